From an optimization exercise on the open Yosys and OpenROAD flow, aimed at small area and a short achievable clock period; shortcuts taken in it are not production practice. Where RTL was checked, it was by simulation tests only, not by an equivalence proof against the original. Runs are listed by start time; runs that overlapped did not see each other's results, and the first one shown may already differ from the original design. Not every run is shown, and edits may drop behaviour that the tests do not exercise. For runs 4 and 10, only the layout was checked, not whether the RTL still works. No activity file was given, so power comes from the tool's default toggle rates.

==> design.v <==
module ALU#(parameter BITS = 32,
            parameter opcode_size = 4)
        (clk, in_a, in_b, sum, carry_in, carry_out, opcode);
    input wire clk, carry_in;
    input wire [BITS-1:0] in_a;
    input wire [BITS-1:0] in_b;
    input wire [opcode_size-1:0] opcode;
    output reg [BITS-1:0] sum;
    output reg carry_out;
    always @(posedge clk) begin
        case (opcode)
            1: {carry_out, sum} <= in_a + in_b + carry_in;
            2: {carry_out, sum} <= in_a - in_b;
            3: {carry_out, sum} <= in_a * in_b;
            4: {carry_out, sum} <= (in_b == 0) ? {(BITS+1){1'b1}} : in_a / in_b;
            5: {carry_out, sum} <= in_a >> in_b;
            6: {carry_out, sum} <= in_a << in_b;
            7: {carry_out, sum} <= in_a | in_b;
            8: {carry_out, sum} <= in_a & in_b;
            9: {carry_out, sum} <= ~(in_a & in_b);
            10: {carry_out, sum} <= in_a ^ in_b;
            11: {carry_out, sum} <= in_a ^~ in_b;
            12: {carry_out, sum} <= ~(in_a | in_b);
            default:  {carry_out, sum} <= 0;
        endcase
    end
endmodule
==> run.sh <==
#!/bin/bash
# synth_recipe.tcl (not shown) runs the flow's synth.tcl, then flattens the netlist and writes it again
# the make line also repeats each setting of config.mk as NAME=value (left out here)
make -C /OpenROAD-flow-scripts/flow DESIGN_CONFIG=/design/flow/config.mk WORK_HOME=/design/flow/orfs CLKGATE_MAP_FILE= SYNTH_SCRIPT=/design/flow/synth_recipe.tcl finish
==> config.mk <==
export PLATFORM = sky130hd
export DESIGN_NAME = ALU
export DESIGN_NICKNAME = ALU
export VERILOG_FILES = /design/flow/design.v
export SDC_FILE = /design/flow/constraint.sdc
export NUM_CORES = 4
export LEC_CHECK = 0
export CAP_MARGIN = 20
export CORE_MARGIN = 2
export CORE_UTILIZATION = 40
export SLEW_MARGIN = 20
==> constraint.sdc <==
create_clock -name core_clock -period 85.0 [get_ports {clk}]
set_input_delay 17.0000 -clock core_clock [delete_from_list [all_inputs] [get_ports {clk}]]
set_output_delay 17.0000 -clock core_clock [all_outputs]
set_load 0.01 [all_outputs]
==> notes.md, run 1 <==
* Primary FF master, synth: dfxtp_1
* Peak supply drop at between 0.09 and 0.1 mV
* Initial antenna violation count at 26
* Ys Warns at 1
* Minimum clock period at 82.63 ns
* Most common cell after layout, fill and taps aside: buf_4
* CTS tree: done
* Hold slack at between 15 and 20 ns
* Grt ovf at 0
* HPWL Detailed at 238.7 mm
* Worst path required time at 85.24 ns
* Die area at 0.1451 mm²
* CTS Root Cell: clkbuf_16
* Vias in the first global route at 65440
* Post-CTS Hold Fix Bufs at 0
* Mapped cell area at ~0.057 mm²
* First-pass GRT wire length at ~440 mm
* Synth Area per Inst at 7.107 µm²
* # fillers at around 14000
* Largest cells by area after synthesis: ha_1 (17%), fa_1 (16%), nand2_1 (6.6%)
* Leak pwr at between 30 and 40 nW
* Register share of total power at 1.3%
* Port-buffer cells at 102
* Worst Path Buf+Inv at 36
* Dpl ws at -4.405 ns
* CP max-delay cell: or4_1
* Die W at 380.9 µm
* Seq cells post-synth at 33
* Synth Net Count at 9285
* Max stage delay on crit path at 0.60 ns
* Fin crit share at 97.21%
* Fmax at 12.10 MHz
* Worst Setup SP: in_b[24]
* Hold Fails Final Rpt at 0
* Initial DRC Count at 7767
* Core ar. at 0.1412 mm²
* Row count at 138
* DRT antenna net count at 0
* Final WL at between 300 and 400 mm
* Die height at 380.9 µm
* Largest net degree at the start of global routing at 89
* CTS sink cnt at 33
* Final total power at between 2 and 2.5 mW
* Hold Path Sink: sum[12]
* Initial Util at approximately two fifths
* Share of cells above drive strength 1 at between 10% and 20%
* Commonest cells after routing, fill and taps aside: buf_4 (1178), nand2_1 (999), nor2_1 (771)
* Number of remaining DRC errors at 0
* Crit path launch type: primary input
* Arr. time, crit path at 82.87 ns
* Synth Instances at 7993
* Worst-Margin Slew at 1.204 ns
* Async S/R FF share, synth at 0%
* Slew Limit Fails at 0
* Comb power frac at 97.4%
* Int Pwr at just over 900 µW
* Longest Clk Path Bufs at 2
* TNS Setup at 0 ns
* CTS buffer count at 5
* Outcome: complete, no violations
* Normalized max-slew margin at 19.72%
* Pre-Repair DR Iteration Count at 10
* Synth-to-Final Area Change at 23.02%
* Cell area after layout at 0.06989 mm²
* Top Ports at 103
* Dpl cell area at 0.06741 mm²
* CP endpoint kind: flop
* Worst-path fanout max at 16
* Synth cell types at 120
* NetSw at 1.436 mW
* Final #Nets at between 10000 and 15000
* Post-synth top area share at 17.20%
* Clk slew on worst S/H paths at around 0.09 ns
* Pwr Density at 33.56 mW/mm²
* Worst path depth at 308
* Via Count at 67570
* Sequential cell area fraction in the yosys report at 1.163%
* Via density at ~6.2
* Worst hold start: in_b[4]
* MaxCap Viol Count at 0
* Synth area leader: ha_1
* Clock network fraction of total power at under 10%
* Setup violations, final at 0
* DR WL/cell at approximately 28 µm
* Hold Path Depth at 6
* Sw frac at 61.22%
* Final worst setup slack at 2.371 ns
* GRT Total Usage at 40.09%
* CP Class: primary input to flop
* Worst path top cell family by delay: compound AO/OA/AOI/OAI gates
* Htree depth at 2
* Worst hold path type: primary input to flop
* Routability cong. at 1.104
* EDFF count, synth at 0
==> worst min-delay path: cells and delay by family <==
family,cells,cell delay [ns]
buffers and inverters,2,0.28
AOI/OAI and AO/OA,2,0.23
and+or+nand+nor,2,0.12
==> final cells by class <==
| class | instances | area [µm²] | share of cell area, % |
|---|---|---|---|
| clock buffers | 5 | 125.1 | 0.1790 |
| repair buffers | 1301 | 10140 | 14.51 |
| well taps | 1890 | 2365 | 3.384 |
| flip-flops and latches | 33 | 660.6 | 0.9453 |
| inverters | 756 | 2844 | 4.069 |
| diodes | 5 | 12.51 | 0.01790 |
| clock inverters | 3 | 65.06 | 0.09310 |
| multi-input cells | 6827 | 53680 | 76.80 |
==> synth_stat cells (all sizes together) (29+ instances only) <==
master / n
a21boi: 30
nand2: 1006
o21a: 145
xor2: 160
o221ai: 29
nor4: 44
a221oi: 39
and2: 53
a21oi: 525
o31a: 30
o31ai: 47
a2111oi: 32
mux2i: 96
or3: 78
xnor2: 292
a211oi: 96
o211ai: 92
a211o: 32
inv: 741
a21o: 203
or2: 38
o21bai: 52
o22ai: 52
nand4: 52
mux2: 74
nor2b: 78
buf: 95
ha: 781
nand2b: 63
and3: 66
nor2: 790
fa: 441
a31oi: 103
nand3: 152
nor3: 188
clkbuf: 283
a22oi: 38
o21ai: 486
dfxtp: 33
==> sequential cells by signal, summed over array words and instances, names as in the netlist <==
signal and flops:
sum 32, carry_out 1
==> per-layer routing <==
metal	wire, µm	track usage [%]	vias to the layer above
met1	120700	51.83	32720
li1	-	-	30130
met3	31690	8.392	961
met4	21400	23.29	26
met2	128600	61.53	3737
met5	209	0	-
==> cell families after synthesis <==
group                    Yosys count  share of synthesized area (%)
flip-flops                        33                          1.163
multiplexers                     173                          3.277
AND/OR/NAND/NOR                 2699                          21.55
XOR/XNOR                         452                          6.969
buffers and inverters           1134                          7.579
AO/OA/AOI/OAI                   2279                          26.71
adder cells (fa/ha/maj)         1222                          32.74
other                              1                       0.006601
==> power groups by stage <==
stage	Combinational, mW	Clock, mW	Sequential [mW]
floorplan	1.41	0	0.0274
CTS	2.20	0.0300	0.0299
global route	2.50	0.0302	0.0302
detailed placement	2.17	0	0.0300
global placement	2.16	0	0.0304
finish	2.28	0.0301	0.0307
==> repair_timing <==
action / CTS / global route
gates cloned: 0 / 2
endpoints found under the setup margin: 2 / 3
gates resized for setup: 74 / 319
buffers inserted: 11 / 63
pin swaps: 8 / 101
==> stage by stage <==
stage | instances | utilization, %
floorplan | 7993 | -
finish | 10820 | 49.48
global route | 10820 | 49.47
global placement | 10730 | 47.73
CTS | 10750 | 48.15
detailed placement | 10730 | 47.73
==> worst max-delay path by stage <==
stage and to:
2_1_floorplan sum[0], 3_3_place_gp sum[0], 3_5_place_dp sum[0], 4_1_cts sum[0]
5_1_grt sum[0], 6_report sum[0]
==> run 2: too many edits to list; what changed since run 1 <==
design.v: 27 -> 1867 lines; modules unchanged: 0
  ALU: edited, 27 -> 1867 lines, shown in part
==> module ALU, changes in run 2, first 50 of 1894 lines <==
@@ -1,27 +1,1867 @@
-module ALU#(parameter BITS = 32,
-            parameter opcode_size = 4)
-        (clk, in_a, in_b, sum, carry_in, carry_out, opcode);
-    input wire clk, carry_in;
-    input wire [BITS-1:0] in_a;
-    input wire [BITS-1:0] in_b;
-    input wire [opcode_size-1:0] opcode;
-    output reg [BITS-1:0] sum;
-    output reg carry_out;
-    always @(posedge clk) begin
-        case (opcode)
-            1: {carry_out, sum} <= in_a + in_b + carry_in;
-            2: {carry_out, sum} <= in_a - in_b;
-            3: {carry_out, sum} <= in_a * in_b;
-            4: {carry_out, sum} <= (in_b == 0) ? {(BITS+1){1'b1}} : in_a / in_b;
-            5: {carry_out, sum} <= in_a >> in_b;
-            6: {carry_out, sum} <= in_a << in_b;
-            7: {carry_out, sum} <= in_a | in_b;
-            8: {carry_out, sum} <= in_a & in_b;
-            9: {carry_out, sum} <= ~(in_a & in_b);
-            10: {carry_out, sum} <= in_a ^ in_b;
-            11: {carry_out, sum} <= in_a ^~ in_b;
-            12: {carry_out, sum} <= ~(in_a | in_b);
-            default:  {carry_out, sum} <= 0;
-        endcase
-    end
+module ALU (clk, in_a, in_b, sum, carry_in, carry_out, opcode);
+  input wire clk, carry_in;
+  input wire [31:0] in_a;
+  input wire [31:0] in_b;
+  input wire [3:0] opcode;
+  output reg [31:0] sum;
+  output reg carry_out;
+  wire [31:0] a = in_a;
+  wire [31:0] b = in_b;
+  wire [32:0] mul_r;
+  wire [31:0] div_q;
+  wire pp1 = (a[0] & b[0]);
+  wire pp2 = (a[0] & b[1]);
+  wire pp3 = (a[1] & b[0]);
+  wire pp4 = (a[0] & b[2]);
+  wire pp5 = (a[1] & b[1]);
+  wire pp6 = (a[2] & b[0]);
+  wire pp7 = (a[0] & b[3]);
+  wire pp8 = (a[1] & b[2]);
+  wire pp9 = (a[2] & b[1]);
+  wire pp10 = (a[3] & b[0]);
+  wire pp11 = (a[0] & b[4]);
+  wire pp12 = (a[1] & b[3]);
--- a/config.mk
+++ b/config.mk
@@ -7,5 +7,6 @@
 export LEC_CHECK = 0
+export ABC_AREA = 1
 export CAP_MARGIN = 20
 export CORE_MARGIN = 2
-export CORE_UTILIZATION = 40
+export CORE_UTILIZATION = 55
 export SLEW_MARGIN = 20
==> notes.md, run 2 <==
* Normalized max-slew margin at 15.65% (-4.1 points)
* Global-route track usage on met1 at 57.15% (+5.3 points)
* Synth Net Count at 10060 (+8.4%)
* Primary FF master, synth: dfxtp_1
* Outcome: complete, no violations
* Ys Warns at 1 (unchanged)
* Post-synthesis xor/xnor area fraction at 9.640% (+2.7 points)
* Sw frac at 61.67% (+0.45 points)
* Post-layout util at 58.17% (+8.7 points)
* DRT antenna net count at 0 (unchanged)
* Htree depth at 2 (unchanged)
* Gr busiest metal: met2
* Mapped cell area at 0.05796 mm² (+2.0%)
* Mux share of post-synthesis cell area at 0.06908% (-3.2 points)
* Vias in the first global route at 57600 (-12%)
* Initial DRC Count at 6354 (-18%)
* CTS Root Cell: clkbuf_16
* Largest cells by area after synthesis: ha_1 (20%), fa_1 (18%), nand2_1 (11%)
* TNS Setup at 0 ns (unchanged)
* Die area at 0.1080 mm² (-26%)
* Hold slack at 17.46 ns (+0.1388 ns)
* Crit path launch type: primary input
* Die height at 328.6 µm (-14%)
* Worst path top cell family by delay: compound AO/OA/AOI/OAI gates
* Synth area leader: ha_1
* Minimum clock period at 75.06 ns (-7.572 ns)
* Pwr Density at 24.50 mW/mm² (-27%)
* Via Count at 60510 (-10%)
* Number of remaining DRC errors at 0 (unchanged)
* Post-CTS Setup Bufs at 0 (-11)
* Combinational family with the most area after synthesis: adder cells
* Grt ovf at 0 (unchanged)
* Port-buffer cells at 102 (unchanged)
* GRT Total Usage at 43.63% (+3.5 points)
* Setup violations, final at 0 (unchanged)
* Synth cell types at 73 (-39%)
* Routability cong. at 1.041 (-5.8%)
* CP Class: primary input to flop
* CP max-delay cell: inv_1
* Synth-to-Final Area Change at 5.338%
* Worst hold path type: primary input to flop
* Final #Nets at 10090 (-1.3%)
* Adder-Cell Fraction of Synth Area at 37.84% (+5.1 points)
* Fmax at 13.32 MHz (+10%)
* CTS buffer count at 5 (unchanged)
* Met3 usage at 12.14% (+3.7 points)
* Synth Instances at 8546 (+6.9%)
* Int Pwr at 573.4 µW (-37%)
* Comb power frac at 96.9% (-0.5 points)
* Most common cell after layout, fill and taps aside: nand2_1
* CTS tree: done
* NetSw at 922.5 µW (-36%)
* Via density at 6.071 (-2.8%)
* First-pass GRT wire length at 355.5 mm (-18%)
* Async S/R FF share, synth at 0% (unchanged)
* Longest Clk Path Bufs at 2 (unchanged)
* Peak supply drop at 0.09444 mV (-2.6%)
* MaxCap Viol Count at 0 (unchanged)
* Arr. time, crit path at 75.25 ns (-7.62 ns)
* Register share of total power at 1.8% (+0.5 points)
* CTS sink cnt at 33 (unchanged)
* Most instantiated cells after synthesis: nand2_1 (1660), inv_1 (1581), ha_1 (934)
* Max FFs per register at 32 (unchanged)
* Post-synthesis compound-gate area fraction at 21.02% (-5.7 points)
* Max stage delay on crit path at 0.76 ns (+0.16 ns)
* Seq cells post-synth at 33 (unchanged)
* Leak pwr at 32.99 nW (-1.5%)
* Most frequent cell after synthesis: nand2_1
* Worst-path fanout max at 30 (+14)
* DR WL/cell at 24.08 µm (-14%)
* Pre-Repair DR Iteration Count at 6 (-4)
* Simple-gate area share of the yosys netlist at 17.82% (-3.7 points)
* Worst path required time at 85.19 ns (-0.05 ns)
* Fin crit share at 88.30% (-8.9 points)
* Core ar. at 0.1050 mm² (-26%)
* Sequential cell area fraction in the yosys report at 1.140% (-0.023 points)
* CP endpoint kind: flop
* Largest net degree at the start of global routing at 77 (-13%)
* Die W at 328.6 µm (-14%)
* Synth Area per Inst at 6.782 µm² (-4.6%)
* Worst Path Buf+Inv at 32 (-11%)
* Post-cts resize count at 0 (-100%)
* HPWL Detailed at 184.3 mm (-23%)
* Post-CTS Hold Fix Bufs at 0 (unchanged)
* M2 GR Usage at 65.72% (+4.2 points)
* Row count at 119 (-14%)
* Commonest cells after routing, fill and taps aside: nand2_1 (1658), inv_1 (1575), ha_1 (934)
* Share of cells above drive strength 1 at 4.189% (-15 points)
* Cell mode on critical path: nand2_1
* RSZ-0062 raised after global routing: false
* Initial Util at 55.22% (+15 points)
* Initial antenna violation count at 18 (-31%)
* EDFF count, synth at 0 (unchanged)
* Top Ports at 103 (unchanged)
* Hold Fails Final Rpt at 0 (unchanged)
* Clk slew on worst S/H paths at 0.07 ns (-0.02 ns)
* Post-synth top area share at 20.16% (+3.0 points)
* Final WL at 240.0 mm (-21%)
* Clock network fraction of total power at 1.3% (about the same)
* Slew Limit Fails at 0 (unchanged)
* Worst-Margin Slew at 1.259 ns (+0.05475 ns)
[run 2: power by group through the flow]
stage	clock [mW]	sequential [mW]	combinational (mW)
floorplan	0	0.0266	0.821
global placement	0	0.0274	1.39
detailed placement	0	0.0274	1.40
CTS	0.0198	0.0270	1.40
global route	0.0198	0.0273	1.54
finish	0.0196	0.0273	1.45
[run 2: area by class of cell]
type                            instances  area [µm²]
Antenna cell                            4       10.01
Clock buffer                            5       125.1
Clock inverter                          1       5.005
Fill cell                           10300       43910
Inverter                             1614        6068
Multi-Input combinational cell       6642       50200
Sequential cell                        33       660.6
Tap cell                             1391        1740
Timing Repair Buffer                  276        2247
[run 2: kinds of logic after synthesis]
| logic type | count (synthesis) |
|---|---|
| and+or+nand+nor | 2476 |
| AOI/OAI and AO/OA | 2078 |
| buffers and inverters | 1871 |
| adders and majority gates | 1446 |
| xor gates and xnor gates | 638 |
| DFF | 33 |
| muxes | 4 |
[run 2: metrics by stage]
stage | cells | setup WS [ns] | cell area, µm² | total power [mW]
5_1_grt | 9962 | 4.268 | 61050 | 1.588
6_report | 9966 | 9.943 | 61060 | 1.496
3_5_place_dp | 9956 | 11.24 | 60910 | 1.428
2_1_floorplan | 8546 | 23.02 | 57960 | 0.8472
3_3_place_gp | 9956 | 12.81 | 60910 | 1.414
4_1_cts | 9962 | 11.41 | 61040 | 1.451
[run 2: worst paths after layout]
check                 cells past startpoint  slack [ns]   endpoint  startpoint
worst max-delay path                    332        9.94     sum[0]    in_b[30]
worst min-delay path                      2       17.46  carry_out     in_b[0]
[run 2: per-layer routing]
layer | vias to the layer above | share of wire (%)
met1 | 28420 | 40
met3 | 750 | 12
met2 | 3236 | 41
li1 | 28090 | -
met4 | 10 | 6.2
met5 | - | 0.040
==> run 3, diff against run 2 <==
==> design.v (replaced) <==
module ALU (clk, in_a, in_b, sum, carry_in, carry_out, opcode);
  input wire clk, carry_in;
  input wire [31:0] in_a;
  input wire [31:0] in_b;
  input wire [3:0] opcode;
  output reg [31:0] sum;
  output reg carry_out;
  wire [31:0] a = in_a;
  wire [31:0] b = in_b;
  wire [32:0] mul_r;
  wire [31:0] div_q;
  wire op_div = (opcode == 4'd4);
  wire [33:0] zb;
  assign zb[33] = 1'b1;
  assign zb[32] = 1'b1;
  assign zb[31] = zb[32] & ~b[31];
  assign zb[30] = zb[31] & ~b[30];
  assign zb[29] = zb[30] & ~b[29];
  assign zb[28] = zb[29] & ~b[28];
  assign zb[27] = zb[28] & ~b[27];
  assign zb[26] = zb[27] & ~b[26];
  assign zb[25] = zb[26] & ~b[25];
  assign zb[24] = zb[25] & ~b[24];
  assign zb[23] = zb[24] & ~b[23];
  assign zb[22] = zb[23] & ~b[22];
  assign zb[21] = zb[22] & ~b[21];
  assign zb[20] = zb[21] & ~b[20];
  assign zb[19] = zb[20] & ~b[19];
  assign zb[18] = zb[19] & ~b[18];
  assign zb[17] = zb[18] & ~b[17];
  assign zb[16] = zb[17] & ~b[16];
  assign zb[15] = zb[16] & ~b[15];
  assign zb[14] = zb[15] & ~b[14];
  assign zb[13] = zb[14] & ~b[13];
  assign zb[12] = zb[13] & ~b[12];
  assign zb[11] = zb[12] & ~b[11];
  assign zb[10] = zb[11] & ~b[10];
  assign zb[9] = zb[10] & ~b[9];
  assign zb[8] = zb[9] & ~b[8];
  assign zb[7] = zb[8] & ~b[7];
  assign zb[6] = zb[7] & ~b[6];
  assign zb[5] = zb[6] & ~b[5];
  assign zb[4] = zb[5] & ~b[4];
  assign zb[3] = zb[4] & ~b[3];
  assign zb[2] = zb[3] & ~b[2];
  assign zb[1] = zb[2] & ~b[1];
  assign zb[0] = zb[1] & ~b[0];
  wire [32:0] bx = {1'b0, b};
  wire [31:0] vv = op_div ? b : a;
  wire [33:0] v3 = {2'b00, vv} + {1'b0, vv, 1'b0};
  wire [33:0] o1 = {2'b00, vv} ^ {34{op_div}};
  wire [33:0] o3 = v3 ^ {34{op_div}};
  wire [2:0] ux0 = {1'b0, {a[31] & op_div, a[30] & op_div}};
  wire [4:0] us1_0 = {1'b0, ux0, 1'b1} + {1'b0, o1[2:0], op_div};
  wire [3:0] us2_0 = {1'b0, ux0[2:1], 1'b1} + {1'b0, o1[1:0], op_div};
  wire [4:0] us3_0 = {1'b0, ux0, 1'b1} + {1'b0, o3[2:0], op_div};
  wire en1_0 = op_div & zb[3];
  wire en2_0 = op_div & zb[2];
  wire en3_0 = op_div & zb[3] & ~bx[2] & ~v3[3];
  wire ms1_0 = ~op_div & (b[31] | b[30]);
  wire ms2_0 = ~op_div & b[31];
  wire ms3_0 = ~op_div & b[31] & b[30];
  wire ge1_0 = (us1_0[4] & en1_0) | ms1_0;
  wire ge2_0 = (us2_0[3] & en2_0) | ms2_0;
  wire ge3_0 = (us3_0[4] & en3_0) | ms3_0;
  assign div_q[31] = ge2_0;
  assign div_q[30] = ge3_0 | (ge1_0 & ~ge2_0);
  wire [2:0] ur0 = ge3_0 ? us3_0[3:1] : ge2_0 ? {us2_0[2:1], ux0[0]} : ge1_0 ? us1_0[3:1] : ux0;
  wire [4:0] ux1 = {ur0, {a[29] & op_div, a[28] & op_div}};
  wire [6:0] us1_1 = {1'b0, ux1, 1'b1} + {1'b0, o1[4:0], op_div};
  wire [5:0] us2_1 = {1'b0, ux1[4:1], 1'b1} + {1'b0, o1[3:0], op_div};
  wire [6:0] us3_1 = {1'b0, ux1, 1'b1} + {1'b0, o3[4:0], op_div};
  wire en1_1 = op_div & zb[5];
  wire en2_1 = op_div & zb[4];
  wire en3_1 = op_div & zb[5] & ~bx[4] & ~v3[5];
  wire ms1_1 = ~op_div & (b[29] | b[28]);
  wire ms2_1 = ~op_div & b[29];
  wire ms3_1 = ~op_div & b[29] & b[28];
  wire ge1_1 = (us1_1[6] & en1_1) | ms1_1;
  wire ge2_1 = (us2_1[5] & en2_1) | ms2_1;
  wire ge3_1 = (us3_1[6] & en3_1) | ms3_1;
  assign div_q[29] = ge2_1;
  assign div_q[28] = ge3_1 | (ge1_1 & ~ge2_1);
  wire [4:0] ur1 = ge3_1 ? us3_1[5:1] : ge2_1 ? {us2_1[4:1], ux1[0]} : ge1_1 ? us1_1[5:1] : ux1;
  wire [6:0] ux2 = {ur1, {a[27] & op_div, a[26] & op_div}};
  wire [8:0] us1_2 = {1'b0, ux2, 1'b1} + {1'b0, o1[6:0], op_div};
  wire [7:0] us2_2 = {1'b0, ux2[6:1], 1'b1} + {1'b0, o1[5:0], op_div};
  wire [8:0] us3_2 = {1'b0, ux2, 1'b1} + {1'b0, o3[6:0], op_div};
  wire en1_2 = op_div & zb[7];
  wire en2_2 = op_div & zb[6];
  wire en3_2 = op_div & zb[7] & ~bx[6] & ~v3[7];
  wire ms1_2 = ~op_div & (b[27] | b[26]);
  wire ms2_2 = ~op_div & b[27];
  wire ms3_2 = ~op_div & b[27] & b[26];
  wire ge1_2 = (us1_2[8] & en1_2) | ms1_2;
  wire ge2_2 = (us2_2[7] & en2_2) | ms2_2;
  wire ge3_2 = (us3_2[8] & en3_2) | ms3_2;
  assign div_q[27] = ge2_2;
  assign div_q[26] = ge3_2 | (ge1_2 & ~ge2_2);
  wire [6:0] ur2 = ge3_2 ? us3_2[7:1] : ge2_2 ? {us2_2[6:1], ux2[0]} : ge1_2 ? us1_2[7:1] : ux2;
  wire [8:0] ux3 = {ur2, {a[25] & op_div, a[24] & op_div}};
  wire [10:0] us1_3 = {1'b0, ux3, 1'b1} + {1'b0, o1[8:0], op_div};
  wire [9:0] us2_3 = {1'b0, ux3[8:1], 1'b1} + {1'b0, o1[7:0], op_div};
  wire [10:0] us3_3 = {1'b0, ux3, 1'b1} + {1'b0, o3[8:0], op_div};
  wire en1_3 = op_div & zb[9];
  wire en2_3 = op_div & zb[8];
  wire en3_3 = op_div & zb[9] & ~bx[8] & ~v3[9];
  wire ms1_3 = ~op_div & (b[25] | b[24]);
  wire ms2_3 = ~op_div & b[25];
  wire ms3_3 = ~op_div & b[25] & b[24];
  wire ge1_3 = (us1_3[10] & en1_3) | ms1_3;
  wire ge2_3 = (us2_3[9] & en2_3) | ms2_3;
  wire ge3_3 = (us3_3[10] & en3_3) | ms3_3;
  assign div_q[25] = ge2_3;
  assign div_q[24] = ge3_3 | (ge1_3 & ~ge2_3);
  wire [8:0] ur3 = ge3_3 ? us3_3[9:1] : ge2_3 ? {us2_3[8:1], ux3[0]} : ge1_3 ? us1_3[9:1] : ux3;
  wire [10:0] ux4 = {ur3, {a[23] & op_div, a[22] & op_div}};
  wire [12:0] us1_4 = {1'b0, ux4, 1'b1} + {1'b0, o1[10:0], op_div};
  wire [11:0] us2_4 = {1'b0, ux4[10:1], 1'b1} + {1'b0, o1[9:0], op_div};
  wire [12:0] us3_4 = {1'b0, ux4, 1'b1} + {1'b0, o3[10:0], op_div};
  wire en1_4 = op_div & zb[11];
  wire en2_4 = op_div & zb[10];
  wire en3_4 = op_div & zb[11] & ~bx[10] & ~v3[11];
  wire ms1_4 = ~op_div & (b[23] | b[22]);
  wire ms2_4 = ~op_div & b[23];
  wire ms3_4 = ~op_div & b[23] & b[22];
  wire ge1_4 = (us1_4[12] & en1_4) | ms1_4;
  wire ge2_4 = (us2_4[11] & en2_4) | ms2_4;
  wire ge3_4 = (us3_4[12] & en3_4) | ms3_4;
  assign div_q[23] = ge2_4;
  assign div_q[22] = ge3_4 | (ge1_4 & ~ge2_4);
  wire [10:0] ur4 = ge3_4 ? us3_4[11:1] : ge2_4 ? {us2_4[10:1], ux4[0]} : ge1_4 ? us1_4[11:1] : ux4;
  wire [12:0] ux5 = {ur4, {a[21] & op_div, a[20] & op_div}};
  wire [14:0] us1_5 = {1'b0, ux5, 1'b1} + {1'b0, o1[12:0], op_div};
  wire [13:0] us2_5 = {1'b0, ux5[12:1], 1'b1} + {1'b0, o1[11:0], op_div};
  wire [14:0] us3_5 = {1'b0, ux5, 1'b1} + {1'b0, o3[12:0], op_div};
  wire en1_5 = op_div & zb[13];
  wire en2_5 = op_div & zb[12];
  wire en3_5 = op_div & zb[13] & ~bx[12] & ~v3[13];
  wire ms1_5 = ~op_div & (b[21] | b[20]);
  wire ms2_5 = ~op_div & b[21];
  wire ms3_5 = ~op_div & b[21] & b[20];
  wire ge1_5 = (us1_5[14] & en1_5) | ms1_5;
  wire ge2_5 = (us2_5[13] & en2_5) | ms2_5;
  wire ge3_5 = (us3_5[14] & en3_5) | ms3_5;
  assign div_q[21] = ge2_5;
  assign div_q[20] = ge3_5 | (ge1_5 & ~ge2_5);
  wire [12:0] ur5 = ge3_5 ? us3_5[13:1] : ge2_5 ? {us2_5[12:1], ux5[0]} : ge1_5 ? us1_5[13:1] : ux5;
  wire [14:0] ux6 = {ur5, {a[19] & op_div, a[18] & op_div}};
  wire [16:0] us1_6 = {1'b0, ux6, 1'b1} + {1'b0, o1[14:0], op_div};
  wire [15:0] us2_6 = {1'b0, ux6[14:1], 1'b1} + {1'b0, o1[13:0], op_div};
  wire [16:0] us3_6 = {1'b0, ux6, 1'b1} + {1'b0, o3[14:0], op_div};
  wire en1_6 = op_div & zb[15];
  wire en2_6 = op_div & zb[14];
  wire en3_6 = op_div & zb[15] & ~bx[14] & ~v3[15];
  wire ms1_6 = ~op_div & (b[19] | b[18]);
  wire ms2_6 = ~op_div & b[19];
  wire ms3_6 = ~op_div & b[19] & b[18];
  wire ge1_6 = (us1_6[16] & en1_6) | ms1_6;
  wire ge2_6 = (us2_6[15] & en2_6) | ms2_6;
  wire ge3_6 = (us3_6[16] & en3_6) | ms3_6;
  assign div_q[19] = ge2_6;
  assign div_q[18] = ge3_6 | (ge1_6 & ~ge2_6);
  wire [14:0] ur6 = ge3_6 ? us3_6[15:1] : ge2_6 ? {us2_6[14:1], ux6[0]} : ge1_6 ? us1_6[15:1] : ux6;
  wire [16:0] ux7 = {ur6, {a[17] & op_div, a[16] & op_div}};
  wire [18:0] us1_7 = {1'b0, ux7, 1'b1} + {1'b0, o1[16:0], op_div};
  wire [17:0] us2_7 = {1'b0, ux7[16:1], 1'b1} + {1'b0, o1[15:0], op_div};
  wire [18:0] us3_7 = {1'b0, ux7, 1'b1} + {1'b0, o3[16:0], op_div};
  wire en1_7 = op_div & zb[17];
  wire en2_7 = op_div & zb[16];
  wire en3_7 = op_div & zb[17] & ~bx[16] & ~v3[17];
  wire ms1_7 = ~op_div & (b[17] | b[16]);
  wire ms2_7 = ~op_div & b[17];
  wire ms3_7 = ~op_div & b[17] & b[16];
  wire ge1_7 = (us1_7[18] & en1_7) | ms1_7;
  wire ge2_7 = (us2_7[17] & en2_7) | ms2_7;
  wire ge3_7 = (us3_7[18] & en3_7) | ms3_7;
  assign div_q[17] = ge2_7;
  assign div_q[16] = ge3_7 | (ge1_7 & ~ge2_7);
  wire [16:0] ur7 = ge3_7 ? us3_7[17:1] : ge2_7 ? {us2_7[16:1], ux7[0]} : ge1_7 ? us1_7[17:1] : ux7;
  wire [18:0] ux8 = {ur7, {a[15] & op_div, a[14] & op_div}};
  wire [20:0] us1_8 = {1'b0, ux8, 1'b1} + {1'b0, o1[18:0], op_div};
  wire [19:0] us2_8 = {1'b0, ux8[18:1], 1'b1} + {1'b0, o1[17:0], op_div};
  wire [20:0] us3_8 = {1'b0, ux8, 1'b1} + {1'b0, o3[18:0], op_div};
  wire en1_8 = op_div & zb[19];
  wire en2_8 = op_div & zb[18];
  wire en3_8 = op_div & zb[19] & ~bx[18] & ~v3[19];
  wire ms1_8 = ~op_div & (b[15] | b[14]);
  wire ms2_8 = ~op_div & b[15];
  wire ms3_8 = ~op_div & b[15] & b[14];
  wire ge1_8 = (us1_8[20] & en1_8) | ms1_8;
  wire ge2_8 = (us2_8[19] & en2_8) | ms2_8;
  wire ge3_8 = (us3_8[20] & en3_8) | ms3_8;
  assign div_q[15] = ge2_8;
  assign div_q[14] = ge3_8 | (ge1_8 & ~ge2_8);
  wire [18:0] ur8 = ge3_8 ? us3_8[19:1] : ge2_8 ? {us2_8[18:1], ux8[0]} : ge1_8 ? us1_8[19:1] : ux8;
  wire [20:0] ux9 = {ur8, {a[13] & op_div, a[12] & op_div}};
  wire [22:0] us1_9 = {1'b0, ux9, 1'b1} + {1'b0, o1[20:0], op_div};
  wire [21:0] us2_9 = {1'b0, ux9[20:1], 1'b1} + {1'b0, o1[19:0], op_div};
  wire [22:0] us3_9 = {1'b0, ux9, 1'b1} + {1'b0, o3[20:0], op_div};
  wire en1_9 = op_div & zb[21];
  wire en2_9 = op_div & zb[20];
  wire en3_9 = op_div & zb[21] & ~bx[20] & ~v3[21];
  wire ms1_9 = ~op_div & (b[13] | b[12]);
  wire ms2_9 = ~op_div & b[13];
  wire ms3_9 = ~op_div & b[13] & b[12];
  wire ge1_9 = (us1_9[22] & en1_9) | ms1_9;
  wire ge2_9 = (us2_9[21] & en2_9) | ms2_9;
  wire ge3_9 = (us3_9[22] & en3_9) | ms3_9;
  assign div_q[13] = ge2_9;
  assign div_q[12] = ge3_9 | (ge1_9 & ~ge2_9);
  wire [20:0] ur9 = ge3_9 ? us3_9[21:1] : ge2_9 ? {us2_9[20:1], ux9[0]} : ge1_9 ? us1_9[21:1] : ux9;
  wire [22:0] ux10 = {ur9, {a[11] & op_div, a[10] & op_div}};
  wire [24:0] us1_10 = {1'b0, ux10, 1'b1} + {1'b0, o1[22:0], op_div};
  wire [23:0] us2_10 = {1'b0, ux10[22:1], 1'b1} + {1'b0, o1[21:0], op_div};
  wire [24:0] us3_10 = {1'b0, ux10, 1'b1} + {1'b0, o3[22:0], op_div};
  wire en1_10 = op_div & zb[23];
  wire en2_10 = op_div & zb[22];
  wire en3_10 = op_div & zb[23] & ~bx[22] & ~v3[23];
  wire ms1_10 = ~op_div & (b[11] | b[10]);
  wire ms2_10 = ~op_div & b[11];
  wire ms3_10 = ~op_div & b[11] & b[10];
  wire ge1_10 = (us1_10[24] & en1_10) | ms1_10;
  wire ge2_10 = (us2_10[23] & en2_10) | ms2_10;
  wire ge3_10 = (us3_10[24] & en3_10) | ms3_10;
  assign div_q[11] = ge2_10;
  assign div_q[10] = ge3_10 | (ge1_10 & ~ge2_10);
  wire [22:0] ur10 = ge3_10 ? us3_10[23:1] : ge2_10 ? {us2_10[22:1], ux10[0]} : ge1_10 ? us1_10[23:1] : ux10;
  wire [24:0] ux11 = {ur10, {a[9] & op_div, a[8] & op_div}};
  wire [26:0] us1_11 = {1'b0, ux11, 1'b1} + {1'b0, o1[24:0], op_div};
  wire [25:0] us2_11 = {1'b0, ux11[24:1], 1'b1} + {1'b0, o1[23:0], op_div};
  wire [26:0] us3_11 = {1'b0, ux11, 1'b1} + {1'b0, o3[24:0], op_div};
  wire en1_11 = op_div & zb[25];
  wire en2_11 = op_div & zb[24];
  wire en3_11 = op_div & zb[25] & ~bx[24] & ~v3[25];
  wire ms1_11 = ~op_div & (b[9] | b[8]);
  wire ms2_11 = ~op_div & b[9];
  wire ms3_11 = ~op_div & b[9] & b[8];
  wire ge1_11 = (us1_11[26] & en1_11) | ms1_11;
  wire ge2_11 = (us2_11[25] & en2_11) | ms2_11;
  wire ge3_11 = (us3_11[26] & en3_11) | ms3_11;
  assign div_q[9] = ge2_11;
  assign div_q[8] = ge3_11 | (ge1_11 & ~ge2_11);
  wire [24:0] ur11 = ge3_11 ? us3_11[25:1] : ge2_11 ? {us2_11[24:1], ux11[0]} : ge1_11 ? us1_11[25:1] : ux11;
  wire [26:0] ux12 = {ur11, {a[7] & op_div, a[6] & op_div}};
  wire [28:0] us1_12 = {1'b0, ux12, 1'b1} + {1'b0, o1[26:0], op_div};
  wire [27:0] us2_12 = {1'b0, ux12[26:1], 1'b1} + {1'b0, o1[25:0], op_div};
  wire [28:0] us3_12 = {1'b0, ux12, 1'b1} + {1'b0, o3[26:0], op_div};
  wire en1_12 = op_div & zb[27];
  wire en2_12 = op_div & zb[26];
  wire en3_12 = op_div & zb[27] & ~bx[26] & ~v3[27];
  wire ms1_12 = ~op_div & (b[7] | b[6]);
  wire ms2_12 = ~op_div & b[7];
  wire ms3_12 = ~op_div & b[7] & b[6];
  wire ge1_12 = (us1_12[28] & en1_12) | ms1_12;
  wire ge2_12 = (us2_12[27] & en2_12) | ms2_12;
  wire ge3_12 = (us3_12[28] & en3_12) | ms3_12;
  assign div_q[7] = ge2_12;
  assign div_q[6] = ge3_12 | (ge1_12 & ~ge2_12);
  wire [26:0] ur12 = ge3_12 ? us3_12[27:1] : ge2_12 ? {us2_12[26:1], ux12[0]} : ge1_12 ? us1_12[27:1] : ux12;
  wire [28:0] ux13 = {ur12, {a[5] & op_div, a[4] & op_div}};
  wire [30:0] us1_13 = {1'b0, ux13, 1'b1} + {1'b0, o1[28:0], op_div};
  wire [29:0] us2_13 = {1'b0, ux13[28:1], 1'b1} + {1'b0, o1[27:0], op_div};
  wire [30:0] us3_13 = {1'b0, ux13, 1'b1} + {1'b0, o3[28:0], op_div};
  wire en1_13 = op_div & zb[29];
  wire en2_13 = op_div & zb[28];
  wire en3_13 = op_div & zb[29] & ~bx[28] & ~v3[29];
  wire ms1_13 = ~op_div & (b[5] | b[4]);
  wire ms2_13 = ~op_div & b[5];
  wire ms3_13 = ~op_div & b[5] & b[4];
  wire ge1_13 = (us1_13[30] & en1_13) | ms1_13;
  wire ge2_13 = (us2_13[29] & en2_13) | ms2_13;
  wire ge3_13 = (us3_13[30] & en3_13) | ms3_13;
  assign div_q[5] = ge2_13;
  assign div_q[4] = ge3_13 | (ge1_13 & ~ge2_13);
  wire [28:0] ur13 = ge3_13 ? us3_13[29:1] : ge2_13 ? {us2_13[28:1], ux13[0]} : ge1_13 ? us1_13[29:1] : ux13;
  wire [30:0] ux14 = {ur13, {a[3] & op_div, a[2] & op_div}};
  wire [32:0] us1_14 = {1'b0, ux14, 1'b1} + {1'b0, o1[30:0], op_div};
  wire [31:0] us2_14 = {1'b0, ux14[30:1], 1'b1} + {1'b0, o1[29:0], op_div};
  wire [32:0] us3_14 = {1'b0, ux14, 1'b1} + {1'b0, o3[30:0], op_div};
  wire en1_14 = op_div & zb[31];
  wire en2_14 = op_div & zb[30];
  wire en3_14 = op_div & zb[31] & ~bx[30] & ~v3[31];
  wire ms1_14 = ~op_div & (b[3] | b[2]);
  wire ms2_14 = ~op_div & b[3];
  wire ms3_14 = ~op_div & b[3] & b[2];
  wire ge1_14 = (us1_14[32] & en1_14) | ms1_14;
  wire ge2_14 = (us2_14[31] & en2_14) | ms2_14;
  wire ge3_14 = (us3_14[32] & en3_14) | ms3_14;
  assign div_q[3] = ge2_14;
  assign div_q[2] = ge3_14 | (ge1_14 & ~ge2_14);
  wire [30:0] ur14 = ge3_14 ? us3_14[31:1] : ge2_14 ? {us2_14[30:1], ux14[0]} : ge1_14 ? us1_14[31:1] : ux14;
  wire [32:0] ux15 = {ur14, {a[1] & op_div, a[0] & op_div}};
  wire [34:0] us1_15 = {1'b0, ux15, 1'b1} + {1'b0, o1[32:0], op_div};
  wire [33:0] us2_15 = {1'b0, ux15[32:1], 1'b1} + {1'b0, o1[31:0], op_div};
  wire [34:0] us3_15 = {1'b0, ux15, 1'b1} + {1'b0, o3[32:0], op_div};
  wire en1_15 = op_div & zb[33];
  wire en2_15 = op_div & zb[32];
  wire en3_15 = op_div & zb[33] & ~bx[32] & ~v3[33];
  wire ms1_15 = ~op_div & (b[1] | b[0]);
  wire ms2_15 = ~op_div & b[1];
  wire ms3_15 = ~op_div & b[1] & b[0];
  wire ge1_15 = (us1_15[34] & en1_15) | ms1_15;
  wire ge2_15 = (us2_15[33] & en2_15) | ms2_15;
  wire ge3_15 = (us3_15[34] & en3_15) | ms3_15;
  assign div_q[1] = ge2_15;
  assign div_q[0] = ge3_15 | (ge1_15 & ~ge2_15);
  wire [32:0] ur15 = ge3_15 ? us3_15[33:1] : ge2_15 ? {us2_15[32:1], ux15[0]} : ge1_15 ? us1_15[33:1] : ux15;
  assign mul_r = ur15;
  wire op_sub = (opcode == 4'd2);
  wire [32:0] as_r = {1'b0, a} + {1'b0, b ^ {32{op_sub}}} + {32'd0, op_sub | carry_in};
  wire as_c = as_r[32] ^ op_sub;
  wire op_shl = (opcode == 4'd6);
  wire [32:0] v;
  assign v[0] = op_shl ? 1'b0 : a[0];
  assign v[32] = op_shl ? a[0] : 1'b0;
  genvar gi;
  generate for (gi = 1; gi < 32; gi = gi + 1) begin : g_rev
    assign v[gi] = op_shl ? a[32-gi] : a[gi];
  end endgenerate
  wire big = (|b[31:6]) | (b[5] & (|b[4:0]));
  wire s32 = b[5] & ~(|b[4:0]) & ~(|b[31:6]);
  wire [32:0] sh0 = v >> b[4:0];
  wire [32:0] shr = big ? 33'd0 : s32 ? {32'd0, v[32]} : sh0;
  wire [32:0] shl;
  generate for (gi = 0; gi < 33; gi = gi + 1) begin : g_rev2
    assign shl[gi] = shr[32-gi];
  end endgenerate
  reg [3:0] tt;  
  always @(*) begin
    case (opcode)
      4'd7: tt = 4'b1110;
      4'd8: tt = 4'b1000;
      4'd9: tt = 4'b0111;
      4'd10: tt = 4'b0110;
      4'd11: tt = 4'b1001;
      4'd12: tt = 4'b0001;
      default: tt = 4'b0000;
    endcase
  end
  wire lg_c = (opcode == 4'd9) | (opcode == 4'd11) | (opcode == 4'd12);
  wire [31:0] lg;
  generate for (gi = 0; gi < 32; gi = gi + 1) begin : g_lg
    assign lg[gi] = tt[{a[gi], b[gi]}];
  end endgenerate
  wire [32:0] res;
  wire sel_as = (opcode == 4'd1) | (opcode == 4'd2);
  wire sel_mul = (opcode == 4'd3);
  wire sel_div = (opcode == 4'd4);
  wire sel_shr = (opcode == 4'd5);
  assign res = ({33{sel_as}} & {as_c, as_r[31:0]})
             | ({33{sel_mul}} & mul_r)
             | ({33{sel_div}} & {zb[0], div_q})
             | ({33{sel_shr}} & shr)
             | ({33{op_shl}} & shl)
             | {lg_c, lg};
  always @(posedge clk) {carry_out, sum} <= res;
endmodule
==> notes.md, run 3 <==
* Outcome: complete, no violations
* Slew Limit Fails at 0 (unchanged)
* Grt ovf at 0 (unchanged)
* Share of cells above drive strength 1 at 7.831% (+3.6 points)
* CP Class: primary input to flop
* TNS Setup at 0 ns (unchanged)
* CTS tree: done
* Worst hold start: in_b[8]
* Post-synth top area share at 20.97% (+0.81 points)
* Cell mode on critical path: nand2_1
* Synth cell types at 95 (+30%)
* Die W at 315.2 µm (-4.1%)
* Worst path required time at 85.05 ns (-0.14 ns)
* Post-CTS Hold Fix Bufs at 0 (unchanged)
* # fillers at 9792 (-4.9%)
* Synth-to-Final Area Change at 5.404% (about the same)
* Setup violations, final at 0 (unchanged)
* Pre-Repair DR Iteration Count at 10 (+4)
* Top Ports at 103 (unchanged)
* Synth Net Count at 9847 (-2.1%)
* Ys Warns at 1 (unchanged)
* Via density at 6.418 (+5.7%)
* CP endpoint kind: flop
* Vias in the first global route at 58650 (+1.8%)
* CTS Root Cell: clkbuf_16
* Most common cell after layout, fill and taps aside: nand2_1
* Most frequent cell after synthesis: nand2_1
* Async S/R FF share, synth at 0% (unchanged)
* Worst hold path type: primary input to flop
* First-pass GRT wire length at 354.7 mm (-0.22%)
* Row count at 114 (-4.2%)
* Arr. time, crit path at 72.30 ns (-2.95 ns)
* Hold Fails Final Rpt at 0 (unchanged)
* Initial antenna violation count at 21 (+3)
* Number of remaining DRC errors at 0 (unchanged)
* Max FFs per register at 32 (unchanged)
* Post-CTS Setup Bufs at 0 (unchanged)
* Primary FF master, synth: dfxtp_1
* RSZ-0062 raised after global routing: false
* Max stage delay on crit path at 1.04 ns (+0.28 ns)
* Synth area leader: ha_1
* CTS buffer count at 5 (unchanged)
* Normalized max-slew margin at 18.47% (+2.8 points)
* Synth Area per Inst at 5.998 µm² (-12%)
* Worst-Margin Slew at 1.212 ns (-0.04718 ns)
* CTS sink cnt at 33 (unchanged)
* Final WL at 242.6 mm (+1.1%)
* Largest net degree at the start of global routing at 78 (+1.3%)
* Fmax at 13.84 MHz (+3.9%)
* MaxCap Viol Count at 0 (unchanged)
* Hold Path Depth at 6 (+4)
* GRT Total Usage at 46.50% (+2.9 points)
* Routability cong. at 1.091 (+4.8%)
* Hold Path Sink: sum[8]
* Mapped cell area at 0.05327 mm² (-8.1%)
* Via Count at 65390 (+8.1%)
* Core ar. at 0.09628 mm² (-8.3%)
* Most instantiated cells after synthesis: nand2_1 (2092), a21oi_1 (1086), inv_1 (913)
* DR WL/cell at 23.81 µm (-1.1%)
* Fin crit share at 85.01% (-3.3 points)
* Post-cts resize count at 0 (unchanged)
* Initial Util at 55.33% (+0.11 points)
* Crit path launch type: primary input
* Worst-path fanout max at 35 (+17%)
* Seq cells post-synth at 33 (unchanged)
* Commonest cells after routing, fill and taps aside: nand2_1 (2090), a21oi_1 (1086), inv_1 (913)
* Htree depth at 2 (unchanged)
* Synth Instances at 8881 (+3.9%)
* Clk slew on worst S/H paths at 0.06 ns (about the same)
* Initial DRC Count at 9079 (+43%)
* CP max-delay cell: nor2_1
* EDFF count, synth at 0 (unchanged)
* Sequential cell area fraction in the yosys report at 1.240% (+0.10 points)
* Minimum clock period at 72.26 ns (-2.800 ns)
* Final #Nets at 9865 (-2.2%)
* HPWL Detailed at 193.2 mm (+4.8%)
* Die height at 315.2 µm (-4.1%)
* Port-buffer cells at 102 (unchanged)
* Longest Clk Path Bufs at 2 (unchanged)
* DRT antenna net count at 0 (unchanged)
* Largest cells by area after synthesis: ha_1 (21%), nand2_1 (15%), a21oi_1 (10%)
* Die area at 0.09936 mm² (-8.0%)
[run 3: routing by layer]
layer	GRT usage (%)	vias to the layer above	part of all wire, %
met3	11.50	854	14
met2	67.35	4129	39
met1	62.23	29730	40
li1	-	30650	-
met5	0	-	0.069
met4	26.45	24	6.9
[run 3: per-stage QoR]
step / setup WS [ns] / instances / utilization [%] / hold WS (ns) / instance area (µm²)
after global routing: 8.478 / 10180 / 58.29 / 17.80 / 56130
after global placement: 15.79 / 10170 / 58.07 / 17.74 / 55910
final: 12.74 / 10190 / 58.32 / 17.78 / 56150
after CTS: 14.51 / 10180 / 58.25 / 17.73 / 56080
after detailed placement: 14.48 / 10170 / 58.07 / 17.73 / 55910
after floorplan: 27.44 / 8881 / - / 17.22 / 53270
[run 3: worst max path at each step]
stage | from | to | slack, ns
2_1_floorplan | opcode[3] | sum[19] | 27.44
3_3_place_gp | opcode[0] | sum[4] | 15.79
3_5_place_dp | opcode[0] | sum[4] | 14.48
4_1_cts | opcode[0] | sum[4] | 14.51
5_1_grt | opcode[0] | sum[4] | 8.48
6_report | in_b[7] | sum[4] | 12.74
[run 3: cells by family (layout without fill, tap and decap cells)]
kind of cell    Yosys count  in the layout  share of synthesized area, %
compound gates         2467           2467                         27.64
buf+inv                1171           1190                         9.090
simple gates           3644           3644                         29.91
mux                       9              9                        0.1691
flops                    33             33                         1.240
other cells               0             12                             0
xor+xnor                661            661                         10.87
fa+ha+maj               896            896                         21.09
[run 3: worst max-delay path, delay by kind of cell]
family	cells	cell delay, ns
adders and majority gates	15	5.53
AOI/OAI and AO/OA	120	23.26
buffers and inverters	35	7.95
and+or+nand+nor	141	18.36
[run 3: final cells by class]
type	count	area, µm²	area share [%]
inverters	972	3664	6.524
diodes	12	30.03	0.05348
clock inverters	1	30.03	0.05348
repair buffers	210	1877	3.342
flip-flops and latches	33	660.6	1.177
multi-input cells	7677	48150	85.75
well taps	1276	1597	2.843
clock buffers	7	142.6	0.2540
Power of run 3 is left out: the tool's default activity adds up to more than one toggle a clock period on the data nets, which glitch-free logic cannot reach.
==> run 4, diff against run 3 <==
--- a/design.v
+++ b/design.v
@@ -15,37 +15,185 @@
   assign zb[32] = 1'b1;
-  assign zb[31] = zb[32] & ~b[31];
-  assign zb[30] = zb[31] & ~b[30];
-  assign zb[29] = zb[30] & ~b[29];
-  assign zb[28] = zb[29] & ~b[28];
-  assign zb[27] = zb[28] & ~b[27];
-  assign zb[26] = zb[27] & ~b[26];
-  assign zb[25] = zb[26] & ~b[25];
-  assign zb[24] = zb[25] & ~b[24];
-  assign zb[23] = zb[24] & ~b[23];
-  assign zb[22] = zb[23] & ~b[22];
-  assign zb[21] = zb[22] & ~b[21];
-  assign zb[20] = zb[21] & ~b[20];
-  assign zb[19] = zb[20] & ~b[19];
-  assign zb[18] = zb[19] & ~b[18];
-  assign zb[17] = zb[18] & ~b[17];
-  assign zb[16] = zb[17] & ~b[16];
-  assign zb[15] = zb[16] & ~b[15];
-  assign zb[14] = zb[15] & ~b[14];
-  assign zb[13] = zb[14] & ~b[13];
-  assign zb[12] = zb[13] & ~b[12];
-  assign zb[11] = zb[12] & ~b[11];
-  assign zb[10] = zb[11] & ~b[10];
-  assign zb[9] = zb[10] & ~b[9];
-  assign zb[8] = zb[9] & ~b[8];
-  assign zb[7] = zb[8] & ~b[7];
-  assign zb[6] = zb[7] & ~b[6];
-  assign zb[5] = zb[6] & ~b[5];
-  assign zb[4] = zb[5] & ~b[4];
-  assign zb[3] = zb[4] & ~b[3];
-  assign zb[2] = zb[3] & ~b[2];
-  assign zb[1] = zb[2] & ~b[1];
-  assign zb[0] = zb[1] & ~b[0];
+  wire zo0_1 = b[30] | b[31];
+  wire zo0_3 = b[28] | b[29];
+  wire zo0_5 = b[26] | b[27];
+  wire zo0_7 = b[24] | b[25];
+  wire zo0_9 = b[22] | b[23];
+  wire zo0_11 = b[20] | b[21];
+  wire zo0_13 = b[18] | b[19];
+  wire zo0_15 = b[16] | b[17];
+  wire zo0_17 = b[14] | b[15];
+  wire zo0_19 = b[12] | b[13];
+  wire zo0_21 = b[10] | b[11];
+  wire zo0_23 = b[8] | b[9];
+  wire zo0_25 = b[6] | b[7];
+  wire zo0_27 = b[4] | b[5];
+  wire zo0_29 = b[2] | b[3];
+  wire zo0_31 = b[0] | b[1];
+  wire zo1_2 = b[29] | zo0_1;
+  wire zo1_3 = zo0_3 | zo0_1;
+  wire zo1_6 = b[25] | zo0_5;
+  wire zo1_7 = zo0_7 | zo0_5;
+  wire zo1_10 = b[21] | zo0_9;
+  wire zo1_11 = zo0_11 | zo0_9;
+  wire zo1_14 = b[17] | zo0_13;
+  wire zo1_15 = zo0_15 | zo0_13;
+  wire zo1_18 = b[13] | zo0_17;
+  wire zo1_19 = zo0_19 | zo0_17;
+  wire zo1_22 = b[9] | zo0_21;
+  wire zo1_23 = zo0_23 | zo0_21;
+  wire zo1_26 = b[5] | zo0_25;
+  wire zo1_27 = zo0_27 | zo0_25;
+  wire zo1_30 = b[1] | zo0_29;
+  wire zo1_31 = zo0_31 | zo0_29;
+  wire zo2_4 = b[27] | zo1_3;
+  wire zo2_5 = zo0_5 | zo1_3;
+  wire zo2_6 = zo1_6 | zo1_3;
+  wire zo2_7 = zo1_7 | zo1_3;
+  wire zo2_12 = b[19] | zo1_11;
+  wire zo2_13 = zo0_13 | zo1_11;
+  wire zo2_14 = zo1_14 | zo1_11;
+  wire zo2_15 = zo1_15 | zo1_11;
+  wire zo2_20 = b[11] | zo1_19;
+  wire zo2_21 = zo0_21 | zo1_19;
+  wire zo2_22 = zo1_22 | zo1_19;
+  wire zo2_23 = zo1_23 | zo1_19;
+  wire zo2_28 = b[3] | zo1_27;
+  wire zo2_29 = zo0_29 | zo1_27;
+  wire zo2_30 = zo1_30 | zo1_27;
+  wire zo2_31 = zo1_31 | zo1_27;
+  wire zo3_8 = b[23] | zo2_7;
+  wire zo3_9 = zo0_9 | zo2_7;
+  wire zo3_10 = zo1_10 | zo2_7;
+  wire zo3_11 = zo1_11 | zo2_7;
+  wire zo3_12 = zo2_12 | zo2_7;
+  wire zo3_13 = zo2_13 | zo2_7;
+  wire zo3_14 = zo2_14 | zo2_7;
+  wire zo3_15 = zo2_15 | zo2_7;
+  wire zo3_24 = b[7] | zo2_23;
+  wire zo3_25 = zo0_25 | zo2_23;
+  wire zo3_26 = zo1_26 | zo2_23;
+  wire zo3_27 = zo1_27 | zo2_23;
+  wire zo3_28 = zo2_28 | zo2_23;
+  wire zo3_29 = zo2_29 | zo2_23;
+  wire zo3_30 = zo2_30 | zo2_23;
+  wire zo3_31 = zo2_31 | zo2_23;
+  wire zo4_16 = b[15] | zo3_15;
+  wire zo4_17 = zo0_17 | zo3_15;
+  wire zo4_18 = zo1_18 | zo3_15;
+  wire zo4_19 = zo1_19 | zo3_15;
+  wire zo4_20 = zo2_20 | zo3_15;
+  wire zo4_21 = zo2_21 | zo3_15;
+  wire zo4_22 = zo2_22 | zo3_15;
+  wire zo4_23 = zo2_23 | zo3_15;
+  wire zo4_24 = zo3_24 | zo3_15;
+  wire zo4_25 = zo3_25 | zo3_15;
+  wire zo4_26 = zo3_26 | zo3_15;
+  wire zo4_27 = zo3_27 | zo3_15;
+  wire zo4_28 = zo3_28 | zo3_15;
+  wire zo4_29 = zo3_29 | zo3_15;
+  wire zo4_30 = zo3_30 | zo3_15;
+  wire zo4_31 = zo3_31 | zo3_15;
+  assign zb[31] = ~b[31];
+  assign zb[30] = ~zo0_1;
+  assign zb[29] = ~zo1_2;
+  assign zb[28] = ~zo1_3;
+  assign zb[27] = ~zo2_4;
+  assign zb[26] = ~zo2_5;
+  assign zb[25] = ~zo2_6;
+  assign zb[24] = ~zo2_7;
+  assign zb[23] = ~zo3_8;
+  assign zb[22] = ~zo3_9;
+  assign zb[21] = ~zo3_10;
+  assign zb[20] = ~zo3_11;
+  assign zb[19] = ~zo3_12;
+  assign zb[18] = ~zo3_13;
+  assign zb[17] = ~zo3_14;
+  assign zb[16] = ~zo3_15;
+  assign zb[15] = ~zo4_16;
+  assign zb[14] = ~zo4_17;
+  assign zb[13] = ~zo4_18;
+  assign zb[12] = ~zo4_19;
+  assign zb[11] = ~zo4_20;
+  assign zb[10] = ~zo4_21;
+  assign zb[9] = ~zo4_22;
+  assign zb[8] = ~zo4_23;
+  assign zb[7] = ~zo4_24;
+  assign zb[6] = ~zo4_25;
+  assign zb[5] = ~zo4_26;
+  assign zb[4] = ~zo4_27;
+  assign zb[3] = ~zo4_28;
+  assign zb[2] = ~zo4_29;
+  assign zb[1] = ~zo4_30;
+  assign zb[0] = ~zo4_31;
   wire [32:0] bx = {1'b0, b};
   wire [31:0] vv = op_div ? b : a;
-  wire [33:0] v3 = {2'b00, vv} + {1'b0, vv, 1'b0};
+  wire [33:0] v3;
+  wire [33:0] v3c;
+  assign v3[0] = vv[0];
+  assign v3c[1] = 1'b0;
+  assign v3[1] = vv[1] ^ vv[0] ^ v3c[1];
+  assign v3c[2] = (vv[1] & vv[0]) | (vv[1] & v3c[1]) | (vv[0] & v3c[1]);
+  assign v3[2] = vv[2] ^ vv[1] ^ v3c[2];
+  assign v3c[3] = (vv[2] & vv[1]) | (vv[2] & v3c[2]) | (vv[1] & v3c[2]);
+  assign v3[3] = vv[3] ^ vv[2] ^ v3c[3];
+  assign v3c[4] = (vv[3] & vv[2]) | (vv[3] & v3c[3]) | (vv[2] & v3c[3]);
+  assign v3[4] = vv[4] ^ vv[3] ^ v3c[4];
+  assign v3c[5] = (vv[4] & vv[3]) | (vv[4] & v3c[4]) | (vv[3] & v3c[4]);
+  assign v3[5] = vv[5] ^ vv[4] ^ v3c[5];
+  assign v3c[6] = (vv[5] & vv[4]) | (vv[5] & v3c[5]) | (vv[4] & v3c[5]);
+  assign v3[6] = vv[6] ^ vv[5] ^ v3c[6];
+  assign v3c[7] = (vv[6] & vv[5]) | (vv[6] & v3c[6]) | (vv[5] & v3c[6]);
+  assign v3[7] = vv[7] ^ vv[6] ^ v3c[7];
+  assign v3c[8] = (vv[7] & vv[6]) | (vv[7] & v3c[7]) | (vv[6] & v3c[7]);
+  assign v3[8] = vv[8] ^ vv[7] ^ v3c[8];
+  assign v3c[9] = (vv[8] & vv[7]) | (vv[8] & v3c[8]) | (vv[7] & v3c[8]);
+  assign v3[9] = vv[9] ^ vv[8] ^ v3c[9];
+  assign v3c[10] = (vv[9] & vv[8]) | (vv[9] & v3c[9]) | (vv[8] & v3c[9]);
+  assign v3[10] = vv[10] ^ vv[9] ^ v3c[10];
+  assign v3c[11] = (vv[10] & vv[9]) | (vv[10] & v3c[10]) | (vv[9] & v3c[10]);
+  assign v3[11] = vv[11] ^ vv[10] ^ v3c[11];
+  assign v3c[12] = (vv[11] & vv[10]) | (vv[11] & v3c[11]) | (vv[10] & v3c[11]);
+  assign v3[12] = vv[12] ^ vv[11] ^ v3c[12];
+  assign v3c[13] = (vv[12] & vv[11]) | (vv[12] & v3c[12]) | (vv[11] & v3c[12]);
+  assign v3[13] = vv[13] ^ vv[12] ^ v3c[13];
+  assign v3c[14] = (vv[13] & vv[12]) | (vv[13] & v3c[13]) | (vv[12] & v3c[13]);
+  assign v3[14] = vv[14] ^ vv[13] ^ v3c[14];
+  assign v3c[15] = (vv[14] & vv[13]) | (vv[14] & v3c[14]) | (vv[13] & v3c[14]);
+  assign v3[15] = vv[15] ^ vv[14] ^ v3c[15];
+  assign v3c[16] = (vv[15] & vv[14]) | (vv[15] & v3c[15]) | (vv[14] & v3c[15]);
+  assign v3[16] = vv[16] ^ vv[15] ^ v3c[16];
+  assign v3c[17] = (vv[16] & vv[15]) | (vv[16] & v3c[16]) | (vv[15] & v3c[16]);
+  assign v3[17] = vv[17] ^ vv[16] ^ v3c[17];
+  assign v3c[18] = (vv[17] & vv[16]) | (vv[17] & v3c[17]) | (vv[16] & v3c[17]);
+  assign v3[18] = vv[18] ^ vv[17] ^ v3c[18];
+  assign v3c[19] = (vv[18] & vv[17]) | (vv[18] & v3c[18]) | (vv[17] & v3c[18]);
+  assign v3[19] = vv[19] ^ vv[18] ^ v3c[19];
+  assign v3c[20] = (vv[19] & vv[18]) | (vv[19] & v3c[19]) | (vv[18] & v3c[19]);
+  assign v3[20] = vv[20] ^ vv[19] ^ v3c[20];
+  assign v3c[21] = (vv[20] & vv[19]) | (vv[20] & v3c[20]) | (vv[19] & v3c[20]);
+  assign v3[21] = vv[21] ^ vv[20] ^ v3c[21];
+  assign v3c[22] = (vv[21] & vv[20]) | (vv[21] & v3c[21]) | (vv[20] & v3c[21]);
+  assign v3[22] = vv[22] ^ vv[21] ^ v3c[22];
+  assign v3c[23] = (vv[22] & vv[21]) | (vv[22] & v3c[22]) | (vv[21] & v3c[22]);
+  assign v3[23] = vv[23] ^ vv[22] ^ v3c[23];
+  assign v3c[24] = (vv[23] & vv[22]) | (vv[23] & v3c[23]) | (vv[22] & v3c[23]);
+  assign v3[24] = vv[24] ^ vv[23] ^ v3c[24];
+  assign v3c[25] = (vv[24] & vv[23]) | (vv[24] & v3c[24]) | (vv[23] & v3c[24]);
+  assign v3[25] = vv[25] ^ vv[24] ^ v3c[25];
+  assign v3c[26] = (vv[25] & vv[24]) | (vv[25] & v3c[25]) | (vv[24] & v3c[25]);
+  assign v3[26] = vv[26] ^ vv[25] ^ v3c[26];
+  assign v3c[27] = (vv[26] & vv[25]) | (vv[26] & v3c[26]) | (vv[25] & v3c[26]);
+  assign v3[27] = vv[27] ^ vv[26] ^ v3c[27];
+  assign v3c[28] = (vv[27] & vv[26]) | (vv[27] & v3c[27]) | (vv[26] & v3c[27]);
+  assign v3[28] = vv[28] ^ vv[27] ^ v3c[28];
+  assign v3c[29] = (vv[28] & vv[27]) | (vv[28] & v3c[28]) | (vv[27] & v3c[28]);
+  assign v3[29] = vv[29] ^ vv[28] ^ v3c[29];
+  assign v3c[30] = (vv[29] & vv[28]) | (vv[29] & v3c[29]) | (vv[28] & v3c[29]);
+  assign v3[30] = vv[30] ^ vv[29] ^ v3c[30];
+  assign v3c[31] = (vv[30] & vv[29]) | (vv[30] & v3c[30]) | (vv[29] & v3c[30]);
+  assign v3[31] = vv[31] ^ vv[30] ^ v3c[31];
+  assign v3c[32] = (vv[31] & vv[30]) | (vv[31] & v3c[31]) | (vv[30] & v3c[31]);
+  assign v3[32] = 1'b0 ^ vv[31] ^ v3c[32];
+  assign v3c[33] = (1'b0 & vv[31]) | (1'b0 & v3c[32]) | (vv[31] & v3c[32]);
+  assign v3[33] = 1'b0 ^ 1'b0 ^ v3c[33];
   wire [33:0] o1 = {2'b00, vv} ^ {34{op_div}};
==> flow/run.sh (new file) <==
#!/bin/bash
set -euo pipefail
MARGIN=20
bash standard.sh SETUP_SLACK_MARGIN=$MARGIN finish > standard_flow.log 2>&1
==> standard.sh (new file) <==
#!/bin/bash
# synth_recipe.tcl (not shown) runs the flow's synth.tcl, then flattens the netlist and writes it again
# the make line also repeats each setting of config.mk as NAME=value (left out here)
make -C /OpenROAD-flow-scripts/flow DESIGN_CONFIG=/design/flow/config.mk WORK_HOME=/design/flow/orfs CLKGATE_MAP_FILE= SYNTH_SCRIPT=/design/flow/synth_recipe.tcl "${@:-finish}"
removed: run.sh
==> notes.md, run 4 <==
* Top Ports at 103 (unchanged)
* Vias in the first global route at 57020 (-2.8%)
* Synth-to-Final Area Change at 11.59%
* Initial antenna violation count at 10 (-52%)
* Sequential cell area fraction in the yosys report at 1.264% (+0.024 points)
* First-pass GRT wire length at 351.0 mm (-1.0%)
* Via density at 6.396 (-0.34%)
* CTS Root Cell: clkbuf_16
* Final WL at 245.5 mm (+1.2%)
* Share of cells above drive strength 1 at 12.51% (+4.7 points)
* Synth Instances at 8672 (-2.4%)
* Longest Clk Path Bufs at 2 (unchanged)
* Largest net degree at the start of global routing at 76 (-2.6%)
* Mapped cell area at 0.05225 mm² (-1.9%)
* HPWL Detailed at 188.5 mm (-2.4%)
* CP endpoint kind: flop
* Setup violations, final at 0 (unchanged)
* Synth cell types at 88 (-7.4%)
* Final #Nets at 9834 (-0.31%)
* RSZ-0062 raised after global routing: false
* Worst hold path type: primary input to flop
* CP Class: primary input to flop
* Initial DRC Count at 8753 (-3.6%)
* CTS sink cnt at 33 (unchanged)
* Fin crit share at 73.46% (-12 points)
* Minimum clock period at 62.44 ns (-9.817 ns)
* Via Count at 64910 (-0.73%)
* Fmax at 16.02 MHz (+16%)
* Commonest cells after routing, fill and taps aside: nand2_1 (2015), a21oi_1 (996), inv_1 (851)
* Post-synth top area share at 20.62% (-0.36 points)
* Outcome: complete, no violations
* Worst-Margin Slew at 1.387 ns (+0.1754 ns)
* MaxCap Viol Count at 0 (unchanged)
* Crit path launch type: primary input
* Slew Limit Fails at 0 (unchanged)
* Synth area leader: ha_1
* Die height at 312.2 µm (-0.95%)
* Worst path required time at 85.15 ns (+0.10 ns)
* Most common cell after layout, fill and taps aside: nand2_1
* Largest cells by area after synthesis: ha_1 (21%), nand2_1 (15%), a21oi_1 (9.9%)
* Max stage delay on crit path at 0.61 ns (-0.43 ns)
* Post-CTS Hold Fix Bufs at 0 (unchanged)
* Die W at 312.2 µm (-0.95%)
* Pre-Repair DR Iteration Count at 9 (-1)
* Primary FF master, synth: dfxtp_1
* Die area at 0.09749 mm² (-1.9%)
* Core ar. at 0.09459 mm² (-1.8%)
* Max FFs per register at 32 (unchanged)
* TNS Setup at 0 ns (unchanged)
* CTS tree: done
* Normalized max-slew margin at 7.338% (-11 points)
* Most frequent cell after synthesis: nand2_1
* Routability cong. at 1.042 (-4.5%)
* GRT Total Usage at 46.66% (+0.16 points)
* Seq cells post-synth at 33 (unchanged)
* DRT antenna net count at 0 (unchanged)
* Number of remaining DRC errors at 0 (unchanged)
* Cell mode on critical path: nand2_1
* CTS buffer count at 5 (unchanged)
* Port-buffer cells at 102 (unchanged)
* Arr. time, crit path at 62.59 ns (-9.71 ns)
* Row count at 113 (-0.88%)
* Clk slew on worst S/H paths at 0.07 ns (about the same)
* Grt ovf at 0 (unchanged)
* Async S/R FF share, synth at 0% (unchanged)
* # fillers at 9278 (-5.2%)
* Synth Net Count at 9633 (-2.2%)
* Initial Util at 55.24% (-0.085 points)
* CP max-delay cell: clkdlybuf4s50_1
* Worst-path fanout max at 23 (-34%)
* Hold Fails Final Rpt at 0 (unchanged)
* Synth Area per Inst at 6.026 µm² (+0.45%)
* EDFF count, synth at 0 (unchanged)
* Ys Warns at 1 (unchanged)
* Most instantiated cells after synthesis: nand2_1 (2062), a21oi_1 (1037), inv_1 (878)
* Htree depth at 2 (unchanged)
* DR WL/cell at 24.19 µm (+1.6%)
run 4: timing repair:
action / CTS / global route
gates resized for setup: 111 / 359
buffers inserted: 37 / 134
pin swaps: 16 / 72
cloned: 7 / 9
setup endpoints to repair: 33 / 33
run 4: kinds of logic (layout without fill, tap and decap cells):
group / count (synthesis) / in the layout / synth area share (%)
simple gates: 3565 / 3570 / 29.92
compound gates: 2406 / 2409 / 27.05
buf+inv: 1125 / 1319 / 9.063
fa+ha+maj: 891 / 891 / 21.77
xor+xnor: 647 / 647 / 10.84
flops: 33 / 33 / 1.264
mux: 5 / 5 / 0.09578
other cells: 0 / 10 / 0
run 4: worst paths after layout:
| check | from | endpoint | slack, ns | cells after the start |
|---|---|---|---|---|
| worst max-delay path | in_b[21] | sum[2] | 22.56 | 313 |
| worst min-delay path | opcode[2] | sum[6] | 17.41 | 6 |
run 4: layout make-up:
type                    count  area (µm²)  area share, %
diodes                     10       25.02        0.04292
clock buffers               6       128.9         0.2210
clock inverters             2       10.01        0.01717
inverters                 936        3652          6.264
multi-input cells        7522       48870          83.81
flip-flops and latches     33       660.6          1.133
well taps                1265        1583          2.714
repair buffers            372        3361          5.764
repair inverters            3       17.52        0.03004
run 4: stage by stage:
step	setup WS (ns)	std cells	util (%)	cell area, µm²	hold slack [ns]
floorplan	26.10	8672	-	52250	17.23
global placement	13.48	9944	57.79	54660	17.74
detailed placement	12.13	9944	57.80	54670	17.74
CTS	20.04	9996	58.77	55590	17.73
global route	19.66	10140	61.62	58290	17.44
finish	22.56	10150	61.65	58310	17.41
run 4: critical path, delay by kind of cell:
family	cells	cell delay [ns]
buffers and inverters	37	5.15
adder cells (fa/ha/maj)	15	4.94
AO/OA/AOI/OAI	127	19.88
AND/OR/NAND/NOR	134	15.55
run 4: routing by layer:
metal	track usage, %	vias to the layer above	share of wire (%)
met5	0.04836	-	0.018
met4	23.20	6	6.4
met3	11.77	727	15
met2	65.93	4276	38
met1	65.01	29630	41
li1	-	30280	-
Power of run 4 is left out for the same reason.
## Run 5: large edit since run 4, in outline
design.v: 506 -> 6197 lines; modules unchanged: 0
  ALU: edited, 506 -> 6197 lines, shown in part
==> module ALU, changes in run 5, first 56 of 6383 lines <==
@@ -9,5 +9,18 @@
   wire [31:0] b = in_b;
-  wire [32:0] mul_r;
-  wire [31:0] div_q;
+  wire op_add = (opcode == 4'd1);
+  wire op_sub = (opcode == 4'd2);
+  wire op_mul = (opcode == 4'd3);
   wire op_div = (opcode == 4'd4);
+  wire op_shr = (opcode == 4'd5);
+  wire op_shl = (opcode == 4'd6);
+  wire big = |b[31:5];                  
+  wire s32 = b[5] & ~(|b[31:6]) & ~(|b[4:0]);
+  wire [31:0] onehot;
+  genvar gi;
+  generate for (gi = 0; gi < 32; gi = gi + 1) begin : g_oh
+    assign onehot[gi] = ~big & (b[4:0] == gi);
+  end endgenerate
+  wire dmode = op_div | op_shr;         
+  wire [31:0] dv = op_shr ? onehot : b;  
+  wire [31:0] md = op_shl ? onehot : b;  
   wire [33:0] zb;
@@ -15,35 +28,35 @@
   assign zb[32] = 1'b1;
-  wire zo0_1 = b[30] | b[31];
-  wire zo0_3 = b[28] | b[29];
-  wire zo0_5 = b[26] | b[27];
-  wire zo0_7 = b[24] | b[25];
-  wire zo0_9 = b[22] | b[23];
-  wire zo0_11 = b[20] | b[21];
-  wire zo0_13 = b[18] | b[19];
-  wire zo0_15 = b[16] | b[17];
-  wire zo0_17 = b[14] | b[15];
-  wire zo0_19 = b[12] | b[13];
-  wire zo0_21 = b[10] | b[11];
-  wire zo0_23 = b[8] | b[9];
-  wire zo0_25 = b[6] | b[7];
-  wire zo0_27 = b[4] | b[5];
-  wire zo0_29 = b[2] | b[3];
-  wire zo0_31 = b[0] | b[1];
-  wire zo1_2 = b[29] | zo0_1;
+  wire zo0_1 = dv[30] | dv[31];
+  wire zo0_3 = dv[28] | dv[29];
+  wire zo0_5 = dv[26] | dv[27];
+  wire zo0_7 = dv[24] | dv[25];
+  wire zo0_9 = dv[22] | dv[23];
+  wire zo0_11 = dv[20] | dv[21];
+  wire zo0_13 = dv[18] | dv[19];
+  wire zo0_15 = dv[16] | dv[17];
+  wire zo0_17 = dv[14] | dv[15];
+  wire zo0_19 = dv[12] | dv[13];
+  wire zo0_21 = dv[10] | dv[11];
+  wire zo0_23 = dv[8] | dv[9];
+  wire zo0_25 = dv[6] | dv[7];
+  wire zo0_27 = dv[4] | dv[5];
+  wire zo0_29 = dv[2] | dv[3];
+  wire zo0_31 = dv[0] | dv[1];
==> flow/run.sh (replaced) <==
#!/bin/bash
set -euo pipefail
MARGIN=30
bash standard.sh SETUP_SLACK_MARGIN=$MARGIN finish > standard_flow.log 2>&1
==> notes.md, run 5 <==
* Outcome: complete, no violations
* Die height at 293.5 µm (-6.0%)
* Mapped cell area at 0.04610 mm² (-12%)
* Longest Clk Path Bufs at 2 (unchanged)
* Worst path required time at 85.09 ns (-0.06 ns)
* Via density at 6.436 (+0.63%)
* HPWL Detailed at 154.8 mm (-18%)
* Gr busiest metal: met2
* Worst Path Buf+Inv at 83 (+120%)
* Commonest cells after routing, fill and taps aside: nand2_1 (1578), buf_4 (811), inv_1 (769)
* Htree depth at 2 (unchanged)
* Grt ovf at 0 (unchanged)
* Share of cells above drive strength 1 at 29.48% (+17 points)
* Minimum clock period at 61.40 ns (-1.043 ns)
* Setup violations, final at 0 (unchanged)
* Worst path top cell family by delay: simple AND/OR/NAND/NOR gates
* Dpl ws at 13.74 ns (+1.608 ns)
* Via Count at 59370 (-8.5%)
* Synth Area per Inst at 6.369 µm² (+5.7%)
* Post-synth top area share at 21.69% (+1.1 points)
* Crit path launch type: primary input
* Most common cell after layout, fill and taps aside: nand2_1
* Initial Util at 55.34% (+0.099 points)
* Post-layout util at 74.87% (+13 points)
* Synth Instances at 7238 (-17%)
* Initial DRC Count at 7764 (-11%)
* Normalized max-slew margin at 10.80% (+3.5 points)
* Vias in the first global route at 53760 (-5.7%)
* Worst Setup SP: in_b[21]
* EDFF count, synth at 0 (unchanged)
* DRT antenna net count at 0 (unchanged)
* First-pass GRT wire length at 322.4 mm (-8.2%)
* MaxCap Viol Count at 0 (unchanged)
* Fin crit share at 72.23% (-1.2 points)
* DR WL/cell at 25.25 µm (+4.4%)
* Met3 usage at 12.21% (+0.44 points)
* Post-CTS Hold Fix Bufs at 0 (unchanged)
* Die W at 293.5 µm (-6.0%)
* Hold slack at 17.21 ns (-0.1985 ns)
* Number of remaining DRC errors at 0 (unchanged)
* Most instantiated cells after synthesis: nand2_1 (2034), inv_1 (817), ha_1 (799)
* Multi-input logic area at 0.04741 mm² (-3.0%)
* Clk slew on worst S/H paths at 0.06 ns (about the same)
* CP endpoint kind: flop
* # fillers at 6409 (-31%)
* Worst hold path type: primary input to flop
* Synth Net Count at 8328 (-14%)
* Worst path depth at 376 (+20%)
* Async S/R FF share, synth at 0% (unchanged)
* CTS sink cnt at 33 (unchanged)
* Synth area leader: ha_1
* Primary FF master, synth: dfxtp_1
* Final #Nets at 9223 (-6.2%)
* Die area at 0.08614 mm² (-12%)
* Row count at 106 (-6.2%)
* Port-buffer cells at 102 (unchanged)
* Most frequent cell after synthesis: nand2_1
* M2 GR Usage at 74.05% (+8.1 points)
* Core ar. at 0.08329 mm² (-12%)
* Hold Fails Final Rpt at 0 (unchanged)
* CTS buffer count at 5 (unchanged)
* Cell mode on critical path: nand2_2
* Final worst setup slack at 23.60 ns (+1.043 ns)
* Worst-Margin Slew at 1.324 ns (-0.06331 ns)
* Synth cell types at 81 (-8.0%)
* Global-route track usage on met1 at 60.16% (-4.8 points)
* Synth-to-Final Area Change at 35.29%
* CP max-delay cell: o31ai_4
* Slew Limit Fails at 0 (unchanged)
* Arr. time, crit path at 61.49 ns (-1.10 ns)
* End point of the critical path: sum[6]
* Seq cells post-synth at 33 (unchanged)
* Register Area at 660.6 µm² (unchanged)
* Ys Warns at 1 (unchanged)
* GRT Total Usage at 48.87% (+2.2 points)
* CP Class: primary input to flop
* Worst-path fanout max at 17 (-26%)
* Sequential cell area fraction in the yosys report at 1.433% (+0.17 points)
* Top Ports at 103 (unchanged)
* CTS Root Cell: clkbuf_16
* Fmax at 16.29 MHz (+1.7%)
* Routability cong. at 1.055 (+1.2%)
* Pre-Repair DR Iteration Count at 10 (+1)
* Initial antenna violation count at 21 (+11)
* Max FFs per register at 32 (unchanged)
* RSZ-0062 raised after global routing: true
* CTS tree: done
* Max stage delay on crit path at 0.38 ns (-0.23 ns)
* TNS Setup at 0 ns (unchanged)
* Largest net degree at the start of global routing at 52 (-32%)
* Final WL at 232.9 mm (-5.2%)
* Largest cells by area after synthesis: ha_1 (22%), nand2_1 (17%), fa_1 (9.6%)
## run 5: cell types whose count changed in the layout (fill, tap and decap cells not counted), sizes merged, moves of 34 or more
cell | previous run | this run
fa | 30 | 221
o21bai | 85 | 17
nand4 | 73 | 35
a21o | 26 | 102
a21boi | 46 | 6
xor2 | 388 | 217
inv | 908 | 855
or2 | 217 | 183
o21ai | 733 | 370
nor2 | 530 | 345
buf | 266 | 957
a211oi | 84 | 29
a21oi | 1056 | 639
ha | 861 | 799
## run 5: final cells by class
cell class              count  share of cell area [%]
inverters                 870                   5.676
clock inverters             1                 0.01204
repair inverters            6                 0.07223
repair buffers           1041                   14.73
diodes                     11                 0.04414
well taps                1080                   2.167
multi-input cells        6176                   76.02
flip-flops and latches     33                   1.059
clock buffers               6                  0.2227
## run 5: routing by layer
layer | up-vias | share of wire, %
li1 | 25990 | -
met1 | 27220 | 36
met2 | 4524 | 41
met3 | 1617 | 13
met4 | 18 | 10
met5 | - | 0.082
## run 5: metrics by stage
step / std cells / instance area (µm²)
2_1_floorplan: 7238 / 47440
3_3_place_gp: 8338 / 49430
3_5_place_dp: 8338 / 49430
4_1_cts: 8962 / 57930
5_1_grt: 9213 / 62330
6_report: 9224 / 62360
## run 5: worst min-delay path, stage by stage
cell	delay [ns]
buf_6	0.10
nand2_1	0.05
a21oi_1	0.13
a221oi_1	0.12
nand2_1	0.08
## run 5: cell families (layout without fill, tap and decap cells)
group                      after synthesis  in the layout  synth area share, %
DFF                                     33             33                1.433
xor gates and xnor gates               485            485                9.215
other                                    0             11                    0
buffers and inverters                 1037           1924                9.576
adders and majority gates             1020           1020                31.29
AOI/OAI and AO/OA                     1418           1418                18.27
and+or+nand+nor                       3245           3253                30.22
## run 5: how the worst min path moves through the flow
stage	from	end	slack (ns)	depth (start not counted)
floorplan	in_a[0]	sum[0]	17.22	3
global placement	sum[10]	sum[10]	17.74	1
detailed placement	sum[9]	sum[9]	17.74	1
CTS	in_b[26]	sum[26]	17.19	5
global route	in_b[24]	sum[24]	17.24	5
finish	in_b[24]	sum[24]	17.21	5
## run 5: repair_timing
action / CTS / global route
endpoints found under the setup margin: 33 / 33
gates resized for setup: 868 / 630
endpoints found under the hold margin: 0 / 0
pin swaps: 428 / 556
setup buffers: 590 / 249
gates cloned: 27 / 1
Power of run 5 is left out for the same reason.
==> run 6, diff against run 5 <==
==> flow/run.sh (replaced) <==
#!/bin/bash
set -euo pipefail
MARGIN=18
bash standard.sh SETUP_SLACK_MARGIN=$MARGIN finish > standard_flow.log 2>&1
==> notes.md, run 6 <==
* Cell area after layout at 0.05233 mm² (-16%)
* CTS Root Cell: clkbuf_16
* Vias in the first global route at 48260 (-10%)
* Synth Area per Inst at 6.369 µm² (unchanged)
* Crit path launch type: primary input
* CTS sink cnt at 33 (unchanged)
* Most instantiated cells after synthesis: nand2_1 (2034), inv_1 (817), ha_1 (799)
* Post-CTS Hold Fix Bufs at 0 (unchanged)
* CTS buffer count at 5 (unchanged)
* Fin crit share at 75.29% (+3.1 points)
* Max FFs per register at 32 (unchanged)
* Core ar. at 0.08329 mm² (unchanged)
* Top Ports at 103 (unchanged)
* GRT Total Usage at 45.31% (-3.6 points)
* Dpl cell area at 0.04826 mm² (-2.4%)
* Sequential cell area fraction in the yosys report at 1.433% (unchanged)
* Mapped cell area at 0.04610 mm² (unchanged)
* Via Count at 52850 (-11%)
* Largest net degree at the start of global routing at 57 (+9.6%)
* Initial Util at 55.34% (unchanged)
* Register Area at 660.6 µm² (unchanged)
* Routability cong. at 1.051 (-0.35%)
* EDFF count, synth at 0 (unchanged)
* Hold Fails Final Rpt at 0 (unchanged)
* Htree depth at 2 (unchanged)
* Initial antenna violation count at 18 (-14%)
* Post-layout util at 62.83% (-12 points)
* Ys Warns at 1 (unchanged)
* Post-synth top area share at 21.69% (unchanged)
* Longest Clk Path Bufs at 2 (unchanged)
* Share of cells above drive strength 1 at 12.86% (-17 points)
* Minimum clock period at 64.00 ns (+2.603 ns)
* Most common cell after layout, fill and taps aside: nand2_1
* CP Class: primary input to flop
* Synth area leader: ha_1
* Most frequent cell after synthesis: nand2_1
* Synth cell types at 81 (unchanged)
* Fmax at 15.63 MHz (-4.1%)
* Port-buffer cells at 102 (unchanged)
* CP endpoint kind: flop
* Setup violations, final at 0 (unchanged)
* Arr. time, crit path at 64.16 ns (+2.67 ns)
* Die area at 0.08614 mm² (unchanged)
* Worst-Margin Slew at 1.544 ns (+0.2202 ns)
* Synth-to-Final Area Change at 13.53%
* HPWL Detailed at 154.4 mm (-0.25%)
* Max stage delay on crit path at 0.60 ns (+0.22 ns)
* Cell mode on critical path: nand2_1
* Number of remaining DRC errors at 0 (unchanged)
* CP max-delay cell: clkdlybuf4s50_1
* Die height at 293.5 µm (unchanged)
* Die W at 293.5 µm (unchanged)
* Grt ovf at 0 (unchanged)
* Pre-Repair DR Iteration Count at 6 (-4)
* Violated layout checks: max-capacitance violations, max-slew violations
* Worst path required time at 85.16 ns (+0.07 ns)
* Synth Net Count at 8328 (unchanged)
* RSZ-0062 raised after global routing: false
* Worst hold path type: primary input to flop
* Via density at 6.188 (-3.9%)
* Row count at 106 (unchanged)
* Primary FF master, synth: dfxtp_1
* Seq cells post-synth at 33 (unchanged)
* Final #Nets at 8544 (-7.4%)
* Async S/R FF share, synth at 0% (unchanged)
* DRT antenna net count at 0 (unchanged)
* Commonest cells after routing, fill and taps aside: nand2_1 (1947), inv_1 (792), ha_1 (756)
* TNS Setup at 0 ns (unchanged)
* Slew Limit Fails at 18 (+18)
* Initial DRC Count at 5493 (-29%)
* Dpl ws at 9.113 ns (-4.624 ns)
* Multi-input logic area at 0.04320 mm² (-8.9%)
* Largest cells by area after synthesis: ha_1 (22%), nand2_1 (17%), fa_1 (9.6%)
* Final worst setup slack at 21.00 ns (-2.603 ns)
* MaxCap Viol Count at 1 (+1)
* Synth Instances at 7238 (unchanged)
* Outcome: finished with violations
* DR WL/cell at 24.05 µm (-4.8%)
* Clk slew on worst S/H paths at 0.06 ns (about the same)
* Final WL at 205.3 mm (-12%)
* Worst-path fanout max at 42 (+25)
* CTS tree: done
* Normalized max-slew margin at -3.058% (-14 points)
* # fillers at 8083 (+26%)
* First-pass GRT wire length at 296.7 mm (-8.0%)
-- run 6: cell counts after synthesis --
No cell type changed its count.
-- run 6: layer usage --
metal	global-route usage (%)	part of all wire, %	vias up
li1	-	-	24620
met1	57.48	39	24350
met2	69.73	42	3022
met3	9.448	11	837
met4	29.07	8.1	20
met5	0	0.066	-
-- run 6: critical path, delay by kind of cell --
family	cells	cell delay (ns)
XOR/XNOR	2	0.40
adder cells (fa/ha/maj)	18	5.77
AO/OA/AOI/OAI	87	14.72
AND/OR/NAND/NOR	224	21.46
buffers and inverters	35	4.56
-- run 6: path summary, 6_finish.rpt --
path | from | end | slack, ns | cells past startpoint
setup / recovery | opcode[1] | sum[14] | 21.00 | 366
hold / removal | in_b[30] | sum[30] | 17.36 | 5
-- run 6: kinds of logic (layout without fill, tap and decap cells) --
kind of cell,Yosys count,count (layout),synth area share [%]
xor gates and xnor gates,485,485,9.215
adders and majority gates,1020,1020,31.29
and+or+nand+nor,3245,3254,30.22
other,0,5,0
AOI/OAI and AO/OA,1418,1418,18.27
buffers and inverters,1037,1245,9.576
DFF,33,33,1.433
-- run 6: final cells by class --
cell class | instances | area share, %
Multi-Input combinational cell | 6177 | 82.54
Timing Repair Buffer | 361 | 6.654
Inverter | 870 | 6.482
Tap cell | 1080 | 2.582
Sequential cell | 33 | 1.262
Clock buffer | 5 | 0.2391
Clock inverter | 3 | 0.1315
Timing Repair inverter | 6 | 0.08368
Antenna cell | 5 | 0.02391
-- run 6: what timing repair did --
| action | 4_1_cts | 5_1_grt |
|---|---|---|
| gates cloned | 7 | 17 |
| setup buffers | 33 | 124 |
| resized for setup | 120 | 377 |
| pin swaps | 18 | 91 |
| endpoints found under the setup margin | 33 | 33 |
-- run 6: metrics by stage --
step                std cells  hold slack (ns)
floorplan                7238            17.22
global placement         8346            17.74
detailed placement       8346            17.74
CTS                      8394            17.50
global route             8535            17.39
finish                   8540            17.36
Power of run 6 is left out for the same reason.
==> run 7: too many edits to list; what changed since run 6 <==
design.v: 6197 -> 6197 lines; modules unchanged: 0
  ALU: edited, 6197 -> 6197 lines, shown in part
==> module ALU, changes in run 7, first 54 of 4384 lines <==
@@ -216,7 +216,7 @@
   wire xl0_1 = a[31] & dmode;
-  wire r0a_p0 = xl0_0 ^ o1[0];
+  wire r0a_p0 = xl0_0 | o1[0];
   wire r0a_g0 = xl0_0 & o1[0];
-  wire r0a_p1 = xl0_1 ^ o1[1];
+  wire r0a_p1 = xl0_1 | o1[1];
   wire r0a_g1 = xl0_1 & o1[1];
-  wire r0a_p2 = 1'b0 ^ o1[2];
+  wire r0a_p2 = 1'b0 | o1[2];
   wire r0a_g2 = 1'b0 & o1[2];
@@ -227,8 +227,8 @@
   wire r0a_G4 = r0a_G2 | (r0a_P2 & r0a_G1);
-  wire r0a_s0 = r0a_p0 ^ dmode;
-  wire r0a_s1 = r0a_p1 ^ r0a_G1;
-  wire r0a_s2 = r0a_p2 ^ r0a_G3;
-  wire r0b_p0 = xl0_1 ^ o1[0];
+  wire r0a_s0 = xl0_0 ^ (o1[0] ^ dmode);
+  wire r0a_s1 = xl0_1 ^ (o1[1] ^ r0a_G1);
+  wire r0a_s2 = 1'b0 ^ (o1[2] ^ r0a_G3);
+  wire r0b_p0 = xl0_1 | o1[0];
   wire r0b_g0 = xl0_1 & o1[0];
-  wire r0b_p1 = 1'b0 ^ o1[1];
+  wire r0b_p1 = 1'b0 | o1[1];
   wire r0b_g1 = 1'b0 & o1[1];
@@ -236,9 +236,9 @@
   wire r0b_G2 = r0b_g1 | (r0b_p1 & r0b_G1);
-  wire r0b_s0 = r0b_p0 ^ dmode;
-  wire r0b_s1 = r0b_p1 ^ r0b_G1;
-  wire r0c_p0 = xl0_0 ^ o3[0];
+  wire r0b_s0 = xl0_1 ^ (o1[0] ^ dmode);
+  wire r0b_s1 = 1'b0 ^ (o1[1] ^ r0b_G1);
+  wire r0c_p0 = xl0_0 | o3[0];
   wire r0c_g0 = xl0_0 & o3[0];
-  wire r0c_p1 = xl0_1 ^ o3[1];
+  wire r0c_p1 = xl0_1 | o3[1];
   wire r0c_g1 = xl0_1 & o3[1];
-  wire r0c_p2 = 1'b0 ^ o3[2];
+  wire r0c_p2 = 1'b0 | o3[2];
   wire r0c_g2 = 1'b0 & o3[2];
@@ -249,5 +249,5 @@
   wire r0c_G4 = r0c_G2 | (r0c_P2 & r0c_G1);
-  wire r0c_s0 = r0c_p0 ^ dmode;
-  wire r0c_s1 = r0c_p1 ^ r0c_G1;
-  wire r0c_s2 = r0c_p2 ^ r0c_G3;
+  wire r0c_s0 = xl0_0 ^ (o3[0] ^ dmode);
+  wire r0c_s1 = xl0_1 ^ (o3[1] ^ r0c_G1);
+  wire r0c_s2 = 1'b0 ^ (o3[2] ^ r0c_G3);
   wire en1_0 = dmode & zb[3];
@@ -268,11 +268,11 @@
   wire xl1_1 = a[29] & dmode;
-  wire r1a_p0 = xl1_0 ^ o1[0];
+  wire r1a_p0 = xl1_0 | o1[0];
   wire r1a_g0 = xl1_0 & o1[0];
removed: flow/run.sh
removed: standard.sh
==> run.sh (new file) <==
#!/bin/bash
# synth_recipe.tcl (not shown) runs the flow's synth.tcl, then flattens the netlist and writes it again
# the make line also repeats each setting of config.mk as NAME=value (left out here)
make -C /OpenROAD-flow-scripts/flow DESIGN_CONFIG=/design/flow/config.mk WORK_HOME=/design/flow/orfs CLKGATE_MAP_FILE= SYNTH_SCRIPT=/design/flow/synth_recipe.tcl finish
==> notes.md, run 7 <==
* Async S/R FF share, synth at 0% (unchanged)
* Max FFs per register at 32 (unchanged)
* Crit path launch type: primary input
* Normalized max-slew margin at 14.08% (+17 points)
* HPWL Detailed at 222.1 mm (+44%)
* Mapped cell area at 0.06353 mm² (+38%)
* Uppermost layer routed: met5
* Synth cell types at 87 (+7.4%)
* Initial Util at 55.49% (+0.15 points)
* Synth-to-Final Area Change at 0.5298%
* CTS Root Cell: clkbuf_16
* Worst-path fanout max at 41 (-2.4%)
* Htree depth at 2 (unchanged)
* Outcome: complete, no violations
* Synth Area per Inst at 5.430 µm² (-15%)
* Seq cells post-synth at 33 (unchanged)
* DR WL/cell at 22.05 µm (-8.3%)
* Via Count at 78300 (+48%)
* Sequential cell area fraction in the yosys report at 1.040% (-0.39 points)
* DRT antenna net count at 0 (unchanged)
* Multi-input logic area at 0.05364 mm² (+24%)
* Setup violations, final at 0 (unchanged)
* Pre-Repair DR Iteration Count at 9 (+3)
* Commonest cells after routing, fill and taps aside: nand2_1 (3944), nand3_1 (1249), inv_1 (1189)
* Grt ovf at 0 (unchanged)
* Max stage delay on crit path at 0.68 ns (+0.08 ns)
* Die area at 0.1183 mm² (+37%)
* Wl on met1 at 106.9 mm (+34%)
* Share of cells above drive strength 1 at 17.56% (+4.7 points)
* MaxCap Viol Count at 0 (-1)
* Largest net degree at the start of global routing at 62 (+8.8%)
* Die height at 343.9 µm (+17%)
* CP max-delay cell: inv_2
* Post-CTS Hold Fix Bufs at 0 (unchanged)
* Worst hold path type: primary input to flop
* Via density at 5.980 (-3.4%)
* EDFF count, synth at 0 (unchanged)
* Post-synth top area share at 23.32% (+1.6 points)
* Synth area leader: nand2_1
* Routed wl met2 at 116.2 mm (+36%)
* Post-CTS Setup Bufs at 0 (-100%)
* Most common cell after layout, fill and taps aside: nand2_1
* Synth Instances at 11700 (+62%)
* Primary FF master, synth: dfxtp_1
* Ys Warns at 1 (unchanged)
* Cell area after layout at 0.06387 mm² (+22%)
* Number of remaining DRC errors at 0 (unchanged)
* Fin crit share at 65.96% (-9.3 points)
* Fmax at 17.84 MHz (+14%)
* Slew Limit Fails at 0 (-18)
* Clk slew on worst S/H paths at 0.07 ns (about the same)
* Port-buffer cells at 102 (unchanged)
* Hold Fails Final Rpt at 0 (unchanged)
* Cell mode on critical path: nand2_1
* Largest cells by area after synthesis: nand2_1 (23%), nand3_1 (9.8%), nand2_2 (7.8%)
* CP Class: primary input to flop
* Row count at 124 (+17%)
* CTS tree: done
* Register Area at 660.6 µm² (unchanged)
* TNS Setup at 0 ns (unchanged)
* First-pass GRT wire length at 425.8 mm (+43%)
* Die W at 343.9 µm (+17%)
* Post-cts resize count at 0 (-100%)
* Minimum clock period at 56.07 ns (-7.934 ns)
* CTS buffer count at 5 (unchanged)
* Top Ports at 103 (unchanged)
* Total met3 wirelength after detailed routing at 38.56 mm (+63%)
* Arr. time, crit path at 56.21 ns (-7.95 ns)
* Initial DRC Count at 8667 (+58%)
* CTS sink cnt at 33 (unchanged)
* Routability cong. at 1.079 (+2.6%)
* Longest Clk Path Bufs at 2 (unchanged)
* # fillers at 12360 (+53%)
* Worst-Margin Slew at 1.281 ns (-0.2632 ns)
* Final WL at 288.8 mm (+41%)
* Final #Nets at 11790 (+38%)
* CP endpoint kind: flop
* Most frequent cell after synthesis: nand2_1
* Dpl cell area at 0.06363 mm² (+32%)
* GRT Total Usage at 46.91% (+1.6 points)
* Post-layout util at 55.78% (-7.0 points)
* Most instantiated cells after synthesis: nand2_1 (3947), nand3_1 (1249), inv_1 (1195)
* Vias in the first global route at 71130 (+47%)
* Core ar. at 0.1145 mm² (+37%)
* Synth Net Count at 11930 (+43%)
* RSZ-0062 raised after global routing: false
* Worst path required time at 85.15 ns (about the same)
* Initial antenna violation count at 46 (+28)
[run 7: cell count changes after synthesis, sizes merged, moves of 99 or more]
cell    change
buf       +104
clkbuf    +122
ha        -793
inv       +526
nand2    +2794
nand3    +1084
nand3b     +99
nor2      +615
[run 7: layout make-up]
cell class / instances / share of cell area [%]
sequential: 33 / 1.034
clock inverter: 1 / 0.04701
antenna: 23 / 0.09011
timing repair buffer: 229 / 3.091
multi-input combinational: 9846 / 83.98
inverter: 1443 / 8.576
clock buffer: 7 / 0.2233
tap: 1512 / 2.962
[run 7: layer usage]
layer | vias up | GRT usage (%)
li1 | 36860 | -
met1 | 35510 | 56.32
met2 | 4575 | 69.71
met3 | 1303 | 14.67
met4 | 54 | 35.74
met5 | - | 0.3606
[run 7: per-stage QoR]
step | hold WS, ns | setup slack [ns] | cells
final | 17.68 | 28.93 | 13090
after global routing | 17.72 | 25.87 | 13080
after CTS | 17.65 | 30.06 | 13070
after detailed placement | 17.74 | 29.86 | 13060
after global placement | 17.74 | 30.55 | 13060
after floorplan | 17.22 | 40.77 | 11700
[run 7: kinds of logic after synthesis]
| group | Yosys count | synth area share, % |
|---|---|---|
| AOI/OAI and AO/OA | 1371 | 12.55 |
| xor gates and xnor gates | 501 | 6.906 |
| adders and majority gates | 161 | 4.986 |
| buffers and inverters | 1821 | 15.12 |
| DFF | 33 | 1.040 |
| and+or+nand+nor | 7813 | 59.40 |
[run 7: worst paths after layout]
kind | startpoint | endpoint | cells after the start
setup / recovery | opcode[2] | sum[22] | 230
hold / removal | in_b[14] | sum[14] | 5
[run 7: worst max-delay path: cells and delay by family]
kind,cells,cell delay (ns)
AOI/OAI and AO/OA,24,5.11
adders and majority gates,5,1.91
buffers and inverters,29,8.42
and+or+nand+nor,172,23.32
Power of run 7 is not shown: the default activity estimate is doubtful for this run.
==> run 8, diff against run 7 <==
==> design.v: back to that of run 5 <==
==> flow/run.sh (new file) <==
#!/bin/bash
set -euo pipefail
MARGIN=18
bash standard.sh SETUP_SLACK_MARGIN=$MARGIN finish > standard_flow.log 2>&1
==> standard.sh (new file) <==
#!/bin/bash
# synth_recipe.tcl (not shown) runs the flow's synth.tcl, then flattens the netlist and writes it again
# the make line also repeats each setting of config.mk as NAME=value (left out here)
make -C /OpenROAD-flow-scripts/flow DESIGN_CONFIG=/design/flow/config.mk WORK_HOME=/design/flow/orfs CLKGATE_MAP_FILE= SYNTH_SCRIPT=/design/flow/synth_recipe.tcl "${@:-finish}"
--- a/config.mk
+++ b/config.mk
@@ -8,5 +8,5 @@
 export ABC_AREA = 1
-export CAP_MARGIN = 20
+export CAP_MARGIN = 35
 export CORE_MARGIN = 2
 export CORE_UTILIZATION = 55
-export SLEW_MARGIN = 20
+export SLEW_MARGIN = 35
removed: run.sh
==> notes.md, run 8 <==
* Max FFs per register at 32 (unchanged)
* Fmax at 15.59 MHz (-13%)
* Hold Path Depth at 4 (-1)
* Async S/R FF share, synth at 0% (unchanged)
* CTS sink cnt at 33 (unchanged)
* Mux share of post-synthesis cell area at 0% (unchanged)
* Crit path launch type: primary input
* Worst hold path type: primary input to flop
* Top Ports at 103 (unchanged)
* Most common cell after layout, fill and taps aside: nand2_1
* Pre-Repair DR Iteration Count at 9 (unchanged)
* Hold Fails Final Rpt at 0 (unchanged)
* TNS Setup at 0 ns (unchanged)
* Port-buffer cells at 102 (unchanged)
* Ys Warns at 1 (unchanged)
* DRT antenna net count at 0 (unchanged)
* Fin crit share at 75.46% (+9.5 points)
* Simple-gate area share of the yosys netlist at 30.22% (-29 points)
* Synth Area per Inst at 6.369 µm² (+17%)
* Row count at 106 (-15%)
* RSZ-0062 raised after global routing: false
* CTS buffer count at 5 (unchanged)
* Worst-Margin Slew at 1.053 ns (-0.2282 ns)
* Synth-to-Final Area Change at 12.97%
* GRT Total Usage at 45.18% (-1.7 points)
* Longest Clk Path Bufs at 2 (unchanged)
* Vias in the first global route at 48510 (-32%)
* First-pass GRT wire length at 296.6 mm (-30%)
* Die area at 0.08614 mm² (-27%)
* Normalized max-slew margin at 29.81% (+16 points)
* CTS tree: done
* Adder-Cell Fraction of Synth Area at 31.29% (+26 points)
* # fillers at 8185 (-34%)
* Initial antenna violation count at 21 (-54%)
* Arr. time, crit path at 64.29 ns (+8.08 ns)
* Worst-path fanout max at 36 (-12%)
* EDFF count, synth at 0 (unchanged)
* Combinational family with the most area after synthesis: adder cells
* Final #Nets at 8528 (-28%)
* Hold Path Sink: sum[1]
* Largest cells by area after synthesis: ha_1 (22%), nand2_1 (17%), fa_1 (9.6%)
* Die height at 293.5 µm (-15%)
* Post-synth top area share at 21.69% (-1.6 points)
* Mapped cell area at 0.04610 mm² (-27%)
* Setup violations, final at 0 (unchanged)
* Die W at 293.5 µm (-15%)
* Hold slack at 17.33 ns (-0.3418 ns)
* Primary FF master, synth: dfxtp_1
* Commonest cells after routing, fill and taps aside: nand2_1 (1956), inv_1 (789), ha_1 (762)
* Initial DRC Count at 5403 (-38%)
* Synth Instances at 7238 (-38%)
* Synth cell types at 81 (-6.9%)
* Largest net degree at the start of global routing at 57 (-8.1%)
* Final WL at 204.1 mm (-29%)
* Via Count at 52540 (-33%)
* Post-synthesis compound-gate area fraction at 18.26% (+5.7 points)
* Via density at 6.162 (+3.0%)
* Synth Net Count at 8328 (-30%)
* Core ar. at 0.08329 mm² (-27%)
* Most instantiated cells after synthesis: nand2_1 (2034), inv_1 (817), ha_1 (799)
* Synth area leader: ha_1
* Seq cells post-synth at 33 (unchanged)
* Worst path depth at 367 (+60%)
* Clk slew on worst S/H paths at 0.07 ns (about the same)
* Routability cong. at 1.051 (-2.6%)
* Worst Path Buf+Inv at 35 (+21%)
* Minimum clock period at 64.14 ns (+8.075 ns)
* Max stage delay on crit path at 0.68 ns (about the same)
* Worst path required time at 85.15 ns (about the same)
* CTS Root Cell: clkbuf_16
* Most frequent cell after synthesis: nand2_1
* Htree depth at 2 (unchanged)
* CP Class: primary input to flop
* Sequential cell area fraction in the yosys report at 1.433% (+0.39 points)
* CP endpoint kind: flop
* Number of remaining DRC errors at 0 (unchanged)
* Grt ovf at 0 (unchanged)
* Initial Util at 55.34% (-0.15 points)
* Slew Limit Fails at 0 (unchanged)
* Share of cells above drive strength 1 at 12.62% (-4.9 points)
* Outcome: complete, no violations
* DR WL/cell at 23.93 µm (+8.5%)
* MaxCap Viol Count at 0 (unchanged)
* Cell mode on critical path: nand2_1
* CP max-delay cell: a21boi_0
* Worst path top cell family by delay: simple AND/OR/NAND/NOR gates
* HPWL Detailed at 154.5 mm (-30%)
* Post-synthesis xor/xnor area fraction at 9.215% (+2.3 points)
* Worst hold start: in_b[1]
-- run 8: cell types whose count changed in the layout (fill, tap and decap cells not counted), sizes merged, moves of 65 or more --
cell    before   now
fa         154   221
o21ai      468   370
nor2       957   346
xor2       282   217
nand3     1613   530
ha           6   799
a21o         6   102
inv       1391   858
nand3b     109    10
nand2     4879  2089
or2        113   183
buf        127   237
-- run 8: per-stage QoR --
step	utilization [%]	cells	worst slack, ns	cell area [µm²]
after detailed placement	58.02	8348	10.35	48320
after CTS	59.20	8394	18.01	49310
after floorplan	-	7238	23.64	46100
after global placement	57.95	8346	10.30	48260
final	62.52	8527	20.86	52070
after global routing	62.51	8522	17.61	52060
-- run 8: routing by layer --
metal  up-vias  GRT usage [%]  share of wire [%]
met1     24110          57.29                 38
li1      24590              -                  -
met5         -              0               0.10
met4        28          28.32                7.8
met2      2999          69.46                 42
met3       813          9.977                 12
-- run 8: what timing repair did --
action / CTS / global route
hold buffers: 0 / 0
setup buffers: 32 / 110
pin swaps: 19 / 83
gates resized for setup: 118 / 368
endpoints found under the setup margin: 33 / 33
cloned: 6 / 15
-- run 8: cell type report --
class,instances,area [µm²],share of cell area (%)
multi-input combinational,6177,43100,82.77
inverter,870,3379,6.490
clock inverter,3,68.82,0.1321
timing repair inverter,5,36.28,0.06968
clock buffer,5,125.1,0.2403
tap,1080,1351,2.595
antenna,8,20.02,0.03844
timing repair buffer,346,3329,6.394
sequential,33,660.6,1.269
-- run 8: kinds of logic after synthesis --
group,count (synthesis)
DFF,33
xor gates and xnor gates,485
AOI/OAI and AO/OA,1418
buffers and inverters,1037
and+or+nand+nor,3245
adders and majority gates,1020
-- run 8: worst max-delay path by stage --
| stage | from | to |
|---|---|---|
| finish | in_b[23] | sum[8] |
| global route | opcode[2] | sum[8] |
| CTS | in_b[11] | sum[21] |
| detailed placement | in_b[18] | sum[1] |
| global placement | in_b[20] | sum[15] |
| floorplan | opcode[2] | sum[12] |
-- run 8: tightest hold or removal path, delay by kind of cell --
kind                   cells  cell delay (ns)
AO/OA/AOI/OAI              2             0.23
AND/OR/NAND/NOR            1             0.15
buffers and inverters      1             0.21
Power of run 8 is left out: the tool's default activity adds up to more than one toggle a clock period on the data nets, which glitch-free logic cannot reach.
==> run 9, diff against run 8 <==
==> flow/run.sh (replaced) <==
#!/bin/bash
set -euo pipefail
MARGIN=21
bash standard.sh SETUP_SLACK_MARGIN=$MARGIN finish > standard_flow.log 2>&1
==> notes.md, run 9 <==
* Synth Area per Inst at 6.369 µm² (unchanged)
* Largest net degree at the start of global routing at 44 (-23%)
* Sequential cell area fraction in the yosys report at 1.433% (unchanged)
* Initial DRC Count at 5844 (+8.2%)
* Commonest cells after routing, fill and taps aside: nand2_1 (1851), inv_1 (779), ha_1 (708)
* Synth cell types at 81 (unchanged)
* TNS Setup at 0 ns (unchanged)
* Initial Util at 55.34% (unchanged)
* Primary FF master, synth: dfxtp_1
* Worst-Margin Slew at 1.163 ns (+0.1100 ns)
* Post-synth top area share at 21.69% (unchanged)
* Async S/R FF share, synth at 0% (unchanged)
* Grt ovf at 0 (unchanged)
* CP endpoint kind: flop
* Ys Warns at 1 (unchanged)
* Arr. time, crit path at 62.01 ns (-2.28 ns)
* Via density at 6.237 (+1.2%)
* Initial antenna violation count at 16 (-24%)
* Most instantiated cells after synthesis: nand2_1 (2034), inv_1 (817), ha_1 (799)
* DR WL/cell at 24.19 µm (+1.1%)
* Hold Path Sink: sum[12]
* Fin crit share at 72.73% (-2.7 points)
* Normalized max-slew margin at 22.48% (-7.3 points)
* Largest cells by area after synthesis: ha_1 (22%), nand2_1 (17%), fa_1 (9.6%)
* Final #Nets at 8663 (+1.6%)
* Most common cell after layout, fill and taps aside: nand2_1
* Max stage delay on crit path at 0.66 ns (-0.02 ns)
* Die W at 293.5 µm (unchanged)
* Outcome: complete, no violations
* Post-synthesis compound-gate area fraction at 18.26% (unchanged)
* Crit path launch type: primary input
* Most frequent cell after synthesis: nand2_1
* Share of cells above drive strength 1 at 17.61% (+5.0 points)
* Cell mode on critical path: nand2_1
* Minimum clock period at 61.82 ns (-2.318 ns)
* Max FFs per register at 32 (unchanged)
* Post-layout util at 65.73% (+3.2 points)
* CP max-delay cell: clkdlybuf4s50_1
* Worst hold start: in_b[12]
* Worst Setup SP: in_b[3]
* Adder-Cell Fraction of Synth Area at 31.29% (unchanged)
* Row count at 106 (unchanged)
* Via Count at 54010 (+2.8%)
* Clk slew on worst S/H paths at 0.08 ns (about the same)
* Pre-Repair DR Iteration Count at 7 (-2)
* Htree depth at 2 (unchanged)
* Post-synthesis xor/xnor area fraction at 9.215% (unchanged)
* First-pass GRT wire length at 302.2 mm (+1.9%)
* Hold Path Depth at 5 (+1)
* CTS buffer count at 5 (unchanged)
* Synth Net Count at 8328 (unchanged)
* Final WL at 209.5 mm (+2.6%)
* Slew Limit Fails at 0 (unchanged)
* Routability cong. at 1.051 (unchanged)
* RSZ-0062 raised after global routing: false
* DRT antenna net count at 0 (unchanged)
* HPWL Detailed at 154.5 mm (unchanged)
* Fmax at 16.18 MHz (+3.7%)
* MaxCap Viol Count at 0 (unchanged)
* Worst hold path type: primary input to flop
* Setup violations, final at 0 (unchanged)
* Hold slack at 17.28 ns (-0.05050 ns)
* Simple-gate area share of the yosys netlist at 30.22% (unchanged)
* Hold Fails Final Rpt at 0 (unchanged)
* Combinational family with the most area after synthesis: adder cells
* GRT Total Usage at 46.05% (+0.87 points)
* EDFF count, synth at 0 (unchanged)
* Worst path required time at 85.19 ns (+0.04 ns)
* Die height at 293.5 µm (unchanged)
* CTS Root Cell: clkbuf_16
* Worst-path fanout max at 21 (-42%)
* Synth Instances at 7238 (unchanged)
* Mapped cell area at 0.04610 mm² (unchanged)
* Port-buffer cells at 102 (unchanged)
* Synth area leader: ha_1
* Longest Clk Path Bufs at 2 (unchanged)
* Core ar. at 0.08329 mm² (unchanged)
* Top Ports at 103 (unchanged)
* Seq cells post-synth at 33 (unchanged)
* CP Class: primary input to flop
* Mux share of post-synthesis cell area at 0% (unchanged)
* CTS sink cnt at 33 (unchanged)
* CTS tree: done
* Number of remaining DRC errors at 0 (unchanged)
* Die area at 0.08614 mm² (unchanged)
* Vias in the first global route at 49540 (+2.1%)
* Synth-to-Final Area Change at 18.76%
-- run 9: cell count changes in the layout (fill, tap and decap cells not counted), sizes merged --
cell and delta:
clkinv -2, diode -2, nand2 +2, clkbuf +17
dlygate4sd2 +1, inv +3, dlymetal6s2s -15, bufbuf +8
clkdlybuf4s50 -5, buf +126
-- run 9: repair_timing --
item / in CTS / in global routing
gates resized for setup: 302 / 550
gates cloned: 21 / 11
endpoints found under the setup margin: 33 / 33
buffers inserted: 87 / 178
pin swaps: 57 / 214
hold endpoints to repair: 0 / 0
hold buffers: 0 / 0
-- run 9: final cells by class --
type	count	area, µm²
clock buffer	5	125.1
timing repair buffer	478	4420
inverter	870	3411
fill	7782	28550
timing repair inverter	6	40.04
antenna	6	15.01
multi-input combinational	6179	44650
sequential	33	660.6
tap	1080	1351
clock inverter	3	68.82
-- run 9: metrics by stage --
stage | cell area [µm²] | instances | setup WS, ns
after floorplan | 46100 | 7238 | 23.64
after global placement | 48260 | 8346 | 10.30
after detailed placement | 48320 | 8348 | 10.35
after CTS | 50810 | 8464 | 21.01
after global routing | 54730 | 8655 | 20.42
final | 54740 | 8660 | 23.18
-- run 9: how the worst max path moves through the flow --
stage                    to  slack [ns]  depth (start not counted)
global route         sum[3]       20.42                        401
global placement    sum[15]       10.30                        388
detailed placement   sum[1]       10.35                        386
CTS                  sum[4]       21.01                        388
floorplan           sum[12]       23.64                        375
finish              sum[21]       23.18                        359
-- run 9: worst max-delay path: cells and delay by family --
kind | cells | cell delay (ns)
adder cells (fa/ha/maj) | 18 | 5.13
AND/OR/NAND/NOR | 214 | 20.00
AO/OA/AOI/OAI | 94 | 14.77
XOR/XNOR | 1 | 0.19
buffers and inverters | 32 | 4.72
-- run 9: cells by family after synthesis --
group / after synthesis
and+or+nand+nor: 3245
AOI/OAI and AO/OA: 1418
buffers and inverters: 1037
adders and majority gates: 1020
xor gates and xnor gates: 485
DFF: 33
-- run 9: per-layer routing --
metal | wire length (µm) | vias to the layer above | share of wire [%] | GRT usage [%]
met2 | 86880 | 3301 | 41 | 70.23
met5 | 154 | - | 0.074 | 0
met1 | 80460 | 24920 | 38 | 58.40
met3 | 24460 | 917 | 12 | 9.985
met4 | 17490 | 24 | 8.3 | 30.38
li1 | - | 24850 | - | -
Power of run 9 is left out for the same reason.
==> run 10, diff against run 9 <==
--- a/design.v
+++ b/design.v
@@ -263,5 +263,5 @@
   assign q[30] = ge3_0 | (ge1_0 & ~ge2_0);
-  wire x0_0 = ge3_0 ? r0c_s0 : ge2_0 ? xl0_0 : ge1_0 ? r0a_s0 : xl0_0;
-  wire x0_1 = ge3_0 ? r0c_s1 : ge2_0 ? r0b_s0 : ge1_0 ? r0a_s1 : xl0_1;
-  wire x0_2 = ge3_0 ? r0c_s2 : ge2_0 ? r0b_s1 : ge1_0 ? r0a_s2 : 1'b0;
+  wire x0_0 = ge2_0 ? (ge3_0 ? r0c_s0 : xl0_0) : (ge1_0 ? r0a_s0 : xl0_0);
+  wire x0_1 = ge2_0 ? (ge3_0 ? r0c_s1 : r0b_s0) : (ge1_0 ? r0a_s1 : xl0_1);
+  wire x0_2 = ge2_0 ? (ge3_0 ? r0c_s2 : r0b_s1) : (ge1_0 ? r0a_s2 : 1'b0);
   wire xl1_0 = a[28] & dmode;
@@ -345,7 +345,7 @@
   assign q[28] = ge3_1 | (ge1_1 & ~ge2_1);
-  wire x1_0 = ge3_1 ? r1c_s0 : ge2_1 ? xl1_0 : ge1_1 ? r1a_s0 : xl1_0;
-  wire x1_1 = ge3_1 ? r1c_s1 : ge2_1 ? r1b_s0 : ge1_1 ? r1a_s1 : xl1_1;
-  wire x1_2 = ge3_1 ? r1c_s2 : ge2_1 ? r1b_s1 : ge1_1 ? r1a_s2 : x0_0;
-  wire x1_3 = ge3_1 ? r1c_s3 : ge2_1 ? r1b_s2 : ge1_1 ? r1a_s3 : x0_1;
-  wire x1_4 = ge3_1 ? r1c_s4 : ge2_1 ? r1b_s3 : ge1_1 ? r1a_s4 : x0_2;
+  wire x1_0 = ge2_1 ? (ge3_1 ? r1c_s0 : xl1_0) : (ge1_1 ? r1a_s0 : xl1_0);
+  wire x1_1 = ge2_1 ? (ge3_1 ? r1c_s1 : r1b_s0) : (ge1_1 ? r1a_s1 : xl1_1);
+  wire x1_2 = ge2_1 ? (ge3_1 ? r1c_s2 : r1b_s1) : (ge1_1 ? r1a_s2 : x0_0);
+  wire x1_3 = ge2_1 ? (ge3_1 ? r1c_s3 : r1b_s2) : (ge1_1 ? r1a_s3 : x0_1);
+  wire x1_4 = ge2_1 ? (ge3_1 ? r1c_s4 : r1b_s3) : (ge1_1 ? r1a_s4 : x0_2);
   wire xl2_0 = a[26] & dmode;
@@ -469,9 +469,9 @@
   assign q[26] = ge3_2 | (ge1_2 & ~ge2_2);
-  wire x2_0 = ge3_2 ? r2c_s0 : ge2_2 ? xl2_0 : ge1_2 ? r2a_s0 : xl2_0;
-  wire x2_1 = ge3_2 ? r2c_s1 : ge2_2 ? r2b_s0 : ge1_2 ? r2a_s1 : xl2_1;
-  wire x2_2 = ge3_2 ? r2c_s2 : ge2_2 ? r2b_s1 : ge1_2 ? r2a_s2 : x1_0;
-  wire x2_3 = ge3_2 ? r2c_s3 : ge2_2 ? r2b_s2 : ge1_2 ? r2a_s3 : x1_1;
-  wire x2_4 = ge3_2 ? r2c_s4 : ge2_2 ? r2b_s3 : ge1_2 ? r2a_s4 : x1_2;
-  wire x2_5 = ge3_2 ? r2c_s5 : ge2_2 ? r2b_s4 : ge1_2 ? r2a_s5 : x1_3;
-  wire x2_6 = ge3_2 ? r2c_s6 : ge2_2 ? r2b_s5 : ge1_2 ? r2a_s6 : x1_4;
+  wire x2_0 = ge2_2 ? (ge3_2 ? r2c_s0 : xl2_0) : (ge1_2 ? r2a_s0 : xl2_0);
+  wire x2_1 = ge2_2 ? (ge3_2 ? r2c_s1 : r2b_s0) : (ge1_2 ? r2a_s1 : xl2_1);
+  wire x2_2 = ge2_2 ? (ge3_2 ? r2c_s2 : r2b_s1) : (ge1_2 ? r2a_s2 : x1_0);
+  wire x2_3 = ge2_2 ? (ge3_2 ? r2c_s3 : r2b_s2) : (ge1_2 ? r2a_s3 : x1_1);
+  wire x2_4 = ge2_2 ? (ge3_2 ? r2c_s4 : r2b_s3) : (ge1_2 ? r2a_s4 : x1_2);
+  wire x2_5 = ge2_2 ? (ge3_2 ? r2c_s5 : r2b_s4) : (ge1_2 ? r2a_s5 : x1_3);
+  wire x2_6 = ge2_2 ? (ge3_2 ? r2c_s6 : r2b_s5) : (ge1_2 ? r2a_s6 : x1_4);
   wire xl3_0 = a[24] & dmode;
@@ -627,11 +627,11 @@
   assign q[24] = ge3_3 | (ge1_3 & ~ge2_3);
-  wire x3_0 = ge3_3 ? r3c_s0 : ge2_3 ? xl3_0 : ge1_3 ? r3a_s0 : xl3_0;
-  wire x3_1 = ge3_3 ? r3c_s1 : ge2_3 ? r3b_s0 : ge1_3 ? r3a_s1 : xl3_1;
-  wire x3_2 = ge3_3 ? r3c_s2 : ge2_3 ? r3b_s1 : ge1_3 ? r3a_s2 : x2_0;
-  wire x3_3 = ge3_3 ? r3c_s3 : ge2_3 ? r3b_s2 : ge1_3 ? r3a_s3 : x2_1;
-  wire x3_4 = ge3_3 ? r3c_s4 : ge2_3 ? r3b_s3 : ge1_3 ? r3a_s4 : x2_2;
-  wire x3_5 = ge3_3 ? r3c_s5 : ge2_3 ? r3b_s4 : ge1_3 ? r3a_s5 : x2_3;
-  wire x3_6 = ge3_3 ? r3c_s6 : ge2_3 ? r3b_s5 : ge1_3 ? r3a_s6 : x2_4;
-  wire x3_7 = ge3_3 ? r3c_s7 : ge2_3 ? r3b_s6 : ge1_3 ? r3a_s7 : x2_5;
-  wire x3_8 = ge3_3 ? r3c_s8 : ge2_3 ? r3b_s7 : ge1_3 ? r3a_s8 : x2_6;
+  wire x3_0 = ge2_3 ? (ge3_3 ? r3c_s0 : xl3_0) : (ge1_3 ? r3a_s0 : xl3_0);
+  wire x3_1 = ge2_3 ? (ge3_3 ? r3c_s1 : r3b_s0) : (ge1_3 ? r3a_s1 : xl3_1);
+  wire x3_2 = ge2_3 ? (ge3_3 ? r3c_s2 : r3b_s1) : (ge1_3 ? r3a_s2 : x2_0);
+  wire x3_3 = ge2_3 ? (ge3_3 ? r3c_s3 : r3b_s2) : (ge1_3 ? r3a_s3 : x2_1);
+  wire x3_4 = ge2_3 ? (ge3_3 ? r3c_s4 : r3b_s3) : (ge1_3 ? r3a_s4 : x2_2);
+  wire x3_5 = ge2_3 ? (ge3_3 ? r3c_s5 : r3b_s4) : (ge1_3 ? r3a_s5 : x2_3);
+  wire x3_6 = ge2_3 ? (ge3_3 ? r3c_s6 : r3b_s5) : (ge1_3 ? r3a_s6 : x2_4);
+  wire x3_7 = ge2_3 ? (ge3_3 ? r3c_s7 : r3b_s6) : (ge1_3 ? r3a_s7 : x2_5);
+  wire x3_8 = ge2_3 ? (ge3_3 ? r3c_s8 : r3b_s7) : (ge1_3 ? r3a_s8 : x2_6);
   wire xl4_0 = a[22] & dmode;
@@ -827,13 +827,13 @@
   assign q[22] = ge3_4 | (ge1_4 & ~ge2_4);
-  wire x4_0 = ge3_4 ? r4c_s0 : ge2_4 ? xl4_0 : ge1_4 ? r4a_s0 : xl4_0;
-  wire x4_1 = ge3_4 ? r4c_s1 : ge2_4 ? r4b_s0 : ge1_4 ? r4a_s1 : xl4_1;
-  wire x4_2 = ge3_4 ? r4c_s2 : ge2_4 ? r4b_s1 : ge1_4 ? r4a_s2 : x3_0;
-  wire x4_3 = ge3_4 ? r4c_s3 : ge2_4 ? r4b_s2 : ge1_4 ? r4a_s3 : x3_1;
-  wire x4_4 = ge3_4 ? r4c_s4 : ge2_4 ? r4b_s3 : ge1_4 ? r4a_s4 : x3_2;
-  wire x4_5 = ge3_4 ? r4c_s5 : ge2_4 ? r4b_s4 : ge1_4 ? r4a_s5 : x3_3;
-  wire x4_6 = ge3_4 ? r4c_s6 : ge2_4 ? r4b_s5 : ge1_4 ? r4a_s6 : x3_4;
-  wire x4_7 = ge3_4 ? r4c_s7 : ge2_4 ? r4b_s6 : ge1_4 ? r4a_s7 : x3_5;
-  wire x4_8 = ge3_4 ? r4c_s8 : ge2_4 ? r4b_s7 : ge1_4 ? r4a_s8 : x3_6;
-  wire x4_9 = ge3_4 ? r4c_s9 : ge2_4 ? r4b_s8 : ge1_4 ? r4a_s9 : x3_7;
-  wire x4_10 = ge3_4 ? r4c_s10 : ge2_4 ? r4b_s9 : ge1_4 ? r4a_s10 : x3_8;
+  wire x4_0 = ge2_4 ? (ge3_4 ? r4c_s0 : xl4_0) : (ge1_4 ? r4a_s0 : xl4_0);
+  wire x4_1 = ge2_4 ? (ge3_4 ? r4c_s1 : r4b_s0) : (ge1_4 ? r4a_s1 : xl4_1);
+  wire x4_2 = ge2_4 ? (ge3_4 ? r4c_s2 : r4b_s1) : (ge1_4 ? r4a_s2 : x3_0);
+  wire x4_3 = ge2_4 ? (ge3_4 ? r4c_s3 : r4b_s2) : (ge1_4 ? r4a_s3 : x3_1);
+  wire x4_4 = ge2_4 ? (ge3_4 ? r4c_s4 : r4b_s3) : (ge1_4 ? r4a_s4 : x3_2);
+  wire x4_5 = ge2_4 ? (ge3_4 ? r4c_s5 : r4b_s4) : (ge1_4 ? r4a_s5 : x3_3);
+  wire x4_6 = ge2_4 ? (ge3_4 ? r4c_s6 : r4b_s5) : (ge1_4 ? r4a_s6 : x3_4);
+  wire x4_7 = ge2_4 ? (ge3_4 ? r4c_s7 : r4b_s6) : (ge1_4 ? r4a_s7 : x3_5);
+  wire x4_8 = ge2_4 ? (ge3_4 ? r4c_s8 : r4b_s7) : (ge1_4 ? r4a_s8 : x3_6);
+  wire x4_9 = ge2_4 ? (ge3_4 ? r4c_s9 : r4b_s8) : (ge1_4 ? r4a_s9 : x3_7);
+  wire x4_10 = ge2_4 ? (ge3_4 ? r4c_s10 : r4b_s9) : (ge1_4 ? r4a_s10 : x3_8);
   wire xl5_0 = a[20] & dmode;
@@ -1071,15 +1071,15 @@
   assign q[20] = ge3_5 | (ge1_5 & ~ge2_5);
-  wire x5_0 = ge3_5 ? r5c_s0 : ge2_5 ? xl5_0 : ge1_5 ? r5a_s0 : xl5_0;
-  wire x5_1 = ge3_5 ? r5c_s1 : ge2_5 ? r5b_s0 : ge1_5 ? r5a_s1 : xl5_1;
-  wire x5_2 = ge3_5 ? r5c_s2 : ge2_5 ? r5b_s1 : ge1_5 ? r5a_s2 : x4_0;
-  wire x5_3 = ge3_5 ? r5c_s3 : ge2_5 ? r5b_s2 : ge1_5 ? r5a_s3 : x4_1;
-  wire x5_4 = ge3_5 ? r5c_s4 : ge2_5 ? r5b_s3 : ge1_5 ? r5a_s4 : x4_2;
-  wire x5_5 = ge3_5 ? r5c_s5 : ge2_5 ? r5b_s4 : ge1_5 ? r5a_s5 : x4_3;
-  wire x5_6 = ge3_5 ? r5c_s6 : ge2_5 ? r5b_s5 : ge1_5 ? r5a_s6 : x4_4;
-  wire x5_7 = ge3_5 ? r5c_s7 : ge2_5 ? r5b_s6 : ge1_5 ? r5a_s7 : x4_5;
-  wire x5_8 = ge3_5 ? r5c_s8 : ge2_5 ? r5b_s7 : ge1_5 ? r5a_s8 : x4_6;
-  wire x5_9 = ge3_5 ? r5c_s9 : ge2_5 ? r5b_s8 : ge1_5 ? r5a_s9 : x4_7;
-  wire x5_10 = ge3_5 ? r5c_s10 : ge2_5 ? r5b_s9 : ge1_5 ? r5a_s10 : x4_8;
-  wire x5_11 = ge3_5 ? r5c_s11 : ge2_5 ? r5b_s10 : ge1_5 ? r5a_s11 : x4_9;
-  wire x5_12 = ge3_5 ? r5c_s12 : ge2_5 ? r5b_s11 : ge1_5 ? r5a_s12 : x4_10;
+  wire x5_0 = ge2_5 ? (ge3_5 ? r5c_s0 : xl5_0) : (ge1_5 ? r5a_s0 : xl5_0);
+  wire x5_1 = ge2_5 ? (ge3_5 ? r5c_s1 : r5b_s0) : (ge1_5 ? r5a_s1 : xl5_1);
+  wire x5_2 = ge2_5 ? (ge3_5 ? r5c_s2 : r5b_s1) : (ge1_5 ? r5a_s2 : x4_0);
+  wire x5_3 = ge2_5 ? (ge3_5 ? r5c_s3 : r5b_s2) : (ge1_5 ? r5a_s3 : x4_1);
+  wire x5_4 = ge2_5 ? (ge3_5 ? r5c_s4 : r5b_s3) : (ge1_5 ? r5a_s4 : x4_2);
+  wire x5_5 = ge2_5 ? (ge3_5 ? r5c_s5 : r5b_s4) : (ge1_5 ? r5a_s5 : x4_3);
+  wire x5_6 = ge2_5 ? (ge3_5 ? r5c_s6 : r5b_s5) : (ge1_5 ? r5a_s6 : x4_4);
+  wire x5_7 = ge2_5 ? (ge3_5 ? r5c_s7 : r5b_s6) : (ge1_5 ? r5a_s7 : x4_5);
+  wire x5_8 = ge2_5 ? (ge3_5 ? r5c_s8 : r5b_s7) : (ge1_5 ? r5a_s8 : x4_6);
+  wire x5_9 = ge2_5 ? (ge3_5 ? r5c_s9 : r5b_s8) : (ge1_5 ? r5a_s9 : x4_7);
+  wire x5_10 = ge2_5 ? (ge3_5 ? r5c_s10 : r5b_s9) : (ge1_5 ? r5a_s10 : x4_8);
+  wire x5_11 = ge2_5 ? (ge3_5 ? r5c_s11 : r5b_s10) : (ge1_5 ? r5a_s11 : x4_9);
+  wire x5_12 = ge2_5 ? (ge3_5 ? r5c_s12 : r5b_s11) : (ge1_5 ? r5a_s12 : x4_10);
   wire xl6_0 = a[18] & dmode;
@@ -1369,17 +1369,17 @@
   assign q[18] = ge3_6 | (ge1_6 & ~ge2_6);
-  wire x6_0 = ge3_6 ? r6c_s0 : ge2_6 ? xl6_0 : ge1_6 ? r6a_s0 : xl6_0;
-  wire x6_1 = ge3_6 ? r6c_s1 : ge2_6 ? r6b_s0 : ge1_6 ? r6a_s1 : xl6_1;
-  wire x6_2 = ge3_6 ? r6c_s2 : ge2_6 ? r6b_s1 : ge1_6 ? r6a_s2 : x5_0;
-  wire x6_3 = ge3_6 ? r6c_s3 : ge2_6 ? r6b_s2 : ge1_6 ? r6a_s3 : x5_1;
-  wire x6_4 = ge3_6 ? r6c_s4 : ge2_6 ? r6b_s3 : ge1_6 ? r6a_s4 : x5_2;
-  wire x6_5 = ge3_6 ? r6c_s5 : ge2_6 ? r6b_s4 : ge1_6 ? r6a_s5 : x5_3;
-  wire x6_6 = ge3_6 ? r6c_s6 : ge2_6 ? r6b_s5 : ge1_6 ? r6a_s6 : x5_4;
-  wire x6_7 = ge3_6 ? r6c_s7 : ge2_6 ? r6b_s6 : ge1_6 ? r6a_s7 : x5_5;
-  wire x6_8 = ge3_6 ? r6c_s8 : ge2_6 ? r6b_s7 : ge1_6 ? r6a_s8 : x5_6;
-  wire x6_9 = ge3_6 ? r6c_s9 : ge2_6 ? r6b_s8 : ge1_6 ? r6a_s9 : x5_7;
-  wire x6_10 = ge3_6 ? r6c_s10 : ge2_6 ? r6b_s9 : ge1_6 ? r6a_s10 : x5_8;
-  wire x6_11 = ge3_6 ? r6c_s11 : ge2_6 ? r6b_s10 : ge1_6 ? r6a_s11 : x5_9;
-  wire x6_12 = ge3_6 ? r6c_s12 : ge2_6 ? r6b_s11 : ge1_6 ? r6a_s12 : x5_10;
-  wire x6_13 = ge3_6 ? r6c_s13 : ge2_6 ? r6b_s12 : ge1_6 ? r6a_s13 : x5_11;
-  wire x6_14 = ge3_6 ? r6c_s14 : ge2_6 ? r6b_s13 : ge1_6 ? r6a_s14 : x5_12;
+  wire x6_0 = ge2_6 ? (ge3_6 ? r6c_s0 : xl6_0) : (ge1_6 ? r6a_s0 : xl6_0);
+  wire x6_1 = ge2_6 ? (ge3_6 ? r6c_s1 : r6b_s0) : (ge1_6 ? r6a_s1 : xl6_1);
+  wire x6_2 = ge2_6 ? (ge3_6 ? r6c_s2 : r6b_s1) : (ge1_6 ? r6a_s2 : x5_0);
+  wire x6_3 = ge2_6 ? (ge3_6 ? r6c_s3 : r6b_s2) : (ge1_6 ? r6a_s3 : x5_1);
+  wire x6_4 = ge2_6 ? (ge3_6 ? r6c_s4 : r6b_s3) : (ge1_6 ? r6a_s4 : x5_2);
+  wire x6_5 = ge2_6 ? (ge3_6 ? r6c_s5 : r6b_s4) : (ge1_6 ? r6a_s5 : x5_3);
+  wire x6_6 = ge2_6 ? (ge3_6 ? r6c_s6 : r6b_s5) : (ge1_6 ? r6a_s6 : x5_4);
+  wire x6_7 = ge2_6 ? (ge3_6 ? r6c_s7 : r6b_s6) : (ge1_6 ? r6a_s7 : x5_5);
+  wire x6_8 = ge2_6 ? (ge3_6 ? r6c_s8 : r6b_s7) : (ge1_6 ? r6a_s8 : x5_6);
+  wire x6_9 = ge2_6 ? (ge3_6 ? r6c_s9 : r6b_s8) : (ge1_6 ? r6a_s9 : x5_7);
+  wire x6_10 = ge2_6 ? (ge3_6 ? r6c_s10 : r6b_s9) : (ge1_6 ? r6a_s10 : x5_8);
+  wire x6_11 = ge2_6 ? (ge3_6 ? r6c_s11 : r6b_s10) : (ge1_6 ? r6a_s11 : x5_9);
+  wire x6_12 = ge2_6 ? (ge3_6 ? r6c_s12 : r6b_s11) : (ge1_6 ? r6a_s12 : x5_10);
+  wire x6_13 = ge2_6 ? (ge3_6 ? r6c_s13 : r6b_s12) : (ge1_6 ? r6a_s13 : x5_11);
+  wire x6_14 = ge2_6 ? (ge3_6 ? r6c_s14 : r6b_s13) : (ge1_6 ? r6a_s14 : x5_12);
   wire xl7_0 = a[16] & dmode;
@@ -1703,19 +1703,19 @@
   assign q[16] = ge3_7 | (ge1_7 & ~ge2_7);
-  wire x7_0 = ge3_7 ? r7c_s0 : ge2_7 ? xl7_0 : ge1_7 ? r7a_s0 : xl7_0;
-  wire x7_1 = ge3_7 ? r7c_s1 : ge2_7 ? r7b_s0 : ge1_7 ? r7a_s1 : xl7_1;
-  wire x7_2 = ge3_7 ? r7c_s2 : ge2_7 ? r7b_s1 : ge1_7 ? r7a_s2 : x6_0;
-  wire x7_3 = ge3_7 ? r7c_s3 : ge2_7 ? r7b_s2 : ge1_7 ? r7a_s3 : x6_1;
-  wire x7_4 = ge3_7 ? r7c_s4 : ge2_7 ? r7b_s3 : ge1_7 ? r7a_s4 : x6_2;
-  wire x7_5 = ge3_7 ? r7c_s5 : ge2_7 ? r7b_s4 : ge1_7 ? r7a_s5 : x6_3;
-  wire x7_6 = ge3_7 ? r7c_s6 : ge2_7 ? r7b_s5 : ge1_7 ? r7a_s6 : x6_4;
-  wire x7_7 = ge3_7 ? r7c_s7 : ge2_7 ? r7b_s6 : ge1_7 ? r7a_s7 : x6_5;
-  wire x7_8 = ge3_7 ? r7c_s8 : ge2_7 ? r7b_s7 : ge1_7 ? r7a_s8 : x6_6;
-  wire x7_9 = ge3_7 ? r7c_s9 : ge2_7 ? r7b_s8 : ge1_7 ? r7a_s9 : x6_7;
-  wire x7_10 = ge3_7 ? r7c_s10 : ge2_7 ? r7b_s9 : ge1_7 ? r7a_s10 : x6_8;
-  wire x7_11 = ge3_7 ? r7c_s11 : ge2_7 ? r7b_s10 : ge1_7 ? r7a_s11 : x6_9;
-  wire x7_12 = ge3_7 ? r7c_s12 : ge2_7 ? r7b_s11 : ge1_7 ? r7a_s12 : x6_10;
-  wire x7_13 = ge3_7 ? r7c_s13 : ge2_7 ? r7b_s12 : ge1_7 ? r7a_s13 : x6_11;
-  wire x7_14 = ge3_7 ? r7c_s14 : ge2_7 ? r7b_s13 : ge1_7 ? r7a_s14 : x6_12;
-  wire x7_15 = ge3_7 ? r7c_s15 : ge2_7 ? r7b_s14 : ge1_7 ? r7a_s15 : x6_13;
-  wire x7_16 = ge3_7 ? r7c_s16 : ge2_7 ? r7b_s15 : ge1_7 ? r7a_s16 : x6_14;
+  wire x7_0 = ge2_7 ? (ge3_7 ? r7c_s0 : xl7_0) : (ge1_7 ? r7a_s0 : xl7_0);
+  wire x7_1 = ge2_7 ? (ge3_7 ? r7c_s1 : r7b_s0) : (ge1_7 ? r7a_s1 : xl7_1);
+  wire x7_2 = ge2_7 ? (ge3_7 ? r7c_s2 : r7b_s1) : (ge1_7 ? r7a_s2 : x6_0);
+  wire x7_3 = ge2_7 ? (ge3_7 ? r7c_s3 : r7b_s2) : (ge1_7 ? r7a_s3 : x6_1);
+  wire x7_4 = ge2_7 ? (ge3_7 ? r7c_s4 : r7b_s3) : (ge1_7 ? r7a_s4 : x6_2);
+  wire x7_5 = ge2_7 ? (ge3_7 ? r7c_s5 : r7b_s4) : (ge1_7 ? r7a_s5 : x6_3);
+  wire x7_6 = ge2_7 ? (ge3_7 ? r7c_s6 : r7b_s5) : (ge1_7 ? r7a_s6 : x6_4);
+  wire x7_7 = ge2_7 ? (ge3_7 ? r7c_s7 : r7b_s6) : (ge1_7 ? r7a_s7 : x6_5);
+  wire x7_8 = ge2_7 ? (ge3_7 ? r7c_s8 : r7b_s7) : (ge1_7 ? r7a_s8 : x6_6);
+  wire x7_9 = ge2_7 ? (ge3_7 ? r7c_s9 : r7b_s8) : (ge1_7 ? r7a_s9 : x6_7);
+  wire x7_10 = ge2_7 ? (ge3_7 ? r7c_s10 : r7b_s9) : (ge1_7 ? r7a_s10 : x6_8);
+  wire x7_11 = ge2_7 ? (ge3_7 ? r7c_s11 : r7b_s10) : (ge1_7 ? r7a_s11 : x6_9);
+  wire x7_12 = ge2_7 ? (ge3_7 ? r7c_s12 : r7b_s11) : (ge1_7 ? r7a_s12 : x6_10);
+  wire x7_13 = ge2_7 ? (ge3_7 ? r7c_s13 : r7b_s12) : (ge1_7 ? r7a_s13 : x6_11);
+  wire x7_14 = ge2_7 ? (ge3_7 ? r7c_s14 : r7b_s13) : (ge1_7 ? r7a_s14 : x6_12);
+  wire x7_15 = ge2_7 ? (ge3_7 ? r7c_s15 : r7b_s14) : (ge1_7 ? r7a_s15 : x6_13);
+  wire x7_16 = ge2_7 ? (ge3_7 ? r7c_s16 : r7b_s15) : (ge1_7 ? r7a_s16 : x6_14);
   wire xl8_0 = a[14] & dmode;
@@ -2079,21 +2079,21 @@
   assign q[14] = ge3_8 | (ge1_8 & ~ge2_8);
-  wire x8_0 = ge3_8 ? r8c_s0 : ge2_8 ? xl8_0 : ge1_8 ? r8a_s0 : xl8_0;
-  wire x8_1 = ge3_8 ? r8c_s1 : ge2_8 ? r8b_s0 : ge1_8 ? r8a_s1 : xl8_1;
-  wire x8_2 = ge3_8 ? r8c_s2 : ge2_8 ? r8b_s1 : ge1_8 ? r8a_s2 : x7_0;
-  wire x8_3 = ge3_8 ? r8c_s3 : ge2_8 ? r8b_s2 : ge1_8 ? r8a_s3 : x7_1;
-  wire x8_4 = ge3_8 ? r8c_s4 : ge2_8 ? r8b_s3 : ge1_8 ? r8a_s4 : x7_2;
-  wire x8_5 = ge3_8 ? r8c_s5 : ge2_8 ? r8b_s4 : ge1_8 ? r8a_s5 : x7_3;
-  wire x8_6 = ge3_8 ? r8c_s6 : ge2_8 ? r8b_s5 : ge1_8 ? r8a_s6 : x7_4;
-  wire x8_7 = ge3_8 ? r8c_s7 : ge2_8 ? r8b_s6 : ge1_8 ? r8a_s7 : x7_5;
-  wire x8_8 = ge3_8 ? r8c_s8 : ge2_8 ? r8b_s7 : ge1_8 ? r8a_s8 : x7_6;
-  wire x8_9 = ge3_8 ? r8c_s9 : ge2_8 ? r8b_s8 : ge1_8 ? r8a_s9 : x7_7;
-  wire x8_10 = ge3_8 ? r8c_s10 : ge2_8 ? r8b_s9 : ge1_8 ? r8a_s10 : x7_8;
-  wire x8_11 = ge3_8 ? r8c_s11 : ge2_8 ? r8b_s10 : ge1_8 ? r8a_s11 : x7_9;
-  wire x8_12 = ge3_8 ? r8c_s12 : ge2_8 ? r8b_s11 : ge1_8 ? r8a_s12 : x7_10;
-  wire x8_13 = ge3_8 ? r8c_s13 : ge2_8 ? r8b_s12 : ge1_8 ? r8a_s13 : x7_11;
-  wire x8_14 = ge3_8 ? r8c_s14 : ge2_8 ? r8b_s13 : ge1_8 ? r8a_s14 : x7_12;
-  wire x8_15 = ge3_8 ? r8c_s15 : ge2_8 ? r8b_s14 : ge1_8 ? r8a_s15 : x7_13;
-  wire x8_16 = ge3_8 ? r8c_s16 : ge2_8 ? r8b_s15 : ge1_8 ? r8a_s16 : x7_14;
-  wire x8_17 = ge3_8 ? r8c_s17 : ge2_8 ? r8b_s16 : ge1_8 ? r8a_s17 : x7_15;
-  wire x8_18 = ge3_8 ? r8c_s18 : ge2_8 ? r8b_s17 : ge1_8 ? r8a_s18 : x7_16;
+  wire x8_0 = ge2_8 ? (ge3_8 ? r8c_s0 : xl8_0) : (ge1_8 ? r8a_s0 : xl8_0);
+  wire x8_1 = ge2_8 ? (ge3_8 ? r8c_s1 : r8b_s0) : (ge1_8 ? r8a_s1 : xl8_1);
+  wire x8_2 = ge2_8 ? (ge3_8 ? r8c_s2 : r8b_s1) : (ge1_8 ? r8a_s2 : x7_0);
+  wire x8_3 = ge2_8 ? (ge3_8 ? r8c_s3 : r8b_s2) : (ge1_8 ? r8a_s3 : x7_1);
+  wire x8_4 = ge2_8 ? (ge3_8 ? r8c_s4 : r8b_s3) : (ge1_8 ? r8a_s4 : x7_2);
+  wire x8_5 = ge2_8 ? (ge3_8 ? r8c_s5 : r8b_s4) : (ge1_8 ? r8a_s5 : x7_3);
+  wire x8_6 = ge2_8 ? (ge3_8 ? r8c_s6 : r8b_s5) : (ge1_8 ? r8a_s6 : x7_4);
+  wire x8_7 = ge2_8 ? (ge3_8 ? r8c_s7 : r8b_s6) : (ge1_8 ? r8a_s7 : x7_5);
+  wire x8_8 = ge2_8 ? (ge3_8 ? r8c_s8 : r8b_s7) : (ge1_8 ? r8a_s8 : x7_6);
+  wire x8_9 = ge2_8 ? (ge3_8 ? r8c_s9 : r8b_s8) : (ge1_8 ? r8a_s9 : x7_7);
+  wire x8_10 = ge2_8 ? (ge3_8 ? r8c_s10 : r8b_s9) : (ge1_8 ? r8a_s10 : x7_8);
+  wire x8_11 = ge2_8 ? (ge3_8 ? r8c_s11 : r8b_s10) : (ge1_8 ? r8a_s11 : x7_9);
+  wire x8_12 = ge2_8 ? (ge3_8 ? r8c_s12 : r8b_s11) : (ge1_8 ? r8a_s12 : x7_10);
+  wire x8_13 = ge2_8 ? (ge3_8 ? r8c_s13 : r8b_s12) : (ge1_8 ? r8a_s13 : x7_11);
+  wire x8_14 = ge2_8 ? (ge3_8 ? r8c_s14 : r8b_s13) : (ge1_8 ? r8a_s14 : x7_12);
+  wire x8_15 = ge2_8 ? (ge3_8 ? r8c_s15 : r8b_s14) : (ge1_8 ? r8a_s15 : x7_13);
+  wire x8_16 = ge2_8 ? (ge3_8 ? r8c_s16 : r8b_s15) : (ge1_8 ? r8a_s16 : x7_14);
+  wire x8_17 = ge2_8 ? (ge3_8 ? r8c_s17 : r8b_s16) : (ge1_8 ? r8a_s17 : x7_15);
+  wire x8_18 = ge2_8 ? (ge3_8 ? r8c_s18 : r8b_s17) : (ge1_8 ? r8a_s18 : x7_16);
   wire xl9_0 = a[12] & dmode;
@@ -2499,23 +2499,23 @@
   assign q[12] = ge3_9 | (ge1_9 & ~ge2_9);
-  wire x9_0 = ge3_9 ? r9c_s0 : ge2_9 ? xl9_0 : ge1_9 ? r9a_s0 : xl9_0;
-  wire x9_1 = ge3_9 ? r9c_s1 : ge2_9 ? r9b_s0 : ge1_9 ? r9a_s1 : xl9_1;
-  wire x9_2 = ge3_9 ? r9c_s2 : ge2_9 ? r9b_s1 : ge1_9 ? r9a_s2 : x8_0;
-  wire x9_3 = ge3_9 ? r9c_s3 : ge2_9 ? r9b_s2 : ge1_9 ? r9a_s3 : x8_1;
-  wire x9_4 = ge3_9 ? r9c_s4 : ge2_9 ? r9b_s3 : ge1_9 ? r9a_s4 : x8_2;
-  wire x9_5 = ge3_9 ? r9c_s5 : ge2_9 ? r9b_s4 : ge1_9 ? r9a_s5 : x8_3;
-  wire x9_6 = ge3_9 ? r9c_s6 : ge2_9 ? r9b_s5 : ge1_9 ? r9a_s6 : x8_4;
-  wire x9_7 = ge3_9 ? r9c_s7 : ge2_9 ? r9b_s6 : ge1_9 ? r9a_s7 : x8_5;
-  wire x9_8 = ge3_9 ? r9c_s8 : ge2_9 ? r9b_s7 : ge1_9 ? r9a_s8 : x8_6;
-  wire x9_9 = ge3_9 ? r9c_s9 : ge2_9 ? r9b_s8 : ge1_9 ? r9a_s9 : x8_7;
-  wire x9_10 = ge3_9 ? r9c_s10 : ge2_9 ? r9b_s9 : ge1_9 ? r9a_s10 : x8_8;
-  wire x9_11 = ge3_9 ? r9c_s11 : ge2_9 ? r9b_s10 : ge1_9 ? r9a_s11 : x8_9;
-  wire x9_12 = ge3_9 ? r9c_s12 : ge2_9 ? r9b_s11 : ge1_9 ? r9a_s12 : x8_10;
-  wire x9_13 = ge3_9 ? r9c_s13 : ge2_9 ? r9b_s12 : ge1_9 ? r9a_s13 : x8_11;
-  wire x9_14 = ge3_9 ? r9c_s14 : ge2_9 ? r9b_s13 : ge1_9 ? r9a_s14 : x8_12;
-  wire x9_15 = ge3_9 ? r9c_s15 : ge2_9 ? r9b_s14 : ge1_9 ? r9a_s15 : x8_13;
-  wire x9_16 = ge3_9 ? r9c_s16 : ge2_9 ? r9b_s15 : ge1_9 ? r9a_s16 : x8_14;
-  wire x9_17 = ge3_9 ? r9c_s17 : ge2_9 ? r9b_s16 : ge1_9 ? r9a_s17 : x8_15;
-  wire x9_18 = ge3_9 ? r9c_s18 : ge2_9 ? r9b_s17 : ge1_9 ? r9a_s18 : x8_16;
-  wire x9_19 = ge3_9 ? r9c_s19 : ge2_9 ? r9b_s18 : ge1_9 ? r9a_s19 : x8_17;
-  wire x9_20 = ge3_9 ? r9c_s20 : ge2_9 ? r9b_s19 : ge1_9 ? r9a_s20 : x8_18;
+  wire x9_0 = ge2_9 ? (ge3_9 ? r9c_s0 : xl9_0) : (ge1_9 ? r9a_s0 : xl9_0);
+  wire x9_1 = ge2_9 ? (ge3_9 ? r9c_s1 : r9b_s0) : (ge1_9 ? r9a_s1 : xl9_1);
+  wire x9_2 = ge2_9 ? (ge3_9 ? r9c_s2 : r9b_s1) : (ge1_9 ? r9a_s2 : x8_0);
+  wire x9_3 = ge2_9 ? (ge3_9 ? r9c_s3 : r9b_s2) : (ge1_9 ? r9a_s3 : x8_1);
+  wire x9_4 = ge2_9 ? (ge3_9 ? r9c_s4 : r9b_s3) : (ge1_9 ? r9a_s4 : x8_2);
+  wire x9_5 = ge2_9 ? (ge3_9 ? r9c_s5 : r9b_s4) : (ge1_9 ? r9a_s5 : x8_3);
+  wire x9_6 = ge2_9 ? (ge3_9 ? r9c_s6 : r9b_s5) : (ge1_9 ? r9a_s6 : x8_4);
+  wire x9_7 = ge2_9 ? (ge3_9 ? r9c_s7 : r9b_s6) : (ge1_9 ? r9a_s7 : x8_5);
+  wire x9_8 = ge2_9 ? (ge3_9 ? r9c_s8 : r9b_s7) : (ge1_9 ? r9a_s8 : x8_6);
+  wire x9_9 = ge2_9 ? (ge3_9 ? r9c_s9 : r9b_s8) : (ge1_9 ? r9a_s9 : x8_7);
+  wire x9_10 = ge2_9 ? (ge3_9 ? r9c_s10 : r9b_s9) : (ge1_9 ? r9a_s10 : x8_8);
+  wire x9_11 = ge2_9 ? (ge3_9 ? r9c_s11 : r9b_s10) : (ge1_9 ? r9a_s11 : x8_9);
+  wire x9_12 = ge2_9 ? (ge3_9 ? r9c_s12 : r9b_s11) : (ge1_9 ? r9a_s12 : x8_10);
+  wire x9_13 = ge2_9 ? (ge3_9 ? r9c_s13 : r9b_s12) : (ge1_9 ? r9a_s13 : x8_11);
+  wire x9_14 = ge2_9 ? (ge3_9 ? r9c_s14 : r9b_s13) : (ge1_9 ? r9a_s14 : x8_12);
+  wire x9_15 = ge2_9 ? (ge3_9 ? r9c_s15 : r9b_s14) : (ge1_9 ? r9a_s15 : x8_13);
+  wire x9_16 = ge2_9 ? (ge3_9 ? r9c_s16 : r9b_s15) : (ge1_9 ? r9a_s16 : x8_14);
+  wire x9_17 = ge2_9 ? (ge3_9 ? r9c_s17 : r9b_s16) : (ge1_9 ? r9a_s17 : x8_15);
+  wire x9_18 = ge2_9 ? (ge3_9 ? r9c_s18 : r9b_s17) : (ge1_9 ? r9a_s18 : x8_16);
+  wire x9_19 = ge2_9 ? (ge3_9 ? r9c_s19 : r9b_s18) : (ge1_9 ? r9a_s19 : x8_17);
+  wire x9_20 = ge2_9 ? (ge3_9 ? r9c_s20 : r9b_s19) : (ge1_9 ? r9a_s20 : x8_18);
   wire xl10_0 = a[10] & dmode;
@@ -2973,25 +2973,25 @@
   assign q[10] = ge3_10 | (ge1_10 & ~ge2_10);
-  wire x10_0 = ge3_10 ? r10c_s0 : ge2_10 ? xl10_0 : ge1_10 ? r10a_s0 : xl10_0;
-  wire x10_1 = ge3_10 ? r10c_s1 : ge2_10 ? r10b_s0 : ge1_10 ? r10a_s1 : xl10_1;
-  wire x10_2 = ge3_10 ? r10c_s2 : ge2_10 ? r10b_s1 : ge1_10 ? r10a_s2 : x9_0;
-  wire x10_3 = ge3_10 ? r10c_s3 : ge2_10 ? r10b_s2 : ge1_10 ? r10a_s3 : x9_1;
-  wire x10_4 = ge3_10 ? r10c_s4 : ge2_10 ? r10b_s3 : ge1_10 ? r10a_s4 : x9_2;
-  wire x10_5 = ge3_10 ? r10c_s5 : ge2_10 ? r10b_s4 : ge1_10 ? r10a_s5 : x9_3;
-  wire x10_6 = ge3_10 ? r10c_s6 : ge2_10 ? r10b_s5 : ge1_10 ? r10a_s6 : x9_4;
-  wire x10_7 = ge3_10 ? r10c_s7 : ge2_10 ? r10b_s6 : ge1_10 ? r10a_s7 : x9_5;
-  wire x10_8 = ge3_10 ? r10c_s8 : ge2_10 ? r10b_s7 : ge1_10 ? r10a_s8 : x9_6;
-  wire x10_9 = ge3_10 ? r10c_s9 : ge2_10 ? r10b_s8 : ge1_10 ? r10a_s9 : x9_7;
-  wire x10_10 = ge3_10 ? r10c_s10 : ge2_10 ? r10b_s9 : ge1_10 ? r10a_s10 : x9_8;
-  wire x10_11 = ge3_10 ? r10c_s11 : ge2_10 ? r10b_s10 : ge1_10 ? r10a_s11 : x9_9;
-  wire x10_12 = ge3_10 ? r10c_s12 : ge2_10 ? r10b_s11 : ge1_10 ? r10a_s12 : x9_10;
-  wire x10_13 = ge3_10 ? r10c_s13 : ge2_10 ? r10b_s12 : ge1_10 ? r10a_s13 : x9_11;
-  wire x10_14 = ge3_10 ? r10c_s14 : ge2_10 ? r10b_s13 : ge1_10 ? r10a_s14 : x9_12;
-  wire x10_15 = ge3_10 ? r10c_s15 : ge2_10 ? r10b_s14 : ge1_10 ? r10a_s15 : x9_13;
-  wire x10_16 = ge3_10 ? r10c_s16 : ge2_10 ? r10b_s15 : ge1_10 ? r10a_s16 : x9_14;
-  wire x10_17 = ge3_10 ? r10c_s17 : ge2_10 ? r10b_s16 : ge1_10 ? r10a_s17 : x9_15;
-  wire x10_18 = ge3_10 ? r10c_s18 : ge2_10 ? r10b_s17 : ge1_10 ? r10a_s18 : x9_16;
-  wire x10_19 = ge3_10 ? r10c_s19 : ge2_10 ? r10b_s18 : ge1_10 ? r10a_s19 : x9_17;
-  wire x10_20 = ge3_10 ? r10c_s20 : ge2_10 ? r10b_s19 : ge1_10 ? r10a_s20 : x9_18;
-  wire x10_21 = ge3_10 ? r10c_s21 : ge2_10 ? r10b_s20 : ge1_10 ? r10a_s21 : x9_19;
-  wire x10_22 = ge3_10 ? r10c_s22 : ge2_10 ? r10b_s21 : ge1_10 ? r10a_s22 : x9_20;
+  wire x10_0 = ge2_10 ? (ge3_10 ? r10c_s0 : xl10_0) : (ge1_10 ? r10a_s0 : xl10_0);
+  wire x10_1 = ge2_10 ? (ge3_10 ? r10c_s1 : r10b_s0) : (ge1_10 ? r10a_s1 : xl10_1);
+  wire x10_2 = ge2_10 ? (ge3_10 ? r10c_s2 : r10b_s1) : (ge1_10 ? r10a_s2 : x9_0);
+  wire x10_3 = ge2_10 ? (ge3_10 ? r10c_s3 : r10b_s2) : (ge1_10 ? r10a_s3 : x9_1);
+  wire x10_4 = ge2_10 ? (ge3_10 ? r10c_s4 : r10b_s3) : (ge1_10 ? r10a_s4 : x9_2);
+  wire x10_5 = ge2_10 ? (ge3_10 ? r10c_s5 : r10b_s4) : (ge1_10 ? r10a_s5 : x9_3);
+  wire x10_6 = ge2_10 ? (ge3_10 ? r10c_s6 : r10b_s5) : (ge1_10 ? r10a_s6 : x9_4);
+  wire x10_7 = ge2_10 ? (ge3_10 ? r10c_s7 : r10b_s6) : (ge1_10 ? r10a_s7 : x9_5);
+  wire x10_8 = ge2_10 ? (ge3_10 ? r10c_s8 : r10b_s7) : (ge1_10 ? r10a_s8 : x9_6);
+  wire x10_9 = ge2_10 ? (ge3_10 ? r10c_s9 : r10b_s8) : (ge1_10 ? r10a_s9 : x9_7);
+  wire x10_10 = ge2_10 ? (ge3_10 ? r10c_s10 : r10b_s9) : (ge1_10 ? r10a_s10 : x9_8);
+  wire x10_11 = ge2_10 ? (ge3_10 ? r10c_s11 : r10b_s10) : (ge1_10 ? r10a_s11 : x9_9);
+  wire x10_12 = ge2_10 ? (ge3_10 ? r10c_s12 : r10b_s11) : (ge1_10 ? r10a_s12 : x9_10);
+  wire x10_13 = ge2_10 ? (ge3_10 ? r10c_s13 : r10b_s12) : (ge1_10 ? r10a_s13 : x9_11);
+  wire x10_14 = ge2_10 ? (ge3_10 ? r10c_s14 : r10b_s13) : (ge1_10 ? r10a_s14 : x9_12);
+  wire x10_15 = ge2_10 ? (ge3_10 ? r10c_s15 : r10b_s14) : (ge1_10 ? r10a_s15 : x9_13);
+  wire x10_16 = ge2_10 ? (ge3_10 ? r10c_s16 : r10b_s15) : (ge1_10 ? r10a_s16 : x9_14);
+  wire x10_17 = ge2_10 ? (ge3_10 ? r10c_s17 : r10b_s16) : (ge1_10 ? r10a_s17 : x9_15);
+  wire x10_18 = ge2_10 ? (ge3_10 ? r10c_s18 : r10b_s17) : (ge1_10 ? r10a_s18 : x9_16);
+  wire x10_19 = ge2_10 ? (ge3_10 ? r10c_s19 : r10b_s18) : (ge1_10 ? r10a_s19 : x9_17);
+  wire x10_20 = ge2_10 ? (ge3_10 ? r10c_s20 : r10b_s19) : (ge1_10 ? r10a_s20 : x9_18);
+  wire x10_21 = ge2_10 ? (ge3_10 ? r10c_s21 : r10b_s20) : (ge1_10 ? r10a_s21 : x9_19);
+  wire x10_22 = ge2_10 ? (ge3_10 ? r10c_s22 : r10b_s21) : (ge1_10 ? r10a_s22 : x9_20);
   wire xl11_0 = a[8] & dmode;
@@ -3493,27 +3493,27 @@
   assign q[8] = ge3_11 | (ge1_11 & ~ge2_11);
-  wire x11_0 = ge3_11 ? r11c_s0 : ge2_11 ? xl11_0 : ge1_11 ? r11a_s0 : xl11_0;
-  wire x11_1 = ge3_11 ? r11c_s1 : ge2_11 ? r11b_s0 : ge1_11 ? r11a_s1 : xl11_1;
-  wire x11_2 = ge3_11 ? r11c_s2 : ge2_11 ? r11b_s1 : ge1_11 ? r11a_s2 : x10_0;
-  wire x11_3 = ge3_11 ? r11c_s3 : ge2_11 ? r11b_s2 : ge1_11 ? r11a_s3 : x10_1;
-  wire x11_4 = ge3_11 ? r11c_s4 : ge2_11 ? r11b_s3 : ge1_11 ? r11a_s4 : x10_2;
-  wire x11_5 = ge3_11 ? r11c_s5 : ge2_11 ? r11b_s4 : ge1_11 ? r11a_s5 : x10_3;
-  wire x11_6 = ge3_11 ? r11c_s6 : ge2_11 ? r11b_s5 : ge1_11 ? r11a_s6 : x10_4;
-  wire x11_7 = ge3_11 ? r11c_s7 : ge2_11 ? r11b_s6 : ge1_11 ? r11a_s7 : x10_5;
-  wire x11_8 = ge3_11 ? r11c_s8 : ge2_11 ? r11b_s7 : ge1_11 ? r11a_s8 : x10_6;
-  wire x11_9 = ge3_11 ? r11c_s9 : ge2_11 ? r11b_s8 : ge1_11 ? r11a_s9 : x10_7;
-  wire x11_10 = ge3_11 ? r11c_s10 : ge2_11 ? r11b_s9 : ge1_11 ? r11a_s10 : x10_8;
-  wire x11_11 = ge3_11 ? r11c_s11 : ge2_11 ? r11b_s10 : ge1_11 ? r11a_s11 : x10_9;
-  wire x11_12 = ge3_11 ? r11c_s12 : ge2_11 ? r11b_s11 : ge1_11 ? r11a_s12 : x10_10;
-  wire x11_13 = ge3_11 ? r11c_s13 : ge2_11 ? r11b_s12 : ge1_11 ? r11a_s13 : x10_11;
-  wire x11_14 = ge3_11 ? r11c_s14 : ge2_11 ? r11b_s13 : ge1_11 ? r11a_s14 : x10_12;
-  wire x11_15 = ge3_11 ? r11c_s15 : ge2_11 ? r11b_s14 : ge1_11 ? r11a_s15 : x10_13;
-  wire x11_16 = ge3_11 ? r11c_s16 : ge2_11 ? r11b_s15 : ge1_11 ? r11a_s16 : x10_14;
-  wire x11_17 = ge3_11 ? r11c_s17 : ge2_11 ? r11b_s16 : ge1_11 ? r11a_s17 : x10_15;
-  wire x11_18 = ge3_11 ? r11c_s18 : ge2_11 ? r11b_s17 : ge1_11 ? r11a_s18 : x10_16;
-  wire x11_19 = ge3_11 ? r11c_s19 : ge2_11 ? r11b_s18 : ge1_11 ? r11a_s19 : x10_17;
-  wire x11_20 = ge3_11 ? r11c_s20 : ge2_11 ? r11b_s19 : ge1_11 ? r11a_s20 : x10_18;
-  wire x11_21 = ge3_11 ? r11c_s21 : ge2_11 ? r11b_s20 : ge1_11 ? r11a_s21 : x10_19;
-  wire x11_22 = ge3_11 ? r11c_s22 : ge2_11 ? r11b_s21 : ge1_11 ? r11a_s22 : x10_20;
-  wire x11_23 = ge3_11 ? r11c_s23 : ge2_11 ? r11b_s22 : ge1_11 ? r11a_s23 : x10_21;
-  wire x11_24 = ge3_11 ? r11c_s24 : ge2_11 ? r11b_s23 : ge1_11 ? r11a_s24 : x10_22;
+  wire x11_0 = ge2_11 ? (ge3_11 ? r11c_s0 : xl11_0) : (ge1_11 ? r11a_s0 : xl11_0);
+  wire x11_1 = ge2_11 ? (ge3_11 ? r11c_s1 : r11b_s0) : (ge1_11 ? r11a_s1 : xl11_1);
+  wire x11_2 = ge2_11 ? (ge3_11 ? r11c_s2 : r11b_s1) : (ge1_11 ? r11a_s2 : x10_0);
+  wire x11_3 = ge2_11 ? (ge3_11 ? r11c_s3 : r11b_s2) : (ge1_11 ? r11a_s3 : x10_1);
+  wire x11_4 = ge2_11 ? (ge3_11 ? r11c_s4 : r11b_s3) : (ge1_11 ? r11a_s4 : x10_2);
+  wire x11_5 = ge2_11 ? (ge3_11 ? r11c_s5 : r11b_s4) : (ge1_11 ? r11a_s5 : x10_3);
+  wire x11_6 = ge2_11 ? (ge3_11 ? r11c_s6 : r11b_s5) : (ge1_11 ? r11a_s6 : x10_4);
+  wire x11_7 = ge2_11 ? (ge3_11 ? r11c_s7 : r11b_s6) : (ge1_11 ? r11a_s7 : x10_5);
+  wire x11_8 = ge2_11 ? (ge3_11 ? r11c_s8 : r11b_s7) : (ge1_11 ? r11a_s8 : x10_6);
+  wire x11_9 = ge2_11 ? (ge3_11 ? r11c_s9 : r11b_s8) : (ge1_11 ? r11a_s9 : x10_7);
+  wire x11_10 = ge2_11 ? (ge3_11 ? r11c_s10 : r11b_s9) : (ge1_11 ? r11a_s10 : x10_8);
+  wire x11_11 = ge2_11 ? (ge3_11 ? r11c_s11 : r11b_s10) : (ge1_11 ? r11a_s11 : x10_9);
+  wire x11_12 = ge2_11 ? (ge3_11 ? r11c_s12 : r11b_s11) : (ge1_11 ? r11a_s12 : x10_10);
+  wire x11_13 = ge2_11 ? (ge3_11 ? r11c_s13 : r11b_s12) : (ge1_11 ? r11a_s13 : x10_11);
+  wire x11_14 = ge2_11 ? (ge3_11 ? r11c_s14 : r11b_s13) : (ge1_11 ? r11a_s14 : x10_12);
+  wire x11_15 = ge2_11 ? (ge3_11 ? r11c_s15 : r11b_s14) : (ge1_11 ? r11a_s15 : x10_13);
+  wire x11_16 = ge2_11 ? (ge3_11 ? r11c_s16 : r11b_s15) : (ge1_11 ? r11a_s16 : x10_14);
+  wire x11_17 = ge2_11 ? (ge3_11 ? r11c_s17 : r11b_s16) : (ge1_11 ? r11a_s17 : x10_15);
+  wire x11_18 = ge2_11 ? (ge3_11 ? r11c_s18 : r11b_s17) : (ge1_11 ? r11a_s18 : x10_16);
+  wire x11_19 = ge2_11 ? (ge3_11 ? r11c_s19 : r11b_s18) : (ge1_11 ? r11a_s19 : x10_17);
+  wire x11_20 = ge2_11 ? (ge3_11 ? r11c_s20 : r11b_s19) : (ge1_11 ? r11a_s20 : x10_18);
+  wire x11_21 = ge2_11 ? (ge3_11 ? r11c_s21 : r11b_s20) : (ge1_11 ? r11a_s21 : x10_19);
+  wire x11_22 = ge2_11 ? (ge3_11 ? r11c_s22 : r11b_s21) : (ge1_11 ? r11a_s22 : x10_20);
+  wire x11_23 = ge2_11 ? (ge3_11 ? r11c_s23 : r11b_s22) : (ge1_11 ? r11a_s23 : x10_21);
+  wire x11_24 = ge2_11 ? (ge3_11 ? r11c_s24 : r11b_s23) : (ge1_11 ? r11a_s24 : x10_22);
   wire xl12_0 = a[6] & dmode;
@@ -4067,29 +4067,29 @@
   assign q[6] = ge3_12 | (ge1_12 & ~ge2_12);
-  wire x12_0 = ge3_12 ? r12c_s0 : ge2_12 ? xl12_0 : ge1_12 ? r12a_s0 : xl12_0;
-  wire x12_1 = ge3_12 ? r12c_s1 : ge2_12 ? r12b_s0 : ge1_12 ? r12a_s1 : xl12_1;
-  wire x12_2 = ge3_12 ? r12c_s2 : ge2_12 ? r12b_s1 : ge1_12 ? r12a_s2 : x11_0;
-  wire x12_3 = ge3_12 ? r12c_s3 : ge2_12 ? r12b_s2 : ge1_12 ? r12a_s3 : x11_1;
-  wire x12_4 = ge3_12 ? r12c_s4 : ge2_12 ? r12b_s3 : ge1_12 ? r12a_s4 : x11_2;
-  wire x12_5 = ge3_12 ? r12c_s5 : ge2_12 ? r12b_s4 : ge1_12 ? r12a_s5 : x11_3;
-  wire x12_6 = ge3_12 ? r12c_s6 : ge2_12 ? r12b_s5 : ge1_12 ? r12a_s6 : x11_4;
-  wire x12_7 = ge3_12 ? r12c_s7 : ge2_12 ? r12b_s6 : ge1_12 ? r12a_s7 : x11_5;
-  wire x12_8 = ge3_12 ? r12c_s8 : ge2_12 ? r12b_s7 : ge1_12 ? r12a_s8 : x11_6;
-  wire x12_9 = ge3_12 ? r12c_s9 : ge2_12 ? r12b_s8 : ge1_12 ? r12a_s9 : x11_7;
-  wire x12_10 = ge3_12 ? r12c_s10 : ge2_12 ? r12b_s9 : ge1_12 ? r12a_s10 : x11_8;
-  wire x12_11 = ge3_12 ? r12c_s11 : ge2_12 ? r12b_s10 : ge1_12 ? r12a_s11 : x11_9;
-  wire x12_12 = ge3_12 ? r12c_s12 : ge2_12 ? r12b_s11 : ge1_12 ? r12a_s12 : x11_10;
-  wire x12_13 = ge3_12 ? r12c_s13 : ge2_12 ? r12b_s12 : ge1_12 ? r12a_s13 : x11_11;
-  wire x12_14 = ge3_12 ? r12c_s14 : ge2_12 ? r12b_s13 : ge1_12 ? r12a_s14 : x11_12;
-  wire x12_15 = ge3_12 ? r12c_s15 : ge2_12 ? r12b_s14 : ge1_12 ? r12a_s15 : x11_13;
-  wire x12_16 = ge3_12 ? r12c_s16 : ge2_12 ? r12b_s15 : ge1_12 ? r12a_s16 : x11_14;
-  wire x12_17 = ge3_12 ? r12c_s17 : ge2_12 ? r12b_s16 : ge1_12 ? r12a_s17 : x11_15;
-  wire x12_18 = ge3_12 ? r12c_s18 : ge2_12 ? r12b_s17 : ge1_12 ? r12a_s18 : x11_16;
-  wire x12_19 = ge3_12 ? r12c_s19 : ge2_12 ? r12b_s18 : ge1_12 ? r12a_s19 : x11_17;
-  wire x12_20 = ge3_12 ? r12c_s20 : ge2_12 ? r12b_s19 : ge1_12 ? r12a_s20 : x11_18;
-  wire x12_21 = ge3_12 ? r12c_s21 : ge2_12 ? r12b_s20 : ge1_12 ? r12a_s21 : x11_19;
-  wire x12_22 = ge3_12 ? r12c_s22 : ge2_12 ? r12b_s21 : ge1_12 ? r12a_s22 : x11_20;
-  wire x12_23 = ge3_12 ? r12c_s23 : ge2_12 ? r12b_s22 : ge1_12 ? r12a_s23 : x11_21;
-  wire x12_24 = ge3_12 ? r12c_s24 : ge2_12 ? r12b_s23 : ge1_12 ? r12a_s24 : x11_22;
-  wire x12_25 = ge3_12 ? r12c_s25 : ge2_12 ? r12b_s24 : ge1_12 ? r12a_s25 : x11_23;
-  wire x12_26 = ge3_12 ? r12c_s26 : ge2_12 ? r12b_s25 : ge1_12 ? r12a_s26 : x11_24;
+  wire x12_0 = ge2_12 ? (ge3_12 ? r12c_s0 : xl12_0) : (ge1_12 ? r12a_s0 : xl12_0);
+  wire x12_1 = ge2_12 ? (ge3_12 ? r12c_s1 : r12b_s0) : (ge1_12 ? r12a_s1 : xl12_1);
+  wire x12_2 = ge2_12 ? (ge3_12 ? r12c_s2 : r12b_s1) : (ge1_12 ? r12a_s2 : x11_0);
+  wire x12_3 = ge2_12 ? (ge3_12 ? r12c_s3 : r12b_s2) : (ge1_12 ? r12a_s3 : x11_1);
+  wire x12_4 = ge2_12 ? (ge3_12 ? r12c_s4 : r12b_s3) : (ge1_12 ? r12a_s4 : x11_2);
+  wire x12_5 = ge2_12 ? (ge3_12 ? r12c_s5 : r12b_s4) : (ge1_12 ? r12a_s5 : x11_3);
+  wire x12_6 = ge2_12 ? (ge3_12 ? r12c_s6 : r12b_s5) : (ge1_12 ? r12a_s6 : x11_4);
+  wire x12_7 = ge2_12 ? (ge3_12 ? r12c_s7 : r12b_s6) : (ge1_12 ? r12a_s7 : x11_5);
+  wire x12_8 = ge2_12 ? (ge3_12 ? r12c_s8 : r12b_s7) : (ge1_12 ? r12a_s8 : x11_6);
+  wire x12_9 = ge2_12 ? (ge3_12 ? r12c_s9 : r12b_s8) : (ge1_12 ? r12a_s9 : x11_7);
+  wire x12_10 = ge2_12 ? (ge3_12 ? r12c_s10 : r12b_s9) : (ge1_12 ? r12a_s10 : x11_8);
+  wire x12_11 = ge2_12 ? (ge3_12 ? r12c_s11 : r12b_s10) : (ge1_12 ? r12a_s11 : x11_9);
+  wire x12_12 = ge2_12 ? (ge3_12 ? r12c_s12 : r12b_s11) : (ge1_12 ? r12a_s12 : x11_10);
+  wire x12_13 = ge2_12 ? (ge3_12 ? r12c_s13 : r12b_s12) : (ge1_12 ? r12a_s13 : x11_11);
+  wire x12_14 = ge2_12 ? (ge3_12 ? r12c_s14 : r12b_s13) : (ge1_12 ? r12a_s14 : x11_12);
+  wire x12_15 = ge2_12 ? (ge3_12 ? r12c_s15 : r12b_s14) : (ge1_12 ? r12a_s15 : x11_13);
+  wire x12_16 = ge2_12 ? (ge3_12 ? r12c_s16 : r12b_s15) : (ge1_12 ? r12a_s16 : x11_14);
+  wire x12_17 = ge2_12 ? (ge3_12 ? r12c_s17 : r12b_s16) : (ge1_12 ? r12a_s17 : x11_15);
+  wire x12_18 = ge2_12 ? (ge3_12 ? r12c_s18 : r12b_s17) : (ge1_12 ? r12a_s18 : x11_16);
+  wire x12_19 = ge2_12 ? (ge3_12 ? r12c_s19 : r12b_s18) : (ge1_12 ? r12a_s19 : x11_17);
+  wire x12_20 = ge2_12 ? (ge3_12 ? r12c_s20 : r12b_s19) : (ge1_12 ? r12a_s20 : x11_18);
+  wire x12_21 = ge2_12 ? (ge3_12 ? r12c_s21 : r12b_s20) : (ge1_12 ? r12a_s21 : x11_19);
+  wire x12_22 = ge2_12 ? (ge3_12 ? r12c_s22 : r12b_s21) : (ge1_12 ? r12a_s22 : x11_20);
+  wire x12_23 = ge2_12 ? (ge3_12 ? r12c_s23 : r12b_s22) : (ge1_12 ? r12a_s23 : x11_21);
+  wire x12_24 = ge2_12 ? (ge3_12 ? r12c_s24 : r12b_s23) : (ge1_12 ? r12a_s24 : x11_22);
+  wire x12_25 = ge2_12 ? (ge3_12 ? r12c_s25 : r12b_s24) : (ge1_12 ? r12a_s25 : x11_23);
+  wire x12_26 = ge2_12 ? (ge3_12 ? r12c_s26 : r12b_s25) : (ge1_12 ? r12a_s26 : x11_24);
   wire xl13_0 = a[4] & dmode;
@@ -4697,31 +4697,31 @@
   assign q[4] = ge3_13 | (ge1_13 & ~ge2_13);
-  wire x13_0 = ge3_13 ? r13c_s0 : ge2_13 ? xl13_0 : ge1_13 ? r13a_s0 : xl13_0;
-  wire x13_1 = ge3_13 ? r13c_s1 : ge2_13 ? r13b_s0 : ge1_13 ? r13a_s1 : xl13_1;
-  wire x13_2 = ge3_13 ? r13c_s2 : ge2_13 ? r13b_s1 : ge1_13 ? r13a_s2 : x12_0;
-  wire x13_3 = ge3_13 ? r13c_s3 : ge2_13 ? r13b_s2 : ge1_13 ? r13a_s3 : x12_1;
-  wire x13_4 = ge3_13 ? r13c_s4 : ge2_13 ? r13b_s3 : ge1_13 ? r13a_s4 : x12_2;
-  wire x13_5 = ge3_13 ? r13c_s5 : ge2_13 ? r13b_s4 : ge1_13 ? r13a_s5 : x12_3;
-  wire x13_6 = ge3_13 ? r13c_s6 : ge2_13 ? r13b_s5 : ge1_13 ? r13a_s6 : x12_4;
-  wire x13_7 = ge3_13 ? r13c_s7 : ge2_13 ? r13b_s6 : ge1_13 ? r13a_s7 : x12_5;
-  wire x13_8 = ge3_13 ? r13c_s8 : ge2_13 ? r13b_s7 : ge1_13 ? r13a_s8 : x12_6;
-  wire x13_9 = ge3_13 ? r13c_s9 : ge2_13 ? r13b_s8 : ge1_13 ? r13a_s9 : x12_7;
-  wire x13_10 = ge3_13 ? r13c_s10 : ge2_13 ? r13b_s9 : ge1_13 ? r13a_s10 : x12_8;
-  wire x13_11 = ge3_13 ? r13c_s11 : ge2_13 ? r13b_s10 : ge1_13 ? r13a_s11 : x12_9;
-  wire x13_12 = ge3_13 ? r13c_s12 : ge2_13 ? r13b_s11 : ge1_13 ? r13a_s12 : x12_10;
-  wire x13_13 = ge3_13 ? r13c_s13 : ge2_13 ? r13b_s12 : ge1_13 ? r13a_s13 : x12_11;
-  wire x13_14 = ge3_13 ? r13c_s14 : ge2_13 ? r13b_s13 : ge1_13 ? r13a_s14 : x12_12;
-  wire x13_15 = ge3_13 ? r13c_s15 : ge2_13 ? r13b_s14 : ge1_13 ? r13a_s15 : x12_13;
-  wire x13_16 = ge3_13 ? r13c_s16 : ge2_13 ? r13b_s15 : ge1_13 ? r13a_s16 : x12_14;
-  wire x13_17 = ge3_13 ? r13c_s17 : ge2_13 ? r13b_s16 : ge1_13 ? r13a_s17 : x12_15;
-  wire x13_18 = ge3_13 ? r13c_s18 : ge2_13 ? r13b_s17 : ge1_13 ? r13a_s18 : x12_16;
-  wire x13_19 = ge3_13 ? r13c_s19 : ge2_13 ? r13b_s18 : ge1_13 ? r13a_s19 : x12_17;
-  wire x13_20 = ge3_13 ? r13c_s20 : ge2_13 ? r13b_s19 : ge1_13 ? r13a_s20 : x12_18;
-  wire x13_21 = ge3_13 ? r13c_s21 : ge2_13 ? r13b_s20 : ge1_13 ? r13a_s21 : x12_19;
-  wire x13_22 = ge3_13 ? r13c_s22 : ge2_13 ? r13b_s21 : ge1_13 ? r13a_s22 : x12_20;
-  wire x13_23 = ge3_13 ? r13c_s23 : ge2_13 ? r13b_s22 : ge1_13 ? r13a_s23 : x12_21;
-  wire x13_24 = ge3_13 ? r13c_s24 : ge2_13 ? r13b_s23 : ge1_13 ? r13a_s24 : x12_22;
-  wire x13_25 = ge3_13 ? r13c_s25 : ge2_13 ? r13b_s24 : ge1_13 ? r13a_s25 : x12_23;
-  wire x13_26 = ge3_13 ? r13c_s26 : ge2_13 ? r13b_s25 : ge1_13 ? r13a_s26 : x12_24;
-  wire x13_27 = ge3_13 ? r13c_s27 : ge2_13 ? r13b_s26 : ge1_13 ? r13a_s27 : x12_25;
-  wire x13_28 = ge3_13 ? r13c_s28 : ge2_13 ? r13b_s27 : ge1_13 ? r13a_s28 : x12_26;
+  wire x13_0 = ge2_13 ? (ge3_13 ? r13c_s0 : xl13_0) : (ge1_13 ? r13a_s0 : xl13_0);
+  wire x13_1 = ge2_13 ? (ge3_13 ? r13c_s1 : r13b_s0) : (ge1_13 ? r13a_s1 : xl13_1);
+  wire x13_2 = ge2_13 ? (ge3_13 ? r13c_s2 : r13b_s1) : (ge1_13 ? r13a_s2 : x12_0);
+  wire x13_3 = ge2_13 ? (ge3_13 ? r13c_s3 : r13b_s2) : (ge1_13 ? r13a_s3 : x12_1);
+  wire x13_4 = ge2_13 ? (ge3_13 ? r13c_s4 : r13b_s3) : (ge1_13 ? r13a_s4 : x12_2);
+  wire x13_5 = ge2_13 ? (ge3_13 ? r13c_s5 : r13b_s4) : (ge1_13 ? r13a_s5 : x12_3);
+  wire x13_6 = ge2_13 ? (ge3_13 ? r13c_s6 : r13b_s5) : (ge1_13 ? r13a_s6 : x12_4);
+  wire x13_7 = ge2_13 ? (ge3_13 ? r13c_s7 : r13b_s6) : (ge1_13 ? r13a_s7 : x12_5);
+  wire x13_8 = ge2_13 ? (ge3_13 ? r13c_s8 : r13b_s7) : (ge1_13 ? r13a_s8 : x12_6);
+  wire x13_9 = ge2_13 ? (ge3_13 ? r13c_s9 : r13b_s8) : (ge1_13 ? r13a_s9 : x12_7);
+  wire x13_10 = ge2_13 ? (ge3_13 ? r13c_s10 : r13b_s9) : (ge1_13 ? r13a_s10 : x12_8);
+  wire x13_11 = ge2_13 ? (ge3_13 ? r13c_s11 : r13b_s10) : (ge1_13 ? r13a_s11 : x12_9);
+  wire x13_12 = ge2_13 ? (ge3_13 ? r13c_s12 : r13b_s11) : (ge1_13 ? r13a_s12 : x12_10);
+  wire x13_13 = ge2_13 ? (ge3_13 ? r13c_s13 : r13b_s12) : (ge1_13 ? r13a_s13 : x12_11);
+  wire x13_14 = ge2_13 ? (ge3_13 ? r13c_s14 : r13b_s13) : (ge1_13 ? r13a_s14 : x12_12);
+  wire x13_15 = ge2_13 ? (ge3_13 ? r13c_s15 : r13b_s14) : (ge1_13 ? r13a_s15 : x12_13);
+  wire x13_16 = ge2_13 ? (ge3_13 ? r13c_s16 : r13b_s15) : (ge1_13 ? r13a_s16 : x12_14);
+  wire x13_17 = ge2_13 ? (ge3_13 ? r13c_s17 : r13b_s16) : (ge1_13 ? r13a_s17 : x12_15);
+  wire x13_18 = ge2_13 ? (ge3_13 ? r13c_s18 : r13b_s17) : (ge1_13 ? r13a_s18 : x12_16);
+  wire x13_19 = ge2_13 ? (ge3_13 ? r13c_s19 : r13b_s18) : (ge1_13 ? r13a_s19 : x12_17);
+  wire x13_20 = ge2_13 ? (ge3_13 ? r13c_s20 : r13b_s19) : (ge1_13 ? r13a_s20 : x12_18);
+  wire x13_21 = ge2_13 ? (ge3_13 ? r13c_s21 : r13b_s20) : (ge1_13 ? r13a_s21 : x12_19);
+  wire x13_22 = ge2_13 ? (ge3_13 ? r13c_s22 : r13b_s21) : (ge1_13 ? r13a_s22 : x12_20);
+  wire x13_23 = ge2_13 ? (ge3_13 ? r13c_s23 : r13b_s22) : (ge1_13 ? r13a_s23 : x12_21);
+  wire x13_24 = ge2_13 ? (ge3_13 ? r13c_s24 : r13b_s23) : (ge1_13 ? r13a_s24 : x12_22);
+  wire x13_25 = ge2_13 ? (ge3_13 ? r13c_s25 : r13b_s24) : (ge1_13 ? r13a_s25 : x12_23);
+  wire x13_26 = ge2_13 ? (ge3_13 ? r13c_s26 : r13b_s25) : (ge1_13 ? r13a_s26 : x12_24);
+  wire x13_27 = ge2_13 ? (ge3_13 ? r13c_s27 : r13b_s26) : (ge1_13 ? r13a_s27 : x12_25);
+  wire x13_28 = ge2_13 ? (ge3_13 ? r13c_s28 : r13b_s27) : (ge1_13 ? r13a_s28 : x12_26);
   wire xl14_0 = a[2] & dmode;
@@ -5393,33 +5393,33 @@
   assign q[2] = ge3_14 | (ge1_14 & ~ge2_14);
-  wire x14_0 = ge3_14 ? r14c_s0 : ge2_14 ? xl14_0 : ge1_14 ? r14a_s0 : xl14_0;
-  wire x14_1 = ge3_14 ? r14c_s1 : ge2_14 ? r14b_s0 : ge1_14 ? r14a_s1 : xl14_1;
-  wire x14_2 = ge3_14 ? r14c_s2 : ge2_14 ? r14b_s1 : ge1_14 ? r14a_s2 : x13_0;
-  wire x14_3 = ge3_14 ? r14c_s3 : ge2_14 ? r14b_s2 : ge1_14 ? r14a_s3 : x13_1;
-  wire x14_4 = ge3_14 ? r14c_s4 : ge2_14 ? r14b_s3 : ge1_14 ? r14a_s4 : x13_2;
-  wire x14_5 = ge3_14 ? r14c_s5 : ge2_14 ? r14b_s4 : ge1_14 ? r14a_s5 : x13_3;
-  wire x14_6 = ge3_14 ? r14c_s6 : ge2_14 ? r14b_s5 : ge1_14 ? r14a_s6 : x13_4;
-  wire x14_7 = ge3_14 ? r14c_s7 : ge2_14 ? r14b_s6 : ge1_14 ? r14a_s7 : x13_5;
-  wire x14_8 = ge3_14 ? r14c_s8 : ge2_14 ? r14b_s7 : ge1_14 ? r14a_s8 : x13_6;
-  wire x14_9 = ge3_14 ? r14c_s9 : ge2_14 ? r14b_s8 : ge1_14 ? r14a_s9 : x13_7;
-  wire x14_10 = ge3_14 ? r14c_s10 : ge2_14 ? r14b_s9 : ge1_14 ? r14a_s10 : x13_8;
-  wire x14_11 = ge3_14 ? r14c_s11 : ge2_14 ? r14b_s10 : ge1_14 ? r14a_s11 : x13_9;
-  wire x14_12 = ge3_14 ? r14c_s12 : ge2_14 ? r14b_s11 : ge1_14 ? r14a_s12 : x13_10;
-  wire x14_13 = ge3_14 ? r14c_s13 : ge2_14 ? r14b_s12 : ge1_14 ? r14a_s13 : x13_11;
-  wire x14_14 = ge3_14 ? r14c_s14 : ge2_14 ? r14b_s13 : ge1_14 ? r14a_s14 : x13_12;
-  wire x14_15 = ge3_14 ? r14c_s15 : ge2_14 ? r14b_s14 : ge1_14 ? r14a_s15 : x13_13;
-  wire x14_16 = ge3_14 ? r14c_s16 : ge2_14 ? r14b_s15 : ge1_14 ? r14a_s16 : x13_14;
-  wire x14_17 = ge3_14 ? r14c_s17 : ge2_14 ? r14b_s16 : ge1_14 ? r14a_s17 : x13_15;
-  wire x14_18 = ge3_14 ? r14c_s18 : ge2_14 ? r14b_s17 : ge1_14 ? r14a_s18 : x13_16;
-  wire x14_19 = ge3_14 ? r14c_s19 : ge2_14 ? r14b_s18 : ge1_14 ? r14a_s19 : x13_17;
-  wire x14_20 = ge3_14 ? r14c_s20 : ge2_14 ? r14b_s19 : ge1_14 ? r14a_s20 : x13_18;
-  wire x14_21 = ge3_14 ? r14c_s21 : ge2_14 ? r14b_s20 : ge1_14 ? r14a_s21 : x13_19;
-  wire x14_22 = ge3_14 ? r14c_s22 : ge2_14 ? r14b_s21 : ge1_14 ? r14a_s22 : x13_20;
-  wire x14_23 = ge3_14 ? r14c_s23 : ge2_14 ? r14b_s22 : ge1_14 ? r14a_s23 : x13_21;
-  wire x14_24 = ge3_14 ? r14c_s24 : ge2_14 ? r14b_s23 : ge1_14 ? r14a_s24 : x13_22;
-  wire x14_25 = ge3_14 ? r14c_s25 : ge2_14 ? r14b_s24 : ge1_14 ? r14a_s25 : x13_23;
-  wire x14_26 = ge3_14 ? r14c_s26 : ge2_14 ? r14b_s25 : ge1_14 ? r14a_s26 : x13_24;
-  wire x14_27 = ge3_14 ? r14c_s27 : ge2_14 ? r14b_s26 : ge1_14 ? r14a_s27 : x13_25;
-  wire x14_28 = ge3_14 ? r14c_s28 : ge2_14 ? r14b_s27 : ge1_14 ? r14a_s28 : x13_26;
-  wire x14_29 = ge3_14 ? r14c_s29 : ge2_14 ? r14b_s28 : ge1_14 ? r14a_s29 : x13_27;
-  wire x14_30 = ge3_14 ? r14c_s30 : ge2_14 ? r14b_s29 : ge1_14 ? r14a_s30 : x13_28;
+  wire x14_0 = ge2_14 ? (ge3_14 ? r14c_s0 : xl14_0) : (ge1_14 ? r14a_s0 : xl14_0);
+  wire x14_1 = ge2_14 ? (ge3_14 ? r14c_s1 : r14b_s0) : (ge1_14 ? r14a_s1 : xl14_1);
+  wire x14_2 = ge2_14 ? (ge3_14 ? r14c_s2 : r14b_s1) : (ge1_14 ? r14a_s2 : x13_0);
+  wire x14_3 = ge2_14 ? (ge3_14 ? r14c_s3 : r14b_s2) : (ge1_14 ? r14a_s3 : x13_1);
+  wire x14_4 = ge2_14 ? (ge3_14 ? r14c_s4 : r14b_s3) : (ge1_14 ? r14a_s4 : x13_2);
+  wire x14_5 = ge2_14 ? (ge3_14 ? r14c_s5 : r14b_s4) : (ge1_14 ? r14a_s5 : x13_3);
+  wire x14_6 = ge2_14 ? (ge3_14 ? r14c_s6 : r14b_s5) : (ge1_14 ? r14a_s6 : x13_4);
+  wire x14_7 = ge2_14 ? (ge3_14 ? r14c_s7 : r14b_s6) : (ge1_14 ? r14a_s7 : x13_5);
+  wire x14_8 = ge2_14 ? (ge3_14 ? r14c_s8 : r14b_s7) : (ge1_14 ? r14a_s8 : x13_6);
+  wire x14_9 = ge2_14 ? (ge3_14 ? r14c_s9 : r14b_s8) : (ge1_14 ? r14a_s9 : x13_7);
+  wire x14_10 = ge2_14 ? (ge3_14 ? r14c_s10 : r14b_s9) : (ge1_14 ? r14a_s10 : x13_8);
+  wire x14_11 = ge2_14 ? (ge3_14 ? r14c_s11 : r14b_s10) : (ge1_14 ? r14a_s11 : x13_9);
+  wire x14_12 = ge2_14 ? (ge3_14 ? r14c_s12 : r14b_s11) : (ge1_14 ? r14a_s12 : x13_10);
+  wire x14_13 = ge2_14 ? (ge3_14 ? r14c_s13 : r14b_s12) : (ge1_14 ? r14a_s13 : x13_11);
+  wire x14_14 = ge2_14 ? (ge3_14 ? r14c_s14 : r14b_s13) : (ge1_14 ? r14a_s14 : x13_12);
+  wire x14_15 = ge2_14 ? (ge3_14 ? r14c_s15 : r14b_s14) : (ge1_14 ? r14a_s15 : x13_13);
+  wire x14_16 = ge2_14 ? (ge3_14 ? r14c_s16 : r14b_s15) : (ge1_14 ? r14a_s16 : x13_14);
+  wire x14_17 = ge2_14 ? (ge3_14 ? r14c_s17 : r14b_s16) : (ge1_14 ? r14a_s17 : x13_15);
+  wire x14_18 = ge2_14 ? (ge3_14 ? r14c_s18 : r14b_s17) : (ge1_14 ? r14a_s18 : x13_16);
+  wire x14_19 = ge2_14 ? (ge3_14 ? r14c_s19 : r14b_s18) : (ge1_14 ? r14a_s19 : x13_17);
+  wire x14_20 = ge2_14 ? (ge3_14 ? r14c_s20 : r14b_s19) : (ge1_14 ? r14a_s20 : x13_18);
+  wire x14_21 = ge2_14 ? (ge3_14 ? r14c_s21 : r14b_s20) : (ge1_14 ? r14a_s21 : x13_19);
+  wire x14_22 = ge2_14 ? (ge3_14 ? r14c_s22 : r14b_s21) : (ge1_14 ? r14a_s22 : x13_20);
+  wire x14_23 = ge2_14 ? (ge3_14 ? r14c_s23 : r14b_s22) : (ge1_14 ? r14a_s23 : x13_21);
+  wire x14_24 = ge2_14 ? (ge3_14 ? r14c_s24 : r14b_s23) : (ge1_14 ? r14a_s24 : x13_22);
+  wire x14_25 = ge2_14 ? (ge3_14 ? r14c_s25 : r14b_s24) : (ge1_14 ? r14a_s25 : x13_23);
+  wire x14_26 = ge2_14 ? (ge3_14 ? r14c_s26 : r14b_s25) : (ge1_14 ? r14a_s26 : x13_24);
+  wire x14_27 = ge2_14 ? (ge3_14 ? r14c_s27 : r14b_s26) : (ge1_14 ? r14a_s27 : x13_25);
+  wire x14_28 = ge2_14 ? (ge3_14 ? r14c_s28 : r14b_s27) : (ge1_14 ? r14a_s28 : x13_26);
+  wire x14_29 = ge2_14 ? (ge3_14 ? r14c_s29 : r14b_s28) : (ge1_14 ? r14a_s29 : x13_27);
+  wire x14_30 = ge2_14 ? (ge3_14 ? r14c_s30 : r14b_s29) : (ge1_14 ? r14a_s30 : x13_28);
   wire xl15_0 = a[0] & dmode;
@@ -6127,35 +6127,35 @@
   assign q[0] = ge3_15 | (ge1_15 & ~ge2_15);
-  wire x15_0 = ge3_15 ? r15c_s0 : ge2_15 ? xl15_0 : ge1_15 ? r15a_s0 : xl15_0;
-  wire x15_1 = ge3_15 ? r15c_s1 : ge2_15 ? r15b_s0 : ge1_15 ? r15a_s1 : xl15_1;
-  wire x15_2 = ge3_15 ? r15c_s2 : ge2_15 ? r15b_s1 : ge1_15 ? r15a_s2 : x14_0;
-  wire x15_3 = ge3_15 ? r15c_s3 : ge2_15 ? r15b_s2 : ge1_15 ? r15a_s3 : x14_1;
-  wire x15_4 = ge3_15 ? r15c_s4 : ge2_15 ? r15b_s3 : ge1_15 ? r15a_s4 : x14_2;
-  wire x15_5 = ge3_15 ? r15c_s5 : ge2_15 ? r15b_s4 : ge1_15 ? r15a_s5 : x14_3;
-  wire x15_6 = ge3_15 ? r15c_s6 : ge2_15 ? r15b_s5 : ge1_15 ? r15a_s6 : x14_4;
-  wire x15_7 = ge3_15 ? r15c_s7 : ge2_15 ? r15b_s6 : ge1_15 ? r15a_s7 : x14_5;
-  wire x15_8 = ge3_15 ? r15c_s8 : ge2_15 ? r15b_s7 : ge1_15 ? r15a_s8 : x14_6;
-  wire x15_9 = ge3_15 ? r15c_s9 : ge2_15 ? r15b_s8 : ge1_15 ? r15a_s9 : x14_7;
-  wire x15_10 = ge3_15 ? r15c_s10 : ge2_15 ? r15b_s9 : ge1_15 ? r15a_s10 : x14_8;
-  wire x15_11 = ge3_15 ? r15c_s11 : ge2_15 ? r15b_s10 : ge1_15 ? r15a_s11 : x14_9;
-  wire x15_12 = ge3_15 ? r15c_s12 : ge2_15 ? r15b_s11 : ge1_15 ? r15a_s12 : x14_10;
-  wire x15_13 = ge3_15 ? r15c_s13 : ge2_15 ? r15b_s12 : ge1_15 ? r15a_s13 : x14_11;
-  wire x15_14 = ge3_15 ? r15c_s14 : ge2_15 ? r15b_s13 : ge1_15 ? r15a_s14 : x14_12;
-  wire x15_15 = ge3_15 ? r15c_s15 : ge2_15 ? r15b_s14 : ge1_15 ? r15a_s15 : x14_13;
-  wire x15_16 = ge3_15 ? r15c_s16 : ge2_15 ? r15b_s15 : ge1_15 ? r15a_s16 : x14_14;
-  wire x15_17 = ge3_15 ? r15c_s17 : ge2_15 ? r15b_s16 : ge1_15 ? r15a_s17 : x14_15;
-  wire x15_18 = ge3_15 ? r15c_s18 : ge2_15 ? r15b_s17 : ge1_15 ? r15a_s18 : x14_16;
-  wire x15_19 = ge3_15 ? r15c_s19 : ge2_15 ? r15b_s18 : ge1_15 ? r15a_s19 : x14_17;
-  wire x15_20 = ge3_15 ? r15c_s20 : ge2_15 ? r15b_s19 : ge1_15 ? r15a_s20 : x14_18;
-  wire x15_21 = ge3_15 ? r15c_s21 : ge2_15 ? r15b_s20 : ge1_15 ? r15a_s21 : x14_19;
-  wire x15_22 = ge3_15 ? r15c_s22 : ge2_15 ? r15b_s21 : ge1_15 ? r15a_s22 : x14_20;
-  wire x15_23 = ge3_15 ? r15c_s23 : ge2_15 ? r15b_s22 : ge1_15 ? r15a_s23 : x14_21;
-  wire x15_24 = ge3_15 ? r15c_s24 : ge2_15 ? r15b_s23 : ge1_15 ? r15a_s24 : x14_22;
-  wire x15_25 = ge3_15 ? r15c_s25 : ge2_15 ? r15b_s24 : ge1_15 ? r15a_s25 : x14_23;
-  wire x15_26 = ge3_15 ? r15c_s26 : ge2_15 ? r15b_s25 : ge1_15 ? r15a_s26 : x14_24;
-  wire x15_27 = ge3_15 ? r15c_s27 : ge2_15 ? r15b_s26 : ge1_15 ? r15a_s27 : x14_25;
-  wire x15_28 = ge3_15 ? r15c_s28 : ge2_15 ? r15b_s27 : ge1_15 ? r15a_s28 : x14_26;
-  wire x15_29 = ge3_15 ? r15c_s29 : ge2_15 ? r15b_s28 : ge1_15 ? r15a_s29 : x14_27;
-  wire x15_30 = ge3_15 ? r15c_s30 : ge2_15 ? r15b_s29 : ge1_15 ? r15a_s30 : x14_28;
-  wire x15_31 = ge3_15 ? r15c_s31 : ge2_15 ? r15b_s30 : ge1_15 ? r15a_s31 : x14_29;
-  wire x15_32 = ge3_15 ? r15c_s32 : ge2_15 ? r15b_s31 : ge1_15 ? r15a_s32 : x14_30;
+  wire x15_0 = ge2_15 ? (ge3_15 ? r15c_s0 : xl15_0) : (ge1_15 ? r15a_s0 : xl15_0);
+  wire x15_1 = ge2_15 ? (ge3_15 ? r15c_s1 : r15b_s0) : (ge1_15 ? r15a_s1 : xl15_1);
+  wire x15_2 = ge2_15 ? (ge3_15 ? r15c_s2 : r15b_s1) : (ge1_15 ? r15a_s2 : x14_0);
+  wire x15_3 = ge2_15 ? (ge3_15 ? r15c_s3 : r15b_s2) : (ge1_15 ? r15a_s3 : x14_1);
+  wire x15_4 = ge2_15 ? (ge3_15 ? r15c_s4 : r15b_s3) : (ge1_15 ? r15a_s4 : x14_2);
+  wire x15_5 = ge2_15 ? (ge3_15 ? r15c_s5 : r15b_s4) : (ge1_15 ? r15a_s5 : x14_3);
+  wire x15_6 = ge2_15 ? (ge3_15 ? r15c_s6 : r15b_s5) : (ge1_15 ? r15a_s6 : x14_4);
+  wire x15_7 = ge2_15 ? (ge3_15 ? r15c_s7 : r15b_s6) : (ge1_15 ? r15a_s7 : x14_5);
+  wire x15_8 = ge2_15 ? (ge3_15 ? r15c_s8 : r15b_s7) : (ge1_15 ? r15a_s8 : x14_6);
+  wire x15_9 = ge2_15 ? (ge3_15 ? r15c_s9 : r15b_s8) : (ge1_15 ? r15a_s9 : x14_7);
+  wire x15_10 = ge2_15 ? (ge3_15 ? r15c_s10 : r15b_s9) : (ge1_15 ? r15a_s10 : x14_8);
+  wire x15_11 = ge2_15 ? (ge3_15 ? r15c_s11 : r15b_s10) : (ge1_15 ? r15a_s11 : x14_9);
+  wire x15_12 = ge2_15 ? (ge3_15 ? r15c_s12 : r15b_s11) : (ge1_15 ? r15a_s12 : x14_10);
+  wire x15_13 = ge2_15 ? (ge3_15 ? r15c_s13 : r15b_s12) : (ge1_15 ? r15a_s13 : x14_11);
+  wire x15_14 = ge2_15 ? (ge3_15 ? r15c_s14 : r15b_s13) : (ge1_15 ? r15a_s14 : x14_12);
+  wire x15_15 = ge2_15 ? (ge3_15 ? r15c_s15 : r15b_s14) : (ge1_15 ? r15a_s15 : x14_13);
+  wire x15_16 = ge2_15 ? (ge3_15 ? r15c_s16 : r15b_s15) : (ge1_15 ? r15a_s16 : x14_14);
+  wire x15_17 = ge2_15 ? (ge3_15 ? r15c_s17 : r15b_s16) : (ge1_15 ? r15a_s17 : x14_15);
+  wire x15_18 = ge2_15 ? (ge3_15 ? r15c_s18 : r15b_s17) : (ge1_15 ? r15a_s18 : x14_16);
+  wire x15_19 = ge2_15 ? (ge3_15 ? r15c_s19 : r15b_s18) : (ge1_15 ? r15a_s19 : x14_17);
+  wire x15_20 = ge2_15 ? (ge3_15 ? r15c_s20 : r15b_s19) : (ge1_15 ? r15a_s20 : x14_18);
+  wire x15_21 = ge2_15 ? (ge3_15 ? r15c_s21 : r15b_s20) : (ge1_15 ? r15a_s21 : x14_19);
+  wire x15_22 = ge2_15 ? (ge3_15 ? r15c_s22 : r15b_s21) : (ge1_15 ? r15a_s22 : x14_20);
+  wire x15_23 = ge2_15 ? (ge3_15 ? r15c_s23 : r15b_s22) : (ge1_15 ? r15a_s23 : x14_21);
+  wire x15_24 = ge2_15 ? (ge3_15 ? r15c_s24 : r15b_s23) : (ge1_15 ? r15a_s24 : x14_22);
+  wire x15_25 = ge2_15 ? (ge3_15 ? r15c_s25 : r15b_s24) : (ge1_15 ? r15a_s25 : x14_23);
+  wire x15_26 = ge2_15 ? (ge3_15 ? r15c_s26 : r15b_s25) : (ge1_15 ? r15a_s26 : x14_24);
+  wire x15_27 = ge2_15 ? (ge3_15 ? r15c_s27 : r15b_s26) : (ge1_15 ? r15a_s27 : x14_25);
+  wire x15_28 = ge2_15 ? (ge3_15 ? r15c_s28 : r15b_s27) : (ge1_15 ? r15a_s28 : x14_26);
+  wire x15_29 = ge2_15 ? (ge3_15 ? r15c_s29 : r15b_s28) : (ge1_15 ? r15a_s29 : x14_27);
+  wire x15_30 = ge2_15 ? (ge3_15 ? r15c_s30 : r15b_s29) : (ge1_15 ? r15a_s30 : x14_28);
+  wire x15_31 = ge2_15 ? (ge3_15 ? r15c_s31 : r15b_s30) : (ge1_15 ? r15a_s31 : x14_29);
+  wire x15_32 = ge2_15 ? (ge3_15 ? r15c_s32 : r15b_s31) : (ge1_15 ? r15a_s32 : x14_30);
   wire [32:0] prod = {x15_32, x15_31, x15_30, x15_29, x15_28, x15_27, x15_26, x15_25, x15_24, x15_23, x15_22, x15_21, x15_20, x15_19, x15_18, x15_17, x15_16, x15_15, x15_14, x15_13, x15_12, x15_11, x15_10, x15_9, x15_8, x15_7, x15_6, x15_5, x15_4, x15_3, x15_2, x15_1, x15_0};
==> flow/run.sh (replaced) <==
#!/bin/bash
set -euo pipefail
MARGIN=18
bash standard.sh SETUP_SLACK_MARGIN=$MARGIN finish > standard_flow.log 2>&1
==> notes.md, run 10 <==
* Most frequent cell after synthesis: nand2_1
* Dpl ws at 12.35 ns (+1.994 ns)
* Max FFs per register at 32 (unchanged)
* GRT Total Usage at 45.36% (-0.69 points)
* EDFF count, synth at 0 (unchanged)
* Mapped cell area at 0.04773 mm² (+3.5%)
* Synth Area per Inst at 6.495 µm² (+2.0%)
* Primary FF master, synth: dfxtp_1
* Row count at 108 (+1.9%)
* Die W at 298.6 µm (+1.7%)
* Synth-to-Final Area Change at 8.948%
* Clk slew on worst S/H paths at 0.06 ns (-0.02 ns)
* Largest cells by area after synthesis: ha_1 (21%), nand2_1 (14%), fa_1 (9.3%)
* Minimum clock period at 63.71 ns (+1.885 ns)
* Number of remaining DRC errors at 0 (unchanged)
* Initial DRC Count at 6057 (+3.6%)
* HPWL Detailed at 163.3 mm (+5.8%)
* Hold Path Depth at 6 (+1)
* Async S/R FF share, synth at 0% (unchanged)
* Cell mode on critical path: nand2_1
* Most instantiated cells after synthesis: nand2_1 (1809), inv_1 (984), ha_1 (799)
* CTS sink cnt at 33 (unchanged)
* TNS Setup at 0 ns (unchanged)
* Post-layout util at 60.22% (-5.5 points)
* CP max-delay cell: clkdlybuf4s50_1
* Htree depth at 2 (unchanged)
* Hold Path Sink: sum[31]
* Post-synth top area share at 20.95% (-0.74 points)
* CP endpoint kind: flop
* Share of cells above drive strength 1 at 10.65% (-7.0 points)
* Ys Warns at 1 (unchanged)
* Max stage delay on crit path at 0.79 ns (+0.13 ns)
* Most common cell after layout, fill and taps aside: nand2_1
* Routability cong. at 1.033 (-1.7%)
* Crit path launch type: primary input
* Worst hold start: in_b[31]
* Vias in the first global route at 49510 (-0.075%)
* First-pass GRT wire length at 306.3 mm (+1.4%)
* Seq cells post-synth at 33 (unchanged)
* Port-buffer cells at 102 (unchanged)
* DRT antenna net count at 0 (unchanged)
* Worst path top cell family by delay: simple AND/OR/NAND/NOR gates
* Worst hold path type: primary input to flop
* CTS buffer count at 5 (unchanged)
* Initial antenna violation count at 15 (-1)
* Grt ovf at 0 (unchanged)
* Worst Path Buf+Inv at 40 (+25%)
* Arr. time, crit path at 63.81 ns (+1.80 ns)
* Setup violations, final at 0 (unchanged)
* Sequential cell area fraction in the yosys report at 1.384% (-0.049 points)
* Final WL at 211.8 mm (+1.1%)
* Outcome: complete, no violations
* CP Class: primary input to flop
* Fin crit share at 74.95% (+2.2 points)
* CTS Root Cell: clkbuf_16
* Longest Clk Path Bufs at 2 (unchanged)
* Final #Nets at 8593 (-0.81%)
* Fmax at 15.70 MHz (-3.0%)
* RSZ-0062 raised after global routing: false
* Synth Net Count at 8438 (+1.3%)
* Pre-Repair DR Iteration Count at 9 (+2)
* Commonest cells after routing, fill and taps aside: nand2_1 (1779), inv_1 (967), ha_1 (794)
* Synth Instances at 7348 (+1.5%)
* MaxCap Viol Count at 0 (unchanged)
* Initial Util at 55.27% (-0.072 points)
* DR WL/cell at 24.43 µm (+1.0%)
* Top Ports at 103 (unchanged)
* Die area at 0.08915 mm² (+3.5%)
* Final worst setup slack at 21.29 ns (-1.885 ns)
* Normalized max-slew margin at 32.37% (+9.9 points)
* Core ar. at 0.08635 mm² (+3.7%)
* Via Count at 53370 (-1.2%)
* Die height at 298.6 µm (+1.7%)
* Slew Limit Fails at 0 (unchanged)
* Synth area leader: ha_1
* CTS tree: done
* Worst-path fanout max at 28 (+33%)
* Via density at 6.157 (-1.3%)
* Synth cell types at 84 (+3.7%)
* Worst path required time at 85.11 ns (-0.08 ns)
* Worst-Margin Slew at 1.015 ns (-0.1483 ns)
* Largest net degree at the start of global routing at 66 (+50%)
* Hold Fails Final Rpt at 0 (unchanged)
==> run 10: cell types whose count changed after synthesis, moves of 34 or more <==
cell      previous run  this run
inv_1              817       984
nand2_2             49       113
nor2_1             296       364
nand3_1            526       486
nand2_1           2034      1809
a21oi_1            624       508
clkbuf_8             0        35
or2_2              176       104
o211ai_1            25        75
xor2_1             217       257
a22oi_1              5        39
==> run 10: worst max-delay path by stage <==
stage | from | to | slack, ns | cells after the start
6_report | in_b[0] | sum[1] | 21.29 | 341
5_1_grt | in_b[12] | sum[1] | 17.79 | 357
4_1_cts | in_b[4] | sum[1] | 18.02 | 348
3_5_place_dp | in_b[15] | sum[1] | 12.35 | 340
3_3_place_gp | in_b[15] | sum[1] | 13.41 | 340
2_1_floorplan | opcode[2] | sum[1] | 24.97 | 349
==> run 10: per-stage QoR <==
step	instances	cell area, µm²	hold WS, ns
floorplan	7348	47730	17.22
finish	8669	52000	17.40
CTS	8578	50490	17.63
global route	8663	51980	17.44
global placement	8534	49840	17.74
detailed placement	8536	49900	17.74
==> run 10: cell families after synthesis <==
logic type,Yosys count,share of synthesized area [%]
AO/OA/AOI/OAI,1408,18.15
XOR/XNOR,540,9.910
adder cells (fa/ha/maj),1020,30.22
buffers and inverters,1204,10.99
flip-flops,33,1.384
AND/OR/NAND/NOR,3143,29.35
==> run 10: timing repair <==
action                                  in CTS  in global routing
hold buffers                                 0                  0
cloned                                       9                  7
buffers inserted                            25                 73
endpoints found under the setup margin      33                 33
pin swaps                                   15                 44
hold endpoints to repair                     0                  0
gates resized for setup                     49                204
==> run 10: cell type report <==
class,count,area [µm²]
clock inverter,3,46.29
timing repair buffer,298,2693
clock buffer,5,125.1
sequential,33,660.6
tap,1155,1445
antenna,10,25.02
timing repair inverter,2,10.01
multi-input combinational,6123,42980
fill,8571,34350
inverter,1040,4013
==> run 10: metal layers <==
metal | GRT usage, % | part of all wire, %
met2 | 68.91 | 41
met1 | 57.30 | 39
met3 | 10.47 | 12
met5 | 0 | 0.087
met4 | 30.23 | 8.3
Power of run 10 is left out for the same reason.
==> run 11, diff against run 10 <==
--- a/design.v
+++ b/design.v
@@ -263,5 +263,9 @@
   assign q[30] = ge3_0 | (ge1_0 & ~ge2_0);
-  wire x0_0 = ge2_0 ? (ge3_0 ? r0c_s0 : xl0_0) : (ge1_0 ? r0a_s0 : xl0_0);
-  wire x0_1 = ge2_0 ? (ge3_0 ? r0c_s1 : r0b_s0) : (ge1_0 ? r0a_s1 : xl0_1);
-  wire x0_2 = ge2_0 ? (ge3_0 ? r0c_s2 : r0b_s1) : (ge1_0 ? r0a_s2 : 1'b0);
+  wire h3_0 = ge3_0;
+  wire h2_0 = ge2_0 & ~ge3_0;
+  wire h1_0 = ge1_0 & ~ge2_0;
+  wire h0_0 = ~ge1_0;
+  wire x0_0 = (h3_0 & r0c_s0) | (h2_0 & xl0_0) | (h1_0 & r0a_s0) | (h0_0 & xl0_0);
+  wire x0_1 = (h3_0 & r0c_s1) | (h2_0 & r0b_s0) | (h1_0 & r0a_s1) | (h0_0 & xl0_1);
+  wire x0_2 = (h3_0 & r0c_s2) | (h2_0 & r0b_s1) | (h1_0 & r0a_s2) | (h0_0 & 1'b0);
   wire xl1_0 = a[28] & dmode;
@@ -345,7 +349,11 @@
   assign q[28] = ge3_1 | (ge1_1 & ~ge2_1);
-  wire x1_0 = ge2_1 ? (ge3_1 ? r1c_s0 : xl1_0) : (ge1_1 ? r1a_s0 : xl1_0);
-  wire x1_1 = ge2_1 ? (ge3_1 ? r1c_s1 : r1b_s0) : (ge1_1 ? r1a_s1 : xl1_1);
-  wire x1_2 = ge2_1 ? (ge3_1 ? r1c_s2 : r1b_s1) : (ge1_1 ? r1a_s2 : x0_0);
-  wire x1_3 = ge2_1 ? (ge3_1 ? r1c_s3 : r1b_s2) : (ge1_1 ? r1a_s3 : x0_1);
-  wire x1_4 = ge2_1 ? (ge3_1 ? r1c_s4 : r1b_s3) : (ge1_1 ? r1a_s4 : x0_2);
+  wire h3_1 = ge3_1;
+  wire h2_1 = ge2_1 & ~ge3_1;
+  wire h1_1 = ge1_1 & ~ge2_1;
+  wire h0_1 = ~ge1_1;
+  wire x1_0 = (h3_1 & r1c_s0) | (h2_1 & xl1_0) | (h1_1 & r1a_s0) | (h0_1 & xl1_0);
+  wire x1_1 = (h3_1 & r1c_s1) | (h2_1 & r1b_s0) | (h1_1 & r1a_s1) | (h0_1 & xl1_1);
+  wire x1_2 = (h3_1 & r1c_s2) | (h2_1 & r1b_s1) | (h1_1 & r1a_s2) | (h0_1 & x0_0);
+  wire x1_3 = (h3_1 & r1c_s3) | (h2_1 & r1b_s2) | (h1_1 & r1a_s3) | (h0_1 & x0_1);
+  wire x1_4 = (h3_1 & r1c_s4) | (h2_1 & r1b_s3) | (h1_1 & r1a_s4) | (h0_1 & x0_2);
   wire xl2_0 = a[26] & dmode;
@@ -469,9 +477,13 @@
   assign q[26] = ge3_2 | (ge1_2 & ~ge2_2);
-  wire x2_0 = ge2_2 ? (ge3_2 ? r2c_s0 : xl2_0) : (ge1_2 ? r2a_s0 : xl2_0);
-  wire x2_1 = ge2_2 ? (ge3_2 ? r2c_s1 : r2b_s0) : (ge1_2 ? r2a_s1 : xl2_1);
-  wire x2_2 = ge2_2 ? (ge3_2 ? r2c_s2 : r2b_s1) : (ge1_2 ? r2a_s2 : x1_0);
-  wire x2_3 = ge2_2 ? (ge3_2 ? r2c_s3 : r2b_s2) : (ge1_2 ? r2a_s3 : x1_1);
-  wire x2_4 = ge2_2 ? (ge3_2 ? r2c_s4 : r2b_s3) : (ge1_2 ? r2a_s4 : x1_2);
-  wire x2_5 = ge2_2 ? (ge3_2 ? r2c_s5 : r2b_s4) : (ge1_2 ? r2a_s5 : x1_3);
-  wire x2_6 = ge2_2 ? (ge3_2 ? r2c_s6 : r2b_s5) : (ge1_2 ? r2a_s6 : x1_4);
+  wire h3_2 = ge3_2;
+  wire h2_2 = ge2_2 & ~ge3_2;
+  wire h1_2 = ge1_2 & ~ge2_2;
+  wire h0_2 = ~ge1_2;
+  wire x2_0 = (h3_2 & r2c_s0) | (h2_2 & xl2_0) | (h1_2 & r2a_s0) | (h0_2 & xl2_0);
+  wire x2_1 = (h3_2 & r2c_s1) | (h2_2 & r2b_s0) | (h1_2 & r2a_s1) | (h0_2 & xl2_1);
+  wire x2_2 = (h3_2 & r2c_s2) | (h2_2 & r2b_s1) | (h1_2 & r2a_s2) | (h0_2 & x1_0);
+  wire x2_3 = (h3_2 & r2c_s3) | (h2_2 & r2b_s2) | (h1_2 & r2a_s3) | (h0_2 & x1_1);
+  wire x2_4 = (h3_2 & r2c_s4) | (h2_2 & r2b_s3) | (h1_2 & r2a_s4) | (h0_2 & x1_2);
+  wire x2_5 = (h3_2 & r2c_s5) | (h2_2 & r2b_s4) | (h1_2 & r2a_s5) | (h0_2 & x1_3);
+  wire x2_6 = (h3_2 & r2c_s6) | (h2_2 & r2b_s5) | (h1_2 & r2a_s6) | (h0_2 & x1_4);
   wire xl3_0 = a[24] & dmode;
@@ -627,11 +639,15 @@
   assign q[24] = ge3_3 | (ge1_3 & ~ge2_3);
-  wire x3_0 = ge2_3 ? (ge3_3 ? r3c_s0 : xl3_0) : (ge1_3 ? r3a_s0 : xl3_0);
-  wire x3_1 = ge2_3 ? (ge3_3 ? r3c_s1 : r3b_s0) : (ge1_3 ? r3a_s1 : xl3_1);
-  wire x3_2 = ge2_3 ? (ge3_3 ? r3c_s2 : r3b_s1) : (ge1_3 ? r3a_s2 : x2_0);
-  wire x3_3 = ge2_3 ? (ge3_3 ? r3c_s3 : r3b_s2) : (ge1_3 ? r3a_s3 : x2_1);
-  wire x3_4 = ge2_3 ? (ge3_3 ? r3c_s4 : r3b_s3) : (ge1_3 ? r3a_s4 : x2_2);
-  wire x3_5 = ge2_3 ? (ge3_3 ? r3c_s5 : r3b_s4) : (ge1_3 ? r3a_s5 : x2_3);
-  wire x3_6 = ge2_3 ? (ge3_3 ? r3c_s6 : r3b_s5) : (ge1_3 ? r3a_s6 : x2_4);
-  wire x3_7 = ge2_3 ? (ge3_3 ? r3c_s7 : r3b_s6) : (ge1_3 ? r3a_s7 : x2_5);
-  wire x3_8 = ge2_3 ? (ge3_3 ? r3c_s8 : r3b_s7) : (ge1_3 ? r3a_s8 : x2_6);
+  wire h3_3 = ge3_3;
+  wire h2_3 = ge2_3 & ~ge3_3;
+  wire h1_3 = ge1_3 & ~ge2_3;
+  wire h0_3 = ~ge1_3;
+  wire x3_0 = (h3_3 & r3c_s0) | (h2_3 & xl3_0) | (h1_3 & r3a_s0) | (h0_3 & xl3_0);
+  wire x3_1 = (h3_3 & r3c_s1) | (h2_3 & r3b_s0) | (h1_3 & r3a_s1) | (h0_3 & xl3_1);
+  wire x3_2 = (h3_3 & r3c_s2) | (h2_3 & r3b_s1) | (h1_3 & r3a_s2) | (h0_3 & x2_0);
+  wire x3_3 = (h3_3 & r3c_s3) | (h2_3 & r3b_s2) | (h1_3 & r3a_s3) | (h0_3 & x2_1);
+  wire x3_4 = (h3_3 & r3c_s4) | (h2_3 & r3b_s3) | (h1_3 & r3a_s4) | (h0_3 & x2_2);
+  wire x3_5 = (h3_3 & r3c_s5) | (h2_3 & r3b_s4) | (h1_3 & r3a_s5) | (h0_3 & x2_3);
+  wire x3_6 = (h3_3 & r3c_s6) | (h2_3 & r3b_s5) | (h1_3 & r3a_s6) | (h0_3 & x2_4);
+  wire x3_7 = (h3_3 & r3c_s7) | (h2_3 & r3b_s6) | (h1_3 & r3a_s7) | (h0_3 & x2_5);
+  wire x3_8 = (h3_3 & r3c_s8) | (h2_3 & r3b_s7) | (h1_3 & r3a_s8) | (h0_3 & x2_6);
   wire xl4_0 = a[22] & dmode;
@@ -827,13 +843,17 @@
   assign q[22] = ge3_4 | (ge1_4 & ~ge2_4);
-  wire x4_0 = ge2_4 ? (ge3_4 ? r4c_s0 : xl4_0) : (ge1_4 ? r4a_s0 : xl4_0);
-  wire x4_1 = ge2_4 ? (ge3_4 ? r4c_s1 : r4b_s0) : (ge1_4 ? r4a_s1 : xl4_1);
-  wire x4_2 = ge2_4 ? (ge3_4 ? r4c_s2 : r4b_s1) : (ge1_4 ? r4a_s2 : x3_0);
-  wire x4_3 = ge2_4 ? (ge3_4 ? r4c_s3 : r4b_s2) : (ge1_4 ? r4a_s3 : x3_1);
-  wire x4_4 = ge2_4 ? (ge3_4 ? r4c_s4 : r4b_s3) : (ge1_4 ? r4a_s4 : x3_2);
-  wire x4_5 = ge2_4 ? (ge3_4 ? r4c_s5 : r4b_s4) : (ge1_4 ? r4a_s5 : x3_3);
-  wire x4_6 = ge2_4 ? (ge3_4 ? r4c_s6 : r4b_s5) : (ge1_4 ? r4a_s6 : x3_4);
-  wire x4_7 = ge2_4 ? (ge3_4 ? r4c_s7 : r4b_s6) : (ge1_4 ? r4a_s7 : x3_5);
-  wire x4_8 = ge2_4 ? (ge3_4 ? r4c_s8 : r4b_s7) : (ge1_4 ? r4a_s8 : x3_6);
-  wire x4_9 = ge2_4 ? (ge3_4 ? r4c_s9 : r4b_s8) : (ge1_4 ? r4a_s9 : x3_7);
-  wire x4_10 = ge2_4 ? (ge3_4 ? r4c_s10 : r4b_s9) : (ge1_4 ? r4a_s10 : x3_8);
+  wire h3_4 = ge3_4;
+  wire h2_4 = ge2_4 & ~ge3_4;
+  wire h1_4 = ge1_4 & ~ge2_4;
+  wire h0_4 = ~ge1_4;
+  wire x4_0 = (h3_4 & r4c_s0) | (h2_4 & xl4_0) | (h1_4 & r4a_s0) | (h0_4 & xl4_0);
+  wire x4_1 = (h3_4 & r4c_s1) | (h2_4 & r4b_s0) | (h1_4 & r4a_s1) | (h0_4 & xl4_1);
+  wire x4_2 = (h3_4 & r4c_s2) | (h2_4 & r4b_s1) | (h1_4 & r4a_s2) | (h0_4 & x3_0);
+  wire x4_3 = (h3_4 & r4c_s3) | (h2_4 & r4b_s2) | (h1_4 & r4a_s3) | (h0_4 & x3_1);
+  wire x4_4 = (h3_4 & r4c_s4) | (h2_4 & r4b_s3) | (h1_4 & r4a_s4) | (h0_4 & x3_2);
+  wire x4_5 = (h3_4 & r4c_s5) | (h2_4 & r4b_s4) | (h1_4 & r4a_s5) | (h0_4 & x3_3);
+  wire x4_6 = (h3_4 & r4c_s6) | (h2_4 & r4b_s5) | (h1_4 & r4a_s6) | (h0_4 & x3_4);
+  wire x4_7 = (h3_4 & r4c_s7) | (h2_4 & r4b_s6) | (h1_4 & r4a_s7) | (h0_4 & x3_5);
+  wire x4_8 = (h3_4 & r4c_s8) | (h2_4 & r4b_s7) | (h1_4 & r4a_s8) | (h0_4 & x3_6);
+  wire x4_9 = (h3_4 & r4c_s9) | (h2_4 & r4b_s8) | (h1_4 & r4a_s9) | (h0_4 & x3_7);
+  wire x4_10 = (h3_4 & r4c_s10) | (h2_4 & r4b_s9) | (h1_4 & r4a_s10) | (h0_4 & x3_8);
   wire xl5_0 = a[20] & dmode;
@@ -1071,15 +1091,19 @@
   assign q[20] = ge3_5 | (ge1_5 & ~ge2_5);
-  wire x5_0 = ge2_5 ? (ge3_5 ? r5c_s0 : xl5_0) : (ge1_5 ? r5a_s0 : xl5_0);
-  wire x5_1 = ge2_5 ? (ge3_5 ? r5c_s1 : r5b_s0) : (ge1_5 ? r5a_s1 : xl5_1);
-  wire x5_2 = ge2_5 ? (ge3_5 ? r5c_s2 : r5b_s1) : (ge1_5 ? r5a_s2 : x4_0);
-  wire x5_3 = ge2_5 ? (ge3_5 ? r5c_s3 : r5b_s2) : (ge1_5 ? r5a_s3 : x4_1);
-  wire x5_4 = ge2_5 ? (ge3_5 ? r5c_s4 : r5b_s3) : (ge1_5 ? r5a_s4 : x4_2);
-  wire x5_5 = ge2_5 ? (ge3_5 ? r5c_s5 : r5b_s4) : (ge1_5 ? r5a_s5 : x4_3);
-  wire x5_6 = ge2_5 ? (ge3_5 ? r5c_s6 : r5b_s5) : (ge1_5 ? r5a_s6 : x4_4);
-  wire x5_7 = ge2_5 ? (ge3_5 ? r5c_s7 : r5b_s6) : (ge1_5 ? r5a_s7 : x4_5);
-  wire x5_8 = ge2_5 ? (ge3_5 ? r5c_s8 : r5b_s7) : (ge1_5 ? r5a_s8 : x4_6);
-  wire x5_9 = ge2_5 ? (ge3_5 ? r5c_s9 : r5b_s8) : (ge1_5 ? r5a_s9 : x4_7);
-  wire x5_10 = ge2_5 ? (ge3_5 ? r5c_s10 : r5b_s9) : (ge1_5 ? r5a_s10 : x4_8);
-  wire x5_11 = ge2_5 ? (ge3_5 ? r5c_s11 : r5b_s10) : (ge1_5 ? r5a_s11 : x4_9);
-  wire x5_12 = ge2_5 ? (ge3_5 ? r5c_s12 : r5b_s11) : (ge1_5 ? r5a_s12 : x4_10);
+  wire h3_5 = ge3_5;
+  wire h2_5 = ge2_5 & ~ge3_5;
+  wire h1_5 = ge1_5 & ~ge2_5;
+  wire h0_5 = ~ge1_5;
+  wire x5_0 = (h3_5 & r5c_s0) | (h2_5 & xl5_0) | (h1_5 & r5a_s0) | (h0_5 & xl5_0);
+  wire x5_1 = (h3_5 & r5c_s1) | (h2_5 & r5b_s0) | (h1_5 & r5a_s1) | (h0_5 & xl5_1);
+  wire x5_2 = (h3_5 & r5c_s2) | (h2_5 & r5b_s1) | (h1_5 & r5a_s2) | (h0_5 & x4_0);
+  wire x5_3 = (h3_5 & r5c_s3) | (h2_5 & r5b_s2) | (h1_5 & r5a_s3) | (h0_5 & x4_1);
+  wire x5_4 = (h3_5 & r5c_s4) | (h2_5 & r5b_s3) | (h1_5 & r5a_s4) | (h0_5 & x4_2);
+  wire x5_5 = (h3_5 & r5c_s5) | (h2_5 & r5b_s4) | (h1_5 & r5a_s5) | (h0_5 & x4_3);
+  wire x5_6 = (h3_5 & r5c_s6) | (h2_5 & r5b_s5) | (h1_5 & r5a_s6) | (h0_5 & x4_4);
+  wire x5_7 = (h3_5 & r5c_s7) | (h2_5 & r5b_s6) | (h1_5 & r5a_s7) | (h0_5 & x4_5);
+  wire x5_8 = (h3_5 & r5c_s8) | (h2_5 & r5b_s7) | (h1_5 & r5a_s8) | (h0_5 & x4_6);
+  wire x5_9 = (h3_5 & r5c_s9) | (h2_5 & r5b_s8) | (h1_5 & r5a_s9) | (h0_5 & x4_7);
+  wire x5_10 = (h3_5 & r5c_s10) | (h2_5 & r5b_s9) | (h1_5 & r5a_s10) | (h0_5 & x4_8);
+  wire x5_11 = (h3_5 & r5c_s11) | (h2_5 & r5b_s10) | (h1_5 & r5a_s11) | (h0_5 & x4_9);
+  wire x5_12 = (h3_5 & r5c_s12) | (h2_5 & r5b_s11) | (h1_5 & r5a_s12) | (h0_5 & x4_10);
   wire xl6_0 = a[18] & dmode;
@@ -1369,17 +1393,21 @@
   assign q[18] = ge3_6 | (ge1_6 & ~ge2_6);
-  wire x6_0 = ge2_6 ? (ge3_6 ? r6c_s0 : xl6_0) : (ge1_6 ? r6a_s0 : xl6_0);
-  wire x6_1 = ge2_6 ? (ge3_6 ? r6c_s1 : r6b_s0) : (ge1_6 ? r6a_s1 : xl6_1);
-  wire x6_2 = ge2_6 ? (ge3_6 ? r6c_s2 : r6b_s1) : (ge1_6 ? r6a_s2 : x5_0);
-  wire x6_3 = ge2_6 ? (ge3_6 ? r6c_s3 : r6b_s2) : (ge1_6 ? r6a_s3 : x5_1);
-  wire x6_4 = ge2_6 ? (ge3_6 ? r6c_s4 : r6b_s3) : (ge1_6 ? r6a_s4 : x5_2);
-  wire x6_5 = ge2_6 ? (ge3_6 ? r6c_s5 : r6b_s4) : (ge1_6 ? r6a_s5 : x5_3);
-  wire x6_6 = ge2_6 ? (ge3_6 ? r6c_s6 : r6b_s5) : (ge1_6 ? r6a_s6 : x5_4);
-  wire x6_7 = ge2_6 ? (ge3_6 ? r6c_s7 : r6b_s6) : (ge1_6 ? r6a_s7 : x5_5);
-  wire x6_8 = ge2_6 ? (ge3_6 ? r6c_s8 : r6b_s7) : (ge1_6 ? r6a_s8 : x5_6);
-  wire x6_9 = ge2_6 ? (ge3_6 ? r6c_s9 : r6b_s8) : (ge1_6 ? r6a_s9 : x5_7);
-  wire x6_10 = ge2_6 ? (ge3_6 ? r6c_s10 : r6b_s9) : (ge1_6 ? r6a_s10 : x5_8);
-  wire x6_11 = ge2_6 ? (ge3_6 ? r6c_s11 : r6b_s10) : (ge1_6 ? r6a_s11 : x5_9);
-  wire x6_12 = ge2_6 ? (ge3_6 ? r6c_s12 : r6b_s11) : (ge1_6 ? r6a_s12 : x5_10);
-  wire x6_13 = ge2_6 ? (ge3_6 ? r6c_s13 : r6b_s12) : (ge1_6 ? r6a_s13 : x5_11);
-  wire x6_14 = ge2_6 ? (ge3_6 ? r6c_s14 : r6b_s13) : (ge1_6 ? r6a_s14 : x5_12);
+  wire h3_6 = ge3_6;
+  wire h2_6 = ge2_6 & ~ge3_6;
+  wire h1_6 = ge1_6 & ~ge2_6;
+  wire h0_6 = ~ge1_6;
+  wire x6_0 = (h3_6 & r6c_s0) | (h2_6 & xl6_0) | (h1_6 & r6a_s0) | (h0_6 & xl6_0);
+  wire x6_1 = (h3_6 & r6c_s1) | (h2_6 & r6b_s0) | (h1_6 & r6a_s1) | (h0_6 & xl6_1);
+  wire x6_2 = (h3_6 & r6c_s2) | (h2_6 & r6b_s1) | (h1_6 & r6a_s2) | (h0_6 & x5_0);
+  wire x6_3 = (h3_6 & r6c_s3) | (h2_6 & r6b_s2) | (h1_6 & r6a_s3) | (h0_6 & x5_1);
+  wire x6_4 = (h3_6 & r6c_s4) | (h2_6 & r6b_s3) | (h1_6 & r6a_s4) | (h0_6 & x5_2);
+  wire x6_5 = (h3_6 & r6c_s5) | (h2_6 & r6b_s4) | (h1_6 & r6a_s5) | (h0_6 & x5_3);
+  wire x6_6 = (h3_6 & r6c_s6) | (h2_6 & r6b_s5) | (h1_6 & r6a_s6) | (h0_6 & x5_4);
+  wire x6_7 = (h3_6 & r6c_s7) | (h2_6 & r6b_s6) | (h1_6 & r6a_s7) | (h0_6 & x5_5);
+  wire x6_8 = (h3_6 & r6c_s8) | (h2_6 & r6b_s7) | (h1_6 & r6a_s8) | (h0_6 & x5_6);
+  wire x6_9 = (h3_6 & r6c_s9) | (h2_6 & r6b_s8) | (h1_6 & r6a_s9) | (h0_6 & x5_7);
+  wire x6_10 = (h3_6 & r6c_s10) | (h2_6 & r6b_s9) | (h1_6 & r6a_s10) | (h0_6 & x5_8);
+  wire x6_11 = (h3_6 & r6c_s11) | (h2_6 & r6b_s10) | (h1_6 & r6a_s11) | (h0_6 & x5_9);
+  wire x6_12 = (h3_6 & r6c_s12) | (h2_6 & r6b_s11) | (h1_6 & r6a_s12) | (h0_6 & x5_10);
+  wire x6_13 = (h3_6 & r6c_s13) | (h2_6 & r6b_s12) | (h1_6 & r6a_s13) | (h0_6 & x5_11);
+  wire x6_14 = (h3_6 & r6c_s14) | (h2_6 & r6b_s13) | (h1_6 & r6a_s14) | (h0_6 & x5_12);
   wire xl7_0 = a[16] & dmode;
@@ -1703,19 +1731,23 @@
   assign q[16] = ge3_7 | (ge1_7 & ~ge2_7);
-  wire x7_0 = ge2_7 ? (ge3_7 ? r7c_s0 : xl7_0) : (ge1_7 ? r7a_s0 : xl7_0);
-  wire x7_1 = ge2_7 ? (ge3_7 ? r7c_s1 : r7b_s0) : (ge1_7 ? r7a_s1 : xl7_1);
-  wire x7_2 = ge2_7 ? (ge3_7 ? r7c_s2 : r7b_s1) : (ge1_7 ? r7a_s2 : x6_0);
-  wire x7_3 = ge2_7 ? (ge3_7 ? r7c_s3 : r7b_s2) : (ge1_7 ? r7a_s3 : x6_1);
-  wire x7_4 = ge2_7 ? (ge3_7 ? r7c_s4 : r7b_s3) : (ge1_7 ? r7a_s4 : x6_2);
-  wire x7_5 = ge2_7 ? (ge3_7 ? r7c_s5 : r7b_s4) : (ge1_7 ? r7a_s5 : x6_3);
-  wire x7_6 = ge2_7 ? (ge3_7 ? r7c_s6 : r7b_s5) : (ge1_7 ? r7a_s6 : x6_4);
-  wire x7_7 = ge2_7 ? (ge3_7 ? r7c_s7 : r7b_s6) : (ge1_7 ? r7a_s7 : x6_5);
-  wire x7_8 = ge2_7 ? (ge3_7 ? r7c_s8 : r7b_s7) : (ge1_7 ? r7a_s8 : x6_6);
-  wire x7_9 = ge2_7 ? (ge3_7 ? r7c_s9 : r7b_s8) : (ge1_7 ? r7a_s9 : x6_7);
-  wire x7_10 = ge2_7 ? (ge3_7 ? r7c_s10 : r7b_s9) : (ge1_7 ? r7a_s10 : x6_8);
-  wire x7_11 = ge2_7 ? (ge3_7 ? r7c_s11 : r7b_s10) : (ge1_7 ? r7a_s11 : x6_9);
-  wire x7_12 = ge2_7 ? (ge3_7 ? r7c_s12 : r7b_s11) : (ge1_7 ? r7a_s12 : x6_10);
-  wire x7_13 = ge2_7 ? (ge3_7 ? r7c_s13 : r7b_s12) : (ge1_7 ? r7a_s13 : x6_11);
-  wire x7_14 = ge2_7 ? (ge3_7 ? r7c_s14 : r7b_s13) : (ge1_7 ? r7a_s14 : x6_12);
-  wire x7_15 = ge2_7 ? (ge3_7 ? r7c_s15 : r7b_s14) : (ge1_7 ? r7a_s15 : x6_13);
-  wire x7_16 = ge2_7 ? (ge3_7 ? r7c_s16 : r7b_s15) : (ge1_7 ? r7a_s16 : x6_14);
+  wire h3_7 = ge3_7;
+  wire h2_7 = ge2_7 & ~ge3_7;
+  wire h1_7 = ge1_7 & ~ge2_7;
+  wire h0_7 = ~ge1_7;
+  wire x7_0 = (h3_7 & r7c_s0) | (h2_7 & xl7_0) | (h1_7 & r7a_s0) | (h0_7 & xl7_0);
+  wire x7_1 = (h3_7 & r7c_s1) | (h2_7 & r7b_s0) | (h1_7 & r7a_s1) | (h0_7 & xl7_1);
+  wire x7_2 = (h3_7 & r7c_s2) | (h2_7 & r7b_s1) | (h1_7 & r7a_s2) | (h0_7 & x6_0);
+  wire x7_3 = (h3_7 & r7c_s3) | (h2_7 & r7b_s2) | (h1_7 & r7a_s3) | (h0_7 & x6_1);
+  wire x7_4 = (h3_7 & r7c_s4) | (h2_7 & r7b_s3) | (h1_7 & r7a_s4) | (h0_7 & x6_2);
+  wire x7_5 = (h3_7 & r7c_s5) | (h2_7 & r7b_s4) | (h1_7 & r7a_s5) | (h0_7 & x6_3);
+  wire x7_6 = (h3_7 & r7c_s6) | (h2_7 & r7b_s5) | (h1_7 & r7a_s6) | (h0_7 & x6_4);
+  wire x7_7 = (h3_7 & r7c_s7) | (h2_7 & r7b_s6) | (h1_7 & r7a_s7) | (h0_7 & x6_5);
+  wire x7_8 = (h3_7 & r7c_s8) | (h2_7 & r7b_s7) | (h1_7 & r7a_s8) | (h0_7 & x6_6);
+  wire x7_9 = (h3_7 & r7c_s9) | (h2_7 & r7b_s8) | (h1_7 & r7a_s9) | (h0_7 & x6_7);
+  wire x7_10 = (h3_7 & r7c_s10) | (h2_7 & r7b_s9) | (h1_7 & r7a_s10) | (h0_7 & x6_8);
+  wire x7_11 = (h3_7 & r7c_s11) | (h2_7 & r7b_s10) | (h1_7 & r7a_s11) | (h0_7 & x6_9);
+  wire x7_12 = (h3_7 & r7c_s12) | (h2_7 & r7b_s11) | (h1_7 & r7a_s12) | (h0_7 & x6_10);
+  wire x7_13 = (h3_7 & r7c_s13) | (h2_7 & r7b_s12) | (h1_7 & r7a_s13) | (h0_7 & x6_11);
+  wire x7_14 = (h3_7 & r7c_s14) | (h2_7 & r7b_s13) | (h1_7 & r7a_s14) | (h0_7 & x6_12);
+  wire x7_15 = (h3_7 & r7c_s15) | (h2_7 & r7b_s14) | (h1_7 & r7a_s15) | (h0_7 & x6_13);
+  wire x7_16 = (h3_7 & r7c_s16) | (h2_7 & r7b_s15) | (h1_7 & r7a_s16) | (h0_7 & x6_14);
   wire xl8_0 = a[14] & dmode;
@@ -2079,21 +2111,25 @@
   assign q[14] = ge3_8 | (ge1_8 & ~ge2_8);
-  wire x8_0 = ge2_8 ? (ge3_8 ? r8c_s0 : xl8_0) : (ge1_8 ? r8a_s0 : xl8_0);
-  wire x8_1 = ge2_8 ? (ge3_8 ? r8c_s1 : r8b_s0) : (ge1_8 ? r8a_s1 : xl8_1);
-  wire x8_2 = ge2_8 ? (ge3_8 ? r8c_s2 : r8b_s1) : (ge1_8 ? r8a_s2 : x7_0);
-  wire x8_3 = ge2_8 ? (ge3_8 ? r8c_s3 : r8b_s2) : (ge1_8 ? r8a_s3 : x7_1);
-  wire x8_4 = ge2_8 ? (ge3_8 ? r8c_s4 : r8b_s3) : (ge1_8 ? r8a_s4 : x7_2);
-  wire x8_5 = ge2_8 ? (ge3_8 ? r8c_s5 : r8b_s4) : (ge1_8 ? r8a_s5 : x7_3);
-  wire x8_6 = ge2_8 ? (ge3_8 ? r8c_s6 : r8b_s5) : (ge1_8 ? r8a_s6 : x7_4);
-  wire x8_7 = ge2_8 ? (ge3_8 ? r8c_s7 : r8b_s6) : (ge1_8 ? r8a_s7 : x7_5);
-  wire x8_8 = ge2_8 ? (ge3_8 ? r8c_s8 : r8b_s7) : (ge1_8 ? r8a_s8 : x7_6);
-  wire x8_9 = ge2_8 ? (ge3_8 ? r8c_s9 : r8b_s8) : (ge1_8 ? r8a_s9 : x7_7);
-  wire x8_10 = ge2_8 ? (ge3_8 ? r8c_s10 : r8b_s9) : (ge1_8 ? r8a_s10 : x7_8);
-  wire x8_11 = ge2_8 ? (ge3_8 ? r8c_s11 : r8b_s10) : (ge1_8 ? r8a_s11 : x7_9);
-  wire x8_12 = ge2_8 ? (ge3_8 ? r8c_s12 : r8b_s11) : (ge1_8 ? r8a_s12 : x7_10);
-  wire x8_13 = ge2_8 ? (ge3_8 ? r8c_s13 : r8b_s12) : (ge1_8 ? r8a_s13 : x7_11);
-  wire x8_14 = ge2_8 ? (ge3_8 ? r8c_s14 : r8b_s13) : (ge1_8 ? r8a_s14 : x7_12);
-  wire x8_15 = ge2_8 ? (ge3_8 ? r8c_s15 : r8b_s14) : (ge1_8 ? r8a_s15 : x7_13);
-  wire x8_16 = ge2_8 ? (ge3_8 ? r8c_s16 : r8b_s15) : (ge1_8 ? r8a_s16 : x7_14);
-  wire x8_17 = ge2_8 ? (ge3_8 ? r8c_s17 : r8b_s16) : (ge1_8 ? r8a_s17 : x7_15);
-  wire x8_18 = ge2_8 ? (ge3_8 ? r8c_s18 : r8b_s17) : (ge1_8 ? r8a_s18 : x7_16);
+  wire h3_8 = ge3_8;
+  wire h2_8 = ge2_8 & ~ge3_8;
+  wire h1_8 = ge1_8 & ~ge2_8;
+  wire h0_8 = ~ge1_8;
+  wire x8_0 = (h3_8 & r8c_s0) | (h2_8 & xl8_0) | (h1_8 & r8a_s0) | (h0_8 & xl8_0);
+  wire x8_1 = (h3_8 & r8c_s1) | (h2_8 & r8b_s0) | (h1_8 & r8a_s1) | (h0_8 & xl8_1);
+  wire x8_2 = (h3_8 & r8c_s2) | (h2_8 & r8b_s1) | (h1_8 & r8a_s2) | (h0_8 & x7_0);
+  wire x8_3 = (h3_8 & r8c_s3) | (h2_8 & r8b_s2) | (h1_8 & r8a_s3) | (h0_8 & x7_1);
+  wire x8_4 = (h3_8 & r8c_s4) | (h2_8 & r8b_s3) | (h1_8 & r8a_s4) | (h0_8 & x7_2);
+  wire x8_5 = (h3_8 & r8c_s5) | (h2_8 & r8b_s4) | (h1_8 & r8a_s5) | (h0_8 & x7_3);
+  wire x8_6 = (h3_8 & r8c_s6) | (h2_8 & r8b_s5) | (h1_8 & r8a_s6) | (h0_8 & x7_4);
+  wire x8_7 = (h3_8 & r8c_s7) | (h2_8 & r8b_s6) | (h1_8 & r8a_s7) | (h0_8 & x7_5);
+  wire x8_8 = (h3_8 & r8c_s8) | (h2_8 & r8b_s7) | (h1_8 & r8a_s8) | (h0_8 & x7_6);
+  wire x8_9 = (h3_8 & r8c_s9) | (h2_8 & r8b_s8) | (h1_8 & r8a_s9) | (h0_8 & x7_7);
+  wire x8_10 = (h3_8 & r8c_s10) | (h2_8 & r8b_s9) | (h1_8 & r8a_s10) | (h0_8 & x7_8);
+  wire x8_11 = (h3_8 & r8c_s11) | (h2_8 & r8b_s10) | (h1_8 & r8a_s11) | (h0_8 & x7_9);
+  wire x8_12 = (h3_8 & r8c_s12) | (h2_8 & r8b_s11) | (h1_8 & r8a_s12) | (h0_8 & x7_10);
+  wire x8_13 = (h3_8 & r8c_s13) | (h2_8 & r8b_s12) | (h1_8 & r8a_s13) | (h0_8 & x7_11);
+  wire x8_14 = (h3_8 & r8c_s14) | (h2_8 & r8b_s13) | (h1_8 & r8a_s14) | (h0_8 & x7_12);
+  wire x8_15 = (h3_8 & r8c_s15) | (h2_8 & r8b_s14) | (h1_8 & r8a_s15) | (h0_8 & x7_13);
+  wire x8_16 = (h3_8 & r8c_s16) | (h2_8 & r8b_s15) | (h1_8 & r8a_s16) | (h0_8 & x7_14);
+  wire x8_17 = (h3_8 & r8c_s17) | (h2_8 & r8b_s16) | (h1_8 & r8a_s17) | (h0_8 & x7_15);
+  wire x8_18 = (h3_8 & r8c_s18) | (h2_8 & r8b_s17) | (h1_8 & r8a_s18) | (h0_8 & x7_16);
   wire xl9_0 = a[12] & dmode;
@@ -2499,23 +2535,27 @@
   assign q[12] = ge3_9 | (ge1_9 & ~ge2_9);
-  wire x9_0 = ge2_9 ? (ge3_9 ? r9c_s0 : xl9_0) : (ge1_9 ? r9a_s0 : xl9_0);
-  wire x9_1 = ge2_9 ? (ge3_9 ? r9c_s1 : r9b_s0) : (ge1_9 ? r9a_s1 : xl9_1);
-  wire x9_2 = ge2_9 ? (ge3_9 ? r9c_s2 : r9b_s1) : (ge1_9 ? r9a_s2 : x8_0);
-  wire x9_3 = ge2_9 ? (ge3_9 ? r9c_s3 : r9b_s2) : (ge1_9 ? r9a_s3 : x8_1);
-  wire x9_4 = ge2_9 ? (ge3_9 ? r9c_s4 : r9b_s3) : (ge1_9 ? r9a_s4 : x8_2);
-  wire x9_5 = ge2_9 ? (ge3_9 ? r9c_s5 : r9b_s4) : (ge1_9 ? r9a_s5 : x8_3);
-  wire x9_6 = ge2_9 ? (ge3_9 ? r9c_s6 : r9b_s5) : (ge1_9 ? r9a_s6 : x8_4);
-  wire x9_7 = ge2_9 ? (ge3_9 ? r9c_s7 : r9b_s6) : (ge1_9 ? r9a_s7 : x8_5);
-  wire x9_8 = ge2_9 ? (ge3_9 ? r9c_s8 : r9b_s7) : (ge1_9 ? r9a_s8 : x8_6);
-  wire x9_9 = ge2_9 ? (ge3_9 ? r9c_s9 : r9b_s8) : (ge1_9 ? r9a_s9 : x8_7);
-  wire x9_10 = ge2_9 ? (ge3_9 ? r9c_s10 : r9b_s9) : (ge1_9 ? r9a_s10 : x8_8);
-  wire x9_11 = ge2_9 ? (ge3_9 ? r9c_s11 : r9b_s10) : (ge1_9 ? r9a_s11 : x8_9);
-  wire x9_12 = ge2_9 ? (ge3_9 ? r9c_s12 : r9b_s11) : (ge1_9 ? r9a_s12 : x8_10);
-  wire x9_13 = ge2_9 ? (ge3_9 ? r9c_s13 : r9b_s12) : (ge1_9 ? r9a_s13 : x8_11);
-  wire x9_14 = ge2_9 ? (ge3_9 ? r9c_s14 : r9b_s13) : (ge1_9 ? r9a_s14 : x8_12);
-  wire x9_15 = ge2_9 ? (ge3_9 ? r9c_s15 : r9b_s14) : (ge1_9 ? r9a_s15 : x8_13);
-  wire x9_16 = ge2_9 ? (ge3_9 ? r9c_s16 : r9b_s15) : (ge1_9 ? r9a_s16 : x8_14);
-  wire x9_17 = ge2_9 ? (ge3_9 ? r9c_s17 : r9b_s16) : (ge1_9 ? r9a_s17 : x8_15);
-  wire x9_18 = ge2_9 ? (ge3_9 ? r9c_s18 : r9b_s17) : (ge1_9 ? r9a_s18 : x8_16);
-  wire x9_19 = ge2_9 ? (ge3_9 ? r9c_s19 : r9b_s18) : (ge1_9 ? r9a_s19 : x8_17);
-  wire x9_20 = ge2_9 ? (ge3_9 ? r9c_s20 : r9b_s19) : (ge1_9 ? r9a_s20 : x8_18);
+  wire h3_9 = ge3_9;
+  wire h2_9 = ge2_9 & ~ge3_9;
+  wire h1_9 = ge1_9 & ~ge2_9;
+  wire h0_9 = ~ge1_9;
+  wire x9_0 = (h3_9 & r9c_s0) | (h2_9 & xl9_0) | (h1_9 & r9a_s0) | (h0_9 & xl9_0);
+  wire x9_1 = (h3_9 & r9c_s1) | (h2_9 & r9b_s0) | (h1_9 & r9a_s1) | (h0_9 & xl9_1);
+  wire x9_2 = (h3_9 & r9c_s2) | (h2_9 & r9b_s1) | (h1_9 & r9a_s2) | (h0_9 & x8_0);
+  wire x9_3 = (h3_9 & r9c_s3) | (h2_9 & r9b_s2) | (h1_9 & r9a_s3) | (h0_9 & x8_1);
+  wire x9_4 = (h3_9 & r9c_s4) | (h2_9 & r9b_s3) | (h1_9 & r9a_s4) | (h0_9 & x8_2);
+  wire x9_5 = (h3_9 & r9c_s5) | (h2_9 & r9b_s4) | (h1_9 & r9a_s5) | (h0_9 & x8_3);
+  wire x9_6 = (h3_9 & r9c_s6) | (h2_9 & r9b_s5) | (h1_9 & r9a_s6) | (h0_9 & x8_4);
+  wire x9_7 = (h3_9 & r9c_s7) | (h2_9 & r9b_s6) | (h1_9 & r9a_s7) | (h0_9 & x8_5);
+  wire x9_8 = (h3_9 & r9c_s8) | (h2_9 & r9b_s7) | (h1_9 & r9a_s8) | (h0_9 & x8_6);
+  wire x9_9 = (h3_9 & r9c_s9) | (h2_9 & r9b_s8) | (h1_9 & r9a_s9) | (h0_9 & x8_7);
+  wire x9_10 = (h3_9 & r9c_s10) | (h2_9 & r9b_s9) | (h1_9 & r9a_s10) | (h0_9 & x8_8);
+  wire x9_11 = (h3_9 & r9c_s11) | (h2_9 & r9b_s10) | (h1_9 & r9a_s11) | (h0_9 & x8_9);
+  wire x9_12 = (h3_9 & r9c_s12) | (h2_9 & r9b_s11) | (h1_9 & r9a_s12) | (h0_9 & x8_10);
+  wire x9_13 = (h3_9 & r9c_s13) | (h2_9 & r9b_s12) | (h1_9 & r9a_s13) | (h0_9 & x8_11);
+  wire x9_14 = (h3_9 & r9c_s14) | (h2_9 & r9b_s13) | (h1_9 & r9a_s14) | (h0_9 & x8_12);
+  wire x9_15 = (h3_9 & r9c_s15) | (h2_9 & r9b_s14) | (h1_9 & r9a_s15) | (h0_9 & x8_13);
+  wire x9_16 = (h3_9 & r9c_s16) | (h2_9 & r9b_s15) | (h1_9 & r9a_s16) | (h0_9 & x8_14);
+  wire x9_17 = (h3_9 & r9c_s17) | (h2_9 & r9b_s16) | (h1_9 & r9a_s17) | (h0_9 & x8_15);
+  wire x9_18 = (h3_9 & r9c_s18) | (h2_9 & r9b_s17) | (h1_9 & r9a_s18) | (h0_9 & x8_16);
+  wire x9_19 = (h3_9 & r9c_s19) | (h2_9 & r9b_s18) | (h1_9 & r9a_s19) | (h0_9 & x8_17);
+  wire x9_20 = (h3_9 & r9c_s20) | (h2_9 & r9b_s19) | (h1_9 & r9a_s20) | (h0_9 & x8_18);
   wire xl10_0 = a[10] & dmode;
@@ -2973,25 +3013,29 @@
   assign q[10] = ge3_10 | (ge1_10 & ~ge2_10);
-  wire x10_0 = ge2_10 ? (ge3_10 ? r10c_s0 : xl10_0) : (ge1_10 ? r10a_s0 : xl10_0);
-  wire x10_1 = ge2_10 ? (ge3_10 ? r10c_s1 : r10b_s0) : (ge1_10 ? r10a_s1 : xl10_1);
-  wire x10_2 = ge2_10 ? (ge3_10 ? r10c_s2 : r10b_s1) : (ge1_10 ? r10a_s2 : x9_0);
-  wire x10_3 = ge2_10 ? (ge3_10 ? r10c_s3 : r10b_s2) : (ge1_10 ? r10a_s3 : x9_1);
-  wire x10_4 = ge2_10 ? (ge3_10 ? r10c_s4 : r10b_s3) : (ge1_10 ? r10a_s4 : x9_2);
-  wire x10_5 = ge2_10 ? (ge3_10 ? r10c_s5 : r10b_s4) : (ge1_10 ? r10a_s5 : x9_3);
-  wire x10_6 = ge2_10 ? (ge3_10 ? r10c_s6 : r10b_s5) : (ge1_10 ? r10a_s6 : x9_4);
-  wire x10_7 = ge2_10 ? (ge3_10 ? r10c_s7 : r10b_s6) : (ge1_10 ? r10a_s7 : x9_5);
-  wire x10_8 = ge2_10 ? (ge3_10 ? r10c_s8 : r10b_s7) : (ge1_10 ? r10a_s8 : x9_6);
-  wire x10_9 = ge2_10 ? (ge3_10 ? r10c_s9 : r10b_s8) : (ge1_10 ? r10a_s9 : x9_7);
-  wire x10_10 = ge2_10 ? (ge3_10 ? r10c_s10 : r10b_s9) : (ge1_10 ? r10a_s10 : x9_8);
-  wire x10_11 = ge2_10 ? (ge3_10 ? r10c_s11 : r10b_s10) : (ge1_10 ? r10a_s11 : x9_9);
-  wire x10_12 = ge2_10 ? (ge3_10 ? r10c_s12 : r10b_s11) : (ge1_10 ? r10a_s12 : x9_10);
-  wire x10_13 = ge2_10 ? (ge3_10 ? r10c_s13 : r10b_s12) : (ge1_10 ? r10a_s13 : x9_11);
-  wire x10_14 = ge2_10 ? (ge3_10 ? r10c_s14 : r10b_s13) : (ge1_10 ? r10a_s14 : x9_12);
-  wire x10_15 = ge2_10 ? (ge3_10 ? r10c_s15 : r10b_s14) : (ge1_10 ? r10a_s15 : x9_13);
-  wire x10_16 = ge2_10 ? (ge3_10 ? r10c_s16 : r10b_s15) : (ge1_10 ? r10a_s16 : x9_14);
-  wire x10_17 = ge2_10 ? (ge3_10 ? r10c_s17 : r10b_s16) : (ge1_10 ? r10a_s17 : x9_15);
-  wire x10_18 = ge2_10 ? (ge3_10 ? r10c_s18 : r10b_s17) : (ge1_10 ? r10a_s18 : x9_16);
-  wire x10_19 = ge2_10 ? (ge3_10 ? r10c_s19 : r10b_s18) : (ge1_10 ? r10a_s19 : x9_17);
-  wire x10_20 = ge2_10 ? (ge3_10 ? r10c_s20 : r10b_s19) : (ge1_10 ? r10a_s20 : x9_18);
-  wire x10_21 = ge2_10 ? (ge3_10 ? r10c_s21 : r10b_s20) : (ge1_10 ? r10a_s21 : x9_19);
-  wire x10_22 = ge2_10 ? (ge3_10 ? r10c_s22 : r10b_s21) : (ge1_10 ? r10a_s22 : x9_20);
+  wire h3_10 = ge3_10;
+  wire h2_10 = ge2_10 & ~ge3_10;
+  wire h1_10 = ge1_10 & ~ge2_10;
+  wire h0_10 = ~ge1_10;
+  wire x10_0 = (h3_10 & r10c_s0) | (h2_10 & xl10_0) | (h1_10 & r10a_s0) | (h0_10 & xl10_0);
+  wire x10_1 = (h3_10 & r10c_s1) | (h2_10 & r10b_s0) | (h1_10 & r10a_s1) | (h0_10 & xl10_1);
+  wire x10_2 = (h3_10 & r10c_s2) | (h2_10 & r10b_s1) | (h1_10 & r10a_s2) | (h0_10 & x9_0);
+  wire x10_3 = (h3_10 & r10c_s3) | (h2_10 & r10b_s2) | (h1_10 & r10a_s3) | (h0_10 & x9_1);
+  wire x10_4 = (h3_10 & r10c_s4) | (h2_10 & r10b_s3) | (h1_10 & r10a_s4) | (h0_10 & x9_2);
+  wire x10_5 = (h3_10 & r10c_s5) | (h2_10 & r10b_s4) | (h1_10 & r10a_s5) | (h0_10 & x9_3);
+  wire x10_6 = (h3_10 & r10c_s6) | (h2_10 & r10b_s5) | (h1_10 & r10a_s6) | (h0_10 & x9_4);
+  wire x10_7 = (h3_10 & r10c_s7) | (h2_10 & r10b_s6) | (h1_10 & r10a_s7) | (h0_10 & x9_5);
+  wire x10_8 = (h3_10 & r10c_s8) | (h2_10 & r10b_s7) | (h1_10 & r10a_s8) | (h0_10 & x9_6);
+  wire x10_9 = (h3_10 & r10c_s9) | (h2_10 & r10b_s8) | (h1_10 & r10a_s9) | (h0_10 & x9_7);
+  wire x10_10 = (h3_10 & r10c_s10) | (h2_10 & r10b_s9) | (h1_10 & r10a_s10) | (h0_10 & x9_8);
+  wire x10_11 = (h3_10 & r10c_s11) | (h2_10 & r10b_s10) | (h1_10 & r10a_s11) | (h0_10 & x9_9);
+  wire x10_12 = (h3_10 & r10c_s12) | (h2_10 & r10b_s11) | (h1_10 & r10a_s12) | (h0_10 & x9_10);
+  wire x10_13 = (h3_10 & r10c_s13) | (h2_10 & r10b_s12) | (h1_10 & r10a_s13) | (h0_10 & x9_11);
+  wire x10_14 = (h3_10 & r10c_s14) | (h2_10 & r10b_s13) | (h1_10 & r10a_s14) | (h0_10 & x9_12);
+  wire x10_15 = (h3_10 & r10c_s15) | (h2_10 & r10b_s14) | (h1_10 & r10a_s15) | (h0_10 & x9_13);
+  wire x10_16 = (h3_10 & r10c_s16) | (h2_10 & r10b_s15) | (h1_10 & r10a_s16) | (h0_10 & x9_14);
+  wire x10_17 = (h3_10 & r10c_s17) | (h2_10 & r10b_s16) | (h1_10 & r10a_s17) | (h0_10 & x9_15);
+  wire x10_18 = (h3_10 & r10c_s18) | (h2_10 & r10b_s17) | (h1_10 & r10a_s18) | (h0_10 & x9_16);
+  wire x10_19 = (h3_10 & r10c_s19) | (h2_10 & r10b_s18) | (h1_10 & r10a_s19) | (h0_10 & x9_17);
+  wire x10_20 = (h3_10 & r10c_s20) | (h2_10 & r10b_s19) | (h1_10 & r10a_s20) | (h0_10 & x9_18);
+  wire x10_21 = (h3_10 & r10c_s21) | (h2_10 & r10b_s20) | (h1_10 & r10a_s21) | (h0_10 & x9_19);
+  wire x10_22 = (h3_10 & r10c_s22) | (h2_10 & r10b_s21) | (h1_10 & r10a_s22) | (h0_10 & x9_20);
   wire xl11_0 = a[8] & dmode;
@@ -3493,27 +3537,31 @@
   assign q[8] = ge3_11 | (ge1_11 & ~ge2_11);
-  wire x11_0 = ge2_11 ? (ge3_11 ? r11c_s0 : xl11_0) : (ge1_11 ? r11a_s0 : xl11_0);
-  wire x11_1 = ge2_11 ? (ge3_11 ? r11c_s1 : r11b_s0) : (ge1_11 ? r11a_s1 : xl11_1);
-  wire x11_2 = ge2_11 ? (ge3_11 ? r11c_s2 : r11b_s1) : (ge1_11 ? r11a_s2 : x10_0);
-  wire x11_3 = ge2_11 ? (ge3_11 ? r11c_s3 : r11b_s2) : (ge1_11 ? r11a_s3 : x10_1);
-  wire x11_4 = ge2_11 ? (ge3_11 ? r11c_s4 : r11b_s3) : (ge1_11 ? r11a_s4 : x10_2);
-  wire x11_5 = ge2_11 ? (ge3_11 ? r11c_s5 : r11b_s4) : (ge1_11 ? r11a_s5 : x10_3);
-  wire x11_6 = ge2_11 ? (ge3_11 ? r11c_s6 : r11b_s5) : (ge1_11 ? r11a_s6 : x10_4);
-  wire x11_7 = ge2_11 ? (ge3_11 ? r11c_s7 : r11b_s6) : (ge1_11 ? r11a_s7 : x10_5);
-  wire x11_8 = ge2_11 ? (ge3_11 ? r11c_s8 : r11b_s7) : (ge1_11 ? r11a_s8 : x10_6);
-  wire x11_9 = ge2_11 ? (ge3_11 ? r11c_s9 : r11b_s8) : (ge1_11 ? r11a_s9 : x10_7);
-  wire x11_10 = ge2_11 ? (ge3_11 ? r11c_s10 : r11b_s9) : (ge1_11 ? r11a_s10 : x10_8);
-  wire x11_11 = ge2_11 ? (ge3_11 ? r11c_s11 : r11b_s10) : (ge1_11 ? r11a_s11 : x10_9);
-  wire x11_12 = ge2_11 ? (ge3_11 ? r11c_s12 : r11b_s11) : (ge1_11 ? r11a_s12 : x10_10);
-  wire x11_13 = ge2_11 ? (ge3_11 ? r11c_s13 : r11b_s12) : (ge1_11 ? r11a_s13 : x10_11);
-  wire x11_14 = ge2_11 ? (ge3_11 ? r11c_s14 : r11b_s13) : (ge1_11 ? r11a_s14 : x10_12);
-  wire x11_15 = ge2_11 ? (ge3_11 ? r11c_s15 : r11b_s14) : (ge1_11 ? r11a_s15 : x10_13);
-  wire x11_16 = ge2_11 ? (ge3_11 ? r11c_s16 : r11b_s15) : (ge1_11 ? r11a_s16 : x10_14);
-  wire x11_17 = ge2_11 ? (ge3_11 ? r11c_s17 : r11b_s16) : (ge1_11 ? r11a_s17 : x10_15);
-  wire x11_18 = ge2_11 ? (ge3_11 ? r11c_s18 : r11b_s17) : (ge1_11 ? r11a_s18 : x10_16);
-  wire x11_19 = ge2_11 ? (ge3_11 ? r11c_s19 : r11b_s18) : (ge1_11 ? r11a_s19 : x10_17);
-  wire x11_20 = ge2_11 ? (ge3_11 ? r11c_s20 : r11b_s19) : (ge1_11 ? r11a_s20 : x10_18);
-  wire x11_21 = ge2_11 ? (ge3_11 ? r11c_s21 : r11b_s20) : (ge1_11 ? r11a_s21 : x10_19);
-  wire x11_22 = ge2_11 ? (ge3_11 ? r11c_s22 : r11b_s21) : (ge1_11 ? r11a_s22 : x10_20);
-  wire x11_23 = ge2_11 ? (ge3_11 ? r11c_s23 : r11b_s22) : (ge1_11 ? r11a_s23 : x10_21);
-  wire x11_24 = ge2_11 ? (ge3_11 ? r11c_s24 : r11b_s23) : (ge1_11 ? r11a_s24 : x10_22);
+  wire h3_11 = ge3_11;
+  wire h2_11 = ge2_11 & ~ge3_11;
+  wire h1_11 = ge1_11 & ~ge2_11;
+  wire h0_11 = ~ge1_11;
+  wire x11_0 = (h3_11 & r11c_s0) | (h2_11 & xl11_0) | (h1_11 & r11a_s0) | (h0_11 & xl11_0);
+  wire x11_1 = (h3_11 & r11c_s1) | (h2_11 & r11b_s0) | (h1_11 & r11a_s1) | (h0_11 & xl11_1);
+  wire x11_2 = (h3_11 & r11c_s2) | (h2_11 & r11b_s1) | (h1_11 & r11a_s2) | (h0_11 & x10_0);
+  wire x11_3 = (h3_11 & r11c_s3) | (h2_11 & r11b_s2) | (h1_11 & r11a_s3) | (h0_11 & x10_1);
+  wire x11_4 = (h3_11 & r11c_s4) | (h2_11 & r11b_s3) | (h1_11 & r11a_s4) | (h0_11 & x10_2);
+  wire x11_5 = (h3_11 & r11c_s5) | (h2_11 & r11b_s4) | (h1_11 & r11a_s5) | (h0_11 & x10_3);
+  wire x11_6 = (h3_11 & r11c_s6) | (h2_11 & r11b_s5) | (h1_11 & r11a_s6) | (h0_11 & x10_4);
+  wire x11_7 = (h3_11 & r11c_s7) | (h2_11 & r11b_s6) | (h1_11 & r11a_s7) | (h0_11 & x10_5);
+  wire x11_8 = (h3_11 & r11c_s8) | (h2_11 & r11b_s7) | (h1_11 & r11a_s8) | (h0_11 & x10_6);
+  wire x11_9 = (h3_11 & r11c_s9) | (h2_11 & r11b_s8) | (h1_11 & r11a_s9) | (h0_11 & x10_7);
+  wire x11_10 = (h3_11 & r11c_s10) | (h2_11 & r11b_s9) | (h1_11 & r11a_s10) | (h0_11 & x10_8);
+  wire x11_11 = (h3_11 & r11c_s11) | (h2_11 & r11b_s10) | (h1_11 & r11a_s11) | (h0_11 & x10_9);
+  wire x11_12 = (h3_11 & r11c_s12) | (h2_11 & r11b_s11) | (h1_11 & r11a_s12) | (h0_11 & x10_10);
+  wire x11_13 = (h3_11 & r11c_s13) | (h2_11 & r11b_s12) | (h1_11 & r11a_s13) | (h0_11 & x10_11);
+  wire x11_14 = (h3_11 & r11c_s14) | (h2_11 & r11b_s13) | (h1_11 & r11a_s14) | (h0_11 & x10_12);
+  wire x11_15 = (h3_11 & r11c_s15) | (h2_11 & r11b_s14) | (h1_11 & r11a_s15) | (h0_11 & x10_13);
+  wire x11_16 = (h3_11 & r11c_s16) | (h2_11 & r11b_s15) | (h1_11 & r11a_s16) | (h0_11 & x10_14);
+  wire x11_17 = (h3_11 & r11c_s17) | (h2_11 & r11b_s16) | (h1_11 & r11a_s17) | (h0_11 & x10_15);
+  wire x11_18 = (h3_11 & r11c_s18) | (h2_11 & r11b_s17) | (h1_11 & r11a_s18) | (h0_11 & x10_16);
+  wire x11_19 = (h3_11 & r11c_s19) | (h2_11 & r11b_s18) | (h1_11 & r11a_s19) | (h0_11 & x10_17);
+  wire x11_20 = (h3_11 & r11c_s20) | (h2_11 & r11b_s19) | (h1_11 & r11a_s20) | (h0_11 & x10_18);
+  wire x11_21 = (h3_11 & r11c_s21) | (h2_11 & r11b_s20) | (h1_11 & r11a_s21) | (h0_11 & x10_19);
+  wire x11_22 = (h3_11 & r11c_s22) | (h2_11 & r11b_s21) | (h1_11 & r11a_s22) | (h0_11 & x10_20);
+  wire x11_23 = (h3_11 & r11c_s23) | (h2_11 & r11b_s22) | (h1_11 & r11a_s23) | (h0_11 & x10_21);
+  wire x11_24 = (h3_11 & r11c_s24) | (h2_11 & r11b_s23) | (h1_11 & r11a_s24) | (h0_11 & x10_22);
   wire xl12_0 = a[6] & dmode;
@@ -4067,29 +4115,33 @@
   assign q[6] = ge3_12 | (ge1_12 & ~ge2_12);
-  wire x12_0 = ge2_12 ? (ge3_12 ? r12c_s0 : xl12_0) : (ge1_12 ? r12a_s0 : xl12_0);
-  wire x12_1 = ge2_12 ? (ge3_12 ? r12c_s1 : r12b_s0) : (ge1_12 ? r12a_s1 : xl12_1);
-  wire x12_2 = ge2_12 ? (ge3_12 ? r12c_s2 : r12b_s1) : (ge1_12 ? r12a_s2 : x11_0);
-  wire x12_3 = ge2_12 ? (ge3_12 ? r12c_s3 : r12b_s2) : (ge1_12 ? r12a_s3 : x11_1);
-  wire x12_4 = ge2_12 ? (ge3_12 ? r12c_s4 : r12b_s3) : (ge1_12 ? r12a_s4 : x11_2);
-  wire x12_5 = ge2_12 ? (ge3_12 ? r12c_s5 : r12b_s4) : (ge1_12 ? r12a_s5 : x11_3);
-  wire x12_6 = ge2_12 ? (ge3_12 ? r12c_s6 : r12b_s5) : (ge1_12 ? r12a_s6 : x11_4);
-  wire x12_7 = ge2_12 ? (ge3_12 ? r12c_s7 : r12b_s6) : (ge1_12 ? r12a_s7 : x11_5);
-  wire x12_8 = ge2_12 ? (ge3_12 ? r12c_s8 : r12b_s7) : (ge1_12 ? r12a_s8 : x11_6);
-  wire x12_9 = ge2_12 ? (ge3_12 ? r12c_s9 : r12b_s8) : (ge1_12 ? r12a_s9 : x11_7);
-  wire x12_10 = ge2_12 ? (ge3_12 ? r12c_s10 : r12b_s9) : (ge1_12 ? r12a_s10 : x11_8);
-  wire x12_11 = ge2_12 ? (ge3_12 ? r12c_s11 : r12b_s10) : (ge1_12 ? r12a_s11 : x11_9);
-  wire x12_12 = ge2_12 ? (ge3_12 ? r12c_s12 : r12b_s11) : (ge1_12 ? r12a_s12 : x11_10);
-  wire x12_13 = ge2_12 ? (ge3_12 ? r12c_s13 : r12b_s12) : (ge1_12 ? r12a_s13 : x11_11);
-  wire x12_14 = ge2_12 ? (ge3_12 ? r12c_s14 : r12b_s13) : (ge1_12 ? r12a_s14 : x11_12);
-  wire x12_15 = ge2_12 ? (ge3_12 ? r12c_s15 : r12b_s14) : (ge1_12 ? r12a_s15 : x11_13);
-  wire x12_16 = ge2_12 ? (ge3_12 ? r12c_s16 : r12b_s15) : (ge1_12 ? r12a_s16 : x11_14);
-  wire x12_17 = ge2_12 ? (ge3_12 ? r12c_s17 : r12b_s16) : (ge1_12 ? r12a_s17 : x11_15);
-  wire x12_18 = ge2_12 ? (ge3_12 ? r12c_s18 : r12b_s17) : (ge1_12 ? r12a_s18 : x11_16);
-  wire x12_19 = ge2_12 ? (ge3_12 ? r12c_s19 : r12b_s18) : (ge1_12 ? r12a_s19 : x11_17);
-  wire x12_20 = ge2_12 ? (ge3_12 ? r12c_s20 : r12b_s19) : (ge1_12 ? r12a_s20 : x11_18);
-  wire x12_21 = ge2_12 ? (ge3_12 ? r12c_s21 : r12b_s20) : (ge1_12 ? r12a_s21 : x11_19);
-  wire x12_22 = ge2_12 ? (ge3_12 ? r12c_s22 : r12b_s21) : (ge1_12 ? r12a_s22 : x11_20);
-  wire x12_23 = ge2_12 ? (ge3_12 ? r12c_s23 : r12b_s22) : (ge1_12 ? r12a_s23 : x11_21);
-  wire x12_24 = ge2_12 ? (ge3_12 ? r12c_s24 : r12b_s23) : (ge1_12 ? r12a_s24 : x11_22);
-  wire x12_25 = ge2_12 ? (ge3_12 ? r12c_s25 : r12b_s24) : (ge1_12 ? r12a_s25 : x11_23);
-  wire x12_26 = ge2_12 ? (ge3_12 ? r12c_s26 : r12b_s25) : (ge1_12 ? r12a_s26 : x11_24);
+  wire h3_12 = ge3_12;
+  wire h2_12 = ge2_12 & ~ge3_12;
+  wire h1_12 = ge1_12 & ~ge2_12;
+  wire h0_12 = ~ge1_12;
+  wire x12_0 = (h3_12 & r12c_s0) | (h2_12 & xl12_0) | (h1_12 & r12a_s0) | (h0_12 & xl12_0);
+  wire x12_1 = (h3_12 & r12c_s1) | (h2_12 & r12b_s0) | (h1_12 & r12a_s1) | (h0_12 & xl12_1);
+  wire x12_2 = (h3_12 & r12c_s2) | (h2_12 & r12b_s1) | (h1_12 & r12a_s2) | (h0_12 & x11_0);
+  wire x12_3 = (h3_12 & r12c_s3) | (h2_12 & r12b_s2) | (h1_12 & r12a_s3) | (h0_12 & x11_1);
+  wire x12_4 = (h3_12 & r12c_s4) | (h2_12 & r12b_s3) | (h1_12 & r12a_s4) | (h0_12 & x11_2);
+  wire x12_5 = (h3_12 & r12c_s5) | (h2_12 & r12b_s4) | (h1_12 & r12a_s5) | (h0_12 & x11_3);
+  wire x12_6 = (h3_12 & r12c_s6) | (h2_12 & r12b_s5) | (h1_12 & r12a_s6) | (h0_12 & x11_4);
+  wire x12_7 = (h3_12 & r12c_s7) | (h2_12 & r12b_s6) | (h1_12 & r12a_s7) | (h0_12 & x11_5);
+  wire x12_8 = (h3_12 & r12c_s8) | (h2_12 & r12b_s7) | (h1_12 & r12a_s8) | (h0_12 & x11_6);
+  wire x12_9 = (h3_12 & r12c_s9) | (h2_12 & r12b_s8) | (h1_12 & r12a_s9) | (h0_12 & x11_7);
+  wire x12_10 = (h3_12 & r12c_s10) | (h2_12 & r12b_s9) | (h1_12 & r12a_s10) | (h0_12 & x11_8);
+  wire x12_11 = (h3_12 & r12c_s11) | (h2_12 & r12b_s10) | (h1_12 & r12a_s11) | (h0_12 & x11_9);
+  wire x12_12 = (h3_12 & r12c_s12) | (h2_12 & r12b_s11) | (h1_12 & r12a_s12) | (h0_12 & x11_10);
+  wire x12_13 = (h3_12 & r12c_s13) | (h2_12 & r12b_s12) | (h1_12 & r12a_s13) | (h0_12 & x11_11);
+  wire x12_14 = (h3_12 & r12c_s14) | (h2_12 & r12b_s13) | (h1_12 & r12a_s14) | (h0_12 & x11_12);
+  wire x12_15 = (h3_12 & r12c_s15) | (h2_12 & r12b_s14) | (h1_12 & r12a_s15) | (h0_12 & x11_13);
+  wire x12_16 = (h3_12 & r12c_s16) | (h2_12 & r12b_s15) | (h1_12 & r12a_s16) | (h0_12 & x11_14);
+  wire x12_17 = (h3_12 & r12c_s17) | (h2_12 & r12b_s16) | (h1_12 & r12a_s17) | (h0_12 & x11_15);
+  wire x12_18 = (h3_12 & r12c_s18) | (h2_12 & r12b_s17) | (h1_12 & r12a_s18) | (h0_12 & x11_16);
+  wire x12_19 = (h3_12 & r12c_s19) | (h2_12 & r12b_s18) | (h1_12 & r12a_s19) | (h0_12 & x11_17);
+  wire x12_20 = (h3_12 & r12c_s20) | (h2_12 & r12b_s19) | (h1_12 & r12a_s20) | (h0_12 & x11_18);
+  wire x12_21 = (h3_12 & r12c_s21) | (h2_12 & r12b_s20) | (h1_12 & r12a_s21) | (h0_12 & x11_19);
+  wire x12_22 = (h3_12 & r12c_s22) | (h2_12 & r12b_s21) | (h1_12 & r12a_s22) | (h0_12 & x11_20);
+  wire x12_23 = (h3_12 & r12c_s23) | (h2_12 & r12b_s22) | (h1_12 & r12a_s23) | (h0_12 & x11_21);
+  wire x12_24 = (h3_12 & r12c_s24) | (h2_12 & r12b_s23) | (h1_12 & r12a_s24) | (h0_12 & x11_22);
+  wire x12_25 = (h3_12 & r12c_s25) | (h2_12 & r12b_s24) | (h1_12 & r12a_s25) | (h0_12 & x11_23);
+  wire x12_26 = (h3_12 & r12c_s26) | (h2_12 & r12b_s25) | (h1_12 & r12a_s26) | (h0_12 & x11_24);
   wire xl13_0 = a[4] & dmode;
@@ -4697,31 +4749,35 @@
   assign q[4] = ge3_13 | (ge1_13 & ~ge2_13);
-  wire x13_0 = ge2_13 ? (ge3_13 ? r13c_s0 : xl13_0) : (ge1_13 ? r13a_s0 : xl13_0);
-  wire x13_1 = ge2_13 ? (ge3_13 ? r13c_s1 : r13b_s0) : (ge1_13 ? r13a_s1 : xl13_1);
-  wire x13_2 = ge2_13 ? (ge3_13 ? r13c_s2 : r13b_s1) : (ge1_13 ? r13a_s2 : x12_0);
-  wire x13_3 = ge2_13 ? (ge3_13 ? r13c_s3 : r13b_s2) : (ge1_13 ? r13a_s3 : x12_1);
-  wire x13_4 = ge2_13 ? (ge3_13 ? r13c_s4 : r13b_s3) : (ge1_13 ? r13a_s4 : x12_2);
-  wire x13_5 = ge2_13 ? (ge3_13 ? r13c_s5 : r13b_s4) : (ge1_13 ? r13a_s5 : x12_3);
-  wire x13_6 = ge2_13 ? (ge3_13 ? r13c_s6 : r13b_s5) : (ge1_13 ? r13a_s6 : x12_4);
-  wire x13_7 = ge2_13 ? (ge3_13 ? r13c_s7 : r13b_s6) : (ge1_13 ? r13a_s7 : x12_5);
-  wire x13_8 = ge2_13 ? (ge3_13 ? r13c_s8 : r13b_s7) : (ge1_13 ? r13a_s8 : x12_6);
-  wire x13_9 = ge2_13 ? (ge3_13 ? r13c_s9 : r13b_s8) : (ge1_13 ? r13a_s9 : x12_7);
-  wire x13_10 = ge2_13 ? (ge3_13 ? r13c_s10 : r13b_s9) : (ge1_13 ? r13a_s10 : x12_8);
-  wire x13_11 = ge2_13 ? (ge3_13 ? r13c_s11 : r13b_s10) : (ge1_13 ? r13a_s11 : x12_9);
-  wire x13_12 = ge2_13 ? (ge3_13 ? r13c_s12 : r13b_s11) : (ge1_13 ? r13a_s12 : x12_10);
-  wire x13_13 = ge2_13 ? (ge3_13 ? r13c_s13 : r13b_s12) : (ge1_13 ? r13a_s13 : x12_11);
-  wire x13_14 = ge2_13 ? (ge3_13 ? r13c_s14 : r13b_s13) : (ge1_13 ? r13a_s14 : x12_12);
-  wire x13_15 = ge2_13 ? (ge3_13 ? r13c_s15 : r13b_s14) : (ge1_13 ? r13a_s15 : x12_13);
-  wire x13_16 = ge2_13 ? (ge3_13 ? r13c_s16 : r13b_s15) : (ge1_13 ? r13a_s16 : x12_14);
-  wire x13_17 = ge2_13 ? (ge3_13 ? r13c_s17 : r13b_s16) : (ge1_13 ? r13a_s17 : x12_15);
-  wire x13_18 = ge2_13 ? (ge3_13 ? r13c_s18 : r13b_s17) : (ge1_13 ? r13a_s18 : x12_16);
-  wire x13_19 = ge2_13 ? (ge3_13 ? r13c_s19 : r13b_s18) : (ge1_13 ? r13a_s19 : x12_17);
-  wire x13_20 = ge2_13 ? (ge3_13 ? r13c_s20 : r13b_s19) : (ge1_13 ? r13a_s20 : x12_18);
-  wire x13_21 = ge2_13 ? (ge3_13 ? r13c_s21 : r13b_s20) : (ge1_13 ? r13a_s21 : x12_19);
-  wire x13_22 = ge2_13 ? (ge3_13 ? r13c_s22 : r13b_s21) : (ge1_13 ? r13a_s22 : x12_20);
-  wire x13_23 = ge2_13 ? (ge3_13 ? r13c_s23 : r13b_s22) : (ge1_13 ? r13a_s23 : x12_21);
-  wire x13_24 = ge2_13 ? (ge3_13 ? r13c_s24 : r13b_s23) : (ge1_13 ? r13a_s24 : x12_22);
-  wire x13_25 = ge2_13 ? (ge3_13 ? r13c_s25 : r13b_s24) : (ge1_13 ? r13a_s25 : x12_23);
-  wire x13_26 = ge2_13 ? (ge3_13 ? r13c_s26 : r13b_s25) : (ge1_13 ? r13a_s26 : x12_24);
-  wire x13_27 = ge2_13 ? (ge3_13 ? r13c_s27 : r13b_s26) : (ge1_13 ? r13a_s27 : x12_25);
-  wire x13_28 = ge2_13 ? (ge3_13 ? r13c_s28 : r13b_s27) : (ge1_13 ? r13a_s28 : x12_26);
+  wire h3_13 = ge3_13;
+  wire h2_13 = ge2_13 & ~ge3_13;
+  wire h1_13 = ge1_13 & ~ge2_13;
+  wire h0_13 = ~ge1_13;
+  wire x13_0 = (h3_13 & r13c_s0) | (h2_13 & xl13_0) | (h1_13 & r13a_s0) | (h0_13 & xl13_0);
+  wire x13_1 = (h3_13 & r13c_s1) | (h2_13 & r13b_s0) | (h1_13 & r13a_s1) | (h0_13 & xl13_1);
+  wire x13_2 = (h3_13 & r13c_s2) | (h2_13 & r13b_s1) | (h1_13 & r13a_s2) | (h0_13 & x12_0);
+  wire x13_3 = (h3_13 & r13c_s3) | (h2_13 & r13b_s2) | (h1_13 & r13a_s3) | (h0_13 & x12_1);
+  wire x13_4 = (h3_13 & r13c_s4) | (h2_13 & r13b_s3) | (h1_13 & r13a_s4) | (h0_13 & x12_2);
+  wire x13_5 = (h3_13 & r13c_s5) | (h2_13 & r13b_s4) | (h1_13 & r13a_s5) | (h0_13 & x12_3);
+  wire x13_6 = (h3_13 & r13c_s6) | (h2_13 & r13b_s5) | (h1_13 & r13a_s6) | (h0_13 & x12_4);
+  wire x13_7 = (h3_13 & r13c_s7) | (h2_13 & r13b_s6) | (h1_13 & r13a_s7) | (h0_13 & x12_5);
+  wire x13_8 = (h3_13 & r13c_s8) | (h2_13 & r13b_s7) | (h1_13 & r13a_s8) | (h0_13 & x12_6);
+  wire x13_9 = (h3_13 & r13c_s9) | (h2_13 & r13b_s8) | (h1_13 & r13a_s9) | (h0_13 & x12_7);
+  wire x13_10 = (h3_13 & r13c_s10) | (h2_13 & r13b_s9) | (h1_13 & r13a_s10) | (h0_13 & x12_8);
+  wire x13_11 = (h3_13 & r13c_s11) | (h2_13 & r13b_s10) | (h1_13 & r13a_s11) | (h0_13 & x12_9);
+  wire x13_12 = (h3_13 & r13c_s12) | (h2_13 & r13b_s11) | (h1_13 & r13a_s12) | (h0_13 & x12_10);
+  wire x13_13 = (h3_13 & r13c_s13) | (h2_13 & r13b_s12) | (h1_13 & r13a_s13) | (h0_13 & x12_11);
+  wire x13_14 = (h3_13 & r13c_s14) | (h2_13 & r13b_s13) | (h1_13 & r13a_s14) | (h0_13 & x12_12);
+  wire x13_15 = (h3_13 & r13c_s15) | (h2_13 & r13b_s14) | (h1_13 & r13a_s15) | (h0_13 & x12_13);
+  wire x13_16 = (h3_13 & r13c_s16) | (h2_13 & r13b_s15) | (h1_13 & r13a_s16) | (h0_13 & x12_14);
+  wire x13_17 = (h3_13 & r13c_s17) | (h2_13 & r13b_s16) | (h1_13 & r13a_s17) | (h0_13 & x12_15);
+  wire x13_18 = (h3_13 & r13c_s18) | (h2_13 & r13b_s17) | (h1_13 & r13a_s18) | (h0_13 & x12_16);
+  wire x13_19 = (h3_13 & r13c_s19) | (h2_13 & r13b_s18) | (h1_13 & r13a_s19) | (h0_13 & x12_17);
+  wire x13_20 = (h3_13 & r13c_s20) | (h2_13 & r13b_s19) | (h1_13 & r13a_s20) | (h0_13 & x12_18);
+  wire x13_21 = (h3_13 & r13c_s21) | (h2_13 & r13b_s20) | (h1_13 & r13a_s21) | (h0_13 & x12_19);
+  wire x13_22 = (h3_13 & r13c_s22) | (h2_13 & r13b_s21) | (h1_13 & r13a_s22) | (h0_13 & x12_20);
+  wire x13_23 = (h3_13 & r13c_s23) | (h2_13 & r13b_s22) | (h1_13 & r13a_s23) | (h0_13 & x12_21);
+  wire x13_24 = (h3_13 & r13c_s24) | (h2_13 & r13b_s23) | (h1_13 & r13a_s24) | (h0_13 & x12_22);
+  wire x13_25 = (h3_13 & r13c_s25) | (h2_13 & r13b_s24) | (h1_13 & r13a_s25) | (h0_13 & x12_23);
+  wire x13_26 = (h3_13 & r13c_s26) | (h2_13 & r13b_s25) | (h1_13 & r13a_s26) | (h0_13 & x12_24);
+  wire x13_27 = (h3_13 & r13c_s27) | (h2_13 & r13b_s26) | (h1_13 & r13a_s27) | (h0_13 & x12_25);
+  wire x13_28 = (h3_13 & r13c_s28) | (h2_13 & r13b_s27) | (h1_13 & r13a_s28) | (h0_13 & x12_26);
   wire xl14_0 = a[2] & dmode;
@@ -5393,33 +5449,37 @@
   assign q[2] = ge3_14 | (ge1_14 & ~ge2_14);
-  wire x14_0 = ge2_14 ? (ge3_14 ? r14c_s0 : xl14_0) : (ge1_14 ? r14a_s0 : xl14_0);
-  wire x14_1 = ge2_14 ? (ge3_14 ? r14c_s1 : r14b_s0) : (ge1_14 ? r14a_s1 : xl14_1);
-  wire x14_2 = ge2_14 ? (ge3_14 ? r14c_s2 : r14b_s1) : (ge1_14 ? r14a_s2 : x13_0);
-  wire x14_3 = ge2_14 ? (ge3_14 ? r14c_s3 : r14b_s2) : (ge1_14 ? r14a_s3 : x13_1);
-  wire x14_4 = ge2_14 ? (ge3_14 ? r14c_s4 : r14b_s3) : (ge1_14 ? r14a_s4 : x13_2);
-  wire x14_5 = ge2_14 ? (ge3_14 ? r14c_s5 : r14b_s4) : (ge1_14 ? r14a_s5 : x13_3);
-  wire x14_6 = ge2_14 ? (ge3_14 ? r14c_s6 : r14b_s5) : (ge1_14 ? r14a_s6 : x13_4);
-  wire x14_7 = ge2_14 ? (ge3_14 ? r14c_s7 : r14b_s6) : (ge1_14 ? r14a_s7 : x13_5);
-  wire x14_8 = ge2_14 ? (ge3_14 ? r14c_s8 : r14b_s7) : (ge1_14 ? r14a_s8 : x13_6);
-  wire x14_9 = ge2_14 ? (ge3_14 ? r14c_s9 : r14b_s8) : (ge1_14 ? r14a_s9 : x13_7);
-  wire x14_10 = ge2_14 ? (ge3_14 ? r14c_s10 : r14b_s9) : (ge1_14 ? r14a_s10 : x13_8);
-  wire x14_11 = ge2_14 ? (ge3_14 ? r14c_s11 : r14b_s10) : (ge1_14 ? r14a_s11 : x13_9);
-  wire x14_12 = ge2_14 ? (ge3_14 ? r14c_s12 : r14b_s11) : (ge1_14 ? r14a_s12 : x13_10);
-  wire x14_13 = ge2_14 ? (ge3_14 ? r14c_s13 : r14b_s12) : (ge1_14 ? r14a_s13 : x13_11);
-  wire x14_14 = ge2_14 ? (ge3_14 ? r14c_s14 : r14b_s13) : (ge1_14 ? r14a_s14 : x13_12);
-  wire x14_15 = ge2_14 ? (ge3_14 ? r14c_s15 : r14b_s14) : (ge1_14 ? r14a_s15 : x13_13);
-  wire x14_16 = ge2_14 ? (ge3_14 ? r14c_s16 : r14b_s15) : (ge1_14 ? r14a_s16 : x13_14);
-  wire x14_17 = ge2_14 ? (ge3_14 ? r14c_s17 : r14b_s16) : (ge1_14 ? r14a_s17 : x13_15);
-  wire x14_18 = ge2_14 ? (ge3_14 ? r14c_s18 : r14b_s17) : (ge1_14 ? r14a_s18 : x13_16);
-  wire x14_19 = ge2_14 ? (ge3_14 ? r14c_s19 : r14b_s18) : (ge1_14 ? r14a_s19 : x13_17);
-  wire x14_20 = ge2_14 ? (ge3_14 ? r14c_s20 : r14b_s19) : (ge1_14 ? r14a_s20 : x13_18);
-  wire x14_21 = ge2_14 ? (ge3_14 ? r14c_s21 : r14b_s20) : (ge1_14 ? r14a_s21 : x13_19);
-  wire x14_22 = ge2_14 ? (ge3_14 ? r14c_s22 : r14b_s21) : (ge1_14 ? r14a_s22 : x13_20);
-  wire x14_23 = ge2_14 ? (ge3_14 ? r14c_s23 : r14b_s22) : (ge1_14 ? r14a_s23 : x13_21);
-  wire x14_24 = ge2_14 ? (ge3_14 ? r14c_s24 : r14b_s23) : (ge1_14 ? r14a_s24 : x13_22);
-  wire x14_25 = ge2_14 ? (ge3_14 ? r14c_s25 : r14b_s24) : (ge1_14 ? r14a_s25 : x13_23);
-  wire x14_26 = ge2_14 ? (ge3_14 ? r14c_s26 : r14b_s25) : (ge1_14 ? r14a_s26 : x13_24);
-  wire x14_27 = ge2_14 ? (ge3_14 ? r14c_s27 : r14b_s26) : (ge1_14 ? r14a_s27 : x13_25);
-  wire x14_28 = ge2_14 ? (ge3_14 ? r14c_s28 : r14b_s27) : (ge1_14 ? r14a_s28 : x13_26);
-  wire x14_29 = ge2_14 ? (ge3_14 ? r14c_s29 : r14b_s28) : (ge1_14 ? r14a_s29 : x13_27);
-  wire x14_30 = ge2_14 ? (ge3_14 ? r14c_s30 : r14b_s29) : (ge1_14 ? r14a_s30 : x13_28);
+  wire h3_14 = ge3_14;
+  wire h2_14 = ge2_14 & ~ge3_14;
+  wire h1_14 = ge1_14 & ~ge2_14;
+  wire h0_14 = ~ge1_14;
+  wire x14_0 = (h3_14 & r14c_s0) | (h2_14 & xl14_0) | (h1_14 & r14a_s0) | (h0_14 & xl14_0);
+  wire x14_1 = (h3_14 & r14c_s1) | (h2_14 & r14b_s0) | (h1_14 & r14a_s1) | (h0_14 & xl14_1);
+  wire x14_2 = (h3_14 & r14c_s2) | (h2_14 & r14b_s1) | (h1_14 & r14a_s2) | (h0_14 & x13_0);
+  wire x14_3 = (h3_14 & r14c_s3) | (h2_14 & r14b_s2) | (h1_14 & r14a_s3) | (h0_14 & x13_1);
+  wire x14_4 = (h3_14 & r14c_s4) | (h2_14 & r14b_s3) | (h1_14 & r14a_s4) | (h0_14 & x13_2);
+  wire x14_5 = (h3_14 & r14c_s5) | (h2_14 & r14b_s4) | (h1_14 & r14a_s5) | (h0_14 & x13_3);
+  wire x14_6 = (h3_14 & r14c_s6) | (h2_14 & r14b_s5) | (h1_14 & r14a_s6) | (h0_14 & x13_4);
+  wire x14_7 = (h3_14 & r14c_s7) | (h2_14 & r14b_s6) | (h1_14 & r14a_s7) | (h0_14 & x13_5);
+  wire x14_8 = (h3_14 & r14c_s8) | (h2_14 & r14b_s7) | (h1_14 & r14a_s8) | (h0_14 & x13_6);
+  wire x14_9 = (h3_14 & r14c_s9) | (h2_14 & r14b_s8) | (h1_14 & r14a_s9) | (h0_14 & x13_7);
+  wire x14_10 = (h3_14 & r14c_s10) | (h2_14 & r14b_s9) | (h1_14 & r14a_s10) | (h0_14 & x13_8);
+  wire x14_11 = (h3_14 & r14c_s11) | (h2_14 & r14b_s10) | (h1_14 & r14a_s11) | (h0_14 & x13_9);
+  wire x14_12 = (h3_14 & r14c_s12) | (h2_14 & r14b_s11) | (h1_14 & r14a_s12) | (h0_14 & x13_10);
+  wire x14_13 = (h3_14 & r14c_s13) | (h2_14 & r14b_s12) | (h1_14 & r14a_s13) | (h0_14 & x13_11);
+  wire x14_14 = (h3_14 & r14c_s14) | (h2_14 & r14b_s13) | (h1_14 & r14a_s14) | (h0_14 & x13_12);
+  wire x14_15 = (h3_14 & r14c_s15) | (h2_14 & r14b_s14) | (h1_14 & r14a_s15) | (h0_14 & x13_13);
+  wire x14_16 = (h3_14 & r14c_s16) | (h2_14 & r14b_s15) | (h1_14 & r14a_s16) | (h0_14 & x13_14);
+  wire x14_17 = (h3_14 & r14c_s17) | (h2_14 & r14b_s16) | (h1_14 & r14a_s17) | (h0_14 & x13_15);
+  wire x14_18 = (h3_14 & r14c_s18) | (h2_14 & r14b_s17) | (h1_14 & r14a_s18) | (h0_14 & x13_16);
+  wire x14_19 = (h3_14 & r14c_s19) | (h2_14 & r14b_s18) | (h1_14 & r14a_s19) | (h0_14 & x13_17);
+  wire x14_20 = (h3_14 & r14c_s20) | (h2_14 & r14b_s19) | (h1_14 & r14a_s20) | (h0_14 & x13_18);
+  wire x14_21 = (h3_14 & r14c_s21) | (h2_14 & r14b_s20) | (h1_14 & r14a_s21) | (h0_14 & x13_19);
+  wire x14_22 = (h3_14 & r14c_s22) | (h2_14 & r14b_s21) | (h1_14 & r14a_s22) | (h0_14 & x13_20);
+  wire x14_23 = (h3_14 & r14c_s23) | (h2_14 & r14b_s22) | (h1_14 & r14a_s23) | (h0_14 & x13_21);
+  wire x14_24 = (h3_14 & r14c_s24) | (h2_14 & r14b_s23) | (h1_14 & r14a_s24) | (h0_14 & x13_22);
+  wire x14_25 = (h3_14 & r14c_s25) | (h2_14 & r14b_s24) | (h1_14 & r14a_s25) | (h0_14 & x13_23);
+  wire x14_26 = (h3_14 & r14c_s26) | (h2_14 & r14b_s25) | (h1_14 & r14a_s26) | (h0_14 & x13_24);
+  wire x14_27 = (h3_14 & r14c_s27) | (h2_14 & r14b_s26) | (h1_14 & r14a_s27) | (h0_14 & x13_25);
+  wire x14_28 = (h3_14 & r14c_s28) | (h2_14 & r14b_s27) | (h1_14 & r14a_s28) | (h0_14 & x13_26);
+  wire x14_29 = (h3_14 & r14c_s29) | (h2_14 & r14b_s28) | (h1_14 & r14a_s29) | (h0_14 & x13_27);
+  wire x14_30 = (h3_14 & r14c_s30) | (h2_14 & r14b_s29) | (h1_14 & r14a_s30) | (h0_14 & x13_28);
   wire xl15_0 = a[0] & dmode;
@@ -6127,35 +6187,39 @@
   assign q[0] = ge3_15 | (ge1_15 & ~ge2_15);
-  wire x15_0 = ge2_15 ? (ge3_15 ? r15c_s0 : xl15_0) : (ge1_15 ? r15a_s0 : xl15_0);
-  wire x15_1 = ge2_15 ? (ge3_15 ? r15c_s1 : r15b_s0) : (ge1_15 ? r15a_s1 : xl15_1);
-  wire x15_2 = ge2_15 ? (ge3_15 ? r15c_s2 : r15b_s1) : (ge1_15 ? r15a_s2 : x14_0);
-  wire x15_3 = ge2_15 ? (ge3_15 ? r15c_s3 : r15b_s2) : (ge1_15 ? r15a_s3 : x14_1);
-  wire x15_4 = ge2_15 ? (ge3_15 ? r15c_s4 : r15b_s3) : (ge1_15 ? r15a_s4 : x14_2);
-  wire x15_5 = ge2_15 ? (ge3_15 ? r15c_s5 : r15b_s4) : (ge1_15 ? r15a_s5 : x14_3);
-  wire x15_6 = ge2_15 ? (ge3_15 ? r15c_s6 : r15b_s5) : (ge1_15 ? r15a_s6 : x14_4);
-  wire x15_7 = ge2_15 ? (ge3_15 ? r15c_s7 : r15b_s6) : (ge1_15 ? r15a_s7 : x14_5);
-  wire x15_8 = ge2_15 ? (ge3_15 ? r15c_s8 : r15b_s7) : (ge1_15 ? r15a_s8 : x14_6);
-  wire x15_9 = ge2_15 ? (ge3_15 ? r15c_s9 : r15b_s8) : (ge1_15 ? r15a_s9 : x14_7);
-  wire x15_10 = ge2_15 ? (ge3_15 ? r15c_s10 : r15b_s9) : (ge1_15 ? r15a_s10 : x14_8);
-  wire x15_11 = ge2_15 ? (ge3_15 ? r15c_s11 : r15b_s10) : (ge1_15 ? r15a_s11 : x14_9);
-  wire x15_12 = ge2_15 ? (ge3_15 ? r15c_s12 : r15b_s11) : (ge1_15 ? r15a_s12 : x14_10);
-  wire x15_13 = ge2_15 ? (ge3_15 ? r15c_s13 : r15b_s12) : (ge1_15 ? r15a_s13 : x14_11);
-  wire x15_14 = ge2_15 ? (ge3_15 ? r15c_s14 : r15b_s13) : (ge1_15 ? r15a_s14 : x14_12);
-  wire x15_15 = ge2_15 ? (ge3_15 ? r15c_s15 : r15b_s14) : (ge1_15 ? r15a_s15 : x14_13);
-  wire x15_16 = ge2_15 ? (ge3_15 ? r15c_s16 : r15b_s15) : (ge1_15 ? r15a_s16 : x14_14);
-  wire x15_17 = ge2_15 ? (ge3_15 ? r15c_s17 : r15b_s16) : (ge1_15 ? r15a_s17 : x14_15);
-  wire x15_18 = ge2_15 ? (ge3_15 ? r15c_s18 : r15b_s17) : (ge1_15 ? r15a_s18 : x14_16);
-  wire x15_19 = ge2_15 ? (ge3_15 ? r15c_s19 : r15b_s18) : (ge1_15 ? r15a_s19 : x14_17);
-  wire x15_20 = ge2_15 ? (ge3_15 ? r15c_s20 : r15b_s19) : (ge1_15 ? r15a_s20 : x14_18);
-  wire x15_21 = ge2_15 ? (ge3_15 ? r15c_s21 : r15b_s20) : (ge1_15 ? r15a_s21 : x14_19);
-  wire x15_22 = ge2_15 ? (ge3_15 ? r15c_s22 : r15b_s21) : (ge1_15 ? r15a_s22 : x14_20);
-  wire x15_23 = ge2_15 ? (ge3_15 ? r15c_s23 : r15b_s22) : (ge1_15 ? r15a_s23 : x14_21);
-  wire x15_24 = ge2_15 ? (ge3_15 ? r15c_s24 : r15b_s23) : (ge1_15 ? r15a_s24 : x14_22);
-  wire x15_25 = ge2_15 ? (ge3_15 ? r15c_s25 : r15b_s24) : (ge1_15 ? r15a_s25 : x14_23);
-  wire x15_26 = ge2_15 ? (ge3_15 ? r15c_s26 : r15b_s25) : (ge1_15 ? r15a_s26 : x14_24);
-  wire x15_27 = ge2_15 ? (ge3_15 ? r15c_s27 : r15b_s26) : (ge1_15 ? r15a_s27 : x14_25);
-  wire x15_28 = ge2_15 ? (ge3_15 ? r15c_s28 : r15b_s27) : (ge1_15 ? r15a_s28 : x14_26);
-  wire x15_29 = ge2_15 ? (ge3_15 ? r15c_s29 : r15b_s28) : (ge1_15 ? r15a_s29 : x14_27);
-  wire x15_30 = ge2_15 ? (ge3_15 ? r15c_s30 : r15b_s29) : (ge1_15 ? r15a_s30 : x14_28);
-  wire x15_31 = ge2_15 ? (ge3_15 ? r15c_s31 : r15b_s30) : (ge1_15 ? r15a_s31 : x14_29);
-  wire x15_32 = ge2_15 ? (ge3_15 ? r15c_s32 : r15b_s31) : (ge1_15 ? r15a_s32 : x14_30);
+  wire h3_15 = ge3_15;
+  wire h2_15 = ge2_15 & ~ge3_15;
+  wire h1_15 = ge1_15 & ~ge2_15;
+  wire h0_15 = ~ge1_15;
+  wire x15_0 = (h3_15 & r15c_s0) | (h2_15 & xl15_0) | (h1_15 & r15a_s0) | (h0_15 & xl15_0);
+  wire x15_1 = (h3_15 & r15c_s1) | (h2_15 & r15b_s0) | (h1_15 & r15a_s1) | (h0_15 & xl15_1);
+  wire x15_2 = (h3_15 & r15c_s2) | (h2_15 & r15b_s1) | (h1_15 & r15a_s2) | (h0_15 & x14_0);
+  wire x15_3 = (h3_15 & r15c_s3) | (h2_15 & r15b_s2) | (h1_15 & r15a_s3) | (h0_15 & x14_1);
+  wire x15_4 = (h3_15 & r15c_s4) | (h2_15 & r15b_s3) | (h1_15 & r15a_s4) | (h0_15 & x14_2);
+  wire x15_5 = (h3_15 & r15c_s5) | (h2_15 & r15b_s4) | (h1_15 & r15a_s5) | (h0_15 & x14_3);
+  wire x15_6 = (h3_15 & r15c_s6) | (h2_15 & r15b_s5) | (h1_15 & r15a_s6) | (h0_15 & x14_4);
+  wire x15_7 = (h3_15 & r15c_s7) | (h2_15 & r15b_s6) | (h1_15 & r15a_s7) | (h0_15 & x14_5);
+  wire x15_8 = (h3_15 & r15c_s8) | (h2_15 & r15b_s7) | (h1_15 & r15a_s8) | (h0_15 & x14_6);
+  wire x15_9 = (h3_15 & r15c_s9) | (h2_15 & r15b_s8) | (h1_15 & r15a_s9) | (h0_15 & x14_7);
+  wire x15_10 = (h3_15 & r15c_s10) | (h2_15 & r15b_s9) | (h1_15 & r15a_s10) | (h0_15 & x14_8);
+  wire x15_11 = (h3_15 & r15c_s11) | (h2_15 & r15b_s10) | (h1_15 & r15a_s11) | (h0_15 & x14_9);
+  wire x15_12 = (h3_15 & r15c_s12) | (h2_15 & r15b_s11) | (h1_15 & r15a_s12) | (h0_15 & x14_10);
+  wire x15_13 = (h3_15 & r15c_s13) | (h2_15 & r15b_s12) | (h1_15 & r15a_s13) | (h0_15 & x14_11);
+  wire x15_14 = (h3_15 & r15c_s14) | (h2_15 & r15b_s13) | (h1_15 & r15a_s14) | (h0_15 & x14_12);
+  wire x15_15 = (h3_15 & r15c_s15) | (h2_15 & r15b_s14) | (h1_15 & r15a_s15) | (h0_15 & x14_13);
+  wire x15_16 = (h3_15 & r15c_s16) | (h2_15 & r15b_s15) | (h1_15 & r15a_s16) | (h0_15 & x14_14);
+  wire x15_17 = (h3_15 & r15c_s17) | (h2_15 & r15b_s16) | (h1_15 & r15a_s17) | (h0_15 & x14_15);
+  wire x15_18 = (h3_15 & r15c_s18) | (h2_15 & r15b_s17) | (h1_15 & r15a_s18) | (h0_15 & x14_16);
+  wire x15_19 = (h3_15 & r15c_s19) | (h2_15 & r15b_s18) | (h1_15 & r15a_s19) | (h0_15 & x14_17);
+  wire x15_20 = (h3_15 & r15c_s20) | (h2_15 & r15b_s19) | (h1_15 & r15a_s20) | (h0_15 & x14_18);
+  wire x15_21 = (h3_15 & r15c_s21) | (h2_15 & r15b_s20) | (h1_15 & r15a_s21) | (h0_15 & x14_19);
+  wire x15_22 = (h3_15 & r15c_s22) | (h2_15 & r15b_s21) | (h1_15 & r15a_s22) | (h0_15 & x14_20);
+  wire x15_23 = (h3_15 & r15c_s23) | (h2_15 & r15b_s22) | (h1_15 & r15a_s23) | (h0_15 & x14_21);
+  wire x15_24 = (h3_15 & r15c_s24) | (h2_15 & r15b_s23) | (h1_15 & r15a_s24) | (h0_15 & x14_22);
+  wire x15_25 = (h3_15 & r15c_s25) | (h2_15 & r15b_s24) | (h1_15 & r15a_s25) | (h0_15 & x14_23);
+  wire x15_26 = (h3_15 & r15c_s26) | (h2_15 & r15b_s25) | (h1_15 & r15a_s26) | (h0_15 & x14_24);
+  wire x15_27 = (h3_15 & r15c_s27) | (h2_15 & r15b_s26) | (h1_15 & r15a_s27) | (h0_15 & x14_25);
+  wire x15_28 = (h3_15 & r15c_s28) | (h2_15 & r15b_s27) | (h1_15 & r15a_s28) | (h0_15 & x14_26);
+  wire x15_29 = (h3_15 & r15c_s29) | (h2_15 & r15b_s28) | (h1_15 & r15a_s29) | (h0_15 & x14_27);
+  wire x15_30 = (h3_15 & r15c_s30) | (h2_15 & r15b_s29) | (h1_15 & r15a_s30) | (h0_15 & x14_28);
+  wire x15_31 = (h3_15 & r15c_s31) | (h2_15 & r15b_s30) | (h1_15 & r15a_s31) | (h0_15 & x14_29);
+  wire x15_32 = (h3_15 & r15c_s32) | (h2_15 & r15b_s31) | (h1_15 & r15a_s32) | (h0_15 & x14_30);
   wire [32:0] prod = {x15_32, x15_31, x15_30, x15_29, x15_28, x15_27, x15_26, x15_25, x15_24, x15_23, x15_22, x15_21, x15_20, x15_19, x15_18, x15_17, x15_16, x15_15, x15_14, x15_13, x15_12, x15_11, x15_10, x15_9, x15_8, x15_7, x15_6, x15_5, x15_4, x15_3, x15_2, x15_1, x15_0};
==> notes.md, run 11 <==
* # fillers at 8794 (+2.6%)
* EDFF count, synth at 0 (unchanged)
* Die area at 0.09051 mm² (+1.5%)
* Slew Limit Fails at 0 (unchanged)
* Worst-Margin Slew at 0.9612 ns (-0.05334 ns)
* Row count at 108 (unchanged)
* Die W at 300.8 µm (+0.76%)
* Post-synth top area share at 20.63% (-0.32 points)
* Synth Instances at 7491 (+1.9%)
* Core ar. at 0.08702 mm² (+0.78%)
* Htree depth at 2 (unchanged)
* Number of remaining DRC errors at 0 (unchanged)
* Final WL at 200.4 mm (-5.4%)
* Pre-Repair DR Iteration Count at 6 (-3)
* Global-route track usage on met1 at 56.02% (-1.3 points)
* Fin crit share at 74.68% (-0.27 points)
* Port-buffer cells at 102 (unchanged)
* Most frequent cell after synthesis: nand2_1
* Setup violations, final at 0 (unchanged)
* Top Ports at 103 (unchanged)
* Synth Net Count at 8581 (+1.7%)
* Fmax at 15.75 MHz (+0.37%)
* Worst-path fanout max at 28 (unchanged)
* Worst path required time at 85.25 ns (+0.14 ns)
* Post-Layout Cell Count at 8731 (+0.72%)
* Share of cells above drive strength 1 at 12.72% (+2.1 points)
* Synth-to-Final Area Change at 5.783%
* RSZ-0062 raised after global routing: false
* Vias in the first global route at 48270 (-2.5%)
* Via density at 5.956 (-3.3%)
* Cell area after layout at 0.05127 mm² (-1.4%)
* Initial DRC Count at 5269 (-13%)
* CP Class: primary input to flop
* M2 GR Usage at 66.10% (-2.8 points)
* Outcome: complete, no violations
* First-pass GRT wire length at 294.2 mm (-4.0%)
* Dpl cell area at 0.05067 mm² (+1.6%)
* Crit path launch type: primary input
* CTS buffer count at 5 (unchanged)
* Async S/R FF share, synth at 0% (unchanged)
* Normalized max-slew margin at 35.85% (+3.5 points)
* DRT antenna net count at 0 (unchanged)
* Minimum clock period at 63.48 ns (-0.2322 ns)
* TNS Setup at 0 ns (unchanged)
* Via Count at 52000 (-2.6%)
* DR WL/cell at 22.95 µm (-6.1%)
* Routability cong. at 1.030 (-0.29%)
* Gr busiest metal: met2
* GRT Total Usage at 42.66% (-2.7 points)
* CP endpoint kind: flop
* Initial Util at 55.69% (+0.42 points)
* Longest Clk Path Bufs at 2 (unchanged)
* Met3 usage at 8.276% (-2.2 points)
* Final #Nets at 8659 (+0.77%)
* Arr. time, crit path at 63.73 ns (-0.08 ns)
* CTS tree: done
* Initial antenna violation count at 18 (+3)
* Most common cell after layout, fill and taps aside: nand2_1
* Mapped cell area at 0.04847 mm² (+1.5%)
* Hold Fails Final Rpt at 0 (unchanged)
* Synth cell types at 88 (+4.8%)
* Cell mode on critical path: nand2_1
* Grt ovf at 0 (unchanged)
* Largest cells by area after synthesis: ha_1 (21%), nand2_1 (12%), fa_1 (9.1%)
* Synth area leader: ha_1
* CTS Root Cell: clkbuf_16
* CP max-delay cell: clkdlybuf4s50_1
* Max FFs per register at 32 (unchanged)
* Commonest cells after routing, fill and taps aside: nand2_1 (1529), inv_1 (912), nor2_1 (802)
* Worst hold path type: primary input to flop
* Sequential cell area fraction in the yosys report at 1.363% (-0.021 points)
* Max stage delay on crit path at 0.63 ns (-0.16 ns)
* Post-placement cell count at 8689 (+1.8%)
* Largest net degree at the start of global routing at 69 (+4.5%)
* MaxCap Viol Count at 0 (unchanged)
* Most instantiated cells after synthesis: nand2_1 (1531), inv_1 (918), nor2_1 (803)
* Die height at 300.8 µm (+0.76%)
* CTS sink cnt at 33 (unchanged)
* Clk slew on worst S/H paths at 0.06 ns (about the same)
* Primary FF master, synth: dfxtp_1
* HPWL Detailed at 155.0 mm (-5.1%)
* Synth Area per Inst at 6.470 µm² (-0.39%)
* Seq cells post-synth at 33 (unchanged)
* Ys Warns at 1 (unchanged)
run 11: changes by cell type after synthesis, sizes merged, moves of 23 or more:
cell | before | now
nor2 | 401 | 857
nand3 | 518 | 332
xnor2 | 283 | 192
o21ai | 377 | 460
o22ai | 21 | 72
o211ai | 77 | 30
inv | 1030 | 984
xor2 | 257 | 301
a22oi | 39 | 3
a31oi | 60 | 29
nand2 | 1950 | 1978
clkbuf | 83 | 58
a21o | 77 | 54
run 11: repair_timing:
item,in CTS,in global routing
buffers inserted,0,18
endpoints found under the setup margin,0,33
hold buffers,0,0
gates resized for setup,0,50
run 11: metrics by stage:
step                util [%]  setup slack, ns  hold WS (ns)
finish                 58.91            21.52         17.61
CTS                    58.40            18.89         17.60
global placement       58.19            19.76         17.74
floorplan                  -            27.89         17.21
detailed placement     58.23            18.70         17.74
global route           58.89            18.02         17.62
run 11: cell type report:
class                      instances  area (µm²)  area share, %
multi-input combinational       6320       43240          84.33
timing repair buffer             218        1952          3.807
tap                             1155        1445          2.819
timing repair inverter             2       12.51        0.02441
sequential                        33       660.6          1.289
clock inverter                     1       7.507        0.01464
antenna                            7       17.52        0.03417
clock buffer                       6       138.9         0.2709
inverter                         989        3799          7.409
run 11: logic make-up (layout without fill, tap and decap cells):
| group | Yosys count | after routing | synth area share [%] |
|---|---|---|---|
| compound gates | 1373 | 1373 | 16.93 |
| xor+xnor | 493 | 493 | 8.909 |
| fa+ha+maj | 1020 | 1020 | 29.76 |
| buf+inv | 1144 | 1216 | 10.40 |
| flops | 33 | 33 | 1.363 |
| other cells | 0 | 7 | 0 |
| simple gates | 3428 | 3434 | 32.63 |
run 11: worst max-delay path, delay by kind of cell:
kind / cells / cell delay, ns
buffers and inverters: 22 / 4.58
AND/OR/NAND/NOR: 188 / 19.84
XOR/XNOR: 1 / 0.19
adder cells (fa/ha/maj): 21 / 7.48
AO/OA/AOI/OAI: 78 / 14.44
run 11: layer usage:
| metal | vias up | part of all wire (%) |
|---|---|---|
| met2 | 2632 | 42 |
| met1 | 24030 | 40 |
| met5 | - | 0.052 |
| met4 | 18 | 6.4 |
| li1 | 24770 | - |
| met3 | 544 | 11 |
run 11: final timing paths:
| check | slack [ns] | to | cells past startpoint | start |
|---|---|---|---|---|
| setup / recovery | 21.52 | sum[9] | 310 | in_b[10] |
| hold / removal | 17.61 | sum[11] | 7 | in_b[11] |
Power of run 11 is left out for the same reason.
==> run 12, diff against run 11 <==
==> flow/run.sh (replaced) <==
#!/bin/bash
set -euo pipefail
MARGIN=21
bash standard.sh SETUP_SLACK_MARGIN=$MARGIN finish > standard_flow.log 2>&1
==> notes.md, run 12 <==
* Outcome: complete, no violations
* Worst path required time at 85.25 ns (about the same)
* Post-placement cell count at 8689 (unchanged)
* Slew Limit Fails at 0 (unchanged)
* Seq cells post-synth at 33 (unchanged)
* CTS sink cnt at 33 (unchanged)
* CP Class: primary input to flop
* Port-buffer cells at 102 (unchanged)
* Mapped cell area at 0.04847 mm² (unchanged)
* Post-CTS Hold Fix Bufs at 0 (unchanged)
* Initial DRC Count at 5636 (+7.0%)
* Most instantiated cells after synthesis: nand2_1 (1531), inv_1 (918), nor2_1 (803)
* Fmax at 16.43 MHz (+4.3%)
* DRT antenna net count at 0 (unchanged)
* Max FFs per register at 32 (unchanged)
* Synth Net Count at 8581 (unchanged)
* Arr. time, crit path at 61.12 ns (-2.61 ns)
* Final WL at 202.5 mm (+1.0%)
* Row count at 108 (unchanged)
* CTS tree: done
* Crit path launch type: primary input
* Initial Util at 55.69% (unchanged)
* First-pass GRT wire length at 295.5 mm (+0.46%)
* Share of cells above drive strength 1 at 13.82% (+1.1 points)
* CP max-delay cell: clkdlybuf4s50_1
* Synth cell types at 88 (unchanged)
* Worst path top cell family by delay: simple AND/OR/NAND/NOR gates
* Sequential cell area fraction in the yosys report at 1.363% (unchanged)
* Synth area leader: ha_1
* TNS Setup at 0 ns (unchanged)
* Fin crit share at 71.61% (-3.1 points)
* HPWL Detailed at 155.0 mm (unchanged)
* Synth Area per Inst at 6.470 µm² (unchanged)
* Vias in the first global route at 48410 (+0.29%)
* Via density at 5.980 (+0.41%)
* Initial antenna violation count at 21 (+3)
* Core ar. at 0.08702 mm² (unchanged)
* Most common cell after layout, fill and taps aside: nand2_1
* Worst hold path type: primary input to flop
* DR WL/cell at 23.04 µm (+0.37%)
* Htree depth at 2 (unchanged)
* Die W at 300.8 µm (unchanged)
* Largest net degree at the start of global routing at 69 (unchanged)
* Final #Nets at 8717 (+0.67%)
* Worst-Margin Slew at 0.9979 ns (+0.03669 ns)
* Cell mode on critical path: nand2_1
* RSZ-0062 raised after global routing: false
* Post-Layout Cell Count at 8789 (+0.66%)
* Grt ovf at 0 (unchanged)
* Synth Instances at 7491 (unchanged)
* Minimum clock period at 60.87 ns (-2.605 ns)
* Post-synth top area share at 20.63% (unchanged)
* Setup violations, final at 0 (unchanged)
* Hold Fails Final Rpt at 0 (unchanged)
* Synth-to-Final Area Change at 7.458%
* Via Count at 52560 (+1.1%)
* EDFF count, synth at 0 (unchanged)
* Hold Path Depth at 5 (-2)
* Async S/R FF share, synth at 0% (unchanged)
* Worst path depth at 300 (-3.2%)
* Ys Warns at 1 (unchanged)
* Commonest cells after routing, fill and taps aside: nand2_1 (1521), inv_1 (906), nor2_1 (796), ha_1 (796), a21oi_1 (515)
* CP endpoint kind: flop
* Clk slew on worst S/H paths at 0.06 ns (about the same)
* MaxCap Viol Count at 0 (unchanged)
* Worst Path Buf+Inv at 20 (-9.1%)
* Max stage delay on crit path at 0.68 ns (+0.05 ns)
* Number of remaining DRC errors at 0 (unchanged)
* # fillers at 8738 (-0.64%)
* Worst-path fanout max at 28 (unchanged)
* Primary FF master, synth: dfxtp_1
* GRT Total Usage at 42.88% (+0.21 points)
* CTS Root Cell: clkbuf_16
* CTS buffer count at 5 (unchanged)
* Top Ports at 103 (unchanged)
* Most frequent cell after synthesis: nand2_1
* Largest cells by area after synthesis: ha_1 (21%), nand2_1 (12%), fa_1 (9.1%)
* Normalized max-slew margin at 33.22% (-2.6 points)
* Die height at 300.8 µm (unchanged)
* Die area at 0.09051 mm² (unchanged)
* Routability cong. at 1.030 (unchanged)
* Pre-Repair DR Iteration Count at 6 (unchanged)
* Longest Clk Path Bufs at 2 (unchanged)
-- run 12: cells by family (layout without fill, tap and decap cells) --
kind of cell,Yosys count,in the layout,share of synthesized area [%]
fa+ha+maj,1020,1020,29.76
other cells,0,7,0
buf+inv,1144,1270,10.40
xor+xnor,493,493,8.909
flops,33,33,1.363
simple gates,3428,3438,32.63
compound gates,1373,1373,16.93
-- run 12: worst paths after layout --
check | start | to | slack, ns
hold / removal | in_b[26] | sum[26] | 17.43
setup / recovery | in_b[0] | sum[17] | 24.13
-- run 12: through the flow --
step	cell area (µm²)	setup WS, ns	util, %	hold slack, ns
5_1_grt	52060	20.81	59.83	17.45
3_5_place_dp	50670	18.70	58.23	17.74
6_report	52080	24.13	59.85	17.43
2_1_floorplan	48470	27.89	-	17.21
3_3_place_gp	50640	19.76	58.19	17.74
4_1_cts	50950	21.02	58.55	17.60
-- run 12: metal layers --
layer | up-vias | wire length (µm) | share of wire, % | track usage (%)
met1 | 24330 | 81230 | 40 | 56.58
met2 | 2723 | 85770 | 42 | 66.44
li1 | 24900 | - | - | -
met5 | - | 155 | 0.077 | 0
met4 | 24 | 12900 | 6.4 | 22.64
met3 | 586 | 22410 | 11 | 7.713
-- run 12: layout make-up --
type                       count  area [µm²]  area share [%]
inverter                     989        3839           7.371
sequential                    33       660.6           1.269
antenna                        7       17.52         0.03363
timing repair inverter         4       28.78         0.05526
multi-input combinational   6324       43510           83.55
timing repair buffer         270        2431           4.668
clock inverter                 1       7.507         0.01441
clock buffer                   6       138.9          0.2667
tap                         1155        1445           2.775
-- run 12: what timing repair did --
item,in CTS,in global routing
pin swaps,4,25
setup buffers,5,63
gates resized for setup,17,115
cloned,4,12
endpoints found under the setup margin,33,33
Power of run 12 is left out for the same reason.
==> run 13, diff against run 12 <==
==> flow/run.sh (replaced) <==
#!/bin/bash
set -euo pipefail
MARGIN=27
bash standard.sh SETUP_SLACK_MARGIN=$MARGIN finish > standard_flow.log 2>&1
==> notes.md, run 13 <==
* Worst-path fanout max at 17 (-39%)
* Initial DRC Count at 5956 (+5.7%)
* End point of the critical path: sum[10]
* Seq cells post-synth at 33 (unchanged)
* Post-synth top area share at 20.63% (unchanged)
* Primary FF master, synth: dfxtp_1
* Multi-input logic area at 0.04565 mm² (+4.9%)
* Worst hold path type: primary input to flop
* CTS tree: done
* Vias in the first global route at 49810 (+2.9%)
* Pre-Repair DR Iteration Count at 6 (unchanged)
* # fillers at 8227 (-5.8%)
* Most common cell after layout, fill and taps aside: nand2_1
* Initial Util at 55.69% (unchanged)
* Synth Net Count at 8581 (unchanged)
* Top Ports at 103 (unchanged)
* Die area at 0.09051 mm² (unchanged)
* Synth area leader: ha_1
* First-pass GRT wire length at 303.4 mm (+2.7%)
* Normalized max-slew margin at 21.98% (-11 points)
* Core ar. at 0.08702 mm² (unchanged)
* Synth Area per Inst at 6.470 µm² (unchanged)
* Crit path launch type: primary input
* CP Class: primary input to flop
* Fin crit share at 66.09% (-5.5 points)
* Synth-to-Final Area Change at 15.86%
* Slew Limit Fails at 0 (unchanged)
* Final WL at 210.5 mm (+4.0%)
* Clk slew on worst S/H paths at 0.06 ns (about the same)
* RSZ-0062 raised after global routing: false
* Dpl cell area at 0.05067 mm² (unchanged)
* Arr. time, crit path at 56.42 ns (-4.70 ns)
* Initial antenna violation count at 22 (+4.8%)
* Register Area at 660.6 µm² (unchanged)
* CTS buffer count at 5 (unchanged)
* Max stage delay on crit path at 0.54 ns (-0.14 ns)
* Post-placement cell count at 8689 (unchanged)
* Ys Warns at 1 (unchanged)
* Synth Instances at 7491 (unchanged)
* Worst path depth at 288 (-4.0%)
* Cell mode on critical path: nand2_1
* TNS Setup at 0 ns (unchanged)
* Minimum clock period at 56.17 ns (-4.698 ns)
* Via density at 6.029 (+0.82%)
* GRT Total Usage at 43.99% (+1.1 points)
* Hold Fails Final Rpt at 0 (unchanged)
* EDFF count, synth at 0 (unchanged)
* Share of cells above drive strength 1 at 19.88% (+6.1 points)
* Worst path required time at 85.24 ns (about the same)
* Synth cell types at 88 (unchanged)
* Worst path top cell family by delay: simple AND/OR/NAND/NOR gates
* Worst Path Buf+Inv at 33 (+65%)
* Most frequent cell after synthesis: nand2_1
* Worst Setup SP: in_b[3]
* DRT antenna net count at 0 (unchanged)
* MaxCap Viol Count at 0 (unchanged)
* Final worst setup slack at 28.83 ns (+4.698 ns)
* Worst-Margin Slew at 1.158 ns (+0.1601 ns)
* Htree depth at 2 (unchanged)
* Sequential cell area fraction in the yosys report at 1.363% (unchanged)
* Post-Layout Cell Count at 9024 (+2.7%)
* DR WL/cell at 23.32 µm (+1.3%)
* Dpl ws at 18.70 ns (unchanged)
* Via Count at 54410 (+3.5%)
* Grt ovf at 0 (unchanged)
* Final #Nets at 8947 (+2.6%)
* Mapped cell area at 0.04847 mm² (unchanged)
* Most instantiated cells after synthesis: nand2_1 (1531), inv_1 (918), nor2_1 (803)
* Number of remaining DRC errors at 0 (unchanged)
* Async S/R FF share, synth at 0% (unchanged)
* Max FFs per register at 32 (unchanged)
* Row count at 108 (unchanged)
* Outcome: complete, no violations
* HPWL Detailed at 155.0 mm (unchanged)
* Commonest cells after routing, fill and taps aside: nand2_1 (1438), inv_1 (904), nor2_1 (780)
* Die height at 300.8 µm (unchanged)
* CTS Root Cell: clkbuf_16
* Largest net degree at the start of global routing at 69 (unchanged)
* CP endpoint kind: flop
* Routability cong. at 1.030 (unchanged)
* Fmax at 17.80 MHz (+8.4%)
* Port-buffer cells at 102 (unchanged)
* Die W at 300.8 µm (unchanged)
* Largest cells by area after synthesis: ha_1 (21%), nand2_1 (12%), fa_1 (9.1%)
* CP max-delay cell: fa_1
* CTS sink cnt at 33 (unchanged)
* Longest Clk Path Bufs at 2 (unchanged)
* Cell area after layout at 0.05615 mm² (+7.8%)
* Setup violations, final at 0 (unchanged)
[run 13: cell counts after synthesis]
Identical to the previous run, type by type.
[run 13: repair_timing]
| item | in CTS | in global routing |
|---|---|---|
| pin swaps | 56 | 174 |
| hold buffers | 0 | 0 |
| gates resized for setup | 209 | 403 |
| buffers inserted | 120 | 164 |
| setup endpoints to repair | 33 | 33 |
| cloned | 23 | 9 |
[run 13: cells by family after synthesis]
family | share of synthesized area [%]
AND/OR/NAND/NOR | 32.63
AO/OA/AOI/OAI | 16.93
flip-flops | 1.363
buffers and inverters | 10.40
XOR/XNOR | 8.909
adder cells (fa/ha/maj) | 29.76
[run 13: worst min path at each step]
stage	from	to	slack [ns]	cells past startpoint
2_1_floorplan	in_a[0]	sum[0]	17.21	3
3_3_place_gp	sum[21]	sum[21]	17.74	1
3_5_place_dp	sum[21]	sum[21]	17.74	1
4_1_cts	in_b[30]	sum[30]	17.39	5
5_1_grt	in_b[30]	sum[30]	17.29	5
6_report	in_b[30]	sum[30]	17.22	5
[run 13: layout make-up]
class / count / area share (%)
antenna: 12 / 0.05348
tap: 1155 / 2.574
clock inverter: 1 / 0.01337
clock buffer: 6 / 0.2473
multi-input combinational: 6331 / 81.29
timing repair buffer: 489 / 7.529
inverter: 989 / 7.014
sequential: 33 / 1.176
timing repair inverter: 8 / 0.1047
[run 13: metrics by stage]
step | hold WS [ns] | util (%)
detailed placement | 17.74 | 58.23
floorplan | 17.21 | -
CTS | 17.39 | 60.90
global placement | 17.74 | 58.19
global route | 17.29 | 64.50
finish | 17.22 | 64.53
[run 13: layer usage]
layer  global-route usage [%]  part of all wire [%]  up-vias
met3                    8.817                    11      750
met1                    57.19                    39    25270
met5                        0                 0.069        -
met2                    68.00                    42     3003
met4                    24.44                   6.8       22
li1                         -                     -    25370
Power of run 13 is left out for the same reason.

[re-timing with driven ports]
How much do the figures lean on ideal ports? The routed layouts below were timed once more, with nothing changed but the port constraints. Step 1 assumes that a clkbuf_16 drives the clock port and a buf_2 every other input. Step 2, shift: input delay + t, output delay - t, t = (earliest + latest rising clock arrival at the registers) / 2. This alone moves slack from input paths to output paths. a / b / c = ideal ports / drivers / drivers and shift; a / b = the first two.
| run | t, ns | setup WS [ns] | clock arrival spread, ns | slew at the worst register clock pin (ns) | worst data-port slew with drivers (ns) |
|---|---|---|---|---|---|
| run 1 | 0.404 | 2.371 / 2.416 / 2.012 | 0.021 / 0.021 | 0.09 / 0.09 | 0.21 |
| run 2 | 0.360 | 9.943 / 9.973 / 9.613 | 0.016 / 0.016 | 0.07 / 0.07 | 0.13 |
| run 3 | 0.324 | 12.743 / 12.756 / 12.432 | 0.014 / 0.014 | 0.07 / 0.07 | 0.18 |
| run 4 | 0.338 | 22.560 / 22.526 / 22.188 | 0.020 / 0.020 | 0.07 / 0.07 | 0.13 |
| run 5 | 0.348 | 23.603 / 23.585 / 23.237 | 0.017 / 0.016 | 0.08 / 0.08 | 0.12 |
| run 6 | 0.362 | 21.000 / 20.968 / 20.606 | 0.018 / 0.017 | 0.08 / 0.08 | 0.14 |
| run 7 | 0.342 | 28.934 / 28.954 / 28.612 | 0.010 / 0.010 | 0.07 / 0.07 | 0.13 |
| run 8 | 0.362 | 20.860 / 20.830 / 20.468 | 0.016 / 0.016 | 0.08 / 0.08 | 0.15 |
| run 9 | 0.356 | 23.178 / 23.163 / 22.807 | 0.018 / 0.018 | 0.08 / 0.08 | 0.14 |
| run 10 | 0.357 | 21.292 / 21.256 / 20.899 | 0.012 / 0.012 | 0.07 / 0.07 | 0.12 |
| run 11 | 0.346 | 21.524 / 21.520 / 21.174 | 0.008 / 0.008 | 0.06 / 0.06 | 0.16 |
| run 12 | 0.348 | 24.129 / 24.150 / 23.803 | 0.008 / 0.009 | 0.06 / 0.06 | 0.18 |
| run 13 | 0.346 | 28.827 / 28.853 / 28.508 | 0.009 / 0.009 | 0.06 / 0.06 | 0.18 |
For run 6, which loses most, drivers alone change the setup slack by -0.032 ns; drivers and shift together by -0.394 ns.
